From an optimization exercise on the open Yosys and OpenROAD flow, aimed at small area; shortcuts taken in it are not production practice.
At most, simulation tests tie the RTL to the original design; equivalence was not proved.
The runs stand in the order in which they began. Some may have run side by side, so a run need not build on the results above it, and the first need not be the original design.
Not every run is shown, and edits may drop behaviour that the tests do not exercise.
Function not checked in runs 3, 5, 8, 10, 11, 13 to 15, 20, 25, 26 and 30: the RTL went through the layout flow alone.
Power figures rest on the tool's default switching activity, not on a simulated workload.

--- design/flow/run.sh ---
#!/bin/bash
# synth_recipe.tcl (not shown) runs the flow's synth.tcl, then flattens the netlist and writes it again
# the make line also repeats each setting of config.mk as NAME=value (left out here)
make -C /OpenROAD-flow-scripts/flow DESIGN_CONFIG=/design/flow/config.mk WORK_HOME=/design/flow/orfs CLKGATE_MAP_FILE= SYNTH_SCRIPT=/design/flow/synth_recipe.tcl finish
--- design/flow/design.v ---
module ALU (a,b,ctrl,res,R15,res_we,R15_we);
	input signed [15:0] a,b;
	input [3:0] ctrl;
	output reg signed [15:0] res;
	output reg signed [15:0] R15;
	output reg res_we, R15_we;
	always@(*)begin
		res = 16'sd0;
		R15 = 16'sd0;
		res_we = 1'b1;
		R15_we = 1'b0;
		case(ctrl)
			3'b000: begin
						res = a + b;
					end
			3'b001: begin
						res = a - b;
					end
			3'b010: begin
						{R15,res} = a * b;
						R15_we = 1'b1;
					end
			3'b011: begin
						R15_we = 1'b1;
						if (b == 16'sd0) begin
							res = -16'sd1;
							R15 = a;
						end
						else begin
							res = a / b;
							R15 = a % b;
						end
					end
			3'b100: begin
						res = a & b;
					end
			3'b101: begin
						res = a | b;
					end
			default: begin
						res_we = 1'b0;
					end
		endcase
	end
endmodule
module alu16(clk, rst, a, b, ctrl, res, R15);
	input clk, rst;
	input [15:0] a, b;
	input [3:0] ctrl;
	output reg [15:0] res;
	output reg [15:0] R15;
	wire [15:0] alu_res, alu_R15;
	wire res_we, R15_we;
	ALU u_alu(.a(a), .b(b), .ctrl(ctrl), .res(alu_res), .R15(alu_R15), .res_we(res_we), .R15_we(R15_we));
	always @(posedge clk, negedge rst) begin
		if (~rst) begin
			res <= 16'h0000;
			R15 <= 16'h0000;
		end
		else begin
			if (res_we)
				res <= alu_res;
			if (R15_we)
				R15 <= alu_R15;
		end
	end
endmodule
--- design/flow/config.mk ---
export PLATFORM = sky130hd
export DESIGN_NAME = alu16
export DESIGN_NICKNAME = alu16
export VERILOG_FILES = /design/flow/design.v
export SDC_FILE = /design/flow/constraint.sdc
export NUM_CORES = 4
export LEC_CHECK = 0
export CAP_MARGIN = 20
export CORE_MARGIN = 2
export CORE_UTILIZATION = 40
export SETUP_SLACK_MARGIN = 1.0
export SLEW_MARGIN = 20
--- design/flow/constraint.sdc ---
create_clock -name core_clock -period 40.0 [get_ports {clk}]
set_input_delay 8.0000 -clock core_clock [delete_from_list [all_inputs] [get_ports {clk}]]
set_output_delay 8.0000 -clock core_clock [all_outputs]
set_load 0.01 [all_outputs]
==> flow_summary_export.csv, run 1 <==
group,metric,value,unit
run_status,status,"finished clean",
detailed_routing,drt_first_iter_violations,2308,
yosys,synthAdderAreaFrac,0.375,
clocking,cts_tree,"yes",
sta,hold_viol_final,0,
sta,period_minus_slack,38.18,ns
setup_path,crit_path_start_kind,"primary input",
sta,tightest_slew,0.991,ns
clocking,cts_max_level,2,
final_layout,area_growth,19.5,%
yosys,synth-compound-area-share,0.209,
yosys,ys_seq_area_frac,0.0357,
global_route,grt.busiest_layer,"met2",
detailed_routing,route.detailed.drc,0,
detailed_routing,vias,23100,
placed_design,place_inst,3730,
detailed_routing,vias_per_cell,6.04,
setup_path,cp.arrival,38.34,ns
floorplan,die-area,0.0580,mm2
yosys,avgSynthCellArea,7.76,um2
yosys,yosysUniqueCellTypes,101,
final_layout,layout_common_cells,"inv_1, nand2_1, fa_1",
setup_path,required,40.16,ns
floorplan,core_area,0.0553,mm2
clocking,clk_pin_slew,0.07,ns
min_path,hp-class,"reg -> reg",
setup_path,crit_type,"in -> reg",
clocking,cts_buffer_depth,2,
setup_path,cp-end-kind,"flop",
yosys,yosys.area.top_type_share,0.235,
global_route,gr-usage-met2,0.518,
global_route,grt_first_pass_wirelength,138000,um
sta,fin_skew,0,ns
pwr,peakVddDrop,0.0834,mV
final_layout,finalNonFillerCells,3818,
placed_design,dp.final_hpwl,71300,um
clocking,cts-root-buf,"clkbuf_16",
sta,rsz0062_at_grt,"false",
yosys,synth_simple_gate_area_share,0.208,
final_layout,nFillCells,5500,
floorplan,die_h,241,um
yosys,synthCells,2892,
global_route,antenna_found_initial,2,
placed_design,routabilityCongestion,1.04,
final_layout,final_area,0.0268,mm2
sta,fmax,26.2,MHz
sta,relSlewSlack,0.333,
setup_path,crit_family,"compound AO/OA/AOI/OAI gates",
yosys,yosysTopAreaCell,"fa_1",
global_route,grt-ovfl-total,0,
final_layout,drive_above_1_share,0.165,
yosys,synth-edff-count,0,
sta,finalSetupViolations,0,
floorplan,start_util,0.406,
setup_path,crit_buf_inv,17,
yosys,synthTopCellsByArea,"fa_1, ha_1, inv_1",
yosys,synth_top_family_by_area,"adder cells",
detailed_routing,antenna_left,0,
placed_design,place_area,0.0248,mm2
pwr,powerDensity,91.3,mW/mm2
global_route,grt.total_usage,0.312,
yosys,synth_xor_area_frac,0.0713,
clocking,numClockSinks,32,
floorplan,ios,70,
pwr,power,2450,uW
yosys,async_reset_ff_frac,1.00,
final_layout,final_common_cell,"inv_1",
clocking,cts_made_buffers,5,
yosys,synthMuxAreaShare,0.0194,
setup_path,slowest_delay,0.54,ns
setup_path,cpMaxStageDelayCell,"clkdlybuf4s50_1",
floorplan,row_count,86,
yosys,synth_seq_cells,32,
clocking,clock_latency,0.30,ns
final_layout,fin_util,0.485,
yosys,synth_area,0.0225,mm2
floorplan,fp.dieW,241,um
sta,fin_crit_sh,0.954,
run,max_cap_violations,0,
global_route,use_met3,0.0389,
yosys,ys.flop_type,"dfrtp_1",
yosys,yosys_warnings,2,
global_route,grt_pass1_vias,23200,
sta,slew_violations,0,
setup_path,crit_top_cell,"ha_1",
detailed_routing,drtPass1Iterations,6,
detailed_routing,wirelength,91800,um
placed_design,port_buffers,69,
setup_path,path_max_fanout,24,
final_layout,final_nets,3612,
global_route,grt_max_degree,45,
global_route,met1_usage,0.405,
pwr,leakage,0.0122,uW
detailed_routing,avgRoutedWirePerCell,24.0,um
repair_timing:
item,4_1_cts,5_1_grt
gates resized for setup,45,235
setup endpoints to repair,32,32
buffers inserted,11,64
hold buffers,0,0
pin swaps,4,87
cloned,0,2
Yosys cell counts (8+ instances only):
cell type,n
nand2b_1,39
buf_2,11
nand3_1,42
a22oi_1,9
fa_1,264
or3_1,23
o22ai_1,8
nand4_1,26
nor3_1,52
o21bai_1,11
o21ai_0,150
a32oi_1,10
a31oi_1,42
or2_2,29
ha_1,244
a221oi_1,15
o31a_1,11
a2111oi_0,8
maj3_1,9
o21a_1,41
inv_1,345
mux2_2,18
clkbuf_1,97
nand2_1,304
a21boi_0,22
nor4_1,10
a21o_1,36
o221ai_1,11
a211oi_1,25
dfrtp_1,32
and3_1,9
nand3b_1,10
a21oi_1,151
nor2b_1,23
mux2i_1,21
xnor2_1,108
and2_1,104
o31ai_1,25
nor2_1,234
o2111ai_1,9
buf_1,15
xor2_1,73
o211ai_1,27
layer usage:
| metal | vias up | wire length, um |
|---|---|---|
| met5 | - | 0 |
| met4 | 0 | 5270 |
| met3 | 309 | 6530 |
| met2 | 1081 | 42200 |
| met1 | 11400 | 37800 |
| li1 | 10300 | - |
logic make-up (layout without fill, tap and decap cells):
family | after synthesis | in the layout
AO/OA/AOI/OAI | 697 | 698
adder cells (fa/ha/maj) | 517 | 517
other | 0 | 3
multiplexers | 40 | 40
buffers and inverters | 476 | 650
XOR/XNOR | 182 | 182
AND/OR/NAND/NOR | 948 | 948
flip-flops | 32 | 32
worst paths after layout:
path | startpoint | endpoint | slack [ns] | cells past startpoint
min reg2reg | R15[6] | R15[6] | 0.50 | 2
min in group asynchronous | rst | R15[6] | 7.80 | 1
min | R15[6] | R15[6] | 0.50 | 2
max reg2reg | R15[15] | R15[15] | 38.99 | 3
max in group asynchronous | rst | res[11] | 31.61 | 1
max | b[10] | R15[14] | 1.82 | 143
cell type report:
| type | instances | area [um2] | share of cell area |
|---|---|---|---|
| sequential | 32 | 801 | 0.0298 |
| tap | 748 | 936 | 0.0349 |
| multi-input combinational | 2385 | 21200 | 0.788 |
| antenna | 3 | 7.51 | 0.000280 |
| clock inverter | 3 | 23.8 | 0.000886 |
| clock buffer | 5 | 125 | 0.00466 |
| timing repair buffer | 293 | 2460 | 0.0917 |
| inverter | 349 | 1320 | 0.0492 |
stage by stage:
step | setup TNS, ns | hold WS (ns) | setup slack, ns
after detailed placement | -13.32 | 0.496 | -1.25
after global routing | 0 | 0.542 | 0.563
after global placement | -2.45 | 0.490 | -0.600
after CTS | 0 | 0.510 | 1.02
after floorplan | 0 | 0.514 | 1.06
final | 0 | 0.498 | 1.82
where the power goes:
part           switching (uW)  internal [uW]
registers                13.8           44.5
logic                    1380            972
clock network            18.9           23.2
registers in the layout, summed over array words and instances, names as in the netlist:
signal,count
R15,16
res,16
worst reg2reg max path: cells and delay by family (launching register included):
family	cells	cell delay, ns
flip-flops	1	0.40
AO/OA/AOI/OAI	3	0.49
==> run 2: changes to the inputs <==
==> design/flow/design.v (replaced) <==
module ALU (a, b, ctrl, res, R15, res_we, R15_we);
	input [15:0] a, b;
	input [3:0] ctrl;
	output reg [15:0] res;
	output reg [15:0] R15;
	output reg res_we, R15_we;
	wire pp0_0 = a[0] & b[0];
	wire pp0_1 = a[1] & b[0];
	wire pp0_2 = a[2] & b[0];
	wire pp0_3 = a[3] & b[0];
	wire pp0_4 = a[4] & b[0];
	wire pp0_5 = a[5] & b[0];
	wire pp0_6 = a[6] & b[0];
	wire pp0_7 = a[7] & b[0];
	wire pp0_8 = a[8] & b[0];
	wire pp0_9 = a[9] & b[0];
	wire pp0_10 = a[10] & b[0];
	wire pp0_11 = a[11] & b[0];
	wire pp0_12 = a[12] & b[0];
	wire pp0_13 = a[13] & b[0];
	wire pp0_14 = a[14] & b[0];
	wire pp0_15 = ~(a[15] & b[0]);
	wire pp1_0 = a[0] & b[1];
	wire pp1_1 = a[1] & b[1];
	wire pp1_2 = a[2] & b[1];
	wire pp1_3 = a[3] & b[1];
	wire pp1_4 = a[4] & b[1];
	wire pp1_5 = a[5] & b[1];
	wire pp1_6 = a[6] & b[1];
	wire pp1_7 = a[7] & b[1];
	wire pp1_8 = a[8] & b[1];
	wire pp1_9 = a[9] & b[1];
	wire pp1_10 = a[10] & b[1];
	wire pp1_11 = a[11] & b[1];
	wire pp1_12 = a[12] & b[1];
	wire pp1_13 = a[13] & b[1];
	wire pp1_14 = a[14] & b[1];
	wire pp1_15 = ~(a[15] & b[1]);
	wire pp2_0 = a[0] & b[2];
	wire pp2_1 = a[1] & b[2];
	wire pp2_2 = a[2] & b[2];
	wire pp2_3 = a[3] & b[2];
	wire pp2_4 = a[4] & b[2];
	wire pp2_5 = a[5] & b[2];
	wire pp2_6 = a[6] & b[2];
	wire pp2_7 = a[7] & b[2];
	wire pp2_8 = a[8] & b[2];
	wire pp2_9 = a[9] & b[2];
	wire pp2_10 = a[10] & b[2];
	wire pp2_11 = a[11] & b[2];
	wire pp2_12 = a[12] & b[2];
	wire pp2_13 = a[13] & b[2];
	wire pp2_14 = a[14] & b[2];
	wire pp2_15 = ~(a[15] & b[2]);
	wire pp3_0 = a[0] & b[3];
	wire pp3_1 = a[1] & b[3];
	wire pp3_2 = a[2] & b[3];
	wire pp3_3 = a[3] & b[3];
	wire pp3_4 = a[4] & b[3];
	wire pp3_5 = a[5] & b[3];
	wire pp3_6 = a[6] & b[3];
	wire pp3_7 = a[7] & b[3];
	wire pp3_8 = a[8] & b[3];
	wire pp3_9 = a[9] & b[3];
	wire pp3_10 = a[10] & b[3];
	wire pp3_11 = a[11] & b[3];
	wire pp3_12 = a[12] & b[3];
	wire pp3_13 = a[13] & b[3];
	wire pp3_14 = a[14] & b[3];
	wire pp3_15 = ~(a[15] & b[3]);
	wire pp4_0 = a[0] & b[4];
	wire pp4_1 = a[1] & b[4];
	wire pp4_2 = a[2] & b[4];
	wire pp4_3 = a[3] & b[4];
	wire pp4_4 = a[4] & b[4];
	wire pp4_5 = a[5] & b[4];
	wire pp4_6 = a[6] & b[4];
	wire pp4_7 = a[7] & b[4];
	wire pp4_8 = a[8] & b[4];
	wire pp4_9 = a[9] & b[4];
	wire pp4_10 = a[10] & b[4];
	wire pp4_11 = a[11] & b[4];
	wire pp4_12 = a[12] & b[4];
	wire pp4_13 = a[13] & b[4];
	wire pp4_14 = a[14] & b[4];
	wire pp4_15 = ~(a[15] & b[4]);
	wire pp5_0 = a[0] & b[5];
	wire pp5_1 = a[1] & b[5];
	wire pp5_2 = a[2] & b[5];
	wire pp5_3 = a[3] & b[5];
	wire pp5_4 = a[4] & b[5];
	wire pp5_5 = a[5] & b[5];
	wire pp5_6 = a[6] & b[5];
	wire pp5_7 = a[7] & b[5];
	wire pp5_8 = a[8] & b[5];
	wire pp5_9 = a[9] & b[5];
	wire pp5_10 = a[10] & b[5];
	wire pp5_11 = a[11] & b[5];
	wire pp5_12 = a[12] & b[5];
	wire pp5_13 = a[13] & b[5];
	wire pp5_14 = a[14] & b[5];
	wire pp5_15 = ~(a[15] & b[5]);
	wire pp6_0 = a[0] & b[6];
	wire pp6_1 = a[1] & b[6];
	wire pp6_2 = a[2] & b[6];
	wire pp6_3 = a[3] & b[6];
	wire pp6_4 = a[4] & b[6];
	wire pp6_5 = a[5] & b[6];
	wire pp6_6 = a[6] & b[6];
	wire pp6_7 = a[7] & b[6];
	wire pp6_8 = a[8] & b[6];
	wire pp6_9 = a[9] & b[6];
	wire pp6_10 = a[10] & b[6];
	wire pp6_11 = a[11] & b[6];
	wire pp6_12 = a[12] & b[6];
	wire pp6_13 = a[13] & b[6];
	wire pp6_14 = a[14] & b[6];
	wire pp6_15 = ~(a[15] & b[6]);
	wire pp7_0 = a[0] & b[7];
	wire pp7_1 = a[1] & b[7];
	wire pp7_2 = a[2] & b[7];
	wire pp7_3 = a[3] & b[7];
	wire pp7_4 = a[4] & b[7];
	wire pp7_5 = a[5] & b[7];
	wire pp7_6 = a[6] & b[7];
	wire pp7_7 = a[7] & b[7];
	wire pp7_8 = a[8] & b[7];
	wire pp7_9 = a[9] & b[7];
	wire pp7_10 = a[10] & b[7];
	wire pp7_11 = a[11] & b[7];
	wire pp7_12 = a[12] & b[7];
	wire pp7_13 = a[13] & b[7];
	wire pp7_14 = a[14] & b[7];
	wire pp7_15 = ~(a[15] & b[7]);
	wire pp8_0 = a[0] & b[8];
	wire pp8_1 = a[1] & b[8];
	wire pp8_2 = a[2] & b[8];
	wire pp8_3 = a[3] & b[8];
	wire pp8_4 = a[4] & b[8];
	wire pp8_5 = a[5] & b[8];
	wire pp8_6 = a[6] & b[8];
	wire pp8_7 = a[7] & b[8];
	wire pp8_8 = a[8] & b[8];
	wire pp8_9 = a[9] & b[8];
	wire pp8_10 = a[10] & b[8];
	wire pp8_11 = a[11] & b[8];
	wire pp8_12 = a[12] & b[8];
	wire pp8_13 = a[13] & b[8];
	wire pp8_14 = a[14] & b[8];
	wire pp8_15 = ~(a[15] & b[8]);
	wire pp9_0 = a[0] & b[9];
	wire pp9_1 = a[1] & b[9];
	wire pp9_2 = a[2] & b[9];
	wire pp9_3 = a[3] & b[9];
	wire pp9_4 = a[4] & b[9];
	wire pp9_5 = a[5] & b[9];
	wire pp9_6 = a[6] & b[9];
	wire pp9_7 = a[7] & b[9];
	wire pp9_8 = a[8] & b[9];
	wire pp9_9 = a[9] & b[9];
	wire pp9_10 = a[10] & b[9];
	wire pp9_11 = a[11] & b[9];
	wire pp9_12 = a[12] & b[9];
	wire pp9_13 = a[13] & b[9];
	wire pp9_14 = a[14] & b[9];
	wire pp9_15 = ~(a[15] & b[9]);
	wire pp10_0 = a[0] & b[10];
	wire pp10_1 = a[1] & b[10];
	wire pp10_2 = a[2] & b[10];
	wire pp10_3 = a[3] & b[10];
	wire pp10_4 = a[4] & b[10];
	wire pp10_5 = a[5] & b[10];
	wire pp10_6 = a[6] & b[10];
	wire pp10_7 = a[7] & b[10];
	wire pp10_8 = a[8] & b[10];
	wire pp10_9 = a[9] & b[10];
	wire pp10_10 = a[10] & b[10];
	wire pp10_11 = a[11] & b[10];
	wire pp10_12 = a[12] & b[10];
	wire pp10_13 = a[13] & b[10];
	wire pp10_14 = a[14] & b[10];
	wire pp10_15 = ~(a[15] & b[10]);
	wire pp11_0 = a[0] & b[11];
	wire pp11_1 = a[1] & b[11];
	wire pp11_2 = a[2] & b[11];
	wire pp11_3 = a[3] & b[11];
	wire pp11_4 = a[4] & b[11];
	wire pp11_5 = a[5] & b[11];
	wire pp11_6 = a[6] & b[11];
	wire pp11_7 = a[7] & b[11];
	wire pp11_8 = a[8] & b[11];
	wire pp11_9 = a[9] & b[11];
	wire pp11_10 = a[10] & b[11];
	wire pp11_11 = a[11] & b[11];
	wire pp11_12 = a[12] & b[11];
	wire pp11_13 = a[13] & b[11];
	wire pp11_14 = a[14] & b[11];
	wire pp11_15 = ~(a[15] & b[11]);
	wire pp12_0 = a[0] & b[12];
	wire pp12_1 = a[1] & b[12];
	wire pp12_2 = a[2] & b[12];
	wire pp12_3 = a[3] & b[12];
	wire pp12_4 = a[4] & b[12];
	wire pp12_5 = a[5] & b[12];
	wire pp12_6 = a[6] & b[12];
	wire pp12_7 = a[7] & b[12];
	wire pp12_8 = a[8] & b[12];
	wire pp12_9 = a[9] & b[12];
	wire pp12_10 = a[10] & b[12];
	wire pp12_11 = a[11] & b[12];
	wire pp12_12 = a[12] & b[12];
	wire pp12_13 = a[13] & b[12];
	wire pp12_14 = a[14] & b[12];
	wire pp12_15 = ~(a[15] & b[12]);
	wire pp13_0 = a[0] & b[13];
	wire pp13_1 = a[1] & b[13];
	wire pp13_2 = a[2] & b[13];
	wire pp13_3 = a[3] & b[13];
	wire pp13_4 = a[4] & b[13];
	wire pp13_5 = a[5] & b[13];
	wire pp13_6 = a[6] & b[13];
	wire pp13_7 = a[7] & b[13];
	wire pp13_8 = a[8] & b[13];
	wire pp13_9 = a[9] & b[13];
	wire pp13_10 = a[10] & b[13];
	wire pp13_11 = a[11] & b[13];
	wire pp13_12 = a[12] & b[13];
	wire pp13_13 = a[13] & b[13];
	wire pp13_14 = a[14] & b[13];
	wire pp13_15 = ~(a[15] & b[13]);
	wire pp14_0 = a[0] & b[14];
	wire pp14_1 = a[1] & b[14];
	wire pp14_2 = a[2] & b[14];
	wire pp14_3 = a[3] & b[14];
	wire pp14_4 = a[4] & b[14];
	wire pp14_5 = a[5] & b[14];
	wire pp14_6 = a[6] & b[14];
	wire pp14_7 = a[7] & b[14];
	wire pp14_8 = a[8] & b[14];
	wire pp14_9 = a[9] & b[14];
	wire pp14_10 = a[10] & b[14];
	wire pp14_11 = a[11] & b[14];
	wire pp14_12 = a[12] & b[14];
	wire pp14_13 = a[13] & b[14];
	wire pp14_14 = a[14] & b[14];
	wire pp14_15 = ~(a[15] & b[14]);
	wire pp15_0 = ~(a[0] & b[15]);
	wire pp15_1 = ~(a[1] & b[15]);
	wire pp15_2 = ~(a[2] & b[15]);
	wire pp15_3 = ~(a[3] & b[15]);
	wire pp15_4 = ~(a[4] & b[15]);
	wire pp15_5 = ~(a[5] & b[15]);
	wire pp15_6 = ~(a[6] & b[15]);
	wire pp15_7 = ~(a[7] & b[15]);
	wire pp15_8 = ~(a[8] & b[15]);
	wire pp15_9 = ~(a[9] & b[15]);
	wire pp15_10 = ~(a[10] & b[15]);
	wire pp15_11 = ~(a[11] & b[15]);
	wire pp15_12 = ~(a[12] & b[15]);
	wire pp15_13 = ~(a[13] & b[15]);
	wire pp15_14 = ~(a[14] & b[15]);
	wire pp15_15 = a[15] & b[15];
	wire hs1 = pp0_13 ^ pp1_12;
	wire hc2 = pp0_13 & pp1_12;
	wire fs3 = pp0_14 ^ pp1_13 ^ pp2_12;
	wire fc4 = (pp0_14 & pp1_13) | (pp2_12 & (pp0_14 ^ pp1_13));
	wire hs5 = pp3_11 ^ pp4_10;
	wire hc6 = pp3_11 & pp4_10;
	wire fs7 = pp0_15 ^ pp1_14 ^ pp2_13;
	wire fc8 = (pp0_15 & pp1_14) | (pp2_13 & (pp0_15 ^ pp1_14));
	wire fs9 = pp3_12 ^ pp4_11 ^ pp5_10;
	wire fc10 = (pp3_12 & pp4_11) | (pp5_10 & (pp3_12 ^ pp4_11));
	wire hs11 = pp6_9 ^ pp7_8;
	wire hc12 = pp6_9 & pp7_8;
	wire fs13 = pp1_15 ^ pp2_14 ^ pp3_13;
	wire fc14 = (pp1_15 & pp2_14) | (pp3_13 & (pp1_15 ^ pp2_14));
	wire fs15 = pp4_12 ^ pp5_11 ^ pp6_10;
	wire fc16 = (pp4_12 & pp5_11) | (pp6_10 & (pp4_12 ^ pp5_11));
	wire fs17 = pp7_9 ^ pp8_8 ^ pp9_7;
	wire fc18 = (pp7_9 & pp8_8) | (pp9_7 & (pp7_9 ^ pp8_8));
	wire fs19 = pp2_15 ^ pp3_14 ^ pp4_13;
	wire fc20 = (pp2_15 & pp3_14) | (pp4_13 & (pp2_15 ^ pp3_14));
	wire fs21 = pp5_12 ^ pp6_11 ^ pp7_10;
	wire fc22 = (pp5_12 & pp6_11) | (pp7_10 & (pp5_12 ^ pp6_11));
	wire fs23 = pp3_15 ^ pp4_14 ^ pp5_13;
	wire fc24 = (pp3_15 & pp4_14) | (pp5_13 & (pp3_15 ^ pp4_14));
	wire hs25 = pp0_9 ^ pp1_8;
	wire hc26 = pp0_9 & pp1_8;
	wire fs27 = pp0_10 ^ pp1_9 ^ pp2_8;
	wire fc28 = (pp0_10 & pp1_9) | (pp2_8 & (pp0_10 ^ pp1_9));
	wire hs29 = pp3_7 ^ pp4_6;
	wire hc30 = pp3_7 & pp4_6;
	wire fs31 = pp0_11 ^ pp1_10 ^ pp2_9;
	wire fc32 = (pp0_11 & pp1_10) | (pp2_9 & (pp0_11 ^ pp1_10));
	wire fs33 = pp3_8 ^ pp4_7 ^ pp5_6;
	wire fc34 = (pp3_8 & pp4_7) | (pp5_6 & (pp3_8 ^ pp4_7));
	wire hs35 = pp6_5 ^ pp7_4;
	wire hc36 = pp6_5 & pp7_4;
	wire fs37 = pp0_12 ^ pp1_11 ^ pp2_10;
	wire fc38 = (pp0_12 & pp1_11) | (pp2_10 & (pp0_12 ^ pp1_11));
	wire fs39 = pp3_9 ^ pp4_8 ^ pp5_7;
	wire fc40 = (pp3_9 & pp4_8) | (pp5_7 & (pp3_9 ^ pp4_8));
	wire fs41 = pp6_6 ^ pp7_5 ^ pp8_4;
	wire fc42 = (pp6_6 & pp7_5) | (pp8_4 & (pp6_6 ^ pp7_5));
	wire hs43 = pp9_3 ^ pp10_2;
	wire hc44 = pp9_3 & pp10_2;
	wire fs45 = pp2_11 ^ pp3_10 ^ pp4_9;
	wire fc46 = (pp2_11 & pp3_10) | (pp4_9 & (pp2_11 ^ pp3_10));
	wire fs47 = pp5_8 ^ pp6_7 ^ pp7_6;
	wire fc48 = (pp5_8 & pp6_7) | (pp7_6 & (pp5_8 ^ pp6_7));
	wire fs49 = pp8_5 ^ pp9_4 ^ pp10_3;
	wire fc50 = (pp8_5 & pp9_4) | (pp10_3 & (pp8_5 ^ pp9_4));
	wire fs51 = pp11_2 ^ pp12_1 ^ pp13_0;
	wire fc52 = (pp11_2 & pp12_1) | (pp13_0 & (pp11_2 ^ pp12_1));
	wire fs53 = pp5_9 ^ pp6_8 ^ pp7_7;
	wire fc54 = (pp5_9 & pp6_8) | (pp7_7 & (pp5_9 ^ pp6_8));
	wire fs55 = pp8_6 ^ pp9_5 ^ pp10_4;
	wire fc56 = (pp8_6 & pp9_5) | (pp10_4 & (pp8_6 ^ pp9_5));
	wire fs57 = pp11_3 ^ pp12_2 ^ pp13_1;
	wire fc58 = (pp11_3 & pp12_2) | (pp13_1 & (pp11_3 ^ pp12_2));
	wire fs59 = pp14_0 ^ fs3 ^ hs5;
	wire fc60 = (pp14_0 & fs3) | (hs5 & (pp14_0 ^ fs3));
	wire fs61 = pp8_7 ^ pp9_6 ^ pp10_5;
	wire fc62 = (pp8_7 & pp9_6) | (pp10_5 & (pp8_7 ^ pp9_6));
	wire fs63 = pp11_4 ^ pp12_3 ^ pp13_2;
	wire fc64 = (pp11_4 & pp12_3) | (pp13_2 & (pp11_4 ^ pp12_3));
	wire fs65 = pp14_1 ^ pp15_0 ^ fs7;
	wire fc66 = (pp14_1 & pp15_0) | (fs7 & (pp14_1 ^ pp15_0));
	wire fs67 = fs9 ^ hs11 ^ fc4;
	wire fc68 = (fs9 & hs11) | (fc4 & (fs9 ^ hs11));
	wire fs69 = pp10_6 ^ pp11_5 ^ pp12_4;
	wire fc70 = (pp10_6 & pp11_5) | (pp12_4 & (pp10_6 ^ pp11_5));
	wire fs71 = pp13_3 ^ pp14_2 ^ pp15_1;
	wire fc72 = (pp13_3 & pp14_2) | (pp15_1 & (pp13_3 ^ pp14_2));
	wire fs73 = 1'b1 ^ fs13 ^ fs15;
	wire fc74 = (1'b1 & fs13) | (fs15 & (1'b1 ^ fs13));
	wire fs75 = fs17 ^ fc8 ^ fc10;
	wire fc76 = (fs17 & fc8) | (fc10 & (fs17 ^ fc8));
	wire fs77 = pp8_9 ^ pp9_8 ^ pp10_7;
	wire fc78 = (pp8_9 & pp9_8) | (pp10_7 & (pp8_9 ^ pp9_8));
	wire fs79 = pp11_6 ^ pp12_5 ^ pp13_4;
	wire fc80 = (pp11_6 & pp12_5) | (pp13_4 & (pp11_6 ^ pp12_5));
	wire fs81 = pp14_3 ^ pp15_2 ^ fs19;
	wire fc82 = (pp14_3 & pp15_2) | (fs19 & (pp14_3 ^ pp15_2));
	wire fs83 = fs21 ^ fc14 ^ fc16;
	wire fc84 = (fs21 & fc14) | (fc16 & (fs21 ^ fc14));
	wire fs85 = pp6_12 ^ pp7_11 ^ pp8_10;
	wire fc86 = (pp6_12 & pp7_11) | (pp8_10 & (pp6_12 ^ pp7_11));
	wire fs87 = pp9_9 ^ pp10_8 ^ pp11_7;
	wire fc88 = (pp9_9 & pp10_8) | (pp11_7 & (pp9_9 ^ pp10_8));
	wire fs89 = pp12_6 ^ pp13_5 ^ pp14_4;
	wire fc90 = (pp12_6 & pp13_5) | (pp14_4 & (pp12_6 ^ pp13_5));
	wire fs91 = pp15_3 ^ fs23 ^ fc20;
	wire fc92 = (pp15_3 & fs23) | (fc20 & (pp15_3 ^ fs23));
	wire fs93 = pp4_15 ^ pp5_14 ^ pp6_13;
	wire fc94 = (pp4_15 & pp5_14) | (pp6_13 & (pp4_15 ^ pp5_14));
	wire fs95 = pp7_12 ^ pp8_11 ^ pp9_10;
	wire fc96 = (pp7_12 & pp8_11) | (pp9_10 & (pp7_12 ^ pp8_11));
	wire fs97 = pp10_9 ^ pp11_8 ^ pp12_7;
	wire fc98 = (pp10_9 & pp11_8) | (pp12_7 & (pp10_9 ^ pp11_8));
	wire fs99 = pp13_6 ^ pp14_5 ^ pp15_4;
	wire fc100 = (pp13_6 & pp14_5) | (pp15_4 & (pp13_6 ^ pp14_5));
	wire fs101 = pp5_15 ^ pp6_14 ^ pp7_13;
	wire fc102 = (pp5_15 & pp6_14) | (pp7_13 & (pp5_15 ^ pp6_14));
	wire fs103 = pp8_12 ^ pp9_11 ^ pp10_10;
	wire fc104 = (pp8_12 & pp9_11) | (pp10_10 & (pp8_12 ^ pp9_11));
	wire fs105 = pp11_9 ^ pp12_8 ^ pp13_7;
	wire fc106 = (pp11_9 & pp12_8) | (pp13_7 & (pp11_9 ^ pp12_8));
	wire fs107 = pp6_15 ^ pp7_14 ^ pp8_13;
	wire fc108 = (pp6_15 & pp7_14) | (pp8_13 & (pp6_15 ^ pp7_14));
	wire fs109 = pp9_12 ^ pp10_11 ^ pp11_10;
	wire fc110 = (pp9_12 & pp10_11) | (pp11_10 & (pp9_12 ^ pp10_11));
	wire fs111 = pp7_15 ^ pp8_14 ^ pp9_13;
	wire fc112 = (pp7_15 & pp8_14) | (pp9_13 & (pp7_15 ^ pp8_14));
	wire hs113 = pp0_6 ^ pp1_5;
	wire hc114 = pp0_6 & pp1_5;
	wire fs115 = pp0_7 ^ pp1_6 ^ pp2_5;
	wire fc116 = (pp0_7 & pp1_6) | (pp2_5 & (pp0_7 ^ pp1_6));
	wire hs117 = pp3_4 ^ pp4_3;
	wire hc118 = pp3_4 & pp4_3;
	wire fs119 = pp0_8 ^ pp1_7 ^ pp2_6;
	wire fc120 = (pp0_8 & pp1_7) | (pp2_6 & (pp0_8 ^ pp1_7));
	wire fs121 = pp3_5 ^ pp4_4 ^ pp5_3;
	wire fc122 = (pp3_5 & pp4_4) | (pp5_3 & (pp3_5 ^ pp4_4));
	wire hs123 = pp6_2 ^ pp7_1;
	wire hc124 = pp6_2 & pp7_1;
	wire fs125 = pp2_7 ^ pp3_6 ^ pp4_5;
	wire fc126 = (pp2_7 & pp3_6) | (pp4_5 & (pp2_7 ^ pp3_6));
	wire fs127 = pp5_4 ^ pp6_3 ^ pp7_2;
	wire fc128 = (pp5_4 & pp6_3) | (pp7_2 & (pp5_4 ^ pp6_3));
	wire fs129 = pp8_1 ^ pp9_0 ^ hs25;
	wire fc130 = (pp8_1 & pp9_0) | (hs25 & (pp8_1 ^ pp9_0));
	wire fs131 = pp5_5 ^ pp6_4 ^ pp7_3;
	wire fc132 = (pp5_5 & pp6_4) | (pp7_3 & (pp5_5 ^ pp6_4));
	wire fs133 = pp8_2 ^ pp9_1 ^ pp10_0;
	wire fc134 = (pp8_2 & pp9_1) | (pp10_0 & (pp8_2 ^ pp9_1));
	wire fs135 = fs27 ^ hs29 ^ hc26;
	wire fc136 = (fs27 & hs29) | (hc26 & (fs27 ^ hs29));
	wire fs137 = pp8_3 ^ pp9_2 ^ pp10_1;
	wire fc138 = (pp8_3 & pp9_2) | (pp10_1 & (pp8_3 ^ pp9_2));
	wire fs139 = pp11_0 ^ fs31 ^ fs33;
	wire fc140 = (pp11_0 & fs31) | (fs33 & (pp11_0 ^ fs31));
	wire fs141 = hs35 ^ fc28 ^ hc30;
	wire fc142 = (hs35 & fc28) | (hc30 & (hs35 ^ fc28));
	wire fs143 = pp11_1 ^ pp12_0 ^ fs37;
	wire fc144 = (pp11_1 & pp12_0) | (fs37 & (pp11_1 ^ pp12_0));
	wire fs145 = fs39 ^ fs41 ^ hs43;
	wire fc146 = (fs39 & fs41) | (hs43 & (fs39 ^ fs41));
	wire fs147 = fc32 ^ fc34 ^ hc36;
	wire fc148 = (fc32 & fc34) | (hc36 & (fc32 ^ fc34));
	wire fs149 = hs1 ^ fs45 ^ fs47;
	wire fc150 = (hs1 & fs45) | (fs47 & (hs1 ^ fs45));
	wire fs151 = fs49 ^ fs51 ^ fc38;
	wire fc152 = (fs49 & fs51) | (fc38 & (fs49 ^ fs51));
	wire fs153 = fc40 ^ fc42 ^ hc44;
	wire fc154 = (fc40 & fc42) | (hc44 & (fc40 ^ fc42));
	wire fs155 = hc2 ^ fs53 ^ fs55;
	wire fc156 = (hc2 & fs53) | (fs55 & (hc2 ^ fs53));
	wire fs157 = fs57 ^ fs59 ^ fc46;
	wire fc158 = (fs57 & fs59) | (fc46 & (fs57 ^ fs59));
	wire fs159 = fc48 ^ fc50 ^ fc52;
	wire fc160 = (fc48 & fc50) | (fc52 & (fc48 ^ fc50));
	wire fs161 = hc6 ^ fs61 ^ fs63;
	wire fc162 = (hc6 & fs61) | (fs63 & (hc6 ^ fs61));
	wire fs163 = fs65 ^ fs67 ^ fc54;
	wire fc164 = (fs65 & fs67) | (fc54 & (fs65 ^ fs67));
	wire fs165 = fc56 ^ fc58 ^ fc60;
	wire fc166 = (fc56 & fc58) | (fc60 & (fc56 ^ fc58));
	wire fs167 = hc12 ^ fs69 ^ fs71;
	wire fc168 = (hc12 & fs69) | (fs71 & (hc12 ^ fs69));
	wire fs169 = fs73 ^ fs75 ^ fc62;
	wire fc170 = (fs73 & fs75) | (fc62 & (fs73 ^ fs75));
	wire fs171 = fc64 ^ fc66 ^ fc68;
	wire fc172 = (fc64 & fc66) | (fc68 & (fc64 ^ fc66));
	wire fs173 = fc18 ^ fs77 ^ fs79;
	wire fc174 = (fc18 & fs77) | (fs79 & (fc18 ^ fs77));
	wire fs175 = fs81 ^ fs83 ^ fc70;
	wire fc176 = (fs81 & fs83) | (fc70 & (fs81 ^ fs83));
	wire fs177 = fc72 ^ fc74 ^ fc76;
	wire fc178 = (fc72 & fc74) | (fc76 & (fc72 ^ fc74));
	wire fs179 = fc22 ^ fs85 ^ fs87;
	wire fc180 = (fc22 & fs85) | (fs87 & (fc22 ^ fs85));
	wire fs181 = fs89 ^ fs91 ^ fc78;
	wire fc182 = (fs89 & fs91) | (fc78 & (fs89 ^ fs91));
	wire fs183 = fc80 ^ fc82 ^ fc84;
	wire fc184 = (fc80 & fc82) | (fc84 & (fc80 ^ fc82));
	wire fs185 = fc24 ^ fs93 ^ fs95;
	wire fc186 = (fc24 & fs93) | (fs95 & (fc24 ^ fs93));
	wire fs187 = fs97 ^ fs99 ^ fc86;
	wire fc188 = (fs97 & fs99) | (fc86 & (fs97 ^ fs99));
	wire fs189 = fc88 ^ fc90 ^ fc92;
	wire fc190 = (fc88 & fc90) | (fc92 & (fc88 ^ fc90));
	wire fs191 = pp14_6 ^ pp15_5 ^ fs101;
	wire fc192 = (pp14_6 & pp15_5) | (fs101 & (pp14_6 ^ pp15_5));
	wire fs193 = fs103 ^ fs105 ^ fc94;
	wire fc194 = (fs103 & fs105) | (fc94 & (fs103 ^ fs105));
	wire fs195 = fc96 ^ fc98 ^ fc100;
	wire fc196 = (fc96 & fc98) | (fc100 & (fc96 ^ fc98));
	wire fs197 = pp12_9 ^ pp13_8 ^ pp14_7;
	wire fc198 = (pp12_9 & pp13_8) | (pp14_7 & (pp12_9 ^ pp13_8));
	wire fs199 = pp15_6 ^ fs107 ^ fs109;
	wire fc200 = (pp15_6 & fs107) | (fs109 & (pp15_6 ^ fs107));
	wire fs201 = fc102 ^ fc104 ^ fc106;
	wire fc202 = (fc102 & fc104) | (fc106 & (fc102 ^ fc104));
	wire fs203 = pp10_12 ^ pp11_11 ^ pp12_10;
	wire fc204 = (pp10_12 & pp11_11) | (pp12_10 & (pp10_12 ^ pp11_11));
	wire fs205 = pp13_9 ^ pp14_8 ^ pp15_7;
	wire fc206 = (pp13_9 & pp14_8) | (pp15_7 & (pp13_9 ^ pp14_8));
	wire fs207 = fs111 ^ fc108 ^ fc110;
	wire fc208 = (fs111 & fc108) | (fc110 & (fs111 ^ fc108));
	wire fs209 = pp8_15 ^ pp9_14 ^ pp10_13;
	wire fc210 = (pp8_15 & pp9_14) | (pp10_13 & (pp8_15 ^ pp9_14));
	wire fs211 = pp11_12 ^ pp12_11 ^ pp13_10;
	wire fc212 = (pp11_12 & pp12_11) | (pp13_10 & (pp11_12 ^ pp12_11));
	wire fs213 = pp14_9 ^ pp15_8 ^ fc112;
	wire fc214 = (pp14_9 & pp15_8) | (fc112 & (pp14_9 ^ pp15_8));
	wire fs215 = pp9_15 ^ pp10_14 ^ pp11_13;
	wire fc216 = (pp9_15 & pp10_14) | (pp11_13 & (pp9_15 ^ pp10_14));
	wire fs217 = pp12_12 ^ pp13_11 ^ pp14_10;
	wire fc218 = (pp12_12 & pp13_11) | (pp14_10 & (pp12_12 ^ pp13_11));
	wire fs219 = pp10_15 ^ pp11_14 ^ pp12_13;
	wire fc220 = (pp10_15 & pp11_14) | (pp12_13 & (pp10_15 ^ pp11_14));
	wire hs221 = pp0_4 ^ pp1_3;
	wire hc222 = pp0_4 & pp1_3;
	wire fs223 = pp0_5 ^ pp1_4 ^ pp2_3;
	wire fc224 = (pp0_5 & pp1_4) | (pp2_3 & (pp0_5 ^ pp1_4));
	wire hs225 = pp3_2 ^ pp4_1;
	wire hc226 = pp3_2 & pp4_1;
	wire fs227 = pp2_4 ^ pp3_3 ^ pp4_2;
	wire fc228 = (pp2_4 & pp3_3) | (pp4_2 & (pp2_4 ^ pp3_3));
	wire fs229 = pp5_1 ^ pp6_0 ^ hs113;
	wire fc230 = (pp5_1 & pp6_0) | (hs113 & (pp5_1 ^ pp6_0));
	wire fs231 = pp5_2 ^ pp6_1 ^ pp7_0;
	wire fc232 = (pp5_2 & pp6_1) | (pp7_0 & (pp5_2 ^ pp6_1));
	wire fs233 = fs115 ^ hs117 ^ hc114;
	wire fc234 = (fs115 & hs117) | (hc114 & (fs115 ^ hs117));
	wire fs235 = pp8_0 ^ fs119 ^ fs121;
	wire fc236 = (pp8_0 & fs119) | (fs121 & (pp8_0 ^ fs119));
	wire fs237 = hs123 ^ fc116 ^ hc118;
	wire fc238 = (hs123 & fc116) | (hc118 & (hs123 ^ fc116));
	wire fs239 = fs125 ^ fs127 ^ fs129;
	wire fc240 = (fs125 & fs127) | (fs129 & (fs125 ^ fs127));
	wire fs241 = fc120 ^ fc122 ^ hc124;
	wire fc242 = (fc120 & fc122) | (hc124 & (fc120 ^ fc122));
	wire fs243 = fs131 ^ fs133 ^ fs135;
	wire fc244 = (fs131 & fs133) | (fs135 & (fs131 ^ fs133));
	wire fs245 = fc126 ^ fc128 ^ fc130;
	wire fc246 = (fc126 & fc128) | (fc130 & (fc126 ^ fc128));
	wire fs247 = fs137 ^ fs139 ^ fs141;
	wire fc248 = (fs137 & fs139) | (fs141 & (fs137 ^ fs139));
	wire fs249 = fc132 ^ fc134 ^ fc136;
	wire fc250 = (fc132 & fc134) | (fc136 & (fc132 ^ fc134));
	wire fs251 = fs143 ^ fs145 ^ fs147;
	wire fc252 = (fs143 & fs145) | (fs147 & (fs143 ^ fs145));
	wire fs253 = fc138 ^ fc140 ^ fc142;
	wire fc254 = (fc138 & fc140) | (fc142 & (fc138 ^ fc140));
	wire fs255 = fs149 ^ fs151 ^ fs153;
	wire fc256 = (fs149 & fs151) | (fs153 & (fs149 ^ fs151));
	wire fs257 = fc144 ^ fc146 ^ fc148;
	wire fc258 = (fc144 & fc146) | (fc148 & (fc144 ^ fc146));
	wire fs259 = fs155 ^ fs157 ^ fs159;
	wire fc260 = (fs155 & fs157) | (fs159 & (fs155 ^ fs157));
	wire fs261 = fc150 ^ fc152 ^ fc154;
	wire fc262 = (fc150 & fc152) | (fc154 & (fc150 ^ fc152));
	wire fs263 = fs161 ^ fs163 ^ fs165;
	wire fc264 = (fs161 & fs163) | (fs165 & (fs161 ^ fs163));
	wire fs265 = fc156 ^ fc158 ^ fc160;
	wire fc266 = (fc156 & fc158) | (fc160 & (fc156 ^ fc158));
	wire fs267 = fs167 ^ fs169 ^ fs171;
	wire fc268 = (fs167 & fs169) | (fs171 & (fs167 ^ fs169));
	wire fs269 = fc162 ^ fc164 ^ fc166;
	wire fc270 = (fc162 & fc164) | (fc166 & (fc162 ^ fc164));
	wire fs271 = fs173 ^ fs175 ^ fs177;
	wire fc272 = (fs173 & fs175) | (fs177 & (fs173 ^ fs175));
	wire fs273 = fc168 ^ fc170 ^ fc172;
	wire fc274 = (fc168 & fc170) | (fc172 & (fc168 ^ fc170));
	wire fs275 = fs179 ^ fs181 ^ fs183;
	wire fc276 = (fs179 & fs181) | (fs183 & (fs179 ^ fs181));
	wire fs277 = fc174 ^ fc176 ^ fc178;
	wire fc278 = (fc174 & fc176) | (fc178 & (fc174 ^ fc176));
	wire fs279 = fs185 ^ fs187 ^ fs189;
	wire fc280 = (fs185 & fs187) | (fs189 & (fs185 ^ fs187));
	wire fs281 = fc180 ^ fc182 ^ fc184;
	wire fc282 = (fc180 & fc182) | (fc184 & (fc180 ^ fc182));
	wire fs283 = fs191 ^ fs193 ^ fs195;
	wire fc284 = (fs191 & fs193) | (fs195 & (fs191 ^ fs193));
	wire fs285 = fc186 ^ fc188 ^ fc190;
	wire fc286 = (fc186 & fc188) | (fc190 & (fc186 ^ fc188));
	wire fs287 = fs197 ^ fs199 ^ fs201;
	wire fc288 = (fs197 & fs199) | (fs201 & (fs197 ^ fs199));
	wire fs289 = fc192 ^ fc194 ^ fc196;
	wire fc290 = (fc192 & fc194) | (fc196 & (fc192 ^ fc194));
	wire fs291 = fs203 ^ fs205 ^ fs207;
	wire fc292 = (fs203 & fs205) | (fs207 & (fs203 ^ fs205));
	wire fs293 = fc198 ^ fc200 ^ fc202;
	wire fc294 = (fc198 & fc200) | (fc202 & (fc198 ^ fc200));
	wire fs295 = fs209 ^ fs211 ^ fs213;
	wire fc296 = (fs209 & fs211) | (fs213 & (fs209 ^ fs211));
	wire fs297 = fc204 ^ fc206 ^ fc208;
	wire fc298 = (fc204 & fc206) | (fc208 & (fc204 ^ fc206));
	wire fs299 = pp15_9 ^ fs215 ^ fs217;
	wire fc300 = (pp15_9 & fs215) | (fs217 & (pp15_9 ^ fs215));
	wire fs301 = fc210 ^ fc212 ^ fc214;
	wire fc302 = (fc210 & fc212) | (fc214 & (fc210 ^ fc212));
	wire fs303 = pp13_12 ^ pp14_11 ^ pp15_10;
	wire fc304 = (pp13_12 & pp14_11) | (pp15_10 & (pp13_12 ^ pp14_11));
	wire fs305 = fs219 ^ fc216 ^ fc218;
	wire fc306 = (fs219 & fc216) | (fc218 & (fs219 ^ fc216));
	wire fs307 = pp11_15 ^ pp12_14 ^ pp13_13;
	wire fc308 = (pp11_15 & pp12_14) | (pp13_13 & (pp11_15 ^ pp12_14));
	wire fs309 = pp14_12 ^ pp15_11 ^ fc220;
	wire fc310 = (pp14_12 & pp15_11) | (fc220 & (pp14_12 ^ pp15_11));
	wire fs311 = pp12_15 ^ pp13_14 ^ pp14_13;
	wire fc312 = (pp12_15 & pp13_14) | (pp14_13 & (pp12_15 ^ pp13_14));
	wire hs313 = pp0_3 ^ pp1_2;
	wire hc314 = pp0_3 & pp1_2;
	wire fs315 = pp2_2 ^ pp3_1 ^ pp4_0;
	wire fc316 = (pp2_2 & pp3_1) | (pp4_0 & (pp2_2 ^ pp3_1));
	wire fs317 = pp5_0 ^ fs223 ^ hs225;
	wire fc318 = (pp5_0 & fs223) | (hs225 & (pp5_0 ^ fs223));
	wire fs319 = fs227 ^ fs229 ^ fc224;
	wire fc320 = (fs227 & fs229) | (fc224 & (fs227 ^ fs229));
	wire fs321 = fs231 ^ fs233 ^ fc228;
	wire fc322 = (fs231 & fs233) | (fc228 & (fs231 ^ fs233));
	wire fs323 = fs235 ^ fs237 ^ fc232;
	wire fc324 = (fs235 & fs237) | (fc232 & (fs235 ^ fs237));
	wire fs325 = fs239 ^ fs241 ^ fc236;
	wire fc326 = (fs239 & fs241) | (fc236 & (fs239 ^ fs241));
	wire fs327 = fs243 ^ fs245 ^ fc240;
	wire fc328 = (fs243 & fs245) | (fc240 & (fs243 ^ fs245));
	wire fs329 = fs247 ^ fs249 ^ fc244;
	wire fc330 = (fs247 & fs249) | (fc244 & (fs247 ^ fs249));
	wire fs331 = fs251 ^ fs253 ^ fc248;
	wire fc332 = (fs251 & fs253) | (fc248 & (fs251 ^ fs253));
	wire fs333 = fs255 ^ fs257 ^ fc252;
	wire fc334 = (fs255 & fs257) | (fc252 & (fs255 ^ fs257));
	wire fs335 = fs259 ^ fs261 ^ fc256;
	wire fc336 = (fs259 & fs261) | (fc256 & (fs259 ^ fs261));
	wire fs337 = fs263 ^ fs265 ^ fc260;
	wire fc338 = (fs263 & fs265) | (fc260 & (fs263 ^ fs265));
	wire fs339 = fs267 ^ fs269 ^ fc264;
	wire fc340 = (fs267 & fs269) | (fc264 & (fs267 ^ fs269));
	wire fs341 = fs271 ^ fs273 ^ fc268;
	wire fc342 = (fs271 & fs273) | (fc268 & (fs271 ^ fs273));
	wire fs343 = fs275 ^ fs277 ^ fc272;
	wire fc344 = (fs275 & fs277) | (fc272 & (fs275 ^ fs277));
	wire fs345 = fs279 ^ fs281 ^ fc276;
	wire fc346 = (fs279 & fs281) | (fc276 & (fs279 ^ fs281));
	wire fs347 = fs283 ^ fs285 ^ fc280;
	wire fc348 = (fs283 & fs285) | (fc280 & (fs283 ^ fs285));
	wire fs349 = fs287 ^ fs289 ^ fc284;
	wire fc350 = (fs287 & fs289) | (fc284 & (fs287 ^ fs289));
	wire fs351 = fs291 ^ fs293 ^ fc288;
	wire fc352 = (fs291 & fs293) | (fc288 & (fs291 ^ fs293));
	wire fs353 = fs295 ^ fs297 ^ fc292;
	wire fc354 = (fs295 & fs297) | (fc292 & (fs295 ^ fs297));
	wire fs355 = fs299 ^ fs301 ^ fc296;
	wire fc356 = (fs299 & fs301) | (fc296 & (fs299 ^ fs301));
	wire fs357 = fs303 ^ fs305 ^ fc300;
	wire fc358 = (fs303 & fs305) | (fc300 & (fs303 ^ fs305));
	wire fs359 = fs307 ^ fs309 ^ fc304;
	wire fc360 = (fs307 & fs309) | (fc304 & (fs307 ^ fs309));
	wire fs361 = pp15_12 ^ fs311 ^ fc308;
	wire fc362 = (pp15_12 & fs311) | (fc308 & (pp15_12 ^ fs311));
	wire fs363 = pp13_15 ^ pp14_14 ^ pp15_13;
	wire fc364 = (pp13_15 & pp14_14) | (pp15_13 & (pp13_15 ^ pp14_14));
	wire hs365 = pp0_2 ^ pp1_1;
	wire hc366 = pp0_2 & pp1_1;
	wire fs367 = pp2_1 ^ pp3_0 ^ hs313;
	wire fc368 = (pp2_1 & pp3_0) | (hs313 & (pp2_1 ^ pp3_0));
	wire fs369 = hs221 ^ fs315 ^ hc314;
	wire fc370 = (hs221 & fs315) | (hc314 & (hs221 ^ fs315));
	wire fs371 = hc222 ^ fs317 ^ fc316;
	wire fc372 = (hc222 & fs317) | (fc316 & (hc222 ^ fs317));
	wire fs373 = hc226 ^ fs319 ^ fc318;
	wire fc374 = (hc226 & fs319) | (fc318 & (hc226 ^ fs319));
	wire fs375 = fc230 ^ fs321 ^ fc320;
	wire fc376 = (fc230 & fs321) | (fc320 & (fc230 ^ fs321));
	wire fs377 = fc234 ^ fs323 ^ fc322;
	wire fc378 = (fc234 & fs323) | (fc322 & (fc234 ^ fs323));
	wire fs379 = fc238 ^ fs325 ^ fc324;
	wire fc380 = (fc238 & fs325) | (fc324 & (fc238 ^ fs325));
	wire fs381 = fc242 ^ fs327 ^ fc326;
	wire fc382 = (fc242 & fs327) | (fc326 & (fc242 ^ fs327));
	wire fs383 = fc246 ^ fs329 ^ fc328;
	wire fc384 = (fc246 & fs329) | (fc328 & (fc246 ^ fs329));
	wire fs385 = fc250 ^ fs331 ^ fc330;
	wire fc386 = (fc250 & fs331) | (fc330 & (fc250 ^ fs331));
	wire fs387 = fc254 ^ fs333 ^ fc332;
	wire fc388 = (fc254 & fs333) | (fc332 & (fc254 ^ fs333));
	wire fs389 = fc258 ^ fs335 ^ fc334;
	wire fc390 = (fc258 & fs335) | (fc334 & (fc258 ^ fs335));
	wire fs391 = fc262 ^ fs337 ^ fc336;
	wire fc392 = (fc262 & fs337) | (fc336 & (fc262 ^ fs337));
	wire fs393 = fc266 ^ fs339 ^ fc338;
	wire fc394 = (fc266 & fs339) | (fc338 & (fc266 ^ fs339));
	wire fs395 = fc270 ^ fs341 ^ fc340;
	wire fc396 = (fc270 & fs341) | (fc340 & (fc270 ^ fs341));
	wire fs397 = fc274 ^ fs343 ^ fc342;
	wire fc398 = (fc274 & fs343) | (fc342 & (fc274 ^ fs343));
	wire fs399 = fc278 ^ fs345 ^ fc344;
	wire fc400 = (fc278 & fs345) | (fc344 & (fc278 ^ fs345));
	wire fs401 = fc282 ^ fs347 ^ fc346;
	wire fc402 = (fc282 & fs347) | (fc346 & (fc282 ^ fs347));
	wire fs403 = fc286 ^ fs349 ^ fc348;
	wire fc404 = (fc286 & fs349) | (fc348 & (fc286 ^ fs349));
	wire fs405 = fc290 ^ fs351 ^ fc350;
	wire fc406 = (fc290 & fs351) | (fc350 & (fc290 ^ fs351));
	wire fs407 = fc294 ^ fs353 ^ fc352;
	wire fc408 = (fc294 & fs353) | (fc352 & (fc294 ^ fs353));
	wire fs409 = fc298 ^ fs355 ^ fc354;
	wire fc410 = (fc298 & fs355) | (fc354 & (fc298 ^ fs355));
	wire fs411 = fc302 ^ fs357 ^ fc356;
	wire fc412 = (fc302 & fs357) | (fc356 & (fc302 ^ fs357));
	wire fs413 = fc306 ^ fs359 ^ fc358;
	wire fc414 = (fc306 & fs359) | (fc358 & (fc306 ^ fs359));
	wire fs415 = fc310 ^ fs361 ^ fc360;
	wire fc416 = (fc310 & fs361) | (fc360 & (fc310 ^ fs361));
	wire fs417 = fc312 ^ fs363 ^ fc362;
	wire fc418 = (fc312 & fs363) | (fc362 & (fc312 ^ fs363));
	wire fs419 = pp14_15 ^ pp15_14 ^ fc364;
	wire fc420 = (pp14_15 & pp15_14) | (fc364 & (pp14_15 ^ pp15_14));
	wire hs421 = pp0_1 ^ pp1_0;
	wire hc422 = pp0_1 & pp1_0;
	wire fs423 = pp2_0 ^ hs365 ^ hc422;
	wire fc424 = (pp2_0 & hs365) | (hc422 & (pp2_0 ^ hs365));
	wire fs425 = fs367 ^ hc366 ^ fc424;
	wire fc426 = (fs367 & hc366) | (fc424 & (fs367 ^ hc366));
	wire fs427 = fs369 ^ fc368 ^ fc426;
	wire fc428 = (fs369 & fc368) | (fc426 & (fs369 ^ fc368));
	wire fs429 = fs371 ^ fc370 ^ fc428;
	wire fc430 = (fs371 & fc370) | (fc428 & (fs371 ^ fc370));
	wire fs431 = fs373 ^ fc372 ^ fc430;
	wire fc432 = (fs373 & fc372) | (fc430 & (fs373 ^ fc372));
	wire fs433 = fs375 ^ fc374 ^ fc432;
	wire fc434 = (fs375 & fc374) | (fc432 & (fs375 ^ fc374));
	wire fs435 = fs377 ^ fc376 ^ fc434;
	wire fc436 = (fs377 & fc376) | (fc434 & (fs377 ^ fc376));
	wire fs437 = fs379 ^ fc378 ^ fc436;
	wire fc438 = (fs379 & fc378) | (fc436 & (fs379 ^ fc378));
	wire fs439 = fs381 ^ fc380 ^ fc438;
	wire fc440 = (fs381 & fc380) | (fc438 & (fs381 ^ fc380));
	wire fs441 = fs383 ^ fc382 ^ fc440;
	wire fc442 = (fs383 & fc382) | (fc440 & (fs383 ^ fc382));
	wire fs443 = fs385 ^ fc384 ^ fc442;
	wire fc444 = (fs385 & fc384) | (fc442 & (fs385 ^ fc384));
	wire fs445 = fs387 ^ fc386 ^ fc444;
	wire fc446 = (fs387 & fc386) | (fc444 & (fs387 ^ fc386));
	wire fs447 = fs389 ^ fc388 ^ fc446;
	wire fc448 = (fs389 & fc388) | (fc446 & (fs389 ^ fc388));
	wire fs449 = fs391 ^ fc390 ^ fc448;
	wire fc450 = (fs391 & fc390) | (fc448 & (fs391 ^ fc390));
	wire fs451 = fs393 ^ fc392 ^ fc450;
	wire fc452 = (fs393 & fc392) | (fc450 & (fs393 ^ fc392));
	wire fs453 = fs395 ^ fc394 ^ fc452;
	wire fc454 = (fs395 & fc394) | (fc452 & (fs395 ^ fc394));
	wire fs455 = fs397 ^ fc396 ^ fc454;
	wire fc456 = (fs397 & fc396) | (fc454 & (fs397 ^ fc396));
	wire fs457 = fs399 ^ fc398 ^ fc456;
	wire fc458 = (fs399 & fc398) | (fc456 & (fs399 ^ fc398));
	wire fs459 = fs401 ^ fc400 ^ fc458;
	wire fc460 = (fs401 & fc400) | (fc458 & (fs401 ^ fc400));
	wire fs461 = fs403 ^ fc402 ^ fc460;
	wire fc462 = (fs403 & fc402) | (fc460 & (fs403 ^ fc402));
	wire fs463 = fs405 ^ fc404 ^ fc462;
	wire fc464 = (fs405 & fc404) | (fc462 & (fs405 ^ fc404));
	wire fs465 = fs407 ^ fc406 ^ fc464;
	wire fc466 = (fs407 & fc406) | (fc464 & (fs407 ^ fc406));
	wire fs467 = fs409 ^ fc408 ^ fc466;
	wire fc468 = (fs409 & fc408) | (fc466 & (fs409 ^ fc408));
	wire fs469 = fs411 ^ fc410 ^ fc468;
	wire fc470 = (fs411 & fc410) | (fc468 & (fs411 ^ fc410));
	wire fs471 = fs413 ^ fc412 ^ fc470;
	wire fc472 = (fs413 & fc412) | (fc470 & (fs413 ^ fc412));
	wire fs473 = fs415 ^ fc414 ^ fc472;
	wire fc474 = (fs415 & fc414) | (fc472 & (fs415 ^ fc414));
	wire fs475 = fs417 ^ fc416 ^ fc474;
	wire fc476 = (fs417 & fc416) | (fc474 & (fs417 ^ fc416));
	wire fs477 = fs419 ^ fc418 ^ fc476;
	wire fc478 = (fs419 & fc418) | (fc476 & (fs419 ^ fc418));
	wire fs479 = pp15_15 ^ fc420 ^ fc478;
	wire fc480 = (pp15_15 & fc420) | (fc478 & (pp15_15 ^ fc420));
	wire [31:0] prod_l = {fc480, fs479, fs477, fs475, fs473, fs471, fs469, fs467, fs465, fs463, fs461, fs459, fs457, fs455, fs453, fs451, fs449, fs447, fs445, fs443, fs441, fs439, fs437, fs435, fs433, fs431, fs429, fs427, fs425, fs423, hs421, pp0_0};
	wire [31:0] prod = {~prod_l[31], prod_l[30:0]};
	wire sa = a[15];
	wire sb = b[15];
	wire [15:0] A, D;
	genvar g, j;
	generate
		for (g = 0; g < 16; g = g + 1) begin : mag
			if (g == 0) begin : m0
				assign A[0] = a[0];
				assign D[0] = b[0];
			end else begin : mn
				assign A[g] = a[g] ^ (sa & (|a[g-1:0]));
				assign D[g] = b[g] ^ (sb & (|b[g-1:0]));
			end
		end
	endgenerate
	wire [16:0] z;
	assign z[16] = 1'b1;
	generate
		for (g = 0; g < 16; g = g + 1) begin : zz
			assign z[g] = z[g+1] & ~D[g];
		end
	endgenerate
	wire [15:0] rr [0:16];
	wire [15:0] q;
	assign rr[16] = 16'd0;
	generate
		for (g = 15; g >= 0; g = g - 1) begin : row
			localparam W = 16 - g;
			wire [W-1:0] P;
			if (W == 1) begin : p1
				assign P = A[g];
			end else begin : pn
				assign P = {rr[g+1][W-2:0], A[g]};
			end
			wire [W:0] c;
			wire [W-1:0] T;
			assign c[0] = 1'b1;
			for (j = 0; j < W; j = j + 1) begin : cb
				assign T[j] = P[j] ^ (q[g] & ~(D[j] ^ c[j]));
				assign c[j+1] = (P[j] & ~D[j]) | (c[j] & (P[j] | ~D[j]));
			end
			assign q[g] = c[W] & z[W];
			wire [W-1:0] r = T;
			if (W == 16) begin : rf
				assign rr[g] = r;
			end else begin : rp
				assign rr[g] = {{(16-W){1'b0}}, r};
			end
		end
	endgenerate
	wire sq = (sa ^ sb) & ~z[0];
	wire [15:0] quo = sq ? -q : q;
	wire [15:0] rem = sa ? -rr[0] : rr[0];
	always @(*) begin
		res = 16'd0;
		R15 = 16'd0;
		res_we = 1'b1;
		R15_we = 1'b0;
		case (ctrl)
			4'd0: res = a + b;
			4'd1: res = a - b;
			4'd2: begin {R15, res} = prod; R15_we = 1'b1; end
			4'd3: begin res = quo; R15 = rem; R15_we = 1'b1; end
			4'd4: res = a & b;
			4'd5: res = a | b;
			default: res_we = 1'b0;
		endcase
	end
endmodule
module alu16(clk, rst, a, b, ctrl, res, R15);
	input clk, rst;
	input [15:0] a, b;
	input [3:0] ctrl;
	output reg [15:0] res;
	output reg [15:0] R15;
	wire [15:0] alu_res, alu_R15;
	wire res_we, R15_we;
	ALU u_alu(.a(a), .b(b), .ctrl(ctrl), .res(alu_res), .R15(alu_R15), .res_we(res_we), .R15_we(R15_we));
	always @(posedge clk, negedge rst) begin
		if (~rst) begin
			res <= 16'h0000;
			R15 <= 16'h0000;
		end
		else begin
			if (res_we)
				res <= alu_res;
			if (R15_we)
				R15 <= alu_R15;
		end
	end
endmodule
--- a/design/flow/config.mk
+++ b/design/flow/config.mk
@@ -5,8 +5,8 @@
 export SDC_FILE = /design/flow/constraint.sdc
 export NUM_CORES = 4
 export LEC_CHECK = 0
+export ABC_AREA = 1
 export CAP_MARGIN = 20
 export CORE_MARGIN = 2
 export CORE_UTILIZATION = 40
-export SETUP_SLACK_MARGIN = 1.0
 export SLEW_MARGIN = 20
==> run 2 against run 1 <==
Critical endpoint is now res[14]. Largest cell class unchanged. Clock power fell by 2%. Critical path type unchanged. Sequential power about the same. Synthesized area is 16% lower. Synthesized cell count down 0.73%.
==> flow_summary_export.csv, run 2 <==
group,metric,value,unit
run_status,status,"finished clean",
yosys,synth_most_common_cell,"nand2_1",
setup_path,cp-end-kind,"flop",
final_layout,layout_common_cells,"nand2_1, inv_1, nand3_1",
floorplan,die_h,221,um
yosys,synth_simple_gate_area_share,0.384,
clocking,clock_latency,0.29,ns
sta,tightest_slew,1.09,ns
clocking,cts_resized,0,
yosys,synthAdderAreaFrac,0.266,
yosys,synth-compound-area-share,0.0627,
yosys,synth_xor_area_frac,0.0731,
final_layout,final_common_cell,"nand2_1",
setup_path,crit_top_cell,"nand3_2",
detailed_routing,drt_first_iter_violations,1179,
pwr,powerDensity,50.0,mW/mm2
setup_path,cpMaxStageDelayCell,"inv_1",
final_layout,multiInputGateArea,0.0148,mm2
run,max_cap_violations,0,
final_layout,finalNonFillerCells,3483,
yosys,yosys_warnings,2,
yosys,synth_seq_cells,32,
clocking,cts_tree,"yes",
sta,fin_crit_sh,0.764,
final_layout,fin_util,0.427,
sta,hold_viol_final,0,
clocking,cts_max_level,2,
clocking,clk_pin_slew,0.06,ns
placed_design,port_buffers,69,
sta,relSlewSlack,0.274,
yosys,avgSynthCellArea,6.55,um2
setup_path,crit_type,"in -> reg",
yosys,synthMuxAreaShare,0,
clocking,cts-root-buf,"clkbuf_16",
final_layout,seqCellArea,801,um2
sta,slew_violations,0,
floorplan,start_util,0.405,
yosys,synth_top_family_by_area,"simple AND/OR/NAND/NOR gates",
yosys,ys_seq_area_frac,0.0426,
detailed_routing,route.detailed.drc,0,
sta,finalSetupViolations,0,
global_route,grt-ovfl-total,0,
yosys,synthCells,2871,
global_route,grt_pass1_vias,18400,
detailed_routing,drtPass1Iterations,6,
setup_path,crit_path_start_kind,"primary input",
setup_path,required,40.18,ns
sta,fin_skew,0,ns
placed_design,routabilityCongestion,0.930,
final_layout,nFillCells,4900,
final_layout,final_nets,3177,
clocking,post-cts-setup-buffers,0,
detailed_routing,avgRoutedWirePerCell,17.5,um
detailed_routing,antenna_left,0,
sta,period_minus_slack,30.58,ns
final_layout,area_growth,5.56,%
clocking,cts_buffer_depth,2,
floorplan,core_area,0.0465,mm2
placed_design,place_inst,3474,
yosys,yosysUniqueCellTypes,67,
floorplan,row_count,79,
global_route,grt.total_usage,0.252,
clocking,cts-hold-fix-buffers,0,
sta,fin_tns_setup,0,ns
yosys,ys.flop_type,"dfrtp_1",
yosys,synthTopCellsByArea,"fa_1, nand2_1, inv_1",
yosys,yosys.area.top_type_share,0.240,
yosys,synthTopCellsByCount,"nand2_1, inv_1, nand3_1, fa_1, nor2_1",
pwr,peakVddDrop,0.0462,mV
final_layout,drive_above_1_share,0.110,
floorplan,die-area,0.0488,mm2
placed_design,dp.final_hpwl,46600,um
setup_path,slowest_delay,0.57,ns
min_path,hp-class,"reg -> reg",
yosys,synth-edff-count,0,
final_layout,reg.largest.list,"R15: 16 flops, res: 16 flops",
floorplan,ios,70,
yosys,async_reset_ff_frac,1.00,
pwr,leakage,0.0110,uW
setup_path,cp.arrival,30.76,ns
detailed_routing,vias,18100,
yosys,synth_area,0.0188,mm2
global_route,grt_first_pass_wirelength,99000,um
global_route,grt_max_degree,51,
clocking,cts_made_buffers,5,
global_route,antenna_found_initial,1,
floorplan,fp.dieW,221,um
detailed_routing,wirelength,61000,um
yosys,yosysTopAreaCell,"fa_1",
clocking,numClockSinks,32,
detailed_routing,vias_per_cell,5.20,
sta,fmax,32.7,MHz
setup_path,path_max_fanout,50,
sta,rsz0062_at_grt,"false",
==> run 2: changes by cell type after synthesis, sizes merged, moves of 44 or more <==
cell | before | now
nand2 | 306 | 961
nand3 | 42 | 336
a21oi | 153 | 41
ha | 244 | 40
clkbuf | 97 | 53
nor3 | 60 | 10
and2 | 104 | 0
o21ai | 156 | 84
inv | 346 | 588
xnor2 | 108 | 25
nor2 | 234 | 175
==> run 2: where the power goes <==
group	switching (uW)	total, uW	leakage [uW]	internal [uW]
clock	16.7	41.3	0.0000766	24.6
combinational	542	894	0.0105	352
sequential	12.9	58.2	0.000395	45.3
total	572	993	0.0110	422
==> run 2: stage by stage <==
| step | hold WS [ns] | area (um2) | total power (uW) | setup WS, ns |
|---|---|---|---|---|
| 6_report | 0.516 | 19800 | 993 | 9.42 |
| 5_1_grt | 0.539 | 19800 | 1100 | 6.81 |
| 4_1_cts | 0.523 | 19800 | 994 | 9.52 |
| 3_5_place_dp | 0.508 | 19700 | 948 | 9.27 |
| 3_3_place_gp | 0.506 | 19700 | 932 | 10.02 |
| 2_1_floorplan | 0.515 | 18800 | 666 | 14.09 |
==> run 2: area by class of cell <==
| class | instances | area share |
|---|---|---|
| clock inverters | 2 | 0.000504 |
| clock buffers | 6 | 0.00700 |
| flip-flops and latches | 32 | 0.0403 |
| multi-input cells | 2122 | 0.746 |
| inverters | 595 | 0.115 |
| diodes | 1 | 0.000126 |
| well taps | 607 | 0.0383 |
| repair buffers | 118 | 0.0526 |
==> run 2: layer usage <==
metal,global-route usage,share of wire,vias to the layer above
met1,0.321,0.42,8719
met2,0.451,0.49,589
met3,0.0191,0.053,139
met5,0,0,-
met4,0.0801,0.032,0
li1,-,-,8649
==> run 2: cells by family (layout without fill, tap and decap cells) <==
| logic type | Yosys count | after routing |
|---|---|---|
| xor+xnor | 139 | 139 |
| fa+ha+maj | 265 | 265 |
| simple gates | 1523 | 1523 |
| other cells | 0 | 1 |
| compound gates | 195 | 195 |
| buf+inv | 717 | 721 |
| flops | 32 | 32 |
==> run 2: final timing paths <==
check                           to  slack, ns  cells after the start    from
hold / removal              R15[7]       0.52                      2  R15[7]
max in group asynchronous   R15[6]      31.61                      1     rst
setup reg to reg            res[2]      39.12                      1  res[2]
min in group asynchronous  res[13]       7.81                      1     rst
setup / recovery           res[14]       9.42                    204    b[0]
hold reg to reg             R15[7]       0.52                      2  R15[7]
==> run 2: critical path: cells and delay by family <==
kind                     cells  cell delay, ns
buffers and inverters       31            4.38
AO/OA/AOI/OAI                7            1.12
AND/OR/NAND/NOR            155           15.13
XOR/XNOR                     8            1.41
adder cells (fa/ha/maj)      3            0.60
==> run 3: too many edits to list; what changed since run 2 <==
design/flow/design.v: 835 -> 1747 lines; modules unchanged: 0
  fa_cell: new, 6 lines, not shown
  ixnor_cell: new, 5 lines
  ior_cell: new, 5 lines
  mul16: new, 803 lines, not shown
  dpg_e: new, 6 lines, not shown
  dpg_o: new, 6 lines, not shown
  dcy_e: new, 5 lines
  dcy_o: new, 5 lines
  dx_e: new, 5 lines
  dx_o: new, 5 lines
  dsel_e: new, 5 lines, not shown
  dmux: new, 5 lines
  dsel_o: new, 5 lines, not shown
  div16: new, 826 lines, shown in part
  addsub16: new, 13 lines, not shown
  ALU: edited, 813 -> 9 lines, not shown
  alu16: edited, 22 -> 33 lines, not shown
==> module ixnor_cell as of run 3 <==
module ixnor_cell (a, b, y);
	input a, b;
	output y;
	assign y = ~(a ^ b);
endmodule
==> module ior_cell as of run 3 <==
module ior_cell (a, b, y);
	input a, b;
	output y;
	assign y = a | b;
endmodule
==> module dcy_e as of run 3 <==
module dcy_e (p, g, c, cn);
	input p, g, c;
	output cn;
	assign cn = ~(g | (p & c));
endmodule
==> module dcy_o as of run 3 <==
module dcy_o (pn, gn, cn, c);
	input pn, gn, cn;
	output c;
	assign c = ~(gn & (pn | cn));
endmodule
==> module dx_e as of run 3 <==
module dx_e (p, g, xn);
	input p, g;
	output xn;
	assign xn = ~p | g;
endmodule
==> module dx_o as of run 3 <==
module dx_o (pn, gn, xn);
	input pn, gn;
	output xn;
	assign xn = pn | ~gn;
endmodule
==> module dmux as of run 3 <==
module dmux (s, a1, a0, y);
	input s, a1, a0;
	output y;
	assign y = s ? a1 : a0;
endmodule
==> module div16 as of run 3, first 33 of 826 lines <==
module div16 (a, b, quo, rem);
	input [15:0] a, b;
	output [15:0] quo, rem;
	wire sa = a[15];
	wire sb = b[15];
	wire [15:0] A, D, nD;
	genvar g;
	generate
		for (g = 0; g < 16; g = g + 1) begin : mag
			if (g == 0) begin : m0
				assign A[0] = a[0];
				assign D[0] = b[0];
			end else begin : mn
				assign A[g] = a[g] ^ (sa & (|a[g-1:0]));
				assign D[g] = b[g] ^ (sb & (|b[g-1:0]));
			end
		end
	endgenerate
	assign nD = ~D;
	wire [16:0] z;
	assign z[16] = 1'b1;
	generate
		for (g = 0; g < 16; g = g + 1) begin : zz
			assign z[g] = z[g+1] & nD[g];
		end
	endgenerate
	wire [15:0] q;
	wire r15c1 = ~(A[15] | nD[0]);
	assign q[15] = ~r15c1 & z[1];
	wire r15r0;
	dmux um15 (.s(q[15]), .a1(A[15] ^ D[0]), .a0(A[15]), .y(r15r0));
	wire r14c1 = ~(A[14] | nD[0]);
	wire r14a1, r14b1, r14c2, r14r1;
--- a/design/flow/config.mk
+++ b/design/flow/config.mk
@@ -5,8 +5,9 @@
 export SDC_FILE = /design/flow/constraint.sdc
 export NUM_CORES = 4
 export LEC_CHECK = 0
-export ABC_AREA = 1
 export CAP_MARGIN = 20
 export CORE_MARGIN = 2
 export CORE_UTILIZATION = 40
 export SLEW_MARGIN = 20
+export SYNTH_HIERARCHICAL = 1
+export SYNTH_MINIMUM_KEEP_SIZE = 0
==> run 3 against run 2 <==
Die area fell by 16%. Core utilization rose by 6.4 points. Global-route usage fell by 0.24 points. Count of clock-buffer cells in the layout fell by 1. Still clean. Final area fell by 4.1%. Synthesized area fell by 16%. Total power rose by 39%. Clock skew did not move. Cell count fell by 27%. Hold slack got worse by 0.030 ns.
==> flow_summary_export.csv, run 3 <==
group,metric,value,unit
yosys,synth-edff-count,0,
detailed_routing,vias_per_cell,5.59,
yosys,ys_seq_area_frac,0.0509,
final_layout,final_nets,2317,
setup_path,crit_top_cell,"o21ai_2",
setup_path,path_max_fanout,6,
sta,holdWs,0.486,ns
final_layout,reg.largest.list,"R15: 16 flops, res: 16 flops",
floorplan,row_count,72,
clocking,clk_pin_slew,0.06,ns
final_layout,area_growth,21.0,%
setup_path,slowest_delay,0.53,ns
setup_path,cp-end-kind,"flop",
detailed_routing,drtPass1Iterations,5,
detailed_routing,antenna_left,0,
yosys,yosys.area.top_type_share,0.305,
clocking,cts_max_level,2,
setup_path,r2r_slack,39.18,ns
floorplan,core_area,0.0387,mm2
setup_path,cpMaxStageDelayCell,"or4_4",
sta,fin_tns_setup,0,ns
sta,period_minus_slack,39.32,ns
final_layout,n_antenna_cell,0,
final_layout,final_area,0.0190,mm2
setup_path,crit_path_start_kind,"primary input",
placed_design,routabilityCongestion,0.935,
final_layout,layout_common_cells,"nand2_1, fa_1, buf_4",
sta,rsz0062_at_grt,"true",
yosys,synthCells,1857,
yosys,synth_seq_cells,32,
floorplan,ios,70,
yosys,yosys_warnings,7,
placed_design,dp.final_hpwl,38000,um
min_path,worstHoldStart,"R15[1]",
global_route,grt.total_usage,0.250,
min_path,whs_endpoint,"R15[1]",
sta,slew_violations,0,
global_route,grt_pass1_vias,14200,
sta,relSlewSlack,0.337,
yosys,ys.flop_type,"dfrtp_1",
sta,fin_skew,0,ns
detailed_routing,route.detailed.drc,0,
setup_path,crit_type,"in -> reg",
pwr,powerDensity,72.3,mW/mm2
setup_path,r2r_cells,1,
sta,finalSetupViolations,0,
placed_design,port_buffers,69,
clocking,clock_latency,0.28,ns
yosys,avgSynthCellArea,8.47,um2
sta,fin_crit_sh,0.983,
setup_path,worstReg2RegStart,"res[0]",
yosys,yosysUniqueCellTypes,60,
yosys,synthTopCellsByCount,"nand2_1, fa_1, xor2_1, mux2i_1, nor2_1",
final_layout,multiInputGateArea,0.0151,mm2
global_route,grt_first_pass_wirelength,78900,um
setup_path,required,40.14,ns
clocking,cts-root-buf,"clkbuf_16",
floorplan,fp.dieW,202,um
setup_path,worstSetupStartpoint,"a[1]",
run_status,status,"finished clean",
final_layout,final_common_cell,"nand2_1",
detailed_routing,vias,14200,
yosys,synth_most_common_cell,"nand2_1",
global_route,grt-ovfl-total,0,
final_layout,seqCellArea,801,um2
detailed_routing,wirelength,53100,um
floorplan,start_util,0.406,
global_route,antenna_found_initial,0,
yosys,synth_area,0.0157,mm2
detailed_routing,drt_first_iter_violations,990,
yosys,async_reset_ff_frac,1.00,
clocking,cts_buffer_depth,2,
setup_path,cp.arrival,39.46,ns
yosys,yosysTopAreaCell,"fa_1",
final_layout,drive_above_1_share,0.233,
setup_path,r2r_end,"res[0]",
pwr,peakVddDrop,0.0658,mV
clocking,cts_tree,"yes",
min_path,holdPathStages,2,
clocking,numClockSinks,32,
sta,fmax,25.4,MHz
global_route,grt_max_degree,55,
detailed_routing,avgRoutedWirePerCell,20.9,um
clocking,cts-hold-fix-buffers,0,
sta,tightest_slew,0.994,ns
floorplan,die-area,0.0409,mm2
sta,hold_viol_final,0,
final_layout,nFillCells,3691,
run,max_cap_violations,0,
placed_design,place_area,0.0174,mm2
floorplan,die_h,202,um
min_path,hp-class,"reg -> reg",
pwr,leakage,0.00752,uW
yosys,synthTopCellsByArea,"fa_1, nand2_1, xor2_1",
clocking,cts_made_buffers,5,
run 3: cell count changes after synthesis, sizes merged, moves of 49 or more:
| cell | change |
|---|---|
| nand2b | +126 |
| nand3 | -334 |
| nand2 | -558 |
| xor2 | +49 |
| inv | -535 |
| mux2i | +136 |
run 3: worst max-delay path by stage:
stage                         end  slack, ns
after floorplan           R15[15]      0.002
after global placement    R15[13]       0.03
after detailed placement  R15[13]      -0.82
after CTS                 R15[14]       0.02
after global routing      R15[15]      -1.01
final                     R15[14]       0.68
run 3: kinds of logic (layout without fill, tap and decap cells):
| kind of cell | Yosys count | after routing | share of synthesized area |
|---|---|---|---|
| AOI/OAI and AO/OA | 251 | 252 | 0.107 |
| muxes | 153 | 153 | 0.103 |
| and+or+nand+nor | 771 | 771 | 0.226 |
| adders and majority gates | 272 | 272 | 0.328 |
| buffers and inverters | 151 | 317 | 0.0596 |
| xor gates and xnor gates | 227 | 227 | 0.126 |
| DFF | 32 | 32 | 0.0509 |
run 3: through the flow:
step	util	power [uW]	instances	setup WS, ns
after floorplan	-	963	1857	0.00220
after global placement	0.450	1160	2438	0.0273
after detailed placement	0.450	1180	2438	-0.820
after CTS	0.456	1240	2451	0.0211
after global routing	0.491	1480	2542	-1.01
final	0.491	1380	2542	0.683
run 3: what timing repair did:
action / CTS / global route
resized for setup: 11 / 158
endpoints found under the setup margin: 18 / 32
cloned: 0 / 1
buffers inserted: 5 / 90
pin swaps: 4 / 146
run 3: worst max-delay path, delay by kind of cell:
family,cells,cell delay (ns)
compound gates,125,17.60
xor+xnor,1,0.10
fa+ha+maj,1,0.19
buf+inv,6,0.60
mux,17,5.17
simple gates,42,7.72
run 3: cell type report:
| class | count | area share |
|---|---|---|
| Sequential cell | 32 | 0.0421 |
| Tap cell | 518 | 0.0340 |
| Clock inverter | 3 | 0.00223 |
| Clock buffer | 5 | 0.00657 |
| Timing Repair Buffer | 256 | 0.112 |
| Inverter | 53 | 0.0106 |
| Multi-Input combinational cell | 1675 | 0.793 |
run 3: Yosys stat by module (local to each module, per instance), a selection:
| module | area [um2] | flops+latches | cells | copies in the design |
|---|---|---|---|---|
| mul16 | 1620 | 0 | 322 | 1 |
| dpg_o | 7.51 | 0 | 2 | 64 |
| dx_e | 6.26 | 0 | 1 | 56 |
| div16 | 1860 | 0 | 276 | 1 |
| addsub16 | 171 | 0 | 18 | 1 |
| ior_cell | 6.26 | 0 | 1 | 30 |
run 3: metal layers:
metal / GRT usage / vias up / wire length, um
li1: - / 6388 / -
met1: 0.338 / 7138 / 22500
met2: 0.393 / 582 / 24100
met3: 0.0651 / 103 / 4950
met4: 0.0712 / 0 / 1620
met5: 0.00476 / - / 0
run 3: where the power goes:
part	internal [uW]	leakage [uW]	switching, uW
clock	29.3	0.0000798	16.3
combinational	555	0.00706	718
sequential	46.3	0.000383	11.7
==> run 4: too many edits to list; what changed since run 3 <==
design/flow/design.v: 1747 -> 1682 lines; modules unchanged: 16
  dsum_e: new, 5 lines
  dsum_o: new, 5 lines
  qfix: new, 5 lines
  div16: edited, 826 -> 746 lines, not shown
==> module dsum_e as of run 4 <==
module dsum_e (xn, c, t);
	input xn, c;
	output t;
	assign t = ~(xn ^ c);
endmodule
==> module dsum_o as of run 4 <==
module dsum_o (xn, cn, t);
	input xn, cn;
	output t;
	assign t = xn ^ cn;
endmodule
==> module qfix as of run 4 <==
module qfix (q0, o, s, qj, y);
	input q0, o, s, qj;
	output y;
	assign y = qj ^ (s & (q0 | o));
endmodule
==> run 4 against run 3 <==
Global-route usage up 0.48 points. Sequential cell count unchanged. Clock skew unchanged. Critical path depth down 20. Combinational power down 5%. Critical path type unchanged.
==> flow_summary_export.csv, run 4 <==
group,metric,value,unit
yosys,synth_area,0.0168,mm2
placed_design,dp.final_hpwl,41100,um
final_layout,seqCellArea,801,um2
global_route,grt.total_usage,0.254,
detailed_routing,route.detailed.drc,0,
run,max_cap_violations,0,
final_layout,reg.largest.list,"R15: 16 flops, res: 16 flops",
sta,fin_skew,0,ns
setup_path,cp-end-kind,"flop",
setup_path,path_max_fanout,11,
detailed_routing,drtPass1Iterations,6,
sta,tightest_slew,1.17,ns
detailed_routing,drt_first_iter_violations,1210,
detailed_routing,antenna_left,0,
final_layout,n_antenna_cell,0,
yosys,synth_most_common_cell,"nand2_1",
floorplan,ios,70,
yosys,synth_seq_cells,32,
placed_design,port_buffers,69,
setup_path,slowest_delay,0.68,ns
floorplan,die_h,209,um
sta,fin_tns_setup,0,ns
yosys,synth-edff-count,0,
sta,slew_violations,0,
final_layout,drive_above_1_share,0.157,
final_layout,final_nets,2392,
setup_path,crit_path_start_kind,"primary input",
yosys,ys.flop_type,"dfrtp_1",
placed_design,routabilityCongestion,0.883,
final_layout,area_growth,11.7,%
floorplan,die-area,0.0436,mm2
sta,hold_viol_final,0,
floorplan,start_util,0.403,
yosys,avgSynthCellArea,8.31,um2
yosys,synthTopCellsByArea,"fa_1, nand2_1, xor2_1",
yosys,yosysTopAreaCell,"fa_1",
run_status,status,"finished clean",
yosys,yosys_warnings,7,
global_route,grt_first_pass_wirelength,86400,um
yosys,synthCells,2020,
clocking,cts_buffer_depth,2,
global_route,grt_max_degree,64,
detailed_routing,vias_per_cell,5.65,
sta,fin_crit_sh,0.955,
final_layout,fin_util,0.450,
sta,fmax,26.2,MHz
floorplan,core_area,0.0417,mm2
detailed_routing,vias,14900,
clocking,clk_pin_slew,0.07,ns
setup_path,crit_type,"in -> reg",
sta,finalSetupViolations,0,
sta,period_minus_slack,38.19,ns
clocking,clock_latency,0.30,ns
setup_path,crit_family,"compound AO/OA/AOI/OAI gates",
pwr,powerDensity,70.1,mW/mm2
final_layout,layout_common_cells,"nand2_1, fa_1, nor2_1",
yosys,ys_seq_area_frac,0.0477,
setup_path,cpMaxStageDelayCell,"or4_1",
yosys,yosysUniqueCellTypes,61,
clocking,cts_made_buffers,5,
min_path,hp-class,"reg -> reg",
clocking,cts_tree,"yes",
floorplan,fp.dieW,209,um
yosys,async_reset_ff_frac,1.00,
setup_path,cp.arrival,38.38,ns
setup_path,crit_top_cell,"a21oi_2",
global_route,grt_pass1_vias,15200,
yosys,synthTopCellsByCount,"nand2_1, fa_1, nor2_1, xor2_1, nand2b_1",
yosys,yosys.area.top_type_share,0.286,
clocking,cts-root-buf,"clkbuf_16",
final_layout,nFillCells,4119,
global_route,grt-ovfl-total,0,
setup_path,crit_buf_inv,21,
final_layout,final_common_cell,"nand2_1",
global_route,antenna_found_initial,0,
detailed_routing,wirelength,55600,um
clocking,numClockSinks,32,
pwr,peakVddDrop,0.0621,mV
sta,relSlewSlack,0.216,
floorplan,row_count,75,
final_layout,multiInputGateArea,0.0154,mm2
setup_path,required,40.19,ns
detailed_routing,avgRoutedWirePerCell,21.1,um
clocking,cts_max_level,2,
pwr,leakage,0.00726,uW
==> run 4: cell count changes after synthesis, sizes merged, moves of 18 or more <==
cell,previous run,this run
mux2,17,46
xnor2,64,101
xor2,163,140
mux2i,136,118
o21ai,104,134
nand2,403,445
==> run 4: path summary, 6_finish.rpt <==
kind | startpoint | end | slack (ns) | cells past startpoint
worst max-delay path | a[9] | res[6] | 1.81 | 172
worst min-delay path | R15[4] | R15[4] | 0.49 | 2
worst max register to register | res[13] | res[13] | 39.17 | 1
worst min register to register | R15[4] | R15[4] | 0.49 | 2
max in group asynchronous | rst | R15[12] | 31.48 | 2
min in group asynchronous | rst | res[13] | 8.14 | 2
==> run 4: logic make-up (layout without fill, tap and decap cells) <==
group                      Yosys count  after routing  share of synthesized area
AOI/OAI and AO/OA                  293            293                      0.116
xor gates and xnor gates           241            241                      0.126
adders and majority gates          275            275                      0.309
buffers and inverters              164            243                     0.0587
DFF                                 32             32                     0.0477
muxes                              164            164                      0.112
other                                1              1                   0.000223
and+or+nand+nor                    850            850                      0.231
==> run 4: repair_timing <==
item / CTS / global route
setup buffers: 0 / 17
endpoints found under the setup margin: 15 / 32
resized for setup: 1 / 74
gates cloned: 0 / 0
hold buffers: 0 / 0
pin swaps: 0 / 6
==> run 4: per-stage QoR <==
step | cell area (um2) | setup WS, ns | total power (uW) | std cells | hold WS, ns
after CTS | 18300 | 0.0483 | 1290 | 2621 | 0.496
after floorplan | 16800 | 0.0368 | 1010 | 2020 | 0.523
after global routing | 18800 | -0.201 | 1410 | 2638 | 0.527
after global placement | 18100 | 0.817 | 1230 | 2613 | 0.477
final | 18800 | 1.81 | 1310 | 2638 | 0.488
after detailed placement | 18100 | -0.237 | 1240 | 2613 | 0.483
==> run 4: report_power, final <==
part	internal, uW	leakage [uW]	switching (uW)
Combinational	536	0.00679	671
Sequential	46.2	0.000383	13.6
Clock	29.4	0.0000808	18.2
==> run 4: Yosys stat by module (local to each module, per instance), excerpt <==
module,cells,area [um2]
dcy_e,1,8.76
ior_cell,1,6.26
alu16,204,1860
fa_cell,1,20.0
dx_e,1,6.26
dmux,1,15.0
dsel_o,2,18.8
dpg_o,2,7.51
dx_o,1,6.26
mul16,322,1620
dpg_e,2,7.51
ixnor_cell,1,8.76
qfix,2,17.5
dcy_o,1,5.00
dsum_o,1,8.76
div16,409,2430
==> run 4: area by class of cell <==
class / count / share of cell area
tap: 539 / 0.0360
sequential: 32 / 0.0427
clock inverter: 2 / 0.00187
multi-input combinational: 1824 / 0.820
clock buffer: 6 / 0.00687
timing repair buffer: 176 / 0.0802
inverter: 59 / 0.0121
==> run 4: metal layers <==
layer | wire (um) | up-vias | track usage
li1 | - | 6745 | -
met1 | 23000 | 7484 | 0.325
met2 | 27000 | 551 | 0.442
met3 | 2990 | 131 | 0.0277
met4 | 2530 | 0 | 0.0990
met5 | 0 | - | 0
--- run 5: outline of the changes from run 4 ---
design/flow/design.v: 1682 -> 1540 lines; modules unchanged: 19
  bpp_n: new, 5 lines
  bpp_p: new, 5 lines
  mul16: edited, 803 -> 651 lines, shown in part
==> module bpp_n as of run 5 <==
module bpp_n (bj, bjm, one, two, neg, y);
	input bj, bjm, one, two, neg;
	output y;
	assign y = ~(((bj & one) | (bjm & two)) ^ neg);
endmodule
==> module bpp_p as of run 5 <==
module bpp_p (bj, bjm, one, two, neg, y);
	input bj, bjm, one, two, neg;
	output y;
	assign y = ((bj & one) | (bjm & two)) ^ neg;
endmodule
==> module mul16 as of run 5, first 44 of 651 lines <==
module mul16 (a, b, pn);
	input [15:0] a, b;
	output [31:0] pn;
	wire one0 = a[0] ^ 1'b0;
	wire two0 = (a[1] & ~a[0] & ~1'b0) | (~a[1] & a[0] & 1'b0);
	wire neg0 = a[1];
	wire one1 = a[2] ^ a[1];
	wire two1 = (a[3] & ~a[2] & ~a[1]) | (~a[3] & a[2] & a[1]);
	wire neg1 = a[3];
	wire one2 = a[4] ^ a[3];
	wire two2 = (a[5] & ~a[4] & ~a[3]) | (~a[5] & a[4] & a[3]);
	wire neg2 = a[5];
	wire one3 = a[6] ^ a[5];
	wire two3 = (a[7] & ~a[6] & ~a[5]) | (~a[7] & a[6] & a[5]);
	wire neg3 = a[7];
	wire one4 = a[8] ^ a[7];
	wire two4 = (a[9] & ~a[8] & ~a[7]) | (~a[9] & a[8] & a[7]);
	wire neg4 = a[9];
	wire one5 = a[10] ^ a[9];
	wire two5 = (a[11] & ~a[10] & ~a[9]) | (~a[11] & a[10] & a[9]);
	wire neg5 = a[11];
	wire one6 = a[12] ^ a[11];
	wire two6 = (a[13] & ~a[12] & ~a[11]) | (~a[13] & a[12] & a[11]);
	wire neg6 = a[13];
	wire one7 = a[14] ^ a[13];
	wire two7 = (a[15] & ~a[14] & ~a[13]) | (~a[15] & a[14] & a[13]);
	wire neg7 = a[15];
	wire ppn0_0;
	bpp_n ub0_0 (.bj(b[0]), .bjm(1'b0), .one(one0), .two(two0), .neg(neg0), .y(ppn0_0));
	wire ppn0_1;
	bpp_n ub0_1 (.bj(b[1]), .bjm(b[0]), .one(one0), .two(two0), .neg(neg0), .y(ppn0_1));
	wire ppn0_2;
	bpp_n ub0_2 (.bj(b[2]), .bjm(b[1]), .one(one0), .two(two0), .neg(neg0), .y(ppn0_2));
	wire ppn0_3;
	bpp_n ub0_3 (.bj(b[3]), .bjm(b[2]), .one(one0), .two(two0), .neg(neg0), .y(ppn0_3));
	wire ppn0_4;
	bpp_n ub0_4 (.bj(b[4]), .bjm(b[3]), .one(one0), .two(two0), .neg(neg0), .y(ppn0_4));
	wire ppn0_5;
	bpp_n ub0_5 (.bj(b[5]), .bjm(b[4]), .one(one0), .two(two0), .neg(neg0), .y(ppn0_5));
	wire ppn0_6;
	bpp_n ub0_6 (.bj(b[6]), .bjm(b[5]), .one(one0), .two(two0), .neg(neg0), .y(ppn0_6));
	wire ppn0_7;
	bpp_n ub0_7 (.bj(b[7]), .bjm(b[6]), .one(one0), .two(two0), .neg(neg0), .y(ppn0_7));
	wire ppn0_8;
==> run 5 against run 4 <==
Still clean on timing, DRC and antenna. Combinational power rose by 13%. Core utilization up 1.7 points. Register-to-register slack lost 0.03 ns. Final area grew 1.4%. Global-route usage grew 0.69 points. Total power is 12% higher. Critical path type unchanged. Largest cell class unchanged.
==> flow_summary_export.csv, run 5 <==
group,metric,value,unit
run_status,status,"finished clean",
clocking,cts_tree,"yes",
floorplan,die-area,0.0428,mm2
yosys,yosys.area.top_type_share,0.164,
clocking,numClockSinks,32,
setup_path,worstReg2RegStart,"res[13]",
setup_path,required,40.14,ns
clocking,clock_latency,0.30,ns
setup_path,cp-end-kind,"flop",
yosys,ys.flop_type,"dfrtp_1",
yosys,synth_seq_cells,32,
sta,holdWs,0.482,ns
min_path,hp-class,"reg -> reg",
sta,finalSetupViolations,0,
final_layout,final_nets,2268,
global_route,grt_pass1_vias,14800,
clocking,cts_made_buffers,5,
floorplan,fp.dieW,207,um
clocking,cts_max_level,2,
yosys,synth_most_common_cell,"xor2_1",
yosys,synthCells,1932,
yosys,avgSynthCellArea,8.52,um2
detailed_routing,top_layer,"met4",
min_path,worstHoldStart,"R15[6]",
placed_design,routabilityCongestion,0.911,
yosys,synthTopCellsByArea,"fa_1, xor2_1, a22oi_2",
global_route,grt_first_pass_wirelength,86000,um
yosys,async_reset_ff_frac,1.00,
detailed_routing,met3_length,4270,um
yosys,synth_area,0.0165,mm2
yosys,synthTopCellsByCount,"xor2_1, nand2_1, nor2_1, a22oi_2, nand2b_1",
setup_path,crit_top_cell,"a21oi_2",
sta,period_minus_slack,38.27,ns
clocking,cts-root-buf,"clkbuf_16",
sta,relSlewSlack,0.282,
final_layout,area_growth,15.5,%
placed_design,dp_slack,-1.20,ns
detailed_routing,wirelength,56500,um
sta,fmax,26.1,MHz
setup_path,worstSetupStartpoint,"a[1]",
yosys,synth-edff-count,0,
setup_path,cp.arrival,38.41,ns
detailed_routing,route.detailed.drc,0,
pwr,power,1470,uW
final_layout,drive_above_1_share,0.240,
pwr,leakage,0.00737,uW
sta,layout_setup_ws,1.73,ns
yosys,yosysTopAreaCell,"fa_1",
sta,slew_violations,0,
floorplan,start_util,0.404,
setup_path,crit_family,"compound AO/OA/AOI/OAI gates",
final_layout,reg.largest.list,"R15: 16 flops, res: 16 flops",
detailed_routing,met2_length,26600,um
yosys,ys_seq_area_frac,0.0486,
pwr,peakVddDrop,0.0694,mV
setup_path,crit_type,"in -> reg",
sta,fin_crit_sh,0.957,
floorplan,row_count,74,
setup_path,slowest_delay,0.55,ns
detailed_routing,wl_met1,24400,um
detailed_routing,vias,15200,
sta,tightest_slew,1.08,ns
setup_path,crit_buf_inv,14,
detailed_routing,drtPass1Iterations,6,
detailed_routing,vias_per_cell,5.81,
clocking,cts_buffer_depth,2,
global_route,grt.total_usage,0.261,
yosys,yosys_warnings,7,
global_route,grt_max_degree,55,
floorplan,die_h,207,um
floorplan,core_area,0.0407,mm2
run,max_cap_violations,0,
placed_design,port_buffers,69,
global_route,antenna_found_initial,2,
setup_path,path_max_fanout,16,
yosys,yosysUniqueCellTypes,64,
sta,hold_viol_final,0,
final_layout,layout_common_cells,"xor2_1, nand2_1, nor2_1",
final_layout,final_common_cell,"xor2_1",
sta,fin_skew,0,ns
setup_path,crit_path_start_kind,"primary input",
global_route,grt-ovfl-total,0,
detailed_routing,drt_first_iter_violations,1417,
pwr,powerDensity,77.5,mW/mm2
setup_path,cpMaxStageDelayCell,"mux2i_1",
detailed_routing,avgRoutedWirePerCell,21.6,um
placed_design,dp.final_hpwl,41600,um
detailed_routing,antenna_left,0,
clocking,clk_pin_slew,0.05,ns
floorplan,ios,70,
[run 5: timing repair]
action / CTS / global route
hold buffers: 0 / 0
setup buffers: 3 / 23
hold endpoints to repair: 0 / 0
gates cloned: 1 / 1
setup endpoints to repair: 32 / 32
pin swaps: 2 / 5
gates resized for setup: 2 / 56
[run 5: path summary, 6_finish.rpt]
kind,end,slack (ns),cells after the start
hold reg to reg,R15[6],0.48,2
setup / recovery,R15[5],1.73,162
max in group asynchronous,R15[10],31.49,2
hold / removal,R15[6],0.48,2
min in group asynchronous,R15[0],8.14,2
setup reg to reg,res[13],39.14,1
[run 5: Yosys stat by module, one instance, submodules excluded, a selection]
module    flops+latches  cells inside  cell area [um2]  times used
ior_cell              0             1             6.26          31
dsum_e                0             1             8.76           7
dpg_o                 0             2             7.51          64
fa_cell               0             1             20.0         135
dcy_e                 0             1             8.76          56
dpg_e                 0             2             7.51          56
alu16                32           204             1860           1
dsel_o                0             2             18.8          56
dsum_o                0             1             8.76           8
dmux                  0             1             15.0          46
bpp_p                 0             2             21.3           8
mul16                 0            77              493           1
dx_e                  0             1             6.26          56
[run 5: kinds of logic after synthesis]
kind of cell,count (synthesis),share of synthesized area
buf+inv,138,0.0419
fa+ha+maj,171,0.189
other cells,2,0.000456
flops,32,0.0486
xor+xnor,384,0.204
simple gates,607,0.181
mux,163,0.113
compound gates,435,0.222
[run 5: power breakdown]
part | total, uW | internal [uW] | switching [uW] | leakage (uW)
Sequential | 59.8 | 46.8 | 13.0 | 0.000383
Combinational | 1370 | 594 | 777 | 0.00692
Clock | 43.2 | 24.9 | 18.3 | 0.0000691
[run 5: per-layer routing]
layer / vias up / GRT usage
met1: 7557 / 0.360
met5: - / 0
met4: 0 / 0.0471
met2: 586 / 0.439
li1: 6937 / -
met3: 95 / 0.0356
[run 5: final cells by class]
type	count	area [um2]
Sequential cell	32	801
Antenna cell	2	5.00
Tap cell	532	666
Inverter	69	259
Clock inverter	2	15.0
Multi-Input combinational cell	1770	15500
Timing Repair Buffer	201	1680
Clock buffer	6	139
Fill cell	3953	21700
[run 5: per-stage QoR]
step	instances	cell area, um2	util	TNS, ns
2_1_floorplan	1939	16500	-	0
3_3_place_gp	2576	18300	0.450	-0.117
3_5_place_dp	2576	18400	0.451	-31.99
4_1_cts	2588	18600	0.455	0
5_1_grt	2612	19000	0.467	-4.68
6_report	2614	19000	0.467	0
--- run 6: outline of the changes from run 5 ---
design/flow/design.v: 1540 -> 1652 lines; modules unchanged: 17
  bsel: new, 5 lines
  bpp_n: edited, 5 -> 5 lines
  bpp_p: edited, 5 -> 5 lines
  mul16: edited, 651 -> 788 lines, not shown
  dmux: edited, 5 -> 5 lines
  div16: edited, 746 -> 716 lines, not shown
==> module bsel as of run 6 <==
module bsel (nbj, nbjm, none, ntwo, y);
	input nbj, nbjm, none, ntwo;
	output y;
	assign y = ~((nbj | none) & (nbjm | ntwo));
endmodule
==> module bpp_n as of run 6 <==
module bpp_n (s, neg, y);
	input s, neg;
	output y;
	assign y = ~(s ^ neg);
endmodule
==> module bpp_p as of run 6 <==
module bpp_p (s, neg, y);
	input s, neg;
	output y;
	assign y = s ^ neg;
endmodule
==> module dmux as of run 6 <==
module dmux (s, a1n, a0n, y);
	input s, a1n, a0n;
	output y;
	assign y = ~(s ? a1n : a0n);
endmodule
==> run 6 against run 5 <==
Still clean on timing, DRC and antenna. Clock skew unchanged. Final area decreased by 6.4%. Via count fell by 5.7%.
==> flow_summary_export.csv, run 6 <==
group,metric,value,unit
run_status,status,"finished clean",
setup_path,crit_path_start_kind,"primary input",
sta,finalSetupViolations,0,
setup_path,path_max_fanout,10,
yosys,synth_area,0.0150,mm2
setup_path,r2r_slack,39.12,ns
setup_path,cp.arrival,38.67,ns
detailed_routing,vias,14300,
yosys,async_reset_ff_frac,1.00,
floorplan,row_count,71,
yosys,synth-edff-count,0,
sta,fin_skew,0,ns
clocking,clk_pin_slew,0.06,ns
global_route,grt_first_pass_wirelength,75600,um
clocking,cts_buffer_depth,2,
clocking,clock_latency,0.29,ns
final_layout,final_common_cell,"xnor2_1",
detailed_routing,drtPass1Iterations,7,
detailed_routing,antenna_left,0,
global_route,grt_pass1_vias,13900,
yosys,synth_seq_cells,32,
clocking,cts_tree,"yes",
final_layout,multiInputGateArea,0.0142,mm2
placed_design,port_buffers,69,
final_layout,reg.largest.list,"R15: 16 flops, res: 16 flops",
floorplan,ios,70,
pwr,peakVddDrop,0.0966,mV
yosys,synth_simple_gate_area_share,0.192,
yosys,synth_most_common_cell,"xnor2_1",
yosys,synth_top_family_by_area,"XOR/XNOR gates",
setup_path,crit_type,"in -> reg",
sta,hold_viol_final,0,
sta,fmax,26.0,MHz
sta,holdWs,0.479,ns
yosys,synthTopCellsByArea,"fa_1, xnor2_1, xor2_1",
pwr,powerDensity,70.4,mW/mm2
placed_design,routabilityCongestion,0.886,
floorplan,core_area,0.0373,mm2
clocking,cts-root-buf,"clkbuf_16",
detailed_routing,wirelength,48400,um
detailed_routing,vias_per_cell,5.78,
yosys,yosysUniqueCellTypes,64,
yosys,yosys_warnings,7,
detailed_routing,route.detailed.drc,0,
placed_design,dp.final_hpwl,36700,um
yosys,ys.flop_type,"dfrtp_1",
yosys,synth-compound-area-share,0.176,
clocking,numClockSinks,32,
final_layout,n_antenna_cell,0,
yosys,synth_xor_area_frac,0.225,
global_route,grt.total_usage,0.244,
setup_path,crit_top_cell,"o21ai_2",
setup_path,cp-end-kind,"flop",
final_layout,area_growth,18.4,%
sta,relSlewSlack,0.266,
pwr,power,1250,uW
sta,tightest_slew,1.09,ns
sta,fin_crit_sh,0.961,
sta,slew_violations,0,
final_layout,drive_above_1_share,0.189,
global_route,grt_max_degree,50,
setup_path,required,40.22,ns
global_route,grt-ovfl-total,0,
yosys,ys_seq_area_frac,0.0532,
min_path,hp-class,"reg -> reg",
setup_path,cpMaxStageDelayCell,"or4b_2",
floorplan,die_h,198,um
yosys,yosysTopAreaCell,"fa_1",
yosys,synthMuxAreaShare,0.0998,
yosys,synthTopCellsByCount,"xnor2_1, nand2_1, xor2_1, o22ai_1, mux2i_1",
clocking,cts_made_buffers,5,
pwr,leakage,0.00679,uW
clocking,cts-hold-fix-buffers,0,
floorplan,start_util,0.403,
clocking,cts_max_level,2,
final_layout,nFillCells,3601,
yosys,yosys.area.top_type_share,0.180,
floorplan,die-area,0.0392,mm2
final_layout,seqCellArea,801,um2
yosys,avgSynthCellArea,8.14,um2
detailed_routing,drt_first_iter_violations,1243,
final_layout,final_nets,2190,
run,max_cap_violations,0,
yosys,synthCells,1848,
yosys,synthAdderAreaFrac,0.204,
final_layout,layout_common_cells,"xnor2_1, nand2_1, xor2_1",
sta,period_minus_slack,38.45,ns
detailed_routing,avgRoutedWirePerCell,19.5,um
global_route,antenna_found_initial,1,
floorplan,fp.dieW,198,um
setup_path,slowest_delay,0.66,ns
run 6: changes by cell type after synthesis, moves of 9 or more:
cell / before / now
a22oi_2: 136 / 0
mux2_4: 46 / 0
mux2i_1: 117 / 150
nand2_1: 212 / 179
nor3_1: 4 / 13
o21ai_0: 47 / 29
o22ai_1: 26 / 166
xnor2_1: 108 / 209
xor2_1: 276 / 177
run 6: what timing repair did:
action	4_1_cts	5_1_grt
gates resized for setup	4	75
pin swaps	1	47
endpoints found under the setup margin	32	32
setup buffers	5	51
run 6: cells by family (layout without fill, tap and decap cells):
group                    after synthesis  after routing
flip-flops                            32             32
adder cells (fa/ha/maj)              167            167
XOR/XNOR                             386            386
other                                  2              9
AO/OA/AOI/OAI                        405            405
buffers and inverters                134            281
AND/OR/NAND/NOR                      572            572
multiplexers                         150            150
run 6: area by class of cell:
class / instances / area share
clock inverters: 2 / 0.000562
inverters: 61 / 0.0129
well taps: 474 / 0.0333
clock buffers: 6 / 0.00780
multi-input cells: 1689 / 0.798
repair buffers: 212 / 0.102
flip-flops and latches: 32 / 0.0450
run 6: final timing paths:
check	start	end	depth (start not counted)
setup / recovery	a[2]	res[12]	192
hold / removal	R15[7]	R15[7]	2
setup reg to reg	res[6]	res[6]	1
hold reg to reg	R15[7]	R15[7]	2
max in group asynchronous	rst	res[13]	1
min in group asynchronous	rst	R15[11]	1
run 6: modules after synthesis, one instance, submodules excluded, excerpt:
module	copies in the design	cells inside	flops+latches
bpp_n	128	1	0
dsum_o	8	1	0
addsub16	1	18	0
bsel	136	1	0
dpg_e	56	2	0
fa_cell	135	1	0
dpg_o	64	2	0
dcy_e	56	1	0
dcy_o	64	1	0
alu16	1	204	32
dx_e	56	1	0
run 6: per-layer routing:
metal  GRT usage  routed length [um]  vias to the layer above
met5           0                   0                        -
met4      0.0677                1150                        0
met3      0.0283                2960                       91
met2       0.422               23800                      524
met1       0.320               20500                     7027
li1            -                   -                     6673
run 6: report_power, final:
group	switching [uW]	internal, uW	total, uW
Sequential	11.2	46.9	58.1
Clock	17.2	24.6	41.8
Combinational	613	540	1150
Total	641	612	1250
run 6: critical path, delay by kind of cell:
family	cells	cell delay, ns
AO/OA/AOI/OAI	132	18.35
multiplexers	16	4.32
buffers and inverters	10	1.68
XOR/XNOR	1	0.14
adder cells (fa/ha/maj)	1	0.22
AND/OR/NAND/NOR	32	5.85
run 6: through the flow:
stage               setup slack, ns  std cells  instance area [um2]   util  TNS, ns
floorplan                    0.0436       1855                15400      -        0
global placement           -0.00792       2412                16800  0.451  -0.0145
detailed placement            -1.04       2412                16800  0.451   -24.76
CTS                          0.0772       2425                17100  0.457        0
global route                 -0.361       2476                17800  0.477    -4.77
finish                         1.55       2476                17800  0.477        0
==> run 7: changes to the inputs <==
--- a/design/flow/design.v
+++ b/design/flow/design.v
@@ -914,7 +914,9 @@
 	wire r14c1 = ~(A[14] | nD[0]);
 	wire r14a1, r14b1, r14c2, r14r1, r14a1x;
 	dpg_o ug14_1 (.p(r15r0), .nd(nD[1]), .pn(r14a1), .gn(r14b1));
-	dcy_o uc14_1 (.pn(r14a1), .gn(r14b1), .cn(r14c1), .c(r14c2));
+	wire r14f1 = ((A[15] ^ D[0]) & nD[1]) | (~r14c1 & ((A[15] ^ D[0]) | nD[1]));
+	wire r14f0 = (A[15] & nD[1]) | (~r14c1 & (A[15] | nD[1]));
+	dmux uf14 (.s(q[15]), .a1n(~r14f1), .a0n(~r14f0), .y(r14c2));
 	dx_o ux14_1 (.pn(r14a1), .gn(r14b1), .xn(r14a1x));
 	dsel_o us14_1 (.xn(r14a1x), .cn(r14c1), .q(q[14]), .p(r15r0), .rn(r14r1));
 	assign q[14] = r14c2 & z[2];
@@ -923,7 +925,9 @@
 	wire r13c1 = ~(A[13] | nD[0]);
 	wire r13a1, r13b1, r13c2, r13r1, r13a1x;
 	dpg_o ug13_1 (.p(r14r0), .nd(nD[1]), .pn(r13a1), .gn(r13b1));
-	dcy_o uc13_1 (.pn(r13a1), .gn(r13b1), .cn(r13c1), .c(r13c2));
+	wire r13f1 = ((A[14] ^ D[0]) & nD[1]) | (~r13c1 & ((A[14] ^ D[0]) | nD[1]));
+	wire r13f0 = (A[14] & nD[1]) | (~r13c1 & (A[14] | nD[1]));
+	dmux uf13 (.s(q[14]), .a1n(~r13f1), .a0n(~r13f0), .y(r13c2));
 	dx_o ux13_1 (.pn(r13a1), .gn(r13b1), .xn(r13a1x));
 	dsel_o us13_1 (.xn(r13a1x), .cn(r13c1), .q(q[13]), .p(r14r0), .rn(r13r1));
 	wire r13a2, r13b2, r13c3, r13r2, r13a2x;
@@ -937,7 +941,9 @@
 	wire r12c1 = ~(A[12] | nD[0]);
 	wire r12a1, r12b1, r12c2, r12r1, r12a1x;
 	dpg_o ug12_1 (.p(r13r0), .nd(nD[1]), .pn(r12a1), .gn(r12b1));
-	dcy_o uc12_1 (.pn(r12a1), .gn(r12b1), .cn(r12c1), .c(r12c2));
+	wire r12f1 = ((A[13] ^ D[0]) & nD[1]) | (~r12c1 & ((A[13] ^ D[0]) | nD[1]));
+	wire r12f0 = (A[13] & nD[1]) | (~r12c1 & (A[13] | nD[1]));
+	dmux uf12 (.s(q[13]), .a1n(~r12f1), .a0n(~r12f0), .y(r12c2));
 	dx_o ux12_1 (.pn(r12a1), .gn(r12b1), .xn(r12a1x));
 	dsel_o us12_1 (.xn(r12a1x), .cn(r12c1), .q(q[12]), .p(r13r0), .rn(r12r1));
 	wire r12a2, r12b2, r12c3, r12r2, r12a2x;
@@ -956,7 +962,9 @@
 	wire r11c1 = ~(A[11] | nD[0]);
 	wire r11a1, r11b1, r11c2, r11r1, r11a1x;
 	dpg_o ug11_1 (.p(r12r0), .nd(nD[1]), .pn(r11a1), .gn(r11b1));
-	dcy_o uc11_1 (.pn(r11a1), .gn(r11b1), .cn(r11c1), .c(r11c2));
+	wire r11f1 = ((A[12] ^ D[0]) & nD[1]) | (~r11c1 & ((A[12] ^ D[0]) | nD[1]));
+	wire r11f0 = (A[12] & nD[1]) | (~r11c1 & (A[12] | nD[1]));
+	dmux uf11 (.s(q[12]), .a1n(~r11f1), .a0n(~r11f0), .y(r11c2));
 	dx_o ux11_1 (.pn(r11a1), .gn(r11b1), .xn(r11a1x));
 	dsel_o us11_1 (.xn(r11a1x), .cn(r11c1), .q(q[11]), .p(r12r0), .rn(r11r1));
 	wire r11a2, r11b2, r11c3, r11r2, r11a2x;
@@ -980,7 +988,9 @@
 	wire r10c1 = ~(A[10] | nD[0]);
 	wire r10a1, r10b1, r10c2, r10r1, r10a1x;
 	dpg_o ug10_1 (.p(r11r0), .nd(nD[1]), .pn(r10a1), .gn(r10b1));
-	dcy_o uc10_1 (.pn(r10a1), .gn(r10b1), .cn(r10c1), .c(r10c2));
+	wire r10f1 = ((A[11] ^ D[0]) & nD[1]) | (~r10c1 & ((A[11] ^ D[0]) | nD[1]));
+	wire r10f0 = (A[11] & nD[1]) | (~r10c1 & (A[11] | nD[1]));
+	dmux uf10 (.s(q[11]), .a1n(~r10f1), .a0n(~r10f0), .y(r10c2));
 	dx_o ux10_1 (.pn(r10a1), .gn(r10b1), .xn(r10a1x));
 	dsel_o us10_1 (.xn(r10a1x), .cn(r10c1), .q(q[10]), .p(r11r0), .rn(r10r1));
 	wire r10a2, r10b2, r10c3, r10r2, r10a2x;
@@ -1009,7 +1019,9 @@
 	wire r9c1 = ~(A[9] | nD[0]);
 	wire r9a1, r9b1, r9c2, r9r1, r9a1x;
 	dpg_o ug9_1 (.p(r10r0), .nd(nD[1]), .pn(r9a1), .gn(r9b1));
-	dcy_o uc9_1 (.pn(r9a1), .gn(r9b1), .cn(r9c1), .c(r9c2));
+	wire r9f1 = ((A[10] ^ D[0]) & nD[1]) | (~r9c1 & ((A[10] ^ D[0]) | nD[1]));
+	wire r9f0 = (A[10] & nD[1]) | (~r9c1 & (A[10] | nD[1]));
+	dmux uf9 (.s(q[10]), .a1n(~r9f1), .a0n(~r9f0), .y(r9c2));
 	dx_o ux9_1 (.pn(r9a1), .gn(r9b1), .xn(r9a1x));
 	dsel_o us9_1 (.xn(r9a1x), .cn(r9c1), .q(q[9]), .p(r10r0), .rn(r9r1));
 	wire r9a2, r9b2, r9c3, r9r2, r9a2x;
@@ -1043,7 +1055,9 @@
 	wire r8c1 = ~(A[8] | nD[0]);
 	wire r8a1, r8b1, r8c2, r8r1, r8a1x;
 	dpg_o ug8_1 (.p(r9r0), .nd(nD[1]), .pn(r8a1), .gn(r8b1));
-	dcy_o uc8_1 (.pn(r8a1), .gn(r8b1), .cn(r8c1), .c(r8c2));
+	wire r8f1 = ((A[9] ^ D[0]) & nD[1]) | (~r8c1 & ((A[9] ^ D[0]) | nD[1]));
+	wire r8f0 = (A[9] & nD[1]) | (~r8c1 & (A[9] | nD[1]));
+	dmux uf8 (.s(q[9]), .a1n(~r8f1), .a0n(~r8f0), .y(r8c2));
 	dx_o ux8_1 (.pn(r8a1), .gn(r8b1), .xn(r8a1x));
 	dsel_o us8_1 (.xn(r8a1x), .cn(r8c1), .q(q[8]), .p(r9r0), .rn(r8r1));
 	wire r8a2, r8b2, r8c3, r8r2, r8a2x;
@@ -1082,7 +1096,9 @@
 	wire r7c1 = ~(A[7] | nD[0]);
 	wire r7a1, r7b1, r7c2, r7r1, r7a1x;
 	dpg_o ug7_1 (.p(r8r0), .nd(nD[1]), .pn(r7a1), .gn(r7b1));
-	dcy_o uc7_1 (.pn(r7a1), .gn(r7b1), .cn(r7c1), .c(r7c2));
+	wire r7f1 = ((A[8] ^ D[0]) & nD[1]) | (~r7c1 & ((A[8] ^ D[0]) | nD[1]));
+	wire r7f0 = (A[8] & nD[1]) | (~r7c1 & (A[8] | nD[1]));
+	dmux uf7 (.s(q[8]), .a1n(~r7f1), .a0n(~r7f0), .y(r7c2));
 	dx_o ux7_1 (.pn(r7a1), .gn(r7b1), .xn(r7a1x));
 	dsel_o us7_1 (.xn(r7a1x), .cn(r7c1), .q(q[7]), .p(r8r0), .rn(r7r1));
 	wire r7a2, r7b2, r7c3, r7r2, r7a2x;
@@ -1126,7 +1142,9 @@
 	wire r6c1 = ~(A[6] | nD[0]);
 	wire r6a1, r6b1, r6c2, r6r1, r6a1x;
 	dpg_o ug6_1 (.p(r7r0), .nd(nD[1]), .pn(r6a1), .gn(r6b1));
-	dcy_o uc6_1 (.pn(r6a1), .gn(r6b1), .cn(r6c1), .c(r6c2));
+	wire r6f1 = ((A[7] ^ D[0]) & nD[1]) | (~r6c1 & ((A[7] ^ D[0]) | nD[1]));
+	wire r6f0 = (A[7] & nD[1]) | (~r6c1 & (A[7] | nD[1]));
+	dmux uf6 (.s(q[7]), .a1n(~r6f1), .a0n(~r6f0), .y(r6c2));
 	dx_o ux6_1 (.pn(r6a1), .gn(r6b1), .xn(r6a1x));
 	dsel_o us6_1 (.xn(r6a1x), .cn(r6c1), .q(q[6]), .p(r7r0), .rn(r6r1));
 	wire r6a2, r6b2, r6c3, r6r2, r6a2x;
@@ -1175,7 +1193,9 @@
 	wire r5c1 = ~(A[5] | nD[0]);
 	wire r5a1, r5b1, r5c2, r5r1, r5a1x;
 	dpg_o ug5_1 (.p(r6r0), .nd(nD[1]), .pn(r5a1), .gn(r5b1));
-	dcy_o uc5_1 (.pn(r5a1), .gn(r5b1), .cn(r5c1), .c(r5c2));
+	wire r5f1 = ((A[6] ^ D[0]) & nD[1]) | (~r5c1 & ((A[6] ^ D[0]) | nD[1]));
+	wire r5f0 = (A[6] & nD[1]) | (~r5c1 & (A[6] | nD[1]));
+	dmux uf5 (.s(q[6]), .a1n(~r5f1), .a0n(~r5f0), .y(r5c2));
 	dx_o ux5_1 (.pn(r5a1), .gn(r5b1), .xn(r5a1x));
 	dsel_o us5_1 (.xn(r5a1x), .cn(r5c1), .q(q[5]), .p(r6r0), .rn(r5r1));
 	wire r5a2, r5b2, r5c3, r5r2, r5a2x;
@@ -1229,7 +1249,9 @@
 	wire r4c1 = ~(A[4] | nD[0]);
 	wire r4a1, r4b1, r4c2, r4r1, r4a1x;
 	dpg_o ug4_1 (.p(r5r0), .nd(nD[1]), .pn(r4a1), .gn(r4b1));
-	dcy_o uc4_1 (.pn(r4a1), .gn(r4b1), .cn(r4c1), .c(r4c2));
+	wire r4f1 = ((A[5] ^ D[0]) & nD[1]) | (~r4c1 & ((A[5] ^ D[0]) | nD[1]));
+	wire r4f0 = (A[5] & nD[1]) | (~r4c1 & (A[5] | nD[1]));
+	dmux uf4 (.s(q[5]), .a1n(~r4f1), .a0n(~r4f0), .y(r4c2));
 	dx_o ux4_1 (.pn(r4a1), .gn(r4b1), .xn(r4a1x));
 	dsel_o us4_1 (.xn(r4a1x), .cn(r4c1), .q(q[4]), .p(r5r0), .rn(r4r1));
 	wire r4a2, r4b2, r4c3, r4r2, r4a2x;
@@ -1288,7 +1310,9 @@
 	wire r3c1 = ~(A[3] | nD[0]);
 	wire r3a1, r3b1, r3c2, r3r1, r3a1x;
 	dpg_o ug3_1 (.p(r4r0), .nd(nD[1]), .pn(r3a1), .gn(r3b1));
-	dcy_o uc3_1 (.pn(r3a1), .gn(r3b1), .cn(r3c1), .c(r3c2));
+	wire r3f1 = ((A[4] ^ D[0]) & nD[1]) | (~r3c1 & ((A[4] ^ D[0]) | nD[1]));
+	wire r3f0 = (A[4] & nD[1]) | (~r3c1 & (A[4] | nD[1]));
+	dmux uf3 (.s(q[4]), .a1n(~r3f1), .a0n(~r3f0), .y(r3c2));
 	dx_o ux3_1 (.pn(r3a1), .gn(r3b1), .xn(r3a1x));
 	dsel_o us3_1 (.xn(r3a1x), .cn(r3c1), .q(q[3]), .p(r4r0), .rn(r3r1));
 	wire r3a2, r3b2, r3c3, r3r2, r3a2x;
@@ -1352,7 +1376,9 @@
 	wire r2c1 = ~(A[2] | nD[0]);
 	wire r2a1, r2b1, r2c2, r2r1, r2a1x;
 	dpg_o ug2_1 (.p(r3r0), .nd(nD[1]), .pn(r2a1), .gn(r2b1));
-	dcy_o uc2_1 (.pn(r2a1), .gn(r2b1), .cn(r2c1), .c(r2c2));
+	wire r2f1 = ((A[3] ^ D[0]) & nD[1]) | (~r2c1 & ((A[3] ^ D[0]) | nD[1]));
+	wire r2f0 = (A[3] & nD[1]) | (~r2c1 & (A[3] | nD[1]));
+	dmux uf2 (.s(q[3]), .a1n(~r2f1), .a0n(~r2f0), .y(r2c2));
 	dx_o ux2_1 (.pn(r2a1), .gn(r2b1), .xn(r2a1x));
 	dsel_o us2_1 (.xn(r2a1x), .cn(r2c1), .q(q[2]), .p(r3r0), .rn(r2r1));
 	wire r2a2, r2b2, r2c3, r2r2, r2a2x;
@@ -1421,7 +1447,9 @@
 	wire r1c1 = ~(A[1] | nD[0]);
 	wire r1a1, r1b1, r1c2, r1r1, r1a1x;
 	dpg_o ug1_1 (.p(r2r0), .nd(nD[1]), .pn(r1a1), .gn(r1b1));
-	dcy_o uc1_1 (.pn(r1a1), .gn(r1b1), .cn(r1c1), .c(r1c2));
+	wire r1f1 = ((A[2] ^ D[0]) & nD[1]) | (~r1c1 & ((A[2] ^ D[0]) | nD[1]));
+	wire r1f0 = (A[2] & nD[1]) | (~r1c1 & (A[2] | nD[1]));
+	dmux uf1 (.s(q[2]), .a1n(~r1f1), .a0n(~r1f0), .y(r1c2));
 	dx_o ux1_1 (.pn(r1a1), .gn(r1b1), .xn(r1a1x));
 	dsel_o us1_1 (.xn(r1a1x), .cn(r1c1), .q(q[1]), .p(r2r0), .rn(r1r1));
 	wire r1a2, r1b2, r1c3, r1r2, r1a2x;
@@ -1495,7 +1523,9 @@
 	wire r0c1 = ~(A[0] | nD[0]);
 	wire r0a1, r0b1, r0c2, r0r1, r0a1x;
 	dpg_o ug0_1 (.p(r1r0), .nd(nD[1]), .pn(r0a1), .gn(r0b1));
-	dcy_o uc0_1 (.pn(r0a1), .gn(r0b1), .cn(r0c1), .c(r0c2));
+	wire r0f1 = ((A[1] ^ D[0]) & nD[1]) | (~r0c1 & ((A[1] ^ D[0]) | nD[1]));
+	wire r0f0 = (A[1] & nD[1]) | (~r0c1 & (A[1] | nD[1]));
+	dmux uf0 (.s(q[1]), .a1n(~r0f1), .a0n(~r0f0), .y(r0c2));
 	dx_o ux0_1 (.pn(r0a1), .gn(r0b1), .xn(r0a1x));
 	dsum_o us0_1 (.xn(r0a1x), .cn(r0c1), .t(r0r1));
 	wire r0a2, r0b2, r0c3, r0r2, r0a2x;
==> run 7 against run 6 <==
Final area rose by 0.42%. Routed wire length barely moved. Synthesized cell count rose by 1.0%. Sequential cell count did not move. Hold slack barely moved. Clock power rose by 9.6%. Cell count rose by 0.77%. Synthesized area rose by 2.1%. Combinational power rose by 9.6%. Critical path type unchanged. Critical endpoint is now res[4]. Largest cell class unchanged. Largest power group unchanged.
==> flow_summary_export.csv, run 7 <==
group,metric,value,unit
pwr,p_clk_frac,0.034,
yosys,async_reset_ff_frac,1.00,
pwr,p_comb_frac,0.923,
final_layout,layout_common_cells,"xnor2_1, nand2_1, xor2_1",
clocking,cts_max_level,2,
setup_path,crit_top_cell,"a21oi_2",
floorplan,die-area,0.0400,mm2
yosys,synthCells,1867,
global_route,grt.total_usage,0.240,
clocking,clock_latency,0.29,ns
setup_path,required,40.21,ns
global_route,antenna_found_initial,0,
pwr,seqPwrFrac,0.043,
sta,period_minus_slack,38.12,ns
yosys,synth_seq_cells,32,
floorplan,start_util,0.407,
final_layout,final_common_cell,"xnor2_1",
detailed_routing,avgRoutedWirePerCell,19.4,um
pwr,internal-power,644,uW
floorplan,fp.dieW,200,um
sta,layout_setup_ws,1.88,ns
placed_design,dp.final_hpwl,37000,um
clocking,cts_buffer_depth,2,
sta,fmax,26.2,MHz
sta,fin_crit_sh,0.953,
setup_path,worstSetupStartpoint,"a[1]",
yosys,synthTopCellsByArea,"fa_1, xnor2_1, mux2i_1",
detailed_routing,route.detailed.drc,0,
setup_path,cp.arrival,38.33,ns
sta,fin_skew,0,ns
setup_path,r2r_slack,39.12,ns
placed_design,port_buffers,69,
setup_path,cpMaxStageDelayCell,"or4_4",
clocking,cts-root-buf,"clkbuf_16",
setup_path,slowest_delay,0.63,ns
min_path,hp-class,"reg -> reg",
floorplan,die_h,200,um
clocking,cts_made_buffers,5,
final_layout,drive_above_1_share,0.159,
global_route,grt_first_pass_wirelength,75700,um
yosys,yosysTopAreaCell,"fa_1",
final_layout,final_area,0.0179,mm2
floorplan,ios,70,
setup_path,crit_type,"in -> reg",
final_layout,n_antenna_cell,0,
yosys,synth-edff-count,0,
yosys,yosys.area.top_type_share,0.176,
run_status,status,"finished clean",
global_route,grt-ovfl-total,0,
sta,relSlewSlack,0.259,
detailed_routing,antenna_left,0,
run,max_cap_violations,0,
final_layout,fin_util,0.474,
clocking,numClockSinks,32,
pwr,netSwitchingFraction,0.527,
setup_path,cp-end-kind,"flop",
clocking,clk_pin_slew,0.06,ns
yosys,synth_area,0.0154,mm2
yosys,avgSynthCellArea,8.23,um2
pwr,peakVddDrop,0.142,mV
setup_path,r2r_end,"res[6]",
sta,finalSetupViolations,0,
detailed_routing,wirelength,48400,um
sta,tightest_slew,1.11,ns
detailed_routing,drt_first_iter_violations,957,
yosys,ys.flop_type,"dfrtp_1",
global_route,grt_pass1_vias,14100,
yosys,ys_seq_area_frac,0.0521,
final_layout,area_growth,16.4,%
pwr,leakage,0.00669,uW
detailed_routing,vias_per_cell,5.70,
pwr,powerDensity,76.2,mW/mm2
yosys,yosysUniqueCellTypes,70,
final_layout,final_nets,2172,
pwr,power,1360,uW
sta,hold_viol_final,0,
global_route,grt_max_degree,53,
yosys,synthTopCellsByCount,"xnor2_1, nand2_1, xor2_1, o22ai_1, mux2i_1",
pwr,p_sw,718,uW
floorplan,row_count,71,
placed_design,place_area,0.0171,mm2
sta,slew_violations,0,
setup_path,r2r_cells,1,
yosys,yosys_warnings,7,
floorplan,core_area,0.0378,mm2
sta,holdWs,0.479,ns
final_layout,reg.largest.list,"R15: 16 flops, res: 16 flops",
setup_path,crit_path_end,"res[4]",
placed_design,dp_slack,-0.549,ns
clocking,cts_tree,"yes",
setup_path,worstReg2RegStart,"res[6]",
setup_path,path_max_fanout,16,
detailed_routing,drtPass1Iterations,5,
placed_design,routabilityCongestion,0.859,
setup_path,crit_path_start_kind,"primary input",
yosys,synth_most_common_cell,"xnor2_1",
detailed_routing,vias,14200,
==> run 7: changes by cell type in the layout (fill, tap and decap cells not counted), moves of 12 or more <==
cell,previous run,this run
buf_4,136,98
mux2i_1,112,126
o21ai_1,15,27
maj3_1,16,46
o21ai_2,75,47
==> run 7: worst min path at each step <==
stage / from / endpoint / slack (ns) / depth (start not counted)
after floorplan: R15[0] / R15[0] / 0.52 / 2
after global placement: R15[9] / R15[9] / 0.47 / 2
after detailed placement: R15[7] / R15[7] / 0.47 / 2
after CTS: R15[7] / R15[7] / 0.48 / 2
after global routing: R15[15] / R15[15] / 0.51 / 2
final: R15[7] / R15[7] / 0.48 / 2
==> run 7: area by class of cell <==
class,count,area [um2]
Clock buffer,6,129
Clock inverter,2,35.0
Fill cell,3694,19900
Inverter,61,231
Multi-Input combinational cell,1712,14600
Sequential cell,32,801
Tap cell,511,639
Timing Repair Buffer,171,1460
==> run 7: what timing repair did <==
action,CTS,global route
endpoints found under the setup margin,32,32
buffers inserted,2,5
gates resized for setup,2,115
pin swaps,1,7
hold buffers,0,0
==> run 7: routing by layer <==
metal	GRT usage	vias up	wire length, um
met3	0.0313	82	2670
met1	0.313	7008	20800
met2	0.412	424	23800
met4	0.0760	0	1130
met5	0	-	0
li1	-	6712	-
==> run 7: stage by stage <==
step           instances  TNS [ns]
4_1_cts             2489         0
2_1_floorplan       1874         0
5_1_grt             2495     -5.30
6_report            2495         0
3_5_place_dp        2479    -14.52
3_3_place_gp        2479         0
==> run 7: cell families (layout without fill, tap and decap cells) <==
logic type      after synthesis  count (layout)  synth area share
flops                        32              32            0.0521
fa+ha+maj                   197             197             0.219
buf+inv                     130             240            0.0428
compound gates              393             393             0.171
other cells                   2               9          0.000489
mux                         165             165             0.108
simple gates                563             563             0.187
xor+xnor                    385             385             0.220
==> run 7: power groups by stage <==
stage,Sequential [uW],Combinational [uW],Clock (uW)
after floorplan,60.7,999,0
after global placement,58.9,1190,0
after detailed placement,59.1,1210,0
after CTS,58.7,1220,46.1
after global routing,59.7,1380,46.5
final,58.5,1260,45.8
==> run 7: worst max-delay path, delay by kind of cell <==
| kind | cells | cell delay [ns] |
|---|---|---|
| AO/OA/AOI/OAI | 118 | 18.09 |
| AND/OR/NAND/NOR | 28 | 5.25 |
| multiplexers | 16 | 4.23 |
| buffers and inverters | 9 | 1.65 |
| adder cells (fa/ha/maj) | 2 | 0.66 |
| XOR/XNOR | 2 | 0.33 |
==> run 7: modules after synthesis (local to each module, per instance), excerpt <==
module	cell area (um2)	copies in the design	flip-flops and latches	cells inside
mul16	587	1	0	94
fa_cell	20.0	135	0	1
bpp_n	8.76	128	0	1
dpg_o	7.51	64	0	2
bsel	6.26	136	0	1
dcy_o	5.00	49	0	1
--- run 8: outline of the changes from run 7 ---
design/flow/design.v: 1682 -> 1557 lines; modules unchanged: 22
  dsel_e2: new, 5 lines
  dsel_o2: new, 5 lines
  div16: edited, 746 -> 611 lines, shown in part
==> module dsel_e2 as of run 8 <==
module dsel_e2 (pn, d, c, q, r);
	input pn, d, c, q;
	output r;
	assign r = ~(pn ^ (q & ~(d ^ c)));
endmodule
==> module dsel_o2 as of run 8 <==
module dsel_o2 (p, nd, cn, q, rn);
	input p, nd, cn, q;
	output rn;
	assign rn = ~(p ^ (q & ~(nd ^ cn)));
endmodule
==> module div16, changes in run 8, first 32 of 739 lines <==
@@ -33,618 +33,483 @@
 	wire r14c1 = ~(A[14] | nD[0]);
 	wire r14a1, r14b1, r14c2, r14r1, r14a1x;
 	dpg_o ug14_1 (.p(r15r0), .nd(nD[1]), .pn(r14a1), .gn(r14b1));
-	wire r14f1 = ((A[15] ^ D[0]) & nD[1]) | (~r14c1 & ((A[15] ^ D[0]) | nD[1]));
-	wire r14f0 = (A[15] & nD[1]) | (~r14c1 & (A[15] | nD[1]));
-	dmux uf14 (.s(q[15]), .a1n(~r14f1), .a0n(~r14f0), .y(r14c2));
-	dx_o ux14_1 (.pn(r14a1), .gn(r14b1), .xn(r14a1x));
-	dsel_o us14_1 (.xn(r14a1x), .cn(r14c1), .q(q[14]), .p(r15r0), .rn(r14r1));
+	dcy_o uc14_1 (.pn(r14a1), .gn(r14b1), .cn(r14c1), .c(r14c2));
+	dsel_o2 us14_1 (.p(r15r0), .nd(nD[1]), .cn(r14c1), .q(q[14]), .rn(r14r1));
 	assign q[14] = r14c2 & z[2];
 	wire r14r0;
 	dmux um14 (.s(q[14]), .a1n(~(A[14] ^ D[0])), .a0n(~A[14]), .y(r14r0));
 	wire r13c1 = ~(A[13] | nD[0]);
 	wire r13a1, r13b1, r13c2, r13r1, r13a1x;
 	dpg_o ug13_1 (.p(r14r0), .nd(nD[1]), .pn(r13a1), .gn(r13b1));
-	wire r13f1 = ((A[14] ^ D[0]) & nD[1]) | (~r13c1 & ((A[14] ^ D[0]) | nD[1]));
-	wire r13f0 = (A[14] & nD[1]) | (~r13c1 & (A[14] | nD[1]));
-	dmux uf13 (.s(q[14]), .a1n(~r13f1), .a0n(~r13f0), .y(r13c2));
-	dx_o ux13_1 (.pn(r13a1), .gn(r13b1), .xn(r13a1x));
-	dsel_o us13_1 (.xn(r13a1x), .cn(r13c1), .q(q[13]), .p(r14r0), .rn(r13r1));
+	dcy_o uc13_1 (.pn(r13a1), .gn(r13b1), .cn(r13c1), .c(r13c2));
+	dsel_o2 us13_1 (.p(r14r0), .nd(nD[1]), .cn(r13c1), .q(q[13]), .rn(r13r1));
 	wire r13a2, r13b2, r13c3, r13r2, r13a2x;
 	dpg_e ug13_2 (.pn(r14r1), .d(D[2]), .p(r13a2), .g(r13b2));
 	dcy_e uc13_2 (.p(r13a2), .g(r13b2), .c(r13c2), .cn(r13c3));
-	dx_e ux13_2 (.p(r13a2), .g(r13b2), .xn(r13a2x));
-	dsel_e us13_2 (.xn(r13a2x), .c(r13c2), .q(q[13]), .pn(r14r1), .r(r13r2));
+	dsel_e2 us13_2 (.pn(r14r1), .d(D[2]), .c(r13c2), .q(q[13]), .r(r13r2));
 	assign q[13] = ~r13c3 & z[3];
 	wire r13r0;
==> run 8 against run 7 <==
Sequential cell count is the same. Critical path depth grew 19. Via count shrank 0.93%. First-iteration DRC count grew 13%. Sequential share of layout area is essentially flat. Hold slack gained 0.0050 ns. Count of clock-buffer cells in the layout shrank 1. Die area shrank 4.5%. Setup slack lost 0.060 ns. Still clean. Register-to-register slack is essentially flat.
==> flow_summary_export.csv, run 8 <==
group,metric,value,unit
detailed_routing,antenna_left,0,
setup_path,crit_type,"in -> reg",
floorplan,die-area,0.0382,mm2
detailed_routing,wirelength,47900,um
clocking,clock_latency,0.29,ns
global_route,antenna_found_initial,1,
placed_design,place_inst,2446,
global_route,grt.total_usage,0.247,
yosys,avgSynthCellArea,7.93,um2
sta,hold_viol_final,0,
yosys,ys_seq_area_frac,0.0547,
sta,slew_violations,0,
setup_path,cp.arrival,38.40,ns
sta,fin_tns_setup,0,ns
yosys,yosys.area.top_type_share,0.188,
yosys,synth_top_family_by_area,"XOR/XNOR gates",
yosys,synthMuxAreaShare,0.0308,
placed_design,dp_slack,-1.34,ns
floorplan,fp.dieW,195,um
final_layout,area_growth,21.7,%
floorplan,row_count,70,
final_layout,fin_util,0.490,
final_layout,finalNonFillerCells,2517,
yosys,synthTopCellsByArea,"xnor2_1, fa_1, xor2_1",
pwr,powerDensity,77.9,mW/mm2
yosys,synthTopCellsByCount,"xnor2_1, nand2_1, xor2_1, o22ai_1, nor2_1",
floorplan,start_util,0.403,
yosys,synth_seq_cells,32,
setup_path,r2r_slack,39.11,ns
pwr,peakVddDrop,0.112,mV
final_layout,final_nets,2237,
clocking,cts_buffer_depth,2,
yosys,synthCells,1848,
clocking,cts_made_buffers,5,
run_status,status,"finished clean",
setup_path,cp-end-kind,"flop",
setup_path,worstReg2RegStart,"res[0]",
sta,relSlewSlack,0.267,
setup_path,r2r_cells,1,
yosys,synthAdderAreaFrac,0.209,
setup_path,r2r_end,"res[0]",
yosys,synth_most_common_cell,"xnor2_1",
setup_path,crit_path_start_kind,"primary input",
final_layout,layout_common_cells,"xnor2_1, nand2_1, buf_4",
clocking,numClockSinks,32,
min_path,whs_endpoint,"R15[0]",
placed_design,routabilityCongestion,0.879,
detailed_routing,route.detailed.drc,0,
placed_design,dp.final_hpwl,35800,um
setup_path,crit_top_cell,"a21oi_2",
setup_path,cpMaxStageDelayCell,"or4b_2",
global_route,grt_first_pass_wirelength,75300,um
yosys,synth_xor_area_frac,0.294,
final_layout,drive_above_1_share,0.207,
detailed_routing,avgRoutedWirePerCell,19.0,um
yosys,yosys_warnings,7,
pwr,leakage,0.00649,uW
yosys,synth-edff-count,0,
sta,fin_skew,0,ns
yosys,async_reset_ff_frac,1.00,
sta,tightest_slew,1.09,ns
sta,layout_setup_ws,1.82,ns
sta,fin_crit_sh,0.954,
run,max_cap_violations,0,
yosys,ys.flop_type,"dfrtp_1",
floorplan,ios,70,
global_route,grt-ovfl-total,0,
final_layout,final_common_cell,"xnor2_1",
clocking,cts_max_level,2,
detailed_routing,drtPass1Iterations,6,
floorplan,die_h,195,um
floorplan,core_area,0.0363,mm2
clocking,cts_tree,"yes",
detailed_routing,vias_per_cell,5.60,
min_path,holdPathStages,2,
yosys,synth-compound-area-share,0.180,
global_route,grt_max_degree,67,
clocking,cts-root-buf,"clkbuf_16",
sta,finalSetupViolations,0,
yosys,yosysTopAreaCell,"xnor2_1",
setup_path,required,40.22,ns
yosys,yosysUniqueCellTypes,64,
sta,holdWs,0.484,ns
yosys,synth_area,0.0146,mm2
final_layout,reg.largest.list,"R15: 16 flops, res: 16 flops",
setup_path,path_max_fanout,11,
clocking,clk_pin_slew,0.06,ns
detailed_routing,drt_first_iter_violations,1082,
placed_design,port_buffers,69,
detailed_routing,vias,14100,
yosys,synth_simple_gate_area_share,0.180,
min_path,hp-class,"reg -> reg",
global_route,grt_pass1_vias,13800,
sta,fmax,26.2,MHz
sta,period_minus_slack,38.18,ns
min_path,worstHoldStart,"R15[0]",
setup_path,slowest_delay,0.67,ns
final_layout,n_antenna_cell,0,
-- run 8: cell count changes after synthesis, sizes merged, moves of 7 or more --
| cell | change |
|---|---|
| xnor2 | +107 |
| o21ai | +16 |
| buf | +9 |
| nand2 | +105 |
| mux2i | -120 |
| nand2b | -103 |
| nor3 | +7 |
| maj3 | -30 |
-- run 8: metrics by stage --
stage,instance area [um2],power [uW]
2_1_floorplan,15000,1070
3_3_place_gp,16800,1240
3_5_place_dp,16800,1260
4_1_cts,17200,1340
5_1_grt,17800,1500
6_report,17800,1390
-- run 8: critical path: cells and delay by family --
family / cells / cell delay (ns)
AO/OA/AOI/OAI: 129 / 17.96
multiplexers: 12 / 3.30
AND/OR/NAND/NOR: 36 / 6.23
adder cells (fa/ha/maj): 1 / 0.22
buffers and inverters: 11 / 1.79
XOR/XNOR: 5 / 0.86
-- run 8: worst max path at each step --
stage | start | to | slack (ns)
2_1_floorplan | a[1] | res[6] | 0.002
3_3_place_gp | a[0] | res[4] | -0.05
3_5_place_dp | a[0] | R15[1] | -1.34
4_1_cts | a[0] | res[2] | 0.04
5_1_grt | a[0] | res[2] | -0.23
6_report | a[1] | res[12] | 1.82
-- run 8: Yosys stat by module, one instance, submodules excluded, excerpt --
module    times used  cell area (um2)
dsel_e2           49             21.3
ior_cell          31             6.26
bpp_n            128             8.76
dsel_o2           56             21.3
bpp_p              8             8.76
div16              1             2040
-- run 8: layout make-up --
type	instances	area (um2)
multi-input cells	1690	13900
fillers	3441	18500
repair buffers	258	2150
clock buffers	5	125
inverters	61	229
clock inverters	3	18.8
well taps	468	586
flip-flops and latches	32	801
-- run 8: logic make-up after synthesis --
group	after synthesis
fa+ha+maj	167
compound gates	405
xor+xnor	491
mux	45
buf+inv	134
simple gates	572
other cells	2
flops	32
-- run 8: layer usage --
layer  share of wire  wire, um  track usage  vias up
met5         0.00027        13            0        -
met4           0.025      1200       0.0902        2
met3           0.060      2880       0.0247       78
met2            0.48     23100        0.417      489
met1            0.43     20700        0.328     6897
li1                -         -            -     6627
-- run 8: power by group --
part           total, uW  internal (uW)  switching [uW]
registers           58.3           46.9            11.4
clock network       40.1           23.0            17.1
logic               1290            593             698
total               1390            663             726
-- run 8: what timing repair did --
action / in CTS / in global routing
pin swaps: 2 / 53
hold buffers: 0 / 0
buffers inserted: 12 / 50
endpoints found under the setup margin: 32 / 32
gates cloned: 1 / 0
gates resized for setup: 17 / 47
==> run 9: changes to the inputs <==
==> design/flow/design.v: back to that of run 6 <==
==> design/flow/flow/run.sh (new file) <==
#!/bin/bash
cp standard.sh standard_sh_copy.txt
export BUFFER_PORTS_ARGS="-buffer_cell sky130_fd_sc_hd__buf_1"
bash standard.sh > standard.log 2>&1
==> design/flow/standard.sh (new file) <==
#!/bin/bash
# synth_recipe.tcl (not shown) runs the flow's synth.tcl, then flattens the netlist and writes it again
# the make line also repeats each setting of config.mk as NAME=value (left out here)
make -C /OpenROAD-flow-scripts/flow DESIGN_CONFIG=/design/flow/config.mk WORK_HOME=/design/flow/orfs CLKGATE_MAP_FILE= SYNTH_SCRIPT=/design/flow/synth_recipe.tcl "${@:-finish}"
removed: design/flow/run.sh
==> run 9 against run 8 <==
Still clean on timing, DRC and antenna. Routed wire length grew 0.18%. Maximum frequency grew 0.11%. Synthesized area grew 2.7%. Cell count shrank 2.1%. Non-clock buffer count shrank 58. Total power shrank 11%. Sequential power shrank 0.9%. Setup slack gained 0.042 ns. Critical path depth shrank 4. Register-to-register slack is essentially flat. Final area shrank 2.9%.
==> flow_summary_export.csv, run 9 <==
group,metric,value,unit
run_status,status,"finished clean",
clocking,cts-root-buf,"clkbuf_16",
setup_path,cp-end-kind,"flop",
setup_path,crit_buf_inv,8,
placed_design,dp_slack,-0.809,ns
pwr,peakVddDrop,0.210,mV
pwr,internal-power,591,uW
setup_path,r2r_end,"res[6]",
placed_design,port_buffers,69,
pwr,powerDensity,71.5,mW/mm2
clocking,cts_tree,"yes",
yosys,synth_area,0.0150,mm2
yosys,synthTopCellsByCount,"xnor2_1, nand2_1, xor2_1, o22ai_1, mux2i_1",
sta,fin_skew,0,ns
yosys,synthCells,1848,
placed_design,place_inst,2415,
setup_path,cpMaxStageDelayCell,"or4b_2",
yosys,yosysTopAreaCell,"fa_1",
pwr,netSwitchingFraction,0.523,
yosys,synth_seq_cells,32,
clocking,numClockSinks,32,
yosys,async_reset_ff_frac,1.00,
floorplan,die-area,0.0392,mm2
sta,fin_crit_sh,0.953,
clocking,cts_made_buffers,5,
placed_design,routabilityCongestion,0.881,
detailed_routing,vias,14200,
sta,finalSetupViolations,0,
clocking,clk_pin_slew,0.06,ns
final_layout,n_antenna_cell,0,
setup_path,crit_type,"in -> reg",
clocking,cts_max_level,2,
clocking,clock_latency,0.29,ns
detailed_routing,antenna_left,0,
yosys,synth_most_common_cell,"xnor2_1",
yosys,synthTopCellsByArea,"fa_1, xnor2_1, xor2_1",
clocking,cts-hold-fix-buffers,0,
final_layout,reg.largest.list,"R15: 16 flops, res: 16 flops",
clocking,cts_buffer_depth,2,
yosys,yosysUniqueCellTypes,64,
floorplan,core_area,0.0373,mm2
setup_path,crit_family,"compound AO/OA/AOI/OAI gates",
final_layout,area_growth,15.1,%
final_layout,seqCellArea,801,um2
global_route,grt-ovfl-total,0,
final_layout,multiInputGateArea,0.0142,mm2
placed_design,dp.final_hpwl,36300,um
min_path,holdPathStages,2,
sta,relSlewSlack,0.268,
detailed_routing,wirelength,48000,um
min_path,whs_endpoint,"R15[12]",
setup_path,cp.arrival,38.31,ns
pwr,power,1240,uW
final_layout,final_common_cell,"xnor2_1",
yosys,avgSynthCellArea,8.14,um2
global_route,grt.total_usage,0.244,
setup_path,crit_path_start_kind,"primary input",
setup_path,r2r_slack,39.11,ns
yosys,yosys.area.top_type_share,0.180,
sta,holdWs,0.475,ns
sta,fmax,26.2,MHz
detailed_routing,route.detailed.drc,0,
detailed_routing,drtPass1Iterations,7,
final_layout,layout_common_cells,"xnor2_1, nand2_1, xor2_1",
final_layout,final_nets,2178,
yosys,ys_seq_area_frac,0.0532,
floorplan,ios,70,
floorplan,start_util,0.403,
setup_path,required,40.18,ns
yosys,synth-edff-count,0,
final_layout,finalNonFillerCells,2464,
sta,slew_violations,0,
final_layout,nFillCells,3685,
pwr,seqPwrFrac,0.047,
pwr,leakage,0.00656,uW
pwr,p_sw,647,uW
sta,tightest_slew,1.09,ns
pwr,p_comb_frac,0.920,
setup_path,path_max_fanout,12,
final_layout,drive_above_1_share,0.183,
floorplan,row_count,71,
setup_path,worstReg2RegStart,"res[6]",
sta,layout_setup_ws,1.86,ns
global_route,grt_pass1_vias,13900,
pwr,p_clk_frac,0.034,
floorplan,die_h,198,um
yosys,ys.flop_type,"dfrtp_1",
yosys,yosys_warnings,7,
global_route,grt_first_pass_wirelength,75900,um
sta,hold_viol_final,0,
min_path,worstHoldStart,"R15[12]",
detailed_routing,avgRoutedWirePerCell,19.5,um
detailed_routing,drt_first_iter_violations,1230,
global_route,antenna_found_initial,0,
setup_path,slowest_delay,0.67,ns
sta,period_minus_slack,38.14,ns
floorplan,fp.dieW,198,um
min_path,hp-class,"reg -> reg",
run,max_cap_violations,0,
sta,fin_tns_setup,0,ns
setup_path,crit_top_cell,"o21ai_2",
setup_path,r2r_cells,1,
global_route,grt_max_degree,52,
detailed_routing,vias_per_cell,5.75,
==> run 9: cell types whose count changed in the layout (fill, tap and decap cells not counted), moves of 59 or more <==
| cell | delta |
|---|---|
| nand2b_1 | +105 |
| buf_1 | +59 |
| buf_4 | -60 |
| clkdlybuf4s50_1 | -66 |
| nand2_1 | -103 |
| mux2i_1 | +84 |
| xnor2_1 | -102 |
==> run 9: power groups by stage <==
stage	Clock, uW	Combinational, uW	Sequential (uW)
2_1_floorplan	0	1010	60.7
3_3_place_gp	0	1070	58.3
3_5_place_dp	0	1080	58.3
4_1_cts	42.4	1090	57.9
5_1_grt	43.2	1250	59.0
6_report	41.6	1140	57.8
==> run 9: area by class of cell <==
| type | count | share of cell area |
|---|---|---|
| Multi-Input combinational cell | 1689 | 0.823 |
| Timing Repair Buffer | 200 | 0.0750 |
| Sequential cell | 32 | 0.0463 |
| Tap cell | 474 | 0.0343 |
| Inverter | 61 | 0.0132 |
| Clock buffer | 8 | 0.00846 |
==> run 9: per-module statistics from Yosys (local to each module, per instance), a selection <==
module      flip-flops and latches  copies in the design  cells
qfix                             0                    15      2
dsel_o                           0                    56      2
ixnor_cell                       0                    32      1
addsub16                         0                     1     18
fa_cell                          0                   135      1
bpp_n                            0                   128      1
dsel_e                           0                    49      2
dpg_e                            0                    56      2
ior_cell                         0                    31      1
dx_o                             0                    64      1
div16                            0                     1    296
dx_e                             0                    56      1
dcy_e                            0                    56      1
dpg_o                            0                    64      2
dcy_o                            0                    64      1
==> run 9: worst max-delay path by stage <==
stage	start	cells after the start	to
final	a[0]	190	res[6]
after global routing	a[0]	191	res[12]
after CTS	a[1]	189	res[12]
after detailed placement	a[1]	190	res[2]
after global placement	a[1]	189	res[2]
after floorplan	a[1]	187	res[6]
==> run 9: cell families (layout without fill, tap and decap cells) <==
logic type / after synthesis / in the layout / share of synthesized area
flops: 32 / 32 / 0.0532
buf+inv: 134 / 269 / 0.0502
mux: 150 / 150 / 0.0998
simple gates: 572 / 572 / 0.192
other cells: 2 / 9 / 0.000499
fa+ha+maj: 167 / 167 / 0.204
xor+xnor: 386 / 386 / 0.225
compound gates: 405 / 405 / 0.176
==> run 9: timing repair <==
item                                   4_1_cts  5_1_grt
setup endpoints to repair                   32       32
buffers inserted                             4       37
endpoints found under the hold margin        0        0
gates cloned                                 0        0
gates resized for setup                      0       73
pin swaps                                    1       36
==> run 9: stage by stage <==
stage	util	cell area, um2
after floorplan	-	15400
after global placement	0.441	16500
after detailed placement	0.441	16500
after CTS	0.446	16600
after global routing	0.464	17300
final	0.464	17300
==> run 9: routing by layer <==
| metal | share of wire | routed length (um) | up-vias | track usage |
|---|---|---|---|---|
| met5 | 0 | 0 | - | 0 |
| met1 | 0.42 | 20200 | 6948 | 0.316 |
| met2 | 0.50 | 23900 | 507 | 0.435 |
| met4 | 0.018 | 857 | 0 | 0.0557 |
| li1 | - | - | 6664 | - |
| met3 | 0.063 | 3010 | 52 | 0.0290 |
==> run 10: changes to the inputs <==
==> design/flow/design.v: back to that of run 8 <==
==> run 10 against run 9 <==
Clock power down 4%. Clock skew stayed put. Still clean on timing, DRC and antenna. Die area decreased by 2.6%. Sequential share of layout area grew 0.066 points. Critical path depth increased by 1. Largest cell class unchanged. Synthesized area down 2.6%.
==> flow_summary_export.csv, run 10 <==
group,metric,value,unit
run_status,status,"finished clean",
clocking,clock_latency,0.28,ns
yosys,synth_seq_cells,32,
yosys,yosysUniqueCellTypes,64,
setup_path,required,40.20,ns
pwr,internal-power,624,uW
yosys,ys.flop_type,"dfrtp_1",
yosys,synthCells,1848,
sta,slew_violations,0,
detailed_routing,top_layer,"met5",
yosys,ys_seq_area_frac,0.0547,
setup_path,crit_type,"in -> reg",
floorplan,start_util,0.403,
sta,hold_viol_final,0,
detailed_routing,avgRoutedWirePerCell,19.1,um
yosys,yosys_warnings,7,
global_route,grt_pass1_vias,13600,
sta,fmax,26.1,MHz
detailed_routing,met3_length,3250,um
final_layout,drive_above_1_share,0.194,
setup_path,path_max_fanout,9,
pwr,p_sw,711,uW
setup_path,cp-end-kind,"flop",
setup_path,crit_family,"compound AO/OA/AOI/OAI gates",
pwr,seqPwrFrac,0.044,
detailed_routing,met2_length,22700,um
detailed_routing,wirelength,47500,um
pwr,netSwitchingFraction,0.533,
clocking,cts_max_level,2,
yosys,yosys.area.top_type_share,0.188,
detailed_routing,vias,14000,
yosys,synthTopCellsByCount,"xnor2_1, nand2_1, xor2_1, o22ai_1, nor2_1",
clocking,cts_made_buffers,5,
sta,tightest_slew,1.15,ns
run,max_cap_violations,0,
floorplan,core_area,0.0363,mm2
pwr,p_comb_frac,0.926,
detailed_routing,route.detailed.drc,0,
clocking,clk_pin_slew,0.05,ns
final_layout,layout_common_cells,"xnor2_1, nand2_1, o22ai_1",
global_route,antenna_found_initial,2,
pwr,leakage,0.00614,uW
placed_design,dp_slack,-1.30,ns
pwr,p_clk_frac,0.030,
setup_path,crit_top_cell,"a21oi_2",
setup_path,path_depth,191,
sta,finalSetupViolations,0,
min_path,hp-class,"reg -> reg",
floorplan,row_count,70,
setup_path,cpMaxStageDelayCell,"or4b_2",
placed_design,dp.final_hpwl,35500,um
yosys,synth_area,0.0146,mm2
setup_path,r2r_cells,1,
floorplan,fp.dieW,195,um
sta,layout_setup_ws,1.73,ns
final_layout,final_common_cell,"xnor2_1",
detailed_routing,vias_per_cell,5.62,
min_path,holdPathStages,2,
detailed_routing,drtPass1Iterations,5,
global_route,grt-ovfl-total,0,
global_route,grt.total_usage,0.243,
yosys,yosysTopAreaCell,"xnor2_1",
clocking,cts-root-buf,"clkbuf_16",
clocking,cts_tree,"yes",
sta,period_minus_slack,38.27,ns
final_layout,area_growth,16.5,%
pwr,peakVddDrop,0.129,mV
placed_design,place_inst,2420,
yosys,async_reset_ff_frac,1.00,
floorplan,die-area,0.0382,mm2
global_route,grt_max_degree,67,
setup_path,crit_path_start_kind,"primary input",
floorplan,ios,70,
detailed_routing,wl_met1,19900,um
setup_path,slowest_delay,0.66,ns
setup_path,crit_buf_inv,13,
yosys,synth-edff-count,0,
setup_path,cp.arrival,38.47,ns
clocking,numClockSinks,32,
placed_design,place_area,0.0162,mm2
detailed_routing,antenna_left,0,
final_layout,finalNonFillerCells,2487,
yosys,synthTopCellsByArea,"xnor2_1, fa_1, xor2_1",
sta,holdWs,0.472,ns
clocking,cts_buffer_depth,2,
final_layout,reg.largest.list,"R15: 16 flops, res: 16 flops",
sta,relSlewSlack,0.231,
detailed_routing,drt_first_iter_violations,988,
pwr,powerDensity,78.2,mW/mm2
sta,fin_crit_sh,0.957,
final_layout,final_nets,2206,
final_layout,fin_util,0.470,
floorplan,die_h,195,um
placed_design,routabilityCongestion,0.903,
sta,fin_skew,0,ns
yosys,synth_most_common_cell,"xnor2_1",
placed_design,port_buffers,69,
yosys,avgSynthCellArea,7.93,um2
global_route,grt_first_pass_wirelength,74100,um
final_layout,final_area,0.0171,mm2
-- run 10: cell families (layout without fill, tap and decap cells) --
logic type | count (synthesis) | count (layout) | synth area share
AND/OR/NAND/NOR | 572 | 572 | 0.180
XOR/XNOR | 491 | 491 | 0.294
AO/OA/AOI/OAI | 405 | 405 | 0.180
adder cells (fa/ha/maj) | 167 | 167 | 0.209
buffers and inverters | 134 | 297 | 0.0515
multiplexers | 45 | 45 | 0.0308
flip-flops | 32 | 32 | 0.0547
other | 2 | 10 | 0.000513
-- run 10: final timing paths --
check / start / end / slack, ns
max: a[0] / R15[4] / 1.73
min: R15[12] / R15[12] / 0.47
max reg2reg: res[6] / res[6] / 39.11
min reg2reg: R15[12] / R15[12] / 0.47
max in group asynchronous: rst / res[11] / 31.59
min in group asynchronous: rst / R15[4] / 7.84
-- run 10: power by group through the flow --
stage | clock (uW) | sequential [uW] | combinational [uW]
global placement | 0 | 58.7 | 1170
floorplan | 0 | 60.7 | 1010
detailed placement | 0 | 59.4 | 1180
global route | 41.5 | 59.9 | 1350
CTS | 40.4 | 58.9 | 1200
finish | 40.0 | 59.0 | 1240
-- run 10: routing by layer --
| layer | global-route usage | vias up |
|---|---|---|
| li1 | - | 6561 |
| met2 | 0.410 | 507 |
| met5 | 0 | - |
| met3 | 0.0361 | 118 |
| met4 | 0.0902 | 2 |
| met1 | 0.317 | 6782 |
-- run 10: modules after synthesis, one instance, submodules excluded, excerpt --
module | times used | cell area, um2 | cells inside
dpg_o | 64 | 7.51 | 2
dcy_o | 64 | 5.00 | 1
dsum_e | 7 | 8.76 | 1
dpg_e | 56 | 7.51 | 2
ixnor_cell | 32 | 8.76 | 1
div16 | 1 | 2040 | 296
dsel_e2 | 49 | 21.3 | 3
dmux | 31 | 10.0 | 1
bsel | 136 | 6.26 | 1
addsub16 | 1 | 171 | 18
alu16 | 1 | 1890 | 204
-- run 10: final cells by class --
type / instances / area [um2]
Antenna cell: 1 / 2.50
Clock buffer: 8 / 146
Fill cell: 3521 / 19300
Inverter: 61 / 229
Multi-Input combinational cell: 1689 / 13800
Sequential cell: 32 / 801
Tap cell: 468 / 586
Timing Repair Buffer: 228 / 1480
-- run 10: per-stage QoR --
| step | setup TNS [ns] | total power, uW |
|---|---|---|
| 5_1_grt | -8.08 | 1450 |
| 3_5_place_dp | -32.08 | 1240 |
| 3_3_place_gp | 0 | 1230 |
| 2_1_floorplan | 0 | 1070 |
| 4_1_cts | 0 | 1300 |
| 6_report | 0 | 1340 |
-- run 10: repair_timing --
action | 4_1_cts | 5_1_grt
setup endpoints to repair | 32 | 32
gates resized for setup | 15 | 44
setup buffers | 9 | 49
hold buffers | 0 | 0
hold endpoints to repair | 0 | 0
pin swaps | 1 | 52
==> run 11: too many edits to list; what changed since run 10 <==
design/flow/design.v: 1557 -> 1658 lines; modules unchanged: 22
  dabs16: new, 14 lines
  dzero: new, 12 lines
  dq_e: new, 5 lines
  dq_o: new, 5 lines
  div16: edited, 611 -> 686 lines, not shown
  removed: dsel_e2, dsel_o2
==> module dabs16 as of run 11 <==
module dabs16 (x, y);
	input [15:0] x;
	output [15:0] y;
	genvar g;
	generate
		for (g = 0; g < 16; g = g + 1) begin : m
			if (g == 0) begin : m0
				assign y[0] = x[0];
			end else begin : mn
				assign y[g] = x[g] ^ (x[15] & (|x[g-1:0]));
			end
		end
	endgenerate
endmodule
==> module dzero as of run 11 <==
module dzero (b, z);
	input [15:0] b;
	output [16:0] z;
	assign z[16] = 1'b1;
	assign z[0] = ~(|b);
	genvar g;
	generate
		for (g = 1; g < 16; g = g + 1) begin : zz
			assign z[g] = b[15] ? ((&b[15:g]) & (|b[g-1:0])) : ~(|b[15:g]);
		end
	endgenerate
endmodule
==> module dq_e as of run 11 <==
module dq_e (p, g, c, z, q);
	input p, g, c, z;
	output q;
	assign q = (g | c) & p & z;
endmodule
==> module dq_o as of run 11 <==
module dq_o (pn, gn, cn, zn, q);
	input pn, gn, cn, zn;
	output q;
	assign q = ~(pn | (gn & cn) | zn);
endmodule
==> run 11 against run 10 <==
Cell count shrank 1.6%. Non-clock buffer count shrank 62. Via count rose by 2.3%. Sequential cell count stayed put. Critical path depth shrank 27. Clock power is 17% higher. Sequential share of layout area grew 0.060 points. Synthesized area up 2.7%. First-iteration DRC count is 1.7% higher. Synthesized cell count is 0.11% higher. Register-to-register slack hardly changed. Critical endpoint is now res[9]. Largest cell class unchanged. Highest routed layer is now met4.
==> flow_summary_export.csv, run 11 <==
group,metric,value,unit
pwr,power,1290,uW
floorplan,row_count,71,
floorplan,core_area,0.0373,mm2
clocking,cts-hold-fix-buffers,0,
setup_path,slowest_delay,0.56,ns
yosys,synth_area,0.0150,mm2
yosys,synthTopCellsByArea,"fa_1, xnor2_1, mux2i_1",
final_layout,nFillCells,3690,
global_route,grt_pass1_vias,13800,
pwr,powerDensity,76.6,mW/mm2
detailed_routing,drtPass1Iterations,5,
final_layout,drive_above_1_share,0.145,
final_layout,final_nets,2160,
detailed_routing,vias_per_cell,5.84,
placed_design,port_buffers,69,
detailed_routing,route.detailed.drc,0,
yosys,async_reset_ff_frac,1.00,
sta,fin_crit_sh,0.951,
setup_path,path_max_fanout,14,
detailed_routing,antenna_left,0,
detailed_routing,avgRoutedWirePerCell,20.1,um
setup_path,required,40.22,ns
clocking,cts_tree,"yes",
setup_path,cp.arrival,38.24,ns
floorplan,die-area,0.0392,mm2
clocking,clock_latency,0.29,ns
yosys,yosys.area.top_type_share,0.180,
final_layout,final_common_cell,"xnor2_1",
placed_design,routabilityCongestion,0.896,
yosys,synthTopCellsByCount,"xnor2_1, nand2_1, o22ai_1, xor2_1, mux2i_1",
placed_design,place_inst,2417,
yosys,synth_most_common_cell,"xnor2_1",
floorplan,fp.dieW,198,um
yosys,yosysTopAreaCell,"fa_1",
global_route,grt_first_pass_wirelength,75400,um
sta,fin_skew,0,ns
clocking,cts_max_level,2,
setup_path,cp-end-kind,"flop",
global_route,grt-ovfl-total,0,
floorplan,ios,70,
clocking,clk_pin_slew,0.06,ns
yosys,ys_seq_area_frac,0.0532,
sta,period_minus_slack,38.03,ns
run,max_cap_violations,0,
global_route,grt_max_degree,65,
yosys,ys.flop_type,"dfrtp_1",
yosys,synthCells,1850,
yosys,yosysUniqueCellTypes,59,
floorplan,die_h,198,um
placed_design,dp.final_hpwl,36500,um
sta,finalSetupViolations,0,
setup_path,crit_top_cell,"a21oi_2",
detailed_routing,vias,14300,
global_route,grt.total_usage,0.245,
final_layout,layout_common_cells,"xnor2_1, nand2_1, o22ai_1",
final_layout,n_antenna_cell,0,
min_path,hp-class,"reg -> reg",
clocking,cts_buffer_depth,2,
setup_path,crit_type,"in -> reg",
yosys,yosys_warnings,7,
pwr,peakVddDrop,0.106,mV
sta,relSlewSlack,0.224,
sta,tightest_slew,1.16,ns
floorplan,start_util,0.403,
final_layout,finalNonFillerCells,2446,
global_route,antenna_found_initial,0,
clocking,cts-root-buf,"clkbuf_16",
yosys,synth-edff-count,0,
yosys,avgSynthCellArea,8.13,um2
yosys,synth_seq_cells,32,
sta,slew_violations,0,
detailed_routing,drt_first_iter_violations,1005,
pwr,leakage,0.00638,uW
clocking,cts_made_buffers,5,
sta,fmax,26.3,MHz
final_layout,area_growth,12.0,%
final_layout,reg.largest.list,"R15: 16 flops, res: 16 flops",
detailed_routing,wirelength,49100,um
sta,hold_viol_final,0,
run_status,status,"finished clean",
setup_path,crit_path_start_kind,"primary input",
setup_path,cpMaxStageDelayCell,"nor4_2",
clocking,numClockSinks,32,
## run 11: cell type report
class / instances / area (um2) / area share
clock buffer: 5 / 125 / 0.00742
clock inverter: 3 / 42.5 / 0.00252
inverter: 88 / 330 / 0.0196
multi-input combinational: 1678 / 13900 / 0.826
sequential: 32 / 801 / 0.0475
tap: 474 / 593 / 0.0352
timing repair buffer: 166 / 1030 / 0.0614
## run 11: per-module statistics from Yosys (local to each module, per instance), excerpt
module / times used / cells / area (um2) / flip-flops and latches
bpp_p: 8 / 1 / 8.76 / 0
bpp_n: 128 / 1 / 8.76 / 0
qfix: 15 / 2 / 17.5 / 0
div16: 1 / 155 / 1040 / 0
dpg_e: 56 / 2 / 7.51 / 0
dabs16: 2 / 40 / 285 / 0
dsum_e: 7 / 1 / 8.76 / 0
## run 11: critical path, delay by kind of cell
family / cells / cell delay [ns]
buffers and inverters: 10 / 1.86
xor gates and xnor gates: 1 / 0.26
muxes: 16 / 4.29
and+or+nand+nor: 19 / 3.10
AOI/OAI and AO/OA: 118 / 20.69
## run 11: report_power, final
part	leakage (uW)	internal (uW)	total [uW]	switching, uW
clock	0.0000798	29.3	46.8	17.5
sequential	0.000380	46.8	58.6	11.8
combinational	0.00592	527	1190	659
## run 11: per-stage QoR
stage	setup TNS [ns]	setup slack (ns)	utilization	cell area, um2	hold slack, ns
after global routing	-0.0962	-0.0390	0.452	16900	0.510
after detailed placement	-7.15	-0.427	0.436	16300	0.480
after floorplan	0	0.0359	-	15100	0.516
final	0	1.97	0.452	16900	0.488
after CTS	0	0.209	0.441	16500	0.494
after global placement	0	0.244	0.435	16200	0.468
## run 11: cell families after synthesis
group	count (synthesis)	share of synthesized area
compound gates	412	0.183
xor+xnor	385	0.224
fa+ha+maj	167	0.204
buf+inv	148	0.0494
flops	32	0.0532
mux	150	0.0998
other cells	3	0.000748
simple gates	553	0.186
## run 11: layer usage
layer  vias up  GRT usage  share of wire
met5         -          0              0
met4         0     0.0769          0.029
met3       108     0.0221          0.064
met2       542      0.416           0.47
met1      7024      0.330           0.43
li1       6620          -              -
## run 11: path summary, 6_finish.rpt
path                       cells past startpoint  slack, ns      end  startpoint
setup / recovery                             164       1.97   res[9]        b[8]
max in group asynchronous                      1      31.58  res[10]         rst
min in group asynchronous                      1       7.82   R15[6]         rst
hold reg to reg                                2       0.49   R15[9]      R15[9]
hold / removal                                 2       0.49   R15[9]      R15[9]
setup reg to reg                               1      39.12   res[6]      res[6]
## run 11: what timing repair did
item | CTS | global route
setup buffers | 3 | 17
gates cloned | 0 | 1
gates resized for setup | 1 | 63
endpoints found under the setup margin | 19 | 32
pin swaps | 1 | 6
--- run 12: outline of the changes from run 11 ---
design/flow/design.v: 1658 -> 1563 lines; modules unchanged: 26
  dsel_e2: new, 5 lines
  dsel_o2: new, 5 lines
  div16: edited, 686 -> 581 lines, shown in part
==> module dsel_e2 as of run 12 <==
module dsel_e2 (pn, d, c, q, r);
	input pn, d, c, q;
	output r;
	assign r = ~(pn ^ (q & ~(d ^ c)));
endmodule
==> module dsel_o2 as of run 12 <==
module dsel_o2 (p, nd, cn, q, rn);
	input p, nd, cn, q;
	output rn;
	assign rn = ~(p ^ (q & ~(nd ^ cn)));
endmodule
==> module div16, changes in run 12, first 31 of 673 lines <==
@@ -19,567 +19,462 @@
 	wire r14a1, r14b1, r14c2, r14r1, r14a1x;
 	dpg_o ug14_1 (.p(r15r0), .nd(nD[1]), .pn(r14a1), .gn(r14b1));
 	dq_o uq14 (.pn(r14a1), .gn(r14b1), .cn(r14c1), .zn(~z[2]), .q(q[14]));
-	dx_o ux14_1 (.pn(r14a1), .gn(r14b1), .xn(r14a1x));
-	dsel_o us14_1 (.xn(r14a1x), .cn(r14c1), .q(q[14]), .p(r15r0), .rn(r14r1));
+	dsel_o2 us14_1 (.p(r15r0), .nd(nD[1]), .cn(r14c1), .q(q[14]), .rn(r14r1));
 	wire r14r0;
 	dmux um14 (.s(q[14]), .a1n(~(A[14] ^ D[0])), .a0n(~A[14]), .y(r14r0));
 	wire r13c1 = ~(A[13] | nD[0]);
 	wire r13a1, r13b1, r13c2, r13r1, r13a1x;
 	dpg_o ug13_1 (.p(r14r0), .nd(nD[1]), .pn(r13a1), .gn(r13b1));
 	dcy_o uc13_1 (.pn(r13a1), .gn(r13b1), .cn(r13c1), .c(r13c2));
-	dx_o ux13_1 (.pn(r13a1), .gn(r13b1), .xn(r13a1x));
-	dsel_o us13_1 (.xn(r13a1x), .cn(r13c1), .q(q[13]), .p(r14r0), .rn(r13r1));
+	dsel_o2 us13_1 (.p(r14r0), .nd(nD[1]), .cn(r13c1), .q(q[13]), .rn(r13r1));
 	wire r13a2, r13b2, r13c3, r13r2, r13a2x;
 	dpg_e ug13_2 (.pn(r14r1), .d(D[2]), .p(r13a2), .g(r13b2));
 	dq_e uq13 (.p(r13a2), .g(r13b2), .c(r13c2), .z(z[3]), .q(q[13]));
-	dx_e ux13_2 (.p(r13a2), .g(r13b2), .xn(r13a2x));
-	dsel_e us13_2 (.xn(r13a2x), .c(r13c2), .q(q[13]), .pn(r14r1), .r(r13r2));
+	dsel_e2 us13_2 (.pn(r14r1), .d(D[2]), .c(r13c2), .q(q[13]), .r(r13r2));
 	wire r13r0;
 	dmux um13 (.s(q[13]), .a1n(~(A[13] ^ D[0])), .a0n(~A[13]), .y(r13r0));
 	wire r12c1 = ~(A[12] | nD[0]);
 	wire r12a1, r12b1, r12c2, r12r1, r12a1x;
 	dpg_o ug12_1 (.p(r13r0), .nd(nD[1]), .pn(r12a1), .gn(r12b1));
 	dcy_o uc12_1 (.pn(r12a1), .gn(r12b1), .cn(r12c1), .c(r12c2));
-	dx_o ux12_1 (.pn(r12a1), .gn(r12b1), .xn(r12a1x));
-	dsel_o us12_1 (.xn(r12a1x), .cn(r12c1), .q(q[12]), .p(r13r0), .rn(r12r1));
+	dsel_o2 us12_1 (.p(r13r0), .nd(nD[1]), .cn(r12c1), .q(q[12]), .rn(r12r1));
==> run 12 against run 11 <==
Synthesized cell count unchanged. Largest power group unchanged. Sequential power decreased by 2%. Core utilization increased by 0.096 points. Critical path type unchanged. Count of clock-buffer cells in the layout increased by 1. Global-route usage increased by 0.092 points.
==> flow_summary_export.csv, run 12 <==
group,metric,value,unit
yosys,synthTopCellsByCount,"xnor2_1, nand2_1, o22ai_1, xor2_1, nor2_1",
detailed_routing,wirelength,47600,um
final_layout,area_growth,12.3,%
yosys,yosys.area.top_type_share,0.198,
sta,period_minus_slack,37.89,ns
yosys,yosys_warnings,7,
pwr,leakage,0.00585,uW
floorplan,ios,70,
min_path,holdPathStages,2,
yosys,synth-edff-count,0,
clocking,cts_tree,"yes",
pwr,powerDensity,79.1,mW/mm2
detailed_routing,vias_per_cell,5.66,
sta,hold_viol_final,0,
pwr,p_sw,702,uW
pwr,p_comb_frac,0.921,
global_route,grt.total_usage,0.246,
min_path,hp-class,"reg -> reg",
floorplan,row_count,70,
setup_path,crit_buf_inv,9,
yosys,synthTopCellsByArea,"xnor2_1, fa_1, xor2_1",
setup_path,crit_type,"in -> reg",
final_layout,reg.largest.list,"R15: 16 flops, res: 16 flops",
setup_path,worstReg2RegStart,"res[0]",
sta,holdWs,0.483,ns
final_layout,nFillCells,3577,
yosys,yosysUniqueCellTypes,59,
global_route,grt_pass1_vias,13700,
global_route,grt_first_pass_wirelength,75100,um
sta,slew_violations,0,
detailed_routing,drtPass1Iterations,5,
clocking,cts-root-buf,"clkbuf_16",
yosys,synth_seq_cells,32,
clocking,cts_max_level,2,
floorplan,start_util,0.403,
placed_design,dp.final_hpwl,35600,um
setup_path,path_max_fanout,19,
placed_design,routabilityCongestion,0.876,
setup_path,crit_path_start_kind,"primary input",
placed_design,port_buffers,69,
run,max_cap_violations,0,
setup_path,required,40.22,ns
detailed_routing,antenna_left,0,
yosys,async_reset_ff_frac,1.00,
setup_path,crit_top_cell,"a21oi_2",
pwr,peakVddDrop,0.0898,mV
setup_path,crit_family,"compound AO/OA/AOI/OAI gates",
pwr,internal-power,598,uW
yosys,ys.flop_type,"dfrtp_1",
clocking,clk_pin_slew,0.06,ns
global_route,grt-ovfl-total,0,
final_layout,final_common_cell,"xnor2_1",
global_route,antenna_found_initial,0,
clocking,numClockSinks,32,
setup_path,cpMaxStageDelayCell,"nor4b_2",
clocking,clock_latency,0.29,ns
yosys,synth_area,0.0147,mm2
sta,fmax,26.4,MHz
setup_path,cp-end-kind,"flop",
sta,finalSetupViolations,0,
final_layout,drive_above_1_share,0.141,
sta,relSlewSlack,0.364,
yosys,yosysTopAreaCell,"xnor2_1",
sta,tightest_slew,0.954,ns
yosys,ys_seq_area_frac,0.0547,
setup_path,r2r_end,"res[0]",
detailed_routing,route.detailed.drc,0,
min_path,whs_endpoint,"R15[5]",
floorplan,core_area,0.0363,mm2
run_status,status,"finished clean",
floorplan,die_h,195,um
setup_path,slowest_delay,0.42,ns
setup_path,r2r_cells,1,
clocking,cts_made_buffers,5,
detailed_routing,avgRoutedWirePerCell,19.6,um
yosys,synthCells,1850,
pwr,netSwitchingFraction,0.540,
placed_design,place_inst,2411,
final_layout,layout_common_cells,"xnor2_1, nand2_1, o22ai_1",
setup_path,cp.arrival,38.11,ns
final_layout,seqCellArea,801,um2
min_path,worstHoldStart,"R15[5]",
global_route,grt_max_degree,65,
pwr,seqPwrFrac,0.044,
sta,fin_skew,0,ns
final_layout,final_nets,2154,
final_layout,multiInputGateArea,0.0136,mm2
setup_path,r2r_slack,39.09,ns
sta,fin_crit_sh,0.947,
detailed_routing,vias,13800,
yosys,synth_most_common_cell,"xnor2_1",
yosys,avgSynthCellArea,7.92,um2
floorplan,fp.dieW,195,um
pwr,p_clk_frac,0.035,
detailed_routing,drt_first_iter_violations,1012,
floorplan,die-area,0.0382,mm2
final_layout,finalNonFillerCells,2434,
final_layout,n_antenna_cell,0,
clocking,cts_buffer_depth,2,
[run 12: cell count changes after synthesis, sizes merged]
cell,before,now
mux2i,150,45
nand2b,128,23
xnor2,227,332
nand2,174,279
[run 12: per-module statistics from Yosys (local to each module, per instance), a selection]
module / area [um2] / copies in the design
dabs16: 285 / 2
dpg_o: 7.51 / 64
dq_o: 12.5 / 8
mul16: 587 / 1
dzero: 363 / 1
dx_e: 6.26 / 7
dcy_o: 5.00 / 56
dq_e: 10.0 / 7
bpp_p: 8.76 / 8
dsum_o: 8.76 / 8
dx_o: 6.26 / 8
qfix: 17.5 / 15
[run 12: power by group through the flow]
stage | logic [uW] | clock network (uW) | registers, uW
floorplan | 993 | 0 | 60.6
global placement | 1140 | 0 | 58.0
detailed placement | 1160 | 0 | 58.3
CTS | 1170 | 46.0 | 57.8
global route | 1300 | 46.7 | 58.9
finish | 1200 | 45.4 | 57.7
[run 12: area by class of cell]
class                      instances  share of cell area
multi-input combinational       1677               0.826
timing repair buffer             161              0.0601
sequential                        32              0.0487
tap                              468              0.0356
inverter                          88              0.0201
clock buffer                       6             0.00783
clock inverter                     2             0.00213
[run 12: cells by family (layout without fill, tap and decap cells)]
| logic type | count (synthesis) | after routing | share of synthesized area |
|---|---|---|---|
| buf+inv | 148 | 257 | 0.0507 |
| xor+xnor | 490 | 490 | 0.293 |
| other cells | 3 | 10 | 0.000769 |
| flops | 32 | 32 | 0.0547 |
| fa+ha+maj | 167 | 167 | 0.209 |
| compound gates | 412 | 412 | 0.188 |
| simple gates | 553 | 553 | 0.173 |
| mux | 45 | 45 | 0.0307 |
[run 12: per-stage QoR]
step / setup WS, ns / total power [uW] / cell area, um2 / setup TNS (ns) / utilization
after floorplan: 0.00112 / 1050 / 14700 / 0 / -
after global placement: 0.333 / 1200 / 15800 / 0 / 0.434
after detailed placement: -0.511 / 1220 / 15800 / -11.02 / 0.435
after CTS: 0.118 / 1280 / 16000 / 0 / 0.440
after global routing: -0.205 / 1410 / 16500 / -2.81 / 0.453
final: 2.11 / 1300 / 16500 / 0 / 0.453
[run 12: worst max path at each step]
| stage | start | depth (start not counted) | end | slack, ns |
|---|---|---|---|---|
| floorplan | b[15] | 161 | res[6] | 0.001 |
| global placement | b[11] | 161 | R15[5] | 0.33 |
| detailed placement | b[11] | 163 | res[9] | -0.51 |
| CTS | a[0] | 164 | res[2] | 0.12 |
| global route | b[15] | 170 | res[15] | -0.21 |
| finish | b[11] | 169 | res[2] | 2.11 |
[run 12: timing repair]
item,CTS,global route
pin swaps,1,7
endpoints found under the setup margin,31,32
hold buffers,0,0
buffers inserted,3,11
gates resized for setup,1,72
[run 12: layer usage]
metal | GRT usage | vias to the layer above | routed length [um]
li1 | - | 6458 | -
met1 | 0.329 | 6710 | 20900
met2 | 0.407 | 496 | 21900
met3 | 0.0314 | 110 | 3020
met4 | 0.0888 | 2 | 1760
met5 | 0.0128 | - | 65
==> run 13: changes to the inputs <==
--- a/design/flow/design.v
+++ b/design/flow/design.v
@@ -915,6 +915,21 @@
 	output rn;
 	assign rn = ~(p ^ (q & ~(nd ^ cn)));
 endmodule
+module dneg16 (x, s, y);
+	input [15:0] x;
+	input s;
+	output [15:0] y;
+	genvar g;
+	generate
+		for (g = 0; g < 16; g = g + 1) begin : m
+			if (g == 0) begin : m0
+				assign y[0] = x[0];
+			end else begin : mn
+				assign y[g] = x[g] ^ (s & (|x[g-1:0]));
+			end
+		end
+	endgenerate
+endmodule
 module dmux (s, a1n, a0n, y);
 	input s, a1n, a0n;
 	output y;
@@ -1408,92 +1423,67 @@
 	wire r0a1, r0b1, r0c2, r0r1, r0a1x;
 	dpg_o ug0_1 (.p(r1r0), .nd(nD[1]), .pn(r0a1), .gn(r0b1));
 	dcy_o uc0_1 (.pn(r0a1), .gn(r0b1), .cn(r0c1), .c(r0c2));
-	dx_o ux0_1 (.pn(r0a1), .gn(r0b1), .xn(r0a1x));
-	dsum_o us0_1 (.xn(r0a1x), .cn(r0c1), .t(r0r1));
+	dsel_o2 us0_1 (.p(r1r0), .nd(nD[1]), .cn(r0c1), .q(q[0]), .rn(r0r1));
 	wire r0a2, r0b2, r0c3, r0r2, r0a2x;
 	dpg_e ug0_2 (.pn(r1r1), .d(D[2]), .p(r0a2), .g(r0b2));
 	dcy_e uc0_2 (.p(r0a2), .g(r0b2), .c(r0c2), .cn(r0c3));
-	dx_e ux0_2 (.p(r0a2), .g(r0b2), .xn(r0a2x));
-	dsum_e us0_2 (.xn(r0a2x), .c(r0c2), .t(r0r2));
+	dsel_e2 us0_2 (.pn(r1r1), .d(D[2]), .c(r0c2), .q(q[0]), .r(r0r2));
 	wire r0a3, r0b3, r0c4, r0r3, r0a3x;
 	dpg_o ug0_3 (.p(r1r2), .nd(nD[3]), .pn(r0a3), .gn(r0b3));
 	dcy_o uc0_3 (.pn(r0a3), .gn(r0b3), .cn(r0c3), .c(r0c4));
-	dx_o ux0_3 (.pn(r0a3), .gn(r0b3), .xn(r0a3x));
-	dsum_o us0_3 (.xn(r0a3x), .cn(r0c3), .t(r0r3));
+	dsel_o2 us0_3 (.p(r1r2), .nd(nD[3]), .cn(r0c3), .q(q[0]), .rn(r0r3));
 	wire r0a4, r0b4, r0c5, r0r4, r0a4x;
 	dpg_e ug0_4 (.pn(r1r3), .d(D[4]), .p(r0a4), .g(r0b4));
 	dcy_e uc0_4 (.p(r0a4), .g(r0b4), .c(r0c4), .cn(r0c5));
-	dx_e ux0_4 (.p(r0a4), .g(r0b4), .xn(r0a4x));
-	dsum_e us0_4 (.xn(r0a4x), .c(r0c4), .t(r0r4));
+	dsel_e2 us0_4 (.pn(r1r3), .d(D[4]), .c(r0c4), .q(q[0]), .r(r0r4));
 	wire r0a5, r0b5, r0c6, r0r5, r0a5x;
 	dpg_o ug0_5 (.p(r1r4), .nd(nD[5]), .pn(r0a5), .gn(r0b5));
 	dcy_o uc0_5 (.pn(r0a5), .gn(r0b5), .cn(r0c5), .c(r0c6));
-	dx_o ux0_5 (.pn(r0a5), .gn(r0b5), .xn(r0a5x));
-	dsum_o us0_5 (.xn(r0a5x), .cn(r0c5), .t(r0r5));
+	dsel_o2 us0_5 (.p(r1r4), .nd(nD[5]), .cn(r0c5), .q(q[0]), .rn(r0r5));
 	wire r0a6, r0b6, r0c7, r0r6, r0a6x;
 	dpg_e ug0_6 (.pn(r1r5), .d(D[6]), .p(r0a6), .g(r0b6));
 	dcy_e uc0_6 (.p(r0a6), .g(r0b6), .c(r0c6), .cn(r0c7));
-	dx_e ux0_6 (.p(r0a6), .g(r0b6), .xn(r0a6x));
-	dsum_e us0_6 (.xn(r0a6x), .c(r0c6), .t(r0r6));
+	dsel_e2 us0_6 (.pn(r1r5), .d(D[6]), .c(r0c6), .q(q[0]), .r(r0r6));
 	wire r0a7, r0b7, r0c8, r0r7, r0a7x;
 	dpg_o ug0_7 (.p(r1r6), .nd(nD[7]), .pn(r0a7), .gn(r0b7));
 	dcy_o uc0_7 (.pn(r0a7), .gn(r0b7), .cn(r0c7), .c(r0c8));
-	dx_o ux0_7 (.pn(r0a7), .gn(r0b7), .xn(r0a7x));
-	dsum_o us0_7 (.xn(r0a7x), .cn(r0c7), .t(r0r7));
+	dsel_o2 us0_7 (.p(r1r6), .nd(nD[7]), .cn(r0c7), .q(q[0]), .rn(r0r7));
 	wire r0a8, r0b8, r0c9, r0r8, r0a8x;
 	dpg_e ug0_8 (.pn(r1r7), .d(D[8]), .p(r0a8), .g(r0b8));
 	dcy_e uc0_8 (.p(r0a8), .g(r0b8), .c(r0c8), .cn(r0c9));
-	dx_e ux0_8 (.p(r0a8), .g(r0b8), .xn(r0a8x));
-	dsum_e us0_8 (.xn(r0a8x), .c(r0c8), .t(r0r8));
+	dsel_e2 us0_8 (.pn(r1r7), .d(D[8]), .c(r0c8), .q(q[0]), .r(r0r8));
 	wire r0a9, r0b9, r0c10, r0r9, r0a9x;
 	dpg_o ug0_9 (.p(r1r8), .nd(nD[9]), .pn(r0a9), .gn(r0b9));
 	dcy_o uc0_9 (.pn(r0a9), .gn(r0b9), .cn(r0c9), .c(r0c10));
-	dx_o ux0_9 (.pn(r0a9), .gn(r0b9), .xn(r0a9x));
-	dsum_o us0_9 (.xn(r0a9x), .cn(r0c9), .t(r0r9));
+	dsel_o2 us0_9 (.p(r1r8), .nd(nD[9]), .cn(r0c9), .q(q[0]), .rn(r0r9));
 	wire r0a10, r0b10, r0c11, r0r10, r0a10x;
 	dpg_e ug0_10 (.pn(r1r9), .d(D[10]), .p(r0a10), .g(r0b10));
 	dcy_e uc0_10 (.p(r0a10), .g(r0b10), .c(r0c10), .cn(r0c11));
-	dx_e ux0_10 (.p(r0a10), .g(r0b10), .xn(r0a10x));
-	dsum_e us0_10 (.xn(r0a10x), .c(r0c10), .t(r0r10));
+	dsel_e2 us0_10 (.pn(r1r9), .d(D[10]), .c(r0c10), .q(q[0]), .r(r0r10));
 	wire r0a11, r0b11, r0c12, r0r11, r0a11x;
 	dpg_o ug0_11 (.p(r1r10), .nd(nD[11]), .pn(r0a11), .gn(r0b11));
 	dcy_o uc0_11 (.pn(r0a11), .gn(r0b11), .cn(r0c11), .c(r0c12));
-	dx_o ux0_11 (.pn(r0a11), .gn(r0b11), .xn(r0a11x));
-	dsum_o us0_11 (.xn(r0a11x), .cn(r0c11), .t(r0r11));
+	dsel_o2 us0_11 (.p(r1r10), .nd(nD[11]), .cn(r0c11), .q(q[0]), .rn(r0r11));
 	wire r0a12, r0b12, r0c13, r0r12, r0a12x;
 	dpg_e ug0_12 (.pn(r1r11), .d(D[12]), .p(r0a12), .g(r0b12));
 	dcy_e uc0_12 (.p(r0a12), .g(r0b12), .c(r0c12), .cn(r0c13));
-	dx_e ux0_12 (.p(r0a12), .g(r0b12), .xn(r0a12x));
-	dsum_e us0_12 (.xn(r0a12x), .c(r0c12), .t(r0r12));
+	dsel_e2 us0_12 (.pn(r1r11), .d(D[12]), .c(r0c12), .q(q[0]), .r(r0r12));
 	wire r0a13, r0b13, r0c14, r0r13, r0a13x;
 	dpg_o ug0_13 (.p(r1r12), .nd(nD[13]), .pn(r0a13), .gn(r0b13));
 	dcy_o uc0_13 (.pn(r0a13), .gn(r0b13), .cn(r0c13), .c(r0c14));
-	dx_o ux0_13 (.pn(r0a13), .gn(r0b13), .xn(r0a13x));
-	dsum_o us0_13 (.xn(r0a13x), .cn(r0c13), .t(r0r13));
+	dsel_o2 us0_13 (.p(r1r12), .nd(nD[13]), .cn(r0c13), .q(q[0]), .rn(r0r13));
 	wire r0a14, r0b14, r0c15, r0r14, r0a14x;
 	dpg_e ug0_14 (.pn(r1r13), .d(D[14]), .p(r0a14), .g(r0b14));
 	dcy_e uc0_14 (.p(r0a14), .g(r0b14), .c(r0c14), .cn(r0c15));
-	dx_e ux0_14 (.p(r0a14), .g(r0b14), .xn(r0a14x));
-	dsum_e us0_14 (.xn(r0a14x), .c(r0c14), .t(r0r14));
+	dsel_e2 us0_14 (.pn(r1r13), .d(D[14]), .c(r0c14), .q(q[0]), .r(r0r14));
 	wire r0a15, r0b15, r0c16, r0r15, r0a15x;
 	dpg_o ug0_15 (.p(r1r14), .nd(nD[15]), .pn(r0a15), .gn(r0b15));
 	dq_o uq0 (.pn(r0a15), .gn(r0b15), .cn(r0c15), .zn(~z[16]), .q(q[0]));
-	dx_o ux0_15 (.pn(r0a15), .gn(r0b15), .xn(r0a15x));
-	dsum_o us0_15 (.xn(r0a15x), .cn(r0c15), .t(r0r15));
-	wire [15:0] T = {r0r15, r0r14, r0r13, r0r12, r0r11, r0r10, r0r9, r0r8, r0r7, r0r6, r0r5, r0r4, r0r3, r0r2, r0r1, (A[0] ^ D[0])};
-	wire [15:0] Pt = {r1r14, ~r1r13, r1r12, ~r1r11, r1r10, ~r1r9, r1r8, ~r1r7, r1r6, ~r1r5, r1r4, ~r1r3, r1r2, ~r1r1, r1r0, A[0]};
-	wire [15:0] RT, RP;
-	assign RT[0] = T[0];
-	assign RP[0] = Pt[0];
-	generate
-		for (g = 1; g < 16; g = g + 1) begin : rfx
-			assign RT[g] = T[g] ^ (sa & (|T[g-1:0]));
-			assign RP[g] = Pt[g] ^ (sa & (|Pt[g-1:0]));
-		end
-		for (g = 0; g < 16; g = g + 1) begin : rsel
-			dmux u (.s(q[0]), .a1n(~RT[g]), .a0n(~RP[g]), .y(rem[g]));
-		end
-	endgenerate
+	dsel_o2 us0_15 (.p(r1r14), .nd(nD[15]), .cn(r0c15), .q(q[0]), .rn(r0r15));
+	wire r0r0;
+	dmux um0 (.s(q[0]), .a1n(~(A[0] ^ D[0])), .a0n(~A[0]), .y(r0r0));
+	wire [15:0] rx = {r0r15, r0r14, r0r13, r0r12, r0r11, r0r10, r0r9, r0r8, r0r7, r0r6, r0r5, r0r4, r0r3, r0r2, r0r1, r0r0};
+	dneg16 u_rneg (.x(rx ^ 16'hAAAA), .s(sa), .y(rem));
 	wire sq = (sa ^ sb) & ~z[0];
 	assign quo[0] = q[0];
 	generate
==> run 13 against run 12 <==
Sequential cell count stayed put. Largest cell class unchanged. Count of clock-buffer cells in the layout stayed put. Critical endpoint is now R15[15]. Routed wire length is 6.7% lower. Final area is 1.4% lower. Critical path depth is 2 lower. Core utilization is 0.45 points higher. Synthesized cell count is 1.9% lower. Highest routed layer is now met4. Clock skew stayed put.
==> flow_summary_export.csv, run 13 <==
group,metric,value,unit
detailed_routing,wirelength,44400,um
floorplan,core_area,0.0355,mm2
floorplan,fp.dieW,194,um
yosys,synth_seq_cells,32,
final_layout,final_area,0.0162,mm2
detailed_routing,drt_first_iter_violations,919,
yosys,synthTopCellsByCount,"xnor2_1, nand2_1, o22ai_1, xor2_1, nor2_1",
pwr,p_clk_frac,0.032,
yosys,synth_area,0.0144,mm2
placed_design,port_buffers,69,
sta,fin_tns_setup,0,ns
floorplan,ios,70,
pwr,p_sw,696,uW
final_layout,area_growth,12.9,%
final_layout,final_nets,2121,
min_path,hp-class,"reg -> reg",
pwr,seqPwrFrac,0.046,
pwr,internal-power,580,uW
sta,hold_viol_final,0,
yosys,async_reset_ff_frac,1.00,
global_route,antenna_found_initial,1,
yosys,synthCells,1815,
sta,fin_skew,0,ns
yosys,yosysUniqueCellTypes,55,
sta,tightest_slew,1.11,ns
sta,relSlewSlack,0.262,
final_layout,final_common_cell,"xnor2_1",
clocking,cts-root-buf,"clkbuf_16",
clocking,cts_buffer_depth,2,
pwr,peakVddDrop,0.153,mV
setup_path,crit_type,"in -> reg",
yosys,yosysTopAreaCell,"xnor2_1",
clocking,clk_pin_slew,0.06,ns
global_route,grt_max_degree,53,
clocking,clock_latency,0.29,ns
sta,finalSetupViolations,0,
setup_path,cpMaxStageDelayCell,"or4_4",
sta,fmax,26.4,MHz
clocking,cts-hold-fix-buffers,0,
clocking,cts_made_buffers,5,
floorplan,die-area,0.0375,mm2
global_route,grt_first_pass_wirelength,70300,um
detailed_routing,drtPass1Iterations,5,
final_layout,layout_common_cells,"xnor2_1, nand2_1, o22ai_1",
final_layout,n_antenna_cell,0,
placed_design,dp.final_hpwl,33500,um
yosys,ys.flop_type,"dfrtp_1",
clocking,numClockSinks,32,
setup_path,cp.arrival,38.16,ns
pwr,power,1280,uW
detailed_routing,route.detailed.drc,0,
clocking,cts_tree,"yes",
setup_path,slowest_delay,0.55,ns
yosys,synthTopCellsByArea,"xnor2_1, fa_1, xor2_1",
run_status,status,"finished clean",
setup_path,crit_top_cell,"a21oi_2",
pwr,p_comb_frac,0.922,
global_route,grt-ovfl-total,0,
final_layout,reg.largest.list,"R15: 16 flops, res: 16 flops",
yosys,yosys.area.top_type_share,0.211,
final_layout,drive_above_1_share,0.149,
detailed_routing,avgRoutedWirePerCell,18.6,um
sta,slew_violations,0,
sta,period_minus_slack,37.93,ns
detailed_routing,vias_per_cell,5.49,
setup_path,path_max_fanout,11,
detailed_routing,vias,13100,
yosys,synth_most_common_cell,"xnor2_1",
global_route,grt.total_usage,0.233,
pwr,netSwitchingFraction,0.545,
placed_design,routabilityCongestion,0.890,
clocking,cts_max_level,2,
pwr,powerDensity,78.7,mW/mm2
yosys,synth-edff-count,0,
setup_path,crit_path_start_kind,"primary input",
floorplan,row_count,69,
yosys,ys_seq_area_frac,0.0557,
setup_path,cp-end-kind,"flop",
placed_design,place_area,0.0156,mm2
final_layout,fin_util,0.457,
floorplan,start_util,0.405,
floorplan,die_h,194,um
pwr,leakage,0.00567,uW
detailed_routing,antenna_left,0,
yosys,yosys_warnings,7,
yosys,avgSynthCellArea,7.92,um2
setup_path,required,40.22,ns
global_route,grt_pass1_vias,12700,
sta,fin_crit_sh,0.948,
run,max_cap_violations,0,
run 13: cell count changes after synthesis, moves of 3 or more:
cell | before | now
o21ai_0 | 28 | 21
mux2i_1 | 45 | 30
xor2_1 | 158 | 144
nand2_1 | 278 | 286
nand2b_1 | 23 | 10
or3_1 | 8 | 5
xnor2_1 | 332 | 346
inv_1 | 88 | 92
run 13: logic make-up (layout without fill, tap and decap cells):
group                    Yosys count  after routing  synth area share
buffers and inverters            152            262            0.0533
other                              3             10          0.000784
flip-flops                        32             32            0.0557
AND/OR/NAND/NOR                  538            538             0.169
adder cells (fa/ha/maj)          167            167             0.213
multiplexers                      30             30            0.0209
XOR/XNOR                         490            490             0.299
AO/OA/AOI/OAI                    403            404             0.188
run 13: critical path, delay by kind of cell:
| family | cells | cell delay, ns |
|---|---|---|
| compound gates | 122 | 21.13 |
| mux | 13 | 3.84 |
| simple gates | 24 | 3.63 |
| buf+inv | 4 | 0.78 |
| xor+xnor | 4 | 0.74 |
run 13: worst paths after layout:
path | startpoint | endpoint | slack, ns | cells past startpoint
min | R15[7] | R15[7] | 0.49 | 2
min in group asynchronous | rst | R15[2] | 7.84 | 1
max reg2reg | res[6] | res[6] | 39.13 | 1
max | b[13] | R15[15] | 2.07 | 167
min reg2reg | R15[7] | R15[7] | 0.49 | 2
max in group asynchronous | rst | res[10] | 31.54 | 1
run 13: Yosys stat by module (local to each module, per instance), a selection:
module | flops+latches | area (um2) | cells
mul16 | 0 | 587 | 94
dneg16 | 0 | 290 | 38
dabs16 | 0 | 285 | 40
addsub16 | 0 | 171 | 18
dsel_e2 | 0 | 21.3 | 3
dsel_o2 | 0 | 21.3 | 3
qfix | 0 | 17.5 | 2
ixnor_cell | 0 | 8.76 | 1
dpg_e | 0 | 7.51 | 2
bsel | 0 | 6.26 | 1
run 13: metal layers:
| layer | part of all wire | wire length [um] | global-route usage |
|---|---|---|---|
| met1 | 0.44 | 19700 | 0.323 |
| met2 | 0.47 | 21000 | 0.381 |
| met3 | 0.058 | 2590 | 0.0242 |
| met4 | 0.026 | 1160 | 0.0721 |
| met5 | 0 | 0 | 0 |
run 13: power by group through the flow:
stage / registers [uW] / clock network [uW] / logic [uW]
after floorplan: 60.6 / 0 / 971
after global placement: 58.6 / 0 / 1140
after detailed placement: 58.9 / 0 / 1150
after CTS: 58.4 / 41.8 / 1160
after global routing: 59.8 / 42.8 / 1300
final: 58.2 / 41.0 / 1180
run 13: area by class of cell:
cell class | instances | area, um2
Sequential cell | 32 | 801
Timing Repair Buffer | 162 | 996
Inverter | 92 | 345
Tap cell | 461 | 577
Multi-Input combinational cell | 1639 | 13400
Fill cell | 3542 | 19300
Clock inverter | 2 | 10.0
Clock buffer | 6 | 139
run 13: repair_timing:
action	CTS	global route
gates cloned	1	0
endpoints found under the setup margin	15	32
buffers inserted	2	12
resized for setup	11	59
pin swaps	3	6
run 13: per-stage QoR:
| step | hold WS, ns | setup slack, ns | cells |
|---|---|---|---|
| floorplan | 0.516 | 0.00807 | 1822 |
| global placement | 0.474 | 0.342 | 2371 |
| detailed placement | 0.478 | -0.833 | 2371 |
| CTS | 0.492 | 0.0496 | 2382 |
| global route | 0.516 | -0.102 | 2394 |
| finish | 0.490 | 2.07 | 2394 |
==> run 14: changes to the inputs <==
==> design/flow/flow/run.sh (replaced) <==
#!/bin/bash
cp standard.sh standard_sh_copy.txt
export BUFFER_PORTS_ARGS="-buffer_cell sky130_fd_sc_hd__buf_1"
export RECOVER_POWER=100
bash standard.sh > standard.log 2>&1
==> run 14 against run 13 <==
Maximum frequency rose by 0.25%. Clock skew unchanged. First-iteration DRC count shrank 3.6%. Synthesized area did not move. Global-route usage unchanged. The layout now fails its checks (capacitance limit, slew limit). Register-to-register slack is essentially flat. Combinational power hardly changed. Highest routed layer unchanged. Sequential power hardly changed. Hold slack about the same. Critical path depth unchanged. Core utilization is essentially flat. Via count is essentially flat.
==> flow_summary_export.csv, run 14 <==
group,metric,value,unit
run_status,status,"failed layout checks",
run_status,check.faults,"capacitance limit, slew limit",
clocking,clk_pin_slew,0.06,ns
detailed_routing,drt_first_iter_violations,886,
setup_path,cp-end-kind,"flop",
yosys,yosys_warnings,7,
sta,period_minus_slack,37.84,ns
global_route,gr-usage-met2,0.381,
floorplan,start_util,0.405,
final_layout,reg.largest.list,"R15: 16 flops, res: 16 flops",
setup_path,crit_path_start_kind,"primary input",
pwr,internal-power,582,uW
floorplan,fp.dieW,194,um
yosys,yosys.area.top_type_share,0.211,
setup_path,cpMaxStageDelayCell,"or4_4",
global_route,grt-ovfl-total,0,
yosys,yosysUniqueCellTypes,55,
placed_design,port_buffers,69,
sta,relSlewSlack,-0.376,
clocking,cts_buffer_depth,2,
final_layout,fin_util,0.457,
global_route,grt_pass1_vias,12700,
floorplan,die-area,0.0375,mm2
setup_path,crit_buf_inv,4,
setup_path,required,40.22,ns
run,max_cap_violations,1,
setup_path,crit_type,"in -> reg",
pwr,leakage,0.00567,uW
yosys,synth_most_common_cell,"xnor2_1",
detailed_routing,wirelength,44500,um
global_route,grt_first_pass_wirelength,70300,um
pwr,p_comb_frac,0.923,
global_route,use_met3,0.0242,
clocking,cts_max_level,2,
min_path,hp-class,"reg -> reg",
sta,tightest_slew,2.06,ns
pwr,p_sw,703,uW
clocking,cts_tree,"yes",
final_layout,layout_common_cells,"xnor2_1, nand2_1, o22ai_1",
yosys,avgSynthCellArea,7.92,um2
sta,fin_tns_setup,0,ns
pwr,peakVddDrop,0.160,mV
placed_design,routabilityCongestion,0.890,
clocking,cts-root-buf,"clkbuf_16",
sta,fin_crit_sh,0.946,
floorplan,core_area,0.0355,mm2
detailed_routing,antenna_left,0,
sta,hold_viol_final,0,
pwr,netSwitchingFraction,0.547,
yosys,synthTopCellsByCount,"xnor2_1, nand2_1, o22ai_1, xor2_1, nor2_1",
final_layout,final_common_cell,"xnor2_1",
detailed_routing,vias_per_cell,5.48,
sta,finalSetupViolations,0,
final_layout,final_area,0.0162,mm2
setup_path,crit_family,"compound AO/OA/AOI/OAI gates",
yosys,yosysTopAreaCell,"xnor2_1",
yosys,synthTopCellsByArea,"xnor2_1, fa_1, xor2_1",
floorplan,row_count,69,
yosys,ys_seq_area_frac,0.0557,
global_route,met1_usage,0.323,
sta,slew_violations,33,
final_layout,finalNonFillerCells,2395,
pwr,p_clk_frac,0.032,
placed_design,place_area,0.0156,mm2
floorplan,ios,70,
final_layout,drive_above_1_share,0.148,
detailed_routing,drtPass1Iterations,5,
global_route,grt_max_degree,53,
yosys,async_reset_ff_frac,1.00,
setup_path,cp.arrival,38.06,ns
yosys,ys.flop_type,"dfrtp_1",
placed_design,dp.final_hpwl,33500,um
clocking,numClockSinks,32,
sta,fmax,26.4,MHz
setup_path,slowest_delay,0.55,ns
clocking,cts_made_buffers,5,
detailed_routing,vias,13100,
global_route,antenna_found_initial,1,
clocking,clock_latency,0.29,ns
setup_path,crit_top_cell,"a21oi_2",
detailed_routing,avgRoutedWirePerCell,18.6,um
yosys,synthCells,1815,
final_layout,area_growth,12.9,%
yosys,synth-edff-count,0,
floorplan,die_h,194,um
pwr,seqPwrFrac,0.045,
sta,fin_skew,0,ns
pwr,power,1290,uW
global_route,grt.busiest_layer,"met2",
yosys,synth_seq_cells,32,
pwr,powerDensity,79.2,mW/mm2
global_route,grt.total_usage,0.233,
final_layout,final_nets,2121,
setup_path,path_max_fanout,11,
placed_design,place_inst,2371,
yosys,synth_area,0.0144,mm2
detailed_routing,route.detailed.drc,0,
[run 14: worst paths after layout]
kind | start | endpoint | slack (ns) | cells past startpoint
max in group asynchronous | rst | res[10] | 30.51 | 1
worst max-delay path | b[13] | R15[15] | 2.16 | 167
min in group asynchronous | rst | R15[2] | 8.29 | 1
worst max register to register | res[6] | res[6] | 39.13 | 1
worst min-delay path | R15[7] | R15[7] | 0.49 | 2
worst min register to register | R15[7] | R15[7] | 0.49 | 2
[run 14: power groups by stage]
stage	registers, uW	logic [uW]	clock network [uW]
floorplan	60.6	971	0
global placement	58.6	1140	0
detailed placement	58.9	1150	0
CTS	58.4	1160	41.8
global route	59.8	1300	42.8
finish	58.3	1190	41.0
[run 14: final cells by class]
type | count | area [um2]
Clock buffer | 6 | 139
Tap cell | 461 | 577
Sequential cell | 32 | 801
Fill cell | 3545 | 19300
Timing Repair Buffer | 162 | 995
Antenna cell | 1 | 2.50
Clock inverter | 2 | 10.0
Multi-Input combinational cell | 1639 | 13400
Inverter | 92 | 345
[run 14: logic make-up after synthesis]
group / after synthesis / share of synthesized area
xor+xnor: 490 / 0.299
flops: 32 / 0.0557
mux: 30 / 0.0209
other cells: 3 / 0.000784
simple gates: 538 / 0.169
fa+ha+maj: 167 / 0.213
compound gates: 403 / 0.188
buf+inv: 152 / 0.0533
[run 14: stage by stage]
stage | hold slack (ns) | setup WS [ns]
CTS | 0.492 | 0.0496
floorplan | 0.516 | 0.00807
global route | 0.516 | -0.102
finish | 0.490 | 2.16
global placement | 0.474 | 0.342
detailed placement | 0.478 | -0.833
[run 14: Yosys stat by module, one instance, submodules excluded, excerpt]
| module | flip-flops and latches | cells inside | area [um2] | copies in the design |
|---|---|---|---|---|
| mul16 | 0 | 94 | 587 | 1 |
| dneg16 | 0 | 38 | 290 | 1 |
| dq_o | 0 | 1 | 12.5 | 8 |
| dsel_e2 | 0 | 3 | 21.3 | 56 |
| dmux | 0 | 1 | 10.0 | 16 |
| dsel_o2 | 0 | 3 | 21.3 | 64 |
| dpg_o | 0 | 2 | 7.51 | 64 |
| dzero | 0 | 63 | 363 | 1 |
| ior_cell | 0 | 1 | 6.26 | 31 |
| qfix | 0 | 2 | 17.5 | 15 |
| dcy_o | 0 | 1 | 5.00 | 56 |
[run 14: repair_timing]
action | in CTS | in global routing
gates resized for setup | 11 | 59
setup buffers | 2 | 12
hold buffers | 0 | 0
endpoints found under the setup margin | 15 | 32
gates cloned | 1 | 0
pin swaps | 3 | 6
[run 14: per-layer routing]
| layer | wire (um) | vias up |
|---|---|---|
| met5 | 0 | - |
| met4 | 1160 | 0 |
| met3 | 2280 | 57 |
| met2 | 21000 | 340 |
| met1 | 20000 | 6403 |
| li1 | - | 6328 |
==> run 15: changes to the inputs <==
==> design/flow/flow/run.sh (replaced) <==
#!/bin/bash
cp standard.sh standard_sh_copy.txt
export BUFFER_PORTS_ARGS="-buffer_cell sky130_fd_sc_hd__buf_1"
bash standard.sh > standard.log 2>&1
--- a/design/flow/config.mk
+++ b/design/flow/config.mk
@@ -8,6 +8,7 @@
 export CAP_MARGIN = 20
 export CORE_MARGIN = 2
 export CORE_UTILIZATION = 40
+export SETUP_SLACK_MARGIN = -1.0
 export SLEW_MARGIN = 20
 export SYNTH_HIERARCHICAL = 1
 export SYNTH_MINIMUM_KEEP_SIZE = 0
==> run 15 against run 14 <==
The run now finishes clean. Sequential cell count unchanged. Global-route usage up 0.63 points. Setup slack worse by 0.91 ns. Sequential power decreased by 1%. Die area did not move. Non-clock buffer count decreased by 10. Core utilization shrank 0.54 points. Routed wire length rose by 4.2%. Total power is 2.6% lower. Combinational power down 3%. Critical endpoint unchanged.
==> flow_summary_export.csv, run 15 <==
group,metric,value,unit
clocking,cts_made_buffers,5,
setup_path,crit_buf_inv,10,
pwr,p_clk_frac,0.032,
global_route,grt_pass1_vias,12900,
clocking,cts_tree,"yes",
setup_path,required,40.23,ns
sta,fin_crit_sh,0.969,
pwr,p_comb_frac,0.922,
yosys,ys.flop_type,"dfrtp_1",
sta,slew_violations,0,
placed_design,dp_slack,-0.638,ns
sta,fin_skew,0,ns
clocking,cts-hold-fix-buffers,0,
floorplan,core_area,0.0355,mm2
yosys,synth_seq_cells,32,
yosys,yosysTopAreaCell,"xnor2_1",
yosys,synthMuxAreaShare,0.0209,
pwr,peakVddDrop,0.0759,mV
yosys,synthAdderAreaFrac,0.213,
yosys,yosysUniqueCellTypes,55,
detailed_routing,avgRoutedWirePerCell,19.4,um
final_layout,final_nets,2110,
clocking,clk_pin_slew,0.06,ns
yosys,synth-compound-area-share,0.188,
detailed_routing,vias,13400,
yosys,yosys_warnings,7,
placed_design,place_area,0.0155,mm2
final_layout,multiInputGateArea,0.0132,mm2
placed_design,dp.final_hpwl,34100,um
clocking,cts_max_level,2,
yosys,synth-edff-count,0,
yosys,ys_seq_area_frac,0.0557,
setup_path,cp-end-kind,"flop",
placed_design,routabilityCongestion,0.909,
yosys,synth_most_common_cell,"xnor2_1",
final_layout,final_common_cell,"xnor2_1",
setup_path,crit_family,"compound AO/OA/AOI/OAI gates",
global_route,grt.total_usage,0.239,
run_status,status,"finished clean",
sta,finalSetupViolations,0,
detailed_routing,drtPass1Iterations,6,
floorplan,start_util,0.405,
sta,holdWs,0.478,ns
final_layout,final_area,0.0160,mm2
placed_design,place_inst,2366,
sta,hold_viol_final,0,
yosys,synth_area,0.0144,mm2
setup_path,crit_type,"in -> reg",
setup_path,slowest_delay,0.60,ns
clocking,cts_buffer_depth,2,
run,max_cap_violations,0,
global_route,grt_first_pass_wirelength,71700,um
pwr,p_sw,679,uW
clocking,cts-root-buf,"clkbuf_16",
yosys,synth_top_family_by_area,"XOR/XNOR gates",
setup_path,crit_path_start_kind,"primary input",
detailed_routing,drt_first_iter_violations,1064,
final_layout,area_growth,11.5,%
floorplan,fp.dieW,194,um
global_route,grt-ovfl-total,0,
sta,layout_setup_ws,1.25,ns
detailed_routing,route.detailed.drc,0,
final_layout,fin_util,0.452,
detailed_routing,wirelength,46300,um
detailed_routing,vias_per_cell,5.62,
final_layout,n_antenna_cell,0,
final_layout,seqCellArea,801,um2
yosys,async_reset_ff_frac,1.00,
yosys,synth_xor_area_frac,0.299,
pwr,netSwitchingFraction,0.543,
yosys,synthTopCellsByArea,"xnor2_1, fa_1, xor2_1",
placed_design,port_buffers,69,
pwr,leakage,0.00562,uW
sta,period_minus_slack,38.75,ns
setup_path,cpMaxStageDelayCell,"or4_4",
sta,fmax,25.8,MHz
yosys,avgSynthCellArea,7.92,um2
final_layout,drive_above_1_share,0.139,
setup_path,cp.arrival,38.98,ns
sta,tightest_slew,1.22,ns
pwr,internal-power,572,uW
final_layout,nFillCells,3534,
global_route,antenna_found_initial,0,
setup_path,crit_top_cell,"a21oi_2",
final_layout,layout_common_cells,"xnor2_1, nand2_1, o22ai_1",
detailed_routing,antenna_left,0,
sta,relSlewSlack,0.189,
floorplan,ios,70,
yosys,synthCells,1815,
pwr,powerDensity,78.1,mW/mm2
min_path,hp-class,"reg -> reg",
yosys,yosys.area.top_type_share,0.211,
clocking,clock_latency,0.29,ns
setup_path,path_max_fanout,26,
clocking,numClockSinks,32,
floorplan,row_count,69,
floorplan,die-area,0.0375,mm2
floorplan,die_h,194,um
final_layout,reg.largest.list,"R15: 16 flops, res: 16 flops",
final_layout,finalNonFillerCells,2383,
pwr,seqPwrFrac,0.046,
global_route,grt_max_degree,53,
yosys,synth_simple_gate_area_share,0.169,
yosys,synthTopCellsByCount,"xnor2_1, nand2_1, o22ai_1, xor2_1, nor2_1",
-- run 15: cell counts after synthesis --
Identical to the previous run, type by type.
-- run 15: Yosys stat by module (local to each module, per instance), a selection --
| module | flops+latches | cells | area [um2] |
|---|---|---|---|
| bpp_n | 0 | 1 | 8.76 |
| bsel | 0 | 1 | 6.26 |
| dabs16 | 0 | 40 | 285 |
| dneg16 | 0 | 38 | 290 |
| dpg_e | 0 | 2 | 7.51 |
| dq_e | 0 | 1 | 10.0 |
| dzero | 0 | 63 | 363 |
| mul16 | 0 | 94 | 587 |
| qfix | 0 | 2 | 17.5 |
-- run 15: metrics by stage --
| stage | total power [uW] | TNS, ns |
|---|---|---|
| 6_report | 1250 | 0 |
| 5_1_grt | 1360 | -15.50 |
| 4_1_cts | 1230 | -2.49 |
| 3_5_place_dp | 1180 | -5.21 |
| 3_3_place_gp | 1160 | 0 |
| 2_1_floorplan | 1030 | -6.53 |
-- run 15: worst paths after layout --
check                          end  slack [ns]   start  depth (start not counted)
setup / recovery           R15[15]        1.25   b[12]                        172
hold / removal              R15[4]        0.48  R15[4]                          2
setup reg to reg            res[0]       39.10  res[0]                          1
hold reg to reg             R15[4]        0.48  R15[4]                          2
max in group asynchronous  res[11]       31.57     rst                          1
min in group asynchronous   R15[4]        7.83     rst                          1
-- run 15: final cells by class --
class | instances | area share
multi-input cells | 1638 | 0.826
repair buffers | 152 | 0.0574
flip-flops and latches | 32 | 0.0500
well taps | 461 | 0.0360
inverters | 92 | 0.0215
clock buffers | 5 | 0.00781
clock inverters | 3 | 0.00117
-- run 15: repair_timing --
action	4_1_cts	5_1_grt
resized for setup	0	66
setup endpoints to repair	0	32
setup buffers	0	8
-- run 15: power by group through the flow --
stage               sequential, uW  clock, uW  combinational (uW)
finish                        57.6       40.0                1150
global route                  59.2       41.4                1260
CTS                           57.8       40.9                1130
detailed placement            58.3          0                1120
global placement              57.9          0                1110
floorplan                     60.6          0                 969
-- run 15: kinds of logic after synthesis --
| kind of cell | Yosys count |
|---|---|
| muxes | 30 |
| adders and majority gates | 167 |
| buffers and inverters | 152 |
| DFF | 32 |
| xor gates and xnor gates | 490 |
| other | 3 |
| AOI/OAI and AO/OA | 403 |
| and+or+nand+nor | 538 |
-- run 15: metal layers --
layer  up-vias  global-route usage  share of wire
li1       6311                   -              -
met3        87              0.0309          0.067
met5         -                   0              0
met1      6526               0.321           0.43
met2       476               0.398           0.47
met4         0              0.0775          0.029
-- run 15: tightest hold or removal path: cells and delay by family, from the launching register on --
kind	cells	cell delay, ns
DFF	1	0.34
AOI/OAI and AO/OA	1	0.06
and+or+nand+nor	1	0.05
==> run 16: changes to the inputs <==
--- a/design/flow/design.v
+++ b/design/flow/design.v
@@ -948,23 +948,23 @@
 	wire [15:0] A, D, nD;
 	wire [16:0] z;
 	dabs16 u_absa (.x(a), .y(A));
-	dabs16 u_absb (.x(b), .y(D));
-	assign nD = ~D;
+	assign nD = b ^ {16{~sb}};
+	assign D = ~nD;
 	dzero u_z (.b(b), .z(z));
 	genvar g;
 	wire [15:0] q;
-	wire r15c1 = ~(A[15] | nD[0]);
+	wire r15c1 = ~(sb ? (A[15] & b[0]) : (A[15] | ~b[0]));
 	assign q[15] = ~r15c1 & z[1];
 	wire r15r0;
-	dmux um15 (.s(q[15]), .a1n(~(A[15] ^ D[0])), .a0n(~A[15]), .y(r15r0));
-	wire r14c1 = ~(A[14] | nD[0]);
+	dmux um15 (.s(q[15]), .a1n(~(A[15] ^ b[0])), .a0n(~A[15]), .y(r15r0));
+	wire r14c1 = ~(sb ? (A[14] & b[0]) : (A[14] | ~b[0]));
 	wire r14a1, r14b1, r14c2, r14r1, r14a1x;
 	dpg_o ug14_1 (.p(r15r0), .nd(nD[1]), .pn(r14a1), .gn(r14b1));
 	dq_o uq14 (.pn(r14a1), .gn(r14b1), .cn(r14c1), .zn(~z[2]), .q(q[14]));
 	dsel_o2 us14_1 (.p(r15r0), .nd(nD[1]), .cn(r14c1), .q(q[14]), .rn(r14r1));
 	wire r14r0;
-	dmux um14 (.s(q[14]), .a1n(~(A[14] ^ D[0])), .a0n(~A[14]), .y(r14r0));
-	wire r13c1 = ~(A[13] | nD[0]);
+	dmux um14 (.s(q[14]), .a1n(~(A[14] ^ b[0])), .a0n(~A[14]), .y(r14r0));
+	wire r13c1 = ~(sb ? (A[13] & b[0]) : (A[13] | ~b[0]));
 	wire r13a1, r13b1, r13c2, r13r1, r13a1x;
 	dpg_o ug13_1 (.p(r14r0), .nd(nD[1]), .pn(r13a1), .gn(r13b1));
 	dcy_o uc13_1 (.pn(r13a1), .gn(r13b1), .cn(r13c1), .c(r13c2));
@@ -974,8 +974,8 @@
 	dq_e uq13 (.p(r13a2), .g(r13b2), .c(r13c2), .z(z[3]), .q(q[13]));
 	dsel_e2 us13_2 (.pn(r14r1), .d(D[2]), .c(r13c2), .q(q[13]), .r(r13r2));
 	wire r13r0;
-	dmux um13 (.s(q[13]), .a1n(~(A[13] ^ D[0])), .a0n(~A[13]), .y(r13r0));
-	wire r12c1 = ~(A[12] | nD[0]);
+	dmux um13 (.s(q[13]), .a1n(~(A[13] ^ b[0])), .a0n(~A[13]), .y(r13r0));
+	wire r12c1 = ~(sb ? (A[12] & b[0]) : (A[12] | ~b[0]));
 	wire r12a1, r12b1, r12c2, r12r1, r12a1x;
 	dpg_o ug12_1 (.p(r13r0), .nd(nD[1]), .pn(r12a1), .gn(r12b1));
 	dcy_o uc12_1 (.pn(r12a1), .gn(r12b1), .cn(r12c1), .c(r12c2));
@@ -989,8 +989,8 @@
 	dq_o uq12 (.pn(r12a3), .gn(r12b3), .cn(r12c3), .zn(~z[4]), .q(q[12]));
 	dsel_o2 us12_3 (.p(r13r2), .nd(nD[3]), .cn(r12c3), .q(q[12]), .rn(r12r3));
 	wire r12r0;
-	dmux um12 (.s(q[12]), .a1n(~(A[12] ^ D[0])), .a0n(~A[12]), .y(r12r0));
-	wire r11c1 = ~(A[11] | nD[0]);
+	dmux um12 (.s(q[12]), .a1n(~(A[12] ^ b[0])), .a0n(~A[12]), .y(r12r0));
+	wire r11c1 = ~(sb ? (A[11] & b[0]) : (A[11] | ~b[0]));
 	wire r11a1, r11b1, r11c2, r11r1, r11a1x;
 	dpg_o ug11_1 (.p(r12r0), .nd(nD[1]), .pn(r11a1), .gn(r11b1));
 	dcy_o uc11_1 (.pn(r11a1), .gn(r11b1), .cn(r11c1), .c(r11c2));
@@ -1008,8 +1008,8 @@
 	dq_e uq11 (.p(r11a4), .g(r11b4), .c(r11c4), .z(z[5]), .q(q[11]));
 	dsel_e2 us11_4 (.pn(r12r3), .d(D[4]), .c(r11c4), .q(q[11]), .r(r11r4));
 	wire r11r0;
-	dmux um11 (.s(q[11]), .a1n(~(A[11] ^ D[0])), .a0n(~A[11]), .y(r11r0));
-	wire r10c1 = ~(A[10] | nD[0]);
+	dmux um11 (.s(q[11]), .a1n(~(A[11] ^ b[0])), .a0n(~A[11]), .y(r11r0));
+	wire r10c1 = ~(sb ? (A[10] & b[0]) : (A[10] | ~b[0]));
 	wire r10a1, r10b1, r10c2, r10r1, r10a1x;
 	dpg_o ug10_1 (.p(r11r0), .nd(nD[1]), .pn(r10a1), .gn(r10b1));
 	dcy_o uc10_1 (.pn(r10a1), .gn(r10b1), .cn(r10c1), .c(r10c2));
@@ -1031,8 +1031,8 @@
 	dq_o uq10 (.pn(r10a5), .gn(r10b5), .cn(r10c5), .zn(~z[6]), .q(q[10]));
 	dsel_o2 us10_5 (.p(r11r4), .nd(nD[5]), .cn(r10c5), .q(q[10]), .rn(r10r5));
 	wire r10r0;
-	dmux um10 (.s(q[10]), .a1n(~(A[10] ^ D[0])), .a0n(~A[10]), .y(r10r0));
-	wire r9c1 = ~(A[9] | nD[0]);
+	dmux um10 (.s(q[10]), .a1n(~(A[10] ^ b[0])), .a0n(~A[10]), .y(r10r0));
+	wire r9c1 = ~(sb ? (A[9] & b[0]) : (A[9] | ~b[0]));
 	wire r9a1, r9b1, r9c2, r9r1, r9a1x;
 	dpg_o ug9_1 (.p(r10r0), .nd(nD[1]), .pn(r9a1), .gn(r9b1));
 	dcy_o uc9_1 (.pn(r9a1), .gn(r9b1), .cn(r9c1), .c(r9c2));
@@ -1058,8 +1058,8 @@
 	dq_e uq9 (.p(r9a6), .g(r9b6), .c(r9c6), .z(z[7]), .q(q[9]));
 	dsel_e2 us9_6 (.pn(r10r5), .d(D[6]), .c(r9c6), .q(q[9]), .r(r9r6));
 	wire r9r0;
-	dmux um9 (.s(q[9]), .a1n(~(A[9] ^ D[0])), .a0n(~A[9]), .y(r9r0));
-	wire r8c1 = ~(A[8] | nD[0]);
+	dmux um9 (.s(q[9]), .a1n(~(A[9] ^ b[0])), .a0n(~A[9]), .y(r9r0));
+	wire r8c1 = ~(sb ? (A[8] & b[0]) : (A[8] | ~b[0]));
 	wire r8a1, r8b1, r8c2, r8r1, r8a1x;
 	dpg_o ug8_1 (.p(r9r0), .nd(nD[1]), .pn(r8a1), .gn(r8b1));
 	dcy_o uc8_1 (.pn(r8a1), .gn(r8b1), .cn(r8c1), .c(r8c2));
@@ -1089,8 +1089,8 @@
 	dq_o uq8 (.pn(r8a7), .gn(r8b7), .cn(r8c7), .zn(~z[8]), .q(q[8]));
 	dsel_o2 us8_7 (.p(r9r6), .nd(nD[7]), .cn(r8c7), .q(q[8]), .rn(r8r7));
 	wire r8r0;
-	dmux um8 (.s(q[8]), .a1n(~(A[8] ^ D[0])), .a0n(~A[8]), .y(r8r0));
-	wire r7c1 = ~(A[7] | nD[0]);
+	dmux um8 (.s(q[8]), .a1n(~(A[8] ^ b[0])), .a0n(~A[8]), .y(r8r0));
+	wire r7c1 = ~(sb ? (A[7] & b[0]) : (A[7] | ~b[0]));
 	wire r7a1, r7b1, r7c2, r7r1, r7a1x;
 	dpg_o ug7_1 (.p(r8r0), .nd(nD[1]), .pn(r7a1), .gn(r7b1));
 	dcy_o uc7_1 (.pn(r7a1), .gn(r7b1), .cn(r7c1), .c(r7c2));
@@ -1124,8 +1124,8 @@
 	dq_e uq7 (.p(r7a8), .g(r7b8), .c(r7c8), .z(z[9]), .q(q[7]));
 	dsel_e2 us7_8 (.pn(r8r7), .d(D[8]), .c(r7c8), .q(q[7]), .r(r7r8));
 	wire r7r0;
-	dmux um7 (.s(q[7]), .a1n(~(A[7] ^ D[0])), .a0n(~A[7]), .y(r7r0));
-	wire r6c1 = ~(A[6] | nD[0]);
+	dmux um7 (.s(q[7]), .a1n(~(A[7] ^ b[0])), .a0n(~A[7]), .y(r7r0));
+	wire r6c1 = ~(sb ? (A[6] & b[0]) : (A[6] | ~b[0]));
 	wire r6a1, r6b1, r6c2, r6r1, r6a1x;
 	dpg_o ug6_1 (.p(r7r0), .nd(nD[1]), .pn(r6a1), .gn(r6b1));
 	dcy_o uc6_1 (.pn(r6a1), .gn(r6b1), .cn(r6c1), .c(r6c2));
@@ -1163,8 +1163,8 @@
 	dq_o uq6 (.pn(r6a9), .gn(r6b9), .cn(r6c9), .zn(~z[10]), .q(q[6]));
 	dsel_o2 us6_9 (.p(r7r8), .nd(nD[9]), .cn(r6c9), .q(q[6]), .rn(r6r9));
 	wire r6r0;
-	dmux um6 (.s(q[6]), .a1n(~(A[6] ^ D[0])), .a0n(~A[6]), .y(r6r0));
-	wire r5c1 = ~(A[5] | nD[0]);
+	dmux um6 (.s(q[6]), .a1n(~(A[6] ^ b[0])), .a0n(~A[6]), .y(r6r0));
+	wire r5c1 = ~(sb ? (A[5] & b[0]) : (A[5] | ~b[0]));
 	wire r5a1, r5b1, r5c2, r5r1, r5a1x;
 	dpg_o ug5_1 (.p(r6r0), .nd(nD[1]), .pn(r5a1), .gn(r5b1));
 	dcy_o uc5_1 (.pn(r5a1), .gn(r5b1), .cn(r5c1), .c(r5c2));
@@ -1206,8 +1206,8 @@
 	dq_e uq5 (.p(r5a10), .g(r5b10), .c(r5c10), .z(z[11]), .q(q[5]));
 	dsel_e2 us5_10 (.pn(r6r9), .d(D[10]), .c(r5c10), .q(q[5]), .r(r5r10));
 	wire r5r0;
-	dmux um5 (.s(q[5]), .a1n(~(A[5] ^ D[0])), .a0n(~A[5]), .y(r5r0));
-	wire r4c1 = ~(A[4] | nD[0]);
+	dmux um5 (.s(q[5]), .a1n(~(A[5] ^ b[0])), .a0n(~A[5]), .y(r5r0));
+	wire r4c1 = ~(sb ? (A[4] & b[0]) : (A[4] | ~b[0]));
 	wire r4a1, r4b1, r4c2, r4r1, r4a1x;
 	dpg_o ug4_1 (.p(r5r0), .nd(nD[1]), .pn(r4a1), .gn(r4b1));
 	dcy_o uc4_1 (.pn(r4a1), .gn(r4b1), .cn(r4c1), .c(r4c2));
@@ -1253,8 +1253,8 @@
 	dq_o uq4 (.pn(r4a11), .gn(r4b11), .cn(r4c11), .zn(~z[12]), .q(q[4]));
 	dsel_o2 us4_11 (.p(r5r10), .nd(nD[11]), .cn(r4c11), .q(q[4]), .rn(r4r11));
 	wire r4r0;
-	dmux um4 (.s(q[4]), .a1n(~(A[4] ^ D[0])), .a0n(~A[4]), .y(r4r0));
-	wire r3c1 = ~(A[3] | nD[0]);
+	dmux um4 (.s(q[4]), .a1n(~(A[4] ^ b[0])), .a0n(~A[4]), .y(r4r0));
+	wire r3c1 = ~(sb ? (A[3] & b[0]) : (A[3] | ~b[0]));
 	wire r3a1, r3b1, r3c2, r3r1, r3a1x;
 	dpg_o ug3_1 (.p(r4r0), .nd(nD[1]), .pn(r3a1), .gn(r3b1));
 	dcy_o uc3_1 (.pn(r3a1), .gn(r3b1), .cn(r3c1), .c(r3c2));
@@ -1304,8 +1304,8 @@
 	dq_e uq3 (.p(r3a12), .g(r3b12), .c(r3c12), .z(z[13]), .q(q[3]));
 	dsel_e2 us3_12 (.pn(r4r11), .d(D[12]), .c(r3c12), .q(q[3]), .r(r3r12));
 	wire r3r0;
-	dmux um3 (.s(q[3]), .a1n(~(A[3] ^ D[0])), .a0n(~A[3]), .y(r3r0));
-	wire r2c1 = ~(A[2] | nD[0]);
+	dmux um3 (.s(q[3]), .a1n(~(A[3] ^ b[0])), .a0n(~A[3]), .y(r3r0));
+	wire r2c1 = ~(sb ? (A[2] & b[0]) : (A[2] | ~b[0]));
 	wire r2a1, r2b1, r2c2, r2r1, r2a1x;
 	dpg_o ug2_1 (.p(r3r0), .nd(nD[1]), .pn(r2a1), .gn(r2b1));
 	dcy_o uc2_1 (.pn(r2a1), .gn(r2b1), .cn(r2c1), .c(r2c2));
@@ -1359,8 +1359,8 @@
 	dq_o uq2 (.pn(r2a13), .gn(r2b13), .cn(r2c13), .zn(~z[14]), .q(q[2]));
 	dsel_o2 us2_13 (.p(r3r12), .nd(nD[13]), .cn(r2c13), .q(q[2]), .rn(r2r13));
 	wire r2r0;
-	dmux um2 (.s(q[2]), .a1n(~(A[2] ^ D[0])), .a0n(~A[2]), .y(r2r0));
-	wire r1c1 = ~(A[1] | nD[0]);
+	dmux um2 (.s(q[2]), .a1n(~(A[2] ^ b[0])), .a0n(~A[2]), .y(r2r0));
+	wire r1c1 = ~(sb ? (A[1] & b[0]) : (A[1] | ~b[0]));
 	wire r1a1, r1b1, r1c2, r1r1, r1a1x;
 	dpg_o ug1_1 (.p(r2r0), .nd(nD[1]), .pn(r1a1), .gn(r1b1));
 	dcy_o uc1_1 (.pn(r1a1), .gn(r1b1), .cn(r1c1), .c(r1c2));
@@ -1418,8 +1418,8 @@
 	dq_e uq1 (.p(r1a14), .g(r1b14), .c(r1c14), .z(z[15]), .q(q[1]));
 	dsel_e2 us1_14 (.pn(r2r13), .d(D[14]), .c(r1c14), .q(q[1]), .r(r1r14));
 	wire r1r0;
-	dmux um1 (.s(q[1]), .a1n(~(A[1] ^ D[0])), .a0n(~A[1]), .y(r1r0));
-	wire r0c1 = ~(A[0] | nD[0]);
+	dmux um1 (.s(q[1]), .a1n(~(A[1] ^ b[0])), .a0n(~A[1]), .y(r1r0));
+	wire r0c1 = ~(sb ? (A[0] & b[0]) : (A[0] | ~b[0]));
 	wire r0a1, r0b1, r0c2, r0r1, r0a1x;
 	dpg_o ug0_1 (.p(r1r0), .nd(nD[1]), .pn(r0a1), .gn(r0b1));
 	dcy_o uc0_1 (.pn(r0a1), .gn(r0b1), .cn(r0c1), .c(r0c2));
@@ -1481,7 +1481,7 @@
 	dq_o uq0 (.pn(r0a15), .gn(r0b15), .cn(r0c15), .zn(~z[16]), .q(q[0]));
 	dsel_o2 us0_15 (.p(r1r14), .nd(nD[15]), .cn(r0c15), .q(q[0]), .rn(r0r15));
 	wire r0r0;
-	dmux um0 (.s(q[0]), .a1n(~(A[0] ^ D[0])), .a0n(~A[0]), .y(r0r0));
+	dmux um0 (.s(q[0]), .a1n(~(A[0] ^ b[0])), .a0n(~A[0]), .y(r0r0));
 	wire [15:0] rx = {r0r15, r0r14, r0r13, r0r12, r0r11, r0r10, r0r9, r0r8, r0r7, r0r6, r0r5, r0r4, r0r3, r0r2, r0r1, r0r0};
 	dneg16 u_rneg (.x(rx ^ 16'hAAAA), .s(sa), .y(rem));
 	wire sq = (sa ^ sb) & ~z[0];
--- a/design/flow/config.mk
+++ b/design/flow/config.mk
@@ -8,7 +8,6 @@
 export CAP_MARGIN = 20
 export CORE_MARGIN = 2
 export CORE_UTILIZATION = 40
-export SETUP_SLACK_MARGIN = -1.0
 export SLEW_MARGIN = 20
 export SYNTH_HIERARCHICAL = 1
 export SYNTH_MINIMUM_KEEP_SIZE = 0
==> run 16 against run 15 <==
Register-to-register slack better by 0.02 ns. Still clean. Critical path type unchanged. Highest routed layer unchanged. Count of clock-buffer cells in the layout rose by 2. Hold slack worse by 0.0011 ns. Global-route usage is 0.19 points higher. Setup slack improved by 0.94 ns. Clock skew stayed put.
==> flow_summary_export.csv, run 16 <==
group,metric,value,unit
sta,relSlewSlack,0.267,
sta,fin_crit_sh,0.945,
setup_path,r2r_slack,39.12,ns
detailed_routing,vias_per_cell,5.56,
floorplan,start_util,0.402,
clocking,clk_pin_slew,0.05,ns
setup_path,slowest_delay,0.55,ns
pwr,power,1240,uW
yosys,avgSynthCellArea,7.88,um2
yosys,yosysUniqueCellTypes,56,
clocking,numClockSinks,32,
clocking,clock_latency,0.28,ns
yosys,synth_top_family_by_area,"XOR/XNOR gates",
yosys,yosys.area.top_type_share,0.219,
final_layout,final_common_cell,"xnor2_1",
yosys,synth-compound-area-share,0.193,
yosys,ys_seq_area_frac,0.0564,
yosys,async_reset_ff_frac,1.00,
sta,finalSetupViolations,0,
run,max_cap_violations,0,
clocking,cts_tree,"yes",
sta,hold_viol_final,0,
sta,slew_violations,0,
pwr,peakVddDrop,0.186,mV
detailed_routing,drtPass1Iterations,5,
final_layout,area_growth,13.9,%
final_layout,fin_util,0.458,
clocking,cts-root-buf,"clkbuf_16",
yosys,ys.flop_type,"dfrtp_1",
sta,period_minus_slack,37.82,ns
setup_path,cp.arrival,37.96,ns
floorplan,row_count,69,
final_layout,layout_common_cells,"xnor2_1, nand2_1, o22ai_1",
detailed_routing,vias,13300,
final_layout,drive_above_1_share,0.157,
run_status,status,"finished clean",
sta,fin_skew,0,ns
setup_path,worstReg2RegStart,"res[0]",
min_path,hp-class,"reg -> reg",
final_layout,finalNonFillerCells,2383,
global_route,grt_pass1_vias,12600,
floorplan,fp.dieW,192,um
placed_design,port_buffers,69,
setup_path,crit_type,"in -> reg",
yosys,synth_seq_cells,32,
placed_design,place_inst,2360,
pwr,leakage,0.00555,uW
detailed_routing,route.detailed.drc,0,
setup_path,path_max_fanout,26,
detailed_routing,avgRoutedWirePerCell,18.6,um
floorplan,core_area,0.0353,mm2
min_path,whs_endpoint,"R15[3]",
yosys,synth_most_common_cell,"xnor2_1",
min_path,holdPathStages,2,
yosys,synth_area,0.0142,mm2
detailed_routing,antenna_left,0,
clocking,cts_buffer_depth,2,
clocking,cts_made_buffers,5,
setup_path,r2r_cells,1,
pwr,powerDensity,76.9,mW/mm2
setup_path,cpMaxStageDelayCell,"or4_4",
sta,tightest_slew,1.10,ns
setup_path,r2r_end,"res[0]",
yosys,yosys_warnings,7,
global_route,grt-ovfl-total,0,
global_route,grt_max_degree,53,
setup_path,cp-end-kind,"flop",
floorplan,ios,70,
global_route,antenna_found_initial,1,
final_layout,final_nets,2094,
yosys,synthTopCellsByCount,"xnor2_1, nand2_1, o22ai_1, xor2_1, fa_1",
detailed_routing,drt_first_iter_violations,860,
floorplan,die-area,0.0370,mm2
setup_path,required,40.15,ns
yosys,synthMuxAreaShare,0.0211,
yosys,yosysTopAreaCell,"xnor2_1",
clocking,cts_max_level,2,
yosys,synth-edff-count,0,
global_route,grt.total_usage,0.241,
min_path,worstHoldStart,"R15[3]",
placed_design,dp.final_hpwl,33800,um
yosys,synth_xor_area_frac,0.312,
yosys,synthAdderAreaFrac,0.202,
yosys,synthCells,1803,
sta,fmax,26.4,MHz
placed_design,routabilityCongestion,0.914,
setup_path,crit_top_cell,"a21oi_2",
yosys,synthTopCellsByArea,"xnor2_1, fa_1, xor2_1",
setup_path,crit_path_start_kind,"primary input",
detailed_routing,wirelength,44400,um
global_route,grt_first_pass_wirelength,70200,um
final_layout,reg.largest.list,"R15: 16 flops, res: 16 flops",
yosys,synth_simple_gate_area_share,0.162,
sta,holdWs,0.477,ns
floorplan,die_h,192,um
## run 16: final cells by class
type / count / area (um2)
inverter: 83 / 312
timing repair buffer: 166 / 1030
tap: 461 / 577
fill: 3506 / 19100
clock buffer: 7 / 153
antenna: 1 / 2.50
multi-input combinational: 1633 / 13300
sequential: 32 / 801
## run 16: cell families after synthesis
logic type / after synthesis
AND/OR/NAND/NOR: 520
XOR/XNOR: 506
AO/OA/AOI/OAI: 412
adder cells (fa/ha/maj): 151
buffers and inverters: 148
flip-flops: 32
multiplexers: 30
other: 4
## run 16: per-stage QoR
step	setup slack, ns	setup TNS (ns)	cell area [um2]
CTS	0.0163	0	15700
finish	2.18	0	16200
detailed placement	-0.941	-9.82	15500
global route	-0.200	-1.14	16200
floorplan	0.00141	0	14300
global placement	0.256	0	15500
## run 16: repair_timing
item | CTS | global route
cloned | 0 | 1
hold buffers | 0 | 0
pin swaps | 4 | 6
resized for setup | 12 | 74
endpoints found under the setup margin | 14 | 32
buffers inserted | 2 | 11
## run 16: worst max path at each step
stage / from / endpoint / slack [ns] / cells past startpoint
after floorplan: a[4] / R15[15] / 0.001 / 163
after global placement: b[13] / R15[14] / 0.26 / 167
after detailed placement: b[13] / R15[11] / -0.94 / 166
after CTS: b[13] / R15[14] / 0.02 / 167
after global routing: b[13] / R15[15] / -0.20 / 171
final: b[13] / R15[15] / 2.18 / 172
## run 16: Yosys stat by module, one instance, submodules excluded, a selection
module,cell area (um2),flip-flops and latches,times used,cells
dq_e,10.0,0,7,1
mul16,587,0,1,94
dmux,10.0,0,16,1
dneg16,290,0,1,38
dabs16,285,0,1,40
alu16,1890,32,1,204
bsel,6.26,0,136,1
dzero,363,0,1,63
dsel_o2,21.3,0,64,3
dpg_o,7.51,0,64,2
dcy_e,8.76,0,49,1
bpp_n,8.76,0,128,1
dpg_e,7.51,0,56,2
## run 16: power breakdown
part           leakage, uW  switching (uW)  internal, uW
Combinational      0.00510             631           511
Clock            0.0000760            14.9          26.1
Sequential        0.000380            12.8          46.9
Total              0.00555             659           584
## run 16: layer usage
metal / track usage / wire length [um] / share of wire
met5: 0 / 0 / 0
met2: 0.388 / 20600 / 0.46
met1: 0.337 / 19700 / 0.44
met4: 0.0658 / 1040 / 0.023
met3: 0.0338 / 3040 / 0.068
## run 16: critical path: cells and delay by family
family	cells	cell delay, ns
compound gates	116	19.33
xor+xnor	9	1.74
buf+inv	10	1.94
mux	8	2.41
simple gates	29	4.48
==> run 17: changes to the inputs <==
--- a/design/flow/config.mk
+++ b/design/flow/config.mk
@@ -8,6 +8,7 @@
 export CAP_MARGIN = 20
 export CORE_MARGIN = 2
 export CORE_UTILIZATION = 40
+export SETUP_SLACK_MARGIN = -1.5
 export SLEW_MARGIN = 20
 export SYNTH_HIERARCHICAL = 1
 export SYNTH_MINIMUM_KEEP_SIZE = 0
==> run 17 against run 16 <==
Core utilization shrank 0.90 points. Maximum frequency is 3.7% lower. First-iteration DRC count increased by 20%. Global-route usage decreased by 0.68 points. Total power shrank 0.17%. Setup slack lost 1.5 ns. Critical endpoint unchanged. Sequential cell count unchanged. Sequential share of layout area increased by 0.099 points. Die area stayed put. Register-to-register slack barely moved. Cell count down 0.67%.
==> flow_summary_export.csv, run 17 <==
group,metric,value,unit
floorplan,core_area,0.0353,mm2
final_layout,reg.largest.list,"R15: 16 flops, res: 16 flops",
global_route,grt-ovfl-total,0,
setup_path,worstReg2RegStart,"res[0]",
setup_path,crit_top_cell,"a21oi_2",
yosys,ys_seq_area_frac,0.0564,
global_route,grt_first_pass_wirelength,68400,um
clocking,cts_buffer_depth,2,
clocking,clk_pin_slew,0.05,ns
setup_path,cpMaxStageDelayCell,"or4_4",
setup_path,r2r_cells,1,
detailed_routing,route.detailed.drc,0,
sta,slew_violations,0,
detailed_routing,met2_length,20400,um
floorplan,row_count,69,
setup_path,cp-end-kind,"flop",
detailed_routing,vias,13100,
final_layout,drive_above_1_share,0.137,
min_path,holdPathStages,2,
detailed_routing,met3_length,2750,um
setup_path,r2r_end,"res[0]",
global_route,grt.total_usage,0.234,
detailed_routing,wirelength,43600,um
detailed_routing,antenna_left,0,
yosys,yosys_warnings,7,
pwr,powerDensity,78.3,mW/mm2
final_layout,layout_common_cells,"xnor2_1, nand2_1, o22ai_1",
run,max_cap_violations,0,
min_path,worstHoldStart,"R15[3]",
yosys,synthCells,1803,
sta,period_minus_slack,39.27,ns
yosys,yosysUniqueCellTypes,56,
min_path,whs_endpoint,"R15[3]",
floorplan,die-area,0.0370,mm2
pwr,power,1240,uW
detailed_routing,drtPass1Iterations,6,
sta,fin_skew,0,ns
setup_path,crit_type,"in -> reg",
min_path,hp-class,"reg -> reg",
floorplan,die_h,192,um
sta,holdWs,0.476,ns
yosys,synthTopCellsByArea,"xnor2_1, fa_1, xor2_1",
clocking,cts_max_level,2,
clocking,cts_made_buffers,5,
sta,relSlewSlack,0.307,
final_layout,seqCellArea,801,um2
yosys,synth_area,0.0142,mm2
final_layout,final_nets,2078,
global_route,grt_max_degree,53,
detailed_routing,drt_first_iter_violations,1035,
setup_path,path_max_fanout,26,
placed_design,dp.final_hpwl,33200,um
yosys,ys.flop_type,"dfrtp_1",
floorplan,start_util,0.402,
detailed_routing,top_layer,"met4",
yosys,avgSynthCellArea,7.88,um2
setup_path,crit_path_start_kind,"primary input",
yosys,synth_seq_cells,32,
clocking,cts-root-buf,"clkbuf_16",
global_route,antenna_found_initial,0,
placed_design,routabilityCongestion,0.893,
placed_design,port_buffers,69,
floorplan,fp.dieW,192,um
global_route,grt_pass1_vias,12300,
run_status,status,"finished clean",
sta,finalSetupViolations,0,
detailed_routing,wl_met1,19600,um
clocking,cts_tree,"yes",
sta,hold_viol_final,0,
floorplan,ios,70,
yosys,yosysTopAreaCell,"xnor2_1",
final_layout,area_growth,11.6,%
sta,tightest_slew,1.04,ns
sta,fin_crit_sh,0.982,
setup_path,required,40.15,ns
final_layout,final_common_cell,"xnor2_1",
setup_path,cp.arrival,39.42,ns
setup_path,r2r_slack,39.12,ns
clocking,numClockSinks,32,
yosys,async_reset_ff_frac,1.00,
final_layout,fin_util,0.449,
detailed_routing,avgRoutedWirePerCell,18.4,um
final_layout,nFillCells,3494,
yosys,synth-edff-count,0,
pwr,peakVddDrop,0.0877,mV
yosys,synthTopCellsByCount,"xnor2_1, nand2_1, o22ai_1, xor2_1, fa_1",
yosys,synth_most_common_cell,"xnor2_1",
sta,fmax,25.5,MHz
setup_path,slowest_delay,0.59,ns
yosys,yosys.area.top_type_share,0.219,
clocking,clock_latency,0.28,ns
detailed_routing,vias_per_cell,5.54,
final_layout,multiInputGateArea,0.0131,mm2
pwr,leakage,0.00543,uW
run 17: per-module statistics from Yosys, one instance, submodules excluded, a selection:
| module | cells inside | flip-flops and latches |
|---|---|---|
| div16 | 110 | 0 |
| mul16 | 94 | 0 |
| dneg16 | 38 | 0 |
| dabs16 | 40 | 0 |
| addsub16 | 18 | 0 |
| qfix | 2 | 0 |
| dq_o | 1 | 0 |
| dq_e | 1 | 0 |
| bpp_n | 1 | 0 |
| ixnor_cell | 1 | 0 |
| dpg_o | 2 | 0 |
| dcy_o | 1 | 0 |
run 17: per-stage QoR:
step	TNS [ns]	instance area [um2]	std cells	worst slack, ns
global route	-28.64	15900	2366	-1.58
global placement	0	15300	2352	0.182
finish	0	15900	2367	0.730
floorplan	-17.57	14300	1812	-1.37
CTS	-6.40	15500	2359	-0.709
detailed placement	-9.92	15400	2352	-0.949
run 17: how the worst max path moves through the flow:
stage | start | to | slack [ns] | cells past startpoint
2_1_floorplan | b[15] | R15[15] | -1.37 | 160
3_3_place_gp | a[0] | R15[14] | 0.18 | 171
3_5_place_dp | a[0] | R15[14] | -0.95 | 169
4_1_cts | a[0] | R15[14] | -0.71 | 169
5_1_grt | b[13] | R15[15] | -1.58 | 171
6_report | b[5] | R15[15] | 0.73 | 170
run 17: layer usage:
| layer | GRT usage | up-vias |
|---|---|---|
| li1 | - | 6239 |
| met1 | 0.325 | 6401 |
| met2 | 0.384 | 417 |
| met3 | 0.0378 | 63 |
| met4 | 0.0487 | 0 |
| met5 | 0 | - |
run 17: area by class of cell:
type	count	area share
clock buffers	7	0.00963
diodes	1	0.000158
multi-input cells	1633	0.827
repair buffers	150	0.0566
inverters	83	0.0196
flip-flops and latches	32	0.0505
well taps	461	0.0364
run 17: power by group:
| part | internal [uW] | switching (uW) | total [uW] |
|---|---|---|---|
| Combinational | 510 | 632 | 1140 |
| Clock | 26.1 | 14.4 | 40.5 |
| Sequential | 46.9 | 12.5 | 59.4 |
| Total | 583 | 659 | 1240 |
run 17: kinds of logic (layout without fill, tap and decap cells):
group,after synthesis,after routing,synth area share
and+or+nand+nor,520,520,0.162
xor gates and xnor gates,506,506,0.312
AOI/OAI and AO/OA,412,413,0.193
adders and majority gates,151,151,0.202
buffers and inverters,148,240,0.0526
DFF,32,32,0.0564
muxes,30,30,0.0211
other,4,14,0.00106
run 17: critical path, delay by kind of cell:
| kind | cells | cell delay [ns] |
|---|---|---|
| AOI/OAI and AO/OA | 120 | 21.40 |
| and+or+nand+nor | 26 | 3.83 |
| muxes | 11 | 3.18 |
| buffers and inverters | 7 | 1.64 |
| xor gates and xnor gates | 6 | 1.36 |
run 17: timing repair:
item	in CTS	in global routing
endpoints found under the setup margin	0	32
resized for setup	0	61
setup buffers	0	8
hold buffers	0	0
==> run 18: changes to the inputs <==
--- a/design/flow/config.mk
+++ b/design/flow/config.mk
@@ -8,7 +8,7 @@
 export CAP_MARGIN = 20
 export CORE_MARGIN = 2
 export CORE_UTILIZATION = 40
-export SETUP_SLACK_MARGIN = -1.5
+export SETUP_SLACK_MARGIN = -1.0
 export SLEW_MARGIN = 20
 export SYNTH_HIERARCHICAL = 1
 export SYNTH_MINIMUM_KEEP_SIZE = 0
==> run 18 against run 17 <==
Non-clock buffer count grew 7. Via count rose by 0.16%. Still clean on timing, DRC and antenna. Largest power group unchanged. First-iteration DRC count decreased by 16%. Maximum frequency up 1.1%. Critical path type unchanged. Clock skew stayed put. Largest cell class unchanged.
==> flow_summary_export.csv, run 18 <==
group,metric,value,unit
run_status,status,"finished clean",
yosys,avgSynthCellArea,7.88,um2
setup_path,cp.arrival,39.02,ns
final_layout,reg.largest.list,"R15: 16 flops, res: 16 flops",
sta,period_minus_slack,38.86,ns
clocking,cts_tree,"yes",
setup_path,slowest_delay,0.55,ns
setup_path,path_max_fanout,14,
yosys,yosysTopAreaCell,"xnor2_1",
sta,tightest_slew,0.970,ns
setup_path,crit_type,"in -> reg",
setup_path,cpMaxStageDelayCell,"or4_4",
setup_path,crit_path_start_kind,"primary input",
pwr,peakVddDrop,0.179,mV
placed_design,place_inst,2360,
detailed_routing,vias,13100,
final_layout,drive_above_1_share,0.143,
clocking,clock_latency,0.28,ns
clocking,cts_made_buffers,5,
pwr,leakage,0.00549,uW
clocking,clk_pin_slew,0.05,ns
final_layout,final_common_cell,"xnor2_1",
yosys,synthTopCellsByArea,"xnor2_1, fa_1, xor2_1",
yosys,yosys_warnings,7,
final_layout,finalNonFillerCells,2373,
global_route,antenna_found_initial,0,
floorplan,start_util,0.402,
yosys,synth_seq_cells,32,
pwr,p_sw,668,uW
final_layout,area_growth,12.2,%
yosys,synth_area,0.0142,mm2
setup_path,cp-end-kind,"flop",
clocking,cts-root-buf,"clkbuf_16",
floorplan,core_area,0.0353,mm2
pwr,seqPwrFrac,0.047,
yosys,ys_seq_area_frac,0.0564,
clocking,cts_buffer_depth,2,
pwr,netSwitchingFraction,0.532,
sta,fin_crit_sh,0.971,
floorplan,die-area,0.0370,mm2
floorplan,row_count,69,
pwr,power,1260,uW
clocking,numClockSinks,32,
placed_design,dp.final_hpwl,33900,um
final_layout,nFillCells,3491,
sta,fmax,25.7,MHz
setup_path,crit_top_cell,"a21oi_2",
final_layout,n_antenna_cell,0,
setup_path,crit_family,"compound AO/OA/AOI/OAI gates",
setup_path,required,40.16,ns
placed_design,dp_slack,-0.812,ns
global_route,grt_first_pass_wirelength,70000,um
min_path,hp-class,"reg -> reg",
yosys,ys.flop_type,"dfrtp_1",
pwr,internal-power,588,uW
sta,hold_viol_final,0,
detailed_routing,drt_first_iter_violations,869,
global_route,grt.total_usage,0.240,
detailed_routing,drtPass1Iterations,5,
sta,fin_skew,0,ns
pwr,p_clk_frac,0.033,
detailed_routing,vias_per_cell,5.54,
setup_path,crit_buf_inv,8,
placed_design,routabilityCongestion,0.922,
pwr,powerDensity,78.8,mW/mm2
sta,finalSetupViolations,0,
pwr,p_comb_frac,0.920,
sta,slew_violations,0,
yosys,yosys.area.top_type_share,0.219,
floorplan,ios,70,
detailed_routing,wirelength,44600,um
yosys,yosysUniqueCellTypes,56,
yosys,synth_most_common_cell,"xnor2_1",
run,max_cap_violations,0,
detailed_routing,avgRoutedWirePerCell,18.8,um
yosys,synth-edff-count,0,
floorplan,die_h,192,um
placed_design,port_buffers,69,
yosys,async_reset_ff_frac,1.00,
floorplan,fp.dieW,192,um
yosys,synthTopCellsByCount,"xnor2_1, nand2_1, o22ai_1, xor2_1, fa_1",
detailed_routing,route.detailed.drc,0,
global_route,grt_pass1_vias,12700,
global_route,grt_max_degree,53,
final_layout,final_nets,2085,
detailed_routing,antenna_left,0,
clocking,cts_max_level,2,
yosys,synthCells,1803,
sta,relSlewSlack,0.350,
final_layout,layout_common_cells,"xnor2_1, nand2_1, o22ai_1",
global_route,grt-ovfl-total,0,
sta,layout_setup_ws,1.14,ns
-- run 18: cell count changes in the layout (fill, tap and decap cells not counted), moves of 2 or more --
cell / change
xnor2_2: +2
o21ai_1: -6
o21ai_2: +6
buf_4: +5
-- run 18: path summary, 6_finish.rpt --
check                       start  endpoint  slack, ns  cells after the start
max                          b[9]   R15[15]       1.14                    170
min                        R15[5]    R15[5]       0.48                      2
max reg2reg                res[6]    res[6]      39.12                      1
min reg2reg                R15[5]    R15[5]       0.48                      2
max in group asynchronous     rst   R15[14]      31.59                      1
min in group asynchronous     rst   res[13]       7.84                      1
-- run 18: power groups by stage --
stage	Clock, uW	Sequential [uW]	Combinational, uW
after floorplan	0	60.6	956
after global placement	0	59.7	1090
after detailed placement	0	59.8	1120
after CTS	42.0	59.4	1120
after global routing	43.3	61.0	1270
final	41.5	59.3	1150
-- run 18: cell type report --
class | instances | area (um2) | share of cell area
clock buffer | 7 | 153 | 0.00958
tap | 461 | 577 | 0.0362
multi-input combinational | 1633 | 13100 | 0.823
timing repair buffer | 157 | 972 | 0.0610
inverter | 83 | 312 | 0.0196
sequential | 32 | 801 | 0.0503
-- run 18: stage by stage --
stage / hold WS [ns] / util / TNS [ns] / instance area [um2]
6_report: 0.476 / 0.451 / 0 / 15900
5_1_grt: 0.519 / 0.451 / -22.41 / 15900
4_1_cts: 0.480 / 0.441 / -3.45 / 15600
3_5_place_dp: 0.469 / 0.437 / -7.13 / 15400
3_3_place_gp: 0.462 / 0.436 / 0 / 15400
2_1_floorplan: 0.516 / - / -6.23 / 14300
-- run 18: Yosys stat by module (local to each module, per instance), a selection --
module	cells	flip-flops and latches	times used
alu16	204	32	1
bpp_p	1	0	8
dpg_o	2	0	64
dq_o	1	0	8
dzero	63	0	1
fa_cell	1	0	135
-- run 18: kinds of logic after synthesis --
group                    after synthesis  share of synthesized area
adder cells (fa/ha/maj)              151                      0.202
multiplexers                          30                     0.0211
AO/OA/AOI/OAI                        412                      0.193
flip-flops                            32                     0.0564
AND/OR/NAND/NOR                      520                      0.162
buffers and inverters                148                     0.0526
XOR/XNOR                             506                      0.312
other                                  4                    0.00106
-- run 18: layer usage --
| metal | global-route usage | wire length (um) | up-vias | part of all wire |
|---|---|---|---|---|
| met3 | 0.0302 | 2520 | 63 | 0.056 |
| met1 | 0.333 | 20200 | 6416 | 0.45 |
| met4 | 0.0528 | 863 | 0 | 0.019 |
| met5 | 0 | 0 | - | 0 |
| met2 | 0.398 | 21000 | 391 | 0.47 |
| li1 | - | - | 6271 | - |
-- run 18: what timing repair did --
| action | 4_1_cts | 5_1_grt |
|---|---|---|
| hold buffers | 0 | 0 |
| endpoints found under the setup margin | 0 | 32 |
| resized for setup | 0 | 66 |
| setup buffers | 0 | 4 |
==> run 19: changes to the inputs <==
--- a/design/flow/config.mk
+++ b/design/flow/config.mk
@@ -7,7 +7,7 @@
 export LEC_CHECK = 0
 export CAP_MARGIN = 20
 export CORE_MARGIN = 2
-export CORE_UTILIZATION = 40
+export CORE_UTILIZATION = 55
 export SETUP_SLACK_MARGIN = -1.0
 export SLEW_MARGIN = 20
 export SYNTH_HIERARCHICAL = 1
==> run 19 against run 18 <==
Final area barely moved. Register-to-register slack improved by 0.04 ns. Total power decreased by 1.4%. Clock skew unchanged. Hold slack better by 0.0056 ns. Core utilization up 18 points. Via count up 1.2%. Largest power group unchanged. Global-route usage rose by 8.1 points. Routed wire length down 1.4%. Die area is 27% lower.
==> flow_summary_export.csv, run 19 <==
group,metric,value,unit
final_layout,drive_above_1_share,0.147,
sta,layout_setup_ws,1.20,ns
setup_path,cpMaxStageDelayCell,"or4_4",
global_route,grt_max_degree,53,
yosys,ys_seq_area_frac,0.0564,
detailed_routing,antenna_left,0,
floorplan,start_util,0.562,
sta,finalSetupViolations,0,
floorplan,ios,70,
setup_path,crit_top_cell,"a21oi_2",
pwr,peakVddDrop,0.221,mV
yosys,synthCells,1803,
yosys,synthTopCellsByCount,"xnor2_1, nand2_1, o22ai_1, xor2_1, fa_1",
yosys,yosys.area.top_type_share,0.219,
floorplan,die-area,0.0271,mm2
yosys,yosysTopAreaCell,"xnor2_1",
sta,slew_violations,0,
global_route,grt-ovfl-total,0,
detailed_routing,vias_per_cell,5.89,
sta,fmax,25.8,MHz
yosys,synth-edff-count,0,
global_route,grt.total_usage,0.321,
setup_path,slowest_delay,0.55,ns
placed_design,dp.final_hpwl,33000,um
setup_path,cp.arrival,38.94,ns
detailed_routing,wirelength,44000,um
sta,fin_skew,0,ns
floorplan,fp.dieW,165,um
final_layout,reg.largest.list,"R15: 16 flops, res: 16 flops",
placed_design,port_buffers,69,
global_route,antenna_found_initial,0,
floorplan,row_count,58,
yosys,yosys_warnings,7,
setup_path,path_max_fanout,14,
run,max_cap_violations,0,
yosys,synthTopCellsByArea,"xnor2_1, fa_1, xor2_1",
final_layout,layout_common_cells,"xnor2_1, nand2_1, o22ai_1",
sta,relSlewSlack,0.428,
run_status,status,"finished clean",
yosys,synth_seq_cells,32,
pwr,powerDensity,77.8,mW/mm2
final_layout,seqCellArea,801,um2
clocking,cts_tree,"yes",
clocking,cts_made_buffers,5,
final_layout,multiInputGateArea,0.0131,mm2
pwr,leakage,0.00557,uW
clocking,cts_max_level,2,
global_route,grt_pass1_vias,12200,
setup_path,required,40.15,ns
detailed_routing,avgRoutedWirePerCell,19.5,um
yosys,avgSynthCellArea,7.88,um2
placed_design,dp_slack,-0.610,ns
sta,tightest_slew,0.858,ns
global_route,grt_first_pass_wirelength,67800,um
sta,hold_viol_final,0,
clocking,cts-root-buf,"clkbuf_16",
setup_path,cp-end-kind,"flop",
detailed_routing,drt_first_iter_violations,1095,
detailed_routing,route.detailed.drc,0,
detailed_routing,vias,13300,
min_path,hp-class,"reg -> reg",
setup_path,crit_path_start_kind,"primary input",
final_layout,nFillCells,2326,
detailed_routing,drtPass1Iterations,7,
final_layout,area_growth,12.1,%
yosys,synth_most_common_cell,"xnor2_1",
clocking,clk_pin_slew,0.06,ns
final_layout,n_antenna_cell,0,
final_layout,fin_util,0.630,
sta,period_minus_slack,38.80,ns
clocking,numClockSinks,32,
final_layout,final_nets,2101,
yosys,yosysUniqueCellTypes,56,
sta,holdWs,0.482,ns
floorplan,core_area,0.0253,mm2
setup_path,crit_type,"in -> reg",
final_layout,final_common_cell,"xnor2_1",
yosys,async_reset_ff_frac,1.00,
clocking,clock_latency,0.28,ns
sta,fin_crit_sh,0.970,
yosys,synth_area,0.0142,mm2
placed_design,routabilityCongestion,0.892,
clocking,cts_buffer_depth,2,
yosys,ys.flop_type,"dfrtp_1",
floorplan,die_h,165,um
## run 19: cell counts after synthesis
No cell type changed its count.
## run 19: where the power goes
group	internal, uW	total, uW	switching (uW)
clock	23.1	38.8	15.6
sequential	46.9	57.5	10.6
combinational	497	1140	646
## run 19: kinds of logic (layout without fill, tap and decap cells)
family,count (synthesis),in the layout,synth area share
AOI/OAI and AO/OA,412,413,0.193
xor gates and xnor gates,506,506,0.312
adders and majority gates,151,151,0.202
buffers and inverters,148,264,0.0526
DFF,32,32,0.0564
muxes,30,30,0.0211
other,4,13,0.00106
and+or+nand+nor,520,520,0.162
## run 19: final cells by class
type	instances	share of cell area
multi-input combinational	1633	0.825
timing repair buffer	173	0.0696
sequential	32	0.0503
tap	330	0.0259
inverter	83	0.0196
clock buffer	5	0.00786
clock inverter	3	0.00149
## run 19: worst max-delay path: cells and delay by family
kind | cells | cell delay, ns
and+or+nand+nor | 29 | 4.08
xor gates and xnor gates | 9 | 1.89
buffers and inverters | 11 | 2.02
muxes | 8 | 2.45
AOI/OAI and AO/OA | 117 | 20.46
## run 19: per-layer routing
| metal | vias to the layer above | track usage | routed length, um |
|---|---|---|---|
| met3 | 78 | 0.0359 | 2940 |
| li1 | 6274 | - | - |
| met2 | 500 | 0.507 | 19700 |
| met4 | 0 | 0.0672 | 936 |
| met5 | - | 0 | 0 |
| met1 | 6446 | 0.475 | 20400 |
## run 19: what timing repair did
action | in CTS | in global routing
hold buffers | 0 | 0
setup buffers | 0 | 18
gates resized for setup | 0 | 65
endpoints found under the setup margin | 0 | 32
## run 19: stage by stage
stage	total power (uW)	setup TNS, ns	std cells	area (um2)
after CTS	1190	-1.47	2240	15400
final	1240	0	2259	15900
after global routing	1340	-19.43	2259	15900
after global placement	1140	0	2232	15300
after detailed placement	1150	-4.69	2232	15300
after floorplan	1020	-6.23	1812	14300
## run 19: Yosys stat by module (local to each module, per instance), a selection
module      cell area [um2]  times used  flops+latches
dcy_e                  8.76          49              0
qfix                   17.5          15              0
ixnor_cell             8.76          32              0
dq_o                   12.5           8              0
dsel_o2                21.3          64              0
alu16                  1890           1             32
bpp_n                  8.76         128              0
## run 19: final timing paths
path | depth (start not counted) | slack, ns | endpoint | from
worst min register to register | 2 | 0.48 | R15[1] | R15[1]
worst min-delay path | 2 | 0.48 | R15[1] | R15[1]
min in group asynchronous | 1 | 7.82 | R15[2] | rst
max in group asynchronous | 1 | 31.63 | res[15] | rst
worst max register to register | 1 | 39.16 | res[6] | res[6]
worst max-delay path | 174 | 1.20 | R15[15] | b[15]
## Run 20: large edit since run 19, in outline
design/flow/design.v: 1553 -> 1509 lines; modules unchanged: 25
  ha_cell: new, 6 lines
  mul16: edited, 788 -> 748 lines, not shown
  ALU: edited, 9 -> 9 lines
  alu16: edited, 33 -> 33 lines, not shown
  removed: ixnor_cell, ior_cell
==> module ha_cell as of run 20 <==
module ha_cell (a, b, s, co);
	input a, b;
	output s, co;
	assign s = a ^ b;
	assign co = a & b;
endmodule
==> module ALU as of run 20 <==
module ALU (a, b, ctrl, sum, prod, quo, rem);
	input [15:0] a, b;
	input [3:0] ctrl;
	output [15:0] sum, quo, rem;
	output [31:0] prod;
	mul16 u_mul (.a(a), .b(b), .prod(prod));
	div16 u_div (.a(a), .b(b), .quo(quo), .rem(rem));
	addsub16 u_add (.a(a), .b(b), .sub(ctrl[0]), .y(sum));
endmodule
--- a/design/flow/config.mk
+++ b/design/flow/config.mk
@@ -7,7 +7,7 @@
 export LEC_CHECK = 0
 export CAP_MARGIN = 20
 export CORE_MARGIN = 2
-export CORE_UTILIZATION = 55
+export CORE_UTILIZATION = 40
 export SETUP_SLACK_MARGIN = -1.0
 export SLEW_MARGIN = 20
 export SYNTH_HIERARCHICAL = 1
==> run 20 against run 19 <==
Setup slack worse by 0.026 ns. Global-route usage down 8.1 points. Routed wire length up 0.40%. Clock power up 7.5%. Core utilization down 17 points. Sequential share of layout area up 0.066 points. Critical path type unchanged.
==> flow_summary_export.csv, run 20 <==
group,metric,value,unit
setup_path,cp-end-kind,"flop",
run_status,status,"finished clean",
yosys,synth-compound-area-share,0.188,
global_route,grt_max_degree,59,
sta,finalSetupViolations,0,
yosys,synthAdderAreaFrac,0.233,
setup_path,path_max_fanout,17,
final_layout,reg.largest.list,"R15: 16 flops, res: 16 flops",
pwr,peakVddDrop,0.151,mV
sta,tightest_slew,1.10,ns
min_path,hp-class,"reg -> reg",
global_route,grt.total_usage,0.240,
floorplan,core_area,0.0345,mm2
sta,relSlewSlack,0.265,
sta,period_minus_slack,38.82,ns
global_route,antenna_found_initial,2,
final_layout,final_area,0.0157,mm2
yosys,synth_seq_cells,32,
yosys,synth_xor_area_frac,0.297,
yosys,synthTopCellsByArea,"fa_1, xor2_1, xnor2_1",
clocking,cts_buffer_depth,2,
clocking,clock_latency,0.29,ns
setup_path,crit_type,"in -> reg",
floorplan,ios,70,
clocking,numClockSinks,32,
clocking,cts_tree,"yes",
final_layout,final_common_cell,"nand2_1",
global_route,grt-ovfl-total,0,
clocking,cts_max_level,2,
placed_design,routabilityCongestion,0.863,
floorplan,start_util,0.406,
yosys,synth-edff-count,0,
placed_design,port_buffers,69,
clocking,cts-hold-fix-buffers,0,
sta,fin_skew,0,ns
final_layout,fin_util,0.456,
detailed_routing,avgRoutedWirePerCell,19.0,um
placed_design,dp.final_hpwl,33500,um
yosys,yosysTopAreaCell,"fa_1",
setup_path,cpMaxStageDelayCell,"or4_4",
detailed_routing,wirelength,44200,um
yosys,yosys.area.top_type_share,0.193,
sta,slew_violations,0,
detailed_routing,antenna_left,0,
detailed_routing,vias,13000,
setup_path,cp.arrival,38.98,ns
final_layout,layout_common_cells,"nand2_1, xor2_1, xnor2_1",
detailed_routing,drt_first_iter_violations,1005,
yosys,synthCells,1760,
final_layout,drive_above_1_share,0.143,
setup_path,crit_path_start_kind,"primary input",
sta,hold_viol_final,0,
setup_path,slowest_delay,0.59,ns
floorplan,die_h,191,um
placed_design,place_inst,2298,
global_route,grt_pass1_vias,12500,
pwr,leakage,0.00591,uW
setup_path,crit_top_cell,"a21oi_2",
yosys,synth_simple_gate_area_share,0.165,
yosys,synthMuxAreaShare,0.0115,
yosys,avgSynthCellArea,7.95,um2
clocking,clk_pin_slew,0.06,ns
yosys,ys.flop_type,"dfrtp_1",
detailed_routing,drtPass1Iterations,6,
yosys,synth_area,0.0140,mm2
yosys,yosysUniqueCellTypes,61,
yosys,ys_seq_area_frac,0.0573,
final_layout,area_growth,12.3,%
detailed_routing,vias_per_cell,5.59,
clocking,cts-root-buf,"clkbuf_16",
floorplan,fp.dieW,191,um
yosys,yosys_warnings,7,
setup_path,required,40.15,ns
yosys,synthTopCellsByCount,"nand2_1, xor2_1, xnor2_1, o22ai_1, nor2_1",
final_layout,final_nets,2070,
yosys,synth_top_family_by_area,"XOR/XNOR gates",
placed_design,place_area,0.0151,mm2
global_route,grt_first_pass_wirelength,68900,um
run,max_cap_violations,0,
yosys,async_reset_ff_frac,1.00,
floorplan,die-area,0.0365,mm2
pwr,powerDensity,76.0,mW/mm2
sta,fin_crit_sh,0.971,
yosys,synth_most_common_cell,"nand2_1",
final_layout,finalNonFillerCells,2322,
clocking,cts_made_buffers,5,
final_layout,nFillCells,3399,
floorplan,row_count,68,
sta,fmax,25.8,MHz
detailed_routing,route.detailed.drc,0,
run 20: critical path: cells and delay by family:
kind / cells / cell delay [ns]
xor gates and xnor gates: 7 / 1.35
AOI/OAI and AO/OA: 119 / 20.67
muxes: 10 / 3.06
and+or+nand+nor: 27 / 3.98
buffers and inverters: 8 / 1.85
run 20: cell type report:
class                      instances  area [um2]  share of cell area
clock buffer                       6         139             0.00884
multi-input combinational       1613       13000               0.828
clock inverter                     2        10.0            0.000637
inverter                          58         218              0.0139
antenna                            1        2.50            0.000159
tap                              455         569              0.0362
sequential                        32         801              0.0510
timing repair buffer             155         966              0.0615
run 20: per-layer routing:
metal  GRT usage  up-vias  wire (um)
li1            -     6154          -
met5           0        -         13
met2       0.400      386      21100
met3      0.0233       69       2290
met4      0.0808        2       1240
met1       0.325     6371      19500
run 20: power by group:
part           total [uW]  leakage (uW)  internal (uW)  switching [uW]
Clock                41.7     0.0000766           24.6            17.1
Combinational        1090       0.00546            465             629
Sequential           57.3      0.000379           46.7            10.6
Total                1190       0.00591            537             657
run 20: what timing repair did:
action / CTS / global route
endpoints found under the setup margin: 0 / 32
hold endpoints to repair: 0 / 0
buffers inserted: 0 / 13
gates resized for setup: 0 / 71
run 20: cell families (layout without fill, tap and decap cells):
kind of cell | Yosys count | count (layout)
simple gates | 531 | 531
xor+xnor | 474 | 474
compound gates | 396 | 396
fa+ha+maj | 183 | 183
buf+inv | 124 | 221
flops | 32 | 32
mux | 16 | 16
other cells | 4 | 14
run 20: through the flow:
stage	power (uW)	TNS (ns)	worst slack [ns]	hold WS, ns
6_report	1190	0	1.18	0.481
5_1_grt	1300	-16.14	-1.17	0.511
4_1_cts	1160	-1.14	-0.226	0.481
3_5_place_dp	1110	-3.13	-0.418	0.469
3_3_place_gp	1100	0	0.678	0.462
2_1_floorplan	969	-6.71	-0.894	0.510
run 20: Yosys stat by module, one instance, submodules excluded, a selection:
module / cell area (um2) / cells inside / flops+latches / times used
dzero: 363 / 63 / 0 / 1
bpp_n: 8.76 / 1 / 0 / 8
dneg16: 290 / 38 / 0 / 1
qfix: 17.5 / 2 / 0 / 15
dabs16: 285 / 40 / 0 / 1
dq_o: 12.5 / 1 / 0 / 8
run 20: path summary, 6_finish.rpt:
kind	startpoint	end	slack, ns	cells after the start
max	b[9]	R15[15]	1.18	171
min	R15[10]	R15[10]	0.48	2
max reg2reg	res[13]	res[13]	39.11	2
min reg2reg	R15[10]	R15[10]	0.48	2
max in group asynchronous	rst	res[11]	31.59	1
min in group asynchronous	rst	R15[3]	7.83	1
==> run 21: changes to the inputs <==
--- a/design/flow/design.v
+++ b/design/flow/design.v
@@ -55,7 +55,8 @@
 	wire neg7 = a[15];
 	wire ppn0_0, ppn0_0s;
 	bsel us0_0 (.nbj(nb[0]), .nbjm(1'b1), .none(~one0), .ntwo(~two0), .y(ppn0_0s));
-	bpp_p ub0_0 (.s(ppn0_0s), .neg(neg0), .y(ppn0_0));
+	assign ppn0_0 = ppn0_0s;
+	wire nc0 = neg0 & ~ppn0_0s;
 	wire ppn0_1, ppn0_1s;
 	bsel us0_1 (.nbj(nb[1]), .nbjm(nb[0]), .none(~one0), .ntwo(~two0), .y(ppn0_1s));
 	bpp_p ub0_1 (.s(ppn0_1s), .neg(neg0), .y(ppn0_1));
@@ -106,7 +107,8 @@
 	bpp_n ub0_16 (.s(ppn0_16s), .neg(neg0), .y(ppn0_16));
 	wire ppn1_0, ppn1_0s;
 	bsel us1_0 (.nbj(nb[0]), .nbjm(1'b1), .none(~one1), .ntwo(~two1), .y(ppn1_0s));
-	bpp_p ub1_0 (.s(ppn1_0s), .neg(neg1), .y(ppn1_0));
+	assign ppn1_0 = ppn1_0s;
+	wire nc1 = neg1 & ~ppn1_0s;
 	wire ppn1_1, ppn1_1s;
 	bsel us1_1 (.nbj(nb[1]), .nbjm(nb[0]), .none(~one1), .ntwo(~two1), .y(ppn1_1s));
 	bpp_p ub1_1 (.s(ppn1_1s), .neg(neg1), .y(ppn1_1));
@@ -157,7 +159,8 @@
 	bpp_n ub1_16 (.s(ppn1_16s), .neg(neg1), .y(ppn1_16));
 	wire ppn2_0, ppn2_0s;
 	bsel us2_0 (.nbj(nb[0]), .nbjm(1'b1), .none(~one2), .ntwo(~two2), .y(ppn2_0s));
-	bpp_p ub2_0 (.s(ppn2_0s), .neg(neg2), .y(ppn2_0));
+	assign ppn2_0 = ppn2_0s;
+	wire nc2 = neg2 & ~ppn2_0s;
 	wire ppn2_1, ppn2_1s;
 	bsel us2_1 (.nbj(nb[1]), .nbjm(nb[0]), .none(~one2), .ntwo(~two2), .y(ppn2_1s));
 	bpp_p ub2_1 (.s(ppn2_1s), .neg(neg2), .y(ppn2_1));
@@ -208,7 +211,8 @@
 	bpp_n ub2_16 (.s(ppn2_16s), .neg(neg2), .y(ppn2_16));
 	wire ppn3_0, ppn3_0s;
 	bsel us3_0 (.nbj(nb[0]), .nbjm(1'b1), .none(~one3), .ntwo(~two3), .y(ppn3_0s));
-	bpp_p ub3_0 (.s(ppn3_0s), .neg(neg3), .y(ppn3_0));
+	assign ppn3_0 = ppn3_0s;
+	wire nc3 = neg3 & ~ppn3_0s;
 	wire ppn3_1, ppn3_1s;
 	bsel us3_1 (.nbj(nb[1]), .nbjm(nb[0]), .none(~one3), .ntwo(~two3), .y(ppn3_1s));
 	bpp_p ub3_1 (.s(ppn3_1s), .neg(neg3), .y(ppn3_1));
@@ -259,7 +263,8 @@
 	bpp_n ub3_16 (.s(ppn3_16s), .neg(neg3), .y(ppn3_16));
 	wire ppn4_0, ppn4_0s;
 	bsel us4_0 (.nbj(nb[0]), .nbjm(1'b1), .none(~one4), .ntwo(~two4), .y(ppn4_0s));
-	bpp_p ub4_0 (.s(ppn4_0s), .neg(neg4), .y(ppn4_0));
+	assign ppn4_0 = ppn4_0s;
+	wire nc4 = neg4 & ~ppn4_0s;
 	wire ppn4_1, ppn4_1s;
 	bsel us4_1 (.nbj(nb[1]), .nbjm(nb[0]), .none(~one4), .ntwo(~two4), .y(ppn4_1s));
 	bpp_p ub4_1 (.s(ppn4_1s), .neg(neg4), .y(ppn4_1));
@@ -310,7 +315,8 @@
 	bpp_n ub4_16 (.s(ppn4_16s), .neg(neg4), .y(ppn4_16));
 	wire ppn5_0, ppn5_0s;
 	bsel us5_0 (.nbj(nb[0]), .nbjm(1'b1), .none(~one5), .ntwo(~two5), .y(ppn5_0s));
-	bpp_p ub5_0 (.s(ppn5_0s), .neg(neg5), .y(ppn5_0));
+	assign ppn5_0 = ppn5_0s;
+	wire nc5 = neg5 & ~ppn5_0s;
 	wire ppn5_1, ppn5_1s;
 	bsel us5_1 (.nbj(nb[1]), .nbjm(nb[0]), .none(~one5), .ntwo(~two5), .y(ppn5_1s));
 	bpp_p ub5_1 (.s(ppn5_1s), .neg(neg5), .y(ppn5_1));
@@ -361,7 +367,8 @@
 	bpp_n ub5_16 (.s(ppn5_16s), .neg(neg5), .y(ppn5_16));
 	wire ppn6_0, ppn6_0s;
 	bsel us6_0 (.nbj(nb[0]), .nbjm(1'b1), .none(~one6), .ntwo(~two6), .y(ppn6_0s));
-	bpp_p ub6_0 (.s(ppn6_0s), .neg(neg6), .y(ppn6_0));
+	assign ppn6_0 = ppn6_0s;
+	wire nc6 = neg6 & ~ppn6_0s;
 	wire ppn6_1, ppn6_1s;
 	bsel us6_1 (.nbj(nb[1]), .nbjm(nb[0]), .none(~one6), .ntwo(~two6), .y(ppn6_1s));
 	bpp_p ub6_1 (.s(ppn6_1s), .neg(neg6), .y(ppn6_1));
@@ -412,7 +419,8 @@
 	bpp_n ub6_16 (.s(ppn6_16s), .neg(neg6), .y(ppn6_16));
 	wire ppn7_0, ppn7_0s;
 	bsel us7_0 (.nbj(nb[0]), .nbjm(1'b1), .none(~one7), .ntwo(~two7), .y(ppn7_0s));
-	bpp_p ub7_0 (.s(ppn7_0s), .neg(neg7), .y(ppn7_0));
+	assign ppn7_0 = ppn7_0s;
+	wire nc7 = neg7 & ~ppn7_0s;
 	wire ppn7_1, ppn7_1s;
 	bsel us7_1 (.nbj(nb[1]), .nbjm(nb[0]), .none(~one7), .ntwo(~two7), .y(ppn7_1s));
 	bpp_p ub7_1 (.s(ppn7_1s), .neg(neg7), .y(ppn7_1));
@@ -470,308 +478,292 @@
 	wire kc7 = ~ppn7_13;
 	wire kc8 = ~ppn7_15;
 	wire s9, c10;
-	ha_cell u10 (.a(ppn0_10), .b(ppn1_8), .s(s9), .co(c10));
+	ha_cell u10 (.a(ppn0_11), .b(ppn1_9), .s(s9), .co(c10));
 	wire s11, c12;
-	ha_cell u12 (.a(ppn0_11), .b(ppn1_9), .s(s11), .co(c12));
+	fa_cell u12 (.a(ppn0_12), .b(ppn1_10), .c(ppn2_8), .s(s11), .co(c12));
 	wire s13, c14;
-	fa_cell u14 (.a(ppn0_12), .b(ppn1_10), .c(ppn2_8), .s(s13), .co(c14));
+	fa_cell u14 (.a(ppn0_13), .b(ppn1_11), .c(ppn2_9), .s(s13), .co(c14));
 	wire s15, c16;
-	ha_cell u16 (.a(ppn3_6), .b(ppn4_4), .s(s15), .co(c16));
+	ha_cell u16 (.a(ppn3_7), .b(ppn4_5), .s(s15), .co(c16));
 	wire s17, c18;
-	fa_cell u18 (.a(ppn0_13), .b(ppn1_11), .c(ppn2_9), .s(s17), .co(c18));
+	fa_cell u18 (.a(ppn0_14), .b(ppn1_12), .c(ppn2_10), .s(s17), .co(c18));
 	wire s19, c20;
-	ha_cell u20 (.a(ppn3_7), .b(ppn4_5), .s(s19), .co(c20));
+	fa_cell u20 (.a(ppn3_8), .b(ppn4_6), .c(ppn5_4), .s(s19), .co(c20));
 	wire s21, c22;
-	fa_cell u22 (.a(ppn0_14), .b(ppn1_12), .c(ppn2_10), .s(s21), .co(c22));
+	fa_cell u22 (.a(ppn0_15), .b(ppn1_13), .c(ppn2_11), .s(s21), .co(c22));
 	wire s23, c24;
-	fa_cell u24 (.a(ppn3_8), .b(ppn4_6), .c(ppn5_4), .s(s23), .co(c24));
+	fa_cell u24 (.a(ppn3_9), .b(ppn4_7), .c(ppn5_5), .s(s23), .co(c24));
 	wire s25, c26;
-	ha_cell u26 (.a(ppn6_2), .b(ppn7_0), .s(s25), .co(c26));
+	ha_cell u26 (.a(ppn6_3), .b(nc7), .s(s25), .co(c26));
 	wire s27, c28;
-	fa_cell u28 (.a(ppn0_15), .b(ppn1_13), .c(ppn2_11), .s(s27), .co(c28));
+	fa_cell u28 (.a(ppn0_16), .b(ppn1_14), .c(ppn2_12), .s(s27), .co(c28));
 	wire s29, c30;
-	fa_cell u30 (.a(ppn3_9), .b(ppn4_7), .c(ppn5_5), .s(s29), .co(c30));
+	fa_cell u30 (.a(ppn3_10), .b(ppn4_8), .c(ppn5_6), .s(s29), .co(c30));
 	wire s31, c32;
-	ha_cell u32 (.a(ppn6_3), .b(ppn7_1), .s(s31), .co(c32));
+	ha_cell u32 (.a(ppn6_4), .b(kc1), .s(s31), .co(c32));
 	wire s33, c34;
-	fa_cell u34 (.a(ppn0_16), .b(ppn1_14), .c(ppn2_12), .s(s33), .co(c34));
+	fa_cell u34 (.a(ppn1_15), .b(ppn2_13), .c(ppn3_11), .s(s33), .co(c34));
 	wire s35, c36;
-	fa_cell u36 (.a(ppn3_10), .b(ppn4_8), .c(ppn5_6), .s(s35), .co(c36));
+	fa_cell u36 (.a(ppn4_9), .b(ppn5_7), .c(ppn6_5), .s(s35), .co(c36));
 	wire s37, c38;
-	ha_cell u38 (.a(ppn6_4), .b(kc1), .s(s37), .co(c38));
+	ha_cell u38 (.a(ppn7_3), .b(kc2), .s(s37), .co(c38));
 	wire s39, c40;
-	fa_cell u40 (.a(ppn1_15), .b(ppn2_13), .c(ppn3_11), .s(s39), .co(c40));
+	fa_cell u40 (.a(ppn1_16), .b(ppn2_14), .c(ppn3_12), .s(s39), .co(c40));
 	wire s41, c42;
-	fa_cell u42 (.a(ppn4_9), .b(ppn5_7), .c(ppn6_5), .s(s41), .co(c42));
+	fa_cell u42 (.a(ppn4_10), .b(ppn5_8), .c(ppn6_6), .s(s41), .co(c42));
 	wire s43, c44;
-	ha_cell u44 (.a(ppn7_3), .b(kc2), .s(s43), .co(c44));
+	ha_cell u44 (.a(ppn7_4), .b(ppn7_2), .s(s43), .co(c44));
 	wire s45, c46;
-	fa_cell u46 (.a(ppn1_16), .b(ppn2_14), .c(ppn3_12), .s(s45), .co(c46));
+	fa_cell u46 (.a(ppn2_15), .b(ppn3_13), .c(ppn4_11), .s(s45), .co(c46));
 	wire s47, c48;
-	fa_cell u48 (.a(ppn4_10), .b(ppn5_8), .c(ppn6_6), .s(s47), .co(c48));
+	ha_cell u48 (.a(ppn5_9), .b(ppn6_7), .s(s47), .co(c48));
 	wire s49, c50;
-	ha_cell u50 (.a(ppn7_4), .b(ppn7_2), .s(s49), .co(c50));
+	fa_cell u50 (.a(ppn2_16), .b(ppn3_14), .c(ppn4_12), .s(s49), .co(c50));
 	wire s51, c52;
-	fa_cell u52 (.a(ppn2_15), .b(ppn3_13), .c(ppn4_11), .s(s51), .co(c52));
+	ha_cell u52 (.a(ppn5_10), .b(ppn6_8), .s(s51), .co(c52));
 	wire s53, c54;
-	ha_cell u54 (.a(ppn5_9), .b(ppn6_7), .s(s53), .co(c54));
+	ha_cell u54 (.a(ppn3_15), .b(ppn4_13), .s(s53), .co(c54));
 	wire s55, c56;
-	fa_cell u56 (.a(ppn2_16), .b(ppn3_14), .c(ppn4_12), .s(s55), .co(c56));
+	ha_cell u56 (.a(ppn3_16), .b(ppn4_14), .s(s55), .co(c56));
 	wire s57, c58;
-	ha_cell u58 (.a(ppn5_10), .b(ppn6_8), .s(s57), .co(c58));
+	ha_cell u58 (.a(ppn0_7), .b(ppn1_5), .s(s57), .co(c58));
 	wire s59, c60;
-	ha_cell u60 (.a(ppn3_15), .b(ppn4_13), .s(s59), .co(c60));
+	fa_cell u60 (.a(ppn0_8), .b(ppn1_6), .c(ppn2_4), .s(s59), .co(c60));
 	wire s61, c62;
-	ha_cell u62 (.a(ppn3_16), .b(ppn4_14), .s(s61), .co(c62));
+	fa_cell u62 (.a(ppn0_9), .b(ppn1_7), .c(ppn2_5), .s(s61), .co(c62));
 	wire s63, c64;
-	ha_cell u64 (.a(ppn0_6), .b(ppn1_4), .s(s63), .co(c64));
+	ha_cell u64 (.a(ppn3_3), .b(nc4), .s(s63), .co(c64));
 	wire s65, c66;
-	ha_cell u66 (.a(ppn0_7), .b(ppn1_5), .s(s65), .co(c66));
+	fa_cell u66 (.a(ppn0_10), .b(ppn1_8), .c(ppn2_6), .s(s65), .co(c66));
 	wire s67, c68;
-	fa_cell u68 (.a(ppn0_8), .b(ppn1_6), .c(ppn2_4), .s(s67), .co(c68));
+	fa_cell u68 (.a(ppn3_4), .b(ppn4_2), .c(ppn5_0), .s(s67), .co(c68));
 	wire s69, c70;
-	ha_cell u70 (.a(ppn3_2), .b(ppn4_0), .s(s69), .co(c70));
+	fa_cell u70 (.a(ppn2_7), .b(ppn3_5), .c(ppn4_3), .s(s69), .co(c70));
 	wire s71, c72;
-	fa_cell u72 (.a(ppn0_9), .b(ppn1_7), .c(ppn2_5), .s(s71), .co(c72));
+	fa_cell u72 (.a(nc5), .b(ppn5_1), .c(s9), .s(s71), .co(c72));
 	wire s73, c74;
-	ha_cell u74 (.a(ppn3_3), .b(ppn4_1), .s(s73), .co(c74));
+	fa_cell u74 (.a(ppn3_6), .b(ppn4_4), .c(ppn5_2), .s(s73), .co(c74));
 	wire s75, c76;
-	fa_cell u76 (.a(ppn2_6), .b(ppn3_4), .c(ppn4_2), .s(s75), .co(c76));
+	fa_cell u76 (.a(ppn6_0), .b(s11), .c(c10), .s(s75), .co(c76));
 	wire s77, c78;
-	fa_cell u78 (.a(ppn5_0), .b(neg5), .c(s9), .s(s77), .co(c78));
+	fa_cell u78 (.a(ppn5_3), .b(nc6), .c(ppn6_1), .s(s77), .co(c78));
 	wire s79, c80;
-	fa_cell u80 (.a(ppn2_7), .b(ppn3_5), .c(ppn4_3), .s(s79), .co(c80));
+	fa_cell u80 (.a(s13), .b(s15), .c(c12), .s(s79), .co(c80));
 	wire s81, c82;
-	fa_cell u82 (.a(ppn5_1), .b(s11), .c(c10), .s(s81), .co(c82));
+	fa_cell u82 (.a(ppn6_2), .b(ppn7_0), .c(s17), .s(s81), .co(c82));
 	wire s83, c84;
-	fa_cell u84 (.a(ppn5_2), .b(ppn6_0), .c(neg6), .s(s83), .co(c84));
+	fa_cell u84 (.a(s19), .b(c14), .c(c16), .s(s83), .co(c84));
 	wire s85, c86;
-	fa_cell u86 (.a(s13), .b(s15), .c(c12), .s(s85), .co(c86));
+	fa_cell u86 (.a(ppn7_1), .b(s21), .c(s23), .s(s85), .co(c86));
 	wire s87, c88;
-	fa_cell u88 (.a(ppn5_3), .b(ppn6_1), .c(s17), .s(s87), .co(c88));
+	fa_cell u88 (.a(s25), .b(c18), .c(c20), .s(s87), .co(c88));
 	wire s89, c90;
-	fa_cell u90 (.a(s19), .b(c14), .c(c16), .s(s89), .co(c90));
+	fa_cell u90 (.a(s27), .b(s29), .c(s31), .s(s89), .co(c90));
 	wire s91, c92;
-	fa_cell u92 (.a(neg7), .b(s21), .c(s23), .s(s91), .co(c92));
+	fa_cell u92 (.a(c22), .b(c24), .c(c26), .s(s91), .co(c92));
 	wire s93, c94;
-	fa_cell u94 (.a(s25), .b(c18), .c(c20), .s(s93), .co(c94));
+	fa_cell u94 (.a(s33), .b(s35), .c(s37), .s(s93), .co(c94));
 	wire s95, c96;
-	fa_cell u96 (.a(s27), .b(s29), .c(s31), .s(s95), .co(c96));
+	fa_cell u96 (.a(c28), .b(c30), .c(c32), .s(s95), .co(c96));
 	wire s97, c98;
-	fa_cell u98 (.a(c22), .b(c24), .c(c26), .s(s97), .co(c98));
+	fa_cell u98 (.a(s39), .b(s41), .c(s43), .s(s97), .co(c98));
 	wire s99, c100;
-	fa_cell u100 (.a(s33), .b(s35), .c(s37), .s(s99), .co(c100));
+	fa_cell u100 (.a(c34), .b(c36), .c(c38), .s(s99), .co(c100));
 	wire s101, c102;
-	fa_cell u102 (.a(c28), .b(c30), .c(c32), .s(s101), .co(c102));
+	fa_cell u102 (.a(kc3), .b(s45), .c(s47), .s(s101), .co(c102));
 	wire s103, c104;
-	fa_cell u104 (.a(s39), .b(s41), .c(s43), .s(s103), .co(c104));
+	fa_cell u104 (.a(c40), .b(c42), .c(c44), .s(s103), .co(c104));
 	wire s105, c106;
-	fa_cell u106 (.a(c34), .b(c36), .c(c38), .s(s105), .co(c106));
+	fa_cell u106 (.a(ppn7_6), .b(ppn7_5), .c(s49), .s(s105), .co(c106));
 	wire s107, c108;
-	fa_cell u108 (.a(s45), .b(s47), .c(s49), .s(s107), .co(c108));
+	fa_cell u108 (.a(s51), .b(c46), .c(c48), .s(s107), .co(c108));
 	wire s109, c110;
-	fa_cell u110 (.a(c40), .b(c42), .c(c44), .s(s109), .co(c110));
+	fa_cell u110 (.a(ppn5_11), .b(ppn6_9), .c(kc4), .s(s109), .co(c110));
 	wire s111, c112;
-	fa_cell u112 (.a(kc3), .b(s51), .c(s53), .s(s111), .co(c112));
+	fa_cell u112 (.a(s53), .b(c50), .c(c52), .s(s111), .co(c112));
 	wire s113, c114;
-	fa_cell u114 (.a(c46), .b(c48), .c(c50), .s(s113), .co(c114));
+	fa_cell u114 (.a(ppn5_12), .b(ppn6_10), .c(ppn7_8), .s(s113), .co(c114));
 	wire s115, c116;
-	fa_cell u116 (.a(ppn7_6), .b(ppn7_5), .c(s55), .s(s115), .co(c116));
+	fa_cell u116 (.a(ppn7_7), .b(s55), .c(c54), .s(s115), .co(c116));
 	wire s117, c118;
-	fa_cell u118 (.a(s57), .b(c52), .c(c54), .s(s117), .co(c118));
+	fa_cell u118 (.a(ppn4_15), .b(ppn5_13), .c(ppn6_11), .s(s117), .co(c118));
 	wire s119, c120;
-	fa_cell u120 (.a(ppn5_11), .b(ppn6_9), .c(kc4), .s(s119), .co(c120));
+	ha_cell u120 (.a(kc5), .b(c56), .s(s119), .co(c120));
 	wire s121, c122;
-	fa_cell u122 (.a(s59), .b(c56), .c(c58), .s(s121), .co(c122));
+	fa_cell u122 (.a(ppn4_16), .b(ppn5_14), .c(ppn6_12), .s(s121), .co(c122));
 	wire s123, c124;
-	fa_cell u124 (.a(ppn5_12), .b(ppn6_10), .c(ppn7_8), .s(s123), .co(c124));
+	ha_cell u124 (.a(ppn7_10), .b(ppn7_9), .s(s123), .co(c124));
 	wire s125, c126;
-	fa_cell u126 (.a(ppn7_7), .b(s61), .c(c60), .s(s125), .co(c126));
+	ha_cell u126 (.a(ppn5_15), .b(ppn6_13), .s(s125), .co(c126));
 	wire s127, c128;
-	fa_cell u128 (.a(ppn4_15), .b(ppn5_13), .c(ppn6_11), .s(s127), .co(c128));
+	ha_cell u128 (.a(ppn5_16), .b(ppn6_14), .s(s127), .co(c128));
 	wire s129, c130;
-	ha_cell u130 (.a(kc5), .b(c62), .s(s129), .co(c130));
+	ha_cell u130 (.a(ppn0_5), .b(ppn1_3), .s(s129), .co(c130));
 	wire s131, c132;
-	fa_cell u132 (.a(ppn4_16), .b(ppn5_14), .c(ppn6_12), .s(s131), .co(c132));
+	fa_cell u132 (.a(ppn0_6), .b(ppn1_4), .c(ppn2_2), .s(s131), .co(c132));
 	wire s133, c134;
-	ha_cell u134 (.a(ppn7_10), .b(ppn7_9), .s(s133), .co(c134));
+	fa_cell u134 (.a(ppn2_3), .b(nc3), .c(ppn3_1), .s(s133), .co(c134));
 	wire s135, c136;
-	ha_cell u136 (.a(ppn5_15), .b(ppn6_13), .s(s135), .co(c136));
+	fa_cell u136 (.a(ppn3_2), .b(ppn4_0), .c(s59), .s(s135), .co(c136));
 	wire s137, c138;
-	ha_cell u138 (.a(ppn5_16), .b(ppn6_14), .s(s137), .co(c138));
+	fa_cell u138 (.a(ppn4_1), .b(s61), .c(s63), .s(s137), .co(c138));
 	wire s139, c140;
-	ha_cell u140 (.a(ppn0_4), .b(ppn1_2), .s(s139), .co(c140));
+	fa_cell u140 (.a(s65), .b(s67), .c(c62), .s(s139), .co(c140));
 	wire s141, c142;
-	ha_cell u142 (.a(ppn0_5), .b(ppn1_3), .s(s141), .co(c142));
+	fa_cell u142 (.a(s69), .b(s71), .c(c66), .s(s141), .co(c142));
 	wire s143, c144;
-	fa_cell u144 (.a(ppn2_2), .b(ppn3_0), .c(neg3), .s(s143), .co(c144));
+	fa_cell u144 (.a(s73), .b(s75), .c(c70), .s(s143), .co(c144));
 	wire s145, c146;
-	fa_cell u146 (.a(ppn2_3), .b(ppn3_1), .c(s65), .s(s145), .co(c146));
+	fa_cell u146 (.a(s77), .b(s79), .c(c74), .s(s145), .co(c146));
 	wire s147, c148;
-	fa_cell u148 (.a(neg4), .b(s67), .c(s69), .s(s147), .co(c148));
+	fa_cell u148 (.a(s81), .b(s83), .c(c78), .s(s147), .co(c148));
 	wire s149, c150;
-	fa_cell u150 (.a(s71), .b(s73), .c(c68), .s(s149), .co(c150));
+	fa_cell u150 (.a(s85), .b(s87), .c(c82), .s(s149), .co(c150));
 	wire s151, c152;
-	fa_cell u152 (.a(s75), .b(s77), .c(c72), .s(s151), .co(c152));
+	fa_cell u152 (.a(s89), .b(s91), .c(c86), .s(s151), .co(c152));
 	wire s153, c154;
-	fa_cell u154 (.a(s79), .b(s81), .c(c76), .s(s153), .co(c154));
+	fa_cell u154 (.a(s93), .b(s95), .c(c90), .s(s153), .co(c154));
 	wire s155, c156;
-	fa_cell u156 (.a(s83), .b(s85), .c(c80), .s(s155), .co(c156));
+	fa_cell u156 (.a(s97), .b(s99), .c(c94), .s(s155), .co(c156));
 	wire s157, c158;
-	fa_cell u158 (.a(s87), .b(s89), .c(c84), .s(s157), .co(c158));
+	fa_cell u158 (.a(s101), .b(s103), .c(c98), .s(s157), .co(c158));
 	wire s159, c160;
-	fa_cell u160 (.a(s91), .b(s93), .c(c88), .s(s159), .co(c160));
+	fa_cell u160 (.a(s105), .b(s107), .c(c102), .s(s159), .co(c160));
 	wire s161, c162;
-	fa_cell u162 (.a(s95), .b(s97), .c(c92), .s(s161), .co(c162));
+	fa_cell u162 (.a(s109), .b(s111), .c(c106), .s(s161), .co(c162));
 	wire s163, c164;
-	fa_cell u164 (.a(s99), .b(s101), .c(c96), .s(s163), .co(c164));
+	fa_cell u164 (.a(s113), .b(s115), .c(c110), .s(s163), .co(c164));
 	wire s165, c166;
-	fa_cell u166 (.a(s103), .b(s105), .c(c100), .s(s165), .co(c166));
+	fa_cell u166 (.a(s117), .b(s119), .c(c114), .s(s165), .co(c166));
 	wire s167, c168;
-	fa_cell u168 (.a(s107), .b(s109), .c(c104), .s(s167), .co(c168));
+	fa_cell u168 (.a(s121), .b(s123), .c(c118), .s(s167), .co(c168));
 	wire s169, c170;
-	fa_cell u170 (.a(s111), .b(s113), .c(c108), .s(s169), .co(c170));
+	fa_cell u170 (.a(kc6), .b(s125), .c(c122), .s(s169), .co(c170));
 	wire s171, c172;
-	fa_cell u172 (.a(s115), .b(s117), .c(c112), .s(s171), .co(c172));
+	fa_cell u172 (.a(ppn7_12), .b(ppn7_11), .c(s127), .s(s171), .co(c172));
 	wire s173, c174;
-	fa_cell u174 (.a(s119), .b(s121), .c(c116), .s(s173), .co(c174));
+	ha_cell u174 (.a(ppn6_15), .b(kc7), .s(s173), .co(c174));
 	wire s175, c176;
-	fa_cell u176 (.a(s123), .b(s125), .c(c120), .s(s175), .co(c176));
+	ha_cell u176 (.a(ppn6_16), .b(ppn7_14), .s(s175), .co(c176));
 	wire s177, c178;
-	fa_cell u178 (.a(s127), .b(s129), .c(c124), .s(s177), .co(c178));
+	ha_cell u178 (.a(ppn0_3), .b(nc1), .s(s177), .co(c178));
 	wire s179, c180;
-	fa_cell u180 (.a(s131), .b(s133), .c(c128), .s(s179), .co(c180));
+	fa_cell u180 (.a(ppn0_4), .b(ppn1_2), .c(ppn2_0), .s(s179), .co(c180));
 	wire s181, c182;
-	fa_cell u182 (.a(kc6), .b(s135), .c(c132), .s(s181), .co(c182));
+	fa_cell u182 (.a(nc2), .b(ppn2_1), .c(s129), .s(s181), .co(c182));
 	wire s183, c184;
-	fa_cell u184 (.a(ppn7_12), .b(ppn7_11), .c(s137), .s(s183), .co(c184));
+	fa_cell u184 (.a(ppn3_0), .b(s131), .c(c130), .s(s183), .co(c184));
 	wire s185, c186;
-	ha_cell u186 (.a(ppn6_15), .b(kc7), .s(s185), .co(c186));
+	fa_cell u186 (.a(s57), .b(s133), .c(c132), .s(s185), .co(c186));
 	wire s187, c188;
-	ha_cell u188 (.a(ppn6_16), .b(ppn7_14), .s(s187), .co(c188));
+	fa_cell u188 (.a(c58), .b(s135), .c(c134), .s(s187), .co(c188));
 	wire s189, c190;
-	ha_cell u190 (.a(ppn0_2), .b(ppn1_0), .s(s189), .co(c190));
+	fa_cell u190 (.a(c60), .b(s137), .c(c136), .s(s189), .co(c190));
 	wire s191, c192;
-	ha_cell u192 (.a(ppn0_3), .b(ppn1_1), .s(s191), .co(c192));
+	fa_cell u192 (.a(c64), .b(s139), .c(c138), .s(s191), .co(c192));
 	wire s193, c194;
-	fa_cell u194 (.a(ppn2_0), .b(neg2), .c(s139), .s(s193), .co(c194));
+	fa_cell u194 (.a(c68), .b(s141), .c(c140), .s(s193), .co(c194));
 	wire s195, c196;
-	fa_cell u196 (.a(ppn2_1), .b(s141), .c(c140), .s(s195), .co(c196));
+	fa_cell u196 (.a(c72), .b(s143), .c(c142), .s(s195), .co(c196));
 	wire s197, c198;
-	fa_cell u198 (.a(s63), .b(s143), .c(c142), .s(s197), .co(c198));
+	fa_cell u198 (.a(c76), .b(s145), .c(c144), .s(s197), .co(c198));
 	wire s199, c200;
-	fa_cell u200 (.a(c64), .b(s145), .c(c144), .s(s199), .co(c200));
+	fa_cell u200 (.a(c80), .b(s147), .c(c146), .s(s199), .co(c200));
 	wire s201, c202;
-	fa_cell u202 (.a(c66), .b(s147), .c(c146), .s(s201), .co(c202));
+	fa_cell u202 (.a(c84), .b(s149), .c(c148), .s(s201), .co(c202));
 	wire s203, c204;
-	fa_cell u204 (.a(c70), .b(s149), .c(c148), .s(s203), .co(c204));
+	fa_cell u204 (.a(c88), .b(s151), .c(c150), .s(s203), .co(c204));
 	wire s205, c206;
-	fa_cell u206 (.a(c74), .b(s151), .c(c150), .s(s205), .co(c206));
+	fa_cell u206 (.a(c92), .b(s153), .c(c152), .s(s205), .co(c206));
 	wire s207, c208;
-	fa_cell u208 (.a(c78), .b(s153), .c(c152), .s(s207), .co(c208));
+	fa_cell u208 (.a(c96), .b(s155), .c(c154), .s(s207), .co(c208));
 	wire s209, c210;
-	fa_cell u210 (.a(c82), .b(s155), .c(c154), .s(s209), .co(c210));
+	fa_cell u210 (.a(c100), .b(s157), .c(c156), .s(s209), .co(c210));
 	wire s211, c212;
-	fa_cell u212 (.a(c86), .b(s157), .c(c156), .s(s211), .co(c212));
+	fa_cell u212 (.a(c104), .b(s159), .c(c158), .s(s211), .co(c212));
 	wire s213, c214;
-	fa_cell u214 (.a(c90), .b(s159), .c(c158), .s(s213), .co(c214));
+	fa_cell u214 (.a(c108), .b(s161), .c(c160), .s(s213), .co(c214));
 	wire s215, c216;
-	fa_cell u216 (.a(c94), .b(s161), .c(c160), .s(s215), .co(c216));
+	fa_cell u216 (.a(c112), .b(s163), .c(c162), .s(s215), .co(c216));
 	wire s217, c218;
-	fa_cell u218 (.a(c98), .b(s163), .c(c162), .s(s217), .co(c218));
+	fa_cell u218 (.a(c116), .b(s165), .c(c164), .s(s217), .co(c218));
 	wire s219, c220;
-	fa_cell u220 (.a(c102), .b(s165), .c(c164), .s(s219), .co(c220));
+	fa_cell u220 (.a(c120), .b(s167), .c(c166), .s(s219), .co(c220));
 	wire s221, c222;
-	fa_cell u222 (.a(c106), .b(s167), .c(c166), .s(s221), .co(c222));
+	fa_cell u222 (.a(c124), .b(s169), .c(c168), .s(s221), .co(c222));
 	wire s223, c224;
-	fa_cell u224 (.a(c110), .b(s169), .c(c168), .s(s223), .co(c224));
+	fa_cell u224 (.a(c126), .b(s171), .c(c170), .s(s223), .co(c224));
 	wire s225, c226;
-	fa_cell u226 (.a(c114), .b(s171), .c(c170), .s(s225), .co(c226));
+	fa_cell u226 (.a(c128), .b(s173), .c(c172), .s(s225), .co(c226));
 	wire s227, c228;
-	fa_cell u228 (.a(c118), .b(s173), .c(c172), .s(s227), .co(c228));
+	fa_cell u228 (.a(ppn7_13), .b(s175), .c(c174), .s(s227), .co(c228));
 	wire s229, c230;
-	fa_cell u230 (.a(c122), .b(s175), .c(c174), .s(s229), .co(c230));
+	ha_cell u230 (.a(kc8), .b(c176), .s(s229), .co(c230));
 	wire s231, c232;
-	fa_cell u232 (.a(c126), .b(s177), .c(c176), .s(s231), .co(c232));
+	ha_cell u232 (.a(ppn7_16), .b(ppn7_15), .s(s231), .co(c232));
 	wire s233, c234;
-	fa_cell u234 (.a(c130), .b(s179), .c(c178), .s(s233), .co(c234));
+	ha_cell u234 (.a(nc0), .b(ppn0_1), .s(s233), .co(c234));
 	wire s235, c236;
-	fa_cell u236 (.a(c134), .b(s181), .c(c180), .s(s235), .co(c236));
+	fa_cell u236 (.a(ppn0_2), .b(ppn1_0), .c(c234), .s(s235), .co(c236));
 	wire s237, c238;
-	fa_cell u238 (.a(c136), .b(s183), .c(c182), .s(s237), .co(c238));
+	fa_cell u238 (.a(ppn1_1), .b(s177), .c(c236), .s(s237), .co(c238));
 	wire s239, c240;
-	fa_cell u240 (.a(c138), .b(s185), .c(c184), .s(s239), .co(c240));
+	fa_cell u240 (.a(s179), .b(c178), .c(c238), .s(s239), .co(c240));
 	wire s241, c242;
-	fa_cell u242 (.a(ppn7_13), .b(s187), .c(c186), .s(s241), .co(c242));
+	fa_cell u242 (.a(s181), .b(c180), .c(c240), .s(s241), .co(c242));
 	wire s243, c244;
-	ha_cell u244 (.a(kc8), .b(c188), .s(s243), .co(c244));
+	fa_cell u244 (.a(s183), .b(c182), .c(c242), .s(s243), .co(c244));
 	wire s245, c246;
-	ha_cell u246 (.a(ppn7_16), .b(ppn7_15), .s(s245), .co(c246));
+	fa_cell u246 (.a(s185), .b(c184), .c(c244), .s(s245), .co(c246));
 	wire s247, c248;
-	ha_cell u248 (.a(ppn0_0), .b(neg0), .s(s247), .co(c248));
+	fa_cell u248 (.a(s187), .b(c186), .c(c246), .s(s247), .co(c248));
 	wire s249, c250;
-	ha_cell u250 (.a(ppn0_1), .b(c248), .s(s249), .co(c250));
+	fa_cell u250 (.a(s189), .b(c188), .c(c248), .s(s249), .co(c250));
 	wire s251, c252;
-	fa_cell u252 (.a(neg1), .b(s189), .c(c250), .s(s251), .co(c252));
+	fa_cell u252 (.a(s191), .b(c190), .c(c250), .s(s251), .co(c252));
 	wire s253, c254;
-	fa_cell u254 (.a(s191), .b(c190), .c(c252), .s(s253), .co(c254));
+	fa_cell u254 (.a(s193), .b(c192), .c(c252), .s(s253), .co(c254));
 	wire s255, c256;
-	fa_cell u256 (.a(s193), .b(c192), .c(c254), .s(s255), .co(c256));
+	fa_cell u256 (.a(s195), .b(c194), .c(c254), .s(s255), .co(c256));
 	wire s257, c258;
-	fa_cell u258 (.a(s195), .b(c194), .c(c256), .s(s257), .co(c258));
+	fa_cell u258 (.a(s197), .b(c196), .c(c256), .s(s257), .co(c258));
 	wire s259, c260;
-	fa_cell u260 (.a(s197), .b(c196), .c(c258), .s(s259), .co(c260));
+	fa_cell u260 (.a(s199), .b(c198), .c(c258), .s(s259), .co(c260));
 	wire s261, c262;
-	fa_cell u262 (.a(s199), .b(c198), .c(c260), .s(s261), .co(c262));
+	fa_cell u262 (.a(s201), .b(c200), .c(c260), .s(s261), .co(c262));
 	wire s263, c264;
-	fa_cell u264 (.a(s201), .b(c200), .c(c262), .s(s263), .co(c264));
+	fa_cell u264 (.a(s203), .b(c202), .c(c262), .s(s263), .co(c264));
 	wire s265, c266;
-	fa_cell u266 (.a(s203), .b(c202), .c(c264), .s(s265), .co(c266));
+	fa_cell u266 (.a(s205), .b(c204), .c(c264), .s(s265), .co(c266));
 	wire s267, c268;
-	fa_cell u268 (.a(s205), .b(c204), .c(c266), .s(s267), .co(c268));
+	fa_cell u268 (.a(s207), .b(c206), .c(c266), .s(s267), .co(c268));
 	wire s269, c270;
-	fa_cell u270 (.a(s207), .b(c206), .c(c268), .s(s269), .co(c270));
+	fa_cell u270 (.a(s209), .b(c208), .c(c268), .s(s269), .co(c270));
 	wire s271, c272;
-	fa_cell u272 (.a(s209), .b(c208), .c(c270), .s(s271), .co(c272));
+	fa_cell u272 (.a(s211), .b(c210), .c(c270), .s(s271), .co(c272));
 	wire s273, c274;
-	fa_cell u274 (.a(s211), .b(c210), .c(c272), .s(s273), .co(c274));
+	fa_cell u274 (.a(s213), .b(c212), .c(c272), .s(s273), .co(c274));
 	wire s275, c276;
-	fa_cell u276 (.a(s213), .b(c212), .c(c274), .s(s275), .co(c276));
+	fa_cell u276 (.a(s215), .b(c214), .c(c274), .s(s275), .co(c276));
 	wire s277, c278;
-	fa_cell u278 (.a(s215), .b(c214), .c(c276), .s(s277), .co(c278));
+	fa_cell u278 (.a(s217), .b(c216), .c(c276), .s(s277), .co(c278));
 	wire s279, c280;
-	fa_cell u280 (.a(s217), .b(c216), .c(c278), .s(s279), .co(c280));
+	fa_cell u280 (.a(s219), .b(c218), .c(c278), .s(s279), .co(c280));
 	wire s281, c282;
-	fa_cell u282 (.a(s219), .b(c218), .c(c280), .s(s281), .co(c282));
+	fa_cell u282 (.a(s221), .b(c220), .c(c280), .s(s281), .co(c282));
 	wire s283, c284;
-	fa_cell u284 (.a(s221), .b(c220), .c(c282), .s(s283), .co(c284));
+	fa_cell u284 (.a(s223), .b(c222), .c(c282), .s(s283), .co(c284));
 	wire s285, c286;
-	fa_cell u286 (.a(s223), .b(c222), .c(c284), .s(s285), .co(c286));
+	fa_cell u286 (.a(s225), .b(c224), .c(c284), .s(s285), .co(c286));
 	wire s287, c288;
-	fa_cell u288 (.a(s225), .b(c224), .c(c286), .s(s287), .co(c288));
+	fa_cell u288 (.a(s227), .b(c226), .c(c286), .s(s287), .co(c288));
 	wire s289, c290;
-	fa_cell u290 (.a(s227), .b(c226), .c(c288), .s(s289), .co(c290));
+	fa_cell u290 (.a(s229), .b(c228), .c(c288), .s(s289), .co(c290));
 	wire s291, c292;
-	fa_cell u292 (.a(s229), .b(c228), .c(c290), .s(s291), .co(c292));
+	fa_cell u292 (.a(s231), .b(c230), .c(c290), .s(s291), .co(c292));
 	wire s293, c294;
-	fa_cell u294 (.a(s231), .b(c230), .c(c292), .s(s293), .co(c294));
-	wire s295, c296;
-	fa_cell u296 (.a(s233), .b(c232), .c(c294), .s(s295), .co(c296));
-	wire s297, c298;
-	fa_cell u298 (.a(s235), .b(c234), .c(c296), .s(s297), .co(c298));
-	wire s299, c300;
-	fa_cell u300 (.a(s237), .b(c236), .c(c298), .s(s299), .co(c300));
-	wire s301, c302;
-	fa_cell u302 (.a(s239), .b(c238), .c(c300), .s(s301), .co(c302));
-	wire s303, c304;
-	fa_cell u304 (.a(s241), .b(c240), .c(c302), .s(s303), .co(c304));
-	wire s305, c306;
-	fa_cell u306 (.a(s243), .b(c242), .c(c304), .s(s305), .co(c306));
-	wire s307, c308;
-	fa_cell u308 (.a(s245), .b(c244), .c(c306), .s(s307), .co(c308));
-	wire s309, c310;
-	ha_cell u310 (.a(c246), .b(c308), .s(s309), .co(c310));
-	assign prod = {~s309, s307, s305, s303, s301, s299, s297, s295, s293, s291, s289, s287, s285, s283, s281, s279, s277, s275, s273, s271, s269, s267, s265, s263, s261, s259, s257, s255, s253, s251, s249, s247};
+	ha_cell u294 (.a(c232), .b(c292), .s(s293), .co(c294));
+	assign prod = {~s293, s291, s289, s287, s285, s283, s281, s279, s277, s275, s273, s271, s269, s267, s265, s263, s261, s259, s257, s255, s253, s251, s249, s247, s245, s243, s241, s239, s237, s235, s233, ppn0_0};
 endmodule
 module dpg_e (pn, d, p, g);
 	input pn, d;
--- a/design/flow/config.mk
+++ b/design/flow/config.mk
@@ -8,6 +8,7 @@
 export CAP_MARGIN = 20
 export CORE_MARGIN = 2
 export CORE_UTILIZATION = 40
+export GPL_TIMING_DRIVEN = 0
 export SETUP_SLACK_MARGIN = -1.0
 export SLEW_MARGIN = 20
 export SYNTH_HIERARCHICAL = 1
==> run 21 against run 20 <==
Still clean on timing, DRC and antenna. Sequential cell count is the same. Final area grew 3.9%. Register-to-register slack gained 0.03 ns. Synthesized cell count shrank 0.45%. Die area shrank 0.79%. First-iteration DRC count shrank 16%. Maximum frequency shrank 0.20%. Count of clock-buffer cells in the layout grew 1. Sequential share of layout area shrank 0.19 points. Total power grew 12%. Highest routed layer is now met4.
==> flow_summary_export.csv, run 21 <==
group,metric,value,unit
setup_path,slowest_delay,0.55,ns
placed_design,place_area,0.0154,mm2
setup_path,cp-end-kind,"flop",
final_layout,fin_util,0.475,
sta,fin_crit_sh,0.973,
placed_design,dp.final_hpwl,32000,um
pwr,powerDensity,82.0,mW/mm2
clocking,numClockSinks,32,
final_layout,multiInputGateArea,0.0131,mm2
global_route,grt_pass1_vias,12800,
yosys,synth-edff-count,0,
final_layout,layout_common_cells,"nand2_1, xor2_1, xnor2_1",
placed_design,place_inst,2313,
global_route,grt-ovfl-total,0,
floorplan,fp.dieW,190,um
yosys,synth_area,0.0139,mm2
final_layout,n_antenna_cell,0,
placed_design,port_buffers,69,
floorplan,start_util,0.404,
clocking,cts-root-buf,"clkbuf_16",
sta,slew_violations,0,
clocking,cts_max_level,2,
global_route,grt.total_usage,0.235,
setup_path,crit_path_start_kind,"primary input",
setup_path,required,40.16,ns
min_path,worstHoldStart,"R15[10]",
setup_path,worstSetupStartpoint,"b[15]",
clocking,cts_tree,"yes",
global_route,antenna_found_initial,0,
detailed_routing,drtPass1Iterations,5,
final_layout,final_common_cell,"nand2_1",
yosys,avgSynthCellArea,7.92,um2
final_layout,seqCellArea,801,um2
final_layout,final_nets,2092,
final_layout,reg.largest.list,"R15: 16 flops, res: 16 flops",
detailed_routing,route.detailed.drc,0,
pwr,power,1340,uW
setup_path,path_max_fanout,17,
sta,tightest_slew,0.991,ns
floorplan,row_count,68,
sta,hold_viol_final,0,
min_path,hp-class,"reg -> reg",
yosys,synthTopCellsByArea,"fa_1, xor2_1, xnor2_1",
detailed_routing,vias_per_cell,5.53,
detailed_routing,avgRoutedWirePerCell,17.9,um
sta,fmax,25.7,MHz
yosys,yosysUniqueCellTypes,61,
setup_path,cp.arrival,39.06,ns
detailed_routing,wirelength,42000,um
yosys,synthTopCellsByCount,"nand2_1, xor2_1, xnor2_1, o22ai_1, nor2_1",
final_layout,finalNonFillerCells,2351,
pwr,peakVddDrop,0.175,mV
final_layout,final_area,0.0163,mm2
detailed_routing,vias,13000,
placed_design,routabilityCongestion,0.884,
sta,finalSetupViolations,0,
final_layout,drive_above_1_share,0.170,
yosys,yosys.area.top_type_share,0.195,
clocking,clock_latency,0.29,ns
yosys,synth_most_common_cell,"nand2_1",
setup_path,r2r_cells,2,
final_layout,nFillCells,3398,
yosys,synth_seq_cells,32,
sta,fin_tns_setup,0,ns
run,max_cap_violations,0,
yosys,async_reset_ff_frac,1.00,
floorplan,die_h,190,um
detailed_routing,antenna_left,0,
sta,period_minus_slack,38.90,ns
sta,fin_skew,0,ns
yosys,ys.flop_type,"dfrtp_1",
floorplan,ios,70,
setup_path,crit_top_cell,"a21oi_2",
yosys,synthCells,1752,
floorplan,core_area,0.0344,mm2
clocking,cts-hold-fix-buffers,0,
floorplan,die-area,0.0362,mm2
clocking,cts_buffer_depth,2,
setup_path,crit_type,"in -> reg",
final_layout,area_growth,17.7,%
yosys,ys_seq_area_frac,0.0577,
global_route,grt_first_pass_wirelength,68300,um
yosys,yosys_warnings,7,
setup_path,cpMaxStageDelayCell,"or4_4",
global_route,grt_max_degree,30,
pwr,leakage,0.00607,uW
run_status,status,"finished clean",
clocking,cts_made_buffers,5,
min_path,holdPathStages,2,
detailed_routing,drt_first_iter_violations,841,
setup_path,worstReg2RegStart,"res[15]",
clocking,clk_pin_slew,0.05,ns
yosys,yosysTopAreaCell,"fa_1",
sta,relSlewSlack,0.339,
==> run 21: worst paths after layout <==
path / to / slack (ns)
worst min-delay path: R15[10] / 0.48
min in group asynchronous: R15[11] / 7.53
worst max register to register: res[15] / 39.14
worst min register to register: R15[10] / 0.48
worst max-delay path: R15[15] / 1.10
max in group asynchronous: res[13] / 32.07
==> run 21: repair_timing <==
item / 4_1_cts / 5_1_grt
pin swaps: 10 / 9
setup buffers: 12 / 17
endpoints found under the setup margin: 32 / 32
resized for setup: 53 / 52
cloned: 1 / 0
==> run 21: per-stage QoR <==
stage,hold slack (ns),setup slack (ns)
3_5_place_dp,0.478,-6.34
2_1_floorplan,0.510,-0.894
6_report,0.482,1.10
4_1_cts,0.490,-0.950
3_3_place_gp,0.471,-7.74
5_1_grt,0.514,-1.13
==> run 21: critical path, delay by kind of cell <==
kind | cells | cell delay, ns
compound gates | 122 | 21.41
xor+xnor | 4 | 0.65
buf+inv | 7 | 1.33
mux | 13 | 3.88
simple gates | 24 | 3.70
==> run 21: kinds of logic after synthesis <==
group,synth area share
compound gates,0.189
mux,0.0115
fa+ha+maj,0.228
buf+inv,0.0482
xor+xnor,0.294
flops,0.0577
simple gates,0.170
other cells,0.00108
==> run 21: power by group <==
| part | internal, uW | leakage (uW) | switching, uW |
|---|---|---|---|
| Combinational | 608 | 0.00560 | 625 |
| Sequential | 46.5 | 0.000379 | 10.6 |
| Clock | 32.8 | 0.0000901 | 15.5 |
==> run 21: layout make-up <==
type,count,share of cell area
buffer,66,0.0277
clock buffer,7,0.00935
clock inverter,1,0.00184
inverter,58,0.0133
multi-input combinational,1606,0.804
sequential,32,0.0491
tap,455,0.0349
timing repair buffer,126,0.0595
==> run 21: layer usage <==
metal	GRT usage	routed length, um	vias to the layer above
li1	-	-	6211
met1	0.320	18200	6302
met2	0.400	20500	415
met3	0.0173	2190	72
met4	0.0710	1060	0
met5	0	0	-
==> run 21: modules after synthesis (local to each module, per instance), a selection <==
module,flip-flops and latches,area (um2)
mul16,0,576
dneg16,0,290
dabs16,0,285
addsub16,0,171
dsel_e2,0,21.3
fa_cell,0,20.0
qfix,0,17.5
ha_cell,0,12.5
dq_o,0,12.5
dmux,0,10.0
dcy_e,0,8.76
bpp_n,0,8.76
bpp_p,0,8.76
bsel,0,6.26
dcy_o,0,5.00
==> run 22: changes to the inputs <==
--- a/design/flow/config.mk
+++ b/design/flow/config.mk
@@ -8,7 +8,6 @@
 export CAP_MARGIN = 20
 export CORE_MARGIN = 2
 export CORE_UTILIZATION = 40
-export GPL_TIMING_DRIVEN = 0
 export SETUP_SLACK_MARGIN = -1.0
 export SLEW_MARGIN = 20
 export SYNTH_HIERARCHICAL = 1
==> run 22 against run 21 <==
Largest power group unchanged. Die area is the same. Total power shrank 14%. Hold slack gained 0.0069 ns.
==> flow_summary_export.csv, run 22 <==
group,metric,value,unit
pwr,peakVddDrop,0.146,mV
floorplan,fp.dieW,190,um
yosys,synth_seq_cells,32,
detailed_routing,vias,13000,
setup_path,slowest_delay,0.43,ns
placed_design,dp.final_hpwl,32800,um
detailed_routing,drtPass1Iterations,5,
floorplan,die_h,190,um
final_layout,area_growth,12.1,%
run,max_cap_violations,0,
yosys,yosysUniqueCellTypes,61,
clocking,cts-root-buf,"clkbuf_16",
sta,fmax,25.7,MHz
clocking,cts_tree,"yes",
final_layout,final_common_cell,"nand2_1",
setup_path,cpMaxStageDelayCell,"nor4_4",
yosys,yosys_warnings,7,
sta,holdWs,0.489,ns
global_route,antenna_found_initial,1,
min_path,worstHoldStart,"R15[6]",
clocking,cts_max_level,2,
setup_path,r2r_cells,2,
detailed_routing,antenna_left,0,
clocking,clock_latency,0.29,ns
yosys,synthTopCellsByCount,"nand2_1, xor2_1, xnor2_1, o22ai_1, nor2_1",
min_path,hp-class,"reg -> reg",
detailed_routing,vias_per_cell,5.64,
final_layout,layout_common_cells,"nand2_1, xor2_1, xnor2_1",
clocking,numClockSinks,32,
yosys,yosysTopAreaCell,"fa_1",
placed_design,place_area,0.0150,mm2
setup_path,cp-end-kind,"flop",
detailed_routing,route.detailed.drc,0,
floorplan,ios,70,
yosys,synth-edff-count,0,
run_status,status,"finished clean",
yosys,async_reset_ff_frac,1.00,
final_layout,final_area,0.0156,mm2
pwr,leakage,0.00574,uW
setup_path,crit_buf_inv,8,
yosys,synth_most_common_cell,"nand2_1",
clocking,clk_pin_slew,0.06,ns
sta,slew_violations,0,
sta,period_minus_slack,38.84,ns
setup_path,cp.arrival,39.00,ns
floorplan,core_area,0.0344,mm2
setup_path,crit_family,"compound AO/OA/AOI/OAI gates",
yosys,avgSynthCellArea,7.92,um2
clocking,cts_made_buffers,5,
detailed_routing,avgRoutedWirePerCell,18.8,um
setup_path,crit_top_cell,"a21oi_2",
yosys,ys_seq_area_frac,0.0577,
global_route,grt-ovfl-total,0,
yosys,yosys.area.top_type_share,0.195,
clocking,cts_buffer_depth,2,
sta,tightest_slew,1.02,ns
pwr,powerDensity,74.2,mW/mm2
setup_path,required,40.16,ns
min_path,holdPathStages,2,
placed_design,port_buffers,69,
final_layout,drive_above_1_share,0.140,
global_route,grt.total_usage,0.240,
placed_design,routabilityCongestion,0.871,
setup_path,path_max_fanout,28,
sta,hold_viol_final,0,
floorplan,start_util,0.404,
setup_path,path_depth,171,
setup_path,crit_type,"in -> reg",
detailed_routing,drt_first_iter_violations,1149,
floorplan,die-area,0.0362,mm2
detailed_routing,wirelength,43300,um
yosys,synthTopCellsByArea,"fa_1, xor2_1, xnor2_1",
clocking,cts-hold-fix-buffers,0,
yosys,ys.flop_type,"dfrtp_1",
sta,fin_tns_setup,0,ns
sta,fin_skew,0,ns
sta,relSlewSlack,0.315,
global_route,grt_max_degree,55,
global_route,grt_pass1_vias,12600,
setup_path,crit_path_start_kind,"primary input",
final_layout,reg.largest.list,"R15: 16 flops, res: 16 flops",
setup_path,worstSetupStartpoint,"a[3]",
sta,fin_crit_sh,0.971,
floorplan,row_count,68,
setup_path,worstReg2RegStart,"res[14]",
yosys,synthCells,1752,
global_route,grt_first_pass_wirelength,69000,um
final_layout,final_nets,2042,
sta,finalSetupViolations,0,
yosys,synth_area,0.0139,mm2
-- run 22: logic make-up (layout without fill, tap and decap cells) --
| group | after synthesis | in the layout | share of synthesized area |
|---|---|---|---|
| simple gates | 539 | 539 | 0.170 |
| xor+xnor | 466 | 466 | 0.294 |
| compound gates | 396 | 396 | 0.189 |
| fa+ha+maj | 175 | 175 | 0.228 |
| buf+inv | 124 | 209 | 0.0482 |
| flops | 32 | 32 | 0.0577 |
| mux | 16 | 16 | 0.0115 |
| other cells | 4 | 14 | 0.00108 |
-- run 22: metrics by stage --
stage,worst slack (ns),power [uW],instances,util
finish,1.16,1150,2302,0.452
global route,-1.17,1260,2302,0.452
CTS,-0.290,1130,2298,0.441
detailed placement,-0.525,1070,2290,0.436
global placement,0.593,1070,2290,0.436
floorplan,-0.894,943,1761,-
-- run 22: area by class of cell --
type | instances | area (um2)
fillers | 3462 | 18800
multi-input cells | 1605 | 12900
well taps | 455 | 569
clock inverters | 3 | 42.5
repair buffers | 143 | 853
diodes | 1 | 2.50
inverters | 58 | 218
clock buffers | 5 | 125
flip-flops and latches | 32 | 801
-- run 22: where the power goes --
part | switching, uW | total, uW | internal (uW)
Sequential | 10.7 | 57.1 | 46.5
Clock | 16.5 | 45.8 | 29.3
Combinational | 602 | 1050 | 449
-- run 22: Yosys stat by module (local to each module, per instance), excerpt --
module / flops+latches / cell area, um2 / cells inside
dcy_o: 0 / 5.00 / 1
dsel_e2: 0 / 21.3 / 3
div16: 0 / 643 / 110
mul16: 0 / 576 / 94
ha_cell: 0 / 12.5 / 1
dcy_e: 0 / 8.76 / 1
dabs16: 0 / 285 / 40
dpg_e: 0 / 7.51 / 2
dzero: 0 / 363 / 63
-- run 22: final timing paths --
| path | slack [ns] | to |
|---|---|---|
| max in group asynchronous | 31.59 | res[5] |
| min in group asynchronous | 7.83 | R15[13] |
| worst max register to register | 39.15 | res[14] |
| worst max-delay path | 1.16 | R15[11] |
| worst min-delay path | 0.49 | R15[6] |
| worst min register to register | 0.49 | R15[6] |
-- run 22: metal layers --
| metal | wire (um) | up-vias | GRT usage | share of wire |
|---|---|---|---|---|
| met2 | 21000 | 447 | 0.411 | 0.48 |
| met5 | 0 | - | 0 | 0 |
| met3 | 2470 | 56 | 0.0169 | 0.057 |
| met4 | 954 | 0 | 0.0677 | 0.022 |
| met1 | 18900 | 6367 | 0.325 | 0.44 |
| li1 | - | 6108 | - | - |
-- run 22: repair_timing --
item | CTS | global route
setup buffers | 0 | 3
gates resized for setup | 0 | 75
endpoints found under the setup margin | 0 | 32
-- run 22: worst register-to-register path, cell delays in order (launching register included) --
cell and delay [ns]:
dfrtp_1 0.42, o22ai_1 0.12, nor3_1 0.22
==> run 23: changes to the inputs <==
--- a/design/flow/config.mk
+++ b/design/flow/config.mk
@@ -7,7 +7,7 @@
 export LEC_CHECK = 0
 export CAP_MARGIN = 20
 export CORE_MARGIN = 2
-export CORE_UTILIZATION = 40
+export CORE_UTILIZATION = 30
 export SETUP_SLACK_MARGIN = -1.0
 export SLEW_MARGIN = 20
 export SYNTH_HIERARCHICAL = 1
==> run 23 against run 22 <==
Still clean on timing, DRC and antenna. Critical path depth fell by 4. Synthesized cell count did not move. Register-to-register slack got worse by 0.06 ns. Via count rose by 1.2%. Core utilization fell by 10 points. First-iteration DRC count rose by 15%. Critical path type unchanged.
==> flow_summary_export.csv, run 23 <==
group,metric,value,unit
run_status,status,"finished clean",
final_layout,layout_common_cells,"nand2_1, xor2_1, xnor2_1",
min_path,whs_endpoint,"R15[1]",
setup_path,cp.arrival,39.06,ns
final_layout,reg.largest.list,"R15: 16 flops, res: 16 flops",
final_layout,nFillCells,4824,
setup_path,r2r_cells,2,
global_route,antenna_found_initial,2,
final_layout,final_nets,2070,
detailed_routing,antenna_left,0,
detailed_routing,vias,13100,
setup_path,cpMaxStageDelayCell,"or4_4",
yosys,synth-edff-count,0,
setup_path,cp-end-kind,"flop",
clocking,clock_latency,0.29,ns
sta,tightest_slew,1.11,ns
yosys,avgSynthCellArea,7.92,um2
detailed_routing,avgRoutedWirePerCell,18.4,um
final_layout,final_common_cell,"nand2_1",
setup_path,path_max_fanout,14,
sta,fmax,25.7,MHz
sta,slew_violations,0,
sta,fin_tns_setup,0,ns
final_layout,seqCellArea,801,um2
yosys,async_reset_ff_frac,1.00,
setup_path,crit_family,"compound AO/OA/AOI/OAI gates",
run,max_cap_violations,0,
placed_design,routabilityCongestion,0.886,
final_layout,area_growth,14.6,%
sta,fin_crit_sh,0.971,
yosys,ys_seq_area_frac,0.0577,
floorplan,die_h,219,um
sta,fin_skew,0,ns
detailed_routing,drt_first_iter_violations,1318,
detailed_routing,vias_per_cell,5.31,
setup_path,crit_buf_inv,4,
final_layout,drive_above_1_share,0.150,
global_route,grt_max_degree,63,
yosys,synth_most_common_cell,"nand2_1",
yosys,synth_seq_cells,32,
yosys,yosysUniqueCellTypes,61,
setup_path,r2r_end,"res[2]",
setup_path,crit_top_cell,"a21oi_2",
yosys,synthTopCellsByArea,"fa_1, xor2_1, xnor2_1",
clocking,cts_tree,"yes",
detailed_routing,wirelength,45500,um
min_path,holdPathStages,2,
setup_path,r2r_slack,39.09,ns
clocking,numClockSinks,32,
yosys,yosysTopAreaCell,"fa_1",
min_path,worstHoldStart,"R15[1]",
sta,hold_viol_final,0,
final_layout,multiInputGateArea,0.0129,mm2
floorplan,row_count,78,
setup_path,crit_path_start_kind,"primary input",
sta,relSlewSlack,0.259,
yosys,yosys_warnings,7,
clocking,clk_pin_slew,0.06,ns
floorplan,fp.dieW,219,um
min_path,hp-class,"reg -> reg",
global_route,grt_first_pass_wirelength,71000,um
setup_path,required,40.21,ns
global_route,grt.total_usage,0.187,
yosys,synth_area,0.0139,mm2
yosys,synthTopCellsByCount,"nand2_1, xor2_1, xnor2_1, o22ai_1, nor2_1",
clocking,cts-root-buf,"clkbuf_16",
clocking,cts-hold-fix-buffers,0,
final_layout,n_antenna_cell,0,
floorplan,die-area,0.0480,mm2
detailed_routing,drtPass1Iterations,5,
clocking,cts_made_buffers,5,
placed_design,dp.final_hpwl,34500,um
setup_path,worstReg2RegStart,"res[2]",
pwr,powerDensity,74.6,mW/mm2
floorplan,core_area,0.0455,mm2
setup_path,crit_type,"in -> reg",
pwr,leakage,0.00585,uW
global_route,grt_pass1_vias,12700,
sta,period_minus_slack,38.85,ns
placed_design,port_buffers,69,
global_route,grt-ovfl-total,0,
setup_path,slowest_delay,0.59,ns
sta,finalSetupViolations,0,
yosys,ys.flop_type,"dfrtp_1",
clocking,cts_buffer_depth,2,
sta,holdWs,0.481,ns
pwr,peakVddDrop,0.0902,mV
yosys,yosys.area.top_type_share,0.195,
floorplan,ios,70,
detailed_routing,route.detailed.drc,0,
clocking,cts_max_level,2,
yosys,synthCells,1752,
floorplan,start_util,0.305,
-- run 23: changes by cell type in the layout (fill, tap and decap cells not counted), sizes merged --
cell	before	now
diode	1	0
bufinv	1	0
buf	128	155
clkbuf	20	21
clkinvlp	1	2
-- run 23: report_power, final --
group	leakage (uW)	internal, uW	switching, uW
registers	0.000379	46.5	11.4
clock network	0.0000660	23.2	16.8
logic	0.00541	457	632
-- run 23: worst register-to-register path, cell delays in order (launching register included) --
cell and delay [ns]:
dfrtp_1 0.46, o22ai_1 0.13, nor3_1 0.23
-- run 23: worst max-delay path by stage --
stage | to | cells past startpoint | slack, ns | from
2_1_floorplan | R15[15] | 164 | -0.89 | b[15]
3_3_place_gp | R15[14] | 169 | 0.50 | a[6]
3_5_place_dp | R15[15] | 166 | -0.84 | a[6]
4_1_cts | R15[15] | 166 | -0.60 | a[6]
5_1_grt | R15[15] | 171 | -1.30 | b[12]
6_report | R15[15] | 167 | 1.15 | a[0]
-- run 23: metrics by stage --
step / utilization / cells / power, uW / area [um2] / setup WS [ns]
after floorplan: - / 1761 / 943 / 13900 / -0.894
after global placement: 0.334 / 2444 / 1080 / 15200 / 0.502
after detailed placement: 0.334 / 2444 / 1100 / 15200 / -0.839
after CTS: 0.338 / 2452 / 1150 / 15400 / -0.597
after global routing: 0.350 / 2474 / 1290 / 15900 / -1.30
final: 0.350 / 2474 / 1190 / 15900 / 1.15
-- run 23: timing repair --
item	in CTS	in global routing
gates resized for setup	0	72
endpoints found under the setup margin	0	32
buffers inserted	0	23
-- run 23: cells by family (layout without fill, tap and decap cells) --
| group | count (synthesis) | after routing | share of synthesized area |
|---|---|---|---|
| simple gates | 539 | 539 | 0.170 |
| compound gates | 396 | 396 | 0.189 |
| buf+inv | 124 | 237 | 0.0482 |
| other cells | 4 | 13 | 0.00108 |
| fa+ha+maj | 175 | 175 | 0.228 |
| mux | 16 | 16 | 0.0115 |
| flops | 32 | 32 | 0.0577 |
| xor+xnor | 466 | 466 | 0.294 |
-- run 23: cell type report --
cell class	count	share of cell area
inverter	58	0.0137
clock buffer	5	0.00787
multi-input combinational	1605	0.812
sequential	32	0.0504
timing repair buffer	171	0.0678
tap	600	0.0472
clock inverter	3	0.00150
-- run 23: Yosys stat by module, one instance, submodules excluded, excerpt --
module / flip-flops and latches / times used / cells / cell area, um2
dsel_e2: 0 / 56 / 3 / 21.3
div16: 0 / 1 / 110 / 643
dabs16: 0 / 1 / 40 / 285
qfix: 0 / 15 / 2 / 17.5
fa_cell: 0 / 135 / 1 / 20.0
mul16: 0 / 1 / 94 / 576
addsub16: 0 / 1 / 18 / 171
bpp_n: 0 / 8 / 1 / 8.76
dq_o: 0 / 8 / 1 / 12.5
dpg_o: 0 / 64 / 2 / 7.51
dcy_e: 0 / 49 / 1 / 8.76
ha_cell: 0 / 24 / 1 / 12.5
-- run 23: per-layer routing --
metal	track usage	up-vias	wire length, um
met5	0	-	27
met3	0.0119	63	2510
met2	0.316	422	21700
met4	0.0482	4	876
met1	0.260	6482	20300
li1	-	6161	-
==> run 24: changes to the inputs <==
--- a/design/flow/config.mk
+++ b/design/flow/config.mk
@@ -7,7 +7,8 @@
 export LEC_CHECK = 0
 export CAP_MARGIN = 20
 export CORE_MARGIN = 2
-export CORE_UTILIZATION = 30
+export CORE_UTILIZATION = 40
+export PLACE_DENSITY = 0.75
 export SETUP_SLACK_MARGIN = -1.0
 export SLEW_MARGIN = 20
 export SYNTH_HIERARCHICAL = 1
==> run 24 against run 23 <==
Die area shrank 25%. Synthesized cell count is the same. Sequential cell count is the same. Synthesized area is the same. Final area shrank 1.7%. Maximum frequency shrank 0.72%. Cell count shrank 6.5%. Clock power grew 15%. Critical path depth grew 2. First-iteration DRC count grew 13%. Largest power group unchanged.
==> flow_summary_export.csv, run 24 <==
group,metric,value,unit
final_layout,final_nets,2052,
pwr,seqPwrFrac,0.051,
clocking,cts_tree,"yes",
pwr,netSwitchingFraction,0.543,
run_status,status,"finished clean",
sta,fin_tns_setup,0,ns
setup_path,crit_type,"in -> reg",
setup_path,worstSetupStartpoint,"a[7]",
yosys,synth-edff-count,0,
setup_path,crit_buf_inv,8,
run,max_cap_violations,0,
detailed_routing,vias_per_cell,5.82,
floorplan,fp.dieW,190,um
clocking,cts_buffer_depth,2,
setup_path,required,40.15,ns
final_layout,nFillCells,3288,
sta,fin_crit_sh,0.978,
min_path,hp-class,"reg -> reg",
setup_path,crit_path_end,"R15[15]",
setup_path,crit_path_start_kind,"primary input",
global_route,antenna_found_initial,0,
sta,slew_violations,0,
clocking,cts_max_level,2,
placed_design,routabilityCongestion,0.940,
yosys,synthMuxAreaShare,0.0115,
yosys,synth_seq_cells,32,
sta,relSlewSlack,0.393,
min_path,holdPathStages,2,
yosys,synth_top_family_by_area,"XOR/XNOR gates",
setup_path,cpMaxStageDelayCell,"or4_4",
pwr,p_clk_frac,0.040,
yosys,avgSynthCellArea,7.92,um2
sta,finalSetupViolations,0,
yosys,synth_xor_area_frac,0.294,
clocking,cts_made_buffers,5,
final_layout,drive_above_1_share,0.148,
detailed_routing,drtPass1Iterations,5,
clocking,clock_latency,0.29,ns
detailed_routing,route.detailed.drc,0,
yosys,synthAdderAreaFrac,0.228,
final_layout,layout_common_cells,"nand2_1, xor2_1, xnor2_1",
floorplan,ios,70,
pwr,leakage,0.00578,uW
final_layout,finalNonFillerCells,2312,
yosys,ys.flop_type,"dfrtp_1",
pwr,p_comb_frac,0.909,
setup_path,r2r_slack,39.10,ns
yosys,yosys.area.top_type_share,0.195,
final_layout,area_growth,12.7,%
yosys,ys_seq_area_frac,0.0577,
setup_path,cp.arrival,39.29,ns
yosys,synth_area,0.0139,mm2
setup_path,path_depth,169,
yosys,synth-compound-area-share,0.189,
setup_path,cp-end-kind,"flop",
yosys,synthCells,1752,
final_layout,final_common_cell,"nand2_1",
yosys,yosysTopAreaCell,"fa_1",
setup_path,r2r_cells,2,
setup_path,crit_top_cell,"a21oi_2",
yosys,synth_simple_gate_area_share,0.170,
yosys,synthTopCellsByCount,"nand2_1, xor2_1, xnor2_1, o22ai_1, nor2_1",
sta,hold_viol_final,0,
pwr,peakVddDrop,0.109,mV
global_route,grt.total_usage,0.236,
detailed_routing,wirelength,43600,um
yosys,synthTopCellsByArea,"fa_1, xor2_1, xnor2_1",
global_route,gr-usage-met2,0.401,
yosys,synth_most_common_cell,"nand2_1",
global_route,use_met3,0.0300,
sta,fmax,25.6,MHz
setup_path,slowest_delay,0.61,ns
setup_path,path_max_fanout,27,
floorplan,start_util,0.404,
final_layout,reg.largest.list,"R15: 16 flops, res: 16 flops",
clocking,cts-root-buf,"clkbuf_16",
sta,fin_skew,0,ns
sta,period_minus_slack,39.14,ns
placed_design,dp.final_hpwl,32200,um
setup_path,r2r_end,"res[14]",
placed_design,port_buffers,69,
final_layout,fin_util,0.455,
floorplan,die_h,190,um
setup_path,crit_family,"compound AO/OA/AOI/OAI gates",
global_route,met1_usage,0.314,
floorplan,core_area,0.0344,mm2
placed_design,place_inst,2289,
floorplan,die-area,0.0362,mm2
clocking,numClockSinks,32,
detailed_routing,vias,13500,
setup_path,worstReg2RegStart,"res[14]",
sta,tightest_slew,0.904,ns
global_route,grt_max_degree,63,
yosys,yosys_warnings,7,
detailed_routing,drt_first_iter_violations,1484,
clocking,clk_pin_slew,0.06,ns
global_route,grt.busiest_layer,"met2",
detailed_routing,antenna_left,0,
floorplan,row_count,68,
global_route,grt-ovfl-total,0,
global_route,grt_pass1_vias,12900,
yosys,yosysUniqueCellTypes,61,
pwr,p_sw,619,uW
detailed_routing,avgRoutedWirePerCell,18.8,um
pwr,powerDensity,73.0,mW/mm2
pwr,internal-power,522,uW
yosys,async_reset_ff_frac,1.00,
global_route,grt_first_pass_wirelength,68700,um
## run 24: cell counts after synthesis
Identical to the previous run, type by type.
## run 24: worst min path at each step
| stage | start | end | slack, ns |
|---|---|---|---|
| detailed placement | R15[0] | R15[0] | 0.47 |
| global placement | R15[10] | R15[10] | 0.47 |
| global route | R15[7] | R15[7] | 0.52 |
| CTS | R15[0] | R15[0] | 0.49 |
| finish | R15[6] | R15[6] | 0.48 |
| floorplan | R15[0] | R15[0] | 0.51 |
## run 24: cell type report
cell class                      instances  area, um2  area share
Multi-Input combinational cell       1605      12900       0.828
Timing Repair Buffer                  153        936      0.0599
Sequential cell                        32        801      0.0512
Tap cell                              455        569      0.0364
Inverter                               58        218      0.0139
Clock buffer                            5        125     0.00800
Clock inverter                          3       42.5     0.00272
Antenna cell                            1       2.50    0.000160
## run 24: per-layer routing
| metal | vias up | routed length, um |
|---|---|---|
| met4 | 0 | 1220 |
| met1 | 6554 | 17500 |
| met2 | 678 | 21000 |
| met3 | 115 | 3850 |
| li1 | 6110 | - |
| met5 | - | 0 |
## run 24: worst register-to-register path: cells and delay by family, from the launching register on
family	cells	cell delay (ns)
and+or+nand+nor	1	0.23
DFF	1	0.45
AOI/OAI and AO/OA	1	0.13
## run 24: timing repair
| item | in CTS | in global routing |
|---|---|---|
| hold buffers | 0 | 0 |
| buffers inserted | 0 | 14 |
| resized for setup | 0 | 85 |
| setup endpoints to repair | 0 | 32 |
## run 24: Yosys stat by module, one instance, submodules excluded, excerpt
| module | area [um2] | times used |
|---|---|---|
| dq_e | 10.0 | 7 |
| bsel | 6.26 | 136 |
| dabs16 | 285 | 1 |
| dpg_o | 7.51 | 64 |
| addsub16 | 171 | 1 |
| fa_cell | 20.0 | 135 |
| bpp_n | 8.76 | 8 |
| dcy_e | 8.76 | 49 |
| div16 | 643 | 1 |
| dzero | 363 | 1 |
| dneg16 | 290 | 1 |
| dq_o | 12.5 | 8 |
| dcy_o | 5.00 | 56 |
| bpp_p | 8.76 | 120 |
| dpg_e | 7.51 | 56 |
## run 24: through the flow
stage / instance area (um2) / setup slack (ns) / total power [uW] / hold slack [ns]
finish: 15600 / 0.865 / 1140 / 0.484
global route: 15600 / -1.50 / 1260 / 0.516
CTS: 15100 / -0.635 / 1110 / 0.487
detailed placement: 15000 / -0.895 / 1060 / 0.474
global placement: 15000 / 0.684 / 1030 / 0.468
floorplan: 13900 / -0.894 / 943 / 0.510
## run 24: kinds of logic (layout without fill, tap and decap cells)
family,Yosys count,after routing
xor+xnor,466,466
other cells,4,14
mux,16,16
buf+inv,124,219
flops,32,32
simple gates,539,539
fa+ha+maj,175,175
compound gates,396,396
## run 24: power by group through the flow
stage	Clock [uW]	Combinational, uW	Sequential, uW
after global placement	0	971	58.1
after floorplan	0	883	59.9
after detailed placement	0	997	58.4
after CTS	46.2	1010	57.8
final	45.8	1040	57.8
after global routing	46.7	1150	58.8
==> run 25: changes to the inputs <==
--- a/design/flow/design.v
+++ b/design/flow/design.v
@@ -1466,6 +1466,17 @@
 	div16 u_div (.a(a), .b(b), .quo(quo), .rem(rem));
 	addsub16 u_add (.a(a), .b(b), .sub(ctrl[0]), .y(sum));
 endmodule
+module osel_r (s_as, s_mul, s_div, s_lg, s_hold, c0, sum, p, quo, a, b, res, y);
+	input s_as, s_mul, s_div, s_lg, s_hold, c0, sum, p, quo, a, b, res;
+	output y;
+	wire lg = (a & b) | (c0 & (a | b));
+	assign y = (s_as & sum) | (s_mul & p) | (s_div & quo) | (s_lg & lg) | (s_hold & res);
+endmodule
+module osel_h (s_mul, s_div, s_hold, p, rem, r15, y);
+	input s_mul, s_div, s_hold, p, rem, r15;
+	output y;
+	assign y = (s_mul & p) | (s_div & rem) | (s_hold & r15);
+endmodule
 module alu16(clk, rst, a, b, ctrl, res, R15);
 	input clk, rst;
 	input [15:0] a, b;
@@ -1474,20 +1485,24 @@
 	output reg [15:0] R15;
 	wire [15:0] sum, quo, rem;
 	wire [31:0] prod;
-	reg [15:0] res_d, R15_d;
+	wire [15:0] res_d, R15_d;
 	ALU u_alu(.a(a), .b(b), .ctrl(ctrl), .sum(sum), .prod(prod), .quo(quo), .rem(rem));
-	always @(*) begin
-		res_d = res;
-		R15_d = R15;
-		case (ctrl)
-			4'd0, 4'd1: res_d = sum;
-			4'd2: {R15_d, res_d} = prod;
-			4'd3: begin res_d = quo; R15_d = rem; end
-			4'd4: res_d = a & b;
-			4'd5: res_d = a | b;
-			default: ;
-		endcase
-	end
+	wire s_as = ctrl[3:1] == 3'b000;
+	wire s_mul = ctrl == 4'd2;
+	wire s_div = ctrl == 4'd3;
+	wire s_lg = ctrl[3:1] == 3'b010;
+	wire s_hold = ~(s_as | s_mul | s_div | s_lg);
+	wire s_hold_h = ~(s_mul | s_div);
+	genvar g;
+	generate
+		for (g = 0; g < 16; g = g + 1) begin : o
+			osel_r ur (.s_as(s_as), .s_mul(s_mul), .s_div(s_div), .s_lg(s_lg), .s_hold(s_hold),
+				.c0(ctrl[0]), .sum(sum[g]), .p(prod[g]), .quo(quo[g]), .a(a[g]), .b(b[g]),
+				.res(res[g]), .y(res_d[g]));
+			osel_h uh (.s_mul(s_mul), .s_div(s_div), .s_hold(s_hold_h), .p(prod[g+16]),
+				.rem(rem[g]), .r15(R15[g]), .y(R15_d[g]));
+		end
+	endgenerate
 	always @(posedge clk, negedge rst) begin
 		if (~rst) begin
 			res <= 16'h0000;
--- a/design/flow/config.mk
+++ b/design/flow/config.mk
@@ -8,7 +8,6 @@
 export CAP_MARGIN = 20
 export CORE_MARGIN = 2
 export CORE_UTILIZATION = 40
-export PLACE_DENSITY = 0.75
 export SETUP_SLACK_MARGIN = -1.0
 export SLEW_MARGIN = 20
 export SYNTH_HIERARCHICAL = 1
==> run 25 against run 24 <==
Sequential cell count is the same. Combinational power shrank 9%. Sequential power shrank 2%. Count of clock-buffer cells in the layout grew 3. Clock power shrank 11%. Clock skew is the same. Setup slack gained 0.22 ns. Maximum frequency grew 0.58%. Synthesized area shrank 1.0%. Via count shrank 3.3%. Largest cell class unchanged. Synthesized cell count shrank 3.8%. Critical path type unchanged. Final area grew 0.59%.
==> flow_summary_export.csv, run 25 <==
group,metric,value,unit
floorplan,die-area,0.0358,mm2
detailed_routing,drtPass1Iterations,6,
setup_path,slowest_delay,0.60,ns
yosys,synthCells,1686,
global_route,grt_pass1_vias,12300,
final_layout,nFillCells,3340,
run,max_cap_violations,0,
floorplan,core_area,0.0337,mm2
global_route,grt-ovfl-total,0,
pwr,leakage,0.00613,uW
floorplan,ios,70,
detailed_routing,met2_length,20300,um
final_layout,final_common_cell,"nand2_1",
detailed_routing,wl_met1,20600,um
min_path,hp-class,"reg -> reg",
clocking,cts_max_level,2,
detailed_routing,vias_per_cell,5.72,
sta,fin_skew,0,ns
setup_path,cpMaxStageDelayCell,"or4_4",
pwr,p_sw,568,uW
yosys,synthTopCellsByCount,"xor2_1, nand2_1, xnor2_1, o22ai_1, fa_1",
final_layout,fin_util,0.467,
detailed_routing,top_layer,"met4",
clocking,cts-hold-fix-buffers,0,
yosys,synthTopCellsByArea,"fa_1, xor2_1, xnor2_1",
placed_design,dp_slack,-0.691,ns
pwr,powerDensity,66.7,mW/mm2
setup_path,cp.arrival,39.09,ns
floorplan,row_count,67,
final_layout,area_growth,14.5,%
sta,hold_viol_final,0,
yosys,synth_area,0.0137,mm2
pwr,seqPwrFrac,0.054,
sta,tightest_slew,1.13,ns
detailed_routing,vias,13000,
yosys,yosysUniqueCellTypes,61,
pwr,peakVddDrop,0.152,mV
placed_design,port_buffers,69,
yosys,ys.flop_type,"dfrtp_1",
pwr,p_comb_frac,0.907,
detailed_routing,route.detailed.drc,0,
setup_path,crit_type,"in -> reg",
setup_path,crit_path_start_kind,"primary input",
sta,slew_violations,0,
sta,finalSetupViolations,0,
sta,fin_crit_sh,0.973,
global_route,antenna_found_initial,2,
final_layout,layout_common_cells,"nand2_1, xor2_1, xnor2_1",
pwr,internal-power,480,uW
sta,relSlewSlack,0.240,
yosys,synth_most_common_cell,"xor2_1",
detailed_routing,drt_first_iter_violations,1239,
setup_path,path_max_fanout,19,
clocking,cts_made_buffers,5,
clocking,clk_pin_slew,0.06,ns
global_route,grt_max_degree,44,
placed_design,routabilityCongestion,0.912,
setup_path,crit_top_cell,"a21oi_2",
floorplan,start_util,0.407,
floorplan,fp.dieW,189,um
run_status,status,"finished clean",
clocking,numClockSinks,32,
yosys,avgSynthCellArea,8.14,um2
yosys,yosysTopAreaCell,"fa_1",
final_layout,reg.largest.list,"R15: 16 flops, res: 16 flops",
placed_design,dp.final_hpwl,34100,um
sta,fmax,25.7,MHz
final_layout,drive_above_1_share,0.166,
sta,period_minus_slack,38.91,ns
yosys,async_reset_ff_frac,1.00,
yosys,ys_seq_area_frac,0.0583,
detailed_routing,antenna_left,0,
pwr,p_clk_frac,0.039,
sta,layout_setup_ws,1.09,ns
final_layout,final_nets,2020,
clocking,cts_tree,"yes",
setup_path,cp-end-kind,"flop",
yosys,yosys_warnings,7,
pwr,netSwitchingFraction,0.542,
clocking,clock_latency,0.30,ns
global_route,grt.total_usage,0.253,
yosys,yosys.area.top_type_share,0.197,
floorplan,die_h,189,um
yosys,synth-edff-count,0,
detailed_routing,avgRoutedWirePerCell,20.1,um
yosys,synth_seq_cells,32,
setup_path,required,40.18,ns
global_route,grt_first_pass_wirelength,71100,um
clocking,cts_buffer_depth,2,
detailed_routing,met3_length,3810,um
sta,fin_tns_setup,0,ns
clocking,cts-root-buf,"clkbuf_16",
detailed_routing,wirelength,45800,um
==> run 25: metal layers <==
metal  track usage  vias up
li1              -     6018
met1         0.367     6365
met2         0.383      564
met3        0.0480       63
met4        0.0683        0
met5             0        -
==> run 25: worst paths after layout <==
kind                              start      end  slack (ns)  cells past startpoint
worst max-delay path               a[8]  R15[15]        1.09                    174
worst min-delay path             R15[6]   R15[6]        0.51                      2
worst max register to register  R15[15]  R15[15]       39.08                      2
worst min register to register   R15[6]   R15[6]        0.51                      2
max in group asynchronous           rst   res[6]       31.53                      1
min in group asynchronous           rst   R15[6]        7.84                      1
==> run 25: repair_timing <==
action / in CTS / in global routing
hold endpoints to repair: 0 / 0
setup buffers: 0 / 20
gates resized for setup: 0 / 74
endpoints found under the setup margin: 0 / 32
==> run 25: per-module statistics from Yosys, one instance, submodules excluded, excerpt <==
module	cells inside	area, um2	copies in the design	flip-flops and latches
dmux	1	10.0	16	0
ha_cell	1	12.5	24	0
addsub16	18	171	1	0
osel_h	2	13.8	16	0
dsel_o2	3	21.3	64	0
osel_r	4	37.5	16	0
fa_cell	1	20.0	135	0
dpg_e	2	7.51	56	0
qfix	2	17.5	15	0
dneg16	38	290	1	0
dzero	63	363	1	0
dabs16	40	285	1	0
dq_e	1	10.0	7	0
==> run 25: critical path, delay by kind of cell <==
kind / cells / cell delay [ns]
compound gates: 115 / 20.15
simple gates: 29 / 4.40
mux: 8 / 2.45
xor+xnor: 9 / 1.69
buf+inv: 13 / 2.33
==> run 25: kinds of logic after synthesis <==
logic type      Yosys count  synth area share
fa+ha+maj               175             0.232
buf+inv                 122            0.0455
flops                    32            0.0583
xor+xnor                466             0.297
compound gates          396             0.205
other cells               4           0.00109
mux                      16            0.0117
simple gates            475             0.150
==> run 25: layout make-up <==
type	count	area, um2	share of cell area
clock buffers	8	146	0.00931
flip-flops and latches	32	801	0.0509
diodes	2	5.00	0.000318
well taps	448	561	0.0356
repair buffers	169	1040	0.0664
multi-input cells	1541	12900	0.820
inverters	74	278	0.0177
==> run 25: stage by stage <==
stage               cells  hold WS, ns  total power (uW)  area (um2)
global placement     2246        0.495               979       15000
global route         2272        0.542              1150       15700
detailed placement   2246        0.500               990       15000
finish               2274        0.512              1050       15700
CTS                  2254        0.515              1040       15200
floorplan            1695        0.541               893       13800
==> run 25: power groups by stage <==
stage	logic [uW]	registers (uW)	clock network, uW
floorplan	832	60.2	0
global placement	923	56.5	0
detailed placement	933	56.4	0
CTS	942	56.1	41.5
global route	1050	57.7	43.5
finish	951	56.4	40.9
==> run 26: changes to the inputs <==
--- a/design/flow/design.v
+++ b/design/flow/design.v
@@ -909,29 +909,34 @@
 	wire r14a1, r14b1, r14c2, r14r1, r14a1x;
 	dpg_o ug14_1 (.p(r15r0), .nd(nD[1]), .pn(r14a1), .gn(r14b1));
 	dq_o uq14 (.pn(r14a1), .gn(r14b1), .cn(r14c1), .zn(~z[2]), .q(q[14]));
-	dsel_o2 us14_1 (.p(r15r0), .nd(nD[1]), .cn(r14c1), .q(q[14]), .rn(r14r1));
+	dx_o ux14_1 (.pn(r14a1), .gn(r14b1), .xn(r14a1x));
+	dsel_o us14_1 (.xn(r14a1x), .cn(r14c1), .q(q[14]), .p(r15r0), .rn(r14r1));
 	wire r14r0;
 	dmux um14 (.s(q[14]), .a1n(~(A[14] ^ b[0])), .a0n(~A[14]), .y(r14r0));
 	wire r13c1 = ~(sb ? (A[13] & b[0]) : (A[13] | ~b[0]));
 	wire r13a1, r13b1, r13c2, r13r1, r13a1x;
 	dpg_o ug13_1 (.p(r14r0), .nd(nD[1]), .pn(r13a1), .gn(r13b1));
 	dcy_o uc13_1 (.pn(r13a1), .gn(r13b1), .cn(r13c1), .c(r13c2));
-	dsel_o2 us13_1 (.p(r14r0), .nd(nD[1]), .cn(r13c1), .q(q[13]), .rn(r13r1));
+	dx_o ux13_1 (.pn(r13a1), .gn(r13b1), .xn(r13a1x));
+	dsel_o us13_1 (.xn(r13a1x), .cn(r13c1), .q(q[13]), .p(r14r0), .rn(r13r1));
 	wire r13a2, r13b2, r13c3, r13r2, r13a2x;
 	dpg_e ug13_2 (.pn(r14r1), .d(D[2]), .p(r13a2), .g(r13b2));
 	dq_e uq13 (.p(r13a2), .g(r13b2), .c(r13c2), .z(z[3]), .q(q[13]));
-	dsel_e2 us13_2 (.pn(r14r1), .d(D[2]), .c(r13c2), .q(q[13]), .r(r13r2));
+	dx_e ux13_2 (.p(r13a2), .g(r13b2), .xn(r13a2x));
+	dsel_e us13_2 (.xn(r13a2x), .c(r13c2), .q(q[13]), .pn(r14r1), .r(r13r2));
 	wire r13r0;
 	dmux um13 (.s(q[13]), .a1n(~(A[13] ^ b[0])), .a0n(~A[13]), .y(r13r0));
 	wire r12c1 = ~(sb ? (A[12] & b[0]) : (A[12] | ~b[0]));
 	wire r12a1, r12b1, r12c2, r12r1, r12a1x;
 	dpg_o ug12_1 (.p(r13r0), .nd(nD[1]), .pn(r12a1), .gn(r12b1));
 	dcy_o uc12_1 (.pn(r12a1), .gn(r12b1), .cn(r12c1), .c(r12c2));
-	dsel_o2 us12_1 (.p(r13r0), .nd(nD[1]), .cn(r12c1), .q(q[12]), .rn(r12r1));
+	dx_o ux12_1 (.pn(r12a1), .gn(r12b1), .xn(r12a1x));
+	dsel_o us12_1 (.xn(r12a1x), .cn(r12c1), .q(q[12]), .p(r13r0), .rn(r12r1));
 	wire r12a2, r12b2, r12c3, r12r2, r12a2x;
 	dpg_e ug12_2 (.pn(r13r1), .d(D[2]), .p(r12a2), .g(r12b2));
 	dcy_e uc12_2 (.p(r12a2), .g(r12b2), .c(r12c2), .cn(r12c3));
-	dsel_e2 us12_2 (.pn(r13r1), .d(D[2]), .c(r12c2), .q(q[12]), .r(r12r2));
+	dx_e ux12_2 (.p(r12a2), .g(r12b2), .xn(r12a2x));
+	dsel_e us12_2 (.xn(r12a2x), .c(r12c2), .q(q[12]), .pn(r13r1), .r(r12r2));
 	wire r12a3, r12b3, r12c4, r12r3, r12a3x;
 	dpg_o ug12_3 (.p(r13r2), .nd(nD[3]), .pn(r12a3), .gn(r12b3));
 	dq_o uq12 (.pn(r12a3), .gn(r12b3), .cn(r12c3), .zn(~z[4]), .q(q[12]));
@@ -942,11 +947,13 @@
 	wire r11a1, r11b1, r11c2, r11r1, r11a1x;
 	dpg_o ug11_1 (.p(r12r0), .nd(nD[1]), .pn(r11a1), .gn(r11b1));
 	dcy_o uc11_1 (.pn(r11a1), .gn(r11b1), .cn(r11c1), .c(r11c2));
-	dsel_o2 us11_1 (.p(r12r0), .nd(nD[1]), .cn(r11c1), .q(q[11]), .rn(r11r1));
+	dx_o ux11_1 (.pn(r11a1), .gn(r11b1), .xn(r11a1x));
+	dsel_o us11_1 (.xn(r11a1x), .cn(r11c1), .q(q[11]), .p(r12r0), .rn(r11r1));
 	wire r11a2, r11b2, r11c3, r11r2, r11a2x;
 	dpg_e ug11_2 (.pn(r12r1), .d(D[2]), .p(r11a2), .g(r11b2));
 	dcy_e uc11_2 (.p(r11a2), .g(r11b2), .c(r11c2), .cn(r11c3));
-	dsel_e2 us11_2 (.pn(r12r1), .d(D[2]), .c(r11c2), .q(q[11]), .r(r11r2));
+	dx_e ux11_2 (.p(r11a2), .g(r11b2), .xn(r11a2x));
+	dsel_e us11_2 (.xn(r11a2x), .c(r11c2), .q(q[11]), .pn(r12r1), .r(r11r2));
 	wire r11a3, r11b3, r11c4, r11r3, r11a3x;
 	dpg_o ug11_3 (.p(r12r2), .nd(nD[3]), .pn(r11a3), .gn(r11b3));
 	dcy_o uc11_3 (.pn(r11a3), .gn(r11b3), .cn(r11c3), .c(r11c4));
@@ -961,11 +968,13 @@
 	wire r10a1, r10b1, r10c2, r10r1, r10a1x;
 	dpg_o ug10_1 (.p(r11r0), .nd(nD[1]), .pn(r10a1), .gn(r10b1));
 	dcy_o uc10_1 (.pn(r10a1), .gn(r10b1), .cn(r10c1), .c(r10c2));
-	dsel_o2 us10_1 (.p(r11r0), .nd(nD[1]), .cn(r10c1), .q(q[10]), .rn(r10r1));
+	dx_o ux10_1 (.pn(r10a1), .gn(r10b1), .xn(r10a1x));
+	dsel_o us10_1 (.xn(r10a1x), .cn(r10c1), .q(q[10]), .p(r11r0), .rn(r10r1));
 	wire r10a2, r10b2, r10c3, r10r2, r10a2x;
 	dpg_e ug10_2 (.pn(r11r1), .d(D[2]), .p(r10a2), .g(r10b2));
 	dcy_e uc10_2 (.p(r10a2), .g(r10b2), .c(r10c2), .cn(r10c3));
-	dsel_e2 us10_2 (.pn(r11r1), .d(D[2]), .c(r10c2), .q(q[10]), .r(r10r2));
+	dx_e ux10_2 (.p(r10a2), .g(r10b2), .xn(r10a2x));
+	dsel_e us10_2 (.xn(r10a2x), .c(r10c2), .q(q[10]), .pn(r11r1), .r(r10r2));
 	wire r10a3, r10b3, r10c4, r10r3, r10a3x;
 	dpg_o ug10_3 (.p(r11r2), .nd(nD[3]), .pn(r10a3), .gn(r10b3));
 	dcy_o uc10_3 (.pn(r10a3), .gn(r10b3), .cn(r10c3), .c(r10c4));
@@ -984,11 +993,13 @@
 	wire r9a1, r9b1, r9c2, r9r1, r9a1x;
 	dpg_o ug9_1 (.p(r10r0), .nd(nD[1]), .pn(r9a1), .gn(r9b1));
 	dcy_o uc9_1 (.pn(r9a1), .gn(r9b1), .cn(r9c1), .c(r9c2));
-	dsel_o2 us9_1 (.p(r10r0), .nd(nD[1]), .cn(r9c1), .q(q[9]), .rn(r9r1));
+	dx_o ux9_1 (.pn(r9a1), .gn(r9b1), .xn(r9a1x));
+	dsel_o us9_1 (.xn(r9a1x), .cn(r9c1), .q(q[9]), .p(r10r0), .rn(r9r1));
 	wire r9a2, r9b2, r9c3, r9r2, r9a2x;
 	dpg_e ug9_2 (.pn(r10r1), .d(D[2]), .p(r9a2), .g(r9b2));
 	dcy_e uc9_2 (.p(r9a2), .g(r9b2), .c(r9c2), .cn(r9c3));
-	dsel_e2 us9_2 (.pn(r10r1), .d(D[2]), .c(r9c2), .q(q[9]), .r(r9r2));
+	dx_e ux9_2 (.p(r9a2), .g(r9b2), .xn(r9a2x));
+	dsel_e us9_2 (.xn(r9a2x), .c(r9c2), .q(q[9]), .pn(r10r1), .r(r9r2));
 	wire r9a3, r9b3, r9c4, r9r3, r9a3x;
 	dpg_o ug9_3 (.p(r10r2), .nd(nD[3]), .pn(r9a3), .gn(r9b3));
 	dcy_o uc9_3 (.pn(r9a3), .gn(r9b3), .cn(r9c3), .c(r9c4));
@@ -1011,11 +1022,13 @@
 	wire r8a1, r8b1, r8c2, r8r1, r8a1x;
 	dpg_o ug8_1 (.p(r9r0), .nd(nD[1]), .pn(r8a1), .gn(r8b1));
 	dcy_o uc8_1 (.pn(r8a1), .gn(r8b1), .cn(r8c1), .c(r8c2));
-	dsel_o2 us8_1 (.p(r9r0), .nd(nD[1]), .cn(r8c1), .q(q[8]), .rn(r8r1));
+	dx_o ux8_1 (.pn(r8a1), .gn(r8b1), .xn(r8a1x));
+	dsel_o us8_1 (.xn(r8a1x), .cn(r8c1), .q(q[8]), .p(r9r0), .rn(r8r1));
 	wire r8a2, r8b2, r8c3, r8r2, r8a2x;
 	dpg_e ug8_2 (.pn(r9r1), .d(D[2]), .p(r8a2), .g(r8b2));
 	dcy_e uc8_2 (.p(r8a2), .g(r8b2), .c(r8c2), .cn(r8c3));
-	dsel_e2 us8_2 (.pn(r9r1), .d(D[2]), .c(r8c2), .q(q[8]), .r(r8r2));
+	dx_e ux8_2 (.p(r8a2), .g(r8b2), .xn(r8a2x));
+	dsel_e us8_2 (.xn(r8a2x), .c(r8c2), .q(q[8]), .pn(r9r1), .r(r8r2));
 	wire r8a3, r8b3, r8c4, r8r3, r8a3x;
 	dpg_o ug8_3 (.p(r9r2), .nd(nD[3]), .pn(r8a3), .gn(r8b3));
 	dcy_o uc8_3 (.pn(r8a3), .gn(r8b3), .cn(r8c3), .c(r8c4));
@@ -1042,11 +1055,13 @@
 	wire r7a1, r7b1, r7c2, r7r1, r7a1x;
 	dpg_o ug7_1 (.p(r8r0), .nd(nD[1]), .pn(r7a1), .gn(r7b1));
 	dcy_o uc7_1 (.pn(r7a1), .gn(r7b1), .cn(r7c1), .c(r7c2));
-	dsel_o2 us7_1 (.p(r8r0), .nd(nD[1]), .cn(r7c1), .q(q[7]), .rn(r7r1));
+	dx_o ux7_1 (.pn(r7a1), .gn(r7b1), .xn(r7a1x));
+	dsel_o us7_1 (.xn(r7a1x), .cn(r7c1), .q(q[7]), .p(r8r0), .rn(r7r1));
 	wire r7a2, r7b2, r7c3, r7r2, r7a2x;
 	dpg_e ug7_2 (.pn(r8r1), .d(D[2]), .p(r7a2), .g(r7b2));
 	dcy_e uc7_2 (.p(r7a2), .g(r7b2), .c(r7c2), .cn(r7c3));
-	dsel_e2 us7_2 (.pn(r8r1), .d(D[2]), .c(r7c2), .q(q[7]), .r(r7r2));
+	dx_e ux7_2 (.p(r7a2), .g(r7b2), .xn(r7a2x));
+	dsel_e us7_2 (.xn(r7a2x), .c(r7c2), .q(q[7]), .pn(r8r1), .r(r7r2));
 	wire r7a3, r7b3, r7c4, r7r3, r7a3x;
 	dpg_o ug7_3 (.p(r8r2), .nd(nD[3]), .pn(r7a3), .gn(r7b3));
 	dcy_o uc7_3 (.pn(r7a3), .gn(r7b3), .cn(r7c3), .c(r7c4));
@@ -1077,11 +1092,13 @@
 	wire r6a1, r6b1, r6c2, r6r1, r6a1x;
 	dpg_o ug6_1 (.p(r7r0), .nd(nD[1]), .pn(r6a1), .gn(r6b1));
 	dcy_o uc6_1 (.pn(r6a1), .gn(r6b1), .cn(r6c1), .c(r6c2));
-	dsel_o2 us6_1 (.p(r7r0), .nd(nD[1]), .cn(r6c1), .q(q[6]), .rn(r6r1));
+	dx_o ux6_1 (.pn(r6a1), .gn(r6b1), .xn(r6a1x));
+	dsel_o us6_1 (.xn(r6a1x), .cn(r6c1), .q(q[6]), .p(r7r0), .rn(r6r1));
 	wire r6a2, r6b2, r6c3, r6r2, r6a2x;
 	dpg_e ug6_2 (.pn(r7r1), .d(D[2]), .p(r6a2), .g(r6b2));
 	dcy_e uc6_2 (.p(r6a2), .g(r6b2), .c(r6c2), .cn(r6c3));
-	dsel_e2 us6_2 (.pn(r7r1), .d(D[2]), .c(r6c2), .q(q[6]), .r(r6r2));
+	dx_e ux6_2 (.p(r6a2), .g(r6b2), .xn(r6a2x));
+	dsel_e us6_2 (.xn(r6a2x), .c(r6c2), .q(q[6]), .pn(r7r1), .r(r6r2));
 	wire r6a3, r6b3, r6c4, r6r3, r6a3x;
 	dpg_o ug6_3 (.p(r7r2), .nd(nD[3]), .pn(r6a3), .gn(r6b3));
 	dcy_o uc6_3 (.pn(r6a3), .gn(r6b3), .cn(r6c3), .c(r6c4));
@@ -1116,11 +1133,13 @@
 	wire r5a1, r5b1, r5c2, r5r1, r5a1x;
 	dpg_o ug5_1 (.p(r6r0), .nd(nD[1]), .pn(r5a1), .gn(r5b1));
 	dcy_o uc5_1 (.pn(r5a1), .gn(r5b1), .cn(r5c1), .c(r5c2));
-	dsel_o2 us5_1 (.p(r6r0), .nd(nD[1]), .cn(r5c1), .q(q[5]), .rn(r5r1));
+	dx_o ux5_1 (.pn(r5a1), .gn(r5b1), .xn(r5a1x));
+	dsel_o us5_1 (.xn(r5a1x), .cn(r5c1), .q(q[5]), .p(r6r0), .rn(r5r1));
 	wire r5a2, r5b2, r5c3, r5r2, r5a2x;
 	dpg_e ug5_2 (.pn(r6r1), .d(D[2]), .p(r5a2), .g(r5b2));
 	dcy_e uc5_2 (.p(r5a2), .g(r5b2), .c(r5c2), .cn(r5c3));
-	dsel_e2 us5_2 (.pn(r6r1), .d(D[2]), .c(r5c2), .q(q[5]), .r(r5r2));
+	dx_e ux5_2 (.p(r5a2), .g(r5b2), .xn(r5a2x));
+	dsel_e us5_2 (.xn(r5a2x), .c(r5c2), .q(q[5]), .pn(r6r1), .r(r5r2));
 	wire r5a3, r5b3, r5c4, r5r3, r5a3x;
 	dpg_o ug5_3 (.p(r6r2), .nd(nD[3]), .pn(r5a3), .gn(r5b3));
 	dcy_o uc5_3 (.pn(r5a3), .gn(r5b3), .cn(r5c3), .c(r5c4));
@@ -1159,11 +1178,13 @@
 	wire r4a1, r4b1, r4c2, r4r1, r4a1x;
 	dpg_o ug4_1 (.p(r5r0), .nd(nD[1]), .pn(r4a1), .gn(r4b1));
 	dcy_o uc4_1 (.pn(r4a1), .gn(r4b1), .cn(r4c1), .c(r4c2));
-	dsel_o2 us4_1 (.p(r5r0), .nd(nD[1]), .cn(r4c1), .q(q[4]), .rn(r4r1));
+	dx_o ux4_1 (.pn(r4a1), .gn(r4b1), .xn(r4a1x));
+	dsel_o us4_1 (.xn(r4a1x), .cn(r4c1), .q(q[4]), .p(r5r0), .rn(r4r1));
 	wire r4a2, r4b2, r4c3, r4r2, r4a2x;
 	dpg_e ug4_2 (.pn(r5r1), .d(D[2]), .p(r4a2), .g(r4b2));
 	dcy_e uc4_2 (.p(r4a2), .g(r4b2), .c(r4c2), .cn(r4c3));
-	dsel_e2 us4_2 (.pn(r5r1), .d(D[2]), .c(r4c2), .q(q[4]), .r(r4r2));
+	dx_e ux4_2 (.p(r4a2), .g(r4b2), .xn(r4a2x));
+	dsel_e us4_2 (.xn(r4a2x), .c(r4c2), .q(q[4]), .pn(r5r1), .r(r4r2));
 	wire r4a3, r4b3, r4c4, r4r3, r4a3x;
 	dpg_o ug4_3 (.p(r5r2), .nd(nD[3]), .pn(r4a3), .gn(r4b3));
 	dcy_o uc4_3 (.pn(r4a3), .gn(r4b3), .cn(r4c3), .c(r4c4));
@@ -1206,11 +1227,13 @@
 	wire r3a1, r3b1, r3c2, r3r1, r3a1x;
 	dpg_o ug3_1 (.p(r4r0), .nd(nD[1]), .pn(r3a1), .gn(r3b1));
 	dcy_o uc3_1 (.pn(r3a1), .gn(r3b1), .cn(r3c1), .c(r3c2));
-	dsel_o2 us3_1 (.p(r4r0), .nd(nD[1]), .cn(r3c1), .q(q[3]), .rn(r3r1));
+	dx_o ux3_1 (.pn(r3a1), .gn(r3b1), .xn(r3a1x));
+	dsel_o us3_1 (.xn(r3a1x), .cn(r3c1), .q(q[3]), .p(r4r0), .rn(r3r1));
 	wire r3a2, r3b2, r3c3, r3r2, r3a2x;
 	dpg_e ug3_2 (.pn(r4r1), .d(D[2]), .p(r3a2), .g(r3b2));
 	dcy_e uc3_2 (.p(r3a2), .g(r3b2), .c(r3c2), .cn(r3c3));
-	dsel_e2 us3_2 (.pn(r4r1), .d(D[2]), .c(r3c2), .q(q[3]), .r(r3r2));
+	dx_e ux3_2 (.p(r3a2), .g(r3b2), .xn(r3a2x));
+	dsel_e us3_2 (.xn(r3a2x), .c(r3c2), .q(q[3]), .pn(r4r1), .r(r3r2));
 	wire r3a3, r3b3, r3c4, r3r3, r3a3x;
 	dpg_o ug3_3 (.p(r4r2), .nd(nD[3]), .pn(r3a3), .gn(r3b3));
 	dcy_o uc3_3 (.pn(r3a3), .gn(r3b3), .cn(r3c3), .c(r3c4));
@@ -1257,11 +1280,13 @@
 	wire r2a1, r2b1, r2c2, r2r1, r2a1x;
 	dpg_o ug2_1 (.p(r3r0), .nd(nD[1]), .pn(r2a1), .gn(r2b1));
 	dcy_o uc2_1 (.pn(r2a1), .gn(r2b1), .cn(r2c1), .c(r2c2));
-	dsel_o2 us2_1 (.p(r3r0), .nd(nD[1]), .cn(r2c1), .q(q[2]), .rn(r2r1));
+	dx_o ux2_1 (.pn(r2a1), .gn(r2b1), .xn(r2a1x));
+	dsel_o us2_1 (.xn(r2a1x), .cn(r2c1), .q(q[2]), .p(r3r0), .rn(r2r1));
 	wire r2a2, r2b2, r2c3, r2r2, r2a2x;
 	dpg_e ug2_2 (.pn(r3r1), .d(D[2]), .p(r2a2), .g(r2b2));
 	dcy_e uc2_2 (.p(r2a2), .g(r2b2), .c(r2c2), .cn(r2c3));
-	dsel_e2 us2_2 (.pn(r3r1), .d(D[2]), .c(r2c2), .q(q[2]), .r(r2r2));
+	dx_e ux2_2 (.p(r2a2), .g(r2b2), .xn(r2a2x));
+	dsel_e us2_2 (.xn(r2a2x), .c(r2c2), .q(q[2]), .pn(r3r1), .r(r2r2));
 	wire r2a3, r2b3, r2c4, r2r3, r2a3x;
 	dpg_o ug2_3 (.p(r3r2), .nd(nD[3]), .pn(r2a3), .gn(r2b3));
 	dcy_o uc2_3 (.pn(r2a3), .gn(r2b3), .cn(r2c3), .c(r2c4));
@@ -1312,11 +1337,13 @@
 	wire r1a1, r1b1, r1c2, r1r1, r1a1x;
 	dpg_o ug1_1 (.p(r2r0), .nd(nD[1]), .pn(r1a1), .gn(r1b1));
 	dcy_o uc1_1 (.pn(r1a1), .gn(r1b1), .cn(r1c1), .c(r1c2));
-	dsel_o2 us1_1 (.p(r2r0), .nd(nD[1]), .cn(r1c1), .q(q[1]), .rn(r1r1));
+	dx_o ux1_1 (.pn(r1a1), .gn(r1b1), .xn(r1a1x));
+	dsel_o us1_1 (.xn(r1a1x), .cn(r1c1), .q(q[1]), .p(r2r0), .rn(r1r1));
 	wire r1a2, r1b2, r1c3, r1r2, r1a2x;
 	dpg_e ug1_2 (.pn(r2r1), .d(D[2]), .p(r1a2), .g(r1b2));
 	dcy_e uc1_2 (.p(r1a2), .g(r1b2), .c(r1c2), .cn(r1c3));
-	dsel_e2 us1_2 (.pn(r2r1), .d(D[2]), .c(r1c2), .q(q[1]), .r(r1r2));
+	dx_e ux1_2 (.p(r1a2), .g(r1b2), .xn(r1a2x));
+	dsel_e us1_2 (.xn(r1a2x), .c(r1c2), .q(q[1]), .pn(r2r1), .r(r1r2));
 	wire r1a3, r1b3, r1c4, r1r3, r1a3x;
 	dpg_o ug1_3 (.p(r2r2), .nd(nD[3]), .pn(r1a3), .gn(r1b3));
 	dcy_o uc1_3 (.pn(r1a3), .gn(r1b3), .cn(r1c3), .c(r1c4));
@@ -1371,11 +1398,13 @@
 	wire r0a1, r0b1, r0c2, r0r1, r0a1x;
 	dpg_o ug0_1 (.p(r1r0), .nd(nD[1]), .pn(r0a1), .gn(r0b1));
 	dcy_o uc0_1 (.pn(r0a1), .gn(r0b1), .cn(r0c1), .c(r0c2));
-	dsel_o2 us0_1 (.p(r1r0), .nd(nD[1]), .cn(r0c1), .q(q[0]), .rn(r0r1));
+	dx_o ux0_1 (.pn(r0a1), .gn(r0b1), .xn(r0a1x));
+	dsel_o us0_1 (.xn(r0a1x), .cn(r0c1), .q(q[0]), .p(r1r0), .rn(r0r1));
 	wire r0a2, r0b2, r0c3, r0r2, r0a2x;
 	dpg_e ug0_2 (.pn(r1r1), .d(D[2]), .p(r0a2), .g(r0b2));
 	dcy_e uc0_2 (.p(r0a2), .g(r0b2), .c(r0c2), .cn(r0c3));
-	dsel_e2 us0_2 (.pn(r1r1), .d(D[2]), .c(r0c2), .q(q[0]), .r(r0r2));
+	dx_e ux0_2 (.p(r0a2), .g(r0b2), .xn(r0a2x));
+	dsel_e us0_2 (.xn(r0a2x), .c(r0c2), .q(q[0]), .pn(r1r1), .r(r0r2));
 	wire r0a3, r0b3, r0c4, r0r3, r0a3x;
 	dpg_o ug0_3 (.p(r1r2), .nd(nD[3]), .pn(r0a3), .gn(r0b3));
 	dcy_o uc0_3 (.pn(r0a3), .gn(r0b3), .cn(r0c3), .c(r0c4));
@@ -1466,17 +1495,6 @@
 	div16 u_div (.a(a), .b(b), .quo(quo), .rem(rem));
 	addsub16 u_add (.a(a), .b(b), .sub(ctrl[0]), .y(sum));
 endmodule
-module osel_r (s_as, s_mul, s_div, s_lg, s_hold, c0, sum, p, quo, a, b, res, y);
-	input s_as, s_mul, s_div, s_lg, s_hold, c0, sum, p, quo, a, b, res;
-	output y;
-	wire lg = (a & b) | (c0 & (a | b));
-	assign y = (s_as & sum) | (s_mul & p) | (s_div & quo) | (s_lg & lg) | (s_hold & res);
-endmodule
-module osel_h (s_mul, s_div, s_hold, p, rem, r15, y);
-	input s_mul, s_div, s_hold, p, rem, r15;
-	output y;
-	assign y = (s_mul & p) | (s_div & rem) | (s_hold & r15);
-endmodule
 module alu16(clk, rst, a, b, ctrl, res, R15);
 	input clk, rst;
 	input [15:0] a, b;
@@ -1485,24 +1503,20 @@
 	output reg [15:0] R15;
 	wire [15:0] sum, quo, rem;
 	wire [31:0] prod;
-	wire [15:0] res_d, R15_d;
+	reg [15:0] res_d, R15_d;
 	ALU u_alu(.a(a), .b(b), .ctrl(ctrl), .sum(sum), .prod(prod), .quo(quo), .rem(rem));
-	wire s_as = ctrl[3:1] == 3'b000;
-	wire s_mul = ctrl == 4'd2;
-	wire s_div = ctrl == 4'd3;
-	wire s_lg = ctrl[3:1] == 3'b010;
-	wire s_hold = ~(s_as | s_mul | s_div | s_lg);
-	wire s_hold_h = ~(s_mul | s_div);
-	genvar g;
-	generate
-		for (g = 0; g < 16; g = g + 1) begin : o
-			osel_r ur (.s_as(s_as), .s_mul(s_mul), .s_div(s_div), .s_lg(s_lg), .s_hold(s_hold),
-				.c0(ctrl[0]), .sum(sum[g]), .p(prod[g]), .quo(quo[g]), .a(a[g]), .b(b[g]),
-				.res(res[g]), .y(res_d[g]));
-			osel_h uh (.s_mul(s_mul), .s_div(s_div), .s_hold(s_hold_h), .p(prod[g+16]),
-				.rem(rem[g]), .r15(R15[g]), .y(R15_d[g]));
-		end
-	endgenerate
+	always @(*) begin
+		res_d = res;
+		R15_d = R15;
+		case (ctrl)
+			4'd0, 4'd1: res_d = sum;
+			4'd2: {R15_d, res_d} = prod;
+			4'd3: begin res_d = quo; R15_d = rem; end
+			4'd4: res_d = a & b;
+			4'd5: res_d = a | b;
+			default: ;
+		endcase
+	end
 	always @(posedge clk, negedge rst) begin
 		if (~rst) begin
 			res <= 16'h0000;
==> run 26 against run 25 <==
Still clean on timing, DRC and antenna. Via count fell by 0.81%. Largest cell class unchanged. Sequential share of layout area rose by 0.054 points. First-iteration DRC count fell by 17%. Critical endpoint is now R15[15].
==> flow_summary_export.csv, run 26 <==
group,metric,value,unit
run_status,status,"finished clean",
setup_path,cp-end-kind,"flop",
clocking,cts_max_level,2,
pwr,powerDensity,74.7,mW/mm2
global_route,grt_pass1_vias,12500,
detailed_routing,wl_met1,18800,um
global_route,grt_max_degree,54,
setup_path,crit_buf_inv,9,
yosys,synthMuxAreaShare,0.0322,
sta,fin_tns_setup,0,ns
clocking,cts_buffer_depth,2,
clocking,cts-hold-fix-buffers,0,
placed_design,dp_slack,-0.641,ns
yosys,ys.flop_type,"dfrtp_1",
yosys,synth_seq_cells,32,
setup_path,r2r_end,"res[1]",
yosys,synth_xor_area_frac,0.274,
final_layout,reg.largest.list,"R15: 16 flops, res: 16 flops",
yosys,async_reset_ff_frac,1.00,
min_path,hp-class,"reg -> reg",
detailed_routing,met2_length,21300,um
detailed_routing,antenna_left,0,
pwr,leakage,0.00587,uW
setup_path,required,40.16,ns
yosys,yosys.area.top_type_share,0.193,
setup_path,path_max_fanout,28,
final_layout,layout_common_cells,"xor2_1, nand2_1, o22ai_1",
yosys,synth_top_family_by_area,"XOR/XNOR gates",
placed_design,routabilityCongestion,0.856,
global_route,grt.total_usage,0.238,
yosys,synth-edff-count,0,
clocking,cts-root-buf,"clkbuf_16",
clocking,clk_pin_slew,0.07,ns
detailed_routing,drtPass1Iterations,5,
detailed_routing,vias,12900,
final_layout,seqCellArea,801,um2
final_layout,area_growth,11.3,%
yosys,synth_most_common_cell,"xor2_1",
min_path,holdPathStages,2,
floorplan,core_area,0.0345,mm2
floorplan,ios,70,
sta,fin_crit_sh,0.969,
detailed_routing,vias_per_cell,5.60,
detailed_routing,wirelength,43300,um
sta,hold_viol_final,0,
clocking,cts_tree,"yes",
yosys,synth-compound-area-share,0.188,
final_layout,multiInputGateArea,0.0130,mm2
sta,slew_violations,0,
detailed_routing,avgRoutedWirePerCell,18.8,um
setup_path,r2r_slack,39.16,ns
setup_path,r2r_cells,2,
pwr,peakVddDrop,0.148,mV
sta,fin_skew,0,ns
setup_path,crit_family,"compound AO/OA/AOI/OAI gates",
sta,relSlewSlack,0.264,
yosys,synthAdderAreaFrac,0.226,
setup_path,crit_top_cell,"a21oi_2",
sta,finalSetupViolations,0,
yosys,yosysTopAreaCell,"fa_1",
sta,fmax,25.8,MHz
yosys,synthTopCellsByCount,"xor2_1, nand2_1, xnor2_1, o22ai_1, nor2_1",
setup_path,worstReg2RegStart,"res[1]",
detailed_routing,drt_first_iter_violations,1023,
floorplan,die_h,191,um
clocking,clock_latency,0.30,ns
sta,tightest_slew,1.10,ns
setup_path,slowest_delay,0.55,ns
yosys,synth_area,0.0140,mm2
min_path,whs_endpoint,"R15[8]",
yosys,yosys_warnings,7,
placed_design,port_buffers,69,
global_route,grt-ovfl-total,0,
yosys,avgSynthCellArea,7.98,um2
yosys,synthTopCellsByArea,"fa_1, xor2_1, xnor2_1",
yosys,synthCells,1752,
setup_path,cp.arrival,38.93,ns
yosys,yosysUniqueCellTypes,61,
yosys,synth_simple_gate_area_share,0.174,
global_route,grt_first_pass_wirelength,68900,um
floorplan,fp.dieW,191,um
detailed_routing,met3_length,2250,um
sta,holdWs,0.485,ns
setup_path,worstSetupStartpoint,"b[12]",
final_layout,final_common_cell,"xor2_1",
floorplan,start_util,0.406,
final_layout,final_nets,2044,
final_layout,nFillCells,3446,
min_path,worstHoldStart,"R15[8]",
setup_path,crit_path_start_kind,"primary input",
sta,layout_setup_ws,1.23,ns
yosys,ys_seq_area_frac,0.0573,
clocking,cts_made_buffers,5,
placed_design,dp.final_hpwl,33200,um
setup_path,crit_type,"in -> reg",
global_route,antenna_found_initial,2,
floorplan,die-area,0.0365,mm2
final_layout,drive_above_1_share,0.137,
detailed_routing,top_layer,"met5",
run,max_cap_violations,0,
setup_path,cpMaxStageDelayCell,"or4_4",
sta,period_minus_slack,38.77,ns
floorplan,row_count,68,
clocking,numClockSinks,32,
detailed_routing,route.detailed.drc,0,
-- run 26: cell count changes after synthesis, moves of 29 or more --
cell      change
a22o_1       -32
o22ai_1      +32
mux2i_1      +29
nand2b_1     +29
xnor2_1      -29
-- run 26: worst register-to-register path: cells and delay by family (launching register included) --
| family | cells | cell delay, ns |
|---|---|---|
| flip-flops | 1 | 0.43 |
| AO/OA/AOI/OAI | 1 | 0.12 |
| AND/OR/NAND/NOR | 1 | 0.20 |
-- run 26: metal layers --
layer,GRT usage,vias to the layer above
met2,0.413,378
met3,0.0191,63
li1,-,6151
met5,0,-
met4,0.0626,2
met1,0.318,6311
-- run 26: report_power, final --
group	internal, uW	switching (uW)	total (uW)
Clock	23.0	17.0	40.0
Combinational	454	610	1060
Sequential	46.5	10.5	57.0
-- run 26: kinds of logic (layout without fill, tap and decap cells) --
family	after synthesis	count (layout)
AO/OA/AOI/OAI	396	397
XOR/XNOR	437	437
adder cells (fa/ha/maj)	175	175
buffers and inverters	124	210
flip-flops	32	32
multiplexers	45	45
other	4	14
AND/OR/NAND/NOR	539	539
-- run 26: area by class of cell --
class                      count  share of cell area
clock inverter                 3             0.00121
timing repair buffer         144              0.0556
clock buffer                   5             0.00804
sequential                    32              0.0515
tap                          455              0.0366
antenna                        1            0.000161
multi-input combinational   1606               0.833
inverter                      58              0.0140
-- run 26: worst max-delay path by stage --
stage / slack (ns) / to / cells after the start
after detailed placement: -0.64 / R15[15] / 163
after floorplan: -0.98 / R15[15] / 164
after global routing: -1.13 / R15[15] / 169
after CTS: -0.42 / R15[11] / 163
after global placement: 0.57 / R15[14] / 163
final: 1.23 / R15[15] / 167
-- run 26: per-module statistics from Yosys, one instance, submodules excluded, excerpt --
| module | copies in the design | flip-flops and latches | cells |
|---|---|---|---|
| bpp_n | 8 | 0 | 1 |
| bsel | 136 | 0 | 1 |
| div16 | 1 | 0 | 110 |
| dneg16 | 1 | 0 | 38 |
| dpg_o | 64 | 0 | 2 |
| dq_e | 7 | 0 | 1 |
| dq_o | 8 | 0 | 1 |
| dsel_e | 14 | 0 | 2 |
| dsel_e2 | 42 | 0 | 3 |
| dsel_o2 | 49 | 0 | 3 |
| dzero | 1 | 0 | 63 |
| mul16 | 1 | 0 | 94 |
| qfix | 15 | 0 | 2 |
-- run 26: repair_timing --
action                     CTS  global route
setup buffers                0             6
setup endpoints to repair    0            32
hold endpoints to repair     0             0
gates resized for setup      0            69
-- run 26: per-stage QoR --
stage	utilization	total power, uW	std cells	instance area (um2)
after floorplan	-	945	1761	14000
after global placement	0.437	1070	2287	15000
after detailed placement	0.437	1090	2288	15100
after CTS	0.441	1140	2296	15200
after global routing	0.452	1270	2303	15600
final	0.452	1160	2304	15600
==> run 27: changes to the inputs <==
==> design/flow/design.v: back to that of run 21 <==
--- a/design/flow/config.mk
+++ b/design/flow/config.mk
@@ -8,6 +8,8 @@
 export CAP_MARGIN = 20
 export CORE_MARGIN = 2
 export CORE_UTILIZATION = 40
+export CTS_BUF_LIST = sky130_fd_sc_hd__clkbuf_8
+export CTS_CLUSTER_SIZE = 12
 export SETUP_SLACK_MARGIN = -1.0
 export SLEW_MARGIN = 20
 export SYNTH_HIERARCHICAL = 1
==> run 27 against run 26 <==
Still clean. Die area shrank 0.76%. First-iteration DRC count grew 4.2%. Total power is 2.0% lower. Cell count hardly changed. Global-route usage grew 0.16 points. Clock power shrank 16%. Register-to-register slack about the same. Sequential cell count unchanged. Clock skew is the same. Critical endpoint unchanged.
==> flow_summary_export.csv, run 27 <==
group,metric,value,unit
run_status,status,"finished clean",
setup_path,path_max_fanout,28,
placed_design,port_buffers,69,
yosys,synth_most_common_cell,"nand2_1",
yosys,avgSynthCellArea,7.92,um2
global_route,antenna_found_initial,1,
sta,fmax,25.8,MHz
detailed_routing,vias_per_cell,5.60,
min_path,holdPathStages,2,
final_layout,finalNonFillerCells,2302,
setup_path,crit_buf_inv,8,
setup_path,crit_top_cell,"a21oi_2",
sta,period_minus_slack,38.72,ns
clocking,cts_max_level,2,
setup_path,worstReg2RegStart,"res[1]",
final_layout,drive_above_1_share,0.140,
setup_path,cpMaxStageDelayCell,"or4_4",
final_layout,reg.largest.list,"R15: 16 flops, res: 16 flops",
setup_path,crit_type,"in -> reg",
sta,hold_viol_final,0,
pwr,leakage,0.00572,uW
pwr,powerDensity,73.5,mW/mm2
clocking,cts_made_buffers,5,
yosys,yosys.area.top_type_share,0.195,
sta,holdWs,0.495,ns
yosys,async_reset_ff_frac,1.00,
yosys,ys.flop_type,"dfrtp_1",
clocking,numClockSinks,32,
placed_design,routabilityCongestion,0.871,
sta,relSlewSlack,0.314,
sta,tightest_slew,1.02,ns
detailed_routing,route.detailed.drc,0,
detailed_routing,vias,12900,
global_route,grt_first_pass_wirelength,69000,um
final_layout,layout_common_cells,"nand2_1, xor2_1, xnor2_1",
yosys,synthCells,1752,
global_route,grt_pass1_vias,12600,
placed_design,dp.final_hpwl,32800,um
min_path,whs_endpoint,"R15[11]",
min_path,worstHoldStart,"R15[11]",
setup_path,r2r_end,"res[1]",
detailed_routing,wirelength,43200,um
setup_path,cp-end-kind,"flop",
yosys,yosysUniqueCellTypes,61,
sta,fin_crit_sh,0.968,
global_route,grt.total_usage,0.240,
yosys,synth_seq_cells,32,
run,max_cap_violations,0,
setup_path,slowest_delay,0.61,ns
pwr,peakVddDrop,0.138,mV
floorplan,die_h,190,um
floorplan,core_area,0.0344,mm2
placed_design,place_inst,2290,
yosys,synth-edff-count,0,
yosys,yosys_warnings,7,
global_route,grt-ovfl-total,0,
final_layout,area_growth,11.7,%
clocking,clock_latency,0.30,ns
setup_path,crit_path_start_kind,"primary input",
yosys,synth_area,0.0139,mm2
yosys,yosysTopAreaCell,"fa_1",
sta,layout_setup_ws,1.28,ns
clocking,cts_tree,"yes",
setup_path,required,40.18,ns
min_path,hp-class,"reg -> reg",
setup_path,cp.arrival,38.90,ns
yosys,synthTopCellsByCount,"nand2_1, xor2_1, xnor2_1, o22ai_1, nor2_1",
floorplan,die-area,0.0362,mm2
yosys,ys_seq_area_frac,0.0577,
detailed_routing,drtPass1Iterations,6,
detailed_routing,drt_first_iter_violations,1066,
detailed_routing,avgRoutedWirePerCell,18.8,um
floorplan,ios,70,
clocking,clk_pin_slew,0.09,ns
pwr,power,1140,uW
floorplan,row_count,68,
clocking,cts_buffer_depth,2,
final_layout,final_common_cell,"nand2_1",
floorplan,fp.dieW,190,um
sta,fin_tns_setup,0,ns
setup_path,r2r_slack,39.17,ns
sta,slew_violations,0,
setup_path,r2r_cells,2,
global_route,grt_max_degree,55,
yosys,synthTopCellsByArea,"fa_1, xor2_1, xnor2_1",
sta,fin_skew,0,ns
final_layout,final_nets,2042,
placed_design,dp_slack,-0.525,ns
detailed_routing,antenna_left,0,
clocking,cts-root-buf,"clkbuf_8",
setup_path,crit_family,"compound AO/OA/AOI/OAI gates",
sta,finalSetupViolations,0,
floorplan,start_util,0.404,
run 27: what timing repair did:
action	CTS	global route
endpoints found under the setup margin	0	32
hold buffers	0	0
resized for setup	0	75
setup buffers	0	3
run 27: worst register-to-register path: cells and delay by family, from the launching register on:
family / cells / cell delay, ns
flops: 1 / 0.45
simple gates: 1 / 0.19
compound gates: 1 / 0.12
run 27: worst max-delay path by stage:
| stage | slack (ns) | cells after the start | startpoint | endpoint |
|---|---|---|---|---|
| after global placement | 0.59 | 169 | b[12] | R15[14] |
| after global routing | -1.12 | 173 | b[12] | R15[15] |
| final | 1.28 | 171 | a[3] | R15[15] |
| after floorplan | -0.89 | 164 | b[15] | R15[15] |
| after CTS | -0.24 | 167 | b[12] | R15[14] |
| after detailed placement | -0.52 | 167 | b[12] | R15[14] |
run 27: through the flow:
stage	cell area [um2]	utilization
after floorplan	13900	-
after global placement	15000	0.436
after detailed placement	15000	0.436
after CTS	15100	0.439
after global routing	15500	0.451
final	15500	0.451
run 27: logic make-up after synthesis:
group	Yosys count	share of synthesized area
simple gates	539	0.170
flops	32	0.0577
other cells	4	0.00108
mux	16	0.0115
buf+inv	124	0.0482
compound gates	396	0.189
fa+ha+maj	175	0.228
xor+xnor	466	0.294
run 27: layer usage:
metal  global-route usage  vias up  part of all wire  routed length (um)
met1                0.325     6284              0.44               18900
met3               0.0164       64             0.055                2360
met2                0.411      447              0.48               20900
li1                     -     6106                 -                   -
met4               0.0674        0             0.023                 975
met5                    0        -                 0                   0
run 27: modules after synthesis, one instance, submodules excluded, a selection:
module / area [um2] / times used
alu16: 1810 / 1
div16: 643 / 1
mul16: 576 / 1
addsub16: 171 / 1
dsel_o2: 21.3 / 64
dq_o: 12.5 / 8
dq_e: 10.0 / 7
bsel: 6.26 / 136
dcy_o: 5.00 / 56
run 27: layout make-up:
cell class	count	area (um2)
Sequential cell	32	801
Tap cell	455	569
Clock inverter	3	42.5
Inverter	58	218
Multi-Input combinational cell	1605	12900
Fill cell	3464	18900
Antenna cell	1	2.50
Clock buffer	5	68.8
Timing Repair Buffer	143	853
run 27: power by group:
group          leakage, uW  switching [uW]  internal, uW  total (uW)
logic              0.00528             600           448        1050
registers         0.000379            10.7          46.4        57.1
clock network    0.0000541            15.2          18.5        33.7
total              0.00572             626           513        1140
==> run 28: changes to the inputs <==
--- a/design/flow/config.mk
+++ b/design/flow/config.mk
@@ -9,7 +9,6 @@
 export CORE_MARGIN = 2
 export CORE_UTILIZATION = 40
 export CTS_BUF_LIST = sky130_fd_sc_hd__clkbuf_8
-export CTS_CLUSTER_SIZE = 12
 export SETUP_SLACK_MARGIN = -1.0
 export SLEW_MARGIN = 20
 export SYNTH_HIERARCHICAL = 1
==> run 28 against run 27 <==
Non-clock buffer count did not move. Largest power group unchanged. Combinational power barely moved. Final area did not move. Register-to-register slack barely moved. Synthesized cell count did not move. Sequential share of layout area did not move. Clock skew did not move. Sequential power barely moved.
==> flow_summary_export.csv, run 28 <==
group,metric,value,unit
global_route,grt_pass1_vias,12600,
detailed_routing,drtPass1Iterations,6,
global_route,grt-ovfl-total,0,
pwr,power,1140,uW
yosys,ys_seq_area_frac,0.0577,
setup_path,crit_type,"in -> reg",
final_layout,nFillCells,3464,
yosys,synth_area,0.0139,mm2
setup_path,worstSetupStartpoint,"a[3]",
yosys,synth_most_common_cell,"nand2_1",
clocking,clock_latency,0.30,ns
yosys,avgSynthCellArea,7.92,um2
final_layout,final_common_cell,"nand2_1",
floorplan,ios,70,
setup_path,crit_top_cell,"a21oi_2",
pwr,peakVddDrop,0.138,mV
yosys,synthCells,1752,
sta,fin_crit_sh,0.968,
final_layout,final_nets,2042,
clocking,clk_pin_slew,0.09,ns
sta,relSlewSlack,0.314,
run,max_cap_violations,0,
floorplan,core_area,0.0344,mm2
setup_path,path_max_fanout,28,
floorplan,die_h,190,um
setup_path,r2r_cells,2,
setup_path,crit_path_start_kind,"primary input",
yosys,ys.flop_type,"dfrtp_1",
setup_path,cp-end-kind,"flop",
yosys,async_reset_ff_frac,1.00,
sta,finalSetupViolations,0,
clocking,cts-root-buf,"clkbuf_8",
sta,period_minus_slack,38.72,ns
clocking,cts-hold-fix-buffers,0,
floorplan,start_util,0.404,
setup_path,worstReg2RegStart,"res[1]",
floorplan,fp.dieW,190,um
pwr,powerDensity,73.5,mW/mm2
placed_design,place_inst,2290,
sta,slew_violations,0,
setup_path,cpMaxStageDelayCell,"or4_4",
detailed_routing,wirelength,43200,um
floorplan,row_count,68,
placed_design,port_buffers,69,
final_layout,area_growth,11.7,%
yosys,yosys.area.top_type_share,0.195,
global_route,grt_max_degree,55,
final_layout,layout_common_cells,"nand2_1, xor2_1, xnor2_1",
global_route,grt_first_pass_wirelength,69000,um
yosys,yosysUniqueCellTypes,61,
global_route,antenna_found_initial,1,
setup_path,r2r_end,"res[1]",
placed_design,dp.final_hpwl,32800,um
setup_path,slowest_delay,0.61,ns
setup_path,required,40.18,ns
clocking,cts_made_buffers,5,
clocking,numClockSinks,32,
setup_path,r2r_slack,39.17,ns
clocking,cts_buffer_depth,2,
min_path,hp-class,"reg -> reg",
setup_path,crit_path_end,"R15[15]",
yosys,synth_seq_cells,32,
clocking,cts_max_level,2,
run_status,status,"finished clean",
floorplan,die-area,0.0362,mm2
pwr,leakage,0.00572,uW
min_path,worstHoldStart,"R15[11]",
detailed_routing,vias,12900,
final_layout,reg.largest.list,"R15: 16 flops, res: 16 flops",
sta,fmax,25.8,MHz
global_route,grt.total_usage,0.240,
clocking,cts_tree,"yes",
yosys,yosysTopAreaCell,"fa_1",
sta,hold_viol_final,0,
final_layout,drive_above_1_share,0.140,
yosys,synth-edff-count,0,
yosys,synthTopCellsByArea,"fa_1, xor2_1, xnor2_1",
detailed_routing,route.detailed.drc,0,
detailed_routing,antenna_left,0,
detailed_routing,avgRoutedWirePerCell,18.8,um
yosys,yosys_warnings,7,
sta,fin_skew,0,ns
yosys,synthTopCellsByCount,"nand2_1, xor2_1, xnor2_1, o22ai_1, nor2_1",
final_layout,finalNonFillerCells,2302,
detailed_routing,drt_first_iter_violations,1066,
setup_path,cp.arrival,38.90,ns
sta,tightest_slew,1.02,ns
placed_design,routabilityCongestion,0.871,
detailed_routing,vias_per_cell,5.60,
-- run 28: critical path: cells and delay by family --
kind | cells | cell delay (ns)
compound gates | 119 | 20.61
simple gates | 27 | 4.21
mux | 10 | 3.01
buf+inv | 8 | 1.65
xor+xnor | 7 | 1.38
-- run 28: how the worst min path moves through the flow --
stage	slack (ns)	end	depth (start not counted)
3_3_place_gp	0.47	R15[3]	2
4_1_cts	0.49	R15[6]	2
3_5_place_dp	0.47	R15[6]	2
5_1_grt	0.52	R15[8]	2
2_1_floorplan	0.51	R15[0]	2
6_report	0.49	R15[11]	2
-- run 28: per-stage QoR --
stage / setup WS, ns / hold slack, ns / setup TNS, ns / util / area, um2
after detailed placement: -0.525 / 0.474 / -4.40 / 0.436 / 15000
after floorplan: -0.894 / 0.510 / -6.71 / - / 13900
final: 1.28 / 0.495 / 0 / 0.451 / 15500
after global routing: -1.12 / 0.522 / -13.83 / 0.451 / 15500
after CTS: -0.242 / 0.494 / -1.38 / 0.439 / 15100
after global placement: 0.593 / 0.468 / 0 / 0.436 / 15000
-- run 28: kinds of logic after synthesis --
family	synth area share
xor gates and xnor gates	0.294
AOI/OAI and AO/OA	0.189
buffers and inverters	0.0482
adders and majority gates	0.228
muxes	0.0115
other	0.00108
DFF	0.0577
and+or+nand+nor	0.170
-- run 28: Yosys stat by module, one instance, submodules excluded, excerpt --
| module | flops+latches | copies in the design | cells | area [um2] |
|---|---|---|---|---|
| dneg16 | 0 | 1 | 38 | 290 |
| dsel_o2 | 0 | 64 | 3 | 21.3 |
| qfix | 0 | 15 | 2 | 17.5 |
| addsub16 | 0 | 1 | 18 | 171 |
| bpp_n | 0 | 8 | 1 | 8.76 |
| alu16 | 32 | 1 | 200 | 1810 |
| dsel_e2 | 0 | 56 | 3 | 21.3 |
| div16 | 0 | 1 | 110 | 643 |
| dcy_o | 0 | 56 | 1 | 5.00 |
| dzero | 0 | 1 | 63 | 363 |
| dcy_e | 0 | 49 | 1 | 8.76 |
| dq_o | 0 | 8 | 1 | 12.5 |
| dq_e | 0 | 7 | 1 | 10.0 |
| dpg_e | 0 | 56 | 2 | 7.51 |
| bpp_p | 0 | 120 | 1 | 8.76 |
-- run 28: report_power, final --
part           total (uW)  switching, uW  internal (uW)
Clock                33.7           15.2           18.5
Sequential           57.1           10.7           46.4
Combinational        1050            600            448
-- run 28: layer usage --
metal | global-route usage | wire length, um | up-vias
li1 | - | - | 6106
met1 | 0.325 | 18900 | 6284
met2 | 0.411 | 20900 | 447
met3 | 0.0164 | 2360 | 64
met4 | 0.0674 | 975 | 0
met5 | 0 | 0 | -
-- run 28: final cells by class --
cell class	instances	area (um2)	area share
Clock buffer	5	68.8	0.00444
Sequential cell	32	801	0.0517
Clock inverter	3	42.5	0.00275
Multi-Input combinational cell	1605	12900	0.835
Inverter	58	218	0.0140
Antenna cell	1	2.50	0.000161
Tap cell	455	569	0.0367
Timing Repair Buffer	143	853	0.0551
-- run 28: timing repair --
item | in CTS | in global routing
endpoints found under the setup margin | 0 | 32
resized for setup | 0 | 75
setup buffers | 0 | 3
==> run 29: changes to the inputs <==
--- a/design/flow/config.mk
+++ b/design/flow/config.mk
@@ -9,7 +9,7 @@
 export CORE_MARGIN = 2
 export CORE_UTILIZATION = 40
 export CTS_BUF_LIST = sky130_fd_sc_hd__clkbuf_8
-export SETUP_SLACK_MARGIN = -1.0
+export SETUP_SLACK_MARGIN = -1.25
 export SLEW_MARGIN = 20
 export SYNTH_HIERARCHICAL = 1
 export SYNTH_MINIMUM_KEEP_SIZE = 0
==> run 29 against run 28 <==
Maximum frequency fell by 0.42%. Die area did not move. Count of clock-buffer cells in the layout did not move. Clock power barely moved. Sequential power barely moved. Critical path depth fell by 1. Synthesized area did not move.
==> flow_summary_export.csv, run 29 <==
group,metric,value,unit
clocking,cts-root-buf,"clkbuf_8",
floorplan,die-area,0.0362,mm2
yosys,yosysUniqueCellTypes,61,
yosys,yosys_warnings,7,
setup_path,crit_buf_inv,7,
detailed_routing,route.detailed.drc,0,
setup_path,crit_type,"in -> reg",
global_route,grt_first_pass_wirelength,69000,um
global_route,grt_max_degree,55,
yosys,synth_area,0.0139,mm2
setup_path,worstSetupStartpoint,"a[3]",
yosys,synth-edff-count,0,
final_layout,final_common_cell,"nand2_1",
setup_path,cp-end-kind,"flop",
min_path,holdPathStages,2,
clocking,numClockSinks,32,
detailed_routing,vias,12900,
sta,slew_violations,0,
pwr,netSwitchingFraction,0.550,
pwr,peakVddDrop,0.146,mV
floorplan,start_util,0.404,
final_layout,area_growth,11.6,%
final_layout,final_nets,2041,
pwr,power,1140,uW
final_layout,layout_common_cells,"nand2_1, xor2_1, xnor2_1",
yosys,avgSynthCellArea,7.92,um2
yosys,async_reset_ff_frac,1.00,
yosys,ys.flop_type,"dfrtp_1",
floorplan,fp.dieW,190,um
setup_path,required,40.18,ns
final_layout,nFillCells,3466,
min_path,hp-class,"reg -> reg",
sta,fin_skew,0,ns
setup_path,r2r_end,"res[1]",
floorplan,die_h,190,um
placed_design,routabilityCongestion,0.871,
setup_path,cp.arrival,39.07,ns
pwr,seqPwrFrac,0.050,
setup_path,r2r_slack,39.16,ns
pwr,p_comb_frac,0.920,
yosys,synth_most_common_cell,"nand2_1",
global_route,grt_pass1_vias,12600,
sta,fin_crit_sh,0.972,
clocking,cts_made_buffers,5,
yosys,yosysTopAreaCell,"fa_1",
clocking,cts-hold-fix-buffers,0,
setup_path,crit_path_start_kind,"primary input",
global_route,grt-ovfl-total,0,
final_layout,drive_above_1_share,0.138,
setup_path,path_depth,170,
pwr,internal-power,513,uW
clocking,cts_max_level,2,
detailed_routing,avgRoutedWirePerCell,18.8,um
pwr,p_sw,627,uW
placed_design,dp.final_hpwl,32800,um
sta,fmax,25.7,MHz
floorplan,ios,70,
setup_path,crit_top_cell,"a21oi_2",
floorplan,row_count,68,
pwr,powerDensity,73.6,mW/mm2
clocking,cts_buffer_depth,2,
setup_path,worstReg2RegStart,"res[1]",
setup_path,slowest_delay,0.61,ns
clocking,clock_latency,0.31,ns
sta,period_minus_slack,38.89,ns
setup_path,crit_family,"compound AO/OA/AOI/OAI gates",
yosys,yosys.area.top_type_share,0.195,
yosys,synth_seq_cells,32,
detailed_routing,drt_first_iter_violations,1113,
sta,hold_viol_final,0,
clocking,cts_tree,"yes",
yosys,synthTopCellsByArea,"fa_1, xor2_1, xnor2_1",
floorplan,core_area,0.0344,mm2
min_path,worstHoldStart,"R15[11]",
placed_design,place_area,0.0150,mm2
detailed_routing,antenna_left,0,
pwr,p_clk_frac,0.030,
detailed_routing,drtPass1Iterations,6,
clocking,clk_pin_slew,0.09,ns
setup_path,r2r_cells,2,
placed_design,port_buffers,69,
final_layout,reg.largest.list,"R15: 16 flops, res: 16 flops",
global_route,antenna_found_initial,1,
sta,tightest_slew,1.02,ns
final_layout,final_area,0.0155,mm2
yosys,synthTopCellsByCount,"nand2_1, xor2_1, xnor2_1, o22ai_1, nor2_1",
placed_design,place_inst,2290,
detailed_routing,wirelength,43300,um
pwr,leakage,0.00571,uW
detailed_routing,vias_per_cell,5.61,
final_layout,finalNonFillerCells,2301,
yosys,ys_seq_area_frac,0.0577,
setup_path,cpMaxStageDelayCell,"or4_4",
setup_path,path_max_fanout,28,
global_route,grt.total_usage,0.240,
sta,relSlewSlack,0.319,
sta,finalSetupViolations,0,
run,max_cap_violations,0,
min_path,whs_endpoint,"R15[11]",
yosys,synthCells,1752,
run_status,status,"finished clean",
## run 29: logic make-up after synthesis
| family | share of synthesized area |
|---|---|
| simple gates | 0.170 |
| fa+ha+maj | 0.228 |
| buf+inv | 0.0482 |
| mux | 0.0115 |
| compound gates | 0.189 |
| xor+xnor | 0.294 |
| flops | 0.0577 |
| other cells | 0.00108 |
## run 29: repair_timing
action / CTS / global route
setup endpoints to repair: 0 / 32
hold endpoints to repair: 0 / 0
resized for setup: 0 / 72
setup buffers: 0 / 2
## run 29: how the worst max path moves through the flow
stage                    to  slack, ns
detailed placement  R15[14]      -0.52
CTS                 R15[14]      -0.24
floorplan           R15[15]      -0.89
global placement    R15[14]       0.59
finish              R15[15]       1.11
global route        R15[15]      -1.33
## run 29: per-stage QoR
step | worst slack, ns | utilization | TNS [ns] | hold slack, ns
CTS | -0.242 | 0.439 | -1.38 | 0.494
finish | 1.11 | 0.450 | 0 | 0.495
detailed placement | -0.525 | 0.436 | -4.40 | 0.474
floorplan | -0.894 | - | -6.71 | 0.510
global route | -1.33 | 0.450 | -18.61 | 0.522
global placement | 0.593 | 0.436 | 0 | 0.468
## run 29: worst reg2reg max path, stage by stage (launching register included)
cell and delay, ns:
dfrtp_1 0.45, o22ai_1 0.12, nor3_1 0.19
## run 29: layout make-up
cell class | instances | area (um2) | area share
multi-input cells | 1605 | 12900 | 0.835
clock buffers | 5 | 68.8 | 0.00445
diodes | 1 | 2.50 | 0.000162
inverters | 58 | 218 | 0.0141
repair buffers | 142 | 846 | 0.0546
well taps | 455 | 569 | 0.0368
clock inverters | 3 | 42.5 | 0.00275
flip-flops and latches | 32 | 801 | 0.0517
## run 29: per-layer routing
metal  wire [um]  vias to the layer above  track usage
li1            -                     6093            -
met2       21000                      431        0.411
met1       19000                     6322        0.325
met5           0                        -            0
met3        2340                       57       0.0164
met4         939                        0       0.0674
## run 29: power by group through the flow
stage               clock network (uW)  registers [uW]  logic (uW)
floorplan                            0            59.9         883
global placement                     0            57.5        1010
detailed placement                   0            57.8        1020
CTS                               34.3            57.1        1020
global route                      34.9            58.2        1150
finish                            33.9            57.2        1050
## run 29: per-module statistics from Yosys, one instance, submodules excluded, excerpt
| module | cells | flip-flops and latches | copies in the design |
|---|---|---|---|
| dsel_o2 | 3 | 0 | 64 |
| dq_o | 1 | 0 | 8 |
| dmux | 1 | 0 | 16 |
| dq_e | 1 | 0 | 7 |
| dcy_e | 1 | 0 | 49 |
| dpg_o | 2 | 0 | 64 |
==> run 30: changes to the inputs <==
--- a/design/flow/design.v
+++ b/design/flow/design.v
@@ -1466,6 +1466,17 @@
 	div16 u_div (.a(a), .b(b), .quo(quo), .rem(rem));
 	addsub16 u_add (.a(a), .b(b), .sub(ctrl[0]), .y(sum));
 endmodule
+module osel_r (s_as, s_mul, s_div, s_lg, s_hold, c0, sum, p, quo, a, b, res, y);
+	input s_as, s_mul, s_div, s_lg, s_hold, c0, sum, p, quo, a, b, res;
+	output y;
+	wire lg = (a & b) | (c0 & (a | b));
+	assign y = (s_as & sum) | (s_mul & p) | (s_div & quo) | (s_lg & lg) | (s_hold & res);
+endmodule
+module osel_h (s_mul, s_div, s_hold, p, rem, r15, y);
+	input s_mul, s_div, s_hold, p, rem, r15;
+	output y;
+	assign y = (s_mul & p) | (s_div & rem) | (s_hold & r15);
+endmodule
 module alu16(clk, rst, a, b, ctrl, res, R15);
 	input clk, rst;
 	input [15:0] a, b;
@@ -1474,20 +1485,24 @@
 	output reg [15:0] R15;
 	wire [15:0] sum, quo, rem;
 	wire [31:0] prod;
-	reg [15:0] res_d, R15_d;
+	wire [15:0] res_d, R15_d;
 	ALU u_alu(.a(a), .b(b), .ctrl(ctrl), .sum(sum), .prod(prod), .quo(quo), .rem(rem));
-	always @(*) begin
-		res_d = res;
-		R15_d = R15;
-		case (ctrl)
-			4'd0, 4'd1: res_d = sum;
-			4'd2: {R15_d, res_d} = prod;
-			4'd3: begin res_d = quo; R15_d = rem; end
-			4'd4: res_d = a & b;
-			4'd5: res_d = a | b;
-			default: ;
-		endcase
-	end
+	wire s_as = ctrl[3:1] == 3'b000;
+	wire s_mul = ctrl == 4'd2;
+	wire s_div = ctrl == 4'd3;
+	wire s_lg = ctrl[3:1] == 3'b010;
+	wire s_hold = ~(s_as | s_mul | s_div | s_lg);
+	wire s_hold_h = ~(s_mul | s_div);
+	genvar g;
+	generate
+		for (g = 0; g < 16; g = g + 1) begin : o
+			osel_r ur (.s_as(s_as), .s_mul(s_mul), .s_div(s_div), .s_lg(s_lg), .s_hold(s_hold),
+				.c0(ctrl[0]), .sum(sum[g]), .p(prod[g]), .quo(quo[g]), .a(a[g]), .b(b[g]),
+				.res(res[g]), .y(res_d[g]));
+			osel_h uh (.s_mul(s_mul), .s_div(s_div), .s_hold(s_hold_h), .p(prod[g+16]),
+				.rem(rem[g]), .r15(R15[g]), .y(R15_d[g]));
+		end
+	endgenerate
 	always @(posedge clk, negedge rst) begin
 		if (~rst) begin
 			res <= 16'h0000;
--- a/design/flow/config.mk
+++ b/design/flow/config.mk
@@ -9,7 +9,7 @@
 export CORE_MARGIN = 2
 export CORE_UTILIZATION = 40
 export CTS_BUF_LIST = sky130_fd_sc_hd__clkbuf_8
-export SETUP_SLACK_MARGIN = -1.25
+export SETUP_SLACK_MARGIN = -1.0
 export SLEW_MARGIN = 20
 export SYNTH_HIERARCHICAL = 1
 export SYNTH_MINIMUM_KEEP_SIZE = 0
==> run 30 against run 29 <==
Cell count fell by 1.2%. Routed wire length rose by 5.6%. Sequential cell count is the same. Still clean. Die area fell by 1.0%. Critical path type unchanged.
==> flow_summary_export.csv, run 30 <==
group,metric,value,unit
yosys,yosysUniqueCellTypes,61,
sta,holdWs,0.517,ns
clocking,cts_tree,"yes",
detailed_routing,vias_per_cell,5.73,
detailed_routing,vias,13000,
floorplan,start_util,0.407,
setup_path,cpMaxStageDelayCell,"or4_4",
sta,hold_viol_final,0,
detailed_routing,antenna_left,0,
yosys,synthCells,1686,
run,max_cap_violations,0,
clocking,cts-root-buf,"clkbuf_8",
yosys,synthTopCellsByCount,"xor2_1, nand2_1, xnor2_1, o22ai_1, fa_1",
yosys,async_reset_ff_frac,1.00,
detailed_routing,drt_first_iter_violations,1280,
sta,fin_skew,0,ns
floorplan,fp.dieW,189,um
floorplan,row_count,67,
min_path,holdPathStages,2,
placed_design,routabilityCongestion,0.912,
final_layout,final_common_cell,"nand2_1",
yosys,ys.flop_type,"dfrtp_1",
sta,period_minus_slack,38.88,ns
yosys,ys_seq_area_frac,0.0583,
global_route,grt_max_degree,44,
min_path,whs_endpoint,"R15[6]",
clocking,numClockSinks,32,
setup_path,cp.arrival,39.10,ns
yosys,avgSynthCellArea,8.14,um2
global_route,grt_pass1_vias,12300,
setup_path,r2r_slack,39.07,ns
setup_path,crit_top_cell,"a21oi_2",
global_route,grt-ovfl-total,0,
detailed_routing,avgRoutedWirePerCell,20.1,um
detailed_routing,wirelength,45700,um
sta,layout_setup_ws,1.12,ns
run_status,status,"finished clean",
min_path,hp-class,"reg -> reg",
yosys,yosys.area.top_type_share,0.197,
setup_path,required,40.22,ns
global_route,antenna_found_initial,1,
global_route,grt_first_pass_wirelength,70900,um
clocking,cts_max_level,2,
setup_path,crit_path_start_kind,"primary input",
sta,finalSetupViolations,0,
clocking,clk_pin_slew,0.07,ns
final_layout,layout_common_cells,"nand2_1, xor2_1, xnor2_1",
pwr,powerDensity,65.8,mW/mm2
floorplan,die_h,189,um
yosys,synthTopCellsByArea,"fa_1, xor2_1, xnor2_1",
clocking,clock_latency,0.33,ns
final_layout,reg.largest.list,"R15: 16 flops, res: 16 flops",
sta,fmax,25.7,MHz
yosys,synth_seq_cells,32,
yosys,synth_most_common_cell,"xor2_1",
global_route,grt.total_usage,0.253,
yosys,synth-edff-count,0,
setup_path,cp-end-kind,"flop",
placed_design,dp.final_hpwl,34100,um
yosys,yosys_warnings,7,
floorplan,ios,70,
setup_path,path_max_fanout,19,
setup_path,r2r_end,"res[7]",
final_layout,drive_above_1_share,0.166,
pwr,leakage,0.00611,uW
placed_design,port_buffers,69,
placed_design,dp_slack,-0.691,ns
yosys,yosysTopAreaCell,"fa_1",
final_layout,fin_util,0.465,
setup_path,worstReg2RegStart,"res[7]",
sta,tightest_slew,1.11,ns
detailed_routing,drtPass1Iterations,6,
sta,slew_violations,0,
setup_path,slowest_delay,0.60,ns
floorplan,core_area,0.0337,mm2
min_path,worstHoldStart,"R15[6]",
sta,relSlewSlack,0.255,
setup_path,crit_type,"in -> reg",
final_layout,area_growth,14.1,%
setup_path,r2r_cells,2,
yosys,synth_area,0.0137,mm2
clocking,cts_made_buffers,5,
sta,fin_crit_sh,0.972,
detailed_routing,route.detailed.drc,0,
pwr,peakVddDrop,0.155,mV
clocking,cts_buffer_depth,2,
floorplan,die-area,0.0358,mm2
final_layout,final_nets,2020,
==> run 30: per-layer routing <==
layer / vias to the layer above / track usage / part of all wire
met2: 592 / 0.382 / 0.44
met3: 55 / 0.0450 / 0.083
met5: - / 0 / 0
li1: 6015 / - / -
met4: 0 / 0.0683 / 0.025
met1: 6370 / 0.369 / 0.45
==> run 30: power breakdown <==
group	switching [uW]	internal, uW
Clock	15.3	13.6
Combinational	538	407
Sequential	9.77	46.4
Total	563	467
==> run 30: what timing repair did <==
item                                    in CTS  in global routing
endpoints found under the setup margin       0                 32
hold buffers                                 0                  0
buffers inserted                             0                 20
resized for setup                            0                 73
==> run 30: worst max-delay path by stage <==
stage	from	end	slack, ns	cells after the start
after floorplan	b[15]	R15[15]	-0.93	164
after global placement	b[14]	R15[15]	0.34	165
after detailed placement	b[14]	R15[15]	-0.69	166
after CTS	b[14]	R15[15]	-0.43	166
after global routing	a[8]	R15[15]	-1.34	176
final	a[8]	R15[15]	1.12	173
==> run 30: area by class of cell <==
class / instances / area, um2
sequential: 32 / 801
tap: 448 / 561
multi-input combinational: 1541 / 12900
fill: 3349 / 18000
antenna: 1 / 2.50
inverter: 74 / 278
clock inverter: 2 / 7.51
clock buffer: 6 / 82.6
timing repair buffer: 169 / 1040
==> run 30: logic make-up after synthesis <==
kind of cell / after synthesis / share of synthesized area
AND/OR/NAND/NOR: 475 / 0.150
XOR/XNOR: 466 / 0.297
AO/OA/AOI/OAI: 396 / 0.205
adder cells (fa/ha/maj): 175 / 0.232
buffers and inverters: 122 / 0.0455
flip-flops: 32 / 0.0583
multiplexers: 16 / 0.0117
other: 4 / 0.00109
==> run 30: per-module statistics from Yosys, one instance, submodules excluded, a selection <==
module   copies in the design  cells inside  flip-flops and latches
dcy_o                      56             1                       0
mul16                       1            94                       0
dq_o                        8             1                       0
dpg_o                      64             2                       0
dzero                       1            63                       0
dsel_o2                    64             3                       0
dpg_e                      56             2                       0
dneg16                      1            38                       0
osel_h                     16             2                       0
qfix                       15             2                       0
dmux                       16             1                       0
ha_cell                    24             1                       0
bpp_n                       8             1                       0
dsel_e2                    56             3                       0
div16                       1           110                       0
osel_r                     16             4                       0
==> run 30: through the flow <==
stage | total power [uW] | cells | setup TNS (ns) | instance area [um2]
after global placement | 979 | 2246 | 0 | 15000
final | 1030 | 2273 | 0 | 15700
after global routing | 1140 | 2272 | -21.32 | 15700
after detailed placement | 990 | 2246 | -5.99 | 15000
after floorplan | 893 | 1695 | -7.26 | 13800
after CTS | 1030 | 2254 | -2.94 | 15100
==> run 30: worst max-delay path: cells and delay by family <==
kind | cells | cell delay, ns
AOI/OAI and AO/OA | 117 | 20.56
xor gates and xnor gates | 8 | 1.38
buffers and inverters | 11 | 2.06
muxes | 9 | 2.74
and+or+nand+nor | 28 | 4.31
==> run 31: changes to the inputs <==
--- a/design/flow/design.v
+++ b/design/flow/design.v
@@ -1466,17 +1466,6 @@
 	div16 u_div (.a(a), .b(b), .quo(quo), .rem(rem));
 	addsub16 u_add (.a(a), .b(b), .sub(ctrl[0]), .y(sum));
 endmodule
-module osel_r (s_as, s_mul, s_div, s_lg, s_hold, c0, sum, p, quo, a, b, res, y);
-	input s_as, s_mul, s_div, s_lg, s_hold, c0, sum, p, quo, a, b, res;
-	output y;
-	wire lg = (a & b) | (c0 & (a | b));
-	assign y = (s_as & sum) | (s_mul & p) | (s_div & quo) | (s_lg & lg) | (s_hold & res);
-endmodule
-module osel_h (s_mul, s_div, s_hold, p, rem, r15, y);
-	input s_mul, s_div, s_hold, p, rem, r15;
-	output y;
-	assign y = (s_mul & p) | (s_div & rem) | (s_hold & r15);
-endmodule
 module alu16(clk, rst, a, b, ctrl, res, R15);
 	input clk, rst;
 	input [15:0] a, b;
@@ -1485,24 +1474,20 @@
 	output reg [15:0] R15;
 	wire [15:0] sum, quo, rem;
 	wire [31:0] prod;
-	wire [15:0] res_d, R15_d;
+	reg [15:0] res_d, R15_d;
 	ALU u_alu(.a(a), .b(b), .ctrl(ctrl), .sum(sum), .prod(prod), .quo(quo), .rem(rem));
-	wire s_as = ctrl[3:1] == 3'b000;
-	wire s_mul = ctrl == 4'd2;
-	wire s_div = ctrl == 4'd3;
-	wire s_lg = ctrl[3:1] == 3'b010;
-	wire s_hold = ~(s_as | s_mul | s_div | s_lg);
-	wire s_hold_h = ~(s_mul | s_div);
-	genvar g;
-	generate
-		for (g = 0; g < 16; g = g + 1) begin : o
-			osel_r ur (.s_as(s_as), .s_mul(s_mul), .s_div(s_div), .s_lg(s_lg), .s_hold(s_hold),
-				.c0(ctrl[0]), .sum(sum[g]), .p(prod[g]), .quo(quo[g]), .a(a[g]), .b(b[g]),
-				.res(res[g]), .y(res_d[g]));
-			osel_h uh (.s_mul(s_mul), .s_div(s_div), .s_hold(s_hold_h), .p(prod[g+16]),
-				.rem(rem[g]), .r15(R15[g]), .y(R15_d[g]));
-		end
-	endgenerate
+	always @(*) begin
+		res_d = res;
+		R15_d = R15;
+		case (ctrl)
+			4'd0, 4'd1: res_d = sum;
+			4'd2: {R15_d, res_d} = prod;
+			4'd3: begin res_d = quo; R15_d = rem; end
+			4'd4: res_d = a & b;
+			4'd5: res_d = a | b;
+			default: ;
+		endcase
+	end
 	always @(posedge clk, negedge rst) begin
 		if (~rst) begin
 			res <= 16'h0000;
--- a/design/flow/config.mk
+++ b/design/flow/config.mk
@@ -13,3 +13,4 @@
 export SLEW_MARGIN = 20
 export SYNTH_HIERARCHICAL = 1
 export SYNTH_MINIMUM_KEEP_SIZE = 0
+export TNS_END_PERCENT = 0
==> run 31 against run 30 <==
Critical path type unchanged. Critical path depth shrank 2. Synthesized cell count grew 3.9%. Setup slack gained 0.16 ns. Cell count up 1.3%. Still clean on timing, DRC and antenna. Sequential share of layout area increased by 0.055 points. Largest power group unchanged. Critical endpoint is now R15[15]. Highest routed layer unchanged.
==> flow_summary_export.csv, run 31 <==
group,metric,value,unit
placed_design,port_buffers,69,
clocking,cts-hold-fix-buffers,0,
floorplan,fp.dieW,190,um
detailed_routing,route.detailed.drc,0,
final_layout,final_common_cell,"nand2_1",
clocking,cts_max_level,2,
clocking,cts_buffer_depth,2,
global_route,grt_pass1_vias,12600,
yosys,avgSynthCellArea,7.92,um2
floorplan,core_area,0.0344,mm2
yosys,ys.flop_type,"dfrtp_1",
clocking,numClockSinks,32,
final_layout,reg.largest.list,"R15: 16 flops, res: 16 flops",
yosys,async_reset_ff_frac,1.00,
final_layout,drive_above_1_share,0.140,
detailed_routing,antenna_left,0,
clocking,cts_made_buffers,5,
yosys,yosys_warnings,7,
setup_path,crit_type,"in -> reg",
sta,layout_setup_ws,1.28,ns
pwr,peakVddDrop,0.138,mV
sta,finalSetupViolations,0,
yosys,synth_most_common_cell,"nand2_1",
global_route,antenna_found_initial,1,
final_layout,final_nets,2042,
floorplan,die-area,0.0362,mm2
placed_design,place_inst,2290,
yosys,synthTopCellsByArea,"fa_1, xor2_1, xnor2_1",
run,max_cap_violations,0,
yosys,ys_seq_area_frac,0.0577,
setup_path,crit_top_cell,"a21oi_2",
sta,period_minus_slack,38.72,ns
sta,tightest_slew,1.02,ns
detailed_routing,vias,12900,
global_route,grt-ovfl-total,0,
setup_path,required,40.18,ns
yosys,synth_area,0.0139,mm2
global_route,grt.total_usage,0.240,
clocking,cts_tree,"yes",
placed_design,routabilityCongestion,0.871,
setup_path,slowest_delay,0.61,ns
yosys,yosys.area.top_type_share,0.195,
sta,relSlewSlack,0.314,
sta,fin_crit_sh,0.968,
final_layout,layout_common_cells,"nand2_1, xor2_1, xnor2_1",
sta,fin_skew,0,ns
global_route,grt_first_pass_wirelength,69000,um
min_path,holdPathStages,2,
yosys,synthTopCellsByCount,"nand2_1, xor2_1, xnor2_1, o22ai_1, nor2_1",
global_route,grt_max_degree,55,
setup_path,cp-end-kind,"flop",
setup_path,cp.arrival,38.90,ns
pwr,powerDensity,73.5,mW/mm2
yosys,synth_seq_cells,32,
min_path,hp-class,"reg -> reg",
detailed_routing,drt_first_iter_violations,1066,
detailed_routing,drtPass1Iterations,6,
final_layout,finalNonFillerCells,2302,
sta,hold_viol_final,0,
floorplan,die_h,190,um
setup_path,path_max_fanout,28,
yosys,yosysTopAreaCell,"fa_1",
pwr,leakage,0.00572,uW
final_layout,area_growth,11.7,%
floorplan,row_count,68,
sta,slew_violations,0,
placed_design,dp_slack,-0.525,ns
detailed_routing,avgRoutedWirePerCell,18.8,um
clocking,cts-root-buf,"clkbuf_8",
yosys,synth-edff-count,0,
setup_path,r2r_cells,2,
setup_path,crit_path_start_kind,"primary input",
final_layout,nFillCells,3464,
pwr,power,1140,uW
sta,fmax,25.8,MHz
detailed_routing,vias_per_cell,5.60,
yosys,synthCells,1752,
run_status,status,"finished clean",
setup_path,cpMaxStageDelayCell,"or4_4",
detailed_routing,wirelength,43200,um
clocking,clk_pin_slew,0.09,ns
clocking,clock_latency,0.30,ns
floorplan,start_util,0.404,
placed_design,dp.final_hpwl,32800,um
floorplan,ios,70,
yosys,yosysUniqueCellTypes,61,
run 31: power by group:
part,switching [uW],internal (uW)
Sequential,10.7,46.4
Combinational,600,448
Clock,15.2,18.5
Total,626,513
run 31: path summary, 6_finish.rpt:
path	from	endpoint	slack, ns
max	a[3]	R15[15]	1.28
min	R15[11]	R15[11]	0.49
max reg2reg	res[1]	res[1]	39.17
min reg2reg	R15[11]	R15[11]	0.49
max in group asynchronous	rst	res[5]	31.60
min in group asynchronous	rst	R15[13]	7.80
run 31: modules after synthesis, one instance, submodules excluded, excerpt:
module,times used,cells
dpg_o,64,2
div16,1,110
dcy_e,49,1
mul16,1,94
dpg_e,56,2
qfix,15,2
alu16,1,200
dmux,16,1
bpp_p,120,1
run 31: critical path: cells and delay by family:
kind | cells | cell delay (ns)
xor gates and xnor gates | 7 | 1.38
and+or+nand+nor | 27 | 4.21
muxes | 10 | 3.01
AOI/OAI and AO/OA | 119 | 20.61
buffers and inverters | 8 | 1.65
run 31: metrics by stage:
step | setup TNS (ns) | utilization | hold slack (ns) | area, um2
floorplan | -6.71 | - | 0.510 | 13900
global placement | 0 | 0.436 | 0.468 | 15000
detailed placement | -4.40 | 0.436 | 0.474 | 15000
CTS | -1.38 | 0.439 | 0.494 | 15100
global route | -13.83 | 0.451 | 0.522 | 15500
finish | 0 | 0.451 | 0.495 | 15500
run 31: metal layers:
| metal | share of wire | wire length [um] | track usage |
|---|---|---|---|
| met1 | 0.44 | 18900 | 0.325 |
| met2 | 0.48 | 20900 | 0.411 |
| met3 | 0.055 | 2360 | 0.0164 |
| met4 | 0.023 | 975 | 0.0674 |
| met5 | 0 | 0 | 0 |
run 31: area by class of cell:
cell class / count / area, um2 / share of cell area
Antenna cell: 1 / 2.50 / 0.000161
Clock buffer: 5 / 68.8 / 0.00444
Clock inverter: 3 / 42.5 / 0.00275
Inverter: 58 / 218 / 0.0140
Multi-Input combinational cell: 1605 / 12900 / 0.835
Sequential cell: 32 / 801 / 0.0517
Tap cell: 455 / 569 / 0.0367
Timing Repair Buffer: 143 / 853 / 0.0551
run 31: logic make-up (layout without fill, tap and decap cells):
kind of cell | after synthesis | in the layout | synth area share
AND/OR/NAND/NOR | 539 | 539 | 0.170
XOR/XNOR | 466 | 466 | 0.294
other | 4 | 14 | 0.00108
adder cells (fa/ha/maj) | 175 | 175 | 0.228
AO/OA/AOI/OAI | 396 | 396 | 0.189
flip-flops | 32 | 32 | 0.0577
multiplexers | 16 | 16 | 0.0115
buffers and inverters | 124 | 209 | 0.0482
run 31: repair_timing:
| item | CTS | global route |
|---|---|---|
| setup endpoints to repair | 0 | 32 |
| gates resized for setup | 0 | 75 |
| setup buffers | 0 | 3 |
==> run 32: changes to the inputs <==
--- a/design/flow/config.mk
+++ b/design/flow/config.mk
@@ -7,10 +7,9 @@
 export LEC_CHECK = 0
 export CAP_MARGIN = 20
 export CORE_MARGIN = 2
-export CORE_UTILIZATION = 40
+export CORE_UTILIZATION = 45
 export CTS_BUF_LIST = sky130_fd_sc_hd__clkbuf_8
 export SETUP_SLACK_MARGIN = -1.0
 export SLEW_MARGIN = 20
 export SYNTH_HIERARCHICAL = 1
 export SYNTH_MINIMUM_KEEP_SIZE = 0
-export TNS_END_PERCENT = 0
==> run 32 against run 31 <==
Still clean. Combinational power barely moved. Core utilization rose by 5.6 points. Count of clock-buffer cells in the layout did not move. Register-to-register slack got worse by 0.03 ns. Synthesized cell count did not move. Largest power group unchanged.
==> flow_summary_export.csv, run 32 <==
group,metric,value,unit
run_status,status,"finished clean",
setup_path,slowest_delay,0.55,ns
yosys,synth-edff-count,0,
yosys,synth_seq_cells,32,
sta,fin_crit_sh,0.969,
yosys,yosysTopAreaCell,"fa_1",
clocking,cts_tree,"yes",
global_route,grt.busiest_layer,"met2",
floorplan,core_area,0.0305,mm2
detailed_routing,antenna_left,0,
sta,slew_violations,0,
clocking,cts_made_buffers,5,
global_route,met1_usage,0.352,
setup_path,crit_top_cell,"a21oi_2",
placed_design,dp.final_hpwl,32700,um
setup_path,cp.arrival,38.95,ns
global_route,grt_max_degree,52,
setup_path,cp-end-kind,"flop",
sta,layout_setup_ws,1.24,ns
sta,fmax,25.8,MHz
yosys,yosys_warnings,7,
detailed_routing,vias_per_cell,5.57,
final_layout,nFillCells,2988,
floorplan,ios,70,
global_route,grt_pass1_vias,12300,
placed_design,dp_slack,-0.537,ns
final_layout,multiInputGateArea,0.0128,mm2
detailed_routing,wirelength,43100,um
yosys,yosys.area.top_type_share,0.195,
clocking,clk_pin_slew,0.08,ns
sta,period_minus_slack,38.76,ns
run,max_cap_violations,0,
yosys,avgSynthCellArea,7.92,um2
pwr,powerDensity,73.6,mW/mm2
final_layout,seqCellArea,801,um2
yosys,yosysUniqueCellTypes,61,
global_route,gr-usage-met2,0.461,
placed_design,port_buffers,69,
pwr,internal-power,514,uW
pwr,p_comb_frac,0.926,
pwr,peakVddDrop,0.189,mV
setup_path,required,40.19,ns
global_route,use_met3,0.0172,
clocking,cts_buffer_depth,2,
final_layout,fin_util,0.507,
final_layout,drive_above_1_share,0.143,
sta,tightest_slew,1.06,ns
sta,fin_tns_setup,0,ns
yosys,synth_area,0.0139,mm2
detailed_routing,drtPass1Iterations,5,
clocking,cts-hold-fix-buffers,0,
floorplan,start_util,0.455,
final_layout,final_nets,2066,
final_layout,layout_common_cells,"nand2_1, xor2_1, xnor2_1",
final_layout,n_antenna_cell,0,
clocking,cts_max_level,2,
detailed_routing,avgRoutedWirePerCell,19.0,um
sta,hold_viol_final,0,
setup_path,cpMaxStageDelayCell,"or4_4",
global_route,grt_first_pass_wirelength,68800,um
clocking,cts-root-buf,"clkbuf_8",
sta,fin_skew,0,ns
floorplan,die_h,180,um
detailed_routing,vias,12600,
yosys,synth_most_common_cell,"nand2_1",
floorplan,fp.dieW,180,um
final_layout,reg.largest.list,"R15: 16 flops, res: 16 flops",
yosys,async_reset_ff_frac,1.00,
setup_path,crit_type,"in -> reg",
sta,finalSetupViolations,0,
pwr,seqPwrFrac,0.049,
pwr,netSwitchingFraction,0.548,
floorplan,die-area,0.0323,mm2
clocking,numClockSinks,32,
placed_design,routabilityCongestion,0.920,
yosys,synthTopCellsByCount,"nand2_1, xor2_1, xnor2_1, o22ai_1, nor2_1",
floorplan,row_count,64,
yosys,synthCells,1752,
final_layout,final_common_cell,"nand2_1",
global_route,antenna_found_initial,0,
yosys,ys.flop_type,"dfrtp_1",
pwr,p_clk_frac,0.024,
pwr,p_sw,624,uW
yosys,synthTopCellsByArea,"fa_1, xor2_1, xnor2_1",
setup_path,path_max_fanout,26,
clocking,clock_latency,0.31,ns
final_layout,area_growth,11.5,%
detailed_routing,drt_first_iter_violations,905,
detailed_routing,route.detailed.drc,0,
yosys,ys_seq_area_frac,0.0577,
sta,relSlewSlack,0.289,
setup_path,crit_path_start_kind,"primary input",
pwr,leakage,0.00579,uW
min_path,hp-class,"reg -> reg",
global_route,grt-ovfl-total,0,
global_route,grt.total_usage,0.262,
## run 32: cell types whose count changed in the layout (fill, tap and decap cells not counted), moves of 2 or more
cell | previous run | this run
buf_4 | 71 | 95
mux2i_1 | 2 | 4
o21ai_1 | 38 | 45
o21ai_2 | 42 | 36
xnor2_2 | 5 | 7
xnor2_4 | 3 | 1
xor2_1 | 250 | 254
xor2_2 | 11 | 7
## run 32: layer usage
metal,vias to the layer above,share of wire
met5,-,0
met4,0,0.015
met3,42,0.041
met2,310,0.50
met1,6119,0.44
li1,6153,-
## run 32: per-module statistics from Yosys (local to each module, per instance), excerpt
module | area (um2) | flip-flops and latches | cells | times used
dpg_o | 7.51 | 0 | 2 | 64
ha_cell | 12.5 | 0 | 1 | 24
div16 | 643 | 0 | 110 | 1
bpp_n | 8.76 | 0 | 1 | 8
dmux | 10.0 | 0 | 1 | 16
dabs16 | 285 | 0 | 40 | 1
alu16 | 1810 | 32 | 200 | 1
dneg16 | 290 | 0 | 38 | 1
dq_e | 10.0 | 0 | 1 | 7
dcy_o | 5.00 | 0 | 1 | 56
dpg_e | 7.51 | 0 | 2 | 56
## run 32: what timing repair did
| action | in CTS | in global routing |
|---|---|---|
| setup endpoints to repair | 0 | 32 |
| setup buffers | 0 | 7 |
| resized for setup | 0 | 61 |
## run 32: layout make-up
| class | instances | share of cell area |
|---|---|---|
| repair buffers | 166 | 0.0661 |
| clock inverters | 3 | 0.00121 |
| multi-input cells | 1606 | 0.830 |
| inverters | 58 | 0.0141 |
| flip-flops and latches | 32 | 0.0518 |
| clock buffers | 5 | 0.00445 |
| well taps | 396 | 0.0320 |
## run 32: worst max-delay path: cells and delay by family
family,cells,cell delay [ns]
AO/OA/AOI/OAI,119,20.91
AND/OR/NAND/NOR,27,4.33
multiplexers,10,2.90
buffers and inverters,8,1.60
XOR/XNOR,7,1.17
## run 32: kinds of logic (layout without fill, tap and decap cells)
| kind of cell | Yosys count | in the layout | synth area share |
|---|---|---|---|
| other | 4 | 13 | 0.00108 |
| adders and majority gates | 175 | 175 | 0.228 |
| buffers and inverters | 124 | 232 | 0.0482 |
| and+or+nand+nor | 539 | 539 | 0.170 |
| muxes | 16 | 16 | 0.0115 |
| AOI/OAI and AO/OA | 396 | 397 | 0.189 |
| xor gates and xnor gates | 466 | 466 | 0.294 |
| DFF | 32 | 32 | 0.0577 |
## run 32: per-stage QoR
stage | total power (uW) | area [um2] | hold slack, ns | std cells
after floorplan | 943 | 13900 | 0.510 | 1761
after global placement | 1060 | 15000 | 0.465 | 2251
final | 1140 | 15500 | 0.480 | 2266
after detailed placement | 1070 | 15000 | 0.469 | 2251
after CTS | 1110 | 15100 | 0.487 | 2259
after global routing | 1250 | 15500 | 0.524 | 2266
## run 32: final timing paths
check	from	to	slack (ns)	depth (start not counted)
max	a[3]	R15[15]	1.24	171
min	R15[7]	R15[7]	0.48	2
max reg2reg	res[2]	res[2]	39.14	2
min reg2reg	R15[7]	R15[7]	0.48	2
max in group asynchronous	rst	res[15]	31.60	1
min in group asynchronous	rst	R15[10]	7.80	1
## run 32: power by group through the flow
stage | sequential (uW) | clock, uW | combinational, uW
after floorplan | 59.9 | 0 | 883
after global placement | 57.0 | 0 | 1000
after detailed placement | 56.9 | 0 | 1010
after CTS | 56.2 | 28.4 | 1020
after global routing | 57.5 | 29.2 | 1170
final | 56.2 | 27.7 | 1050
==> run 33: changes to the inputs <==
--- a/design/flow/config.mk
+++ b/design/flow/config.mk
@@ -7,7 +7,7 @@
 export LEC_CHECK = 0
 export CAP_MARGIN = 20
 export CORE_MARGIN = 2
-export CORE_UTILIZATION = 45
+export CORE_UTILIZATION = 35
 export CTS_BUF_LIST = sky130_fd_sc_hd__clkbuf_8
 export SETUP_SLACK_MARGIN = -1.0
 export SLEW_MARGIN = 20
==> run 33 against run 32 <==
Still clean. Global-route usage decreased by 5.5 points. Die area increased by 28%. Setup slack improved by 0.085 ns. Sequential share of layout area decreased by 0.076 points. Cell count increased by 5.2%. Critical path type unchanged.
==> flow_summary_export.csv, run 33 <==
group,metric,value,unit
setup_path,path_max_fanout,28,
detailed_routing,avgRoutedWirePerCell,18.3,um
sta,fin_skew,0,ns
setup_path,required,40.23,ns
placed_design,routabilityCongestion,0.888,
pwr,p_clk_frac,0.031,
final_layout,nFillCells,4017,
placed_design,dp_slack,-0.433,ns
min_path,hp-class,"reg -> reg",
setup_path,cpMaxStageDelayCell,"or4_4",
pwr,internal-power,523,uW
global_route,antenna_found_initial,1,
setup_path,crit_family,"compound AO/OA/AOI/OAI gates",
clocking,cts_tree,"yes",
pwr,seqPwrFrac,0.049,
clocking,clock_latency,0.30,ns
yosys,synth_xor_area_frac,0.294,
yosys,yosys.area.top_type_share,0.195,
sta,layout_setup_ws,1.32,ns
setup_path,crit_path_start_kind,"primary input",
sta,hold_viol_final,0,
floorplan,core_area,0.0389,mm2
clocking,numClockSinks,32,
detailed_routing,wirelength,43600,um
final_layout,final_area,0.0157,mm2
yosys,synth_seq_cells,32,
run,max_cap_violations,0,
final_layout,reg.largest.list,"R15: 16 flops, res: 16 flops",
detailed_routing,vias_per_cell,5.42,
pwr,netSwitchingFraction,0.550,
sta,relSlewSlack,0.392,
detailed_routing,antenna_left,0,
yosys,yosys_warnings,7,
global_route,grt_first_pass_wirelength,67800,um
detailed_routing,drt_first_iter_violations,1068,
final_layout,finalNonFillerCells,2384,
yosys,synthTopCellsByArea,"fa_1, xor2_1, xnor2_1",
yosys,synth_area,0.0139,mm2
setup_path,crit_buf_inv,11,
setup_path,crit_type,"in -> reg",
yosys,synthTopCellsByCount,"nand2_1, xor2_1, xnor2_1, o22ai_1, nor2_1",
pwr,leakage,0.00582,uW
floorplan,row_count,72,
final_layout,fin_util,0.404,
placed_design,dp.final_hpwl,33300,um
clocking,cts-root-buf,"clkbuf_8",
global_route,grt_max_degree,62,
sta,tightest_slew,0.912,ns
pwr,powerDensity,74.1,mW/mm2
run_status,status,"finished clean",
final_layout,final_nets,2062,
pwr,peakVddDrop,0.125,mV
clocking,clk_pin_slew,0.08,ns
final_layout,area_growth,13.2,%
yosys,synthAdderAreaFrac,0.228,
floorplan,ios,70,
floorplan,die_h,203,um
yosys,synthCells,1752,
clocking,cts_max_level,2,
yosys,synth-compound-area-share,0.189,
yosys,synth_simple_gate_area_share,0.170,
setup_path,crit_top_cell,"a21oi_2",
yosys,yosysTopAreaCell,"fa_1",
setup_path,cp-end-kind,"flop",
detailed_routing,drtPass1Iterations,5,
final_layout,final_common_cell,"nand2_1",
final_layout,seqCellArea,801,um2
global_route,grt.total_usage,0.207,
yosys,synth_top_family_by_area,"XOR/XNOR gates",
final_layout,multiInputGateArea,0.0129,mm2
setup_path,slowest_delay,0.55,ns
pwr,p_sw,641,uW
final_layout,drive_above_1_share,0.145,
yosys,avgSynthCellArea,7.92,um2
clocking,cts_made_buffers,5,
sta,fmax,25.9,MHz
setup_path,cp.arrival,38.91,ns
yosys,yosysUniqueCellTypes,61,
detailed_routing,vias,12900,
sta,slew_violations,0,
yosys,synthMuxAreaShare,0.0115,
placed_design,place_area,0.0152,mm2
global_route,grt_pass1_vias,12400,
yosys,synth-edff-count,0,
floorplan,start_util,0.356,
yosys,ys.flop_type,"dfrtp_1",
sta,period_minus_slack,38.68,ns
clocking,cts_buffer_depth,2,
final_layout,n_antenna_cell,0,
sta,fin_crit_sh,0.967,
yosys,synth_most_common_cell,"nand2_1",
global_route,grt-ovfl-total,0,
placed_design,place_inst,2367,
pwr,p_comb_frac,0.920,
detailed_routing,route.detailed.drc,0,
yosys,async_reset_ff_frac,1.00,
floorplan,die-area,0.0412,mm2
final_layout,layout_common_cells,"nand2_1, xor2_1, xnor2_1",
sta,finalSetupViolations,0,
yosys,ys_seq_area_frac,0.0577,
floorplan,fp.dieW,203,um
placed_design,port_buffers,69,
## run 33: cell count changes in the layout (fill, tap and decap cells not counted), moves of 3 or more
cell and delta:
o21ai_2 +4, mux2i_1 -3, o21ai_1 -5, mux2i_2 +3
buf_6 +3, buf_4 -6
## run 33: cells by family (layout without fill, tap and decap cells)
| group | Yosys count | after routing |
|---|---|---|
| and+or+nand+nor | 539 | 539 |
| xor gates and xnor gates | 466 | 466 |
| AOI/OAI and AO/OA | 396 | 396 |
| adders and majority gates | 175 | 175 |
| buffers and inverters | 124 | 229 |
| DFF | 32 | 32 |
| muxes | 16 | 16 |
| other | 4 | 13 |
## run 33: what timing repair did
item / 4_1_cts / 5_1_grt
setup buffers: 0 / 8
gates resized for setup: 0 / 70
setup endpoints to repair: 0 / 32
hold buffers: 0 / 0
## run 33: cell type report
class / count / area share
multi-input combinational: 1605 / 0.821
timing repair buffer: 163 / 0.0644
clock inverter: 1 / 0.00191
inverter: 58 / 0.0139
sequential: 32 / 0.0510
tap: 518 / 0.0413
clock buffer: 7 / 0.00613
## run 33: power by group through the flow
stage	Clock [uW]	Sequential [uW]	Combinational (uW)
CTS	36.7	57.5	1040
global placement	0	58.1	1010
global route	37.8	58.7	1170
detailed placement	0	58.1	1030
floorplan	0	59.9	883
finish	36.3	57.1	1070
## run 33: routing by layer
layer	track usage	up-vias	wire length (um)
met3	0.0167	36	2560
li1	-	6145	-
met1	0.279	6305	19000
met5	0	-	13
met2	0.363	426	21500
met4	0.0401	2	481
## run 33: per-module statistics from Yosys (local to each module, per instance), excerpt
| module | copies in the design | flops+latches | cells |
|---|---|---|---|
| alu16 | 1 | 32 | 200 |
| div16 | 1 | 0 | 110 |
| dneg16 | 1 | 0 | 38 |
| addsub16 | 1 | 0 | 18 |
| dsel_o2 | 64 | 0 | 3 |
| dsel_e2 | 56 | 0 | 3 |
| fa_cell | 135 | 0 | 1 |
| qfix | 15 | 0 | 2 |
| dq_e | 7 | 0 | 1 |
| bpp_n | 8 | 0 | 1 |
| dpg_e | 56 | 0 | 2 |
## run 33: tightest hold or removal path: stages, from the launching register on
cell and delay [ns]:
dfrtp_1 0.34, nand2_1 0.04, o21ai_0 0.06
## run 33: path summary, 6_finish.rpt
path,startpoint,endpoint,slack (ns),cells after the start
worst max-delay path,a[0],R15[15],1.32,173
worst min-delay path,R15[6],R15[6],0.48,2
worst max register to register,res[2],res[2],39.11,2
worst min register to register,R15[6],R15[6],0.48,2
max in group asynchronous,rst,res[3],31.61,1
min in group asynchronous,rst,R15[2],7.80,1
## run 33: stage by stage
step	TNS, ns	total power [uW]	hold WS, ns
after floorplan	-6.71	943	0.510
final	0	1160	0.480
after detailed placement	-3.20	1090	0.472
after global routing	-14.84	1270	0.509
after global placement	0	1070	0.469
after CTS	-1.13	1140	0.487
==> run 34: changes to the inputs <==
--- a/design/flow/config.mk
+++ b/design/flow/config.mk
@@ -7,8 +7,9 @@
 export LEC_CHECK = 0
 export CAP_MARGIN = 20
 export CORE_MARGIN = 2
-export CORE_UTILIZATION = 35
+export CORE_UTILIZATION = 40
 export CTS_BUF_LIST = sky130_fd_sc_hd__clkbuf_8
+export PLACE_DENSITY = 0.5
 export SETUP_SLACK_MARGIN = -1.0
 export SLEW_MARGIN = 20
 export SYNTH_HIERARCHICAL = 1
==> run 34 against run 33 <==
Synthesized area unchanged. Non-clock buffer count is 2 lower. Via count down 2.1%. Critical endpoint unchanged.
==> flow_summary_export.csv, run 34 <==
group,metric,value,unit
run_status,status,"finished clean",
placed_design,place_inst,2304,
setup_path,cpMaxStageDelayCell,"or4_4",
final_layout,reg.largest.list,"R15: 16 flops, res: 16 flops",
global_route,grt_first_pass_wirelength,71100,um
clocking,cts_tree,"yes",
clocking,clock_latency,0.32,ns
floorplan,die_h,190,um
run,max_cap_violations,0,
pwr,p_comb_frac,0.920,
yosys,yosys.area.top_type_share,0.195,
sta,finalSetupViolations,0,
pwr,leakage,0.00581,uW
global_route,grt-ovfl-total,0,
setup_path,crit_path_start_kind,"primary input",
final_layout,nFillCells,3543,
sta,tightest_slew,1.05,ns
detailed_routing,vias,12600,
pwr,netSwitchingFraction,0.545,
pwr,p_clk_frac,0.030,
setup_path,r2r_cells,2,
pwr,powerDensity,72.1,mW/mm2
yosys,async_reset_ff_frac,1.00,
sta,fin_skew,0,ns
placed_design,routabilityCongestion,0.894,
sta,period_minus_slack,38.47,ns
global_route,grt_pass1_vias,12500,
detailed_routing,antenna_left,0,
floorplan,die-area,0.0362,mm2
sta,fin_crit_sh,0.962,
placed_design,dp_slack,-0.301,ns
yosys,yosysUniqueCellTypes,61,
global_route,grt_max_degree,52,
min_path,hp-class,"reg -> reg",
final_layout,area_growth,12.7,%
final_layout,final_nets,2061,
placed_design,port_buffers,69,
detailed_routing,drt_first_iter_violations,757,
final_layout,fin_util,0.455,
clocking,cts-root-buf,"clkbuf_8",
sta,layout_setup_ws,1.53,ns
setup_path,path_max_fanout,17,
setup_path,slowest_delay,0.56,ns
final_layout,layout_common_cells,"nand2_1, xor2_1, xnor2_1",
min_path,holdPathStages,2,
clocking,clk_pin_slew,0.09,ns
yosys,synth_most_common_cell,"nand2_1",
detailed_routing,wirelength,45300,um
yosys,ys_seq_area_frac,0.0577,
yosys,yosys_warnings,7,
floorplan,start_util,0.404,
global_route,antenna_found_initial,0,
yosys,yosysTopAreaCell,"fa_1",
detailed_routing,route.detailed.drc,0,
clocking,cts_buffer_depth,2,
sta,hold_viol_final,0,
detailed_routing,avgRoutedWirePerCell,19.5,um
pwr,internal-power,513,uW
sta,fin_tns_setup,0,ns
floorplan,ios,70,
clocking,cts-hold-fix-buffers,0,
floorplan,fp.dieW,190,um
yosys,synthTopCellsByArea,"fa_1, xor2_1, xnor2_1",
final_layout,finalNonFillerCells,2320,
final_layout,final_common_cell,"nand2_1",
setup_path,required,40.19,ns
yosys,ys.flop_type,"dfrtp_1",
clocking,cts_made_buffers,5,
setup_path,cp-end-kind,"flop",
floorplan,row_count,68,
clocking,cts_max_level,2,
sta,relSlewSlack,0.295,
placed_design,dp.final_hpwl,34400,um
global_route,grt.total_usage,0.252,
yosys,synth_seq_cells,32,
setup_path,crit_type,"in -> reg",
clocking,numClockSinks,32,
pwr,p_sw,614,uW
yosys,synthTopCellsByCount,"nand2_1, xor2_1, xnor2_1, o22ai_1, nor2_1",
yosys,synth_area,0.0139,mm2
sta,slew_violations,0,
pwr,seqPwrFrac,0.050,
sta,fmax,26.0,MHz
setup_path,crit_top_cell,"a21oi_2",
pwr,peakVddDrop,0.0643,mV
yosys,synthCells,1752,
detailed_routing,drtPass1Iterations,5,
final_layout,n_antenna_cell,0,
final_layout,drive_above_1_share,0.149,
yosys,avgSynthCellArea,7.92,um2
yosys,synth-edff-count,0,
setup_path,cp.arrival,38.67,ns
detailed_routing,vias_per_cell,5.45,
floorplan,core_area,0.0344,mm2
## run 34: cell types whose count changed in the layout (fill, tap and decap cells not counted), sizes merged
cell	delta
o211a	+1
clkinv	+1
buf	-1
clkbuf	-3
clkinvlp	+1
## run 34: critical path, delay by kind of cell
family	cells	cell delay, ns
AND/OR/NAND/NOR	27	4.12
buffers and inverters	9	1.70
AO/OA/AOI/OAI	119	20.57
multiplexers	10	3.03
XOR/XNOR	7	1.18
## run 34: logic make-up (layout without fill, tap and decap cells)
logic type / Yosys count / after routing / share of synthesized area
and+or+nand+nor: 539 / 539 / 0.170
xor gates and xnor gates: 466 / 466 / 0.294
AOI/OAI and AO/OA: 396 / 397 / 0.189
adders and majority gates: 175 / 175 / 0.228
buffers and inverters: 124 / 227 / 0.0482
DFF: 32 / 32 / 0.0577
muxes: 16 / 16 / 0.0115
other: 4 / 13 / 0.00108
## run 34: final cells by class
class | instances | area, um2 | share of cell area
sequential | 32 | 801 | 0.0512
tap | 455 | 569 | 0.0364
inverter | 58 | 218 | 0.0139
multi-input combinational | 1606 | 12900 | 0.828
timing repair buffer | 161 | 982 | 0.0628
clock inverter | 3 | 42.5 | 0.00272
clock buffer | 5 | 68.8 | 0.00440
## run 34: routing by layer
metal,part of all wire,global-route usage
met5,0,0
met4,0.028,0.0841
met3,0.035,0.0188
met2,0.48,0.433
met1,0.45,0.334
## run 34: power by group through the flow
stage                     registers [uW]  logic [uW]  clock network [uW]
final                               56.3        1040                34.2
after global routing                57.4        1160                35.8
after CTS                           56.3        1010                35.2
after detailed placement            56.9        1010                   0
after global placement              56.8        1000                   0
after floorplan                     59.9         883                   0
## run 34: final timing paths
path,start,end,slack (ns)
min in group asynchronous,rst,R15[15],7.80
max in group asynchronous,rst,res[6],31.60
max,a[3],R15[15],1.53
max reg2reg,res[15],res[15],39.17
min,R15[1],R15[1],0.48
min reg2reg,R15[1],R15[1],0.48
## run 34: through the flow
stage | area, um2 | hold slack, ns | total power (uW)
final | 15600 | 0.483 | 1130
after global routing | 15600 | 0.537 | 1260
after CTS | 15200 | 0.492 | 1110
after detailed placement | 15100 | 0.473 | 1060
after global placement | 15100 | 0.464 | 1060
after floorplan | 13900 | 0.510 | 943
## run 34: what timing repair did
action,in CTS,in global routing
setup endpoints to repair,0,32
resized for setup,0,76
buffers inserted,0,9
## run 34: modules after synthesis, one instance, submodules excluded, a selection
module / cells / flip-flops and latches
dzero: 63 / 0
div16: 110 / 0
qfix: 2 / 0
bpp_p: 1 / 0
dcy_e: 1 / 0
dq_o: 1 / 0
dq_e: 1 / 0
dsel_e2: 3 / 0
ha_cell: 1 / 0
alu16: 200 / 32
addsub16: 18 / 0
dsel_o2: 3 / 0
dpg_o: 2 / 0
dcy_o: 1 / 0
==> run 35: changes to the inputs <==
--- a/design/flow/config.mk
+++ b/design/flow/config.mk
@@ -9,7 +9,7 @@
 export CORE_MARGIN = 2
 export CORE_UTILIZATION = 40
 export CTS_BUF_LIST = sky130_fd_sc_hd__clkbuf_8
-export PLACE_DENSITY = 0.5
+export GPL_ROUTABILITY_DRIVEN = 0
 export SETUP_SLACK_MARGIN = -1.0
 export SLEW_MARGIN = 20
 export SYNTH_HIERARCHICAL = 1
==> run 35 against run 34 <==
Still clean on timing, DRC and antenna. Synthesized area stayed put. Critical path depth decreased by 1. Combinational power about the same. First-iteration DRC count increased by 41%. Routed wire length shrank 4.7%. Sequential cell count stayed put. Hold slack improved by 0.012 ns. Largest power group unchanged. Highest routed layer unchanged.
==> flow_summary_export.csv, run 35 <==
group,metric,value,unit
run_status,status,"finished clean",
clocking,cts-root-buf,"clkbuf_8",
clocking,clock_latency,0.30,ns
sta,holdWs,0.495,ns
sta,relSlewSlack,0.314,
yosys,synth_seq_cells,32,
setup_path,r2r_slack,39.17,ns
pwr,netSwitchingFraction,0.550,
yosys,yosys_warnings,7,
sta,fin_skew,0,ns
global_route,gr-usage-met2,0.411,
setup_path,crit_path_start_kind,"primary input",
sta,fin_tns_setup,0,ns
sta,period_minus_slack,38.72,ns
min_path,holdPathStages,2,
global_route,antenna_found_initial,1,
pwr,leakage,0.00572,uW
yosys,yosysTopAreaCell,"fa_1",
floorplan,start_util,0.404,
detailed_routing,drtPass1Iterations,6,
detailed_routing,wirelength,43200,um
setup_path,r2r_end,"res[1]",
sta,fin_crit_sh,0.968,
setup_path,cp.arrival,38.90,ns
final_layout,fin_util,0.451,
global_route,grt_max_degree,55,
clocking,clk_pin_slew,0.09,ns
sta,tightest_slew,1.02,ns
yosys,synthCells,1752,
yosys,yosys.area.top_type_share,0.195,
detailed_routing,route.detailed.drc,0,
placed_design,port_buffers,69,
final_layout,area_growth,11.7,%
min_path,whs_endpoint,"R15[11]",
floorplan,row_count,68,
global_route,grt_first_pass_wirelength,69000,um
pwr,peakVddDrop,0.138,mV
global_route,grt.total_usage,0.240,
final_layout,finalNonFillerCells,2302,
yosys,synth_most_common_cell,"nand2_1",
detailed_routing,antenna_left,0,
yosys,ys_seq_area_frac,0.0577,
clocking,numClockSinks,32,
setup_path,crit_type,"in -> reg",
detailed_routing,drt_first_iter_violations,1066,
sta,slew_violations,0,
final_layout,final_common_cell,"nand2_1",
min_path,hp-class,"reg -> reg",
global_route,grt-ovfl-total,0,
setup_path,crit_top_cell,"a21oi_2",
final_layout,seqCellArea,801,um2
sta,fmax,25.8,MHz
final_layout,final_nets,2042,
clocking,cts_tree,"yes",
sta,finalSetupViolations,0,
floorplan,ios,70,
clocking,cts_buffer_depth,2,
setup_path,cpMaxStageDelayCell,"or4_4",
setup_path,path_max_fanout,28,
placed_design,dp.final_hpwl,32800,um
sta,hold_viol_final,0,
setup_path,worstReg2RegStart,"res[1]",
yosys,synth_area,0.0139,mm2
pwr,power,1140,uW
min_path,worstHoldStart,"R15[11]",
global_route,met1_usage,0.325,
final_layout,multiInputGateArea,0.0129,mm2
pwr,seqPwrFrac,0.050,
global_route,grt.busiest_layer,"met2",
pwr,p_sw,626,uW
pwr,p_comb_frac,0.920,
final_layout,reg.largest.list,"R15: 16 flops, res: 16 flops",
pwr,p_clk_frac,0.030,
yosys,yosysUniqueCellTypes,61,
setup_path,cp-end-kind,"flop",
clocking,cts_made_buffers,5,
pwr,powerDensity,73.5,mW/mm2
setup_path,slowest_delay,0.61,ns
final_layout,drive_above_1_share,0.140,
detailed_routing,vias,12900,
detailed_routing,vias_per_cell,5.60,
yosys,async_reset_ff_frac,1.00,
floorplan,die-area,0.0362,mm2
floorplan,fp.dieW,190,um
clocking,cts_max_level,2,
global_route,grt_pass1_vias,12600,
floorplan,die_h,190,um
global_route,use_met3,0.0164,
setup_path,required,40.18,ns
detailed_routing,avgRoutedWirePerCell,18.8,um
yosys,ys.flop_type,"dfrtp_1",
setup_path,r2r_cells,2,
placed_design,place_inst,2290,
run,max_cap_violations,0,
final_layout,nFillCells,3464,
yosys,avgSynthCellArea,7.92,um2
yosys,synthTopCellsByArea,"fa_1, xor2_1, xnor2_1",
pwr,internal-power,513,uW
floorplan,core_area,0.0344,mm2
final_layout,layout_common_cells,"nand2_1, xor2_1, xnor2_1",
yosys,synth-edff-count,0,
yosys,synthTopCellsByCount,"nand2_1, xor2_1, xnor2_1, o22ai_1, nor2_1",
-- run 35: power groups by stage --
stage | clock, uW | sequential (uW) | combinational [uW]
final | 33.7 | 57.1 | 1050
after global routing | 34.9 | 58.2 | 1160
after CTS | 34.3 | 57.1 | 1020
after detailed placement | 0 | 57.8 | 1020
after global placement | 0 | 57.5 | 1010
after floorplan | 0 | 59.9 | 883
-- run 35: worst max-delay path by stage --
stage                from       to  cells past startpoint
floorplan           b[15]  R15[15]                    164
global placement    b[12]  R15[14]                    169
detailed placement  b[12]  R15[14]                    167
CTS                 b[12]  R15[14]                    167
global route        b[12]  R15[15]                    173
finish               a[3]  R15[15]                    171
-- run 35: layout make-up --
| cell class | count | share of cell area |
|---|---|---|
| Antenna cell | 1 | 0.000161 |
| Clock buffer | 5 | 0.00444 |
| Clock inverter | 3 | 0.00275 |
| Inverter | 58 | 0.0140 |
| Multi-Input combinational cell | 1605 | 0.835 |
| Sequential cell | 32 | 0.0517 |
| Tap cell | 455 | 0.0367 |
| Timing Repair Buffer | 143 | 0.0551 |
-- run 35: Yosys stat by module, one instance, submodules excluded, a selection --
module	flip-flops and latches	cells inside	area [um2]
dneg16	0	38	290
dpg_e	0	2	7.51
bpp_n	0	1	8.76
fa_cell	0	1	20.0
dcy_o	0	1	5.00
mul16	0	94	576
alu16	32	200	1810
dzero	0	63	363
dq_e	0	1	10.0
dpg_o	0	2	7.51
dsel_e2	0	3	21.3
-- run 35: cell families (layout without fill, tap and decap cells) --
group,after synthesis,count (layout),synth area share
muxes,16,16,0.0115
xor gates and xnor gates,466,466,0.294
other,4,14,0.00108
DFF,32,32,0.0577
buffers and inverters,124,209,0.0482
and+or+nand+nor,539,539,0.170
AOI/OAI and AO/OA,396,396,0.189
adders and majority gates,175,175,0.228
-- run 35: critical path: cells and delay by family --
| family | cells | cell delay [ns] |
|---|---|---|
| compound gates | 119 | 20.61 |
| mux | 10 | 3.01 |
| xor+xnor | 7 | 1.38 |
| buf+inv | 8 | 1.65 |
| simple gates | 27 | 4.21 |
-- run 35: through the flow --
step | instance area, um2 | setup WS [ns]
2_1_floorplan | 13900 | -0.894
3_3_place_gp | 15000 | 0.593
3_5_place_dp | 15000 | -0.525
4_1_cts | 15100 | -0.242
5_1_grt | 15500 | -1.12
6_report | 15500 | 1.28
-- run 35: what timing repair did --
item                                    in CTS  in global routing
gates resized for setup                      0                 75
setup buffers                                0                  3
endpoints found under the setup margin       0                 32
hold buffers                                 0                  0
-- run 35: layer usage --
| layer | vias up | part of all wire |
|---|---|---|
| met4 | 0 | 0.023 |
| met3 | 64 | 0.055 |
| met5 | - | 0 |
| li1 | 6106 | - |
| met1 | 6284 | 0.44 |
| met2 | 447 | 0.48 |
==> run 36: changes to the inputs <==
==> design/flow/flow/run.sh (replaced) <==
#!/bin/bash
cp standard.sh standard_sh_copy.txt
export BUFFER_PORTS_ARGS="-buffer_cell sky130_fd_sc_hd__buf_1"
export SKIP_GATE_CLONING=1
bash standard.sh > standard.log 2>&1
--- a/design/flow/config.mk
+++ b/design/flow/config.mk
@@ -9,7 +9,6 @@
 export CORE_MARGIN = 2
 export CORE_UTILIZATION = 40
 export CTS_BUF_LIST = sky130_fd_sc_hd__clkbuf_8
-export GPL_ROUTABILITY_DRIVEN = 0
 export SETUP_SLACK_MARGIN = -1.0
 export SLEW_MARGIN = 20
 export SYNTH_HIERARCHICAL = 1
==> run 36 against run 35 <==
Combinational power hardly changed. Largest cell class unchanged. Final area stayed put. Total power stayed put. Critical path depth stayed put. Sequential cell count stayed put. Largest power group unchanged. First-iteration DRC count stayed put. Highest routed layer unchanged. Clock skew stayed put.
==> flow_summary_export.csv, run 36 <==
group,metric,value,unit
final_layout,area_growth,11.7,%
global_route,antenna_found_initial,1,
yosys,ys.flop_type,"dfrtp_1",
detailed_routing,antenna_left,0,
setup_path,crit_path_start_kind,"primary input",
final_layout,final_nets,2042,
final_layout,final_area,0.0155,mm2
floorplan,fp.dieW,190,um
setup_path,cp.arrival,38.90,ns
pwr,p_comb_frac,0.920,
yosys,yosysUniqueCellTypes,61,
floorplan,core_area,0.0344,mm2
floorplan,die-area,0.0362,mm2
clocking,cts_max_level,2,
yosys,synth_seq_cells,32,
sta,period_minus_slack,38.72,ns
detailed_routing,vias,12900,
global_route,grt-ovfl-total,0,
sta,slew_violations,0,
yosys,synthTopCellsByArea,"fa_1, xor2_1, xnor2_1",
clocking,cts_tree,"yes",
sta,tightest_slew,1.02,ns
sta,fin_crit_sh,0.968,
min_path,hp-class,"reg -> reg",
yosys,avgSynthCellArea,7.92,um2
run_status,status,"finished clean",
final_layout,layout_common_cells,"nand2_1, xor2_1, xnor2_1",
detailed_routing,vias_per_cell,5.60,
clocking,clk_pin_slew,0.09,ns
sta,hold_viol_final,0,
final_layout,finalNonFillerCells,2302,
pwr,peakVddDrop,0.138,mV
yosys,synth_most_common_cell,"nand2_1",
global_route,grt.total_usage,0.240,
setup_path,cpMaxStageDelayCell,"or4_4",
clocking,cts_buffer_depth,2,
detailed_routing,route.detailed.drc,0,
yosys,async_reset_ff_frac,1.00,
global_route,grt_first_pass_wirelength,69000,um
sta,fin_skew,0,ns
setup_path,crit_top_cell,"a21oi_2",
placed_design,dp.final_hpwl,32800,um
detailed_routing,drt_first_iter_violations,1066,
yosys,synthTopCellsByCount,"nand2_1, xor2_1, xnor2_1, o22ai_1, nor2_1",
sta,fin_tns_setup,0,ns
global_route,grt_pass1_vias,12600,
yosys,yosys_warnings,7,
floorplan,ios,70,
detailed_routing,wirelength,43200,um
setup_path,crit_type,"in -> reg",
clocking,numClockSinks,32,
placed_design,routabilityCongestion,0.871,
setup_path,path_max_fanout,28,
clocking,cts_made_buffers,5,
setup_path,cp-end-kind,"flop",
pwr,netSwitchingFraction,0.550,
pwr,p_clk_frac,0.030,
clocking,clock_latency,0.30,ns
sta,finalSetupViolations,0,
setup_path,slowest_delay,0.61,ns
placed_design,port_buffers,69,
placed_design,place_area,0.0150,mm2
pwr,p_sw,626,uW
yosys,synth-edff-count,0,
detailed_routing,drtPass1Iterations,6,
setup_path,required,40.18,ns
yosys,yosysTopAreaCell,"fa_1",
sta,relSlewSlack,0.314,
clocking,cts-root-buf,"clkbuf_8",
pwr,seqPwrFrac,0.050,
detailed_routing,avgRoutedWirePerCell,18.8,um
yosys,synth_area,0.0139,mm2
floorplan,die_h,190,um
yosys,synthCells,1752,
sta,fmax,25.8,MHz
floorplan,start_util,0.404,
pwr,powerDensity,73.5,mW/mm2
pwr,leakage,0.00572,uW
final_layout,reg.largest.list,"R15: 16 flops, res: 16 flops",
pwr,internal-power,513,uW
yosys,yosys.area.top_type_share,0.195,
yosys,ys_seq_area_frac,0.0577,
clocking,cts-hold-fix-buffers,0,
final_layout,final_common_cell,"nand2_1",
floorplan,row_count,68,
global_route,grt_max_degree,55,
run,max_cap_violations,0,
final_layout,drive_above_1_share,0.140,
placed_design,place_inst,2290,
run 36: what timing repair did:
| action | in CTS | in global routing |
|---|---|---|
| resized for setup | 0 | 75 |
| setup endpoints to repair | 0 | 32 |
| setup buffers | 0 | 3 |
run 36: cell families after synthesis:
family | Yosys count | synth area share
compound gates | 396 | 0.189
simple gates | 539 | 0.170
mux | 16 | 0.0115
xor+xnor | 466 | 0.294
other cells | 4 | 0.00108
fa+ha+maj | 175 | 0.228
flops | 32 | 0.0577
buf+inv | 124 | 0.0482
run 36: through the flow:
step	hold WS [ns]	utilization	total power (uW)	setup WS, ns
2_1_floorplan	0.510	-	943	-0.894
3_3_place_gp	0.468	0.436	1070	0.593
3_5_place_dp	0.474	0.436	1070	-0.525
4_1_cts	0.494	0.439	1110	-0.242
5_1_grt	0.522	0.451	1250	-1.12
6_report	0.495	0.451	1140	1.28
run 36: final timing paths:
| path | start | to | slack [ns] | depth (start not counted) |
|---|---|---|---|---|
| max in group asynchronous | rst | res[5] | 31.60 | 1 |
| worst max-delay path | a[3] | R15[15] | 1.28 | 171 |
| worst max register to register | res[1] | res[1] | 39.17 | 2 |
| worst min-delay path | R15[11] | R15[11] | 0.49 | 2 |
| min in group asynchronous | rst | R15[13] | 7.80 | 1 |
| worst min register to register | R15[11] | R15[11] | 0.49 | 2 |
run 36: layout make-up:
| type | instances | area [um2] |
|---|---|---|
| fill | 3464 | 18900 |
| multi-input combinational | 1605 | 12900 |
| timing repair buffer | 143 | 853 |
| sequential | 32 | 801 |
| tap | 455 | 569 |
| inverter | 58 | 218 |
| clock buffer | 5 | 68.8 |
| clock inverter | 3 | 42.5 |
| antenna | 1 | 2.50 |
run 36: critical path: cells and delay by family:
family	cells	cell delay [ns]
AO/OA/AOI/OAI	119	20.61
AND/OR/NAND/NOR	27	4.21
multiplexers	10	3.01
buffers and inverters	8	1.65
XOR/XNOR	7	1.38
run 36: power by group through the flow:
stage          clock network (uW)  registers (uW)  logic, uW
3_5_place_dp                    0            57.8       1020
4_1_cts                      34.3            57.1       1020
2_1_floorplan                   0            59.9        883
3_3_place_gp                    0            57.5       1010
6_report                     33.7            57.1       1050
5_1_grt                      34.9            58.2       1160
run 36: routing by layer:
metal	up-vias	wire length, um	part of all wire	global-route usage
met5	-	0	0	0
met4	0	975	0.023	0.0674
met3	64	2360	0.055	0.0164
met2	447	20900	0.48	0.411
met1	6284	18900	0.44	0.325
li1	6106	-	-	-
run 36: modules after synthesis, one instance, submodules excluded, a selection:
module	copies in the design	cell area, um2
dcy_e	49	8.76
dq_e	7	10.0
dneg16	1	290
dzero	1	363
dsel_e2	56	21.3
bsel	136	6.26
dmux	16	10.0
dpg_e	56	7.51
dabs16	1	285
fa_cell	135	20.0
bpp_p	120	8.76
mul16	1	576
dcy_o	56	5.00
bpp_n	8	8.76
qfix	15	17.5

[port drivers added, routing unchanged]
The flow's constraints put no driver on any port. The routed layouts listed below were extracted and timed again, unchanged, in two steps. Step 1: set_driving_cell puts a clkbuf_16 on clk and a buf_2 on each other input, an assumption about the parent block. Step 2 adds t to the input delays and takes it off the output delays; t is the mean of the earliest and latest rising clock arrival at the registers after step 1. Input paths then give back, and output paths get back, about the clock's delay inside the block. a / b / c = ideal / step 1 / step 2; a / b = the first two.
| run | t, ns | slack for setup (ns) | hold slack, ns | worst register clock-pin slew, ns |
|---|---|---|---|---|
| run 1 | 0.351 | 1.823 / 1.843 / 1.492 | 0.498 / 0.498 / 0.498 | 0.07 / 0.07 |
| run 2 | 0.339 | 9.422 / 9.449 / 9.110 | 0.516 / 0.516 / 0.516 | 0.06 / 0.06 |
| run 3 | 0.312 | 0.683 / 0.683 / 0.370 | 0.486 / 0.486 / 0.486 | 0.06 / 0.06 |
| run 4 | 0.343 | 1.805 / 1.827 / 1.484 | 0.488 / 0.488 / 0.488 | 0.07 / 0.07 |
| run 5 | 0.334 | 1.733 / 1.751 / 1.417 | 0.482 / 0.482 / 0.482 | 0.07 / 0.07 |
| run 6 | 0.328 | 1.547 / 1.524 / 1.196 | 0.479 / 0.479 / 0.479 | 0.07 / 0.07 |
| run 7 | 0.334 | 1.880 / 1.902 / 1.568 | 0.479 / 0.479 / 0.479 | 0.06 / 0.06 |
| run 8 | 0.335 | 1.821 / 1.843 / 1.508 | 0.484 / 0.484 / 0.484 | 0.06 / 0.06 |
| run 9 | 0.336 | 1.862 / 1.879 / 1.543 | 0.475 / 0.475 / 0.475 | 0.06 / 0.06 |
| run 10 | 0.330 | 1.730 / 1.749 / 1.419 | 0.472 / 0.472 / 0.472 | 0.06 / 0.06 |
| run 11 | 0.338 | 1.973 / 1.990 / 1.652 | 0.488 / 0.488 / 0.488 | 0.06 / 0.06 |
| run 12 | 0.331 | 2.108 / 2.122 / 1.791 | 0.483 / 0.483 / 0.483 | 0.06 / 0.06 |
| run 13 | 0.333 | 2.066 / 2.085 / 1.752 | 0.490 / 0.490 / 0.490 | 0.06 / 0.06 |
| run 14 | 0.333 | 2.161 / 2.180 / 1.847 | 0.490 / 0.490 / 0.490 | 0.06 / 0.06 |
| run 15 | 0.340 | 1.247 / 1.269 / 0.930 | 0.478 / 0.478 / 0.478 | 0.06 / 0.06 |
| run 16 | 0.326 | 2.184 / 2.153 / 1.827 | 0.477 / 0.477 / 0.477 | 0.06 / 0.06 |
| run 17 | 0.326 | 0.730 / 0.747 / 0.421 | 0.476 / 0.476 / 0.476 | 0.06 / 0.06 |
| run 18 | 0.330 | 1.144 / 1.150 / 0.820 | 0.476 / 0.476 / 0.476 | 0.06 / 0.06 |
| run 19 | 0.318 | 1.201 / 1.196 / 0.878 | 0.482 / 0.482 / 0.482 | 0.06 / 0.06 |
| run 20 | 0.332 | 1.175 / 1.185 / 0.853 | 0.481 / 0.481 / 0.481 | 0.06 / 0.06 |
| run 21 | 0.334 | 1.096 / 1.119 / 0.785 | 0.482 / 0.482 / 0.482 | 0.06 / 0.06 |
| run 22 | 0.333 | 1.161 / 1.181 / 0.848 | 0.489 / 0.489 / 0.489 | 0.06 / 0.06 |
| run 23 | 0.338 | 1.148 / 1.120 / 0.783 | 0.481 / 0.481 / 0.481 | 0.06 / 0.06 |
| run 24 | 0.330 | 0.865 / 0.796 / 0.466 | 0.484 / 0.484 / 0.484 | 0.06 / 0.06 |
| run 25 | 0.346 | 1.089 / 1.113 / 0.768 | 0.512 / 0.512 / 0.512 | 0.06 / 0.06 |
| run 26 | 0.334 | 1.228 / 1.236 / 0.903 | 0.485 / 0.485 / 0.485 | 0.07 / 0.07 |
| run 27 | 0.343 | 1.276 / 1.289 / 0.946 | 0.495 / 0.495 / 0.495 | 0.09 / 0.09 |
| run 28 | 0.343 | 1.276 / 1.289 / 0.946 | 0.495 / 0.495 / 0.495 | 0.09 / 0.09 |
| run 29 | 0.347 | 1.112 / 1.096 / 0.749 | 0.495 / 0.495 / 0.495 | 0.09 / 0.09 |
| run 30 | 0.372 | 1.117 / 1.121 / 0.749 | 0.517 / 0.517 / 0.517 | 0.07 / 0.07 |
| run 31 | 0.343 | 1.276 / 1.289 / 0.946 | 0.495 / 0.495 / 0.495 | 0.09 / 0.09 |
| run 32 | 0.350 | 1.239 / 1.239 / 0.888 | 0.480 / 0.480 / 0.480 | 0.08 / 0.08 |
| run 33 | 0.345 | 1.324 / 1.341 / 0.997 | 0.480 / 0.480 / 0.480 | 0.08 / 0.08 |
| run 34 | 0.355 | 1.526 / 1.531 / 1.176 | 0.483 / 0.483 / 0.483 | 0.09 / 0.09 |
| run 35 | 0.343 | 1.276 / 1.289 / 0.946 | 0.495 / 0.495 / 0.495 | 0.09 / 0.09 |
| run 36 | 0.343 | 1.276 / 1.289 / 0.946 | 0.495 / 0.495 / 0.495 | 0.09 / 0.09 |
The setup slack of run 24, which loses most, moves by -0.069 ns with the drivers and by -0.399 ns with both steps.
